Background: an optimization exercise with open tools, aiming at small area. Do not read the settings as production practice.
Function was checked by simulation only, so behaviour that the tests miss may differ from the original.
The runs stand in the order in which they began. Some may have run side by side, so a run need not build on the results above it, and the first need not be the original design.
Some runs may be left out. An edit can pass the tests and still lose a function that they never use.

### flow/run.sh
#!/bin/bash
# synth_recipe.tcl (not shown) runs the flow's synth.tcl, then flattens the netlist and writes it again
# the make line also repeats each setting of config.mk as NAME=value (left out here)
make -C /OpenROAD-flow-scripts/flow DESIGN_CONFIG=/design/flow/config.mk WORK_HOME=/design/flow/orfs CLKGATE_MAP_FILE= SYNTH_SCRIPT=/design/flow/synth_recipe.tcl finish
### flow/config.mk
export PLATFORM = sky130hd
export DESIGN_NAME = sd_card_top
export DESIGN_NICKNAME = sd_card_top
export VERILOG_FILES = /design/flow/design.v
export SDC_FILE = /design/flow/constraint.sdc
export NUM_CORES = 4
export LEC_CHECK = 0
export CAP_MARGIN = 20
export CORE_MARGIN = 2
export CORE_UTILIZATION = 40
export SLEW_MARGIN = 20
### flow/constraint.sdc
create_clock -name core_clock -period 5.0 [get_ports {clk}]
set_input_delay 1.0000 -clock core_clock [delete_from_list [all_inputs] [get_ports {clk}]]
set_output_delay 1.0000 -clock core_clock [all_outputs]
set_load 0.01 [all_outputs]
### flow/design.v
module spi_master
(
	input                       sys_clk,
	input                       rst,
	output                      nCS,        
	output                      DCLK,       
	output                      MOSI,       
	input                       MISO,       
	input                       CPOL,
	input                       CPHA,
	input                       nCS_ctrl,
	input[15:0]                 clk_div,
	input                       wr_req,
	output                      wr_ack,
	input[7:0]                  data_in,
	output[7:0]                 data_out
);
localparam                   IDLE            = 0;
localparam                   DCLK_EDGE       = 1;
localparam                   DCLK_IDLE       = 2;
localparam                   ACK             = 3;
localparam                   LAST_HALF_CYCLE = 4;
localparam                   ACK_WAIT        = 5;
reg                          DCLK_reg;
reg[7:0]                     MOSI_shift;
reg[7:0]                     MISO_shift;
reg[2:0]                     state;
reg[2:0]                     next_state;
reg [15:0]                   clk_cnt;
reg[4:0]                     clk_edge_cnt;
assign MOSI = MOSI_shift[7];
assign DCLK = DCLK_reg;
assign data_out = MISO_shift;
assign wr_ack = (state == ACK);
assign nCS = nCS_ctrl;
always@(posedge sys_clk or posedge rst)
begin
	if(rst)
		state <= IDLE;
	else
		state <= next_state;
end
always@(*)
begin
	case(state)
		IDLE:
			if(wr_req == 1'b1)
				next_state <= DCLK_IDLE;
			else
				next_state <= IDLE;
		DCLK_IDLE:
			if(clk_cnt == clk_div)
				next_state <= DCLK_EDGE;
			else
				next_state <= DCLK_IDLE;
		DCLK_EDGE:
			if(clk_edge_cnt == 5'd15)
				next_state <= LAST_HALF_CYCLE;
			else
				next_state <= DCLK_IDLE;
		LAST_HALF_CYCLE:
			if(clk_cnt == clk_div)
				next_state <= ACK;
			else
				next_state <= LAST_HALF_CYCLE;
		ACK:
			next_state <= ACK_WAIT;
		ACK_WAIT:
			next_state <= IDLE;
		default:
			next_state <= IDLE;
	endcase
end
always@(posedge sys_clk or posedge rst)
begin
	if(rst)
		DCLK_reg <= 1'b0;
	else if(state == IDLE)
		DCLK_reg <= CPOL;
	else if(state == DCLK_EDGE)
		DCLK_reg <= ~DCLK_reg; 
end
always@(posedge sys_clk or posedge rst)
begin
	if(rst)
		clk_cnt <= 16'd0;
	else if(state == DCLK_IDLE || state == LAST_HALF_CYCLE)
		clk_cnt <= clk_cnt + 16'd1;
	else
		clk_cnt <= 16'd0;
end
always@(posedge sys_clk or posedge rst)
begin
	if(rst)
		clk_edge_cnt <= 5'd0;
	else if(state == DCLK_EDGE)
		clk_edge_cnt <= clk_edge_cnt + 5'd1;
	else if(state == IDLE)
		clk_edge_cnt <= 5'd0;
end
always@(posedge sys_clk or posedge rst)
begin
	if(rst)
		MOSI_shift <= 8'd0;
	else if(state == IDLE && wr_req)
		MOSI_shift <= data_in;
	else if(state == DCLK_EDGE)
		if(CPHA == 1'b0 && clk_edge_cnt[0] == 1'b1)
			MOSI_shift <= {MOSI_shift[6:0],MOSI_shift[7]};
		else if(CPHA == 1'b1 && (clk_edge_cnt != 5'd0 && clk_edge_cnt[0] == 1'b0))
			MOSI_shift <= {MOSI_shift[6:0],MOSI_shift[7]};
end
always@(posedge sys_clk or posedge rst)
begin
	if(rst)
		MISO_shift <= 8'd0;
	else if(state == IDLE && wr_req)
		MISO_shift <= 8'h00;
	else if(state == DCLK_EDGE)
		if(CPHA == 1'b0 && clk_edge_cnt[0] == 1'b0)
			MISO_shift <= {MISO_shift[6:0],MISO};
		else if(CPHA == 1'b1 && (clk_edge_cnt[0] == 1'b1))
			MISO_shift <= {MISO_shift[6:0],MISO};
end
endmodule
module sd_card_cmd(
	input                       sys_clk,
	input                       rst,
	input[15:0]                 spi_clk_div,                   
	input                       cmd_req,                       
	output                      cmd_req_ack,                   
	output reg                  cmd_req_error,                 
	input[47:0]                 cmd,                           
	input[7:0]                  cmd_r1,                        
	input[15:0]                 cmd_data_len,                  
	input                       block_read_req,                
	output reg                  block_read_valid,              
	output reg[7:0]             block_read_data,               
	output                      block_read_req_ack,            
	input                       block_write_req,               
	input[7:0]                  block_write_data,              
	output                      block_write_data_rd,           
	output                      block_write_req_ack,           
	output                      nCS_ctrl,                      
	output reg[15:0]            clk_div,
	output reg                  spi_wr_req,                    
	input                       spi_wr_ack,                    
	output[7:0]                 spi_data_in,                   
	input[7:0]                  spi_data_out                   
);
parameter S_IDLE         = 0;
parameter S_WAIT         = 1;
parameter S_INIT         = 2;
parameter S_CMD_PRE      = 3;
parameter S_CMD          = 4;
parameter S_CMD_DATA     = 5;
parameter S_READ_WAIT    = 6;
parameter S_READ         = 7;
parameter S_READ_ACK     = 8;
parameter S_WRITE_TOKEN  = 9;
parameter S_WRITE_DATA_0 = 10;
parameter S_WRITE_DATA_1 = 11;
parameter S_WRITE_CRC    = 12;
parameter S_WRITE_SUC    = 13;
parameter S_WRITE_BUSY   = 14;
parameter S_WRITE_ACK    = 15;
parameter S_ERR          = 16;
parameter S_END          = 17;
reg[4:0]                      state;
reg                           CS_reg;
reg[15:0]                     byte_cnt;
reg[7:0]                      send_data;
wire[7:0]                     data_recv;
reg[9:0]                      wr_data_cnt;
assign cmd_req_ack = (state == S_END);
assign block_read_req_ack = (state == S_READ_ACK);
assign block_write_req_ack= (state == S_WRITE_ACK);
assign block_write_data_rd = (state == S_WRITE_DATA_0);
assign spi_data_in = send_data;
assign data_recv = spi_data_out;
assign nCS_ctrl = CS_reg;
always@(posedge sys_clk or posedge rst)
begin
	if(rst == 1'b1)
	begin
		CS_reg <= 1'b1;
		spi_wr_req <= 1'b0;
		byte_cnt <= 16'd0;
		clk_div <= 16'd0;
		send_data <= 8'hff;
		state <= S_IDLE;
		cmd_req_error <= 1'b0;
		wr_data_cnt <= 10'd0;
	end
	else
		case(state)
			S_IDLE:
			begin
				state <= S_INIT;
				clk_div <= spi_clk_div;
				CS_reg <= 1'b1;
			end
			S_INIT:
			begin
				if(spi_wr_ack == 1'b1)
				begin
					if(byte_cnt >= 16'd10)
					begin
						byte_cnt <= 16'd0;
						spi_wr_req <= 1'b0;
						state <= S_WAIT;
					end
					begin
						byte_cnt <= byte_cnt + 16'd1;
					end
				end
				else
				begin
					spi_wr_req <= 1'b1;
					send_data <= 8'hff;
				end
			end
			S_WAIT:
			begin
				cmd_req_error <= 1'b0;
				wr_data_cnt <= 10'd0;
				if(cmd_req == 1'b1)
					state <= S_CMD_PRE;
				else if(block_read_req == 1'b1)
					state <= S_READ_WAIT;
				else if(block_write_req == 1'b1)
					state <= S_WRITE_TOKEN;
				clk_div <= spi_clk_div;
			end
			S_CMD_PRE:
			begin
				if(spi_wr_ack == 1'b1)
				begin
					state <= S_CMD;
					spi_wr_req <= 1'b0;
					byte_cnt <= 16'd0;
				end
				else
				begin
					spi_wr_req <= 1'b1;
					CS_reg <= 1'b1;
					send_data <= 8'hff;
				end
			end
			S_CMD:
			begin
				if(spi_wr_ack == 1'b1)
				begin
					if((byte_cnt == 16'hffff) || (data_recv != cmd_r1 && data_recv[7] == 1'b0))
					begin
						state <= S_ERR;
						spi_wr_req <= 1'b0;
						byte_cnt <= 16'd0;
					end
					else if(data_recv == cmd_r1)
					begin
						spi_wr_req <= 1'b0;
						if(cmd_data_len != 16'd0)
						begin
							state <= S_CMD_DATA;
							byte_cnt <= 16'd0;
						end
						else
						begin
							state <= S_END;
							byte_cnt <= 16'd0;
						end
					end
					else
						byte_cnt <=  byte_cnt + 16'd1;
				end
				else
				begin
					spi_wr_req <= 1'b1;
					CS_reg <= 1'b0;
					if(byte_cnt == 16'd0)
						send_data <= (cmd[47:40] | 8'h40);
					else if(byte_cnt == 16'd1)
						send_data <= cmd[39:32];
					else if(byte_cnt == 16'd2)
						send_data <= cmd[31:24];
					else if(byte_cnt == 16'd3)
						send_data <= cmd[23:16];
					else if(byte_cnt == 16'd4)
						send_data <= cmd[15:8];
					else if(byte_cnt == 16'd5)
						send_data <= cmd[7:0];
					else
						send_data <= 8'hff;
				end
			end
			S_CMD_DATA:
			begin
				if(spi_wr_ack == 1'b1)
				begin
					if(byte_cnt == cmd_data_len - 16'd1)
					begin
						state <= S_END;
						spi_wr_req <= 1'b0;
						byte_cnt <= 16'd0;
					end
					else
					begin
						byte_cnt <= byte_cnt + 16'd1;
					end
				end
				else
				begin
					spi_wr_req <= 1'b1;
					send_data <= 8'hff;
				end
			end
			S_READ_WAIT:
			begin
				if(spi_wr_ack == 1'b1 && data_recv == 8'hfe)
				begin
					spi_wr_req <= 1'b0;
					state <= S_READ;
					byte_cnt <= 16'd0;
				end
				else
				begin
					spi_wr_req <= 1'b1;
					send_data <= 8'hff;
				end
			end
			S_READ:
			begin
				if(spi_wr_ack == 1'b1)
				begin
					if(byte_cnt == 16'd513)
					begin
						state <= S_READ_ACK;
						spi_wr_req <= 1'b0;
						byte_cnt <= 16'd0;
					end
					else
					begin
						byte_cnt <= byte_cnt + 16'd1;
					end
				end
				else
				begin
					spi_wr_req <= 1'b1;
					send_data <= 8'hff;
				end
			end
			S_WRITE_TOKEN:
				if(spi_wr_ack == 1'b1)
				begin
					state <= S_WRITE_DATA_0;
					spi_wr_req <= 1'b0;
					byte_cnt <= 16'd0;  
				end
				else
				begin
					spi_wr_req <= 1'b1;
					send_data <= 8'hfe;
				end
			S_WRITE_DATA_0:
			begin
				state <= S_WRITE_DATA_1;
				wr_data_cnt <= wr_data_cnt + 10'd1;
			end
			S_WRITE_DATA_1:
			begin
				if(spi_wr_ack == 1'b1 && wr_data_cnt == 10'd512)
				begin
					state <= S_WRITE_CRC;
					spi_wr_req <= 1'b0;
				end
				else if(spi_wr_ack == 1'b1)
				begin
					state <= S_WRITE_DATA_0;
					spi_wr_req <= 1'b0;
				end
				else
				begin
					spi_wr_req <= 1'b1;
					send_data <= block_write_data;
				end
			end
			S_WRITE_CRC:
			begin
				if(spi_wr_ack == 1'b1)
				begin
					if(byte_cnt == 16'd1)
					begin
						state <= S_WRITE_SUC;
						spi_wr_req <= 1'b0;
						byte_cnt <= 16'd0;
					end
					else
					begin
						byte_cnt <= byte_cnt + 16'd1;
					end
				end
				else
				begin
					spi_wr_req <= 1'b1;
					send_data <= 8'hff;
				end
			end
			S_WRITE_SUC :
			begin
				if(spi_wr_ack == 1'b1)
				begin
					if(data_recv[4:0] == 5'b00101)
					begin
						state <= S_WRITE_BUSY;
						spi_wr_req <= 1'b0;
					end
				end
				else
				begin
					spi_wr_req <= 1'b1;
					send_data <= 8'hff;
				end
			end
			S_WRITE_BUSY :
			begin
				if(spi_wr_ack == 1'b1)
				begin
					if(data_recv == 8'hff)
					begin
						state <= S_WRITE_ACK;
						spi_wr_req <= 1'b0;
					end
				end
				else
				begin
					spi_wr_req <= 1'b1;
					send_data <= 8'hff;
				end
			end
			S_ERR:
			begin
				state <= S_END;
				cmd_req_error <= 1'b1;
			end
			S_READ_ACK,S_WRITE_ACK,S_END:
			begin
				state <= S_WAIT;
			end
			default:
				state <= S_IDLE;
		endcase
end
always@(posedge sys_clk or posedge rst)
begin
	if(rst == 1'b1)
		block_read_valid <= 1'b0;
	else if(state == S_READ && byte_cnt < 16'd512)
		block_read_valid <= spi_wr_ack;
	else
		block_read_valid <= 1'b0;
end
always@(posedge sys_clk or posedge rst)
begin
	if(rst == 1'b1)
		block_read_data <= 8'd0;
	else if(state == S_READ && spi_wr_ack == 1'b1)
		block_read_data <= data_recv;
end
endmodule
module sd_card_sec_read_write
#(
	parameter  SPI_LOW_SPEED_DIV = 248,          
	parameter  SPI_HIGH_SPEED_DIV = 0            
)
(
	input            clk,
	input            rst,
	output reg       sd_init_done,
	input            sd_sec_read,
	input[31:0]      sd_sec_read_addr,
	output[7:0]      sd_sec_read_data,
	output           sd_sec_read_data_valid,
	output           sd_sec_read_end,
	input            sd_sec_write,
	input[31:0]      sd_sec_write_addr,
	input[7:0]       sd_sec_write_data,
	output           sd_sec_write_data_req,
	output           sd_sec_write_end,
	output reg[15:0] spi_clk_div,
	output reg       cmd_req,
	input            cmd_req_ack,
	input            cmd_req_error,
	output reg[47:0] cmd,
	output reg[7:0]  cmd_r1,
	output reg[15:0] cmd_data_len,
	output reg       block_read_req,
	input            block_read_valid,
	input[7:0]       block_read_data,
	input            block_read_req_ack,
	output reg       block_write_req,
	output[7:0]      block_write_data,
	input            block_write_data_rd,
	input            block_write_req_ack
);
reg[7:0] read_data;
reg[31:0] timer;
localparam S_IDLE               = 0;
localparam S_CMD0               = 1;
localparam S_CMD8               = 2;
localparam S_CMD55              = 3;
localparam S_CMD41              = 4;
localparam S_CMD17              = 5;
localparam S_READ               = 6;
localparam S_CMD24              = 7;
localparam S_WRITE              = 8;
localparam S_ERR                = 14;
localparam S_WRITE_END          = 15;
localparam S_READ_END           = 16;
localparam S_WAIT_READ_WRITE    = 17;
localparam S_CMD16              = 18;
reg[4:0]                       state;
reg[31:0]                      sec_addr;
assign sd_sec_read_data_valid = (state == S_READ) && block_read_valid;
assign sd_sec_read_data = block_read_data;
assign sd_sec_read_end = (state == S_READ_END);
assign sd_sec_write_data_req = (state == S_WRITE) && block_write_data_rd;
assign block_write_data = sd_sec_write_data;
assign sd_sec_write_end = (state == S_WRITE_END);
always@(posedge clk or posedge rst)
begin
	if(rst == 1'b1)
	begin
		state <= S_IDLE;
		cmd_req <= 1'b0;
		cmd_data_len <= 16'd0;
		cmd_r1 <= 8'd0;
		cmd <= 48'd0;
		spi_clk_div <= SPI_LOW_SPEED_DIV[15:0];
		block_write_req <= 1'b0;
		block_read_req <= 1'b0;
		sec_addr <= 32'd0;
		sd_init_done <= 1'b0;
	end
	else
		case(state)
			S_IDLE:
			begin
				state <= S_CMD0;
				sd_init_done <= 1'b0;
				spi_clk_div <= SPI_LOW_SPEED_DIV[15:0];
			end
			S_CMD0:
			begin
				if(cmd_req_ack & ~cmd_req_error)
				begin
					state <= S_CMD8;
					cmd_req <= 1'b0;
				end
				else
				begin
					cmd_req <= 1'b1;
					cmd_data_len <= 16'd0;
					cmd_r1 <= 8'h01;
					cmd <= {8'd0,8'h00,8'h00,8'h00,8'h00,8'h95};
				end
			end
			S_CMD8:
			begin
				if(cmd_req_ack & ~cmd_req_error)
				begin
					state <= S_CMD55;
					cmd_req <= 1'b0;
				end
				else
				begin
					cmd_req <= 1'b1;
					cmd_data_len <= 16'd4;
					cmd_r1 <= 8'h01;
					cmd <= {8'd8,8'h00,8'h00,8'h01,8'haa,8'h87};
				end
			end
			S_CMD55:
			begin
				if(cmd_req_ack & ~cmd_req_error)
				begin
					state <= S_CMD41;
					cmd_req <= 1'b0;
				end
				else
				begin
					cmd_req <= 1'b1;
					cmd_data_len <= 16'd0;
					cmd_r1 <= 8'h01;
					cmd <= {8'd55,8'h00,8'h00,8'h00,8'h00,8'hff};
				end
			end
			S_CMD41:
			begin
				if(cmd_req_ack & ~cmd_req_error)
				begin
					state <= S_CMD16;
					cmd_req <= 1'b0;
					sd_init_done <= 1'b1;
					spi_clk_div <= SPI_HIGH_SPEED_DIV[15:0];
				end
				else if(cmd_req_ack)
				begin
					state <= S_CMD55;
				end
				else
				begin
					cmd_req <= 1'b1;
					cmd_data_len <= 16'd0;
					cmd_r1 <= 8'h00;
					cmd <= {8'd41,8'h40,8'h00,8'h00,8'h00,8'hff};
				end
			end
			S_CMD16:
			begin
				if(cmd_req_ack & ~cmd_req_error)
				begin
					state <= S_WAIT_READ_WRITE;
					cmd_req <= 1'b0;
					sd_init_done <= 1'b1;
					spi_clk_div <= SPI_HIGH_SPEED_DIV[15:0];
				end
				else if(cmd_req_ack)
				begin
					state <= S_CMD55;
				end
				else
				begin
					cmd_req <= 1'b1;
					cmd_data_len <= 16'd0;
					cmd_r1 <= 8'h00;
					cmd <= {8'd16,32'd512,8'hff};
				end
			end			
			S_WAIT_READ_WRITE:
			begin
				if(sd_sec_write ==  1'b1)
				begin
					state <= S_CMD24;
					sec_addr <= sd_sec_write_addr;
				end
				else if(sd_sec_read == 1'b1)
				begin
					state <= S_CMD17;
					sec_addr <= sd_sec_read_addr;
				end
				spi_clk_div <= 16'd0;
			end
			S_CMD24:
			begin
				if(cmd_req_ack & ~cmd_req_error)
				begin
					state <= S_WRITE;
					cmd_req <= 1'b0;
				end
				else
				begin
					cmd_req <= 1'b1;
					cmd_data_len <= 16'd0;
					cmd_r1 <= 8'h00;
					cmd <= {8'd24,sec_addr,8'hff};
				end
			end
			S_WRITE:
			begin
				if(block_write_req_ack == 1'b1)
				begin
					block_write_req <= 1'b0;
					state <= S_WRITE_END;
				end
				else
					block_write_req <= 1'b1;
			end
			S_CMD17:
			begin
				if(cmd_req_ack & ~cmd_req_error)
				begin
					state <= S_READ;
					cmd_req <= 1'b0;
				end
				else
				begin
					cmd_req <= 1'b1;
					cmd_data_len <= 16'd0;
					cmd_r1 <= 8'h00;
					cmd <= {8'd17,sec_addr,8'hff};
				end
			end
			S_READ:
			begin
				if(block_read_req_ack)
				begin
					state <= S_READ_END;
					block_read_req <= 1'b0;
				end
				else
				begin
					block_read_req <= 1'b1;
				end
			end
			S_WRITE_END:
			begin
				state <= S_WAIT_READ_WRITE;
			end
			S_READ_END:
			begin
				state <= S_WAIT_READ_WRITE;
			end
			default:
				state <= S_IDLE;
		endcase
end
endmodule
module sd_card_top
#(
	parameter  SPI_LOW_SPEED_DIV = 248,          
	parameter  SPI_HIGH_SPEED_DIV = 0            
)
(
	input            clk,
	input            rst,
	output           SD_nCS,                     
	output           SD_DCLK,                    
	output           SD_MOSI,                    
	input            SD_MISO,                    
	output           sd_init_done,               
	input            sd_sec_read,                
	input[31:0]      sd_sec_read_addr,           
	output[7:0]      sd_sec_read_data,           
	output           sd_sec_read_data_valid,     
	output           sd_sec_read_end,            
	input            sd_sec_write,               
	input[31:0]      sd_sec_write_addr,          
	input[7:0]       sd_sec_write_data,          
	output           sd_sec_write_data_req,      
	output           sd_sec_write_end            
);
wire[15:0]           spi_clk_div;                
wire                 cmd_req;                    
wire                 cmd_req_ack;                
wire                 cmd_req_error;              
wire[47:0]           cmd;                        
wire[7:0]            cmd_r1;                     
wire[15:0]           cmd_data_len;               
wire                 block_read_req;             
wire                 block_read_valid;           
wire[7:0]            block_read_data;            
wire                 block_read_req_ack;         
wire                 block_write_req;            
wire[7:0]            block_write_data;           
wire                 block_write_data_rd;        
wire                 block_write_req_ack;        
wire                 nCS_ctrl;                   
wire                 spi_wr_req;                 
wire                 spi_wr_ack;                 
wire[7:0]            spi_data_in;                
wire[7:0]            spi_data_out;               
wire[15:0]           clk_div;
sd_card_sec_read_write
#(
	.SPI_LOW_SPEED_DIV(SPI_LOW_SPEED_DIV),
	.SPI_HIGH_SPEED_DIV(SPI_HIGH_SPEED_DIV)
)
sd_card_sec_read_write_m0(
	.clk                            (clk                    ),
	.rst                            (rst                    ),
	.sd_init_done                   (sd_init_done           ),
	.sd_sec_read                    (sd_sec_read            ),
	.sd_sec_read_addr               (sd_sec_read_addr       ),
	.sd_sec_read_data               (sd_sec_read_data       ),
	.sd_sec_read_data_valid         (sd_sec_read_data_valid ),
	.sd_sec_read_end                (sd_sec_read_end        ),
	.sd_sec_write                   (sd_sec_write           ),
	.sd_sec_write_addr              (sd_sec_write_addr      ),
	.sd_sec_write_data              (sd_sec_write_data      ),
	.sd_sec_write_data_req          (sd_sec_write_data_req  ),
	.sd_sec_write_end               (sd_sec_write_end       ),
	.spi_clk_div                    (spi_clk_div            ),
	.cmd_req                        (cmd_req                ),
	.cmd_req_ack                    (cmd_req_ack            ),
	.cmd_req_error                  (cmd_req_error          ),
	.cmd                            (cmd                    ),
	.cmd_r1                         (cmd_r1                 ),
	.cmd_data_len                   (cmd_data_len           ),
	.block_read_req                 (block_read_req         ),
	.block_read_valid               (block_read_valid       ),
	.block_read_data                (block_read_data        ),
	.block_read_req_ack             (block_read_req_ack     ),
	.block_write_req                (block_write_req        ),
	.block_write_data               (block_write_data       ),
	.block_write_data_rd            (block_write_data_rd    ),
	.block_write_req_ack            (block_write_req_ack    )
);
sd_card_cmd sd_card_cmd_m0(
	.sys_clk                        (clk                    ),
	.rst                            (rst                    ),
	.spi_clk_div                    (spi_clk_div            ),
	.cmd_req                        (cmd_req                ),
	.cmd_req_ack                    (cmd_req_ack            ),
	.cmd_req_error                  (cmd_req_error          ),
	.cmd                            (cmd                    ),
	.cmd_r1                         (cmd_r1                 ),
	.cmd_data_len                   (cmd_data_len           ),
	.block_read_req                 (block_read_req         ),
	.block_read_req_ack             (block_read_req_ack     ),
	.block_read_data                (block_read_data        ),
	.block_read_valid               (block_read_valid       ),
	.block_write_req                (block_write_req        ),
	.block_write_data               (block_write_data       ),
	.block_write_data_rd            (block_write_data_rd    ),
	.block_write_req_ack            (block_write_req_ack    ),
	.nCS_ctrl                       (nCS_ctrl               ),
	.clk_div                        (clk_div                ),
	.spi_wr_req                     (spi_wr_req             ),
	.spi_wr_ack                     (spi_wr_ack             ),
	.spi_data_in                    (spi_data_in            ),
	.spi_data_out                   (spi_data_out           )
);
spi_master spi_master_m0(
	.sys_clk                        (clk                    ),
	.rst                            (rst                    ),
	.nCS                            (SD_nCS                 ),
	.DCLK                           (SD_DCLK                ),
	.MOSI                           (SD_MOSI                ),
	.MISO                           (SD_MISO                ),
	.clk_div                        (clk_div                ),
	.CPOL                           (1'b1                   ),
	.CPHA                           (1'b1                   ),
	.nCS_ctrl                       (nCS_ctrl               ),
	.wr_req                         (spi_wr_req             ),
	.wr_ack                         (spi_wr_ack             ),
	.data_in                        (spi_data_in            ),
	.data_out                       (spi_data_out           )
);
endmodule
==> report_table.html, run 1 <==
<table>
<tr><th>Metric</th><th>Value</th></tr>
<tr><th colspan="2">Routing</th></tr>
<tr><td>Wirelength, routed</td><td>23920 um</td></tr>
<tr><td>Antenna viol nets, final</td><td>0</td></tr>
<tr><td>Via total after detailed routing</td><td>approximately 8.0k</td></tr>
<tr><td>Average detailed-routed wire length per instance</td><td>about 17 um</td></tr>
<tr><td>Starting DRT DRC Count</td><td>662</td></tr>
<tr><td>Vias per cell</td><td>roughly 5.6</td></tr>
<tr><td>1st-pass router iterations</td><td>5</td></tr>
<tr><td>Remaining design rule violation count</td><td>0</td></tr>
<tr><th colspan="2">Final layout</th></tr>
<tr><td>Most flops, register</td><td>sd_card_sec_read_write_m0.cmd</td></tr>
<tr><td>Share of cells above drive strength 1</td><td>0.07658</td></tr>
<tr><td>Flip-flop count of the largest register after layout</td><td>41</td></tr>
<tr><td>Top flop regs</td><td>sd_card_sec_read_write_m0.cmd (41), sd_card_sec_read_write_m0.sec_addr (32)</td></tr>
<tr><td>Area Overhead vs Synth</td><td>19.53%</td></tr>
<tr><td>Final cell count without fillers</td><td>1429</td></tr>
<tr><td>Number of antenna cells inserted</td><td>0</td></tr>
<tr><td>Nets</td><td>1185</td></tr>
<tr><th colspan="2">Timing</th></tr>
<tr><td>Clock tree skew after final layout</td><td>about 12 ps</td></tr>
<tr><td>Fmax</td><td>257.8 MHz</td></tr>
<tr><td>Count of pins over their slew limit</td><td>0</td></tr>
<tr><td>Setup repair after global routing missed its margin</td><td>no</td></tr>
<tr><td>Total setup violations reported at the end of the flow</td><td>0</td></tr>
<tr><td>Hold Slack</td><td>476.4 ps</td></tr>
<tr><td>Summed negative setup slack over all endpoints</td><td>0 ps</td></tr>
<tr><td>Share of the cycle needed by the critical path after routing</td><td>0.7759</td></tr>
<tr><td>Number of hold violations in the final report</td><td>0</td></tr>
<tr><td>Final critical delay including setup and external delays</td><td>around 3900 ps</td></tr>
<tr><td>Post-route worst setup slack</td><td>about 1100 ps</td></tr>
<tr><td>Slew at the pin with the worst max-slew slack</td><td>927.1 ps</td></tr>
<tr><td>Remaining max-slew budget at the tightest pin</td><td>0.3796</td></tr>
<tr><th colspan="2">Placed design</th></tr>
<tr><td>Dpl hpwl</td><td>17160 um</td></tr>
<tr><td>Placement Setup Slack</td><td>1599 ps</td></tr>
<tr><td>Placed cells</td><td>approximately 1.4k</td></tr>
<tr><td>Global placer's final weighted congestion</td><td>slightly below 0.9</td></tr>
<tr><td>Count of buffers from port buffering</td><td>between 90 and 100</td></tr>
<tr><th colspan="2">Critical path</th></tr>
<tr><td>Data arrival at the endpoint of the critical path</td><td>2880 ps</td></tr>
<tr><td>Largest driver fanout on the critical path</td><td>28</td></tr>
<tr><td>Critical path capture point type</td><td>output port</td></tr>
<tr><td>List of cells traversed by the critical path</td><td>or3b_2 &gt; or2_2 &gt; nor3_1 &gt; clkdlybuf4s50_1</td></tr>
<tr><td>Worst reg-to-reg setup slack</td><td>1640 ps</td></tr>
<tr><td>Data required time at the worst endpoint</td><td>~4000 ps</td></tr>
<tr><td>Delay contributed by the slowest stage of the critical path</td><td>about 700 ps</td></tr>
<tr><td>Slowest cell on crit path</td><td>dfrtp_1</td></tr>
<tr><td>Crit Path Class</td><td>reg2out</td></tr>
<tr><td>Nature of the critical path startpoint</td><td>flip-flop</td></tr>
<tr><th colspan="2">Clock network</th></tr>
<tr><td>H-tree levels</td><td>4</td></tr>
<tr><td>Clock tree from TritonCTS</td><td>done</td></tr>
<tr><td>Cell at the root of the clock tree</td><td>clkbuf_16</td></tr>
<tr><td>TritonCTS sink count</td><td>between 150 and 200</td></tr>
<tr><td>Clock slew at reported path FFs</td><td>approximately 70 ps</td></tr>
<tr><td>Num CTS Buffers</td><td>17</td></tr>
<tr><td>Clock Path Buffers</td><td>2</td></tr>
<tr><td>Worst skew pair latency</td><td>about 440 ps</td></tr>
<tr><td>PostCTS Resize Cnt</td><td>0</td></tr>
<tr><td>Post-CTS setup repair buffer count</td><td>0</td></tr>
<tr><td>Number of hold buffers added after cts</td><td>0</td></tr>
<tr><th colspan="2">Synthesis</th></tr>
<tr><td>Syn. warnings</td><td>3</td></tr>
<tr><td>Most instantiated flip-flop cell in the synthesis netlist</td><td>dfrtp_1</td></tr>
<tr><td>EDFF count, synth</td><td>0</td></tr>
<tr><td>Post-synth top area cell</td><td>dfrtp_1</td></tr>
<tr><td>Mapped cell area</td><td>9425 um2</td></tr>
<tr><td>Ranking of synthesized cells by area</td><td>dfrtp_1, mux2i_1, a21oi_1, nor2_1, o21ai_0</td></tr>
<tr><td>Flop and latch count out of synthesis</td><td>between 150 and 200</td></tr>
<tr><td>Fraction of synthesized cell area taken by the top area cell type</td><td>0.4460</td></tr>
<tr><td>Mapped Avg Cell Area</td><td>around 9.1 um2</td></tr>
<tr><td>Number of unique standard cell types used by synthesis</td><td>67</td></tr>
<tr><td>Sequential area share after synthesis</td><td>0.4739</td></tr>
<tr><td>Net count after synthesis</td><td>about 1.1k</td></tr>
<tr><td>Post-synthesis async set-or-reset flop share</td><td>1.000</td></tr>
<tr><td>Number of instances in the synthesized netlist</td><td>between 1k and 1.5k</td></tr>
<tr><th colspan="2">GRT</th></tr>
<tr><td>All-layer global routing usage</td><td>0.2003</td></tr>
<tr><td>Number of antenna violations at the first check in global routing</td><td>0</td></tr>
<tr><td>Global route hottest layer</td><td>met2</td></tr>
<tr><td>Met1 demand-to-capacity share in global routing</td><td>0.2817</td></tr>
<tr><td>First-pass GRT wire length</td><td>between 30000 and 40000 um</td></tr>
<tr><td>Met2 GRT Util</td><td>0.3248</td></tr>
<tr><td>Global-route track usage on met3</td><td>0.02781</td></tr>
<tr><td>Pin count of the biggest net entering global routing</td><td>108</td></tr>
<tr><td>Vias in the first global route</td><td>between 7k and 8k</td></tr>
<tr><td>Global route total overflow</td><td>0</td></tr>
<tr><th colspan="2">Floorplanning</th></tr>
<tr><td>Num ports</td><td>between 90 and 100</td></tr>
<tr><td>Core Area</td><td>between 20000 and 25000 um2</td></tr>
<tr><td>Height of the die</td><td>157.5 um</td></tr>
<tr><td>Die outline width</td><td>157.5 um</td></tr>
<tr><td>Num rows</td><td>56</td></tr>
<tr><td>Floorplan die area</td><td>approximately 25000 um2</td></tr>
<tr><td>Starting utilization of the core area</td><td>0.4040</td></tr>
<tr><th colspan="2">Status</th></tr>
<tr><td>Outcome</td><td>no timing/DRC/antenna violations</td></tr>
<tr><th colspan="2">Hold path</th></tr>
<tr><td>Path type of the worst min-delay path</td><td>reg2reg</td></tr>
<tr><th colspan="2">Flow run</th></tr>
<tr><td>Max Cap Violations</td><td>0</td></tr>
</table>
through the flow:
stage	area [um2]	util
final	11270	0.4828
after global routing	11270	0.4828
after CTS	11240	0.4818
after detailed placement	10630	0.4557
after global placement	10630	0.4557
after floorplan	9429	-
worst max-delay path: cells and delay by family (launching register included):
family | cells | cell delay [ps]
simple gates | 3 | 1180
flops | 1 | 700
buf+inv | 1 | 570
area by class of cell:
type / instances / area, um2
clock buffers: 17 / 425.4
fillers: 2263 / 12070
well taps: 319 / 399.1
flip-flops and latches: 178 / 4467
multi-input cells: 765 / 4633
clock inverters: 15 / 182.7
inverters: 29 / 112.6
repair buffers: 106 / 1046
synth_stat cells, types with 13 or more instances:
| cell type | count |
|---|---|
| o21ai_0 | 83 |
| nor3_1 | 17 |
| nand2_1 | 104 |
| clkbuf_1 | 53 |
| nand3_1 | 39 |
| mux2i_1 | 46 |
| dfrtp_1 | 168 |
| a22o_1 | 29 |
| nor2_1 | 114 |
| nor2b_1 | 13 |
| inv_1 | 29 |
| a21oi_1 | 86 |
| and3_1 | 16 |
cells in the final DEF, fill, tap and decap left out, types with 12 or more instances in the layout:
cell / synthesis / final
a22o_1: 29 / 29
nand2b_1: 12 / 12
mux2_2: 12 / 12
o22ai_1: 12 / 12
a21oi_1: 86 / 86
inv_1: 29 / 28
nor2b_1: 13 / 13
nand2_1: 104 / 104
nor3_1: 17 / 16
nand3_1: 39 / 39
buf_4: 0 / 12
o21ai_0: 83 / 83
clkbuf_16: 0 / 17
nor2_1: 114 / 113
a31oi_1: 12 / 12
dfrtp_1: 168 / 168
clkdlybuf4s50_1: 0 / 91
nand4_1: 12 / 12
and3_1: 16 / 16
mux2i_1: 46 / 46
worst paths after layout:
kind	from	end	depth (start not counted)
max in group asynchronous	rst	spi_master_m0.MISO_shift[1]	3
min in group asynchronous	rst	sd_card_sec_read_write_m0.state[3]	2
min	sd_card_sec_read_write_m0.cmd[7]	sd_card_sec_read_write_m0.cmd[7]	1
max	sd_card_cmd_m0.state[2]	sd_sec_write_data_req	4
max reg2reg	sd_card_cmd_m0.state[2]	sd_card_cmd_m0.byte_cnt[11]	8
min reg2reg	sd_card_sec_read_write_m0.cmd[7]	sd_card_sec_read_write_m0.cmd[7]	1
layer usage:
metal,vias to the layer above,part of all wire
met1,3828,0.48
met4,0,0.013
met2,202,0.47
li1,3905,-
met3,19,0.037
met5,-,0
logic make-up (layout without fill, tap and decap cells):
family,Yosys count,in the layout,share of synthesized area
AO/OA/AOI/OAI,307,307,0.2088
flip-flops,178,178,0.4739
AND/OR/NAND/NOR,374,374,0.1890
buffers and inverters,91,167,0.03650
multiplexers,58,58,0.06319
XOR/XNOR,15,15,0.01394
adder cells (fa/ha/maj),11,11,0.01460
Power of run 1 is not shown: the default activity estimate is doubtful for this run.
==> run 2, diff against run 1 <==
==> flow/design.v (replaced) <==
module sd_card_top
#(
	parameter  SPI_LOW_SPEED_DIV = 248,
	parameter  SPI_HIGH_SPEED_DIV = 0
)
(
	input            clk,
	input            rst,
	output           SD_nCS,
	output           SD_DCLK,
	output           SD_MOSI,
	input            SD_MISO,
	output reg       sd_init_done,
	input            sd_sec_read,
	input[31:0]      sd_sec_read_addr,
	output reg[7:0]  sd_sec_read_data,
	output reg       sd_sec_read_data_valid,
	output           sd_sec_read_end,
	input            sd_sec_write,
	input[31:0]      sd_sec_write_addr,
	input[7:0]       sd_sec_write_data,
	output           sd_sec_write_data_req,
	output           sd_sec_write_end
);
localparam [4:0] H_LAST = 5'd16, H_AW = 5'd18, H_IDLE = 5'd20, H_RST = 5'd21;
reg  [4:0] h;
reg  [7:0] cc;           
reg  [7:0] tx;           
reg  [7:0] rx;           
reg        mosi_q;       
reg        wr_req;
wire edge_c = cc[0] & ~cc[1] & ~cc[2] & (cc[7:3] == {5{~sd_init_done}});
wire active = ~h[4] | (h == H_LAST);
wire ack    = (h == H_LAST) & edge_c;
reg  [2:0] idx;
always @(*)
	case (h[3:0])
		4'd0, 4'd1, 4'd2: idx = 3'd7;
		4'd3, 4'd4:       idx = 3'd6;
		4'd5, 4'd6:       idx = 3'd5;
		4'd7, 4'd8:       idx = 3'd4;
		4'd9, 4'd10:      idx = 3'd3;
		4'd11, 4'd12:     idx = 3'd2;
		4'd13, 4'd14:     idx = 3'd1;
		default:          idx = 3'd0;
	endcase
assign SD_MOSI = h[4] ? mosi_q : tx[idx];
assign SD_DCLK = ~h[0];
always @(posedge clk or posedge rst)
	if (rst) begin
		h <= H_RST;
		mosi_q <= 1'b0;
	end else begin
		mosi_q <= SD_MOSI;
		if (h == H_RST || h == H_AW)
			h <= H_IDLE;
		else if (h == H_IDLE) begin
			if (wr_req) h <= 5'd0;
		end else if (edge_c)
			h <= (h == H_LAST) ? H_AW : h + 5'd1;
	end
always @(posedge clk) begin
	cc <= (active & ~edge_c) ? cc + 8'd1 : 8'd0;
	if (~h[4] & edge_c & h[0]) rx <= {rx[6:0], SD_MISO};
end
localparam [3:0] S_IDLE = 4'd0, S_CMD0 = 4'd1, S_CMD8 = 4'd2, S_CMD55 = 4'd3,
	S_CMD41 = 4'd4, S_CMD16 = 4'd5, S_CMD17 = 4'd6, S_CMD24 = 4'd7,
	S_READ = 4'd8, S_WRITE = 4'd9, S_REND = 4'd10, S_WEND = 4'd11, S_WRW = 4'd12;
localparam [4:0] C_IDLE = 5'd0, C_INIT = 5'd1, C_WAIT = 5'd2, C_PRE = 5'd3,
	C_CMD = 5'd4, C_CDATA = 5'd5, C_RWAIT = 5'd6, C_READ = 5'd7, C_RACK = 5'd8,
	C_WTOK = 5'd9, C_WD0 = 5'd10, C_WD1 = 5'd11, C_WCRC = 5'd12, C_WSUC = 5'd13,
	C_WBUSY = 5'd14, C_WACK = 5'd15, C_ERR = 5'd16, C_END = 5'd17, C_ENDE = 5'd18;
reg  [3:0]  ss;
reg  [4:0]  cs;
reg         req;
reg  [31:0] addr;
reg  [15:0] bc;
reg         ncs;
assign SD_nCS = ncs;
assign sd_sec_read_end = (ss == S_REND);
assign sd_sec_write_end = (ss == S_WEND);
assign sd_sec_write_data_req = (cs == C_WD0);
wire r1 = (ss == S_CMD0) | (ss == S_CMD8) | (ss == S_CMD55);
wire r1_ok = (rx[7:1] == 7'd0) & (rx[0] == r1);
always @(posedge clk or posedge rst)
	if (rst) begin
		ss <= S_IDLE;
		req <= 1'b0;
		sd_init_done <= 1'b0;
	end else begin
		req <= ~((ss == S_IDLE) | (ss == S_WRW) | (ss == S_REND) | (ss == S_WEND)) &
		       ~((cs == C_END) | (cs == C_RACK) | (cs == C_WACK));
		if (ss == S_CMD41 && cs == C_END) sd_init_done <= 1'b1;
		case (ss)
			S_IDLE:  ss <= S_CMD0;
			S_CMD0:  if (cs == C_END) ss <= S_CMD8;
			S_CMD8:  if (cs == C_END) ss <= S_CMD55;
			S_CMD55: if (cs == C_END) ss <= S_CMD41;
			S_CMD41: if (cs == C_END) ss <= S_CMD16; else if (cs == C_ENDE) ss <= S_CMD55;
			S_CMD16: if (cs == C_END) ss <= S_WRW;   else if (cs == C_ENDE) ss <= S_CMD55;
			S_WRW:   if (sd_sec_write) ss <= S_CMD24; else if (sd_sec_read) ss <= S_CMD17;
			S_CMD24: if (cs == C_END) ss <= S_WRITE;
			S_CMD17: if (cs == C_END) ss <= S_READ;
			S_WRITE: if (cs == C_WACK) ss <= S_WEND;
			S_READ:  if (cs == C_RACK) ss <= S_REND;
			default: ss <= S_WRW;
		endcase
	end
always @(posedge clk)
	if (ss == S_WRW) addr <= sd_sec_write ? sd_sec_write_addr : sd_sec_read_addr;
reg [7:0] cbyte;
always @(*) begin
	cbyte = 8'hff;
	if (bc[15:3] == 13'd0)
		case (bc[2:0])
			3'd0: case (ss)
				S_CMD0:  cbyte = 8'h40;
				S_CMD8:  cbyte = 8'h48;
				S_CMD55: cbyte = 8'h77;
				S_CMD41: cbyte = 8'h69;
				S_CMD16: cbyte = 8'h50;
				S_CMD17: cbyte = 8'h51;
				default: cbyte = 8'h58;
			endcase
			3'd1: cbyte = (ss == S_CMD17 || ss == S_CMD24) ? addr[31:24] : (ss == S_CMD41) ? 8'h40 : 8'h00;
			3'd2: cbyte = (ss == S_CMD17 || ss == S_CMD24) ? addr[23:16] : 8'h00;
			3'd3: cbyte = (ss == S_CMD17 || ss == S_CMD24) ? addr[15:8] : (ss == S_CMD8) ? 8'h01 : (ss == S_CMD16) ? 8'h02 : 8'h00;
			3'd4: cbyte = (ss == S_CMD17 || ss == S_CMD24) ? addr[7:0] : (ss == S_CMD8) ? 8'haa : 8'h00;
			3'd5: cbyte = (ss == S_CMD0) ? 8'h95 : (ss == S_CMD8) ? 8'h87 : 8'hff;
			default: cbyte = 8'hff;
		endcase
end
always @(posedge clk)
	case (cs)
		C_CMD:   tx <= cbyte;
		C_WTOK:  tx <= 8'hfe;
		C_WD1:   tx <= wr_req ? tx : sd_sec_write_data;
		default: tx <= 8'hff;
	endcase
reg [4:0] cn;
always @(*) begin
	cn = cs;
	case (cs)
		C_IDLE:  cn = C_INIT;
		C_INIT:  if (ack & bc[3] & bc[1]) cn = C_WAIT;
		C_WAIT:  if (req) cn = (ss == S_READ) ? C_RWAIT : (ss == S_WRITE) ? C_WTOK : C_PRE;
		C_PRE:   if (ack) cn = C_CMD;
		C_CMD:   if (ack) begin
				if ((&bc) | (~r1_ok & ~rx[7])) cn = C_ERR;
				else if (r1_ok) cn = (ss == S_CMD8) ? C_CDATA : C_END;
			end
		C_CDATA: if (ack & bc[1] & bc[0]) cn = C_END;
		C_RWAIT: if (ack & (rx == 8'hfe)) cn = C_READ;
		C_READ:  if (ack & bc[9] & bc[0]) cn = C_RACK;
		C_WTOK:  if (ack) cn = C_WD0;
		C_WD0:   cn = C_WD1;
		C_WD1:   if (ack) cn = bc[9] ? C_WCRC : C_WD0;
		C_WCRC:  if (ack & bc[0]) cn = C_WSUC;
		C_WSUC:  if (ack & (rx[4:0] == 5'b00101)) cn = C_WBUSY;
		C_WBUSY: if (ack & (&rx)) cn = C_WACK;
		C_ERR:   cn = C_ENDE;
		default: cn = C_WAIT;
	endcase
end
wire xfer = (cs == C_INIT) | (cs == C_PRE) | (cs == C_CMD) | (cs == C_CDATA) |
            (cs == C_RWAIT) | (cs == C_READ) | (cs == C_WTOK) | (cs == C_WD1) |
            (cs == C_WCRC) | (cs == C_WSUC) | (cs == C_WBUSY);
always @(posedge clk or posedge rst)
	if (rst) begin
		cs <= C_IDLE;
		wr_req <= 1'b0;
		ncs <= 1'b1;
		sd_sec_read_data_valid <= 1'b0;
		sd_sec_read_data <= 8'd0;
	end else begin
		cs <= cn;
		wr_req <= xfer & (cn == cs);
		if (cs == C_PRE) ncs <= 1'b1;
		else if (cs == C_CMD) ncs <= 1'b0;
		sd_sec_read_data_valid <= (cs == C_READ) & ~bc[9] & ack;
		if (cs == C_READ && ack) sd_sec_read_data <= rx;
	end
wire bc_clr = (cs == C_IDLE) | (cs == C_WAIT) |
              ((cs == C_CMD) & ack & r1_ok & (ss == S_CMD8)) |
              ((cs == C_WD1) & ack & bc[9]);
wire bc_inc = (cs == C_WD0) | (ack & ((cs == C_INIT) | (cs == C_CMD) | (cs == C_CDATA) |
              (cs == C_READ) | (cs == C_WCRC)));
always @(posedge clk)
	if (bc_clr) bc <= 16'd0;
	else if (bc_inc) bc <= bc + 16'd1;
endmodule
==> run 2 against run 1 <==
  * Hold slack gained 12 ps
  * Via count shrank 35%
  * Count of clock-buffer cells in the layout is 8 lower
  * Cell count fell by 38%
  * Maximum frequency down 9.9%
  * Non-clock buffer count shrank 9
  * Register-to-register slack improved by 190 ps
  * Global-route usage grew 0.35 points
  * Sequential share of layout area decreased by 3.8 points
==> report_table.html, run 2 <==
<table>
<tr><th>Metric</th><th>Value</th></tr>
<tr><th colspan="2">Status</th></tr>
<tr><td>Outcome</td><td>no timing/DRC/antenna violations (unchanged)</td></tr>
<tr><th colspan="2">Hold path</th></tr>
<tr><td>Path type of the worst min-delay path</td><td>reg2reg (unchanged)</td></tr>
<tr><th colspan="2">Final layout</th></tr>
<tr><td>Commonest cells after routing, fill and taps aside</td><td>clkdlybuf4s50_1, nor2_1, nand2_1, edfxtp_1, mux2_2 (was dfrtp_1, nor2_1, nand2_1, clkdlybuf4s50_1, a21oi_1)</td></tr>
<tr><td>Area Overhead vs Synth</td><td>21.54% (was 19.53%)</td></tr>
<tr><td>Top flop regs</td><td>addr (32), bc (16) (was sd_card_sec_read_write_m0.cmd (41), sd_card_sec_read_write_m0.sec_addr (32))</td></tr>
<tr><td>Most flops, register</td><td>addr (was sd_card_sec_read_write_m0.cmd)</td></tr>
<tr><td>Share of cells above drive strength 1</td><td>0.1237 (was 0.07658)</td></tr>
<tr><td>Final cell count without fillers</td><td>879 (was 1429)</td></tr>
<tr><td>Number of antenna cells inserted</td><td>0 (unchanged)</td></tr>
<tr><td>Nets</td><td>779 (was 1185)</td></tr>
<tr><td>Flip-flop count of the largest register after layout</td><td>32 (was 41)</td></tr>
<tr><td>Fill cell total of the finished layout</td><td>1370 (was 2263)</td></tr>
<tr><td>Leading cell type in the layout, fill and taps excluded</td><td>clkdlybuf4s50_1 (was dfrtp_1)</td></tr>
<tr><th colspan="2">Timing</th></tr>
<tr><td>Remaining max-slew budget at the tightest pin</td><td>0.2833 (was 0.3796)</td></tr>
<tr><td>Clock tree skew after final layout</td><td>10.59 ps (was 12.44 ps)</td></tr>
<tr><td>Count of pins over their slew limit</td><td>0 (unchanged)</td></tr>
<tr><td>Summed negative setup slack over all endpoints</td><td>0 ps (unchanged)</td></tr>
<tr><td>Total setup violations reported at the end of the flow</td><td>0 (unchanged)</td></tr>
<tr><td>Setup repair after global routing missed its margin</td><td>no (unchanged)</td></tr>
<tr><td>Fmax</td><td>232.2 MHz (was 257.8 MHz)</td></tr>
<tr><td>Slew at the pin with the worst max-slew slack</td><td>1070 ps (was 927.1 ps)</td></tr>
<tr><td>Number of hold violations in the final report</td><td>0 (unchanged)</td></tr>
<tr><td>Share of the cycle needed by the critical path after routing</td><td>0.8614 (was 0.7759)</td></tr>
<tr><td>Final critical delay including setup and external delays</td><td>4307 ps (was 3880 ps)</td></tr>
<tr><th colspan="2">Synthesis</th></tr>
<tr><td>Mapped cell area</td><td>6030 um2 (was 9425 um2)</td></tr>
<tr><td>Post-synthesis async set-or-reset flop share</td><td>0.2800 (was 1.000)</td></tr>
<tr><td>Post-synth top area cell</td><td>edfxtp_1 (was dfrtp_1)</td></tr>
<tr><td>Sequential area share after synthesis</td><td>0.4358 (was 0.4739)</td></tr>
<tr><td>Fraction of synthesized cell area taken by the top area cell type</td><td>0.2391 (was 0.4460)</td></tr>
<tr><td>EDFF count, synth</td><td>48 (was 0)</td></tr>
<tr><td>Number of instances in the synthesized netlist</td><td>621 (was 1034)</td></tr>
<tr><td>Most repeated cell in the gate-level netlist after synthesis</td><td>nor2_1 (was dfrtp_1)</td></tr>
<tr><td>Most numerous cell types in the synthesized netlist</td><td>nor2_1, nand2_1, edfxtp_1 (was dfrtp_1, nor2_1, nand2_1)</td></tr>
<tr><td>Net count after synthesis</td><td>710 (was 1122)</td></tr>
<tr><td>Most instantiated flip-flop cell in the synthesis netlist</td><td>edfxtp_1 (was dfrtp_1)</td></tr>
<tr><td>Mapped Avg Cell Area</td><td>9.709 um2 (was 9.115 um2)</td></tr>
<tr><td>Syn. warnings</td><td>1 (was 3)</td></tr>
<tr><td>Ranking of synthesized cells by area</td><td>edfxtp_1, dfrtp_1, mux2_2, dfxtp_1, nor2_1 (was dfrtp_1, mux2i_1, a21oi_1, nor2_1, o21ai_0)</td></tr>
<tr><td>Number of unique standard cell types used by synthesis</td><td>75 (was 67)</td></tr>
<tr><td>Flop and latch count out of synthesis</td><td>100 (was 178)</td></tr>
<tr><th colspan="2">Placed design</th></tr>
<tr><td>Count of buffers from port buffering</td><td>92 (unchanged)</td></tr>
<tr><td>Placed cells</td><td>863 (was 1396)</td></tr>
<tr><td>Global placer's final weighted congestion</td><td>0.9467 (was 0.8885)</td></tr>
<tr><td>Dpl hpwl</td><td>11650 um (was 17160 um)</td></tr>
<tr><th colspan="2">Clock network</th></tr>
<tr><td>H-tree levels</td><td>3 (was 4)</td></tr>
<tr><td>Clock Path Buffers</td><td>2 (unchanged)</td></tr>
<tr><td>Number of hold buffers added after cts</td><td>0 (unchanged)</td></tr>
<tr><td>Clock slew at reported path FFs</td><td>70 ps (about the same)</td></tr>
<tr><td>Worst skew pair latency</td><td>370 ps (was 440 ps)</td></tr>
<tr><td>Post-CTS setup repair buffer count</td><td>0 (unchanged)</td></tr>
<tr><td>Clock tree from TritonCTS</td><td>done (unchanged)</td></tr>
<tr><td>Num CTS Buffers</td><td>9 (was 17)</td></tr>
<tr><td>Cell at the root of the clock tree</td><td>clkbuf_16 (unchanged)</td></tr>
<tr><td>PostCTS Resize Cnt</td><td>0 (unchanged)</td></tr>
<tr><td>TritonCTS sink count</td><td>100 (was 178)</td></tr>
<tr><th colspan="2">GRT</th></tr>
<tr><td>Vias in the first global route</td><td>5043 (was 7444)</td></tr>
<tr><td>Number of antenna violations at the first check in global routing</td><td>0 (unchanged)</td></tr>
<tr><td>First-pass GRT wire length</td><td>25960 um (was 39630 um)</td></tr>
<tr><td>Global route total overflow</td><td>0 (unchanged)</td></tr>
<tr><td>Pin count of the biggest net entering global routing</td><td>34 (was 108)</td></tr>
<tr><td>All-layer global routing usage</td><td>0.2039 (was 0.2003)</td></tr>
<tr><th colspan="2">Critical path</th></tr>
<tr><td>Nature of the critical path startpoint</td><td>flip-flop (unchanged)</td></tr>
<tr><td>Critical path capture point type</td><td>output port (unchanged)</td></tr>
<tr><td>Crit Path Class</td><td>reg2out (unchanged)</td></tr>
<tr><td>Data required time at the worst endpoint</td><td>4000 ps (about the same)</td></tr>
<tr><td>Delay contributed by the slowest stage of the critical path</td><td>570 ps (was 700 ps)</td></tr>
<tr><td>Worst reg-to-reg setup slack</td><td>1830 ps (was 1640 ps)</td></tr>
<tr><td>List of cells traversed by the critical path</td><td>inv_1 &gt; ha_1 &gt; mux2i_1 &gt; mux2_2 &gt; o32ai_1 &gt; a222oi_1 &gt; mux2_2 &gt; clkdlybuf4s50_1 (was or3b_2 &gt; or2_2 &gt; nor3_1 &gt; clkdlybuf4s50_1)</td></tr>
<tr><td>Data arrival at the endpoint of the critical path</td><td>3310 ps (was 2880 ps)</td></tr>
<tr><td>Slowest cell on crit path</td><td>dfstp_2 (was dfrtp_1)</td></tr>
<tr><td>Cell repeated most along the worst path</td><td>mux2_2</td></tr>
<tr><td>Largest driver fanout on the critical path</td><td>6 (was 28)</td></tr>
<tr><th colspan="2">Routing</th></tr>
<tr><td>Antenna viol nets, final</td><td>0 (unchanged)</td></tr>
<tr><td>Vias per cell</td><td>5.918 (was 5.566)</td></tr>
<tr><td>Average detailed-routed wire length per instance</td><td>18.30 um (was 16.74 um)</td></tr>
<tr><td>Remaining design rule violation count</td><td>0 (unchanged)</td></tr>
<tr><td>Via total after detailed routing</td><td>5202 (was 7954)</td></tr>
<tr><td>Wirelength, routed</td><td>16090 um (was 23920 um)</td></tr>
<tr><td>Starting DRT DRC Count</td><td>401 (was 662)</td></tr>
<tr><td>1st-pass router iterations</td><td>5 (unchanged)</td></tr>
<tr><th colspan="2">Floorplanning</th></tr>
<tr><td>Num ports</td><td>93 (unchanged)</td></tr>
<tr><td>Die outline width</td><td>126.8 um (was 157.5 um)</td></tr>
<tr><td>Starting utilization of the core area</td><td>0.4117 (was 0.4040)</td></tr>
<tr><td>Height of the die</td><td>126.8 um (was 157.5 um)</td></tr>
<tr><td>Core Area</td><td>14640 um2 (was 23330 um2)</td></tr>
<tr><td>Num rows</td><td>44 (was 56)</td></tr>
<tr><td>Floorplan die area</td><td>16070 um2 (was 24810 um2)</td></tr>
<tr><th colspan="2">Flow run</th></tr>
<tr><td>Max Cap Violations</td><td>0 (unchanged)</td></tr>
</table>
==> run 2: worst paths after layout <==
check / startpoint / to / cells past startpoint
worst max-delay path: h[0] / SD_MOSI / 8
worst min-delay path: ncs / ncs / 2
worst max register to register: bc[2] / wr_req / 5
worst min register to register: ncs / ncs / 2
max in group asynchronous: rst / h[2] / 3
min in group asynchronous: rst / cs[0] / 3
==> run 2: layout make-up <==
| class | instances | area [um2] | area share |
|---|---|---|---|
| inverters | 21 | 78.83 | 0.01076 |
| multi-input cells | 461 | 3143 | 0.4289 |
| clock inverters | 7 | 65.06 | 0.008878 |
| well taps | 184 | 230.2 | 0.03142 |
| clock buffers | 9 | 225.2 | 0.03073 |
| repair buffers | 97 | 958.4 | 0.1308 |
| flip-flops and latches | 100 | 2628 | 0.3585 |
==> run 2: layer usage <==
| metal | up-vias | part of all wire | GRT usage |
|---|---|---|---|
| met3 | 20 | 0.060 | 0.04302 |
| li1 | 2484 | - | - |
| met4 | 0 | 0.017 | 0.06658 |
| met2 | 182 | 0.48 | 0.3364 |
| met5 | - | 0 | 0 |
| met1 | 2516 | 0.44 | 0.2689 |
==> run 2: through the flow <==
stage | worst slack [ps] | hold slack [ps] | cell area, um2 | utilization
floorplan | 1697 | 441.4 | 6030 | -
global placement | 1154 | 457.4 | 7038 | 0.4806
detailed placement | 1093 | 480.8 | 7038 | 0.4806
CTS | 680.0 | 490.9 | 7328 | 0.5004
global route | 517.1 | 519.5 | 7328 | 0.5004
finish | 692.9 | 488.0 | 7328 | 0.5004
==> run 2: kinds of logic after synthesis <==
group,share of synthesized area
simple gates,0.1828
compound gates,0.1919
flops,0.4358
buf+inv,0.04337
mux,0.09359
xor+xnor,0.02760
fa+ha+maj,0.02490
==> run 2: critical path: cells and delay by family (launching register included) <==
family          cells  cell delay [ps]
fa+ha+maj           1              320
mux                 3             1070
buf+inv             2              590
compound gates      2              380
flops               1              570
Power of run 2 is not shown: the default activity estimate is doubtful for this run.
==> run 3, diff against run 2 <==
--- a/flow/config.mk
+++ b/flow/config.mk
@@ -5,6 +5,8 @@
 export SDC_FILE = /design/flow/constraint.sdc
 export NUM_CORES = 4
 export LEC_CHECK = 0
+export ABC_AREA = 1
+export ABC_CLOCK_PERIOD_IN_PS = 5000
 export CAP_MARGIN = 20
 export CORE_MARGIN = 2
 export CORE_UTILIZATION = 40
==> run 3 against run 2 <==
  * Cell count rose by 26%
  * Maximum frequency rose by 3.8%
  * Still clean on timing, DRC and antenna
  * Clock skew down 2.3 ps
  * Global-route usage grew 0.23 points
  * Hold slack lost 16 ps
  * Worst setup slack better by 160 ps
  * First-iteration DRC count fell by 10%
  * Flip-flop and latch count unchanged
  * Non-clock buffer count unchanged
  * Cell area increased by 2.8%
  * Register-to-register slack better by 690 ps
  * Critical endpoint unchanged
  * Highest routed layer is now met5
==> report_table.html, run 3 <==
<table>
<tr><th>Metric</th><th>Value</th></tr>
<tr><th colspan="2">Final layout</th></tr>
<tr><td>Share of cells above drive strength 1</td><td>0.08785 (was 0.1237)</td></tr>
<tr><td>Flip-flop count of the largest register after layout</td><td>32 (unchanged)</td></tr>
<tr><td>Top flop regs</td><td>addr (32), bc (16) (unchanged)</td></tr>
<tr><td>Most flops, register</td><td>addr (unchanged)</td></tr>
<tr><td>Final non-filler cell area</td><td>7535 um2 (was 7328 um2)</td></tr>
<tr><td>Area Overhead vs Synth</td><td>23.20% (was 21.54%)</td></tr>
<tr><td>Fill cell total of the finished layout</td><td>1519 (was 1370)</td></tr>
<tr><td>Commonest cells after routing, fill and taps aside</td><td>nand2_1, inv_1, clkdlybuf4s50_1, nor2_1, nand3_1 (was clkdlybuf4s50_1, nor2_1, nand2_1, edfxtp_1, mux2_2)</td></tr>
<tr><td>Leading cell type in the layout, fill and taps excluded</td><td>nand2_1 (was clkdlybuf4s50_1)</td></tr>
<tr><td>Number of antenna cells inserted</td><td>0 (unchanged)</td></tr>
<tr><td>Nets</td><td>1006 (was 779)</td></tr>
<tr><th colspan="2">Routing</th></tr>
<tr><td>Remaining design rule violation count</td><td>0 (unchanged)</td></tr>
<tr><td>Antenna viol nets, final</td><td>0 (unchanged)</td></tr>
<tr><td>Vias per cell</td><td>4.988 (was 5.918)</td></tr>
<tr><td>Starting DRT DRC Count</td><td>361 (was 401)</td></tr>
<tr><td>Via total after detailed routing</td><td>5537 (was 5202)</td></tr>
<tr><td>1st-pass router iterations</td><td>5 (unchanged)</td></tr>
<tr><td>Wirelength, routed</td><td>16000 um (was 16090 um)</td></tr>
<tr><td>Average detailed-routed wire length per instance</td><td>14.42 um (was 18.30 um)</td></tr>
<tr><th colspan="2">Synthesis</th></tr>
<tr><td>Complex-gate fraction of the synthesized area</td><td>0.1152 (was 0.1919)</td></tr>
<tr><td>Syn. warnings</td><td>1 (unchanged)</td></tr>
<tr><td>Post-synth top area cell</td><td>edfxtp_1 (unchanged)</td></tr>
<tr><td>Sequential area share after synthesis</td><td>0.4296 (was 0.4358)</td></tr>
<tr><td>Mapped Avg Cell Area</td><td>7.413 um2 (was 9.709 um2)</td></tr>
<tr><td>Number of unique standard cell types used by synthesis</td><td>56 (was 75)</td></tr>
<tr><td>Most instantiated flip-flop cell in the synthesis netlist</td><td>edfxtp_1 (unchanged)</td></tr>
<tr><td>Share of synthesized cell area in full adder, half adder and majority cells</td><td>0.02455 (was 0.02490)</td></tr>
<tr><td>Fraction of synthesized cell area taken by the top area cell type</td><td>0.2357 (was 0.2391)</td></tr>
<tr><td>Multiplexer area fraction after synthesis</td><td>0.005319 (was 0.09359)</td></tr>
<tr><td>Ranking of synthesized cells by area</td><td>edfxtp_1, nand2_1, dfrtp_1, dfxtp_1, inv_1 (was edfxtp_1, dfrtp_1, mux2_2, dfxtp_1, nor2_1)</td></tr>
<tr><td>EDFF count, synth</td><td>48 (unchanged)</td></tr>
<tr><td>Area share of and/or/nand/nor cells after synthesis</td><td>0.3318 (was 0.1828)</td></tr>
<tr><td>Post-synthesis async set-or-reset flop share</td><td>0.2800 (unchanged)</td></tr>
<tr><td>Net count after synthesis</td><td>914 (was 710)</td></tr>
<tr><td>Number of instances in the synthesized netlist</td><td>825 (was 621)</td></tr>
<tr><td>Mapped cell area</td><td>6116 um2 (was 6030 um2)</td></tr>
<tr><td>Largest family of logic cells by synthesized area</td><td>simple AND/OR/NAND/NOR gates (was compound AO/OA/AOI/OAI gates)</td></tr>
<tr><td>Flop and latch count out of synthesis</td><td>100 (unchanged)</td></tr>
<tr><td>Synthesized-area fraction occupied by xor and xnor cells</td><td>0.01146 (was 0.02760)</td></tr>
<tr><td>Most numerous cell types in the synthesized netlist</td><td>nand2_1, inv_1, nor2_1 (was nor2_1, nand2_1, edfxtp_1)</td></tr>
<tr><td>Most repeated cell in the gate-level netlist after synthesis</td><td>nand2_1 (was nor2_1)</td></tr>
<tr><th colspan="2">Clock network</th></tr>
<tr><td>Num CTS Buffers</td><td>9 (unchanged)</td></tr>
<tr><td>Number of hold buffers added after cts</td><td>0 (unchanged)</td></tr>
<tr><td>Cell at the root of the clock tree</td><td>clkbuf_16 (unchanged)</td></tr>
<tr><td>Worst skew pair latency</td><td>360 ps (was 370 ps)</td></tr>
<tr><td>PostCTS Resize Cnt</td><td>0 (unchanged)</td></tr>
<tr><td>Clock tree from TritonCTS</td><td>done (unchanged)</td></tr>
<tr><td>H-tree levels</td><td>3 (unchanged)</td></tr>
<tr><td>Clock slew at reported path FFs</td><td>70 ps (about the same)</td></tr>
<tr><td>TritonCTS sink count</td><td>100 (unchanged)</td></tr>
<tr><td>Post-CTS setup repair buffer count</td><td>0 (unchanged)</td></tr>
<tr><td>Clock Path Buffers</td><td>2 (unchanged)</td></tr>
<tr><th colspan="2">GRT</th></tr>
<tr><td>Pin count of the biggest net entering global routing</td><td>35 (was 34)</td></tr>
<tr><td>Global route total overflow</td><td>0 (unchanged)</td></tr>
<tr><td>All-layer global routing usage</td><td>0.2061 (was 0.2039)</td></tr>
<tr><td>Number of antenna violations at the first check in global routing</td><td>1 (was 0)</td></tr>
<tr><td>Vias in the first global route</td><td>5241 (was 5043)</td></tr>
<tr><td>First-pass GRT wire length</td><td>26500 um (was 25960 um)</td></tr>
<tr><th colspan="2">Floorplanning</th></tr>
<tr><td>Height of the die</td><td>127.7 um (was 126.8 um)</td></tr>
<tr><td>Num rows</td><td>45 (was 44)</td></tr>
<tr><td>Core Area</td><td>15090 um2 (was 14640 um2)</td></tr>
<tr><td>Floorplan die area</td><td>16290 um2 (was 16070 um2)</td></tr>
<tr><td>Die outline width</td><td>127.7 um (was 126.8 um)</td></tr>
<tr><td>Starting utilization of the core area</td><td>0.4053 (was 0.4117)</td></tr>
<tr><td>Num ports</td><td>93 (unchanged)</td></tr>
<tr><th colspan="2">Timing</th></tr>
<tr><td>Slew at the pin with the worst max-slew slack</td><td>875.4 ps (was 1070 ps)</td></tr>
<tr><td>Fmax</td><td>240.9 MHz (was 232.2 MHz)</td></tr>
<tr><td>Summed negative setup slack over all endpoints</td><td>0 ps (unchanged)</td></tr>
<tr><td>Count of pins over their slew limit</td><td>0 (unchanged)</td></tr>
<tr><td>Remaining max-slew budget at the tightest pin</td><td>0.4142 (was 0.2833)</td></tr>
<tr><td>Number of hold violations in the final report</td><td>0 (unchanged)</td></tr>
<tr><td>Share of the cycle needed by the critical path after routing</td><td>0.8302 (was 0.8614)</td></tr>
<tr><td>Hold Slack</td><td>472.1 ps (was 488.0 ps)</td></tr>
<tr><td>Total setup violations reported at the end of the flow</td><td>0 (unchanged)</td></tr>
<tr><td>Setup repair after global routing missed its margin</td><td>no (unchanged)</td></tr>
<tr><td>Final critical delay including setup and external delays</td><td>4151 ps (was 4307 ps)</td></tr>
<tr><td>Clock tree skew after final layout</td><td>8.271 ps (was 10.59 ps)</td></tr>
<tr><th colspan="2">Critical path</th></tr>
<tr><td>Origin of the critical flop-to-flop path</td><td>h[0] (was bc[2])</td></tr>
<tr><td>Length in cells of the worst reg-to-reg path</td><td>15 (was 5)</td></tr>
<tr><td>Worst reg2reg path endpoint</td><td>bc[12] (was wr_req)</td></tr>
<tr><td>Nature of the critical path startpoint</td><td>flip-flop (unchanged)</td></tr>
<tr><td>Data required time at the worst endpoint</td><td>4000 ps (about the same)</td></tr>
<tr><td>Critical path capture point type</td><td>output port (unchanged)</td></tr>
<tr><td>Largest driver fanout on the critical path</td><td>7 (was 6)</td></tr>
<tr><td>Crit Path Class</td><td>reg2out (unchanged)</td></tr>
<tr><td>Data arrival at the endpoint of the critical path</td><td>3150 ps (was 3310 ps)</td></tr>
<tr><td>Worst reg-to-reg setup slack</td><td>2520 ps (was 1830 ps)</td></tr>
<tr><th colspan="2">Hold path</th></tr>
<tr><td>End point of the most critical hold path</td><td>cc[0] (was ncs)</td></tr>
<tr><td>Path type of the worst min-delay path</td><td>reg2reg (unchanged)</td></tr>
<tr><td>Worst Min Path Start</td><td>cc[0] (was ncs)</td></tr>
<tr><td>Worst hold path stage count</td><td>1 (was 2)</td></tr>
<tr><th colspan="2">Placed design</th></tr>
<tr><td>Placed instance area</td><td>7243 um2 (was 7038 um2)</td></tr>
<tr><td>Count of buffers from port buffering</td><td>92 (unchanged)</td></tr>
<tr><td>Global placer's final weighted congestion</td><td>0.9120 (was 0.9467)</td></tr>
<tr><td>Dpl hpwl</td><td>12340 um (was 11650 um)</td></tr>
<tr><th colspan="2">Status</th></tr>
<tr><td>Outcome</td><td>no timing/DRC/antenna violations (unchanged)</td></tr>
<tr><th colspan="2">Flow run</th></tr>
<tr><td>Max Cap Violations</td><td>0 (unchanged)</td></tr>
</table>
## run 3: cell types whose count changed after synthesis, sizes merged, moves of 14 or more
cell	change
mux2	-41
nor2	+30
o21ai	+25
nand2	+208
xnor2	-14
inv	+87
nand3	+45
## run 3: final cells by class
class / count / area, um2 / share of cell area
clock buffers: 13 / 271.5 / 0.03603
multi-input cells: 595 / 2992 / 0.3970
inverters: 114 / 430.4 / 0.05712
well taps: 188 / 235.2 / 0.03122
clock inverters: 3 / 20.02 / 0.002657
flip-flops and latches: 100 / 2628 / 0.3487
repair buffers: 97 / 958.4 / 0.1272
## run 3: worst max-delay path, stage by stage, from the launching register on
cell and delay [ps]:
dfstp_2 560, inv_1 120, ha_1 330, o21ai_0 480
nor2_1 100, o32ai_1 270, o21ai_0 140, o21ai_0 220
clkdlybuf4s50_1 570
## run 3: worst max-delay path by stage
stage / slack [ps] / start / endpoint / cells after the start
6_report: 850 / h[0] / SD_MOSI / 8
5_1_grt: 630 / h[0] / SD_MOSI / 8
4_1_cts: 880 / h[0] / SD_MOSI / 8
3_5_place_dp: 1290 / h[0] / SD_MOSI / 8
3_3_place_gp: 1330 / h[0] / SD_MOSI / 8
2_1_floorplan: 1320 / ss[1] / ss[0] / 7
## run 3: kinds of logic (layout without fill, tap and decap cells)
group,count (synthesis),after routing
simple gates,452,452
compound gates,120,120
mux,3,3
buf+inv,130,227
xor+xnor,8,8
flops,100,100
fa+ha+maj,12,12
## run 3: metal layers
metal | part of all wire | global-route usage | vias up
met1 | 0.48 | 0.2771 | 2457
met2 | 0.45 | 0.3278 | 153
met3 | 0.045 | 0.03798 | 30
li1 | - | - | 2895
met5 | 0.0010 | 0 | -
met4 | 0.028 | 0.08727 | 2
## run 3: through the flow
stage | instances | utilization | worst slack (ps)
floorplan | 825 | - | 1321
global placement | 1094 | 0.4800 | 1333
detailed placement | 1094 | 0.4800 | 1287
CTS | 1110 | 0.4993 | 880.1
global route | 1110 | 0.4993 | 632.1
finish | 1110 | 0.4993 | 848.9
Power of run 3 is not shown: the default activity estimate is doubtful for this run.
==> run 4, diff against run 3 <==
--- a/flow/config.mk
+++ b/flow/config.mk
@@ -6,7 +6,6 @@
 export NUM_CORES = 4
 export LEC_CHECK = 0
 export ABC_AREA = 1
-export ABC_CLOCK_PERIOD_IN_PS = 5000
 export CAP_MARGIN = 20
 export CORE_MARGIN = 2
 export CORE_UTILIZATION = 40
==> run 4 against run 3 <==
  * Sequential share of layout area unchanged
  * Cell area unchanged
  * Maximum frequency unchanged
  * Die area unchanged
  * Cell count unchanged
  * Core utilization unchanged
  * Area after synthesis unchanged
  * Worst setup slack unchanged
==> report_table.html, run 4 <==
<table>
<tr><th>Metric</th><th>Value</th></tr>
<tr><th colspan="2">Final layout</th></tr>
<tr><td>Commonest cells after routing, fill and taps aside</td><td>nand2_1, inv_1, clkdlybuf4s50_1, nor2_1, nand3_1 (unchanged)</td></tr>
<tr><td>Flip-flop count of the largest register after layout</td><td>32 (unchanged)</td></tr>
<tr><td>Number of antenna cells inserted</td><td>0 (unchanged)</td></tr>
<tr><td>Top flop regs</td><td>addr (32), bc (16) (unchanged)</td></tr>
<tr><td>Leading cell type in the layout, fill and taps excluded</td><td>nand2_1 (unchanged)</td></tr>
<tr><td>Share of cells above drive strength 1</td><td>0.08785 (unchanged)</td></tr>
<tr><td>Fill cell total of the finished layout</td><td>1519 (unchanged)</td></tr>
<tr><td>Area Overhead vs Synth</td><td>23.20% (unchanged)</td></tr>
<tr><td>Most flops, register</td><td>addr (unchanged)</td></tr>
<tr><td>Nets</td><td>1006 (unchanged)</td></tr>
<tr><th colspan="2">Clock network</th></tr>
<tr><td>Number of hold buffers added after cts</td><td>0 (unchanged)</td></tr>
<tr><td>Worst skew pair latency</td><td>360 ps (about the same)</td></tr>
<tr><td>TritonCTS sink count</td><td>100 (unchanged)</td></tr>
<tr><td>Clock tree from TritonCTS</td><td>done (unchanged)</td></tr>
<tr><td>Cell at the root of the clock tree</td><td>clkbuf_16 (unchanged)</td></tr>
<tr><td>Num CTS Buffers</td><td>9 (unchanged)</td></tr>
<tr><td>Post-CTS setup repair buffer count</td><td>0 (unchanged)</td></tr>
<tr><td>H-tree levels</td><td>3 (unchanged)</td></tr>
<tr><td>PostCTS Resize Cnt</td><td>0 (unchanged)</td></tr>
<tr><td>Clock Path Buffers</td><td>2 (unchanged)</td></tr>
<tr><td>Clock slew at reported path FFs</td><td>70 ps (about the same)</td></tr>
<tr><th colspan="2">Critical path</th></tr>
<tr><td>Worst reg-to-reg setup slack</td><td>2520 ps (about the same)</td></tr>
<tr><td>Worst reg2reg path endpoint</td><td>bc[12] (unchanged)</td></tr>
<tr><td>Delay contributed by the slowest stage of the critical path</td><td>570 ps (about the same)</td></tr>
<tr><td>Slowest cell on crit path</td><td>clkdlybuf4s50_1 (unchanged)</td></tr>
<tr><td>CP Launch Point</td><td>h[0] (unchanged)</td></tr>
<tr><td>Top Family by Delay on Critical Path</td><td>compound AO/OA/AOI/OAI gates (unchanged)</td></tr>
<tr><td>List of cells traversed by the critical path</td><td>inv_1 &gt; ha_1 &gt; o21ai_0 &gt; nor2_1 &gt; o32ai_1 &gt; o21ai_0 &gt; o21ai_0 &gt; clkdlybuf4s50_1 (unchanged)</td></tr>
<tr><td>Origin of the critical flop-to-flop path</td><td>h[0] (unchanged)</td></tr>
<tr><td>Crit Path Class</td><td>reg2out (unchanged)</td></tr>
<tr><td>Data arrival at the endpoint of the critical path</td><td>3150 ps (about the same)</td></tr>
<tr><td>Number of buffers and inverters on the critical path</td><td>2 (unchanged)</td></tr>
<tr><td>Length in cells of the worst reg-to-reg path</td><td>15 (unchanged)</td></tr>
<tr><td>Data required time at the worst endpoint</td><td>4000 ps (about the same)</td></tr>
<tr><td>Critical path capture point type</td><td>output port (unchanged)</td></tr>
<tr><td>Largest driver fanout on the critical path</td><td>7 (unchanged)</td></tr>
<tr><td>Nature of the critical path startpoint</td><td>flip-flop (unchanged)</td></tr>
<tr><td>Cell repeated most along the worst path</td><td>o21ai_0 (unchanged)</td></tr>
<tr><th colspan="2">Flow run</th></tr>
<tr><td>Max Cap Violations</td><td>0 (unchanged)</td></tr>
<tr><th colspan="2">Timing</th></tr>
<tr><td>Setup repair after global routing missed its margin</td><td>no (unchanged)</td></tr>
<tr><td>Total setup violations reported at the end of the flow</td><td>0 (unchanged)</td></tr>
<tr><td>Remaining max-slew budget at the tightest pin</td><td>0.4142 (unchanged)</td></tr>
<tr><td>Slew at the pin with the worst max-slew slack</td><td>875.4 ps (unchanged)</td></tr>
<tr><td>Fmax</td><td>240.9 MHz (unchanged)</td></tr>
<tr><td>Clock tree skew after final layout</td><td>8.271 ps (unchanged)</td></tr>
<tr><td>Number of hold violations in the final report</td><td>0 (unchanged)</td></tr>
<tr><td>Count of pins over their slew limit</td><td>0 (unchanged)</td></tr>
<tr><td>Final critical delay including setup and external delays</td><td>4151 ps (unchanged)</td></tr>
<tr><td>Summed negative setup slack over all endpoints</td><td>0 ps (unchanged)</td></tr>
<tr><td>Share of the cycle needed by the critical path after routing</td><td>0.8302 (unchanged)</td></tr>
<tr><th colspan="2">Placed design</th></tr>
<tr><td>Global placer's final weighted congestion</td><td>0.9120 (unchanged)</td></tr>
<tr><td>Dpl hpwl</td><td>12340 um (unchanged)</td></tr>
<tr><td>Count of buffers from port buffering</td><td>92 (unchanged)</td></tr>
<tr><th colspan="2">Synthesis</th></tr>
<tr><td>Most numerous cell types in the synthesized netlist</td><td>nand2_1, inv_1, nor2_1 (unchanged)</td></tr>
<tr><td>Number of unique standard cell types used by synthesis</td><td>56 (unchanged)</td></tr>
<tr><td>Mapped Avg Cell Area</td><td>7.413 um2 (unchanged)</td></tr>
<tr><td>Post-synthesis async set-or-reset flop share</td><td>0.2800 (unchanged)</td></tr>
<tr><td>Most repeated cell in the gate-level netlist after synthesis</td><td>nand2_1 (unchanged)</td></tr>
<tr><td>Syn. warnings</td><td>1 (unchanged)</td></tr>
<tr><td>Flop and latch count out of synthesis</td><td>100 (unchanged)</td></tr>
<tr><td>Number of instances in the synthesized netlist</td><td>825 (unchanged)</td></tr>
<tr><td>Ranking of synthesized cells by area</td><td>edfxtp_1, nand2_1, dfrtp_1, dfxtp_1, inv_1 (unchanged)</td></tr>
<tr><td>Fraction of synthesized cell area taken by the top area cell type</td><td>0.2357 (unchanged)</td></tr>
<tr><td>Mapped cell area</td><td>6116 um2 (unchanged)</td></tr>
<tr><td>EDFF count, synth</td><td>48 (unchanged)</td></tr>
<tr><td>Most instantiated flip-flop cell in the synthesis netlist</td><td>edfxtp_1 (unchanged)</td></tr>
<tr><td>Net count after synthesis</td><td>914 (unchanged)</td></tr>
<tr><td>Post-synth top area cell</td><td>edfxtp_1 (unchanged)</td></tr>
<tr><td>Sequential area share after synthesis</td><td>0.4296 (unchanged)</td></tr>
<tr><th colspan="2">Hold path</th></tr>
<tr><td>Worst Min Path Start</td><td>cc[0] (unchanged)</td></tr>
<tr><td>End point of the most critical hold path</td><td>cc[0] (unchanged)</td></tr>
<tr><td>Worst hold path stage count</td><td>1 (unchanged)</td></tr>
<tr><td>Path type of the worst min-delay path</td><td>reg2reg (unchanged)</td></tr>
<tr><th colspan="2">Floorplanning</th></tr>
<tr><td>Num rows</td><td>45 (unchanged)</td></tr>
<tr><td>Core Area</td><td>15090 um2 (unchanged)</td></tr>
<tr><td>Height of the die</td><td>127.7 um (unchanged)</td></tr>
<tr><td>Die outline width</td><td>127.7 um (unchanged)</td></tr>
<tr><td>Starting utilization of the core area</td><td>0.4053 (unchanged)</td></tr>
<tr><td>Num ports</td><td>93 (unchanged)</td></tr>
<tr><td>Floorplan die area</td><td>16290 um2 (unchanged)</td></tr>
<tr><th colspan="2">GRT</th></tr>
<tr><td>Vias in the first global route</td><td>5241 (unchanged)</td></tr>
<tr><td>Number of antenna violations at the first check in global routing</td><td>1 (unchanged)</td></tr>
<tr><td>First-pass GRT wire length</td><td>26500 um (unchanged)</td></tr>
<tr><td>All-layer global routing usage</td><td>0.2061 (unchanged)</td></tr>
<tr><td>Global route total overflow</td><td>0 (unchanged)</td></tr>
<tr><td>Pin count of the biggest net entering global routing</td><td>35 (unchanged)</td></tr>
<tr><th colspan="2">Routing</th></tr>
<tr><td>1st-pass router iterations</td><td>5 (unchanged)</td></tr>
<tr><td>Remaining design rule violation count</td><td>0 (unchanged)</td></tr>
<tr><td>Starting DRT DRC Count</td><td>361 (unchanged)</td></tr>
<tr><td>Average detailed-routed wire length per instance</td><td>14.42 um (unchanged)</td></tr>
<tr><td>Vias per cell</td><td>4.988 (unchanged)</td></tr>
<tr><td>Antenna viol nets, final</td><td>0 (unchanged)</td></tr>
<tr><td>Via total after detailed routing</td><td>5537 (unchanged)</td></tr>
<tr><td>Wirelength, routed</td><td>16000 um (unchanged)</td></tr>
<tr><th colspan="2">Status</th></tr>
<tr><td>Outcome</td><td>no timing/DRC/antenna violations (unchanged)</td></tr>
</table>
## run 4: cell counts after synthesis
Identical to the previous run, type by type.
## run 4: stage by stage
| stage | cell area [um2] | setup WS [ps] | utilization | instances | hold WS [ps] |
|---|---|---|---|---|---|
| after floorplan | 6116 | 1321 | - | 825 | 433.7 |
| after global placement | 7243 | 1333 | 0.4800 | 1094 | 453.1 |
| after detailed placement | 7243 | 1287 | 0.4800 | 1094 | 458.1 |
| after CTS | 7535 | 880.1 | 0.4993 | 1110 | 473.0 |
| after global routing | 7535 | 632.1 | 0.4993 | 1110 | 490.0 |
| final | 7535 | 848.9 | 0.4993 | 1110 | 472.1 |
## run 4: cells by family (layout without fill, tap and decap cells)
family,count (synthesis),in the layout,share of synthesized area
AO/OA/AOI/OAI,120,120,0.1152
XOR/XNOR,8,8,0.01146
adder cells (fa/ha/maj),12,12,0.02455
buffers and inverters,130,227,0.08204
flip-flops,100,100,0.4296
multiplexers,3,3,0.005319
AND/OR/NAND/NOR,452,452,0.3318
## run 4: worst max-delay path by stage
stage / end / depth (start not counted)
2_1_floorplan: ss[0] / 7
4_1_cts: SD_MOSI / 8
6_report: SD_MOSI / 8
3_3_place_gp: SD_MOSI / 8
3_5_place_dp: SD_MOSI / 8
5_1_grt: SD_MOSI / 8
## run 4: area by class of cell
cell class                      count  area [um2]  area share
Multi-Input combinational cell    595        2992      0.3970
Sequential cell                   100        2628      0.3487
Timing Repair Buffer               97       958.4      0.1272
Inverter                          114       430.4     0.05712
Clock buffer                       13       271.5     0.03603
Tap cell                          188       235.2     0.03122
Clock inverter                      3       20.02    0.002657
## run 4: metal layers
metal	routed length [um]	share of wire	GRT usage	vias up
met1	7635	0.48	0.2771	2457
met2	7179	0.45	0.3278	153
met5	16	0.0010	0	-
li1	-	-	-	2895
met3	723	0.045	0.03798	30
met4	447	0.028	0.08727	2
Power of run 4 is not shown: the default activity estimate is doubtful for this run.
==> run 5, diff against run 4 <==
--- a/flow/design.v
+++ b/flow/design.v
@@ -29,7 +29,7 @@
 reg  [7:0] rx;           
 reg        mosi_q;       
 reg        wr_req;
-wire edge_c = cc[0] & ~cc[1] & ~cc[2] & (cc[7:3] == {5{~sd_init_done}});
+wire edge_c = sd_init_done ? (cc == 8'h01) : (cc == 8'hec);
 wire active = ~h[4] | (h == H_LAST);
 wire ack    = (h == H_LAST) & edge_c;
 reg  [2:0] idx;
@@ -60,7 +60,7 @@
 			h <= (h == H_LAST) ? H_AW : h + 5'd1;
 	end
 always @(posedge clk) begin
-	cc <= (active & ~edge_c) ? cc + 8'd1 : 8'd0;
+	cc <= (active & ~edge_c) ? {cc[6:0], ~(cc[7] ^ cc[5] ^ cc[4] ^ cc[3])} : 8'd0;
 	if (~h[4] & edge_c & h[0]) rx <= {rx[6:0], SD_MISO};
 end
 localparam [3:0] S_IDLE = 4'd0, S_CMD0 = 4'd1, S_CMD8 = 4'd2, S_CMD55 = 4'd3,
@@ -75,6 +75,9 @@
 reg         req;
 reg  [31:0] addr;
 reg  [15:0] bc;
+wire bc_512  = (bc == 16'ha031);
+wire bc_513  = (bc == 16'h4062);
+wire bc_last = (bc == 16'h8000);
 reg         ncs;
 assign SD_nCS = ncs;
 assign sd_sec_read_end = (ss == S_REND);
@@ -111,9 +114,9 @@
 reg [7:0] cbyte;
 always @(*) begin
 	cbyte = 8'hff;
-	if (bc[15:3] == 13'd0)
-		case (bc[2:0])
-			3'd0: case (ss)
+	if (bc[15:5] == 11'd0)
+		case (bc[4:0])
+			5'h00: case (ss)
 				S_CMD0:  cbyte = 8'h40;
 				S_CMD8:  cbyte = 8'h48;
 				S_CMD55: cbyte = 8'h77;
@@ -122,11 +125,11 @@
 				S_CMD17: cbyte = 8'h51;
 				default: cbyte = 8'h58;
 			endcase
-			3'd1: cbyte = (ss == S_CMD17 || ss == S_CMD24) ? addr[31:24] : (ss == S_CMD41) ? 8'h40 : 8'h00;
-			3'd2: cbyte = (ss == S_CMD17 || ss == S_CMD24) ? addr[23:16] : 8'h00;
-			3'd3: cbyte = (ss == S_CMD17 || ss == S_CMD24) ? addr[15:8] : (ss == S_CMD8) ? 8'h01 : (ss == S_CMD16) ? 8'h02 : 8'h00;
-			3'd4: cbyte = (ss == S_CMD17 || ss == S_CMD24) ? addr[7:0] : (ss == S_CMD8) ? 8'haa : 8'h00;
-			3'd5: cbyte = (ss == S_CMD0) ? 8'h95 : (ss == S_CMD8) ? 8'h87 : 8'hff;
+			5'h01: cbyte = (ss == S_CMD17 || ss == S_CMD24) ? addr[31:24] : (ss == S_CMD41) ? 8'h40 : 8'h00;
+			5'h02: cbyte = (ss == S_CMD17 || ss == S_CMD24) ? addr[23:16] : 8'h00;
+			5'h04: cbyte = (ss == S_CMD17 || ss == S_CMD24) ? addr[15:8] : (ss == S_CMD8) ? 8'h01 : (ss == S_CMD16) ? 8'h02 : 8'h00;
+			5'h08: cbyte = (ss == S_CMD17 || ss == S_CMD24) ? addr[7:0] : (ss == S_CMD8) ? 8'haa : 8'h00;
+			5'h10: cbyte = (ss == S_CMD0) ? 8'h95 : (ss == S_CMD8) ? 8'h87 : 8'hff;
 			default: cbyte = 8'hff;
 		endcase
 end
@@ -142,19 +145,19 @@
 	cn = cs;
 	case (cs)
 		C_IDLE:  cn = C_INIT;
-		C_INIT:  if (ack & bc[3] & bc[1]) cn = C_WAIT;
+		C_INIT:  if (ack & bc[9]) cn = C_WAIT;
 		C_WAIT:  if (req) cn = (ss == S_READ) ? C_RWAIT : (ss == S_WRITE) ? C_WTOK : C_PRE;
 		C_PRE:   if (ack) cn = C_CMD;
 		C_CMD:   if (ack) begin
-				if ((&bc) | (~r1_ok & ~rx[7])) cn = C_ERR;
+				if (bc_last | (~r1_ok & ~rx[7])) cn = C_ERR;
 				else if (r1_ok) cn = (ss == S_CMD8) ? C_CDATA : C_END;
 			end
-		C_CDATA: if (ack & bc[1] & bc[0]) cn = C_END;
+		C_CDATA: if (ack & bc[2]) cn = C_END;
 		C_RWAIT: if (ack & (rx == 8'hfe)) cn = C_READ;
-		C_READ:  if (ack & bc[9] & bc[0]) cn = C_RACK;
+		C_READ:  if (ack & bc_513) cn = C_RACK;
 		C_WTOK:  if (ack) cn = C_WD0;
 		C_WD0:   cn = C_WD1;
-		C_WD1:   if (ack) cn = bc[9] ? C_WCRC : C_WD0;
+		C_WD1:   if (ack) cn = bc_512 ? C_WCRC : C_WD0;
 		C_WCRC:  if (ack & bc[0]) cn = C_WSUC;
 		C_WSUC:  if (ack & (rx[4:0] == 5'b00101)) cn = C_WBUSY;
 		C_WBUSY: if (ack & (&rx)) cn = C_WACK;
@@ -177,15 +180,15 @@
 		wr_req <= xfer & (cn == cs);
 		if (cs == C_PRE) ncs <= 1'b1;
 		else if (cs == C_CMD) ncs <= 1'b0;
-		sd_sec_read_data_valid <= (cs == C_READ) & ~bc[9] & ack;
+		sd_sec_read_data_valid <= (cs == C_READ) & ~bc_512 & ~bc_513 & ack;
 		if (cs == C_READ && ack) sd_sec_read_data <= rx;
 	end
 wire bc_clr = (cs == C_IDLE) | (cs == C_WAIT) |
               ((cs == C_CMD) & ack & r1_ok & (ss == S_CMD8)) |
-              ((cs == C_WD1) & ack & bc[9]);
+              ((cs == C_WD1) & ack & bc_512);
 wire bc_inc = (cs == C_WD0) | (ack & ((cs == C_INIT) | (cs == C_CMD) | (cs == C_CDATA) |
               (cs == C_READ) | (cs == C_WCRC)));
 always @(posedge clk)
 	if (bc_clr) bc <= 16'd0;
-	else if (bc_inc) bc <= bc + 16'd1;
+	else if (bc_inc) bc <= {bc[14:0], bc[15] ^ bc[13] ^ bc[12] ^ bc[10] ^ (bc[14:0] == 15'd0)};
 endmodule
--- a/flow/config.mk
+++ b/flow/config.mk
@@ -5,7 +5,6 @@
 export SDC_FILE = /design/flow/constraint.sdc
 export NUM_CORES = 4
 export LEC_CHECK = 0
-export ABC_AREA = 1
 export CAP_MARGIN = 20
 export CORE_MARGIN = 2
 export CORE_UTILIZATION = 40
==> run 5 against run 4 <==
  * Still clean on timing, DRC and antenna
  * Register-to-register slack got worse by 410 ps
  * Flip-flop and latch count did not move
  * Area after synthesis down 7.4%
  * Worst setup slack worse by 94 ps
  * Maximum frequency shrank 2.2%
  * Non-clock buffer count is 4 higher
  * Core utilization increased by 0.70 points
  * Cell count down 24%
  * Critical endpoint unchanged
  * Highest routed layer is now met4
==> report_table.html, run 5 <==
<table>
<tr><th>Metric</th><th>Value</th></tr>
<tr><th colspan="2">Synthesis</th></tr>
<tr><td>Complex-gate fraction of the synthesized area</td><td>0.1918 (was 0.1152)</td></tr>
<tr><td>Largest family of logic cells by synthesized area</td><td>compound AO/OA/AOI/OAI gates (was simple AND/OR/NAND/NOR gates)</td></tr>
<tr><td>Sequential area share after synthesis</td><td>0.4641 (was 0.4296)</td></tr>
<tr><td>Multiplexer area fraction after synthesis</td><td>0.09569 (was 0.005319)</td></tr>
<tr><td>Ranking of synthesized cells by area</td><td>edfxtp_1, dfrtp_1, dfxtp_1, mux2_2, a21oi_1 (was edfxtp_1, nand2_1, dfrtp_1, dfxtp_1, inv_1)</td></tr>
<tr><td>Syn. warnings</td><td>1 (unchanged)</td></tr>
<tr><td>Fraction of synthesized cell area taken by the top area cell type</td><td>0.2546 (was 0.2357)</td></tr>
<tr><td>Net count after synthesis</td><td>667 (was 914)</td></tr>
<tr><td>Mapped cell area</td><td>5662 um2 (was 6116 um2)</td></tr>
<tr><td>Post-synthesis async set-or-reset flop share</td><td>0.2800 (unchanged)</td></tr>
<tr><td>Flop and latch count out of synthesis</td><td>100 (unchanged)</td></tr>
<tr><td>Post-synth top area cell</td><td>edfxtp_1 (unchanged)</td></tr>
<tr><td>Most instantiated flip-flop cell in the synthesis netlist</td><td>edfxtp_1 (unchanged)</td></tr>
<tr><td>Most repeated cell in the gate-level netlist after synthesis</td><td>nor2_1 (was nand2_1)</td></tr>
<tr><td>Mapped Avg Cell Area</td><td>9.678 um2 (was 7.413 um2)</td></tr>
<tr><td>Synthesized-area fraction occupied by xor and xnor cells</td><td>0.01083 (was 0.01146)</td></tr>
<tr><td>Most numerous cell types in the synthesized netlist</td><td>nor2_1, edfxtp_1, a21oi_1, nand2_1, mux2_2 (was nand2_1, inv_1, nor2_1)</td></tr>
<tr><td>Number of unique standard cell types used by synthesis</td><td>69 (was 56)</td></tr>
<tr><td>Area share of and/or/nand/nor cells after synthesis</td><td>0.1903 (was 0.3318)</td></tr>
<tr><td>Number of instances in the synthesized netlist</td><td>585 (was 825)</td></tr>
<tr><td>EDFF count, synth</td><td>48 (unchanged)</td></tr>
<tr><td>Share of synthesized cell area in full adder, half adder and majority cells</td><td>0.01282 (was 0.02455)</td></tr>
<tr><th colspan="2">Clock network</th></tr>
<tr><td>H-tree levels</td><td>3 (unchanged)</td></tr>
<tr><td>Number of hold buffers added after cts</td><td>0 (unchanged)</td></tr>
<tr><td>Num CTS Buffers</td><td>9 (unchanged)</td></tr>
<tr><td>Clock Path Buffers</td><td>2 (unchanged)</td></tr>
<tr><td>Clock slew at reported path FFs</td><td>60 ps (was 70 ps)</td></tr>
<tr><td>TritonCTS sink count</td><td>100 (unchanged)</td></tr>
<tr><td>Worst skew pair latency</td><td>350 ps (was 360 ps)</td></tr>
<tr><td>Clock tree from TritonCTS</td><td>done (unchanged)</td></tr>
<tr><td>Cell at the root of the clock tree</td><td>clkbuf_16 (unchanged)</td></tr>
<tr><td>Post-CTS setup repair buffer count</td><td>0 (unchanged)</td></tr>
<tr><td>PostCTS Resize Cnt</td><td>0 (unchanged)</td></tr>
<tr><th colspan="2">Floorplanning</th></tr>
<tr><td>Num ports</td><td>93 (unchanged)</td></tr>
<tr><td>Starting utilization of the core area</td><td>0.4095 (was 0.4053)</td></tr>
<tr><td>Num rows</td><td>43 (was 45)</td></tr>
<tr><td>Height of the die</td><td>123.0 um (was 127.7 um)</td></tr>
<tr><td>Floorplan die area</td><td>15120 um2 (was 16290 um2)</td></tr>
<tr><td>Die outline width</td><td>123.0 um (was 127.7 um)</td></tr>
<tr><td>Core Area</td><td>13830 um2 (was 15090 um2)</td></tr>
<tr><th colspan="2">GRT</th></tr>
<tr><td>Pin count of the biggest net entering global routing</td><td>35 (unchanged)</td></tr>
<tr><td>Number of antenna violations at the first check in global routing</td><td>0 (was 1)</td></tr>
<tr><td>First-pass GRT wire length</td><td>23810 um (was 26500 um)</td></tr>
<tr><td>Global route total overflow</td><td>0 (unchanged)</td></tr>
<tr><td>All-layer global routing usage</td><td>0.2043 (was 0.2061)</td></tr>
<tr><td>Vias in the first global route</td><td>4604 (was 5241)</td></tr>
<tr><th colspan="2">Final layout</th></tr>
<tr><td>Commonest cells after routing, fill and taps aside</td><td>clkdlybuf4s50_1, nor2_1, edfxtp_1, nand2_1, a21oi_1 (was nand2_1, inv_1, clkdlybuf4s50_1, nor2_1, nand3_1)</td></tr>
<tr><td>Nets</td><td>740 (was 1006)</td></tr>
<tr><td>Final cell count without fillers</td><td>843 (was 1110)</td></tr>
<tr><td>Share of cells above drive strength 1</td><td>0.1222 (was 0.08785)</td></tr>
<tr><td>Leading cell type in the layout, fill and taps excluded</td><td>clkdlybuf4s50_1 (was nand2_1)</td></tr>
<tr><td>Number of antenna cells inserted</td><td>0 (unchanged)</td></tr>
<tr><td>Fill cell total of the finished layout</td><td>1280 (was 1519)</td></tr>
<tr><td>Final core area utilization</td><td>0.5064 (was 0.4993)</td></tr>
<tr><td>Flip-flop count of the largest register after layout</td><td>32 (unchanged)</td></tr>
<tr><td>FF+latch area</td><td>2628 um2 (unchanged)</td></tr>
<tr><td>Multi-input logic area</td><td>2841 um2 (was 2992 um2)</td></tr>
<tr><td>Area Overhead vs Synth</td><td>23.67% (was 23.20%)</td></tr>
<tr><td>Most flops, register</td><td>addr (unchanged)</td></tr>
<tr><td>Top flop regs</td><td>addr (32), bc (16) (unchanged)</td></tr>
<tr><th colspan="2">Timing</th></tr>
<tr><td>Number of hold violations in the final report</td><td>0 (unchanged)</td></tr>
<tr><td>Share of the cycle needed by the critical path after routing</td><td>0.8490 (was 0.8302)</td></tr>
<tr><td>Fmax</td><td>235.6 MHz (was 240.9 MHz)</td></tr>
<tr><td>Final critical delay including setup and external delays</td><td>4245 ps (was 4151 ps)</td></tr>
<tr><td>Slew at the pin with the worst max-slew slack</td><td>958.6 ps (was 875.4 ps)</td></tr>
<tr><td>Remaining max-slew budget at the tightest pin</td><td>0.3586 (was 0.4142)</td></tr>
<tr><td>Summed negative setup slack over all endpoints</td><td>0 ps (unchanged)</td></tr>
<tr><td>Total setup violations reported at the end of the flow</td><td>0 (unchanged)</td></tr>
<tr><td>Clock tree skew after final layout</td><td>7.884 ps (was 8.271 ps)</td></tr>
<tr><td>Count of pins over their slew limit</td><td>0 (unchanged)</td></tr>
<tr><td>Setup repair after global routing missed its margin</td><td>no (unchanged)</td></tr>
<tr><th colspan="2">Routing</th></tr>
<tr><td>Wirelength, routed</td><td>14890 um (was 16000 um)</td></tr>
<tr><td>Remaining design rule violation count</td><td>0 (unchanged)</td></tr>
<tr><td>Vias per cell</td><td>5.658 (was 4.988)</td></tr>
<tr><td>Via total after detailed routing</td><td>4770 (was 5537)</td></tr>
<tr><td>Antenna viol nets, final</td><td>0 (unchanged)</td></tr>
<tr><td>Starting DRT DRC Count</td><td>422 (was 361)</td></tr>
<tr><td>1st-pass router iterations</td><td>5 (unchanged)</td></tr>
<tr><td>Average detailed-routed wire length per instance</td><td>17.66 um (was 14.42 um)</td></tr>
<tr><th colspan="2">Critical path</th></tr>
<tr><td>Number of logic stages on the critical path including buffering</td><td>8 (unchanged)</td></tr>
<tr><td>Origin of the critical flop-to-flop path</td><td>h[0] (unchanged)</td></tr>
<tr><td>Number of buffers and inverters on the critical path</td><td>2 (unchanged)</td></tr>
<tr><td>List of cells traversed by the critical path</td><td>inv_1 &gt; ha_1 &gt; o21ai_0 &gt; mux2_2 &gt; o32ai_1 &gt; a211oi_1 &gt; a21o_1 &gt; clkdlybuf4s50_1 (was inv_1 &gt; ha_1 &gt; o21ai_0 &gt; nor2_1 &gt; o32ai_1 &gt; o21ai_0 &gt; o21ai_0 &gt; clkdlybuf4s50_1)</td></tr>
<tr><td>Nature of the critical path startpoint</td><td>flip-flop (unchanged)</td></tr>
<tr><td>CP Launch Point</td><td>h[0] (unchanged)</td></tr>
<tr><td>Crit Path Class</td><td>reg2out (unchanged)</td></tr>
<tr><td>Slowest cell on crit path</td><td>dfstp_2 (was clkdlybuf4s50_1)</td></tr>
<tr><td>Delay contributed by the slowest stage of the critical path</td><td>570 ps (about the same)</td></tr>
<tr><td>Data required time at the worst endpoint</td><td>4000 ps (about the same)</td></tr>
<tr><td>Length in cells of the worst reg-to-reg path</td><td>9 (was 15)</td></tr>
<tr><td>Top Family by Delay on Critical Path</td><td>compound AO/OA/AOI/OAI gates (unchanged)</td></tr>
<tr><td>Critical path capture point type</td><td>output port (unchanged)</td></tr>
<tr><td>Data arrival at the endpoint of the critical path</td><td>3250 ps (was 3150 ps)</td></tr>
<tr><td>Largest driver fanout on the critical path</td><td>6 (was 7)</td></tr>
<tr><th colspan="2">Placed design</th></tr>
<tr><td>Count of buffers from port buffering</td><td>92 (unchanged)</td></tr>
<tr><td>Global placer's final weighted congestion</td><td>0.8848 (was 0.9120)</td></tr>
<tr><td>Placed cells</td><td>827 (was 1094)</td></tr>
<tr><td>Dpl hpwl</td><td>10970 um (was 12340 um)</td></tr>
<tr><th colspan="2">Hold path</th></tr>
<tr><td>Path type of the worst min-delay path</td><td>reg2reg (unchanged)</td></tr>
<tr><td>Worst hold path stage count</td><td>1 (unchanged)</td></tr>
<tr><td>Worst Min Path Start</td><td>cc[1] (was cc[0])</td></tr>
<tr><th colspan="2">Flow run</th></tr>
<tr><td>Max Cap Violations</td><td>0 (unchanged)</td></tr>
<tr><th colspan="2">Status</th></tr>
<tr><td>Outcome</td><td>no timing/DRC/antenna violations (unchanged)</td></tr>
</table>
[run 5: final timing paths]
path | to | slack, ps
max in group asynchronous | h[4] | 3650
worst min-delay path | cc[2] | 470
worst max register to register | bc[2] | 2110
worst min register to register | cc[2] | 470
min in group asynchronous | sd_sec_read_data[4] | 1030
worst max-delay path | SD_MOSI | 750
[run 5: area by class of cell]
type,count,share of cell area
inverter,9,0.004825
clock inverter,5,0.007505
clock buffer,11,0.03324
tap,180,0.03217
multi-input combinational,437,0.4058
sequential,100,0.3753
timing repair buffer,101,0.1412
[run 5: through the flow]
step                      instance area [um2]  hold slack [ps]  worst slack [ps]
after floorplan                          5662            430.5              1770
after global placement                   6716            440.2              1247
after detailed placement                 6716            449.7              1120
after CTS                                7002            473.4             744.3
after global routing                     7002            488.3             518.2
final                                    7002            466.7             754.8
[run 5: logic make-up (layout without fill, tap and decap cells)]
group | after synthesis | count (layout)
compound gates | 170 | 170
fa+ha+maj | 6 | 6
buf+inv | 48 | 126
mux | 48 | 48
simple gates | 206 | 206
flops | 100 | 100
xor+xnor | 7 | 7
[run 5: layer usage]
layer,up-vias,routed length (um),track usage
li1,2343,-,-
met1,2250,6794,0.2811
met4,0,296,0.07102
met5,-,0,0
met2,154,6880,0.3149
met3,23,920,0.05028
Power of run 5 is not shown: the default activity estimate is doubtful for this run.
==> run 6, diff against run 5 <==
==> flow/flow/run.sh (new file) <==
#!/bin/bash
# Own layout flow: the standard layout (standard.sh, all ORFS steps) with two changes:
#  1. synthesis maps logic with an area-oriented ABC script (flow/area.abc) instead of
#     ORFS's speed script; everything else in synthesis (registers included) is unchanged;
#  2. clock tree synthesis inserts no dummy loads (CTS_ARGS, from CTS_ARGS_OWN below).
# Each tool's output is in the ORFS logs under orfs/logs/; make's own output is in flow_make.log.
set -euo pipefail
W=$(pwd)
F="$W/flow"
cat > "$W/own_synth.tcl" <<EOT
# The standard flow's synthesis (synth_recipe.tcl), with abc's -script and -D replaced by flow/area.abc
proc abc {args} {
  set out {}
  set skip 0
  foreach a \$args {
    if {\$skip} { set skip 0; continue }
    if {\$a eq "-script" || \$a eq "-D"} { set skip 1; continue }
    lappend out \$a
  }
  yosys abc -script $F/area.abc {*}\$out
}
source $W/synth_recipe.tcl
EOT
sed "s#SYNTH_SCRIPT=[^ ]*synth_recipe.tcl#SYNTH_SCRIPT=$W/own_synth.tcl#" "$W/standard.sh" > "$W/own_standard.sh"
grep -q "SYNTH_SCRIPT=$W/own_synth.tcl" "$W/own_standard.sh"
export CTS_ARGS="${CTS_ARGS_OWN:--sink_clustering_enable -repair_clock_nets -dont_use_dummy_load}"
bash "$W/own_standard.sh" > "$W/flow_make.log" 2>&1
==> flow/flow/area.abc (new file) <==
strash
&get -n
&deepsyn -T 30
&put
dch -f
map -a
topo
==> flow/standard.sh (new file) <==
#!/bin/bash
# synth_recipe.tcl (not shown) runs the flow's synth.tcl, then flattens the netlist and writes it again
# the make line also repeats each setting of config.mk as NAME=value (left out here)
make -C /OpenROAD-flow-scripts/flow DESIGN_CONFIG=/design/flow/config.mk WORK_HOME=/design/flow/orfs CLKGATE_MAP_FILE= SYNTH_SCRIPT=/design/flow/synth_recipe.tcl "${@:-finish}"
removed: flow/run.sh
==> run 6 against run 5 <==
  * Critical path depth unchanged
  * Via count down 9.8%
  * Global-route usage is 0.63 points lower
  * Synthesized cell count fell by 7.2%
  * Still clean
==> report_table.html, run 6 <==
<table>
<tr><th>Metric</th><th>Value</th></tr>
<tr><th colspan="2">Synthesis</th></tr>
<tr><td>Post-synthesis async set-or-reset flop share</td><td>0.2800 (unchanged)</td></tr>
<tr><td>Flop and latch count out of synthesis</td><td>100 (unchanged)</td></tr>
<tr><td>Number of unique standard cell types used by synthesis</td><td>36 (was 69)</td></tr>
<tr><td>Mapped cell area</td><td>4961 um2 (was 5662 um2)</td></tr>
<tr><td>Sequential area share after synthesis</td><td>0.5296 (was 0.4641)</td></tr>
<tr><td>Ranking of synthesized cells by area</td><td>edfxtp_1, dfrtp_1, dfxtp_1, mux2_2, nand2_1 (was edfxtp_1, dfrtp_1, dfxtp_1, mux2_2, a21oi_1)</td></tr>
<tr><td>Syn. warnings</td><td>1 (unchanged)</td></tr>
<tr><td>EDFF count, synth</td><td>48 (unchanged)</td></tr>
<tr><td>Post-synth top area cell</td><td>edfxtp_1 (unchanged)</td></tr>
<tr><td>Most instantiated flip-flop cell in the synthesis netlist</td><td>edfxtp_1 (unchanged)</td></tr>
<tr><td>Fraction of synthesized cell area taken by the top area cell type</td><td>0.2905 (was 0.2546)</td></tr>
<tr><td>Mapped Avg Cell Area</td><td>9.136 um2 (was 9.678 um2)</td></tr>
<tr><td>Most repeated cell in the gate-level netlist after synthesis</td><td>nand2_1 (was nor2_1)</td></tr>
<tr><td>Number of instances in the synthesized netlist</td><td>543 (was 585)</td></tr>
<tr><td>Net count after synthesis</td><td>625 (was 667)</td></tr>
<tr><td>Most numerous cell types in the synthesized netlist</td><td>nand2_1, nor2_1, clkinv_1 (was nor2_1, edfxtp_1, a21oi_1, nand2_1, mux2_2)</td></tr>
<tr><th colspan="2">Timing</th></tr>
<tr><td>Clock tree skew after final layout</td><td>17.11 ps (was 7.884 ps)</td></tr>
<tr><td>Fmax</td><td>253.3 MHz (was 235.6 MHz)</td></tr>
<tr><td>Final critical delay including setup and external delays</td><td>3948 ps (was 4245 ps)</td></tr>
<tr><td>Slew at the pin with the worst max-slew slack</td><td>967.3 ps (was 958.6 ps)</td></tr>
<tr><td>Total setup violations reported at the end of the flow</td><td>0 (unchanged)</td></tr>
<tr><td>Summed negative setup slack over all endpoints</td><td>0 ps (unchanged)</td></tr>
<tr><td>Remaining max-slew budget at the tightest pin</td><td>0.3385 (was 0.3586)</td></tr>
<tr><td>Setup repair after global routing missed its margin</td><td>no (unchanged)</td></tr>
<tr><td>Number of hold violations in the final report</td><td>0 (unchanged)</td></tr>
<tr><td>Count of pins over their slew limit</td><td>0 (unchanged)</td></tr>
<tr><td>Share of the cycle needed by the critical path after routing</td><td>0.7896 (was 0.8490)</td></tr>
<tr><th colspan="2">Critical path</th></tr>
<tr><td>Nature of the critical path startpoint</td><td>flip-flop (unchanged)</td></tr>
<tr><td>Worst reg-to-reg setup slack</td><td>1160 ps (was 2110 ps)</td></tr>
<tr><td>Critical path capture point type</td><td>output port (unchanged)</td></tr>
<tr><td>Delay contributed by the slowest stage of the critical path</td><td>560 ps (was 570 ps)</td></tr>
<tr><td>Largest driver fanout on the critical path</td><td>7 (was 6)</td></tr>
<tr><td>Slowest cell on crit path</td><td>dfstp_2 (unchanged)</td></tr>
<tr><td>Data arrival at the endpoint of the critical path</td><td>2950 ps (was 3250 ps)</td></tr>
<tr><td>List of cells traversed by the critical path</td><td>clkinv_1 &gt; ha_1 &gt; o21ai_0 &gt; nand2_1 &gt; a21boi_0 &gt; a221o_2 &gt; a21oi_1 &gt; clkdlybuf4s50_1 (was inv_1 &gt; ha_1 &gt; o21ai_0 &gt; mux2_2 &gt; o32ai_1 &gt; a211oi_1 &gt; a21o_1 &gt; clkdlybuf4s50_1)</td></tr>
<tr><td>Data required time at the worst endpoint</td><td>4000 ps (about the same)</td></tr>
<tr><td>Crit Path Class</td><td>reg2out (unchanged)</td></tr>
<tr><th colspan="2">Final layout</th></tr>
<tr><td>Fill cell total of the finished layout</td><td>1108 (was 1280)</td></tr>
<tr><td>Most flops, register</td><td>addr (unchanged)</td></tr>
<tr><td>Number of antenna cells inserted</td><td>0 (unchanged)</td></tr>
<tr><td>Commonest cells after routing, fill and taps aside</td><td>clkdlybuf4s50_1, nand2_1, nor2_1, clkinv_1, edfxtp_1 (was clkdlybuf4s50_1, nor2_1, edfxtp_1, nand2_1, a21oi_1)</td></tr>
<tr><td>Final non-filler cell area</td><td>6370 um2 (was 7002 um2)</td></tr>
<tr><td>Flip-flop count of the largest register after layout</td><td>32 (unchanged)</td></tr>
<tr><td>Share of cells above drive strength 1</td><td>0.08346 (was 0.1222)</td></tr>
<tr><td>Area Overhead vs Synth</td><td>28.40% (was 23.67%)</td></tr>
<tr><td>Nets</td><td>731 (was 740)</td></tr>
<tr><td>Leading cell type in the layout, fill and taps excluded</td><td>clkdlybuf4s50_1 (unchanged)</td></tr>
<tr><td>Top flop regs</td><td>addr (32), bc (16) (unchanged)</td></tr>
<tr><th colspan="2">Status</th></tr>
<tr><td>Outcome</td><td>no timing/DRC/antenna violations (unchanged)</td></tr>
<tr><th colspan="2">Clock network</th></tr>
<tr><td>Number of hold buffers added after cts</td><td>0 (unchanged)</td></tr>
<tr><td>Worst skew pair latency</td><td>350 ps (about the same)</td></tr>
<tr><td>Cell at the root of the clock tree</td><td>clkbuf_16 (unchanged)</td></tr>
<tr><td>Clock tree from TritonCTS</td><td>done (unchanged)</td></tr>
<tr><td>TritonCTS sink count</td><td>100 (unchanged)</td></tr>
<tr><td>Num CTS Buffers</td><td>9 (unchanged)</td></tr>
<tr><td>PostCTS Resize Cnt</td><td>0 (unchanged)</td></tr>
<tr><td>Clock Path Buffers</td><td>2 (unchanged)</td></tr>
<tr><td>Clock slew at reported path FFs</td><td>70 ps (was 60 ps)</td></tr>
<tr><td>Post-CTS setup repair buffer count</td><td>0 (unchanged)</td></tr>
<tr><td>H-tree levels</td><td>3 (unchanged)</td></tr>
<tr><th colspan="2">Floorplanning</th></tr>
<tr><td>Num ports</td><td>93 (unchanged)</td></tr>
<tr><td>Die outline width</td><td>115.4 um (was 123.0 um)</td></tr>
<tr><td>Floorplan die area</td><td>13310 um2 (was 15120 um2)</td></tr>
<tr><td>Core Area</td><td>12060 um2 (was 13830 um2)</td></tr>
<tr><td>Height of the die</td><td>115.4 um (was 123.0 um)</td></tr>
<tr><td>Starting utilization of the core area</td><td>0.4113 (was 0.4095)</td></tr>
<tr><td>Num rows</td><td>40 (was 43)</td></tr>
<tr><th colspan="2">Placed design</th></tr>
<tr><td>Global placer's final weighted congestion</td><td>0.9230 (was 0.8848)</td></tr>
<tr><td>Placed instance area</td><td>6140 um2 (was 6716 um2)</td></tr>
<tr><td>Dpl hpwl</td><td>9729 um (was 10970 um)</td></tr>
<tr><td>Count of buffers from port buffering</td><td>92 (unchanged)</td></tr>
<tr><th colspan="2">GRT</th></tr>
<tr><td>All-layer global routing usage</td><td>0.1980 (was 0.2043)</td></tr>
<tr><td>Vias in the first global route</td><td>4163 (was 4604)</td></tr>
<tr><td>Number of antenna violations at the first check in global routing</td><td>0 (unchanged)</td></tr>
<tr><td>Pin count of the biggest net entering global routing</td><td>35 (unchanged)</td></tr>
<tr><td>First-pass GRT wire length</td><td>20420 um (was 23810 um)</td></tr>
<tr><td>Global route total overflow</td><td>0 (unchanged)</td></tr>
<tr><th colspan="2">Routing</th></tr>
<tr><td>Antenna viol nets, final</td><td>0 (unchanged)</td></tr>
<tr><td>1st-pass router iterations</td><td>4 (was 5)</td></tr>
<tr><td>Remaining design rule violation count</td><td>0 (unchanged)</td></tr>
<tr><td>Starting DRT DRC Count</td><td>247 (was 422)</td></tr>
<tr><td>Wirelength, routed</td><td>12660 um (was 14890 um)</td></tr>
<tr><td>Vias per cell</td><td>5.281 (was 5.658)</td></tr>
<tr><td>Via total after detailed routing</td><td>4304 (was 4770)</td></tr>
<tr><td>Average detailed-routed wire length per instance</td><td>15.53 um (was 17.66 um)</td></tr>
<tr><th colspan="2">Flow run</th></tr>
<tr><td>Max Cap Violations</td><td>0 (unchanged)</td></tr>
<tr><th colspan="2">Hold path</th></tr>
<tr><td>Path type of the worst min-delay path</td><td>reg2reg (unchanged)</td></tr>
</table>
## run 6: cell types whose count changed after synthesis, sizes merged, moves of 13 or more
| cell | previous run | this run |
|---|---|---|
| a21oi | 46 | 29 |
| clkbuf | 30 | 0 |
| clkinv | 1 | 77 |
| mux2 | 46 | 32 |
| nand2 | 46 | 80 |
| nor2 | 51 | 78 |
| o21ai | 42 | 24 |
| o22ai | 7 | 20 |
## run 6: critical path, delay by kind of cell, from the launching register on
kind                     cells  cell delay [ps]
AND/OR/NAND/NOR              1              160
buffers and inverters        2              760
adder cells (fa/ha/maj)      1              370
AO/OA/AOI/OAI                4              760
flip-flops                   1              560
## run 6: path summary, 6_finish.rpt
check                      start      end  cells past startpoint
setup / recovery            h[0]  SD_MOSI                      8
hold / removal             cc[5]    cc[6]                      2
setup reg to reg            h[0]   wr_req                     15
hold reg to reg            cc[5]    cc[6]                      2
max in group asynchronous    rst      ncs                      3
min in group asynchronous    rst   mosi_q                      2
## run 6: metal layers
layer,up-vias,global-route usage,wire length (um)
met5,-,0,0
met4,0,0.07711,332
met3,24,0.03532,710
met2,160,0.3201,5937
met1,1988,0.2651,5674
li1,2132,-,-
## run 6: area by class of cell
class | count | area [um2] | share of cell area
multi-input cells | 366 | 2054 | 0.3225
flip-flops and latches | 100 | 2628 | 0.4125
well taps | 168 | 210.2 | 0.03300
inverters | 77 | 289.0 | 0.04537
clock buffers | 9 | 225.2 | 0.03536
repair buffers | 95 | 963.4 | 0.1512
## run 6: kinds of logic after synthesis
family | after synthesis | share of synthesized area
XOR/XNOR | 4 | 0.007063
multiplexers | 32 | 0.07264
flip-flops | 100 | 0.5296
adder cells (fa/ha/maj) | 5 | 0.01261
AND/OR/NAND/NOR | 211 | 0.1763
AO/OA/AOI/OAI | 114 | 0.1435
buffers and inverters | 77 | 0.05826
## run 6: metrics by stage
stage,util,hold WS (ps),std cells,setup slack [ps]
6_report,0.5281,438.1,815,1052
4_1_cts,0.5277,440.9,815,1025
3_5_place_dp,0.5090,428.6,806,1267
3_3_place_gp,0.5067,423.0,805,1468
5_1_grt,0.5281,457.1,815,808.0
2_1_floorplan,-,403.8,543,1212
Power of run 6 is not shown: the default activity estimate is doubtful for this run.
==> run 7, diff against run 6 <==
--- a/flow/design.v
+++ b/flow/design.v
@@ -109,8 +109,9 @@
 			default: ss <= S_WRW;
 		endcase
 	end
+wire wsel = (ss == S_WRW) & sd_sec_write, rsel = (ss == S_WRW) & ~sd_sec_write, hsel = (ss != S_WRW);
 always @(posedge clk)
-	if (ss == S_WRW) addr <= sd_sec_write ? sd_sec_write_addr : sd_sec_read_addr;
+	addr <= ({32{wsel}} & sd_sec_write_addr) | ({32{rsel}} & sd_sec_read_addr) | ({32{hsel}} & addr);
 reg [7:0] cbyte;
 always @(*) begin
 	cbyte = 8'hff;
--- a/flow/flow/run.sh
+++ b/flow/flow/run.sh
@@ -23,5 +23,5 @@
 EOT
 sed "s#SYNTH_SCRIPT=[^ ]*synth_recipe.tcl#SYNTH_SCRIPT=$W/own_synth.tcl#" "$W/standard.sh" > "$W/own_standard.sh"
 grep -q "SYNTH_SCRIPT=$W/own_synth.tcl" "$W/own_standard.sh"
-export CTS_ARGS="${CTS_ARGS_OWN:--sink_clustering_enable -repair_clock_nets -dont_use_dummy_load}"
+export CTS_ARGS="-sink_clustering_enable -repair_clock_nets -dont_use_dummy_load -buf_list sky130_fd_sc_hd__clkbuf_4 -root_buf sky130_fd_sc_hd__clkbuf_8 -sink_clustering_size 10 -sink_clustering_max_diameter 60"
 bash "$W/own_standard.sh" > "$W/flow_make.log" 2>&1
==> flow/flow/area.abc (replaced) <==
strash
&get -n
&deepsyn -T 30
&nf -a
&put
==> run 7 against run 6 <==
  * Maximum frequency increased by 0.65%
  * Cell area decreased by 6.7%
  * Count of clock-buffer cells in the layout unchanged
  * Via count increased by 0.33%
  * Flip-flop and latch count unchanged
  * Clock skew increased by 1.6 ps
  * Hold slack improved by 50 ps
==> report_table.html, run 7 <==
<table>
<tr><th>Metric</th><th>Value</th></tr>
<tr><th colspan="2">Floorplanning</th></tr>
<tr><td>Die outline width</td><td>112.2 um (was 115.4 um)</td></tr>
<tr><td>Num ports</td><td>93 (unchanged)</td></tr>
<tr><td>Core Area</td><td>11420 um2 (was 12060 um2)</td></tr>
<tr><td>Height of the die</td><td>112.2 um (was 115.4 um)</td></tr>
<tr><td>Num rows</td><td>39 (was 40)</td></tr>
<tr><td>Floorplan die area</td><td>12590 um2 (was 13310 um2)</td></tr>
<tr><td>Starting utilization of the core area</td><td>0.4100 (was 0.4113)</td></tr>
<tr><th colspan="2">Timing</th></tr>
<tr><td>Summed negative setup slack over all endpoints</td><td>0 ps (unchanged)</td></tr>
<tr><td>Share of the cycle needed by the critical path after routing</td><td>0.7845 (was 0.7896)</td></tr>
<tr><td>Count of pins over their slew limit</td><td>0 (unchanged)</td></tr>
<tr><td>Setup repair after global routing missed its margin</td><td>no (unchanged)</td></tr>
<tr><td>Total setup violations reported at the end of the flow</td><td>0 (unchanged)</td></tr>
<tr><td>Final critical delay including setup and external delays</td><td>3923 ps (was 3948 ps)</td></tr>
<tr><td>Fmax</td><td>254.9 MHz (was 253.3 MHz)</td></tr>
<tr><td>Slew at the pin with the worst max-slew slack</td><td>1061 ps (was 967.3 ps)</td></tr>
<tr><td>Remaining max-slew budget at the tightest pin</td><td>0.2907 (was 0.3385)</td></tr>
<tr><td>Number of hold violations in the final report</td><td>0 (unchanged)</td></tr>
<tr><td>Clock tree skew after final layout</td><td>18.72 ps (was 17.11 ps)</td></tr>
<tr><th colspan="2">Synthesis</th></tr>
<tr><td>Syn. warnings</td><td>1 (unchanged)</td></tr>
<tr><td>Net count after synthesis</td><td>586 (was 625)</td></tr>
<tr><td>Flop and latch count out of synthesis</td><td>100 (unchanged)</td></tr>
<tr><td>Fraction of synthesized cell area taken by the top area cell type</td><td>0.2394 (was 0.2905)</td></tr>
<tr><td>Sequential area share after synthesis</td><td>0.4928 (was 0.5296)</td></tr>
<tr><td>Mapped Avg Cell Area</td><td>9.290 um2 (was 9.136 um2)</td></tr>
<tr><td>EDFF count, synth</td><td>16 (was 48)</td></tr>
<tr><td>Most instantiated flip-flop cell in the synthesis netlist</td><td>dfxtp_1 (was edfxtp_1)</td></tr>
<tr><td>Number of instances in the synthesized netlist</td><td>504 (was 543)</td></tr>
<tr><td>Ranking of synthesized cells by area</td><td>dfxtp_1, dfrtp_1, edfxtp_1, nor2_1, o22ai_1 (was edfxtp_1, dfrtp_1, dfxtp_1, mux2_2, nand2_1)</td></tr>
<tr><td>Most numerous cell types in the synthesized netlist</td><td>nor2_1, dfxtp_1, nand2_1 (was nand2_1, nor2_1, clkinv_1)</td></tr>
<tr><td>Post-synthesis async set-or-reset flop share</td><td>0.2800 (unchanged)</td></tr>
<tr><td>Most repeated cell in the gate-level netlist after synthesis</td><td>nor2_1 (was nand2_1)</td></tr>
<tr><td>Post-synth top area cell</td><td>dfxtp_1 (was edfxtp_1)</td></tr>
<tr><td>Mapped cell area</td><td>4682 um2 (was 4961 um2)</td></tr>
<tr><td>Number of unique standard cell types used by synthesis</td><td>54 (was 36)</td></tr>
<tr><th colspan="2">Critical path</th></tr>
<tr><td>Critical path capture point type</td><td>output port (unchanged)</td></tr>
<tr><td>Data arrival at the endpoint of the critical path</td><td>2920 ps (was 2950 ps)</td></tr>
<tr><td>Delay contributed by the slowest stage of the critical path</td><td>590 ps (was 560 ps)</td></tr>
<tr><td>Cell repeated most along the worst path</td><td>clkinv_1</td></tr>
<tr><td>Slowest cell on crit path</td><td>dfstp_2 (unchanged)</td></tr>
<tr><td>Largest driver fanout on the critical path</td><td>6 (was 7)</td></tr>
<tr><td>Top Family by Delay on Critical Path</td><td>compound AO/OA/AOI/OAI gates (was buffers and inverters)</td></tr>
<tr><td>Crit Path Class</td><td>reg2out (unchanged)</td></tr>
<tr><td>Nature of the critical path startpoint</td><td>flip-flop (unchanged)</td></tr>
<tr><td>List of cells traversed by the critical path</td><td>clkinv_1 &gt; ha_1 &gt; clkinv_1 &gt; a22o_1 &gt; a31oi_1 &gt; a221oi_1 &gt; a311oi_1 &gt; a21oi_1 &gt; clkdlybuf4s50_1 (was clkinv_1 &gt; ha_1 &gt; o21ai_0 &gt; nand2_1 &gt; a21boi_0 &gt; a221o_2 &gt; a21oi_1 &gt; clkdlybuf4s50_1)</td></tr>
<tr><td>Number of buffers and inverters on the critical path</td><td>3 (was 2)</td></tr>
<tr><td>Data required time at the worst endpoint</td><td>4000 ps (about the same)</td></tr>
<tr><th colspan="2">Clock network</th></tr>
<tr><td>Clock slew at reported path FFs</td><td>90 ps (was 70 ps)</td></tr>
<tr><td>Cell at the root of the clock tree</td><td>clkbuf_8 (was clkbuf_16)</td></tr>
<tr><td>TritonCTS sink count</td><td>100 (unchanged)</td></tr>
<tr><td>Num CTS Buffers</td><td>9 (unchanged)</td></tr>
<tr><td>H-tree levels</td><td>3 (unchanged)</td></tr>
<tr><td>Clock tree from TritonCTS</td><td>done (unchanged)</td></tr>
<tr><td>Number of hold buffers added after cts</td><td>0 (unchanged)</td></tr>
<tr><td>Post-CTS setup repair buffer count</td><td>0 (unchanged)</td></tr>
<tr><td>Clock Path Buffers</td><td>2 (unchanged)</td></tr>
<tr><td>PostCTS Resize Cnt</td><td>0 (unchanged)</td></tr>
<tr><td>Worst skew pair latency</td><td>380 ps (was 350 ps)</td></tr>
<tr><th colspan="2">Routing</th></tr>
<tr><td>Wirelength, routed</td><td>12740 um (was 12660 um)</td></tr>
<tr><td>Average detailed-routed wire length per instance</td><td>16.94 um (was 15.53 um)</td></tr>
<tr><td>Starting DRT DRC Count</td><td>290 (was 247)</td></tr>
<tr><td>Remaining design rule violation count</td><td>0 (unchanged)</td></tr>
<tr><td>Via total after detailed routing</td><td>4318 (was 4304)</td></tr>
<tr><td>Vias per cell</td><td>5.742 (was 5.281)</td></tr>
<tr><td>Antenna viol nets, final</td><td>0 (unchanged)</td></tr>
<tr><td>1st-pass router iterations</td><td>5 (was 4)</td></tr>
<tr><th colspan="2">Placed design</th></tr>
<tr><td>Dpl hpwl</td><td>9321 um (was 9729 um)</td></tr>
<tr><td>Global placer's final weighted congestion</td><td>0.9152 (was 0.9230)</td></tr>
<tr><td>Count of buffers from port buffering</td><td>92 (unchanged)</td></tr>
<tr><th colspan="2">Final layout</th></tr>
<tr><td>Top flop regs</td><td>addr (32), bc (16) (unchanged)</td></tr>
<tr><td>Most flops, register</td><td>addr (unchanged)</td></tr>
<tr><td>Commonest cells after routing, fill and taps aside</td><td>nor2_1, clkdlybuf4s50_1, dfxtp_1, nand2_1, o22ai_1 (was clkdlybuf4s50_1, nand2_1, nor2_1, clkinv_1, edfxtp_1)</td></tr>
<tr><td>Leading cell type in the layout, fill and taps excluded</td><td>nor2_1 (was clkdlybuf4s50_1)</td></tr>
<tr><td>Number of antenna cells inserted</td><td>0 (unchanged)</td></tr>
<tr><td>Area Overhead vs Synth</td><td>26.91% (was 28.40%)</td></tr>
<tr><td>Final core area utilization</td><td>0.5204 (was 0.5281)</td></tr>
<tr><td>Share of cells above drive strength 1</td><td>0.03120 (was 0.08346)</td></tr>
<tr><td>Flip-flop count of the largest register after layout</td><td>32 (unchanged)</td></tr>
<tr><td>Nets</td><td>693 (was 731)</td></tr>
<tr><th colspan="2">GRT</th></tr>
<tr><td>All-layer global routing usage</td><td>0.2015 (was 0.1980)</td></tr>
<tr><td>Number of antenna violations at the first check in global routing</td><td>0 (unchanged)</td></tr>
<tr><td>Pin count of the biggest net entering global routing</td><td>35 (unchanged)</td></tr>
<tr><td>Vias in the first global route</td><td>4100 (was 4163)</td></tr>
<tr><td>First-pass GRT wire length</td><td>20230 um (was 20420 um)</td></tr>
<tr><td>Global route total overflow</td><td>0 (unchanged)</td></tr>
<tr><th colspan="2">Status</th></tr>
<tr><td>Outcome</td><td>no timing/DRC/antenna violations (unchanged)</td></tr>
<tr><th colspan="2">Flow run</th></tr>
<tr><td>Max Cap Violations</td><td>0 (unchanged)</td></tr>
<tr><th colspan="2">Hold path</th></tr>
<tr><td>Path type of the worst min-delay path</td><td>reg2reg (unchanged)</td></tr>
</table>
## run 7: cell types whose count changed in the layout (fill, tap and decap cells not counted), moves of 11 or more
cell,previous run,this run
a22o_1,0,16
and2_0,0,12
clkinv_1,77,16
dfxtp_1,24,56
edfxtp_1,48,16
mux2_2,32,0
nand2_1,80,34
nor2_1,78,96
o21ai_0,24,13
o22ai_1,20,32
## run 7: cell families after synthesis
group / share of synthesized area
and+or+nand+nor: 0.2191
adders and majority gates: 0.01336
xor gates and xnor gates: 0.01122
AOI/OAI and AO/OA: 0.2178
buffers and inverters: 0.01363
DFF: 0.4928
muxes: 0.03207
## run 7: worst register-to-register path, stage by stage (launching register included)
cell and delay, ps:
dfstp_2 610, nor2b_1 270, nand2_1 160, a2111oi_1 920, and2_0 270, nand3_1 420
mux2_1 490
## run 7: layout make-up
cell class | instances | area [um2]
repair buffers | 96 | 950.9
flip-flops and latches | 100 | 2307
well taps | 143 | 178.9
multi-input cells | 387 | 2316
clock buffers | 9 | 123.9
fillers | 1089 | 5477
inverters | 17 | 65.06
## run 7: through the flow
step | hold slack [ps] | worst slack [ps] | instances | area [um2]
2_1_floorplan | 423.5 | 2106 | 504 | 4682
5_1_grt | 501.1 | 834.1 | 752 | 5942
3_3_place_gp | 462.8 | 1614 | 743 | 5813
4_1_cts | 496.2 | 1089 | 752 | 5942
6_report | 488.0 | 1077 | 752 | 5942
3_5_place_dp | 476.1 | 1522 | 743 | 5818
## run 7: final timing paths
path | start | to | slack (ps) | cells after the start
min in group asynchronous | rst | sd_sec_read_data_valid | 960 | 2
max in group asynchronous | rst | h[0] | 3680 | 2
worst min-delay path | cc[2] | cc[3] | 490 | 1
worst max register to register | h[4] | sd_sec_read_data[1] | 1720 | 6
worst max-delay path | h[0] | SD_MOSI | 1080 | 9
worst min register to register | cc[2] | cc[3] | 490 | 1
## run 7: per-layer routing
metal  part of all wire  GRT usage  wire length [um]
met1               0.46     0.2692              5868
met2               0.46     0.3153              5815
met3              0.059    0.04482               757
met4              0.023    0.08943               299
met5                  0          0                 0
Power of run 7 is not shown: the default activity estimate is doubtful for this run.
==> run 8, diff against run 7 <==
--- a/flow/flow/run.sh
+++ b/flow/flow/run.sh
@@ -23,5 +23,5 @@
 EOT
 sed "s#SYNTH_SCRIPT=[^ ]*synth_recipe.tcl#SYNTH_SCRIPT=$W/own_synth.tcl#" "$W/standard.sh" > "$W/own_standard.sh"
 grep -q "SYNTH_SCRIPT=$W/own_synth.tcl" "$W/own_standard.sh"
-export CTS_ARGS="-sink_clustering_enable -repair_clock_nets -dont_use_dummy_load -buf_list sky130_fd_sc_hd__clkbuf_4 -root_buf sky130_fd_sc_hd__clkbuf_8 -sink_clustering_size 10 -sink_clustering_max_diameter 60"
+export CTS_ARGS="-sink_clustering_enable -repair_clock_nets -dont_use_dummy_load -buf_list sky130_fd_sc_hd__clkbuf_8 -root_buf sky130_fd_sc_hd__clkbuf_8 -sink_clustering_size 30 -sink_clustering_max_diameter 150"
 bash "$W/own_standard.sh" > "$W/flow_make.log" 2>&1
==> run 8 against run 7 <==
  * Still clean
  * Critical path depth unchanged
  * Count of clock-buffer cells in the layout unchanged
  * Area after synthesis did not move
  * Cell count did not move
  * Core utilization did not move
  * Maximum frequency unchanged
  * Sequential share of layout area is the same
  * Largest cell class unchanged
==> report_table.html, run 8 <==
<table>
<tr><th>Metric</th><th>Value</th></tr>
<tr><th colspan="2">Status</th></tr>
<tr><td>Outcome</td><td>no timing/DRC/antenna violations (unchanged)</td></tr>
<tr><th colspan="2">Clock network</th></tr>
<tr><td>TritonCTS sink count</td><td>100 (unchanged)</td></tr>
<tr><td>Number of hold buffers added after cts</td><td>0 (unchanged)</td></tr>
<tr><td>Worst skew pair latency</td><td>380 ps (about the same)</td></tr>
<tr><td>H-tree levels</td><td>3 (unchanged)</td></tr>
<tr><td>Clock Path Buffers</td><td>2 (unchanged)</td></tr>
<tr><td>Clock slew at reported path FFs</td><td>90 ps (about the same)</td></tr>
<tr><td>Cell at the root of the clock tree</td><td>clkbuf_8 (unchanged)</td></tr>
<tr><td>PostCTS Resize Cnt</td><td>0 (unchanged)</td></tr>
<tr><td>Num CTS Buffers</td><td>9 (unchanged)</td></tr>
<tr><td>Post-CTS setup repair buffer count</td><td>0 (unchanged)</td></tr>
<tr><td>Clock tree from TritonCTS</td><td>done (unchanged)</td></tr>
<tr><th colspan="2">Synthesis</th></tr>
<tr><td>Mapped cell area</td><td>4682 um2 (unchanged)</td></tr>
<tr><td>Ranking of synthesized cells by area</td><td>dfxtp_1, dfrtp_1, edfxtp_1, nor2_1, o22ai_1 (unchanged)</td></tr>
<tr><td>Number of unique standard cell types used by synthesis</td><td>54 (unchanged)</td></tr>
<tr><td>Most numerous cell types in the synthesized netlist</td><td>nor2_1, dfxtp_1, nand2_1 (unchanged)</td></tr>
<tr><td>Mapped Avg Cell Area</td><td>9.290 um2 (unchanged)</td></tr>
<tr><td>Post-synthesis async set-or-reset flop share</td><td>0.2800 (unchanged)</td></tr>
<tr><td>Flop and latch count out of synthesis</td><td>100 (unchanged)</td></tr>
<tr><td>Syn. warnings</td><td>1 (unchanged)</td></tr>
<tr><td>Most repeated cell in the gate-level netlist after synthesis</td><td>nor2_1 (unchanged)</td></tr>
<tr><td>Net count after synthesis</td><td>586 (unchanged)</td></tr>
<tr><td>Sequential area share after synthesis</td><td>0.4928 (unchanged)</td></tr>
<tr><td>Number of instances in the synthesized netlist</td><td>504 (unchanged)</td></tr>
<tr><td>Most instantiated flip-flop cell in the synthesis netlist</td><td>dfxtp_1 (unchanged)</td></tr>
<tr><td>Fraction of synthesized cell area taken by the top area cell type</td><td>0.2394 (unchanged)</td></tr>
<tr><td>EDFF count, synth</td><td>16 (unchanged)</td></tr>
<tr><td>Post-synth top area cell</td><td>dfxtp_1 (unchanged)</td></tr>
<tr><th colspan="2">Floorplanning</th></tr>
<tr><td>Floorplan die area</td><td>12590 um2 (unchanged)</td></tr>
<tr><td>Die outline width</td><td>112.2 um (unchanged)</td></tr>
<tr><td>Num rows</td><td>39 (unchanged)</td></tr>
<tr><td>Num ports</td><td>93 (unchanged)</td></tr>
<tr><td>Core Area</td><td>11420 um2 (unchanged)</td></tr>
<tr><td>Starting utilization of the core area</td><td>0.4100 (unchanged)</td></tr>
<tr><td>Height of the die</td><td>112.2 um (unchanged)</td></tr>
<tr><th colspan="2">Timing</th></tr>
<tr><td>Remaining max-slew budget at the tightest pin</td><td>0.2907 (unchanged)</td></tr>
<tr><td>Slew at the pin with the worst max-slew slack</td><td>1061 ps (unchanged)</td></tr>
<tr><td>Final critical delay including setup and external delays</td><td>3923 ps (unchanged)</td></tr>
<tr><td>Share of the cycle needed by the critical path after routing</td><td>0.7845 (unchanged)</td></tr>
<tr><td>Fmax</td><td>254.9 MHz (unchanged)</td></tr>
<tr><td>Number of hold violations in the final report</td><td>0 (unchanged)</td></tr>
<tr><td>Setup repair after global routing missed its margin</td><td>no (unchanged)</td></tr>
<tr><td>Clock tree skew after final layout</td><td>18.72 ps (unchanged)</td></tr>
<tr><td>Total setup violations reported at the end of the flow</td><td>0 (unchanged)</td></tr>
<tr><td>Summed negative setup slack over all endpoints</td><td>0 ps (unchanged)</td></tr>
<tr><td>Count of pins over their slew limit</td><td>0 (unchanged)</td></tr>
<tr><th colspan="2">Critical path</th></tr>
<tr><td>Worst reg2reg path endpoint</td><td>sd_sec_read_data[1] (unchanged)</td></tr>
<tr><td>Length in cells of the worst reg-to-reg path</td><td>6 (unchanged)</td></tr>
<tr><td>Worst reg-to-reg setup slack</td><td>1720 ps (about the same)</td></tr>
<tr><td>Data required time at the worst endpoint</td><td>4000 ps (about the same)</td></tr>
<tr><td>CP Launch Point</td><td>h[0] (unchanged)</td></tr>
<tr><td>Nature of the critical path startpoint</td><td>flip-flop (unchanged)</td></tr>
<tr><td>Worst setup path endpoint</td><td>SD_MOSI (unchanged)</td></tr>
<tr><td>Data arrival at the endpoint of the critical path</td><td>2920 ps (about the same)</td></tr>
<tr><td>Origin of the critical flop-to-flop path</td><td>h[4] (unchanged)</td></tr>
<tr><td>Crit Path Class</td><td>reg2out (unchanged)</td></tr>
<tr><td>Largest driver fanout on the critical path</td><td>6 (unchanged)</td></tr>
<tr><td>Critical path capture point type</td><td>output port (unchanged)</td></tr>
<tr><th colspan="2">GRT</th></tr>
<tr><td>Pin count of the biggest net entering global routing</td><td>35 (unchanged)</td></tr>
<tr><td>Global route total overflow</td><td>0 (unchanged)</td></tr>
<tr><td>Met1 demand-to-capacity share in global routing</td><td>0.2692 (unchanged)</td></tr>
<tr><td>Global route hottest layer</td><td>met2 (unchanged)</td></tr>
<tr><td>All-layer global routing usage</td><td>0.2015 (unchanged)</td></tr>
<tr><td>First-pass GRT wire length</td><td>20230 um (unchanged)</td></tr>
<tr><td>Number of antenna violations at the first check in global routing</td><td>0 (unchanged)</td></tr>
<tr><td>Vias in the first global route</td><td>4100 (unchanged)</td></tr>
<tr><td>Global-route track usage on met3</td><td>0.04482 (unchanged)</td></tr>
<tr><td>Met2 GRT Util</td><td>0.3153 (unchanged)</td></tr>
<tr><th colspan="2">Final layout</th></tr>
<tr><td>Nets</td><td>693 (unchanged)</td></tr>
<tr><td>Top flop regs</td><td>addr (32), bc (16) (unchanged)</td></tr>
<tr><td>Number of antenna cells inserted</td><td>0 (unchanged)</td></tr>
<tr><td>Leading cell type in the layout, fill and taps excluded</td><td>nor2_1 (unchanged)</td></tr>
<tr><td>Area Overhead vs Synth</td><td>26.91% (unchanged)</td></tr>
<tr><td>Commonest cells after routing, fill and taps aside</td><td>nor2_1, clkdlybuf4s50_1, dfxtp_1, nand2_1, o22ai_1 (unchanged)</td></tr>
<tr><td>Most flops, register</td><td>addr (unchanged)</td></tr>
<tr><td>Final cell count without fillers</td><td>752 (unchanged)</td></tr>
<tr><td>Share of cells above drive strength 1</td><td>0.03120 (unchanged)</td></tr>
<tr><td>Flip-flop count of the largest register after layout</td><td>32 (unchanged)</td></tr>
<tr><th colspan="2">Routing</th></tr>
<tr><td>Average detailed-routed wire length per instance</td><td>16.94 um (unchanged)</td></tr>
<tr><td>1st-pass router iterations</td><td>5 (unchanged)</td></tr>
<tr><td>Vias per cell</td><td>5.742 (unchanged)</td></tr>
<tr><td>Antenna viol nets, final</td><td>0 (unchanged)</td></tr>
<tr><td>Remaining design rule violation count</td><td>0 (unchanged)</td></tr>
<tr><td>Wirelength, routed</td><td>12740 um (unchanged)</td></tr>
<tr><td>Via total after detailed routing</td><td>4318 (unchanged)</td></tr>
<tr><td>Starting DRT DRC Count</td><td>290 (unchanged)</td></tr>
<tr><th colspan="2">Placed design</th></tr>
<tr><td>Global placer's final weighted congestion</td><td>0.9152 (unchanged)</td></tr>
<tr><td>Count of buffers from port buffering</td><td>92 (unchanged)</td></tr>
<tr><td>Dpl hpwl</td><td>9321 um (unchanged)</td></tr>
<tr><td>Placed cells</td><td>743 (unchanged)</td></tr>
<tr><th colspan="2">Hold path</th></tr>
<tr><td>Path type of the worst min-delay path</td><td>reg2reg (unchanged)</td></tr>
<tr><th colspan="2">Flow run</th></tr>
<tr><td>Max Cap Violations</td><td>0 (unchanged)</td></tr>
</table>
[run 8: cell counts after synthesis]
No cell type changed its count.
[run 8: worst min-delay path by stage]
stage	end	from	slack [ps]	cells past startpoint
after floorplan	cc[2]	cc[1]	420	1
after global placement	cc[2]	cc[1]	460	1
after detailed placement	cc[7]	cc[6]	480	1
after CTS	cc[7]	cc[6]	500	1
after global routing	cc[3]	cc[2]	500	1
final	cc[3]	cc[2]	490	1
[run 8: per-layer routing]
| metal | up-vias | share of wire |
|---|---|---|
| met2 | 152 | 0.46 |
| met5 | - | 0 |
| li1 | 2113 | - |
| met3 | 21 | 0.059 |
| met1 | 2032 | 0.46 |
| met4 | 0 | 0.023 |
[run 8: worst max-delay path, stage by stage, from the launching register on]
cell	delay (ps)
dfstp_2	590
clkinv_1	170
ha_1	290
clkinv_1	90
a22o_1	200
a31oi_1	60
a221oi_1	310
a311oi_1	90
a21oi_1	180
clkdlybuf4s50_1	560
[run 8: kinds of logic (layout without fill, tap and decap cells)]
family	after synthesis	count (layout)	synth area share
simple gates	218	218	0.2191
flops	100	100	0.4928
mux	14	14	0.03207
xor+xnor	6	6	0.01122
compound gates	144	144	0.2178
fa+ha+maj	5	5	0.01336
buf+inv	17	122	0.01363
[run 8: area by class of cell]
class / count / area (um2)
fill: 1089 / 5477
clock buffer: 9 / 123.9
timing repair buffer: 96 / 950.9
sequential: 100 / 2307
inverter: 17 / 65.06
multi-input combinational: 387 / 2316
tap: 143 / 178.9
[run 8: through the flow]
stage / worst slack (ps) / cell area (um2) / utilization / hold slack [ps]
floorplan: 2106 / 4682 / - / 423.5
global placement: 1614 / 5813 / 0.5091 / 462.8
detailed placement: 1522 / 5818 / 0.5095 / 476.1
CTS: 1089 / 5942 / 0.5204 / 496.2
global route: 834.1 / 5942 / 0.5204 / 501.1
finish: 1077 / 5942 / 0.5204 / 488.0
Power of run 8 is not shown: the default activity estimate is doubtful for this run.
==> run 9, diff against run 8 <==
--- a/flow/flow/run.sh
+++ b/flow/flow/run.sh
@@ -23,5 +23,5 @@
 EOT
 sed "s#SYNTH_SCRIPT=[^ ]*synth_recipe.tcl#SYNTH_SCRIPT=$W/own_synth.tcl#" "$W/standard.sh" > "$W/own_standard.sh"
 grep -q "SYNTH_SCRIPT=$W/own_synth.tcl" "$W/own_standard.sh"
-export CTS_ARGS="-sink_clustering_enable -repair_clock_nets -dont_use_dummy_load -buf_list sky130_fd_sc_hd__clkbuf_8 -root_buf sky130_fd_sc_hd__clkbuf_8 -sink_clustering_size 30 -sink_clustering_max_diameter 150"
+export CTS_ARGS="-sink_clustering_enable -repair_clock_nets -dont_use_dummy_load -buf_list sky130_fd_sc_hd__clkbuf_8 -root_buf sky130_fd_sc_hd__clkbuf_8"
 bash "$W/own_standard.sh" > "$W/flow_make.log" 2>&1
==> run 9 against run 8 <==
  * Non-clock buffer count fell by 1
  * Largest cell class is now sequential cells
  * Cell count fell by 2.3%
  * Via count fell by 0.76%
  * Still clean on timing, DRC and antenna
  * Highest routed layer unchanged
  * Register-to-register slack improved by 320 ps
  * Maximum frequency rose by 2.2%
  * Clock skew rose by 6.2 ps
  * Worst setup slack improved by 84 ps
  * Routed wire length rose by 1.2%
  * Area after synthesis fell by 0.19%
  * Critical path depth fell by 1
  * Cell area fell by 0.25%
==> report_table.html, run 9 <==
<table>
<tr><th>Metric</th><th>Value</th></tr>
<tr><th colspan="2">Floorplanning</th></tr>
<tr><td>Core Area</td><td>11420 um2 (unchanged)</td></tr>
<tr><td>Floorplan die area</td><td>12560 um2 (was 12590 um2)</td></tr>
<tr><td>Height of the die</td><td>112.1 um (was 112.2 um)</td></tr>
<tr><td>Num rows</td><td>39 (unchanged)</td></tr>
<tr><td>Starting utilization of the core area</td><td>0.4093 (was 0.4100)</td></tr>
<tr><td>Die outline width</td><td>112.1 um (was 112.2 um)</td></tr>
<tr><td>Num ports</td><td>93 (unchanged)</td></tr>
<tr><th colspan="2">Critical path</th></tr>
<tr><td>Largest driver fanout on the critical path</td><td>9 (was 6)</td></tr>
<tr><td>Length in cells of the worst reg-to-reg path</td><td>7 (was 6)</td></tr>
<tr><td>Nature of the critical path startpoint</td><td>flip-flop (unchanged)</td></tr>
<tr><td>Data required time at the worst endpoint</td><td>4000 ps (about the same)</td></tr>
<tr><td>Data arrival at the endpoint of the critical path</td><td>2840 ps (was 2920 ps)</td></tr>
<tr><td>Crit Path Class</td><td>reg2out (unchanged)</td></tr>
<tr><td>Critical path capture point type</td><td>output port (unchanged)</td></tr>
<tr><th colspan="2">Synthesis</th></tr>
<tr><td>Mapped Avg Cell Area</td><td>9.576 um2 (was 9.290 um2)</td></tr>
<tr><td>Most repeated cell in the gate-level netlist after synthesis</td><td>nor2_1 (unchanged)</td></tr>
<tr><td>Number of instances in the synthesized netlist</td><td>488 (was 504)</td></tr>
<tr><td>Post-synthesis async set-or-reset flop share</td><td>0.2800 (unchanged)</td></tr>
<tr><td>Post-synth top area cell</td><td>dfxtp_1 (unchanged)</td></tr>
<tr><td>Most numerous cell types in the synthesized netlist</td><td>nor2_1, dfxtp_1, nand2_1 (unchanged)</td></tr>
<tr><td>Net count after synthesis</td><td>570 (was 586)</td></tr>
<tr><td>Fraction of synthesized cell area taken by the top area cell type</td><td>0.2399 (was 0.2394)</td></tr>
<tr><td>Mapped cell area</td><td>4673 um2 (was 4682 um2)</td></tr>
<tr><td>Most instantiated flip-flop cell in the synthesis netlist</td><td>dfxtp_1 (unchanged)</td></tr>
<tr><td>Ranking of synthesized cells by area</td><td>dfxtp_1, dfrtp_1, edfxtp_1, a222oi_1, nor2_1 (was dfxtp_1, dfrtp_1, edfxtp_1, nor2_1, o22ai_1)</td></tr>
<tr><td>EDFF count, synth</td><td>16 (unchanged)</td></tr>
<tr><td>Syn. warnings</td><td>1 (unchanged)</td></tr>
<tr><td>Number of unique standard cell types used by synthesis</td><td>56 (was 54)</td></tr>
<tr><td>Sequential area share after synthesis</td><td>0.4937 (was 0.4928)</td></tr>
<tr><td>Flop and latch count out of synthesis</td><td>100 (unchanged)</td></tr>
<tr><th colspan="2">Timing</th></tr>
<tr><td>Setup repair after global routing missed its margin</td><td>no (unchanged)</td></tr>
<tr><td>Summed negative setup slack over all endpoints</td><td>0 ps (unchanged)</td></tr>
<tr><td>Share of the cycle needed by the critical path after routing</td><td>0.7678 (was 0.7845)</td></tr>
<tr><td>Remaining max-slew budget at the tightest pin</td><td>0.2722 (was 0.2907)</td></tr>
<tr><td>Clock tree skew after final layout</td><td>24.93 ps (was 18.72 ps)</td></tr>
<tr><td>Slew at the pin with the worst max-slew slack</td><td>1090 ps (was 1061 ps)</td></tr>
<tr><td>Count of pins over their slew limit</td><td>0 (unchanged)</td></tr>
<tr><td>Total setup violations reported at the end of the flow</td><td>0 (unchanged)</td></tr>
<tr><td>Number of hold violations in the final report</td><td>0 (unchanged)</td></tr>
<tr><td>Final critical delay including setup and external delays</td><td>3839 ps (was 3923 ps)</td></tr>
<tr><td>Fmax</td><td>260.5 MHz (was 254.9 MHz)</td></tr>
<tr><th colspan="2">Clock network</th></tr>
<tr><td>TritonCTS sink count</td><td>100 (unchanged)</td></tr>
<tr><td>Post-CTS setup repair buffer count</td><td>0 (unchanged)</td></tr>
<tr><td>Num CTS Buffers</td><td>9 (unchanged)</td></tr>
<tr><td>Worst skew pair latency</td><td>370 ps (was 380 ps)</td></tr>
<tr><td>PostCTS Resize Cnt</td><td>0 (unchanged)</td></tr>
<tr><td>Clock Path Buffers</td><td>2 (unchanged)</td></tr>
<tr><td>Clock tree from TritonCTS</td><td>done (unchanged)</td></tr>
<tr><td>Cell at the root of the clock tree</td><td>clkbuf_8 (unchanged)</td></tr>
<tr><td>H-tree levels</td><td>3 (unchanged)</td></tr>
<tr><td>Clock slew at reported path FFs</td><td>70 ps (was 90 ps)</td></tr>
<tr><td>Number of hold buffers added after cts</td><td>0 (unchanged)</td></tr>
<tr><th colspan="2">Routing</th></tr>
<tr><td>Average detailed-routed wire length per instance</td><td>17.54 um (was 16.94 um)</td></tr>
<tr><td>1st-pass router iterations</td><td>8 (was 5)</td></tr>
<tr><td>Remaining design rule violation count</td><td>0 (unchanged)</td></tr>
<tr><td>Via total after detailed routing</td><td>4285 (was 4318)</td></tr>
<tr><td>Antenna viol nets, final</td><td>0 (unchanged)</td></tr>
<tr><td>Starting DRT DRC Count</td><td>405 (was 290)</td></tr>
<tr><td>Wirelength, routed</td><td>12890 um (was 12740 um)</td></tr>
<tr><td>Vias per cell</td><td>5.830 (was 5.742)</td></tr>
<tr><th colspan="2">Placed design</th></tr>
<tr><td>Dpl hpwl</td><td>9523 um (was 9321 um)</td></tr>
<tr><td>Global placer's final weighted congestion</td><td>0.8685 (was 0.9152)</td></tr>
<tr><td>Count of buffers from port buffering</td><td>92 (unchanged)</td></tr>
<tr><th colspan="2">Final layout</th></tr>
<tr><td>Number of antenna cells inserted</td><td>0 (unchanged)</td></tr>
<tr><td>Most flops, register</td><td>addr (unchanged)</td></tr>
<tr><td>Top flop regs</td><td>addr (32), bc (16) (unchanged)</td></tr>
<tr><td>Nets</td><td>676 (was 693)</td></tr>
<tr><td>Area Overhead vs Synth</td><td>26.83% (was 26.91%)</td></tr>
<tr><td>Share of cells above drive strength 1</td><td>0.03041 (was 0.03120)</td></tr>
<tr><td>Leading cell type in the layout, fill and taps excluded</td><td>clkdlybuf4s50_1 (was nor2_1)</td></tr>
<tr><td>Flip-flop count of the largest register after layout</td><td>32 (unchanged)</td></tr>
<tr><td>Commonest cells after routing, fill and taps aside</td><td>clkdlybuf4s50_1, nor2_1, dfxtp_1, nand2_1, clkinv_1 (was nor2_1, clkdlybuf4s50_1, dfxtp_1, nand2_1, o22ai_1)</td></tr>
<tr><th colspan="2">GRT</th></tr>
<tr><td>Vias in the first global route</td><td>4261 (was 4100)</td></tr>
<tr><td>First-pass GRT wire length</td><td>21220 um (was 20230 um)</td></tr>
<tr><td>Number of antenna violations at the first check in global routing</td><td>0 (unchanged)</td></tr>
<tr><td>Global route total overflow</td><td>0 (unchanged)</td></tr>
<tr><td>Pin count of the biggest net entering global routing</td><td>29 (was 35)</td></tr>
<tr><td>All-layer global routing usage</td><td>0.2084 (was 0.2015)</td></tr>
<tr><th colspan="2">Status</th></tr>
<tr><td>Outcome</td><td>no timing/DRC/antenna violations (unchanged)</td></tr>
<tr><th colspan="2">Flow run</th></tr>
<tr><td>Max Cap Violations</td><td>0 (unchanged)</td></tr>
<tr><th colspan="2">Hold path</th></tr>
<tr><td>Path type of the worst min-delay path</td><td>reg2reg (unchanged)</td></tr>
<tr><td>Worst hold path stage count</td><td>1 (unchanged)</td></tr>
</table>
-- run 9: per-stage QoR --
stage / utilization / setup WS (ps) / std cells / hold slack, ps / instance area (um2)
6_report: 0.5191 / 1161 / 735 / 456.2 / 5927
3_3_place_gp: 0.5076 / 1632 / 726 / 440.4 / 5796
5_1_grt: 0.5191 / 970.3 / 735 / 488.6 / 5927
2_1_floorplan: - / 2108 / 488 / 431.7 / 4673
4_1_cts: 0.5191 / 1157 / 735 / 460.6 / 5927
3_5_place_dp: 0.5082 / 1560 / 726 / 453.1 / 5803
-- run 9: per-layer routing --
layer	vias up	global-route usage	routed length [um]
met2	152	0.3386	6028
met1	2017	0.2813	5892
li1	2101	-	-
met3	15	0.04752	795
met5	-	0	0
met4	0	0.05854	173
-- run 9: area by class of cell --
cell class	instances	area, um2
Fill cell	1086	5492
Sequential cell	100	2307
Inverter	33	125.1
Multi-Input combinational cell	355	2248
Timing Repair Buffer	95	943.4
Clock buffer	9	123.9
Tap cell	143	178.9
-- run 9: logic make-up after synthesis --
family,count (synthesis),synth area share
multiplexers,10,0.02329
XOR/XNOR,7,0.01312
AND/OR/NAND/NOR,187,0.1922
buffers and inverters,33,0.02651
AO/OA/AOI/OAI,146,0.2378
flip-flops,100,0.4937
adder cells (fa/ha/maj),5,0.01339
-- run 9: path summary, 6_finish.rpt --
| kind | from | to | slack (ps) |
|---|---|---|---|
| worst max-delay path | h[0] | SD_MOSI | 1160 |
| worst min-delay path | cc[1] | cc[2] | 460 |
| worst max register to register | cs[2] | wr_req | 2040 |
| worst min register to register | cc[1] | cc[2] | 460 |
| max in group asynchronous | rst | h[0] | 3650 |
| min in group asynchronous | rst | sd_sec_read_data[1] | 970 |
-- run 9: critical path, stage by stage (launching register included) --
cell and delay [ps]:
dfstp_2 600, clkinv_1 150, ha_1 330, nor2_1 230, a211oi_1 110, a221oi_1 250
a31oi_1 120, a22o_1 220, clkdlybuf4s50_1 470
Power of run 9 is not shown: the default activity estimate is doubtful for this run.
==> run 10, diff against run 9 <==
==> flow/design.v (replaced) <==
module sd_card_top
#(
	parameter  SPI_LOW_SPEED_DIV = 248,
	parameter  SPI_HIGH_SPEED_DIV = 0
)
(
	input            clk,
	input            rst,
	output           SD_nCS,
	output           SD_DCLK,
	output           SD_MOSI,
	input            SD_MISO,
	output reg       sd_init_done,
	input            sd_sec_read,
	input[31:0]      sd_sec_read_addr,
	output reg[7:0]  sd_sec_read_data,
	output reg       sd_sec_read_data_valid,
	output           sd_sec_read_end,
	input            sd_sec_write,
	input[31:0]      sd_sec_write_addr,
	input[7:0]       sd_sec_write_data,
	output           sd_sec_write_data_req,
	output           sd_sec_write_end
);
localparam [3:0] S_CMD0 = 4'b0000, S_CMD8 = 4'b0001, S_CMD55 = 4'b0010, S_CMD41 = 4'b0011,
	S_CMD16 = 4'b0100, S_CMD17 = 4'b0110, S_CMD24 = 4'b0111,
	S_IDLE = 4'b1000, S_WRW = 4'b1001, S_REND = 4'b1010, S_WEND = 4'b1011,
	S_READ = 4'b1100, S_WRITE = 4'b1101;
localparam [4:0] C_IDLE = 5'b00000, C_WAIT = 5'b00001, C_ERR = 5'b00010, C_ENDE = 5'b00011,
	C_END = 5'b00100, C_RACK = 5'b00110, C_WACK = 5'b00111,
	C_PRE = 5'b01000, C_RWAIT = 5'b01001, C_WTOK = 5'b01010, C_WSUC = 5'b01100, C_WBUSY = 5'b01101,
	C_WD0 = 5'b10100,
	C_INIT = 5'b11000, C_CMD = 5'b11001, C_CDATA = 5'b11010, C_READ = 5'b11011,
	C_WD1 = 5'b11100, C_WCRC = 5'b11101;
reg  [3:0]  ss;
reg  [4:0]  cs;
reg         req;         
reg         wr_req;      
reg  [31:0] addr;        
reg  [15:0] bc;          
reg         ncs;
localparam [4:0] H_LAST = 5'd16, H_AW = 5'd18, H_IDLE = 5'd20, H_RST = 5'd21;
reg  [4:0] h;
reg  [7:0] cc;           
reg  [7:0] rx;           
reg        mosi_q;       
wire edge_c = sd_init_done ? (cc == 8'h01) : (cc == 8'hec);
wire active = ~h[4] | (h == H_LAST);
wire ack    = (h == H_LAST) & edge_c;
reg  [2:0] idx;
always @(*)
	case (h[3:0])
		4'd0, 4'd1, 4'd2: idx = 3'd7;
		4'd3, 4'd4:       idx = 3'd6;
		4'd5, 4'd6:       idx = 3'd5;
		4'd7, 4'd8:       idx = 3'd4;
		4'd9, 4'd10:      idx = 3'd3;
		4'd11, 4'd12:     idx = 3'd2;
		4'd13, 4'd14:     idx = 3'd1;
		default:          idx = 3'd0;
	endcase
wire [7:0] tbyte;
assign SD_MOSI = h[4] ? mosi_q : tbyte[idx];
assign SD_DCLK = ~h[0];
always @(posedge clk or posedge rst)
	if (rst) begin
		h <= H_RST;
		mosi_q <= 1'b0;
	end else begin
		mosi_q <= SD_MOSI;
		if (h == H_RST || h == H_AW)
			h <= H_IDLE;
		else if (h == H_IDLE) begin
			if (cs[3] & wr_req) h <= 5'd0;
		end else if (edge_c)
			h <= (h == H_LAST) ? H_AW : h + 5'd1;
	end
always @(posedge clk) begin
	cc <= (active & ~edge_c) ? {cc[6:0], ~(cc[7] ^ cc[5] ^ cc[4] ^ cc[3])} : 8'd0;
	if (~h[4] & edge_c & h[0]) rx <= {rx[6:0], SD_MISO};
end
wire bc_511  = bc[3] & bc[4] & ~bc[5] & ~bc[9] & bc[12] & bc[14];     
wire bc_512  = (bc == 16'ha031);
wire bc_513  = bc[1] & bc[5] & ~bc[7] & ~bc[11] & ~bc[12] & bc[14];   
wire bc_last = (bc == 16'h8000);
wire bc_lo   = (bc[15:5] == 11'd0);
assign SD_nCS = ncs;
assign sd_sec_read_end = (ss == S_REND);
assign sd_sec_write_end = (ss == S_WEND);
assign sd_sec_write_data_req = (cs == C_WD0);
wire r1 = (ss == S_CMD0) | (ss == S_CMD8) | (ss == S_CMD55);
wire r1_ok = (rx[7:1] == 7'd0) & (rx[0] == r1);
wire cs_ackst = ~cs[4] & ~cs[3] & cs[2];    
always @(posedge clk)
	req <= (~ss[3] | ss[2]) & ~cs_ackst;
always @(posedge clk or posedge rst)
	if (rst) begin
		ss <= S_IDLE;
		sd_init_done <= 1'b0;
	end else begin
		if (ss == S_CMD41 && cs == C_END) sd_init_done <= 1'b1;
		case (ss)
			S_IDLE:  ss <= S_CMD0;
			S_CMD0:  if (cs == C_END) ss <= S_CMD8;
			S_CMD8:  if (cs == C_END) ss <= S_CMD55;
			S_CMD55: if (cs == C_END) ss <= S_CMD41;
			S_CMD41: if (cs == C_END) ss <= S_CMD16; else if (cs == C_ENDE) ss <= S_CMD55;
			S_CMD16: if (cs == C_END) ss <= S_WRW;   else if (cs == C_ENDE) ss <= S_CMD55;
			S_WRW:   if (sd_sec_write) ss <= S_CMD24; else if (sd_sec_read) ss <= S_CMD17;
			S_CMD24: if (cs == C_END) ss <= S_WRITE;
			S_CMD17: if (cs == C_END) ss <= S_READ;
			S_WRITE: if (cs == C_WACK) ss <= S_WEND;
			S_READ:  if (cs == C_RACK) ss <= S_REND;
			default: ss <= S_WRW;
		endcase
	end
wire a_w = (ss == S_WRW) & sd_sec_write;
wire a_r = (ss == S_WRW) & ~sd_sec_write;
wire a_d = (cs == C_WD1) & ~wr_req;
wire a_h = (ss != S_WRW);
always @(posedge clk) begin
	addr[31:8] <= ({24{a_w}} & sd_sec_write_addr[31:8]) | ({24{a_r}} & sd_sec_read_addr[31:8]) |
	              ({24{a_h}} & addr[31:8]);
	addr[7:0]  <= ({8{a_w}} & sd_sec_write_addr[7:0]) | ({8{a_r}} & sd_sec_read_addr[7:0]) |
	              ({8{a_d}} & sd_sec_write_data) | ({8{a_h & ~a_d}} & addr[7:0]);
end
wire rw  = (cs == C_CMD) & (ss[2:1] == 2'b11);
wire ab1 = rw & bc_lo & (bc[4:0] == 5'h01);
wire ab2 = rw & bc_lo & (bc[4:0] == 5'h02);
wire ab3 = rw & bc_lo & (bc[4:0] == 5'h04);
wire ab4 = (rw & bc_lo & (bc[4:0] == 5'h08)) | (cs == C_WD1);
reg [7:0] cconst;
always @(*) begin
	cconst = 8'hff;
	if (cs == C_WTOK)
		cconst = 8'hfe;
	else if (cs == C_WD1)
		cconst = 8'h00;
	else if (cs == C_CMD && bc_lo)
		case (bc[4:0])
			5'h00: case (ss)
				S_CMD0:  cconst = 8'h40;
				S_CMD8:  cconst = 8'h48;
				S_CMD55: cconst = 8'h77;
				S_CMD41: cconst = 8'h69;
				S_CMD16: cconst = 8'h50;
				S_CMD17: cconst = 8'h51;
				default: cconst = 8'h58;
			endcase
			5'h01: cconst = (ss == S_CMD41) ? 8'h40 : 8'h00;
			5'h02: cconst = 8'h00;
			5'h04: cconst = (ss == S_CMD8) ? 8'h01 : (ss == S_CMD16) ? 8'h02 : 8'h00;
			5'h08: cconst = (ss == S_CMD8) ? 8'haa : 8'h00;
			5'h10: cconst = (ss == S_CMD0) ? 8'h95 : (ss == S_CMD8) ? 8'h87 : 8'hff;
			default: cconst = 8'hff;
		endcase
end
assign tbyte = cconst | ({8{ab1}} & addr[31:24]) | ({8{ab2}} & addr[23:16]) |
               ({8{ab3}} & addr[15:8]) | ({8{ab4}} & addr[7:0]);
reg [4:0] cn;
always @(*) begin
	cn = cs;
	case (cs)
		C_IDLE:  cn = C_INIT;
		C_INIT:  if (ack & bc[9]) cn = C_WAIT;
		C_WAIT:  if (req) cn = (ss == S_READ) ? C_RWAIT : (ss == S_WRITE) ? C_WTOK : C_PRE;
		C_PRE:   if (ack) cn = C_CMD;
		C_CMD:   if (ack) begin
				if (bc_last | (~r1_ok & ~rx[7])) cn = C_ERR;
				else if (r1_ok) cn = (ss == S_CMD8) ? C_CDATA : C_END;
			end
		C_CDATA: if (ack & bc[2]) cn = C_END;
		C_RWAIT: if (ack & (rx == 8'hfe)) cn = C_READ;
		C_READ:  if (ack & bc_513) cn = C_RACK;
		C_WTOK:  if (ack) cn = C_WD0;
		C_WD0:   cn = C_WD1;
		C_WD1:   if (ack) cn = bc_511 ? C_WCRC : C_WD0;
		C_WCRC:  if (ack & bc[0]) cn = C_WSUC;
		C_WSUC:  if (ack & (rx[4:0] == 5'b00101)) cn = C_WBUSY;
		C_WBUSY: if (ack & (&rx)) cn = C_WACK;
		C_ERR:   cn = C_ENDE;
		default: cn = C_WAIT;
	endcase
end
always @(posedge clk or posedge rst)
	if (rst) begin
		cs <= C_IDLE;
		wr_req <= 1'b0;
		ncs <= 1'b1;
		sd_sec_read_data_valid <= 1'b0;
		sd_sec_read_data <= 8'd0;
	end else begin
		cs <= cn;
		wr_req <= cs[3];
		if (cs == C_PRE) ncs <= 1'b1;
		else if (cs == C_CMD) ncs <= 1'b0;
		sd_sec_read_data_valid <= (cs == C_READ) & ~bc_512 & ~bc_513 & ack;
		if (cs == C_READ && ack) sd_sec_read_data <= rx;
	end
wire bc_clr = ~cs[4] |
              ((cs == C_CMD) & ack & r1_ok & (ss == S_CMD8)) |
              ((cs == C_WD1) & ack & bc_511);
always @(posedge clk)
	if (bc_clr) bc <= 16'd0;
	else if (ack) bc <= {bc[14:0], bc[15] ^ bc[13] ^ bc[12] ^ bc[10] ^ (bc[14:0] == 15'd0)};
endmodule
==> flow/flow/area.abc (replaced) <==
strash
&get -n
&deepsyn -T 30
&nf -a
&put
mfs3 -a
topo
==> run 10 against run 9 <==
  * Critical path depth is 1 lower
  * Core utilization is 1.3 points higher
  * Still clean on timing, DRC and antenna
  * Area after synthesis is 6.1% lower
  * Synthesized cell count is 4.5% lower
  * Critical endpoint unchanged
  * Highest routed layer unchanged
  * Via count is 0.16% lower
  * Cell count is 2.0% lower
==> report_table.html, run 10 <==
<table>
<tr><th>Metric</th><th>Value</th></tr>
<tr><th colspan="2">Routing</th></tr>
<tr><td>Antenna viol nets, final</td><td>0 (unchanged)</td></tr>
<tr><td>1st-pass router iterations</td><td>7 (was 8)</td></tr>
<tr><td>Vias per cell</td><td>5.942 (was 5.830)</td></tr>
<tr><td>Starting DRT DRC Count</td><td>412 (was 405)</td></tr>
<tr><td>Average detailed-routed wire length per instance</td><td>17.82 um (was 17.54 um)</td></tr>
<tr><td>Remaining design rule violation count</td><td>0 (unchanged)</td></tr>
<tr><td>Via total after detailed routing</td><td>4278 (was 4285)</td></tr>
<tr><td>Wirelength, routed</td><td>12830 um (was 12890 um)</td></tr>
<tr><th colspan="2">Synthesis</th></tr>
<tr><td>Post-synthesis async set-or-reset flop share</td><td>0.2935 (was 0.2800)</td></tr>
<tr><td>Most numerous cell types in the synthesized netlist</td><td>dfxtp_1, nand2_1, clkinv_1 (was nor2_1, dfxtp_1, nand2_1)</td></tr>
<tr><td>Number of unique standard cell types used by synthesis</td><td>54 (was 56)</td></tr>
<tr><td>Fraction of synthesized cell area taken by the top area cell type</td><td>0.2601 (was 0.2399)</td></tr>
<tr><td>Net count after synthesis</td><td>547 (was 570)</td></tr>
<tr><td>Post-synth top area cell</td><td>dfxtp_1 (unchanged)</td></tr>
<tr><td>Number of instances in the synthesized netlist</td><td>466 (was 488)</td></tr>
<tr><td>Most repeated cell in the gate-level netlist after synthesis</td><td>dfxtp_1 (was nor2_1)</td></tr>
<tr><td>Ranking of synthesized cells by area</td><td>dfxtp_1, dfrtp_1, a222oi_1, edfxtp_1, nand2_1 (was dfxtp_1, dfrtp_1, edfxtp_1, a222oi_1, nor2_1)</td></tr>
<tr><td>Mapped Avg Cell Area</td><td>9.416 um2 (was 9.576 um2)</td></tr>
<tr><td>Syn. warnings</td><td>1 (unchanged)</td></tr>
<tr><td>Most instantiated flip-flop cell in the synthesis netlist</td><td>dfxtp_1 (unchanged)</td></tr>
<tr><td>Sequential area share after synthesis</td><td>0.4702 (was 0.4937)</td></tr>
<tr><td>Flop and latch count out of synthesis</td><td>92 (was 100)</td></tr>
<tr><td>Mapped cell area</td><td>4388 um2 (was 4673 um2)</td></tr>
<tr><td>EDFF count, synth</td><td>8 (was 16)</td></tr>
<tr><th colspan="2">Timing</th></tr>
<tr><td>Clock tree skew after final layout</td><td>22.12 ps (was 24.93 ps)</td></tr>
<tr><td>Total setup violations reported at the end of the flow</td><td>0 (unchanged)</td></tr>
<tr><td>Count of pins over their slew limit</td><td>0 (unchanged)</td></tr>
<tr><td>Post-route worst setup slack</td><td>296.0 ps (was 1161 ps)</td></tr>
<tr><td>Final critical delay including setup and external delays</td><td>4704 ps (was 3839 ps)</td></tr>
<tr><td>Hold Slack</td><td>443.1 ps (was 456.2 ps)</td></tr>
<tr><td>Fmax</td><td>212.6 MHz (was 260.5 MHz)</td></tr>
<tr><td>Summed negative setup slack over all endpoints</td><td>0 ps (unchanged)</td></tr>
<tr><td>Share of the cycle needed by the critical path after routing</td><td>0.9408 (was 0.7678)</td></tr>
<tr><td>Number of hold violations in the final report</td><td>0 (unchanged)</td></tr>
<tr><td>Setup repair after global routing missed its margin</td><td>no (unchanged)</td></tr>
<tr><td>Remaining max-slew budget at the tightest pin</td><td>0.3571 (was 0.2722)</td></tr>
<tr><td>Slew at the pin with the worst max-slew slack</td><td>962.0 ps (was 1090 ps)</td></tr>
<tr><th colspan="2">Clock network</th></tr>
<tr><td>Num CTS Buffers</td><td>9 (unchanged)</td></tr>
<tr><td>Worst skew pair latency</td><td>360 ps (was 370 ps)</td></tr>
<tr><td>TritonCTS sink count</td><td>92 (was 100)</td></tr>
<tr><td>Clock slew at reported path FFs</td><td>80 ps (was 70 ps)</td></tr>
<tr><td>H-tree levels</td><td>3 (unchanged)</td></tr>
<tr><td>Number of hold buffers added after cts</td><td>0 (unchanged)</td></tr>
<tr><td>Cell at the root of the clock tree</td><td>clkbuf_8 (unchanged)</td></tr>
<tr><td>Clock Path Buffers</td><td>2 (unchanged)</td></tr>
<tr><td>Clock tree from TritonCTS</td><td>done (unchanged)</td></tr>
<tr><th colspan="2">Hold path</th></tr>
<tr><td>Path type of the worst min-delay path</td><td>reg2reg (unchanged)</td></tr>
<tr><td>Worst hold path stage count</td><td>2 (was 1)</td></tr>
<tr><th colspan="2">Floorplanning</th></tr>
<tr><td>Num ports</td><td>93 (unchanged)</td></tr>
<tr><td>Die outline width</td><td>108.7 um (was 112.1 um)</td></tr>
<tr><td>Num rows</td><td>38 (was 39)</td></tr>
<tr><td>Core Area</td><td>10790 um2 (was 11420 um2)</td></tr>
<tr><td>Starting utilization of the core area</td><td>0.4066 (was 0.4093)</td></tr>
<tr><td>Floorplan die area</td><td>11820 um2 (was 12560 um2)</td></tr>
<tr><td>Height of the die</td><td>108.7 um (was 112.1 um)</td></tr>
<tr><th colspan="2">Final layout</th></tr>
<tr><td>Most flops, register</td><td>addr (unchanged)</td></tr>
<tr><td>Share of cells above drive strength 1</td><td>0.05345 (was 0.03041)</td></tr>
<tr><td>Nets</td><td>663 (was 676)</td></tr>
<tr><td>Commonest cells after routing, fill and taps aside</td><td>clkdlybuf4s50_1, dfxtp_1, nand2_1, clkinv_1, a222oi_1 (was clkdlybuf4s50_1, nor2_1, dfxtp_1, nand2_1, clkinv_1)</td></tr>
<tr><td>Leading cell type in the layout, fill and taps excluded</td><td>clkdlybuf4s50_1 (unchanged)</td></tr>
<tr><td>Area Overhead vs Synth</td><td>30.85% (was 26.83%)</td></tr>
<tr><td>Number of antenna cells inserted</td><td>0 (unchanged)</td></tr>
<tr><td>Flip-flop count of the largest register after layout</td><td>32 (unchanged)</td></tr>
<tr><td>Final cell count without fillers</td><td>720 (was 735)</td></tr>
<tr><td>Top flop regs</td><td>addr (32), bc (16) (unchanged)</td></tr>
<tr><th colspan="2">GRT</th></tr>
<tr><td>Global route total overflow</td><td>0 (unchanged)</td></tr>
<tr><td>Number of antenna violations at the first check in global routing</td><td>0 (unchanged)</td></tr>
<tr><td>Pin count of the biggest net entering global routing</td><td>33 (was 29)</td></tr>
<tr><td>Vias in the first global route</td><td>4121 (was 4261)</td></tr>
<tr><td>First-pass GRT wire length</td><td>20620 um (was 21220 um)</td></tr>
<tr><td>All-layer global routing usage</td><td>0.2240 (was 0.2084)</td></tr>
<tr><th colspan="2">Critical path</th></tr>
<tr><td>Crit Path Class</td><td>reg2out (unchanged)</td></tr>
<tr><td>Delay contributed by the slowest stage of the critical path</td><td>770 ps (was 600 ps)</td></tr>
<tr><td>Critical path capture point type</td><td>output port (unchanged)</td></tr>
<tr><td>Data required time at the worst endpoint</td><td>4000 ps (about the same)</td></tr>
<tr><td>Slowest cell on crit path</td><td>o31ai_1 (was dfstp_2)</td></tr>
<tr><td>Data arrival at the endpoint of the critical path</td><td>3700 ps (was 2840 ps)</td></tr>
<tr><td>Nature of the critical path startpoint</td><td>flip-flop (unchanged)</td></tr>
<tr><td>Largest driver fanout on the critical path</td><td>6 (was 9)</td></tr>
<tr><td>List of cells traversed by the critical path</td><td>ha_1 &gt; o31ai_1 &gt; o221ai_1 &gt; a2111o_1 &gt; a32o_1 &gt; o41a_1 &gt; clkdlybuf4s50_1 (was clkinv_1 &gt; ha_1 &gt; nor2_1 &gt; a211oi_1 &gt; a221oi_1 &gt; a31oi_1 &gt; a22o_1 &gt; clkdlybuf4s50_1)</td></tr>
<tr><td>Length in cells of the worst reg-to-reg path</td><td>9 (was 7)</td></tr>
<tr><th colspan="2">Placed design</th></tr>
<tr><td>Global placer's final weighted congestion</td><td>0.9224 (was 0.8685)</td></tr>
<tr><td>Count of buffers from port buffering</td><td>92 (unchanged)</td></tr>
<tr><td>Placement Setup Slack</td><td>509.8 ps (was 1560 ps)</td></tr>
<tr><td>Dpl hpwl</td><td>9755 um (was 9523 um)</td></tr>
<tr><td>Placed cells</td><td>710 (was 726)</td></tr>
<tr><th colspan="2">Flow run</th></tr>
<tr><td>Max Cap Violations</td><td>0 (unchanged)</td></tr>
<tr><th colspan="2">Status</th></tr>
<tr><td>Outcome</td><td>no timing/DRC/antenna violations (unchanged)</td></tr>
</table>
==> run 10: per-stage QoR <==
step | utilization | cell area [um2]
after global placement | 0.5160 | 5569
after floorplan | - | 4388
after CTS | 0.5305 | 5725
after detailed placement | 0.5190 | 5602
after global routing | 0.5320 | 5742
final | 0.5320 | 5742
==> run 10: repair_timing <==
| item | in CTS | in global routing |
|---|---|---|
| setup endpoints to repair | 0 | 1 |
| buffers inserted | 0 | 1 |
| resized for setup | 0 | 4 |
==> run 10: metal layers <==
metal,global-route usage,share of wire,up-vias
li1,-,-,2035
met1,0.2897,0.44,2037
met2,0.3701,0.48,189
met3,0.05021,0.069,17
met4,0.07509,0.015,0
met5,0,0,-
==> run 10: worst paths after layout <==
| check | from | endpoint | slack, ps |
|---|---|---|---|
| max | h[0] | SD_MOSI | 300 |
| min | addr[3] | addr[3] | 440 |
| max reg2reg | cc[7] | cs[4] | 1470 |
| min reg2reg | addr[3] | addr[3] | 440 |
| max in group asynchronous | rst | ss[3] | 3510 |
| min in group asynchronous | rst | sd_init_done | 940 |
==> run 10: kinds of logic (layout without fill, tap and decap cells) <==
logic type,after synthesis,count (layout),synth area share
buffers and inverters,45,159,0.03849
muxes,10,10,0.02509
AOI/OAI and AO/OA,140,140,0.2509
and+or+nand+nor,170,170,0.1939
DFF,92,92,0.4702
xor gates and xnor gates,5,5,0.009982
adders and majority gates,4,4,0.01141
==> run 10: worst max-delay path: cells and delay by family, from the launching register on <==
family / cells / cell delay, ps
AO/OA/AOI/OAI: 5 / 2230
adder cells (fa/ha/maj): 1 / 230
buffers and inverters: 1 / 490
flip-flops: 1 / 400
==> run 10: area by class of cell <==
| class | count | area (um2) |
|---|---|---|
| sequential | 92 | 2064 |
| inverter | 45 | 168.9 |
| timing repair buffer | 105 | 1039 |
| fill | 996 | 5051 |
| multi-input combinational | 329 | 2171 |
| tap | 140 | 175.2 |
| clock buffer | 9 | 123.9 |
Power of run 10 is not shown: the default activity estimate is doubtful for this run.
==> run 11, diff against run 10 <==
--- a/flow/design.v
+++ b/flow/design.v
@@ -41,10 +41,10 @@
 reg         ncs;
 localparam [4:0] H_LAST = 5'd16, H_AW = 5'd18, H_IDLE = 5'd20, H_RST = 5'd21;
 reg  [4:0] h;
-reg  [7:0] cc;           
+reg        ccf;          
 reg  [7:0] rx;           
 reg        mosi_q;       
-wire edge_c = sd_init_done ? (cc == 8'h01) : (cc == 8'hec);
+wire edge_c = sd_init_done ? ccf : (addr[7:0] == 8'hec);
 wire active = ~h[4] | (h == H_LAST);
 wire ack    = (h == H_LAST) & edge_c;
 reg  [2:0] idx;
@@ -76,7 +76,7 @@
 			h <= (h == H_LAST) ? H_AW : h + 5'd1;
 	end
 always @(posedge clk) begin
-	cc <= (active & ~edge_c) ? {cc[6:0], ~(cc[7] ^ cc[5] ^ cc[4] ^ cc[3])} : 8'd0;
+	ccf <= active & ~ccf;
 	if (~h[4] & edge_c & h[0]) rx <= {rx[6:0], SD_MISO};
 end
 wire bc_511  = bc[3] & bc[4] & ~bc[5] & ~bc[9] & bc[12] & bc[14];     
@@ -118,11 +118,15 @@
 wire a_r = (ss == S_WRW) & ~sd_sec_write;
 wire a_d = (cs == C_WD1) & ~wr_req;
 wire a_h = (ss != S_WRW);
+wire a_c = ~sd_init_done & active & ~edge_c;
 always @(posedge clk) begin
 	addr[31:8] <= ({24{a_w}} & sd_sec_write_addr[31:8]) | ({24{a_r}} & sd_sec_read_addr[31:8]) |
 	              ({24{a_h}} & addr[31:8]);
-	addr[7:0]  <= ({8{a_w}} & sd_sec_write_addr[7:0]) | ({8{a_r}} & sd_sec_read_addr[7:0]) |
-	              ({8{a_d}} & sd_sec_write_data) | ({8{a_h & ~a_d}} & addr[7:0]);
+	if (sd_init_done)
+		addr[7:0] <= ({8{a_w}} & sd_sec_write_addr[7:0]) | ({8{a_r}} & sd_sec_read_addr[7:0]) |
+		             ({8{a_d}} & sd_sec_write_data) | ({8{a_h & ~a_d}} & addr[7:0]);
+	else
+		addr[7:0] <= {8{a_c}} & {addr[6:0], ~(addr[7] ^ addr[5] ^ addr[4] ^ addr[3])};
 end
 wire rw  = (cs == C_CMD) & (ss[2:1] == 2'b11);
 wire ab1 = rw & bc_lo & (bc[4:0] == 5'h01);
--- a/flow/config.mk
+++ b/flow/config.mk
@@ -8,4 +8,5 @@
 export CAP_MARGIN = 20
 export CORE_MARGIN = 2
 export CORE_UTILIZATION = 40
+export GPL_TIMING_DRIVEN = 0
 export SLEW_MARGIN = 20
==> run 11 against run 10 <==
  * Synthesized cell count down 2.4%
  * Sequential share of layout area down 1.1 points
  * Highest routed layer unchanged
  * Cell area down 3.9%
  * Clock skew up 12 ps
  * Critical path depth up 2
  * Global-route usage down 0.29 points
  * Routed wire length down 5.4%
  * Cell count down 3.6%
  * Core utilization up 0.25 points
  * Hold slack worse by 8.4 ps
  * Still clean on timing, DRC and antenna
  * Non-clock buffer count down 11
==> report_table.html, run 11 <==
<table>
<tr><th>Metric</th><th>Value</th></tr>
<tr><th colspan="2">Floorplanning</th></tr>
<tr><td>Height of the die</td><td>106.9 um (was 108.7 um)</td></tr>
<tr><td>Core Area</td><td>10320 um2 (was 10790 um2)</td></tr>
<tr><td>Floorplan die area</td><td>11430 um2 (was 11820 um2)</td></tr>
<tr><td>Num rows</td><td>37 (was 38)</td></tr>
<tr><td>Num ports</td><td>93 (unchanged)</td></tr>
<tr><td>Starting utilization of the core area</td><td>0.4103 (was 0.4066)</td></tr>
<tr><td>Die outline width</td><td>106.9 um (was 108.7 um)</td></tr>
<tr><th colspan="2">Status</th></tr>
<tr><td>Outcome</td><td>no timing/DRC/antenna violations (unchanged)</td></tr>
<tr><th colspan="2">Critical path</th></tr>
<tr><td>Data required time at the worst endpoint</td><td>4000 ps (about the same)</td></tr>
<tr><td>Largest driver fanout on the critical path</td><td>12 (was 6)</td></tr>
<tr><td>Data arrival at the endpoint of the critical path</td><td>3780 ps (was 3700 ps)</td></tr>
<tr><td>Slowest cell on crit path</td><td>clkdlybuf4s50_1 (was o31ai_1)</td></tr>
<tr><td>List of cells traversed by the critical path</td><td>nor2_1 &gt; and3_1 &gt; a22o_1 &gt; clkinv_1 &gt; o21ai_0 &gt; o22ai_1 &gt; a2111o_1 &gt; a41oi_1 &gt; clkdlybuf4s50_1 (was ha_1 &gt; o31ai_1 &gt; o221ai_1 &gt; a2111o_1 &gt; a32o_1 &gt; o41a_1 &gt; clkdlybuf4s50_1)</td></tr>
<tr><td>Crit Path Class</td><td>reg2out (unchanged)</td></tr>
<tr><td>Critical path capture point type</td><td>output port (unchanged)</td></tr>
<tr><td>Nature of the critical path startpoint</td><td>flip-flop (unchanged)</td></tr>
<tr><td>Delay contributed by the slowest stage of the critical path</td><td>610 ps (was 770 ps)</td></tr>
<tr><th colspan="2">Final layout</th></tr>
<tr><td>Most flops, register</td><td>addr (unchanged)</td></tr>
<tr><td>Area Overhead vs Synth</td><td>30.28% (was 30.85%)</td></tr>
<tr><td>Final non-filler cell area</td><td>5518 um2 (was 5742 um2)</td></tr>
<tr><td>Final cell count without fillers</td><td>694 (was 720)</td></tr>
<tr><td>Share of cells above drive strength 1</td><td>0.04480 (was 0.05345)</td></tr>
<tr><td>Number of antenna cells inserted</td><td>0 (unchanged)</td></tr>
<tr><td>Leading cell type in the layout, fill and taps excluded</td><td>clkdlybuf4s50_1 (unchanged)</td></tr>
<tr><td>Nets</td><td>641 (was 663)</td></tr>
<tr><td>Fill cell total of the finished layout</td><td>985 (was 996)</td></tr>
<tr><td>Top flop regs</td><td>addr (32), bc (16) (unchanged)</td></tr>
<tr><td>Flip-flop count of the largest register after layout</td><td>32 (unchanged)</td></tr>
<tr><td>Multi-input logic area</td><td>2190 um2 (was 2171 um2)</td></tr>
<tr><td>Commonest cells after routing, fill and taps aside</td><td>clkdlybuf4s50_1, dfxtp_1, nand2_1, nor2_1, clkinv_1 (was clkdlybuf4s50_1, dfxtp_1, nand2_1, clkinv_1, a222oi_1)</td></tr>
<tr><td>FF+latch area</td><td>1926 um2 (was 2064 um2)</td></tr>
<tr><th colspan="2">Routing</th></tr>
<tr><td>Antenna viol nets, final</td><td>0 (unchanged)</td></tr>
<tr><td>Starting DRT DRC Count</td><td>344 (was 412)</td></tr>
<tr><td>Wirelength, routed</td><td>12140 um (was 12830 um)</td></tr>
<tr><td>Remaining design rule violation count</td><td>0 (unchanged)</td></tr>
<tr><td>1st-pass router iterations</td><td>7 (unchanged)</td></tr>
<tr><td>Vias per cell</td><td>5.928 (was 5.942)</td></tr>
<tr><td>Average detailed-routed wire length per instance</td><td>17.49 um (was 17.82 um)</td></tr>
<tr><td>Via total after detailed routing</td><td>4114 (was 4278)</td></tr>
<tr><th colspan="2">Timing</th></tr>
<tr><td>Final critical delay including setup and external delays</td><td>4780 ps (was 4704 ps)</td></tr>
<tr><td>Post-route worst setup slack</td><td>220.2 ps (was 296.0 ps)</td></tr>
<tr><td>Total setup violations reported at the end of the flow</td><td>0 (unchanged)</td></tr>
<tr><td>Setup repair after global routing missed its margin</td><td>no (unchanged)</td></tr>
<tr><td>Share of the cycle needed by the critical path after routing</td><td>0.9560 (was 0.9408)</td></tr>
<tr><td>Clock tree skew after final layout</td><td>34.61 ps (was 22.12 ps)</td></tr>
<tr><td>Count of pins over their slew limit</td><td>0 (unchanged)</td></tr>
<tr><td>Fmax</td><td>209.2 MHz (was 212.6 MHz)</td></tr>
<tr><td>Number of hold violations in the final report</td><td>0 (unchanged)</td></tr>
<tr><td>Slew at the pin with the worst max-slew slack</td><td>1038 ps (was 962.0 ps)</td></tr>
<tr><td>Remaining max-slew budget at the tightest pin</td><td>0.3057 (was 0.3571)</td></tr>
<tr><th colspan="2">Clock network</th></tr>
<tr><td>TritonCTS sink count</td><td>85 (was 92)</td></tr>
<tr><td>Cell at the root of the clock tree</td><td>clkbuf_8 (unchanged)</td></tr>
<tr><td>Clock Path Buffers</td><td>2 (unchanged)</td></tr>
<tr><td>Clock slew at reported path FFs</td><td>70 ps (was 80 ps)</td></tr>
<tr><td>H-tree levels</td><td>3 (unchanged)</td></tr>
<tr><td>Number of hold buffers added after cts</td><td>0 (unchanged)</td></tr>
<tr><td>Num CTS Buffers</td><td>9 (unchanged)</td></tr>
<tr><td>Clock tree from TritonCTS</td><td>done (unchanged)</td></tr>
<tr><td>Worst skew pair latency</td><td>360 ps (about the same)</td></tr>
<tr><th colspan="2">Placed design</th></tr>
<tr><td>Global placer's final weighted congestion</td><td>0.8826 (was 0.9224)</td></tr>
<tr><td>Count of buffers from port buffering</td><td>92 (unchanged)</td></tr>
<tr><td>Placement Setup Slack</td><td>74.21 ps (was 509.8 ps)</td></tr>
<tr><td>Dpl hpwl</td><td>8999 um (was 9755 um)</td></tr>
<tr><td>Placed instance area</td><td>5359 um2 (was 5602 um2)</td></tr>
<tr><td>Placed cells</td><td>685 (was 710)</td></tr>
<tr><th colspan="2">Synthesis</th></tr>
<tr><td>Largest family of logic cells by synthesized area</td><td>compound AO/OA/AOI/OAI gates (unchanged)</td></tr>
<tr><td>Most instantiated flip-flop cell in the synthesis netlist</td><td>dfxtp_1 (unchanged)</td></tr>
<tr><td>Post-synth top area cell</td><td>dfxtp_1 (unchanged)</td></tr>
<tr><td>Fraction of synthesized cell area taken by the top area cell type</td><td>0.2363 (was 0.2601)</td></tr>
<tr><td>Synthesized-area fraction occupied by xor and xnor cells</td><td>0.01034 (was 0.009980)</td></tr>
<tr><td>Ranking of synthesized cells by area</td><td>dfxtp_1, dfrtp_1, a222oi_1, edfxtp_1, nand2_1 (unchanged)</td></tr>
<tr><td>Flop and latch count out of synthesis</td><td>85 (was 92)</td></tr>
<tr><td>Most numerous cell types in the synthesized netlist</td><td>dfxtp_1, nand2_1, nor2_1 (was dfxtp_1, nand2_1, clkinv_1)</td></tr>
<tr><td>Area share of and/or/nand/nor cells after synthesis</td><td>0.1900 (was 0.1939)</td></tr>
<tr><td>EDFF count, synth</td><td>8 (unchanged)</td></tr>
<tr><td>Share of synthesized cell area in full adder, half adder and majority cells</td><td>0.01182 (was 0.01141)</td></tr>
<tr><td>Sequential area share after synthesis</td><td>0.4541 (was 0.4702)</td></tr>
<tr><td>Mapped Avg Cell Area</td><td>9.308 um2 (was 9.416 um2)</td></tr>
<tr><td>Mapped cell area</td><td>4235 um2 (was 4388 um2)</td></tr>
<tr><td>Complex-gate fraction of the synthesized area</td><td>0.2744 (was 0.2509)</td></tr>
<tr><td>Most repeated cell in the gate-level netlist after synthesis</td><td>dfxtp_1 (unchanged)</td></tr>
<tr><td>Syn. warnings</td><td>1 (unchanged)</td></tr>
<tr><td>Multiplexer area fraction after synthesis</td><td>0.02127 (was 0.02509)</td></tr>
<tr><td>Number of instances in the synthesized netlist</td><td>455 (was 466)</td></tr>
<tr><td>Post-synthesis async set-or-reset flop share</td><td>0.3176 (was 0.2935)</td></tr>
<tr><td>Net count after synthesis</td><td>536 (was 547)</td></tr>
<tr><td>Number of unique standard cell types used by synthesis</td><td>58 (was 54)</td></tr>
<tr><th colspan="2">Hold path</th></tr>
<tr><td>Path type of the worst min-delay path</td><td>reg2reg (unchanged)</td></tr>
<tr><th colspan="2">Flow run</th></tr>
<tr><td>Max Cap Violations</td><td>0 (unchanged)</td></tr>
<tr><th colspan="2">GRT</th></tr>
<tr><td>Vias in the first global route</td><td>4060 (was 4121)</td></tr>
<tr><td>All-layer global routing usage</td><td>0.2211 (was 0.2240)</td></tr>
<tr><td>Number of antenna violations at the first check in global routing</td><td>0 (unchanged)</td></tr>
<tr><td>Global route total overflow</td><td>0 (unchanged)</td></tr>
<tr><td>First-pass GRT wire length</td><td>20110 um (was 20620 um)</td></tr>
<tr><td>Pin count of the biggest net entering global routing</td><td>30 (was 33)</td></tr>
</table>
-- run 11: metrics by stage --
step | util | hold WS, ps | setup TNS, ps
2_1_floorplan | - | 393.2 | 0
3_3_place_gp | 0.5159 | 404.6 | -207.9
3_5_place_dp | 0.5191 | 422.3 | 0
4_1_cts | 0.5328 | 432.7 | 0
5_1_grt | 0.5345 | 469.2 | 0
6_report | 0.5345 | 434.7 | 0
-- run 11: logic make-up after synthesis --
group	count (synthesis)
compound gates	144
xor+xnor	5
fa+ha+maj	4
buf+inv	43
flops	85
mux	8
simple gates	166
-- run 11: timing repair --
item / CTS / global route
gates cloned: 0 / 0
endpoints found under the setup margin: 1 / 1
resized for setup: 2 / 4
setup buffers: 0 / 0
-- run 11: area by class of cell --
cell class	count	share of cell area
multi-input combinational	327	0.3968
sequential	85	0.3490
timing repair buffer	94	0.1717
tap	136	0.03084
inverter	43	0.02925
clock buffer	9	0.02245
-- run 11: path summary, 6_finish.rpt --
kind / startpoint / to / slack (ps) / cells past startpoint
max: cs[0] / SD_MOSI / 220 / 9
min: ccf / ccf / 430 / 1
max reg2reg: ss[3] / addr[7] / 1660 / 8
min reg2reg: ccf / ccf / 430 / 1
max in group asynchronous: rst / cs[4] / 3540 / 2
min in group asynchronous: rst / ss[0] / 1030 / 2
-- run 11: worst max-delay path, delay by kind of cell (launching register included) --
kind,cells,cell delay (ps)
simple gates,2,840
compound gates,5,1280
flops,1,530
buf+inv,2,800
-- run 11: metal layers --
layer	GRT usage	routed length, um
met2	0.3749	5879
met4	0.04545	106
met5	0	0
met3	0.04498	737
met1	0.2926	5411
Power of run 11 is not shown: the default activity estimate is doubtful for this run.
==> run 12, diff against run 11 <==
==> flow/config.mk (replaced) <==
export PLATFORM = sky130hd
export DESIGN_NAME = sd_card_top
export DESIGN_NICKNAME = sd_card_top
export VERILOG_FILES = /design/flow/design.v
export SDC_FILE = /design/flow/constraint.sdc
export NUM_CORES = 4
export LEC_CHECK = 0
export CAP_MARGIN = 0
export CORE_MARGIN = 2
export CORE_UTILIZATION = 60
export GPL_TIMING_DRIVEN = 0
export SLEW_MARGIN = 0
==> run 12 against run 11 <==
  * Still clean
  * Maximum frequency up 1.0%
  * Sequential share of layout area increased by 0.59 points
  * First-iteration DRC count up 50%
  * Core utilization increased by 26 points
  * Worst setup slack improved by 48 ps
  * Highest routed layer unchanged
==> report_table.html, run 12 <==
<table>
<tr><th>Metric</th><th>Value</th></tr>
<tr><th colspan="2">Status</th></tr>
<tr><td>Outcome</td><td>no timing/DRC/antenna violations (unchanged)</td></tr>
<tr><th colspan="2">Placed design</th></tr>
<tr><td>Count of buffers from port buffering</td><td>92 (unchanged)</td></tr>
<tr><td>Dpl hpwl</td><td>8217 um (was 8999 um)</td></tr>
<tr><td>Global placer's final weighted congestion</td><td>0.9113 (was 0.8826)</td></tr>
<tr><th colspan="2">Synthesis</th></tr>
<tr><td>Mapped Avg Cell Area</td><td>9.308 um2 (unchanged)</td></tr>
<tr><td>Number of instances in the synthesized netlist</td><td>455 (unchanged)</td></tr>
<tr><td>Post-synthesis async set-or-reset flop share</td><td>0.3176 (unchanged)</td></tr>
<tr><td>Fraction of synthesized cell area taken by the top area cell type</td><td>0.2363 (unchanged)</td></tr>
<tr><td>Flop and latch count out of synthesis</td><td>85 (unchanged)</td></tr>
<tr><td>EDFF count, synth</td><td>8 (unchanged)</td></tr>
<tr><td>Post-synth top area cell</td><td>dfxtp_1 (unchanged)</td></tr>
<tr><td>Most instantiated flip-flop cell in the synthesis netlist</td><td>dfxtp_1 (unchanged)</td></tr>
<tr><td>Sequential area share after synthesis</td><td>0.4541 (unchanged)</td></tr>
<tr><td>Ranking of synthesized cells by area</td><td>dfxtp_1, dfrtp_1, a222oi_1, edfxtp_1, nand2_1 (unchanged)</td></tr>
<tr><td>Most repeated cell in the gate-level netlist after synthesis</td><td>dfxtp_1 (unchanged)</td></tr>
<tr><td>Most numerous cell types in the synthesized netlist</td><td>dfxtp_1, nand2_1, nor2_1 (unchanged)</td></tr>
<tr><td>Net count after synthesis</td><td>536 (unchanged)</td></tr>
<tr><td>Syn. warnings</td><td>1 (unchanged)</td></tr>
<tr><td>Number of unique standard cell types used by synthesis</td><td>58 (unchanged)</td></tr>
<tr><td>Mapped cell area</td><td>4235 um2 (unchanged)</td></tr>
<tr><th colspan="2">Routing</th></tr>
<tr><td>Via total after detailed routing</td><td>4264 (was 4114)</td></tr>
<tr><td>Wirelength, routed</td><td>11400 um (was 12140 um)</td></tr>
<tr><td>Starting DRT DRC Count</td><td>515 (was 344)</td></tr>
<tr><td>Metal2 WL</td><td>5476 um (was 5879 um)</td></tr>
<tr><td>Highest metal layer with signal wires</td><td>met4 (unchanged)</td></tr>
<tr><td>Remaining design rule violation count</td><td>0 (unchanged)</td></tr>
<tr><td>1st-pass router iterations</td><td>7 (unchanged)</td></tr>
<tr><td>Metal-1 WL</td><td>4587 um (was 5411 um)</td></tr>
<tr><td>Met3 wire length</td><td>952 um (was 737 um)</td></tr>
<tr><td>Antenna viol nets, final</td><td>0 (unchanged)</td></tr>
<tr><td>Vias per cell</td><td>6.540 (was 5.928)</td></tr>
<tr><td>Average detailed-routed wire length per instance</td><td>17.48 um (was 17.49 um)</td></tr>
<tr><th colspan="2">Clock network</th></tr>
<tr><td>Clock Path Buffers</td><td>2 (unchanged)</td></tr>
<tr><td>Clock slew at reported path FFs</td><td>70 ps (about the same)</td></tr>
<tr><td>Num CTS Buffers</td><td>9 (unchanged)</td></tr>
<tr><td>Cell at the root of the clock tree</td><td>clkbuf_8 (unchanged)</td></tr>
<tr><td>Clock tree from TritonCTS</td><td>done (unchanged)</td></tr>
<tr><td>H-tree levels</td><td>3 (unchanged)</td></tr>
<tr><td>TritonCTS sink count</td><td>85 (unchanged)</td></tr>
<tr><td>Post-CTS setup repair buffer count</td><td>0 (unchanged)</td></tr>
<tr><td>Worst skew pair latency</td><td>370 ps (was 360 ps)</td></tr>
<tr><th colspan="2">Critical path</th></tr>
<tr><td>Data arrival at the endpoint of the critical path</td><td>3730 ps (was 3780 ps)</td></tr>
<tr><td>Largest driver fanout on the critical path</td><td>12 (unchanged)</td></tr>
<tr><td>Critical path capture point type</td><td>output port (unchanged)</td></tr>
<tr><td>Nature of the critical path startpoint</td><td>flip-flop (unchanged)</td></tr>
<tr><td>Crit Path Class</td><td>reg2out (unchanged)</td></tr>
<tr><td>Data required time at the worst endpoint</td><td>4000 ps (about the same)</td></tr>
<tr><th colspan="2">GRT</th></tr>
<tr><td>All-layer global routing usage</td><td>0.3027 (was 0.2211)</td></tr>
<tr><td>Global route total overflow</td><td>0 (unchanged)</td></tr>
<tr><td>First-pass GRT wire length</td><td>18570 um (was 20110 um)</td></tr>
<tr><td>Pin count of the biggest net entering global routing</td><td>30 (unchanged)</td></tr>
<tr><td>Number of antenna violations at the first check in global routing</td><td>0 (unchanged)</td></tr>
<tr><td>Vias in the first global route</td><td>3981 (was 4060)</td></tr>
<tr><th colspan="2">Final layout</th></tr>
<tr><td>Commonest cells after routing, fill and taps aside</td><td>clkdlybuf4s50_1, dfxtp_1, nand2_1, clkinv_1, nor2_1 (was clkdlybuf4s50_1, dfxtp_1, nand2_1, nor2_1, clkinv_1)</td></tr>
<tr><td>Top flop regs</td><td>addr (32), bc (16) (unchanged)</td></tr>
<tr><td>Nets</td><td>639 (was 641)</td></tr>
<tr><td>Most flops, register</td><td>addr (unchanged)</td></tr>
<tr><td>Flip-flop count of the largest register after layout</td><td>32 (unchanged)</td></tr>
<tr><td>Multi-input logic area</td><td>2175 um2 (was 2190 um2)</td></tr>
<tr><td>Area Overhead vs Synth</td><td>28.12% (was 30.28%)</td></tr>
<tr><td>Fill cell total of the finished layout</td><td>473 (was 985)</td></tr>
<tr><td>Number of antenna cells inserted</td><td>0 (unchanged)</td></tr>
<tr><td>Share of cells above drive strength 1</td><td>0.03417 (was 0.04480)</td></tr>
<tr><td>Leading cell type in the layout, fill and taps excluded</td><td>clkdlybuf4s50_1 (unchanged)</td></tr>
<tr><td>FF+latch area</td><td>1926 um2 (unchanged)</td></tr>
<tr><th colspan="2">Timing</th></tr>
<tr><td>Slew at the pin with the worst max-slew slack</td><td>1162 ps (was 1038 ps)</td></tr>
<tr><td>Number of hold violations in the final report</td><td>0 (unchanged)</td></tr>
<tr><td>Count of pins over their slew limit</td><td>0 (unchanged)</td></tr>
<tr><td>Clock tree skew after final layout</td><td>30.77 ps (was 34.61 ps)</td></tr>
<tr><td>Total setup violations reported at the end of the flow</td><td>0 (unchanged)</td></tr>
<tr><td>Final critical delay including setup and external delays</td><td>4732 ps (was 4780 ps)</td></tr>
<tr><td>Fmax</td><td>211.3 MHz (was 209.2 MHz)</td></tr>
<tr><td>Share of the cycle needed by the critical path after routing</td><td>0.9463 (was 0.9560)</td></tr>
<tr><td>Setup repair after global routing missed its margin</td><td>no (unchanged)</td></tr>
<tr><td>Summed negative setup slack over all endpoints</td><td>0 ps (unchanged)</td></tr>
<tr><td>Remaining max-slew budget at the tightest pin</td><td>0.2053 (was 0.3057)</td></tr>
<tr><th colspan="2">Hold path</th></tr>
<tr><td>Path type of the worst min-delay path</td><td>reg2reg (unchanged)</td></tr>
<tr><th colspan="2">Floorplanning</th></tr>
<tr><td>Floorplan die area</td><td>7747 um2 (was 11430 um2)</td></tr>
<tr><td>Num ports</td><td>93 (unchanged)</td></tr>
<tr><td>Height of the die</td><td>88.02 um (was 106.9 um)</td></tr>
<tr><td>Num rows</td><td>30 (was 37)</td></tr>
<tr><td>Core Area</td><td>6794 um2 (was 10320 um2)</td></tr>
<tr><td>Starting utilization of the core area</td><td>0.6234 (was 0.4103)</td></tr>
<tr><td>Die outline width</td><td>88.02 um (was 106.9 um)</td></tr>
<tr><th colspan="2">Flow run</th></tr>
<tr><td>Max Cap Violations</td><td>0 (unchanged)</td></tr>
</table>
==> run 12: worst paths after layout <==
path,start,to,slack (ps),cells past startpoint
min reg2reg,ccf,ccf,420,1
min in group asynchronous,rst,sd_sec_read_data[0],1040,2
min,ccf,ccf,420,1
max in group asynchronous,rst,cs[3],3450,2
max,cs[0],SD_MOSI,270,10
max reg2reg,ss[3],addr[2],1460,7
==> run 12: critical path, cell delays in order (launching register included) <==
cell and delay (ps):
dfrtp_1 530, nor2_1 370, and3_1 390, a22o_1 380
clkinv_1 190, nand4_1 150, nor2_1 70, or4_1 480
o2111ai_1 110, a41oi_1 170, clkdlybuf4s50_1 530
==> run 12: metrics by stage <==
stage | instance area [um2] | utilization | setup WS, ps | std cells | hold WS, ps
after global placement | 5276 | 0.7766 | -122.4 | 643 | 401.8
after detailed placement | 5279 | 0.7770 | -156.1 | 643 | 411.7
final | 5426 | 0.7987 | 268.4 | 652 | 420.3
after floorplan | 4235 | - | 1126 | 455 | 393.2
after CTS | 5409 | 0.7961 | 18.43 | 652 | 420.9
after global routing | 5426 | 0.7987 | 49.44 | 652 | 452.8
==> run 12: repair_timing <==
action | in CTS | in global routing
pin swaps | 0 | 0
endpoints found under the hold margin | 0 | 0
endpoints found under the setup margin | 1 | 1
hold buffers | 0 | 0
resized for setup | 2 | 4
==> run 12: layout make-up <==
cell class / instances / share of cell area
Inverter: 43 / 0.02974
Sequential cell: 85 / 0.3549
Clock buffer: 9 / 0.02283
Timing Repair Buffer: 92 / 0.1697
Multi-Input combinational cell: 327 / 0.4007
Tap cell: 96 / 0.02214
==> run 12: kinds of logic (layout without fill, tap and decap cells) <==
group / after synthesis / after routing / share of synthesized area
DFF: 85 / 85 / 0.4541
xor gates and xnor gates: 5 / 5 / 0.01034
muxes: 8 / 8 / 0.02127
and+or+nand+nor: 166 / 166 / 0.1900
adders and majority gates: 4 / 4 / 0.01182
AOI/OAI and AO/OA: 144 / 144 / 0.2745
buffers and inverters: 43 / 144 / 0.03811
==> run 12: metal layers <==
metal	vias up	GRT usage
li1	1993	-
met1	1946	0.3835
met2	275	0.4986
met3	50	0.07163
met4	0	0.1240
met5	-	0
Power of run 12 is not shown: the default activity estimate is doubtful for this run.
==> run 13, diff against run 12 <==
--- a/flow/design.v
+++ b/flow/design.v
@@ -80,7 +80,7 @@
 	if (~h[4] & edge_c & h[0]) rx <= {rx[6:0], SD_MISO};
 end
 wire bc_511  = bc[3] & bc[4] & ~bc[5] & ~bc[9] & bc[12] & bc[14];     
-wire bc_512  = (bc == 16'ha031);
+wire bc_512  = bc[0] & bc[4] & ~bc[6] & ~bc[10] & ~bc[11] & bc[13];  
 wire bc_513  = bc[1] & bc[5] & ~bc[7] & ~bc[11] & ~bc[12] & bc[14];   
 wire bc_last = (bc == 16'h8000);
 wire bc_lo   = (bc[15:5] == 11'd0);
==> flow/flow/area.abc (replaced) <==
strash
dc2
&get -n
&deepsyn -T 30
&nf -a -R 1000
&put
mfs3 -ae
topo
--- a/flow/config.mk
+++ b/flow/config.mk
@@ -7,6 +7,6 @@
 export LEC_CHECK = 0
 export CAP_MARGIN = 0
 export CORE_MARGIN = 2
-export CORE_UTILIZATION = 60
+export CORE_UTILIZATION = 75
 export GPL_TIMING_DRIVEN = 0
 export SLEW_MARGIN = 0
==> run 13 against run 12 <==
  * The run now fails in 3_3_place_gp
  * Area after synthesis down 1.2%
  * Synthesized cell count down 3.1%
==> report_table.html, run 13 <==
<table>
<tr><th>Metric</th><th>Value</th></tr>
<tr><th colspan="2">Status</th></tr>
<tr><td>Log Error</td><td>[ERROR GPL-0301] Utilization 106.619 % exceeds 100%.</td></tr>
<tr><td>Last step reached</td><td>3_3_place_gp</td></tr>
<tr><td>Outcome</td><td>did not finish (was no timing/DRC/antenna violations)</td></tr>
<tr><th colspan="2">Synthesis</th></tr>
<tr><td>EDFF count, synth</td><td>8 (unchanged)</td></tr>
<tr><td>Fraction of synthesized cell area taken by the top area cell type</td><td>0.2392 (was 0.2363)</td></tr>
<tr><td>Sequential area share after synthesis</td><td>0.4595 (was 0.4541)</td></tr>
<tr><td>Largest family of logic cells by synthesized area</td><td>compound AO/OA/AOI/OAI gates (unchanged)</td></tr>
<tr><td>Ranking of synthesized cells by area</td><td>dfxtp_1, dfrtp_1, a222oi_1, edfxtp_1, nand2_1 (unchanged)</td></tr>
<tr><td>Net count after synthesis</td><td>522 (was 536)</td></tr>
<tr><td>Most numerous cell types in the synthesized netlist</td><td>dfxtp_1, nand2_1, clkinv_1 (was dfxtp_1, nand2_1, nor2_1)</td></tr>
<tr><td>Share of synthesized cell area in full adder, half adder and majority cells</td><td>0.01196 (was 0.01182)</td></tr>
<tr><td>Multiplexer area fraction after synthesis</td><td>0.03109 (was 0.02127)</td></tr>
<tr><td>Post-synth top area cell</td><td>dfxtp_1 (unchanged)</td></tr>
<tr><td>Syn. warnings</td><td>1 (unchanged)</td></tr>
<tr><td>Synthesized-area fraction occupied by xor and xnor cells</td><td>0.01256 (was 0.01034)</td></tr>
<tr><td>Post-synthesis async set-or-reset flop share</td><td>0.3176 (unchanged)</td></tr>
<tr><td>Mapped cell area</td><td>4185 um2 (was 4235 um2)</td></tr>
<tr><td>Flop and latch count out of synthesis</td><td>85 (unchanged)</td></tr>
<tr><td>Most instantiated flip-flop cell in the synthesis netlist</td><td>dfxtp_1 (unchanged)</td></tr>
<tr><td>Complex-gate fraction of the synthesized area</td><td>0.2706 (was 0.2744)</td></tr>
<tr><td>Number of unique standard cell types used by synthesis</td><td>56 (was 58)</td></tr>
<tr><td>Area share of and/or/nand/nor cells after synthesis</td><td>0.1794 (was 0.1900)</td></tr>
<tr><td>Number of instances in the synthesized netlist</td><td>441 (was 455)</td></tr>
<tr><td>Mapped Avg Cell Area</td><td>9.490 um2 (was 9.308 um2)</td></tr>
<tr><td>Most repeated cell in the gate-level netlist after synthesis</td><td>dfxtp_1 (unchanged)</td></tr>
<tr><th colspan="2">Placed design</th></tr>
<tr><td>Count of buffers from port buffering</td><td>92 (unchanged)</td></tr>
<tr><th colspan="2">Floorplanning</th></tr>
<tr><td>Starting utilization of the core area</td><td>0.7695 (was 0.6234)</td></tr>
<tr><td>Num rows</td><td>27 (was 30)</td></tr>
<tr><td>Num ports</td><td>93 (unchanged)</td></tr>
<tr><td>Die outline width</td><td>78.70 um (was 88.02 um)</td></tr>
<tr><td>Height of the die</td><td>78.70 um (was 88.02 um)</td></tr>
</table>
==> run 13: cell types whose count changed after synthesis, moves of 5 or more <==
cell | before | now
nand2b_1 | 2 | 9
a21oi_1 | 13 | 18
a32oi_1 | 5 | 0
nand2_1 | 48 | 41
nor3_1 | 10 | 16
a22oi_1 | 10 | 15
nor2_1 | 44 | 35
==> run 13: kinds of logic after synthesis <==
logic type,Yosys count
adder cells (fa/ha/maj),4
XOR/XNOR,6
AND/OR/NAND/NOR,152
buffers and inverters,39
multiplexers,12
flip-flops,85
AO/OA/AOI/OAI,143
==> run 14, diff against run 13 <==
==> flow/flow/area.abc (replaced) <==
strash
dc2
&get -n
&deepsyn -I 1 -T 1000
&nf -a -R 1000
&put
mfs3 -ae
topo
--- a/flow/config.mk
+++ b/flow/config.mk
@@ -7,6 +7,6 @@
 export LEC_CHECK = 0
 export CAP_MARGIN = 0
 export CORE_MARGIN = 2
-export CORE_UTILIZATION = 75
+export CORE_UTILIZATION = 60
 export GPL_TIMING_DRIVEN = 0
 export SLEW_MARGIN = 0
==> run 14 against run 13 <==
  * Area after synthesis barely moved
  * Now clean on timing, DRC and antenna
  * Synthesized cell count increased by 3.2%
==> report_table.html, run 14 <==
<table>
<tr><th>Metric</th><th>Value</th></tr>
<tr><th colspan="2">Status</th></tr>
<tr><td>Outcome</td><td>no timing/DRC/antenna violations (was did not finish)</td></tr>
<tr><th colspan="2">Floorplanning</th></tr>
<tr><td>Num rows</td><td>30 (was 27)</td></tr>
<tr><td>Core Area</td><td>slightly below 7000 um2</td></tr>
<tr><td>Floorplan die area</td><td>7662 um2</td></tr>
<tr><td>Height of the die</td><td>87.53 um (was 78.70 um)</td></tr>
<tr><td>Die outline width</td><td>87.53 um (was 78.70 um)</td></tr>
<tr><td>Num ports</td><td>93 (unchanged)</td></tr>
<tr><td>Starting utilization of the core area</td><td>0.6196 (was 0.7695)</td></tr>
<tr><th colspan="2">Synthesis</th></tr>
<tr><td>Post-synthesis async set-or-reset flop share</td><td>0.3176 (unchanged)</td></tr>
<tr><td>Most repeated cell in the gate-level netlist after synthesis</td><td>dfxtp_1 (unchanged)</td></tr>
<tr><td>Post-synth top area cell</td><td>dfxtp_1 (unchanged)</td></tr>
<tr><td>Mapped Avg Cell Area</td><td>9.201 um2 (was 9.490 um2)</td></tr>
<tr><td>Syn. warnings</td><td>1 (unchanged)</td></tr>
<tr><td>Sequential area share after synthesis</td><td>0.4594 (was 0.4595)</td></tr>
<tr><td>Number of instances in the synthesized netlist</td><td>455 (was 441)</td></tr>
<tr><td>Net count after synthesis</td><td>536 (was 522)</td></tr>
<tr><td>Number of unique standard cell types used by synthesis</td><td>51 (was 56)</td></tr>
<tr><td>EDFF count, synth</td><td>8 (unchanged)</td></tr>
<tr><td>Most instantiated flip-flop cell in the synthesis netlist</td><td>dfxtp_1 (unchanged)</td></tr>
<tr><td>Flop and latch count out of synthesis</td><td>85 (unchanged)</td></tr>
<tr><td>Fraction of synthesized cell area taken by the top area cell type</td><td>0.2391 (was 0.2392)</td></tr>
<tr><td>Most numerous cell types in the synthesized netlist</td><td>dfxtp_1, nand2_1, nor2_1 (was dfxtp_1, nand2_1, clkinv_1)</td></tr>
<tr><td>Ranking of synthesized cells by area</td><td>dfxtp_1, dfrtp_1, a222oi_1, edfxtp_1, nand2_1 (unchanged)</td></tr>
<tr><td>Mapped cell area</td><td>4187 um2 (was 4185 um2)</td></tr>
<tr><th colspan="2">GRT</th></tr>
<tr><td>All-layer global routing usage</td><td>0.2925</td></tr>
<tr><td>Global route total overflow</td><td>0</td></tr>
<tr><td>Number of antenna violations at the first check in global routing</td><td>0</td></tr>
<tr><td>Vias in the first global route</td><td>3858</td></tr>
<tr><td>Pin count of the biggest net entering global routing</td><td>28</td></tr>
<tr><td>First-pass GRT wire length</td><td>between 15000 and 20000 um</td></tr>
<tr><th colspan="2">Final layout</th></tr>
<tr><td>Final core area utilization</td><td>0.7952</td></tr>
<tr><td>Most flops, register</td><td>addr</td></tr>
<tr><td>Top flop regs</td><td>addr (32), bc (16)</td></tr>
<tr><td>Commonest cells after routing, fill and taps aside</td><td>clkdlybuf4s50_1, dfxtp_1, nand2_1, nor2_1, clkinv_1</td></tr>
<tr><td>Number of antenna cells inserted</td><td>0</td></tr>
<tr><td>Nets</td><td>~640</td></tr>
<tr><td>Final non-filler cell area</td><td>between 5000 and 6000 um2</td></tr>
<tr><td>Area Overhead vs Synth</td><td>28.33%</td></tr>
<tr><td>Flip-flop count of the largest register after layout</td><td>32</td></tr>
<tr><td>Share of cells above drive strength 1</td><td>0.04856</td></tr>
<tr><td>Final cell count without fillers</td><td>between 600 and 700</td></tr>
<tr><td>Leading cell type in the layout, fill and taps excluded</td><td>clkdlybuf4s50_1</td></tr>
<tr><th colspan="2">Placed design</th></tr>
<tr><td>Placed cells</td><td>between 600 and 700</td></tr>
<tr><td>Global placer's final weighted congestion</td><td>around 0.91</td></tr>
<tr><td>Dpl hpwl</td><td>7956 um</td></tr>
<tr><td>Placed instance area</td><td>approximately 5200 um2</td></tr>
<tr><td>Count of buffers from port buffering</td><td>92 (unchanged)</td></tr>
<tr><th colspan="2">Routing</th></tr>
<tr><td>Remaining design rule violation count</td><td>0</td></tr>
<tr><td>Highest metal layer with signal wires</td><td>met4</td></tr>
<tr><td>Starting DRT DRC Count</td><td>527</td></tr>
<tr><td>Metal2 WL</td><td>approximately 5500 um</td></tr>
<tr><td>1st-pass router iterations</td><td>7</td></tr>
<tr><td>Wirelength, routed</td><td>between 10000 and 15000 um</td></tr>
<tr><td>Average detailed-routed wire length per instance</td><td>between 15 and 20 um</td></tr>
<tr><td>Via total after detailed routing</td><td>4221</td></tr>
<tr><td>Antenna viol nets, final</td><td>0</td></tr>
<tr><td>Metal-1 WL</td><td>4589 um</td></tr>
<tr><td>Vias per cell</td><td>around 6.6</td></tr>
<tr><td>Met3 wire length</td><td>approximately 790 um</td></tr>
<tr><th colspan="2">Timing</th></tr>
<tr><td>Total setup violations reported at the end of the flow</td><td>0</td></tr>
<tr><td>Clock tree skew after final layout</td><td>around 21 ps</td></tr>
<tr><td>Final critical delay including setup and external delays</td><td>between 4000 and 5000 ps</td></tr>
<tr><td>Slew at the pin with the worst max-slew slack</td><td>1055 ps</td></tr>
<tr><td>Number of hold violations in the final report</td><td>0</td></tr>
<tr><td>Fmax</td><td>208.6 MHz</td></tr>
<tr><td>Setup repair after global routing missed its margin</td><td>no</td></tr>
<tr><td>Share of the cycle needed by the critical path after routing</td><td>0.9586</td></tr>
<tr><td>Count of pins over their slew limit</td><td>0</td></tr>
<tr><td>Hold Slack</td><td>just over 400 ps</td></tr>
<tr><td>Remaining max-slew budget at the tightest pin</td><td>0.2940</td></tr>
<tr><th colspan="2">Clock network</th></tr>
<tr><td>Number of hold buffers added after cts</td><td>0</td></tr>
<tr><td>Cell at the root of the clock tree</td><td>clkbuf_8</td></tr>
<tr><td>Worst skew pair latency</td><td>roughly 350 ps</td></tr>
<tr><td>Clock slew at reported path FFs</td><td>around 80 ps</td></tr>
<tr><td>Clock tree from TritonCTS</td><td>done</td></tr>
<tr><td>TritonCTS sink count</td><td>between 80 and 90</td></tr>
<tr><td>Clock Path Buffers</td><td>2</td></tr>
<tr><td>Num CTS Buffers</td><td>9</td></tr>
<tr><td>H-tree levels</td><td>3</td></tr>
<tr><th colspan="2">Critical path</th></tr>
<tr><td>Length in cells of the worst reg-to-reg path</td><td>7</td></tr>
<tr><td>Worst setup path endpoint</td><td>SD_MOSI</td></tr>
<tr><td>Nature of the critical path startpoint</td><td>flip-flop</td></tr>
<tr><td>Crit Path Class</td><td>reg2out</td></tr>
<tr><td>Critical path capture point type</td><td>output port</td></tr>
<tr><td>Worst reg2reg path endpoint</td><td>addr[0]</td></tr>
<tr><td>Data arrival at the endpoint of the critical path</td><td>approximately 3800 ps</td></tr>
<tr><td>Worst reg-to-reg setup slack</td><td>1470 ps</td></tr>
<tr><td>Origin of the critical flop-to-flop path</td><td>ss[3]</td></tr>
<tr><td>Largest driver fanout on the critical path</td><td>11</td></tr>
<tr><td>CP Launch Point</td><td>cs[0]</td></tr>
<tr><td>Data required time at the worst endpoint</td><td>~4000 ps</td></tr>
<tr><th colspan="2">Flow run</th></tr>
<tr><td>Max Cap Violations</td><td>0</td></tr>
<tr><th colspan="2">Hold path</th></tr>
<tr><td>Path type of the worst min-delay path</td><td>reg2reg</td></tr>
</table>
==> run 14: routing by layer <==
metal / vias to the layer above / track usage
li1: 1966 / -
met1: 2002 / 0.3813
met2: 232 / 0.4924
met3: 21 / 0.05749
met4: 0 / 0.09231
met5: - / 0
==> run 14: layout make-up <==
| cell class | instances | area, um2 |
|---|---|---|
| fillers | 469 | 1384 |
| repair buffers | 92 | 920.9 |
| multi-input cells | 333 | 2162 |
| inverters | 37 | 138.9 |
| well taps | 80 | 100.1 |
| flip-flops and latches | 85 | 1927 |
| clock buffers | 9 | 123.9 |
==> run 14: kinds of logic after synthesis <==
| kind of cell | synth area share |
|---|---|
| adder cells (fa/ha/maj) | 0.01196 |
| AO/OA/AOI/OAI | 0.2672 |
| XOR/XNOR | 0.01046 |
| flip-flops | 0.4594 |
| buffers and inverters | 0.03317 |
| AND/OR/NAND/NOR | 0.1964 |
| multiplexers | 0.02152 |
==> run 14: how the worst min path moves through the flow <==
| stage | slack (ps) | endpoint | startpoint | cells past startpoint |
|---|---|---|---|---|
| after floorplan | 390 | ccf | ccf | 1 |
| after global placement | 400 | ccf | ccf | 1 |
| after detailed placement | 410 | ccf | ccf | 1 |
| after CTS | 410 | ccf | ccf | 1 |
| after global routing | 450 | ccf | ccf | 1 |
| final | 410 | ccf | ccf | 1 |
==> run 14: what timing repair did <==
item	in CTS	in global routing
resized for setup	12	11
buffers inserted	0	0
pin swaps	0	0
endpoints found under the setup margin	1	1
==> run 14: stage by stage <==
step                setup TNS, ps  worst slack, ps
global placement           -70.89           -70.89
global route                    0            36.36
detailed placement         -102.6           -102.6
finish                          0            207.0
CTS                             0            2.252
floorplan                       0             1170
==> run 14: worst max-delay path, cell delays in order (launching register included) <==
cell and delay (ps):
dfrtp_1 580, or2_1 320, a21boi_0 150, nor2b_1 180, and2_2 250, a21o_2 280
o21ai_0 250, a21oi_1 60, a2111oi_0 440, nor4_1 90, o21ai_1 240, clkdlybuf4s50_1 590
Power of run 14 is not shown: the default activity estimate is doubtful for this run.
==> run 15, diff against run 14 <==
--- a/flow/flow/run.sh
+++ b/flow/flow/run.sh
@@ -23,5 +23,6 @@
 EOT
 sed "s#SYNTH_SCRIPT=[^ ]*synth_recipe.tcl#SYNTH_SCRIPT=$W/own_synth.tcl#" "$W/standard.sh" > "$W/own_standard.sh"
 grep -q "SYNTH_SCRIPT=$W/own_synth.tcl" "$W/own_standard.sh"
+export BUFFER_PORTS_ARGS="-inputs -outputs -buffer_cell sky130_fd_sc_hd__buf_1"
 export CTS_ARGS="-sink_clustering_enable -repair_clock_nets -dont_use_dummy_load -buf_list sky130_fd_sc_hd__clkbuf_8 -root_buf sky130_fd_sc_hd__clkbuf_8"
 bash "$W/own_standard.sh" > "$W/flow_make.log" 2>&1
==> flow/flow/area.abc (replaced) <==
strash
dc2
&get -n
&deepsyn -T 30
&nf -a -R 1000
&put
mfs3 -ae
topo
==> run 15 against run 14 <==
  * Flip-flop and latch count did not move
  * First-iteration DRC count fell by 27%
  * Clock skew rose by 2.1 ps
  * Hold slack improved by 3.4 ps
  * Area after synthesis barely moved
  * Via count fell by 2.5%
  * Critical path depth rose by 5
  * Synthesized cell count fell by 3.1%
==> report_table.html, run 15 <==
<table>
<tr><th>Metric</th><th>Value</th></tr>
<tr><th colspan="2">Synthesis</th></tr>
<tr><td>Share of synthesized cell area in full adder, half adder and majority cells</td><td>0.01196 (was 0.01195)</td></tr>
<tr><td>EDFF count, synth</td><td>8 (unchanged)</td></tr>
<tr><td>Multiplexer area fraction after synthesis</td><td>0.03109 (was 0.02152)</td></tr>
<tr><td>Number of instances in the synthesized netlist</td><td>441 (was 455)</td></tr>
<tr><td>Area share of and/or/nand/nor cells after synthesis</td><td>0.1794 (was 0.1964)</td></tr>
<tr><td>Complex-gate fraction of the synthesized area</td><td>0.2706 (was 0.2672)</td></tr>
<tr><td>Synthesized-area fraction occupied by xor and xnor cells</td><td>0.01256 (was 0.01046)</td></tr>
<tr><td>Post-synth top area cell</td><td>dfxtp_1 (unchanged)</td></tr>
<tr><td>Sequential area share after synthesis</td><td>0.4595 (was 0.4594)</td></tr>
<tr><td>Largest family of logic cells by synthesized area</td><td>compound AO/OA/AOI/OAI gates (unchanged)</td></tr>
<tr><td>Syn. warnings</td><td>1 (unchanged)</td></tr>
<tr><td>Mapped Avg Cell Area</td><td>9.490 um2 (was 9.201 um2)</td></tr>
<tr><td>Post-synthesis async set-or-reset flop share</td><td>0.3176 (unchanged)</td></tr>
<tr><td>Net count after synthesis</td><td>522 (was 536)</td></tr>
<tr><td>Most numerous cell types in the synthesized netlist</td><td>dfxtp_1, nand2_1, clkinv_1 (was dfxtp_1, nand2_1, nor2_1)</td></tr>
<tr><td>Fraction of synthesized cell area taken by the top area cell type</td><td>0.2392 (was 0.2391)</td></tr>
<tr><td>Flop and latch count out of synthesis</td><td>85 (unchanged)</td></tr>
<tr><td>Number of unique standard cell types used by synthesis</td><td>56 (was 51)</td></tr>
<tr><td>Ranking of synthesized cells by area</td><td>dfxtp_1, dfrtp_1, a222oi_1, edfxtp_1, nand2_1 (unchanged)</td></tr>
<tr><td>Most instantiated flip-flop cell in the synthesis netlist</td><td>dfxtp_1 (unchanged)</td></tr>
<tr><td>Mapped cell area</td><td>4185 um2 (was 4187 um2)</td></tr>
<tr><td>Most repeated cell in the gate-level netlist after synthesis</td><td>dfxtp_1 (unchanged)</td></tr>
<tr><th colspan="2">Timing</th></tr>
<tr><td>Count of pins over their slew limit</td><td>0 (unchanged)</td></tr>
<tr><td>Final critical delay including setup and external delays</td><td>4737 ps (was 4793 ps)</td></tr>
<tr><td>Remaining max-slew budget at the tightest pin</td><td>0.2250 (was 0.2940)</td></tr>
<tr><td>Setup repair after global routing missed its margin</td><td>no (unchanged)</td></tr>
<tr><td>Slew at the pin with the worst max-slew slack</td><td>1154 ps (was 1055 ps)</td></tr>
<tr><td>Clock tree skew after final layout</td><td>22.98 ps (was 20.86 ps)</td></tr>
<tr><td>Fmax</td><td>211.1 MHz (was 208.6 MHz)</td></tr>
<tr><td>Total setup violations reported at the end of the flow</td><td>0 (unchanged)</td></tr>
<tr><td>Summed negative setup slack over all endpoints</td><td>0 ps (unchanged)</td></tr>
<tr><td>Number of hold violations in the final report</td><td>0 (unchanged)</td></tr>
<tr><td>Share of the cycle needed by the critical path after routing</td><td>0.9474 (was 0.9586)</td></tr>
<tr><th colspan="2">Final layout</th></tr>
<tr><td>Commonest cells after routing, fill and taps aside</td><td>buf_1, dfxtp_1, nand2_1, clkinv_1, a222oi_1 (was clkdlybuf4s50_1, dfxtp_1, nand2_1, nor2_1, clkinv_1)</td></tr>
<tr><td>Leading cell type in the layout, fill and taps excluded</td><td>buf_1 (was clkdlybuf4s50_1)</td></tr>
<tr><td>Final non-filler cell area</td><td>4801 um2 (was 5373 um2)</td></tr>
<tr><td>Flip-flop count of the largest register after layout</td><td>32 (unchanged)</td></tr>
<tr><td>Top flop regs</td><td>addr (32), bc (16) (unchanged)</td></tr>
<tr><td>FF+latch area</td><td>1924 um2 (was 1927 um2)</td></tr>
<tr><td>Nets</td><td>627 (was 639)</td></tr>
<tr><td>Most flops, register</td><td>addr (unchanged)</td></tr>
<tr><td>Multi-input logic area</td><td>2138 um2 (was 2162 um2)</td></tr>
<tr><td>Share of cells above drive strength 1</td><td>0.04044 (was 0.04856)</td></tr>
<tr><td>Area Overhead vs Synth</td><td>14.71% (was 28.33%)</td></tr>
<tr><td>Number of antenna cells inserted</td><td>0 (unchanged)</td></tr>
<tr><td>Fill cell total of the finished layout</td><td>547 (was 469)</td></tr>
<tr><th colspan="2">Routing</th></tr>
<tr><td>Wirelength, routed</td><td>10750 um (was 11140 um)</td></tr>
<tr><td>Remaining design rule violation count</td><td>0 (unchanged)</td></tr>
<tr><td>Average detailed-routed wire length per instance</td><td>17.23 um (was 17.51 um)</td></tr>
<tr><td>Starting DRT DRC Count</td><td>387 (was 527)</td></tr>
<tr><td>Via total after detailed routing</td><td>4114 (was 4221)</td></tr>
<tr><td>1st-pass router iterations</td><td>8 (was 7)</td></tr>
<tr><td>Antenna viol nets, final</td><td>0 (unchanged)</td></tr>
<tr><td>Vias per cell</td><td>6.593 (was 6.637)</td></tr>
<tr><th colspan="2">Placed design</th></tr>
<tr><td>Dpl hpwl</td><td>7754 um (was 7956 um)</td></tr>
<tr><td>Global placer's final weighted congestion</td><td>0.9211 (was 0.9081)</td></tr>
<tr><td>Placed instance area</td><td>4662 um2 (was 5210 um2)</td></tr>
<tr><td>Count of buffers from port buffering</td><td>92 (unchanged)</td></tr>
<tr><th colspan="2">Floorplanning</th></tr>
<tr><td>Num ports</td><td>93 (unchanged)</td></tr>
<tr><td>Floorplan die area</td><td>7660 um2 (was 7662 um2)</td></tr>
<tr><td>Num rows</td><td>30 (unchanged)</td></tr>
<tr><td>Height of the die</td><td>87.52 um (was 87.53 um)</td></tr>
<tr><td>Core Area</td><td>6756 um2 (unchanged)</td></tr>
<tr><td>Starting utilization of the core area</td><td>0.6194 (was 0.6196)</td></tr>
<tr><td>Die outline width</td><td>87.52 um (was 87.53 um)</td></tr>
<tr><th colspan="2">Critical path</th></tr>
<tr><td>Data arrival at the endpoint of the critical path</td><td>3740 ps (was 3790 ps)</td></tr>
<tr><td>Delay contributed by the slowest stage of the critical path</td><td>450 ps (was 590 ps)</td></tr>
<tr><td>Data required time at the worst endpoint</td><td>4000 ps (about the same)</td></tr>
<tr><td>Number of buffers and inverters on the critical path</td><td>2 (was 1)</td></tr>
<tr><td>Slowest cell on crit path</td><td>dfrtp_2 (was clkdlybuf4s50_1)</td></tr>
<tr><td>Critical path capture point type</td><td>output port (unchanged)</td></tr>
<tr><td>Top Family by Delay on Critical Path</td><td>simple AND/OR/NAND/NOR gates (was compound AO/OA/AOI/OAI gates)</td></tr>
<tr><td>Largest driver fanout on the critical path</td><td>7 (was 11)</td></tr>
<tr><td>Cell repeated most along the worst path</td><td>o21ai_0</td></tr>
<tr><td>List of cells traversed by the critical path</td><td>clkinv_1 &gt; nor2_2 &gt; nand3_1 &gt; nor2_4 &gt; nor4bb_1 &gt; o21ai_0 &gt; or2_0 &gt; o41ai_1 &gt; nand2_1 &gt; a21boi_2 &gt; o2111ai_1 &gt; a311oi_1 &gt; o21ai_0 &gt; o21ai_0 &gt; nor2_1 &gt; buf_1 (was or2_1 &gt; a21boi_0 &gt; nor2b_1 &gt; and2_2 &gt; a21o_2 &gt; o21ai_0 &gt; a21oi_1 &gt; a2111oi_0 &gt; nor4_1 &gt; o21ai_1 &gt; clkdlybuf4s50_1)</td></tr>
<tr><td>Nature of the critical path startpoint</td><td>flip-flop (unchanged)</td></tr>
<tr><td>Crit Path Class</td><td>reg2out (unchanged)</td></tr>
<tr><th colspan="2">Clock network</th></tr>
<tr><td>TritonCTS sink count</td><td>85 (unchanged)</td></tr>
<tr><td>Post-CTS setup repair buffer count</td><td>0 (unchanged)</td></tr>
<tr><td>Clock Path Buffers</td><td>2 (unchanged)</td></tr>
<tr><td>Number of hold buffers added after cts</td><td>0 (unchanged)</td></tr>
<tr><td>Clock tree from TritonCTS</td><td>done (unchanged)</td></tr>
<tr><td>Worst skew pair latency</td><td>350 ps (about the same)</td></tr>
<tr><td>H-tree levels</td><td>3 (unchanged)</td></tr>
<tr><td>Cell at the root of the clock tree</td><td>clkbuf_8 (unchanged)</td></tr>
<tr><td>Num CTS Buffers</td><td>9 (unchanged)</td></tr>
<tr><td>Clock slew at reported path FFs</td><td>80 ps (about the same)</td></tr>
<tr><th colspan="2">GRT</th></tr>
<tr><td>First-pass GRT wire length</td><td>17750 um (was 17960 um)</td></tr>
<tr><td>All-layer global routing usage</td><td>0.2888 (was 0.2925)</td></tr>
<tr><td>Vias in the first global route</td><td>3815 (was 3858)</td></tr>
<tr><td>Number of antenna violations at the first check in global routing</td><td>0 (unchanged)</td></tr>
<tr><td>Pin count of the biggest net entering global routing</td><td>28 (unchanged)</td></tr>
<tr><td>Global route total overflow</td><td>0 (unchanged)</td></tr>
<tr><th colspan="2">Status</th></tr>
<tr><td>Outcome</td><td>no timing/DRC/antenna violations (unchanged)</td></tr>
<tr><th colspan="2">Hold path</th></tr>
<tr><td>Path type of the worst min-delay path</td><td>reg2reg (unchanged)</td></tr>
<tr><th colspan="2">Flow run</th></tr>
<tr><td>Max Cap Violations</td><td>0 (unchanged)</td></tr>
</table>
[run 15: logic make-up after synthesis]
family / count (synthesis)
AOI/OAI and AO/OA: 143
xor gates and xnor gates: 6
adders and majority gates: 4
buffers and inverters: 39
DFF: 85
muxes: 12
and+or+nand+nor: 152
[run 15: routing by layer]
metal,global-route usage,vias to the layer above,routed length [um]
li1,-,1946,-
met2,0.4752,218,5246
met3,0.05498,21,722
met5,0,-,0
met1,0.3796,1929,4603
met4,0.1063,0,181
[run 15: worst register-to-register path, stage by stage (launching register included)]
cell,delay [ps]
dfrtp_1,490
nor4b_1,340
nand3_1,110
nor2_1,160
a21oi_1,130
nor3b_1,620
a21boi_0,200
a311oi_1,530
o21ai_0,430
a311oi_1,300
a21oi_1,70
[run 15: path summary, 6_finish.rpt]
kind	end	slack [ps]	cells past startpoint	startpoint
worst min-delay path	ccf	420	1	ccf
worst max-delay path	SD_MOSI	260	16	cs[3]
worst max register to register	cs[0]	1500	10	sd_init_done
max in group asynchronous	cs[3]	3800	2	rst
worst min register to register	ccf	420	1	ccf
min in group asynchronous	sd_sec_read_data[2]	720	2	rst
[run 15: final cells by class]
class | count | share of cell area
clock buffers | 9 | 0.02580
inverters | 39 | 0.03049
multi-input cells | 317 | 0.4454
flip-flops and latches | 85 | 0.4008
well taps | 80 | 0.02085
repair buffers | 94 | 0.07662
[run 15: what timing repair did]
action | CTS | global route
gates cloned | 0 | 0
setup endpoints to repair | 1 | 1
gates resized for setup | 1 | 5
[run 15: metrics by stage]
step	std cells	utilization	hold slack, ps	worst slack [ps]
final	624	0.7106	416.9	263.0
after global routing	624	0.7106	440.7	8.460
after CTS	624	0.7083	419.2	23.09
after detailed placement	615	0.6900	407.8	320.8
after global placement	613	0.6854	402.1	334.3
after floorplan	441	-	392.8	1178
Power of run 15 is not shown: the default activity estimate is doubtful for this run.
==> run 16, diff against run 15 <==
--- a/flow/flow/run.sh
+++ b/flow/flow/run.sh
@@ -1,8 +1,9 @@
 #!/bin/bash
-# Own layout flow: the standard layout (standard.sh, all ORFS steps) with two changes:
+# Own layout flow: the standard layout (standard.sh, all ORFS steps) with these changes:
 #  1. synthesis maps logic with an area-oriented ABC script (flow/area.abc) instead of
 #     ORFS's speed script; everything else in synthesis (registers included) is unchanged;
-#  2. clock tree synthesis inserts no dummy loads (CTS_ARGS, from CTS_ARGS_OWN below).
+#  2. clock tree synthesis uses clkbuf_8 buffers and inserts no dummy loads (CTS_ARGS);
+#  3. every input and output port still gets its own buffer, but a buf_1 (BUFFER_PORTS_ARGS).
 # Each tool's output is in the ORFS logs under orfs/logs/; make's own output is in flow_make.log.
 set -euo pipefail
 W=$(pwd)
==> run 16 against run 15 <==
  * Die area did not move
  * Hold slack did not move
  * Cell count did not move
  * Critical endpoint unchanged
  * Largest cell class unchanged
  * Highest routed layer unchanged
==> report_table.html, run 16 <==
<table>
<tr><th>Metric</th><th>Value</th></tr>
<tr><th colspan="2">Routing</th></tr>
<tr><td>Met3 wire length</td><td>722 um (unchanged)</td></tr>
<tr><td>Highest metal layer with signal wires</td><td>met4 (unchanged)</td></tr>
<tr><td>Vias per cell</td><td>6.593 (unchanged)</td></tr>
<tr><td>Via total after detailed routing</td><td>4114 (unchanged)</td></tr>
<tr><td>Starting DRT DRC Count</td><td>387 (unchanged)</td></tr>
<tr><td>Average detailed-routed wire length per instance</td><td>17.23 um (unchanged)</td></tr>
<tr><td>Antenna viol nets, final</td><td>0 (unchanged)</td></tr>
<tr><td>Metal2 WL</td><td>5246 um (unchanged)</td></tr>
<tr><td>Remaining design rule violation count</td><td>0 (unchanged)</td></tr>
<tr><td>1st-pass router iterations</td><td>8 (unchanged)</td></tr>
<tr><td>Metal-1 WL</td><td>4603 um (unchanged)</td></tr>
<tr><td>Wirelength, routed</td><td>10750 um (unchanged)</td></tr>
<tr><th colspan="2">Timing</th></tr>
<tr><td>Total setup violations reported at the end of the flow</td><td>0 (unchanged)</td></tr>
<tr><td>Setup repair after global routing missed its margin</td><td>no (unchanged)</td></tr>
<tr><td>Final critical delay including setup and external delays</td><td>4737 ps (unchanged)</td></tr>
<tr><td>Slew at the pin with the worst max-slew slack</td><td>1154 ps (unchanged)</td></tr>
<tr><td>Clock tree skew after final layout</td><td>22.98 ps (unchanged)</td></tr>
<tr><td>Share of the cycle needed by the critical path after routing</td><td>0.9474 (unchanged)</td></tr>
<tr><td>Count of pins over their slew limit</td><td>0 (unchanged)</td></tr>
<tr><td>Fmax</td><td>211.1 MHz (unchanged)</td></tr>
<tr><td>Number of hold violations in the final report</td><td>0 (unchanged)</td></tr>
<tr><td>Remaining max-slew budget at the tightest pin</td><td>0.2250 (unchanged)</td></tr>
<tr><td>Summed negative setup slack over all endpoints</td><td>0 ps (unchanged)</td></tr>
<tr><th colspan="2">Critical path</th></tr>
<tr><td>Data required time at the worst endpoint</td><td>4000 ps (about the same)</td></tr>
<tr><td>Data arrival at the endpoint of the critical path</td><td>3740 ps (about the same)</td></tr>
<tr><td>Crit Path Class</td><td>reg2out (unchanged)</td></tr>
<tr><td>Cell repeated most along the worst path</td><td>o21ai_0 (unchanged)</td></tr>
<tr><td>Origin of the critical flop-to-flop path</td><td>sd_init_done (unchanged)</td></tr>
<tr><td>Worst reg2reg path endpoint</td><td>cs[0] (unchanged)</td></tr>
<tr><td>Top Family by Delay on Critical Path</td><td>simple AND/OR/NAND/NOR gates (unchanged)</td></tr>
<tr><td>List of cells traversed by the critical path</td><td>clkinv_1 &gt; nor2_2 &gt; nand3_1 &gt; nor2_4 &gt; nor4bb_1 &gt; o21ai_0 &gt; or2_0 &gt; o41ai_1 &gt; nand2_1 &gt; a21boi_2 &gt; o2111ai_1 &gt; a311oi_1 &gt; o21ai_0 &gt; o21ai_0 &gt; nor2_1 &gt; buf_1 (unchanged)</td></tr>
<tr><td>Nature of the critical path startpoint</td><td>flip-flop (unchanged)</td></tr>
<tr><td>Length in cells of the worst reg-to-reg path</td><td>10 (unchanged)</td></tr>
<tr><td>Worst reg-to-reg setup slack</td><td>1500 ps (about the same)</td></tr>
<tr><td>Critical path capture point type</td><td>output port (unchanged)</td></tr>
<tr><td>Largest driver fanout on the critical path</td><td>7 (unchanged)</td></tr>
<tr><td>Slowest cell on crit path</td><td>dfrtp_2 (unchanged)</td></tr>
<tr><td>Number of buffers and inverters on the critical path</td><td>2 (unchanged)</td></tr>
<tr><td>Delay contributed by the slowest stage of the critical path</td><td>450 ps (about the same)</td></tr>
<tr><th colspan="2">Clock network</th></tr>
<tr><td>H-tree levels</td><td>3 (unchanged)</td></tr>
<tr><td>Cell at the root of the clock tree</td><td>clkbuf_8 (unchanged)</td></tr>
<tr><td>Number of hold buffers added after cts</td><td>0 (unchanged)</td></tr>
<tr><td>Post-CTS setup repair buffer count</td><td>0 (unchanged)</td></tr>
<tr><td>Worst skew pair latency</td><td>350 ps (about the same)</td></tr>
<tr><td>Clock Path Buffers</td><td>2 (unchanged)</td></tr>
<tr><td>Num CTS Buffers</td><td>9 (unchanged)</td></tr>
<tr><td>Clock slew at reported path FFs</td><td>80 ps (about the same)</td></tr>
<tr><td>TritonCTS sink count</td><td>85 (unchanged)</td></tr>
<tr><td>Clock tree from TritonCTS</td><td>done (unchanged)</td></tr>
<tr><th colspan="2">Floorplanning</th></tr>
<tr><td>Die outline width</td><td>87.52 um (unchanged)</td></tr>
<tr><td>Height of the die</td><td>87.52 um (unchanged)</td></tr>
<tr><td>Num rows</td><td>30 (unchanged)</td></tr>
<tr><td>Starting utilization of the core area</td><td>0.6194 (unchanged)</td></tr>
<tr><td>Core Area</td><td>6756 um2 (unchanged)</td></tr>
<tr><td>Floorplan die area</td><td>7660 um2 (unchanged)</td></tr>
<tr><td>Num ports</td><td>93 (unchanged)</td></tr>
<tr><th colspan="2">Synthesis</th></tr>
<tr><td>Flop and latch count out of synthesis</td><td>85 (unchanged)</td></tr>
<tr><td>Post-synth top area cell</td><td>dfxtp_1 (unchanged)</td></tr>
<tr><td>Post-synthesis async set-or-reset flop share</td><td>0.3176 (unchanged)</td></tr>
<tr><td>Number of instances in the synthesized netlist</td><td>441 (unchanged)</td></tr>
<tr><td>Sequential area share after synthesis</td><td>0.4595 (unchanged)</td></tr>
<tr><td>Fraction of synthesized cell area taken by the top area cell type</td><td>0.2392 (unchanged)</td></tr>
<tr><td>Ranking of synthesized cells by area</td><td>dfxtp_1, dfrtp_1, a222oi_1, edfxtp_1, nand2_1 (unchanged)</td></tr>
<tr><td>Net count after synthesis</td><td>522 (unchanged)</td></tr>
<tr><td>Most repeated cell in the gate-level netlist after synthesis</td><td>dfxtp_1 (unchanged)</td></tr>
<tr><td>Most instantiated flip-flop cell in the synthesis netlist</td><td>dfxtp_1 (unchanged)</td></tr>
<tr><td>Mapped Avg Cell Area</td><td>9.490 um2 (unchanged)</td></tr>
<tr><td>Mapped cell area</td><td>4185 um2 (unchanged)</td></tr>
<tr><td>Most numerous cell types in the synthesized netlist</td><td>dfxtp_1, nand2_1, clkinv_1 (unchanged)</td></tr>
<tr><td>Syn. warnings</td><td>1 (unchanged)</td></tr>
<tr><td>Number of unique standard cell types used by synthesis</td><td>56 (unchanged)</td></tr>
<tr><td>EDFF count, synth</td><td>8 (unchanged)</td></tr>
<tr><th colspan="2">Final layout</th></tr>
<tr><td>Nets</td><td>627 (unchanged)</td></tr>
<tr><td>Share of cells above drive strength 1</td><td>0.04044 (unchanged)</td></tr>
<tr><td>Leading cell type in the layout, fill and taps excluded</td><td>buf_1 (unchanged)</td></tr>
<tr><td>Flip-flop count of the largest register after layout</td><td>32 (unchanged)</td></tr>
<tr><td>Number of antenna cells inserted</td><td>0 (unchanged)</td></tr>
<tr><td>Area Overhead vs Synth</td><td>14.71% (unchanged)</td></tr>
<tr><td>Commonest cells after routing, fill and taps aside</td><td>buf_1, dfxtp_1, nand2_1, clkinv_1, a222oi_1 (unchanged)</td></tr>
<tr><td>Top flop regs</td><td>addr (32), bc (16) (unchanged)</td></tr>
<tr><td>Most flops, register</td><td>addr (unchanged)</td></tr>
<tr><th colspan="2">GRT</th></tr>
<tr><td>Number of antenna violations at the first check in global routing</td><td>0 (unchanged)</td></tr>
<tr><td>Vias in the first global route</td><td>3815 (unchanged)</td></tr>
<tr><td>Pin count of the biggest net entering global routing</td><td>28 (unchanged)</td></tr>
<tr><td>All-layer global routing usage</td><td>0.2888 (unchanged)</td></tr>
<tr><td>First-pass GRT wire length</td><td>17750 um (unchanged)</td></tr>
<tr><td>Global route total overflow</td><td>0 (unchanged)</td></tr>
<tr><th colspan="2">Status</th></tr>
<tr><td>Outcome</td><td>no timing/DRC/antenna violations (unchanged)</td></tr>
<tr><th colspan="2">Hold path</th></tr>
<tr><td>End point of the most critical hold path</td><td>ccf (unchanged)</td></tr>
<tr><td>Worst Min Path Start</td><td>ccf (unchanged)</td></tr>
<tr><td>Worst hold path stage count</td><td>1 (unchanged)</td></tr>
<tr><td>Path type of the worst min-delay path</td><td>reg2reg (unchanged)</td></tr>
<tr><th colspan="2">Placed design</th></tr>
<tr><td>Count of buffers from port buffering</td><td>92 (unchanged)</td></tr>
<tr><td>Global placer's final weighted congestion</td><td>0.9211 (unchanged)</td></tr>
<tr><td>Dpl hpwl</td><td>7754 um (unchanged)</td></tr>
<tr><th colspan="2">Flow run</th></tr>
<tr><td>Max Cap Violations</td><td>0 (unchanged)</td></tr>
</table>
==> run 16: cell counts after synthesis <==
No cell type changed its count.
==> run 16: worst max-delay path by stage <==
stage / from / to / slack (ps) / cells past startpoint
2_1_floorplan: cs[3] / SD_MOSI / 1180 / 15
3_3_place_gp: cs[3] / SD_MOSI / 330 / 16
3_5_place_dp: cs[3] / SD_MOSI / 320 / 16
4_1_cts: cs[3] / SD_MOSI / 20 / 16
5_1_grt: cs[3] / SD_MOSI / 8 / 16
6_report: cs[3] / SD_MOSI / 260 / 16
==> run 16: final cells by class <==
type,instances,area [um2]
Tap cell,80,100.1
Fill cell,547,1956
Timing Repair Buffer,94,367.9
Sequential cell,85,1924
Inverter,39,146.4
Multi-Input combinational cell,317,2138
Clock buffer,9,123.9
==> run 16: logic make-up (layout without fill, tap and decap cells) <==
logic type / after synthesis / after routing / synth area share
AOI/OAI and AO/OA: 143 / 143 / 0.2706
xor gates and xnor gates: 6 / 6 / 0.01256
adders and majority gates: 4 / 4 / 0.01196
buffers and inverters: 39 / 142 / 0.03498
DFF: 85 / 85 / 0.4595
muxes: 12 / 12 / 0.03109
and+or+nand+nor: 152 / 152 / 0.1794
==> run 16: metrics by stage <==
| step | instances | setup WS (ps) | cell area (um2) | util | hold WS [ps] |
|---|---|---|---|---|---|
| 2_1_floorplan | 441 | 1178 | 4185 | - | 392.8 |
| 5_1_grt | 624 | 8.460 | 4801 | 0.7106 | 440.7 |
| 4_1_cts | 624 | 23.09 | 4786 | 0.7083 | 419.2 |
| 6_report | 624 | 263.0 | 4801 | 0.7106 | 416.9 |
| 3_5_place_dp | 615 | 320.8 | 4662 | 0.6900 | 407.8 |
| 3_3_place_gp | 613 | 334.3 | 4631 | 0.6854 | 402.1 |
==> run 16: routing by layer <==
| layer | global-route usage | up-vias |
|---|---|---|
| li1 | - | 1946 |
| met1 | 0.3796 | 1929 |
| met2 | 0.4752 | 218 |
| met3 | 0.05498 | 21 |
| met4 | 0.1063 | 0 |
| met5 | 0 | - |
==> run 16: repair_timing <==
action | 4_1_cts | 5_1_grt
resized for setup | 1 | 5
hold endpoints to repair | 0 | 0
setup endpoints to repair | 1 | 1
Power of run 16 is not shown: the default activity estimate is doubtful for this run.
==> run 17, diff against run 16 <==
--- a/flow/flow/run.sh
+++ b/flow/flow/run.sh
@@ -2,7 +2,7 @@
 # Own layout flow: the standard layout (standard.sh, all ORFS steps) with these changes:
 #  1. synthesis maps logic with an area-oriented ABC script (flow/area.abc) instead of
 #     ORFS's speed script; everything else in synthesis (registers included) is unchanged;
-#  2. clock tree synthesis uses clkbuf_8 buffers and inserts no dummy loads (CTS_ARGS);
+#  2. clock tree synthesis uses clkbuf_4 buffers (clkbuf_8 at the root) and inserts no dummy loads (CTS_ARGS);
 #  3. every input and output port still gets its own buffer, but a buf_1 (BUFFER_PORTS_ARGS).
 # Each tool's output is in the ORFS logs under orfs/logs/; make's own output is in flow_make.log.
 set -euo pipefail
@@ -25,5 +25,5 @@
 sed "s#SYNTH_SCRIPT=[^ ]*synth_recipe.tcl#SYNTH_SCRIPT=$W/own_synth.tcl#" "$W/standard.sh" > "$W/own_standard.sh"
 grep -q "SYNTH_SCRIPT=$W/own_synth.tcl" "$W/own_standard.sh"
 export BUFFER_PORTS_ARGS="-inputs -outputs -buffer_cell sky130_fd_sc_hd__buf_1"
-export CTS_ARGS="-sink_clustering_enable -repair_clock_nets -dont_use_dummy_load -buf_list sky130_fd_sc_hd__clkbuf_8 -root_buf sky130_fd_sc_hd__clkbuf_8"
+export CTS_ARGS="-sink_clustering_enable -repair_clock_nets -dont_use_dummy_load -buf_list sky130_fd_sc_hd__clkbuf_4 -root_buf sky130_fd_sc_hd__clkbuf_8"
 bash "$W/own_standard.sh" > "$W/flow_make.log" 2>&1
==> run 17 against run 16 <==
  * Count of clock-buffer cells in the layout stayed put
  * Register-to-register slack is essentially flat
  * Routed wire length is the same
  * Global-route usage unchanged
  * Maximum frequency unchanged
  * Flip-flop and latch count unchanged
  * Area after synthesis is the same
  * Cell count is the same
  * Cell area stayed put
  * Critical endpoint unchanged
==> report_table.html, run 17 <==
<table>
<tr><th>Metric</th><th>Value</th></tr>
<tr><th colspan="2">Timing</th></tr>
<tr><td>Setup repair after global routing missed its margin</td><td>no (unchanged)</td></tr>
<tr><td>Clock tree skew after final layout</td><td>22.98 ps (unchanged)</td></tr>
<tr><td>Total setup violations reported at the end of the flow</td><td>0 (unchanged)</td></tr>
<tr><td>Share of the cycle needed by the critical path after routing</td><td>0.9474 (unchanged)</td></tr>
<tr><td>Summed negative setup slack over all endpoints</td><td>0 ps (unchanged)</td></tr>
<tr><td>Count of pins over their slew limit</td><td>0 (unchanged)</td></tr>
<tr><td>Slew at the pin with the worst max-slew slack</td><td>1154 ps (unchanged)</td></tr>
<tr><td>Final critical delay including setup and external delays</td><td>4737 ps (unchanged)</td></tr>
<tr><td>Remaining max-slew budget at the tightest pin</td><td>0.2250 (unchanged)</td></tr>
<tr><td>Fmax</td><td>211.1 MHz (unchanged)</td></tr>
<tr><td>Number of hold violations in the final report</td><td>0 (unchanged)</td></tr>
<tr><th colspan="2">Routing</th></tr>
<tr><td>Antenna viol nets, final</td><td>0 (unchanged)</td></tr>
<tr><td>Average detailed-routed wire length per instance</td><td>17.23 um (unchanged)</td></tr>
<tr><td>1st-pass router iterations</td><td>8 (unchanged)</td></tr>
<tr><td>Via total after detailed routing</td><td>4114 (unchanged)</td></tr>
<tr><td>Starting DRT DRC Count</td><td>387 (unchanged)</td></tr>
<tr><td>Wirelength, routed</td><td>10750 um (unchanged)</td></tr>
<tr><td>Vias per cell</td><td>6.593 (unchanged)</td></tr>
<tr><td>Remaining design rule violation count</td><td>0 (unchanged)</td></tr>
<tr><th colspan="2">Synthesis</th></tr>
<tr><td>Number of instances in the synthesized netlist</td><td>441 (unchanged)</td></tr>
<tr><td>Most repeated cell in the gate-level netlist after synthesis</td><td>dfxtp_1 (unchanged)</td></tr>
<tr><td>EDFF count, synth</td><td>8 (unchanged)</td></tr>
<tr><td>Post-synthesis async set-or-reset flop share</td><td>0.3176 (unchanged)</td></tr>
<tr><td>Syn. warnings</td><td>1 (unchanged)</td></tr>
<tr><td>Most numerous cell types in the synthesized netlist</td><td>dfxtp_1, nand2_1, clkinv_1 (unchanged)</td></tr>
<tr><td>Net count after synthesis</td><td>522 (unchanged)</td></tr>
<tr><td>Post-synth top area cell</td><td>dfxtp_1 (unchanged)</td></tr>
<tr><td>Flop and latch count out of synthesis</td><td>85 (unchanged)</td></tr>
<tr><td>Sequential area share after synthesis</td><td>0.4595 (unchanged)</td></tr>
<tr><td>Mapped cell area</td><td>4185 um2 (unchanged)</td></tr>
<tr><td>Number of unique standard cell types used by synthesis</td><td>56 (unchanged)</td></tr>
<tr><td>Ranking of synthesized cells by area</td><td>dfxtp_1, dfrtp_1, a222oi_1, edfxtp_1, nand2_1 (unchanged)</td></tr>
<tr><td>Most instantiated flip-flop cell in the synthesis netlist</td><td>dfxtp_1 (unchanged)</td></tr>
<tr><td>Fraction of synthesized cell area taken by the top area cell type</td><td>0.2392 (unchanged)</td></tr>
<tr><td>Mapped Avg Cell Area</td><td>9.490 um2 (unchanged)</td></tr>
<tr><th colspan="2">Final layout</th></tr>
<tr><td>Flip-flop count of the largest register after layout</td><td>32 (unchanged)</td></tr>
<tr><td>Most flops, register</td><td>addr (unchanged)</td></tr>
<tr><td>Number of antenna cells inserted</td><td>0 (unchanged)</td></tr>
<tr><td>Commonest cells after routing, fill and taps aside</td><td>buf_1, dfxtp_1, nand2_1, clkinv_1, a222oi_1 (unchanged)</td></tr>
<tr><td>Area Overhead vs Synth</td><td>14.71% (unchanged)</td></tr>
<tr><td>Top flop regs</td><td>addr (32), bc (16) (unchanged)</td></tr>
<tr><td>Leading cell type in the layout, fill and taps excluded</td><td>buf_1 (unchanged)</td></tr>
<tr><td>Share of cells above drive strength 1</td><td>0.04044 (unchanged)</td></tr>
<tr><td>Nets</td><td>627 (unchanged)</td></tr>
<tr><td>Fill cell total of the finished layout</td><td>547 (unchanged)</td></tr>
<tr><th colspan="2">Floorplanning</th></tr>
<tr><td>Starting utilization of the core area</td><td>0.6194 (unchanged)</td></tr>
<tr><td>Num rows</td><td>30 (unchanged)</td></tr>
<tr><td>Die outline width</td><td>87.52 um (unchanged)</td></tr>
<tr><td>Num ports</td><td>93 (unchanged)</td></tr>
<tr><td>Core Area</td><td>6756 um2 (unchanged)</td></tr>
<tr><td>Floorplan die area</td><td>7660 um2 (unchanged)</td></tr>
<tr><td>Height of the die</td><td>87.52 um (unchanged)</td></tr>
<tr><th colspan="2">Critical path</th></tr>
<tr><td>Largest driver fanout on the critical path</td><td>7 (unchanged)</td></tr>
<tr><td>Critical path capture point type</td><td>output port (unchanged)</td></tr>
<tr><td>List of cells traversed by the critical path</td><td>clkinv_1 &gt; nor2_2 &gt; nand3_1 &gt; nor2_4 &gt; nor4bb_1 &gt; o21ai_0 &gt; or2_0 &gt; o41ai_1 &gt; nand2_1 &gt; a21boi_2 &gt; o2111ai_1 &gt; a311oi_1 &gt; o21ai_0 &gt; o21ai_0 &gt; nor2_1 &gt; buf_1 (unchanged)</td></tr>
<tr><td>Data required time at the worst endpoint</td><td>4000 ps (about the same)</td></tr>
<tr><td>Cell repeated most along the worst path</td><td>o21ai_0 (unchanged)</td></tr>
<tr><td>Crit Path Class</td><td>reg2out (unchanged)</td></tr>
<tr><td>Top Family by Delay on Critical Path</td><td>simple AND/OR/NAND/NOR gates (unchanged)</td></tr>
<tr><td>Delay contributed by the slowest stage of the critical path</td><td>450 ps (about the same)</td></tr>
<tr><td>Data arrival at the endpoint of the critical path</td><td>3740 ps (about the same)</td></tr>
<tr><td>Nature of the critical path startpoint</td><td>flip-flop (unchanged)</td></tr>
<tr><td>Number of buffers and inverters on the critical path</td><td>2 (unchanged)</td></tr>
<tr><td>Slowest cell on crit path</td><td>dfrtp_2 (unchanged)</td></tr>
<tr><th colspan="2">Clock network</th></tr>
<tr><td>Num CTS Buffers</td><td>9 (unchanged)</td></tr>
<tr><td>Clock tree from TritonCTS</td><td>done (unchanged)</td></tr>
<tr><td>Clock slew at reported path FFs</td><td>80 ps (about the same)</td></tr>
<tr><td>Number of hold buffers added after cts</td><td>0 (unchanged)</td></tr>
<tr><td>Worst skew pair latency</td><td>350 ps (about the same)</td></tr>
<tr><td>Cell at the root of the clock tree</td><td>clkbuf_8 (unchanged)</td></tr>
<tr><td>Clock Path Buffers</td><td>2 (unchanged)</td></tr>
<tr><td>H-tree levels</td><td>3 (unchanged)</td></tr>
<tr><td>TritonCTS sink count</td><td>85 (unchanged)</td></tr>
<tr><td>Post-CTS setup repair buffer count</td><td>0 (unchanged)</td></tr>
<tr><th colspan="2">Flow run</th></tr>
<tr><td>Max Cap Violations</td><td>0 (unchanged)</td></tr>
<tr><th colspan="2">Status</th></tr>
<tr><td>Outcome</td><td>no timing/DRC/antenna violations (unchanged)</td></tr>
<tr><th colspan="2">GRT</th></tr>
<tr><td>All-layer global routing usage</td><td>0.2888 (unchanged)</td></tr>
<tr><td>Global route total overflow</td><td>0 (unchanged)</td></tr>
<tr><td>Vias in the first global route</td><td>3815 (unchanged)</td></tr>
<tr><td>Pin count of the biggest net entering global routing</td><td>28 (unchanged)</td></tr>
<tr><td>First-pass GRT wire length</td><td>17750 um (unchanged)</td></tr>
<tr><td>Number of antenna violations at the first check in global routing</td><td>0 (unchanged)</td></tr>
<tr><th colspan="2">Placed design</th></tr>
<tr><td>Global placer's final weighted congestion</td><td>0.9211 (unchanged)</td></tr>
<tr><td>Count of buffers from port buffering</td><td>92 (unchanged)</td></tr>
<tr><td>Dpl hpwl</td><td>7754 um (unchanged)</td></tr>
<tr><th colspan="2">Hold path</th></tr>
<tr><td>Path type of the worst min-delay path</td><td>reg2reg (unchanged)</td></tr>
</table>
-- run 17: final timing paths --
kind / start / end / slack, ps / depth (start not counted)
setup / recovery: cs[3] / SD_MOSI / 260 / 16
min in group asynchronous: rst / sd_sec_read_data[2] / 720 / 2
setup reg to reg: sd_init_done / cs[0] / 1500 / 10
max in group asynchronous: rst / cs[3] / 3800 / 2
hold reg to reg: ccf / ccf / 420 / 1
hold / removal: ccf / ccf / 420 / 1
-- run 17: cell type report --
| type | count | area [um2] | area share |
|---|---|---|---|
| clock buffer | 9 | 123.9 | 0.02580 |
| inverter | 39 | 146.4 | 0.03049 |
| multi-input combinational | 317 | 2138 | 0.4454 |
| sequential | 85 | 1924 | 0.4008 |
| tap | 80 | 100.1 | 0.02085 |
| timing repair buffer | 94 | 367.9 | 0.07662 |
-- run 17: stage by stage --
| stage | worst slack (ps) | utilization | hold WS (ps) | area, um2 | instances |
|---|---|---|---|---|---|
| floorplan | 1178 | - | 392.8 | 4185 | 441 |
| global placement | 334.3 | 0.6854 | 402.1 | 4631 | 613 |
| detailed placement | 320.8 | 0.6900 | 407.8 | 4662 | 615 |
| CTS | 23.09 | 0.7083 | 419.2 | 4786 | 624 |
| global route | 8.460 | 0.7106 | 440.7 | 4801 | 624 |
| finish | 263.0 | 0.7106 | 416.9 | 4801 | 624 |
-- run 17: logic make-up (layout without fill, tap and decap cells) --
group | after synthesis | count (layout) | share of synthesized area
AND/OR/NAND/NOR | 152 | 152 | 0.1794
flip-flops | 85 | 85 | 0.4595
adder cells (fa/ha/maj) | 4 | 4 | 0.01196
AO/OA/AOI/OAI | 143 | 143 | 0.2706
XOR/XNOR | 6 | 6 | 0.01256
multiplexers | 12 | 12 | 0.03109
buffers and inverters | 39 | 142 | 0.03498
-- run 17: routing by layer --
metal | wire (um) | share of wire | vias up | GRT usage
li1 | - | - | 1946 | -
met1 | 4603 | 0.43 | 1929 | 0.3796
met2 | 5246 | 0.49 | 218 | 0.4752
met3 | 722 | 0.067 | 21 | 0.05498
met4 | 181 | 0.017 | 0 | 0.1063
met5 | 0 | 0 | - | 0
-- run 17: what timing repair did --
action,4_1_cts,5_1_grt
gates resized for setup,1,5
endpoints found under the hold margin,0,0
setup endpoints to repair,1,1
Power of run 17 is not shown: the default activity estimate is doubtful for this run.
==> run 18, diff against run 17 <==
--- a/flow/design.v
+++ b/flow/design.v
@@ -62,19 +62,21 @@
 wire [7:0] tbyte;
 assign SD_MOSI = h[4] ? mosi_q : tbyte[idx];
 assign SD_DCLK = ~h[0];
+wire [4:0] h_n = (h[4] & h[0]) | (h == H_AW) ? H_IDLE :
+                 (h == H_IDLE) ? ((cs[3] & wr_req) ? 5'd0 : H_IDLE) :
+                 edge_c ? ((h == H_LAST) ? H_AW : h + 5'd1) : h;
 always @(posedge clk or posedge rst)
 	if (rst) begin
-		h <= H_RST;
+		h[4] <= 1'b1;
+		h[0] <= 1'b1;
 		mosi_q <= 1'b0;
 	end else begin
+		h[4] <= h_n[4];
+		h[0] <= h_n[0];
 		mosi_q <= SD_MOSI;
-		if (h == H_RST || h == H_AW)
-			h <= H_IDLE;
-		else if (h == H_IDLE) begin
-			if (cs[3] & wr_req) h <= 5'd0;
-		end else if (edge_c)
-			h <= (h == H_LAST) ? H_AW : h + 5'd1;
 	end
+always @(posedge clk)
+	h[3:1] <= h_n[3:1];
 always @(posedge clk) begin
 	ccf <= active & ~ccf;
 	if (~h[4] & edge_c & h[0]) rx <= {rx[6:0], SD_MISO};
@@ -189,13 +191,11 @@
 always @(posedge clk or posedge rst)
 	if (rst) begin
 		cs <= C_IDLE;
-		wr_req <= 1'b0;
 		ncs <= 1'b1;
 		sd_sec_read_data_valid <= 1'b0;
 		sd_sec_read_data <= 8'd0;
 	end else begin
 		cs <= cn;
-		wr_req <= cs[3];
 		if (cs == C_PRE) ncs <= 1'b1;
 		else if (cs == C_CMD) ncs <= 1'b0;
 		sd_sec_read_data_valid <= (cs == C_READ) & ~bc_512 & ~bc_513 & ack;
@@ -205,6 +205,8 @@
               ((cs == C_CMD) & ack & r1_ok & (ss == S_CMD8)) |
               ((cs == C_WD1) & ack & bc_511);
 always @(posedge clk)
+	wr_req <= cs[3];
+always @(posedge clk)
 	if (bc_clr) bc <= 16'd0;
 	else if (ack) bc <= {bc[14:0], bc[15] ^ bc[13] ^ bc[12] ^ bc[10] ^ (bc[14:0] == 15'd0)};
 endmodule
--- a/flow/flow/run.sh
+++ b/flow/flow/run.sh
@@ -2,7 +2,7 @@
 # Own layout flow: the standard layout (standard.sh, all ORFS steps) with these changes:
 #  1. synthesis maps logic with an area-oriented ABC script (flow/area.abc) instead of
 #     ORFS's speed script; everything else in synthesis (registers included) is unchanged;
-#  2. clock tree synthesis uses clkbuf_4 buffers (clkbuf_8 at the root) and inserts no dummy loads (CTS_ARGS);
+#  2. clock tree synthesis uses clkbuf_8 buffers and inserts no dummy loads (CTS_ARGS);
 #  3. every input and output port still gets its own buffer, but a buf_1 (BUFFER_PORTS_ARGS).
 # Each tool's output is in the ORFS logs under orfs/logs/; make's own output is in flow_make.log.
 set -euo pipefail
@@ -25,5 +25,5 @@
 sed "s#SYNTH_SCRIPT=[^ ]*synth_recipe.tcl#SYNTH_SCRIPT=$W/own_synth.tcl#" "$W/standard.sh" > "$W/own_standard.sh"
 grep -q "SYNTH_SCRIPT=$W/own_synth.tcl" "$W/own_standard.sh"
 export BUFFER_PORTS_ARGS="-inputs -outputs -buffer_cell sky130_fd_sc_hd__buf_1"
-export CTS_ARGS="-sink_clustering_enable -repair_clock_nets -dont_use_dummy_load -buf_list sky130_fd_sc_hd__clkbuf_4 -root_buf sky130_fd_sc_hd__clkbuf_8"
+export CTS_ARGS="-sink_clustering_enable -repair_clock_nets -dont_use_dummy_load -buf_list sky130_fd_sc_hd__clkbuf_8 -root_buf sky130_fd_sc_hd__clkbuf_8"
 bash "$W/own_standard.sh" > "$W/flow_make.log" 2>&1
==> run 18 against run 17 <==
  * Non-clock buffer count up 2
  * Cell count is 4.3% higher
  * Hold slack got worse by 3.3 ps
  * Via count down 0.44%
  * Routed wire length rose by 0.20%
  * Count of clock-buffer cells in the layout unchanged
  * Largest cell class unchanged
==> report_table.html, run 18 <==
<table>
<tr><th>Metric</th><th>Value</th></tr>
<tr><th colspan="2">Status</th></tr>
<tr><td>Outcome</td><td>no timing/DRC/antenna violations (unchanged)</td></tr>
<tr><th colspan="2">Clock network</th></tr>
<tr><td>Clock tree from TritonCTS</td><td>done (unchanged)</td></tr>
<tr><td>Num CTS Buffers</td><td>9 (unchanged)</td></tr>
<tr><td>Clock Path Buffers</td><td>2 (unchanged)</td></tr>
<tr><td>Cell at the root of the clock tree</td><td>clkbuf_8 (unchanged)</td></tr>
<tr><td>Clock slew at reported path FFs</td><td>70 ps (was 80 ps)</td></tr>
<tr><td>H-tree levels</td><td>3 (unchanged)</td></tr>
<tr><td>Number of hold buffers added after cts</td><td>0 (unchanged)</td></tr>
<tr><td>Worst skew pair latency</td><td>350 ps (about the same)</td></tr>
<tr><td>TritonCTS sink count</td><td>85 (unchanged)</td></tr>
<tr><th colspan="2">Routing</th></tr>
<tr><td>Remaining design rule violation count</td><td>0 (unchanged)</td></tr>
<tr><td>Average detailed-routed wire length per instance</td><td>16.55 um (was 17.23 um)</td></tr>
<tr><td>Vias per cell</td><td>6.292 (was 6.593)</td></tr>
<tr><td>Starting DRT DRC Count</td><td>473 (was 387)</td></tr>
<tr><td>Antenna viol nets, final</td><td>0 (unchanged)</td></tr>
<tr><td>Via total after detailed routing</td><td>4096 (was 4114)</td></tr>
<tr><td>Wirelength, routed</td><td>10780 um (was 10750 um)</td></tr>
<tr><td>1st-pass router iterations</td><td>5 (was 8)</td></tr>
<tr><th colspan="2">Final layout</th></tr>
<tr><td>Top flop regs</td><td>addr (32), bc (16) (unchanged)</td></tr>
<tr><td>Final cell count without fillers</td><td>651 (was 624)</td></tr>
<tr><td>Multi-input logic area</td><td>2186 um2 (was 2138 um2)</td></tr>
<tr><td>Most flops, register</td><td>addr (unchanged)</td></tr>
<tr><td>Final non-filler cell area</td><td>4746 um2 (was 4801 um2)</td></tr>
<tr><td>Nets</td><td>653 (was 627)</td></tr>
<tr><td>Leading cell type in the layout, fill and taps excluded</td><td>buf_1 (unchanged)</td></tr>
<tr><td>Area Overhead vs Synth</td><td>15.39% (was 14.71%)</td></tr>
<tr><td>Fill cell total of the finished layout</td><td>562 (was 547)</td></tr>
<tr><td>FF+latch area</td><td>1904 um2 (was 1924 um2)</td></tr>
<tr><td>Number of antenna cells inserted</td><td>0 (unchanged)</td></tr>
<tr><td>Share of cells above drive strength 1</td><td>0.04378 (was 0.04044)</td></tr>
<tr><td>Flip-flop count of the largest register after layout</td><td>32 (unchanged)</td></tr>
<tr><td>Commonest cells after routing, fill and taps aside</td><td>buf_1, nor2_1, dfxtp_1, nand2_1, o22ai_1 (was buf_1, dfxtp_1, nand2_1, clkinv_1, a222oi_1)</td></tr>
<tr><th colspan="2">Floorplanning</th></tr>
<tr><td>Starting utilization of the core area</td><td>0.6121 (was 0.6194)</td></tr>
<tr><td>Num ports</td><td>93 (unchanged)</td></tr>
<tr><td>Core Area</td><td>6719 um2 (was 6756 um2)</td></tr>
<tr><td>Die outline width</td><td>86.79 um (was 87.52 um)</td></tr>
<tr><td>Num rows</td><td>30 (unchanged)</td></tr>
<tr><td>Height of the die</td><td>86.79 um (was 87.52 um)</td></tr>
<tr><td>Floorplan die area</td><td>7533 um2 (was 7660 um2)</td></tr>
<tr><th colspan="2">Synthesis</th></tr>
<tr><td>Sequential area share after synthesis</td><td>0.4624 (was 0.4595)</td></tr>
<tr><td>Number of instances in the synthesized netlist</td><td>466 (was 441)</td></tr>
<tr><td>Syn. warnings</td><td>1 (unchanged)</td></tr>
<tr><td>Net count after synthesis</td><td>546 (was 522)</td></tr>
<tr><td>EDFF count, synth</td><td>8 (unchanged)</td></tr>
<tr><td>Most instantiated flip-flop cell in the synthesis netlist</td><td>dfxtp_1 (unchanged)</td></tr>
<tr><td>Most repeated cell in the gate-level netlist after synthesis</td><td>nor2_1 (was dfxtp_1)</td></tr>
<tr><td>Number of unique standard cell types used by synthesis</td><td>54 (was 56)</td></tr>
<tr><td>Post-synthesis async set-or-reset flop share</td><td>0.2706 (was 0.3176)</td></tr>
<tr><td>Post-synth top area cell</td><td>dfxtp_1 (unchanged)</td></tr>
<tr><td>Mapped Avg Cell Area</td><td>8.826 um2 (was 9.490 um2)</td></tr>
<tr><td>Fraction of synthesized cell area taken by the top area cell type</td><td>0.2629 (was 0.2392)</td></tr>
<tr><td>Mapped cell area</td><td>4113 um2 (was 4185 um2)</td></tr>
<tr><td>Ranking of synthesized cells by area</td><td>dfxtp_1, dfrtp_1, nor2_1, edfxtp_1, nand2_1 (was dfxtp_1, dfrtp_1, a222oi_1, edfxtp_1, nand2_1)</td></tr>
<tr><td>Flop and latch count out of synthesis</td><td>85 (unchanged)</td></tr>
<tr><td>Most numerous cell types in the synthesized netlist</td><td>nor2_1, dfxtp_1, nand2_1 (was dfxtp_1, nand2_1, clkinv_1)</td></tr>
<tr><th colspan="2">Placed design</th></tr>
<tr><td>Placed instance area</td><td>4581 um2 (was 4662 um2)</td></tr>
<tr><td>Count of buffers from port buffering</td><td>92 (unchanged)</td></tr>
<tr><td>Dpl hpwl</td><td>7792 um (was 7754 um)</td></tr>
<tr><td>Placed cells</td><td>639 (was 615)</td></tr>
<tr><td>Global placer's final weighted congestion</td><td>0.9531 (was 0.9211)</td></tr>
<tr><th colspan="2">Critical path</th></tr>
<tr><td>Cell repeated most along the worst path</td><td>nand2_1 (was o21ai_0)</td></tr>
<tr><td>Nature of the critical path startpoint</td><td>flip-flop (unchanged)</td></tr>
<tr><td>Slowest cell on crit path</td><td>dfrtp_2 (unchanged)</td></tr>
<tr><td>Data required time at the worst endpoint</td><td>4000 ps (about the same)</td></tr>
<tr><td>List of cells traversed by the critical path</td><td>nor2b_2 &gt; and2_1 &gt; nand2_1 &gt; or2_1 &gt; or3_1 &gt; nor3_2 &gt; or2_4 &gt; a31oi_1 &gt; a31oi_2 &gt; nand3_1 &gt; a21oi_1 &gt; nand2_1 &gt; a311o_1 &gt; o22a_1 &gt; buf_1 (was clkinv_1 &gt; nor2_2 &gt; nand3_1 &gt; nor2_4 &gt; nor4bb_1 &gt; o21ai_0 &gt; or2_0 &gt; o41ai_1 &gt; nand2_1 &gt; a21boi_2 &gt; o2111ai_1 &gt; a311oi_1 &gt; o21ai_0 &gt; o21ai_0 &gt; nor2_1 &gt; buf_1)</td></tr>
<tr><td>Data arrival at the endpoint of the critical path</td><td>3770 ps (was 3740 ps)</td></tr>
<tr><td>Crit Path Class</td><td>reg2out (unchanged)</td></tr>
<tr><td>Delay contributed by the slowest stage of the critical path</td><td>490 ps (was 450 ps)</td></tr>
<tr><td>Critical path capture point type</td><td>output port (unchanged)</td></tr>
<tr><td>Largest driver fanout on the critical path</td><td>10 (was 7)</td></tr>
<tr><th colspan="2">GRT</th></tr>
<tr><td>Global route total overflow</td><td>0 (unchanged)</td></tr>
<tr><td>All-layer global routing usage</td><td>0.2984 (was 0.2888)</td></tr>
<tr><td>Pin count of the biggest net entering global routing</td><td>27 (was 28)</td></tr>
<tr><td>Number of antenna violations at the first check in global routing</td><td>0 (unchanged)</td></tr>
<tr><td>Vias in the first global route</td><td>3853 (was 3815)</td></tr>
<tr><td>First-pass GRT wire length</td><td>18050 um (was 17750 um)</td></tr>
<tr><th colspan="2">Timing</th></tr>
<tr><td>Final critical delay including setup and external delays</td><td>4768 ps (was 4737 ps)</td></tr>
<tr><td>Fmax</td><td>209.7 MHz (was 211.1 MHz)</td></tr>
<tr><td>Number of hold violations in the final report</td><td>0 (unchanged)</td></tr>
<tr><td>Total setup violations reported at the end of the flow</td><td>0 (unchanged)</td></tr>
<tr><td>Summed negative setup slack over all endpoints</td><td>0 ps (unchanged)</td></tr>
<tr><td>Slew at the pin with the worst max-slew slack</td><td>1126 ps (was 1154 ps)</td></tr>
<tr><td>Clock tree skew after final layout</td><td>26.85 ps (was 22.98 ps)</td></tr>
<tr><td>Hold Slack</td><td>413.7 ps (was 416.9 ps)</td></tr>
<tr><td>Count of pins over their slew limit</td><td>0 (unchanged)</td></tr>
<tr><td>Share of the cycle needed by the critical path after routing</td><td>0.9535 (was 0.9474)</td></tr>
<tr><td>Remaining max-slew budget at the tightest pin</td><td>0.2431 (was 0.2250)</td></tr>
<tr><th colspan="2">Flow run</th></tr>
<tr><td>Max Cap Violations</td><td>0 (unchanged)</td></tr>
<tr><th colspan="2">Hold path</th></tr>
<tr><td>Path type of the worst min-delay path</td><td>reg2reg (unchanged)</td></tr>
</table>
[run 18: cell count changes in the layout (fill, tap and decap cells not counted), sizes merged, moves of 4 or more]
cell / before / now
a21oi: 18 / 22
a222oi: 35 / 9
a31oi: 1 / 5
clkinv: 39 / 13
dfxtp: 50 / 54
mux2i: 4 / 0
nand2: 41 / 48
nand3: 11 / 18
nor2: 35 / 82
o22ai: 2 / 28
xor2: 0 / 4
[run 18: final timing paths]
| path | start | endpoint | slack (ps) | cells past startpoint |
|---|---|---|---|---|
| max | cs[2] | SD_MOSI | 230 | 15 |
| min | ccf | ccf | 410 | 1 |
| max in group asynchronous | rst | cs[2] | 3870 | 2 |
| min reg2reg | ccf | ccf | 410 | 1 |
| max reg2reg | cs[2] | mosi_q | 1580 | 14 |
| min in group asynchronous | rst | sd_sec_read_data[0] | 680 | 2 |
[run 18: area by class of cell]
type	instances	area share
clock buffer	9	0.02610
inverter	13	0.01028
multi-input combinational	368	0.4606
sequential	85	0.4013
tap	80	0.02109
timing repair buffer	96	0.08067
[run 18: kinds of logic after synthesis]
group,Yosys count,synth area share
xor gates and xnor gates,7,0.01491
buffers and inverters,13,0.01187
adders and majority gates,3,0.009128
muxes,9,0.02464
and+or+nand+nor,208,0.2318
AOI/OAI and AO/OA,141,0.2452
DFF,85,0.4624
[run 18: worst max-delay path: cells and delay by family, from the launching register on]
| kind | cells | cell delay, ps |
|---|---|---|
| AOI/OAI and AO/OA | 5 | 1030 |
| buffers and inverters | 1 | 140 |
| DFF | 1 | 490 |
| and+or+nand+nor | 9 | 1770 |
[run 18: per-layer routing]
layer	up-vias	wire [um]	track usage	part of all wire
met3	28	704	0.05714	0.065
li1	1989	-	-	-
met1	1908	4599	0.3878	0.43
met4	0	248	0.1165	0.023
met2	171	5223	0.4899	0.48
met5	-	0	0	0
[run 18: what timing repair did]
item / 4_1_cts / 5_1_grt
hold endpoints to repair: 0 / 0
pin swaps: 0 / 1
resized for setup: 4 / 8
setup endpoints to repair: 1 / 1
buffers inserted: 1 / 2
[run 18: per-stage QoR]
| step | utilization | setup WS [ps] |
|---|---|---|
| after CTS | 0.7026 | 49.62 |
| after floorplan | - | 842.1 |
| after global routing | 0.7063 | -7.816 |
| final | 0.7063 | 232.3 |
| after detailed placement | 0.6818 | 147.3 |
| after global placement | 0.6784 | 188.6 |
Power of run 18 is not shown: the default activity estimate is doubtful for this run.
==> run 19, diff against run 18 <==
--- a/flow/flow/run.sh
+++ b/flow/flow/run.sh
@@ -25,5 +25,5 @@
 sed "s#SYNTH_SCRIPT=[^ ]*synth_recipe.tcl#SYNTH_SCRIPT=$W/own_synth.tcl#" "$W/standard.sh" > "$W/own_standard.sh"
 grep -q "SYNTH_SCRIPT=$W/own_synth.tcl" "$W/own_standard.sh"
 export BUFFER_PORTS_ARGS="-inputs -outputs -buffer_cell sky130_fd_sc_hd__buf_1"
-export CTS_ARGS="-sink_clustering_enable -repair_clock_nets -dont_use_dummy_load -buf_list sky130_fd_sc_hd__clkbuf_8 -root_buf sky130_fd_sc_hd__clkbuf_8"
+export CTS_ARGS="-repair_clock_nets -dont_use_dummy_load -buf_list sky130_fd_sc_hd__clkbuf_8 -root_buf sky130_fd_sc_hd__clkbuf_8"
 bash "$W/own_standard.sh" > "$W/flow_make.log" 2>&1
==> run 19 against run 18 <==
  * Non-clock buffer count unchanged
  * Count of clock-buffer cells in the layout unchanged
  * Worst setup slack unchanged
  * Routed wire length unchanged
  * Cell area unchanged
  * Still clean
  * Global-route usage unchanged
  * Sequential share of layout area unchanged
  * Clock skew unchanged
  * Hold slack unchanged
  * Via count unchanged
  * Die area unchanged
  * Critical path depth unchanged
==> report_table.html, run 19 <==
<table>
<tr><th>Metric</th><th>Value</th></tr>
<tr><th colspan="2">Floorplanning</th></tr>
<tr><td>Num rows</td><td>30 (unchanged)</td></tr>
<tr><td>Num ports</td><td>93 (unchanged)</td></tr>
<tr><td>Core Area</td><td>6719 um2 (unchanged)</td></tr>
<tr><td>Die outline width</td><td>86.79 um (unchanged)</td></tr>
<tr><td>Floorplan die area</td><td>7533 um2 (unchanged)</td></tr>
<tr><td>Height of the die</td><td>86.79 um (unchanged)</td></tr>
<tr><td>Starting utilization of the core area</td><td>0.6121 (unchanged)</td></tr>
<tr><th colspan="2">Critical path</th></tr>
<tr><td>Data arrival at the endpoint of the critical path</td><td>3770 ps (about the same)</td></tr>
<tr><td>Largest driver fanout on the critical path</td><td>10 (unchanged)</td></tr>
<tr><td>Nature of the critical path startpoint</td><td>flip-flop (unchanged)</td></tr>
<tr><td>CP Launch Point</td><td>cs[2] (unchanged)</td></tr>
<tr><td>Origin of the critical flop-to-flop path</td><td>cs[2] (unchanged)</td></tr>
<tr><td>Delay contributed by the slowest stage of the critical path</td><td>490 ps (about the same)</td></tr>
<tr><td>Cell repeated most along the worst path</td><td>nand2_1 (unchanged)</td></tr>
<tr><td>Data required time at the worst endpoint</td><td>4000 ps (about the same)</td></tr>
<tr><td>List of cells traversed by the critical path</td><td>nor2b_2 &gt; and2_1 &gt; nand2_1 &gt; or2_1 &gt; or3_1 &gt; nor3_2 &gt; or2_4 &gt; a31oi_1 &gt; a31oi_2 &gt; nand3_1 &gt; a21oi_1 &gt; nand2_1 &gt; a311o_1 &gt; o22a_1 &gt; buf_1 (unchanged)</td></tr>
<tr><td>Crit Path Class</td><td>reg2out (unchanged)</td></tr>
<tr><td>Slowest cell on crit path</td><td>dfrtp_2 (unchanged)</td></tr>
<tr><td>Critical path capture point type</td><td>output port (unchanged)</td></tr>
<tr><th colspan="2">Routing</th></tr>
<tr><td>Remaining design rule violation count</td><td>0 (unchanged)</td></tr>
<tr><td>Vias per cell</td><td>6.292 (unchanged)</td></tr>
<tr><td>Antenna viol nets, final</td><td>0 (unchanged)</td></tr>
<tr><td>Starting DRT DRC Count</td><td>473 (unchanged)</td></tr>
<tr><td>Via total after detailed routing</td><td>4096 (unchanged)</td></tr>
<tr><td>Average detailed-routed wire length per instance</td><td>16.55 um (unchanged)</td></tr>
<tr><td>Wirelength, routed</td><td>10780 um (unchanged)</td></tr>
<tr><td>1st-pass router iterations</td><td>5 (unchanged)</td></tr>
<tr><th colspan="2">Hold path</th></tr>
<tr><td>Worst Min Path Start</td><td>ccf (unchanged)</td></tr>
<tr><td>Path type of the worst min-delay path</td><td>reg2reg (unchanged)</td></tr>
<tr><th colspan="2">Clock network</th></tr>
<tr><td>H-tree levels</td><td>3 (unchanged)</td></tr>
<tr><td>Worst skew pair latency</td><td>350 ps (about the same)</td></tr>
<tr><td>Num CTS Buffers</td><td>9 (unchanged)</td></tr>
<tr><td>Cell at the root of the clock tree</td><td>clkbuf_8 (unchanged)</td></tr>
<tr><td>Clock Path Buffers</td><td>2 (unchanged)</td></tr>
<tr><td>Clock tree from TritonCTS</td><td>done (unchanged)</td></tr>
<tr><td>TritonCTS sink count</td><td>85 (unchanged)</td></tr>
<tr><td>Clock slew at reported path FFs</td><td>70 ps (about the same)</td></tr>
<tr><th colspan="2">Status</th></tr>
<tr><td>Outcome</td><td>no timing/DRC/antenna violations (unchanged)</td></tr>
<tr><th colspan="2">Synthesis</th></tr>
<tr><td>Sequential area share after synthesis</td><td>0.4624 (unchanged)</td></tr>
<tr><td>Mapped Avg Cell Area</td><td>8.826 um2 (unchanged)</td></tr>
<tr><td>Fraction of synthesized cell area taken by the top area cell type</td><td>0.2629 (unchanged)</td></tr>
<tr><td>Most instantiated flip-flop cell in the synthesis netlist</td><td>dfxtp_1 (unchanged)</td></tr>
<tr><td>Flop and latch count out of synthesis</td><td>85 (unchanged)</td></tr>
<tr><td>Ranking of synthesized cells by area</td><td>dfxtp_1, dfrtp_1, nor2_1, edfxtp_1, nand2_1 (unchanged)</td></tr>
<tr><td>Post-synthesis async set-or-reset flop share</td><td>0.2706 (unchanged)</td></tr>
<tr><td>Number of instances in the synthesized netlist</td><td>466 (unchanged)</td></tr>
<tr><td>Most repeated cell in the gate-level netlist after synthesis</td><td>nor2_1 (unchanged)</td></tr>
<tr><td>Most numerous cell types in the synthesized netlist</td><td>nor2_1, dfxtp_1, nand2_1 (unchanged)</td></tr>
<tr><td>EDFF count, synth</td><td>8 (unchanged)</td></tr>
<tr><td>Mapped cell area</td><td>4113 um2 (unchanged)</td></tr>
<tr><td>Number of unique standard cell types used by synthesis</td><td>54 (unchanged)</td></tr>
<tr><td>Net count after synthesis</td><td>546 (unchanged)</td></tr>
<tr><td>Syn. warnings</td><td>1 (unchanged)</td></tr>
<tr><td>Post-synth top area cell</td><td>dfxtp_1 (unchanged)</td></tr>
<tr><th colspan="2">Timing</th></tr>
<tr><td>Final critical delay including setup and external delays</td><td>4768 ps (unchanged)</td></tr>
<tr><td>Number of hold violations in the final report</td><td>0 (unchanged)</td></tr>
<tr><td>Total setup violations reported at the end of the flow</td><td>0 (unchanged)</td></tr>
<tr><td>Remaining max-slew budget at the tightest pin</td><td>0.2431 (unchanged)</td></tr>
<tr><td>Share of the cycle needed by the critical path after routing</td><td>0.9535 (unchanged)</td></tr>
<tr><td>Count of pins over their slew limit</td><td>0 (unchanged)</td></tr>
<tr><td>Clock tree skew after final layout</td><td>26.85 ps (unchanged)</td></tr>
<tr><td>Fmax</td><td>209.7 MHz (unchanged)</td></tr>
<tr><td>Slew at the pin with the worst max-slew slack</td><td>1126 ps (unchanged)</td></tr>
<tr><th colspan="2">Placed design</th></tr>
<tr><td>Count of buffers from port buffering</td><td>92 (unchanged)</td></tr>
<tr><td>Dpl hpwl</td><td>7792 um (unchanged)</td></tr>
<tr><td>Placed instance area</td><td>4581 um2 (unchanged)</td></tr>
<tr><td>Global placer's final weighted congestion</td><td>0.9531 (unchanged)</td></tr>
<tr><th colspan="2">Final layout</th></tr>
<tr><td>Final non-filler cell area</td><td>4746 um2 (unchanged)</td></tr>
<tr><td>Share of cells above drive strength 1</td><td>0.04378 (unchanged)</td></tr>
<tr><td>Number of antenna cells inserted</td><td>0 (unchanged)</td></tr>
<tr><td>Leading cell type in the layout, fill and taps excluded</td><td>buf_1 (unchanged)</td></tr>
<tr><td>Final core area utilization</td><td>0.7063 (unchanged)</td></tr>
<tr><td>Flip-flop count of the largest register after layout</td><td>32 (unchanged)</td></tr>
<tr><td>Most flops, register</td><td>addr (unchanged)</td></tr>
<tr><td>Area Overhead vs Synth</td><td>15.39% (unchanged)</td></tr>
<tr><td>Commonest cells after routing, fill and taps aside</td><td>buf_1, nor2_1, dfxtp_1, nand2_1, o22ai_1 (unchanged)</td></tr>
<tr><td>Nets</td><td>653 (unchanged)</td></tr>
<tr><td>Top flop regs</td><td>addr (32), bc (16) (unchanged)</td></tr>
<tr><th colspan="2">GRT</th></tr>
<tr><td>First-pass GRT wire length</td><td>18050 um (unchanged)</td></tr>
<tr><td>All-layer global routing usage</td><td>0.2984 (unchanged)</td></tr>
<tr><td>Number of antenna violations at the first check in global routing</td><td>0 (unchanged)</td></tr>
<tr><td>Pin count of the biggest net entering global routing</td><td>27 (unchanged)</td></tr>
<tr><td>Global route total overflow</td><td>0 (unchanged)</td></tr>
<tr><td>Vias in the first global route</td><td>3853 (unchanged)</td></tr>
<tr><th colspan="2">Flow run</th></tr>
<tr><td>Max Cap Violations</td><td>0 (unchanged)</td></tr>
</table>
==> run 19: cell counts after synthesis <==
Identical to the previous run, type by type.
==> run 19: path summary, 6_finish.rpt <==
path                                        to  slack [ps]  cells past startpoint
min in group asynchronous  sd_sec_read_data[0]         680                      2
min reg2reg                                ccf         410                      1
min                                        ccf         410                      1
max reg2reg                             mosi_q        1580                     14
max in group asynchronous                cs[2]        3870                      2
max                                    SD_MOSI         230                     15
==> run 19: stage by stage <==
| stage | TNS (ps) | hold slack (ps) | instances | setup WS, ps |
|---|---|---|---|---|
| 6_report | 0 | 413.7 | 651 | 232.3 |
| 5_1_grt | -7.816 | 445.9 | 651 | -7.816 |
| 4_1_cts | 0 | 417.0 | 649 | 49.62 |
| 3_5_place_dp | 0 | 407.9 | 639 | 147.3 |
| 3_3_place_gp | 0 | 401.9 | 638 | 188.6 |
| 2_1_floorplan | 0 | 392.9 | 466 | 842.1 |
==> run 19: what timing repair did <==
action	in CTS	in global routing
pin swaps	0	1
hold buffers	0	0
gates cloned	0	0
setup endpoints to repair	1	1
hold endpoints to repair	0	0
resized for setup	4	8
buffers inserted	1	2
==> run 19: layer usage <==
metal | track usage | part of all wire | vias up
met5 | 0 | 0 | -
met4 | 0.1165 | 0.023 | 0
met3 | 0.05714 | 0.065 | 28
met2 | 0.4899 | 0.48 | 171
met1 | 0.3878 | 0.43 | 1908
li1 | - | - | 1989
==> run 19: kinds of logic after synthesis <==
| group | synth area share |
|---|---|
| AO/OA/AOI/OAI | 0.2452 |
| XOR/XNOR | 0.01491 |
| adder cells (fa/ha/maj) | 0.009128 |
| buffers and inverters | 0.01187 |
| flip-flops | 0.4624 |
| multiplexers | 0.02464 |
| AND/OR/NAND/NOR | 0.2318 |
==> run 19: cell type report <==
class                      count  area (um2)
fill                         562        1973
inverter                      13       48.80
sequential                    85        1904
timing repair buffer          96       382.9
multi-input combinational    368        2186
tap                           80       100.1
clock buffer                   9       123.9
==> run 19: worst max-delay path, delay by kind of cell (launching register included) <==
kind                   cells  cell delay (ps)
AND/OR/NAND/NOR            9             1770
buffers and inverters      1              140
AO/OA/AOI/OAI              5             1030
flip-flops                 1              490
Power of run 19 is not shown: the default activity estimate is doubtful for this run.
==> run 20, diff against run 19 <==
--- a/flow/flow/run.sh
+++ b/flow/flow/run.sh
@@ -25,5 +25,5 @@
 sed "s#SYNTH_SCRIPT=[^ ]*synth_recipe.tcl#SYNTH_SCRIPT=$W/own_synth.tcl#" "$W/standard.sh" > "$W/own_standard.sh"
 grep -q "SYNTH_SCRIPT=$W/own_synth.tcl" "$W/own_standard.sh"
 export BUFFER_PORTS_ARGS="-inputs -outputs -buffer_cell sky130_fd_sc_hd__buf_1"
-export CTS_ARGS="-repair_clock_nets -dont_use_dummy_load -buf_list sky130_fd_sc_hd__clkbuf_8 -root_buf sky130_fd_sc_hd__clkbuf_8"
+export CTS_ARGS="-sink_clustering_enable -dont_use_dummy_load -buf_list sky130_fd_sc_hd__clkbuf_2 -root_buf sky130_fd_sc_hd__clkbuf_8"
 bash "$W/own_standard.sh" > "$W/flow_make.log" 2>&1
==> run 20 against run 19 <==
  * Still clean
  * Worst setup slack unchanged
  * Cell area stayed put
  * Flip-flop and latch count unchanged
  * Core utilization unchanged
  * Area after synthesis stayed put
  * First-iteration DRC count unchanged
  * Count of clock-buffer cells in the layout unchanged
  * Critical path depth unchanged
  * Synthesized cell count did not move
  * Global-route usage is the same
  * Routed wire length unchanged
==> report_table.html, run 20 <==
<table>
<tr><th>Metric</th><th>Value</th></tr>
<tr><th colspan="2">Status</th></tr>
<tr><td>Outcome</td><td>no timing/DRC/antenna violations (unchanged)</td></tr>
<tr><th colspan="2">Critical path</th></tr>
<tr><td>Slowest cell on crit path</td><td>dfrtp_2 (unchanged)</td></tr>
<tr><td>Cell repeated most along the worst path</td><td>nand2_1 (unchanged)</td></tr>
<tr><td>Critical path capture point type</td><td>output port (unchanged)</td></tr>
<tr><td>Data arrival at the endpoint of the critical path</td><td>3770 ps (about the same)</td></tr>
<tr><td>Crit Path Class</td><td>reg2out (unchanged)</td></tr>
<tr><td>List of cells traversed by the critical path</td><td>nor2b_2 &gt; and2_1 &gt; nand2_1 &gt; or2_1 &gt; or3_1 &gt; nor3_2 &gt; or2_4 &gt; a31oi_1 &gt; a31oi_2 &gt; nand3_1 &gt; a21oi_1 &gt; nand2_1 &gt; a311o_1 &gt; o22a_1 &gt; buf_1 (unchanged)</td></tr>
<tr><td>Largest driver fanout on the critical path</td><td>10 (unchanged)</td></tr>
<tr><td>Delay contributed by the slowest stage of the critical path</td><td>490 ps (about the same)</td></tr>
<tr><td>Nature of the critical path startpoint</td><td>flip-flop (unchanged)</td></tr>
<tr><td>Data required time at the worst endpoint</td><td>4000 ps (about the same)</td></tr>
<tr><th colspan="2">Timing</th></tr>
<tr><td>Slew at the pin with the worst max-slew slack</td><td>1126 ps (unchanged)</td></tr>
<tr><td>Share of the cycle needed by the critical path after routing</td><td>0.9535 (unchanged)</td></tr>
<tr><td>Clock tree skew after final layout</td><td>26.85 ps (unchanged)</td></tr>
<tr><td>Fmax</td><td>209.7 MHz (unchanged)</td></tr>
<tr><td>Remaining max-slew budget at the tightest pin</td><td>0.2431 (unchanged)</td></tr>
<tr><td>Count of pins over their slew limit</td><td>0 (unchanged)</td></tr>
<tr><td>Total setup violations reported at the end of the flow</td><td>0 (unchanged)</td></tr>
<tr><td>Summed negative setup slack over all endpoints</td><td>0 ps (unchanged)</td></tr>
<tr><td>Final critical delay including setup and external delays</td><td>4768 ps (unchanged)</td></tr>
<tr><td>Number of hold violations in the final report</td><td>0 (unchanged)</td></tr>
<tr><td>Hold Slack</td><td>413.7 ps (unchanged)</td></tr>
<tr><th colspan="2">Placed design</th></tr>
<tr><td>Count of buffers from port buffering</td><td>92 (unchanged)</td></tr>
<tr><td>Placed instance area</td><td>4581 um2 (unchanged)</td></tr>
<tr><td>Global placer's final weighted congestion</td><td>0.9531 (unchanged)</td></tr>
<tr><td>Dpl hpwl</td><td>7792 um (unchanged)</td></tr>
<tr><th colspan="2">Final layout</th></tr>
<tr><td>Nets</td><td>653 (unchanged)</td></tr>
<tr><td>Number of antenna cells inserted</td><td>0 (unchanged)</td></tr>
<tr><td>Flip-flop count of the largest register after layout</td><td>32 (unchanged)</td></tr>
<tr><td>Area Overhead vs Synth</td><td>15.39% (unchanged)</td></tr>
<tr><td>Fill cell total of the finished layout</td><td>562 (unchanged)</td></tr>
<tr><td>Commonest cells after routing, fill and taps aside</td><td>buf_1, nor2_1, dfxtp_1, nand2_1, o22ai_1 (unchanged)</td></tr>
<tr><td>Top flop regs</td><td>addr (32), bc (16) (unchanged)</td></tr>
<tr><td>Most flops, register</td><td>addr (unchanged)</td></tr>
<tr><td>Leading cell type in the layout, fill and taps excluded</td><td>buf_1 (unchanged)</td></tr>
<tr><td>Share of cells above drive strength 1</td><td>0.04378 (unchanged)</td></tr>
<tr><td>Final non-filler cell area</td><td>4746 um2 (unchanged)</td></tr>
<tr><th colspan="2">Synthesis</th></tr>
<tr><td>Sequential area share after synthesis</td><td>0.4624 (unchanged)</td></tr>
<tr><td>Syn. warnings</td><td>1 (unchanged)</td></tr>
<tr><td>Post-synth top area cell</td><td>dfxtp_1 (unchanged)</td></tr>
<tr><td>Most numerous cell types in the synthesized netlist</td><td>nor2_1, dfxtp_1, nand2_1 (unchanged)</td></tr>
<tr><td>EDFF count, synth</td><td>8 (unchanged)</td></tr>
<tr><td>Mapped Avg Cell Area</td><td>8.826 um2 (unchanged)</td></tr>
<tr><td>Post-synthesis async set-or-reset flop share</td><td>0.2706 (unchanged)</td></tr>
<tr><td>Net count after synthesis</td><td>546 (unchanged)</td></tr>
<tr><td>Number of unique standard cell types used by synthesis</td><td>54 (unchanged)</td></tr>
<tr><td>Most repeated cell in the gate-level netlist after synthesis</td><td>nor2_1 (unchanged)</td></tr>
<tr><td>Flop and latch count out of synthesis</td><td>85 (unchanged)</td></tr>
<tr><td>Number of instances in the synthesized netlist</td><td>466 (unchanged)</td></tr>
<tr><td>Fraction of synthesized cell area taken by the top area cell type</td><td>0.2629 (unchanged)</td></tr>
<tr><td>Mapped cell area</td><td>4113 um2 (unchanged)</td></tr>
<tr><td>Ranking of synthesized cells by area</td><td>dfxtp_1, dfrtp_1, nor2_1, edfxtp_1, nand2_1 (unchanged)</td></tr>
<tr><td>Most instantiated flip-flop cell in the synthesis netlist</td><td>dfxtp_1 (unchanged)</td></tr>
<tr><th colspan="2">Routing</th></tr>
<tr><td>1st-pass router iterations</td><td>5 (unchanged)</td></tr>
<tr><td>Wirelength, routed</td><td>10780 um (unchanged)</td></tr>
<tr><td>Starting DRT DRC Count</td><td>473 (unchanged)</td></tr>
<tr><td>Antenna viol nets, final</td><td>0 (unchanged)</td></tr>
<tr><td>Via total after detailed routing</td><td>4096 (unchanged)</td></tr>
<tr><td>Vias per cell</td><td>6.292 (unchanged)</td></tr>
<tr><td>Remaining design rule violation count</td><td>0 (unchanged)</td></tr>
<tr><td>Average detailed-routed wire length per instance</td><td>16.55 um (unchanged)</td></tr>
<tr><th colspan="2">GRT</th></tr>
<tr><td>Pin count of the biggest net entering global routing</td><td>27 (unchanged)</td></tr>
<tr><td>Vias in the first global route</td><td>3853 (unchanged)</td></tr>
<tr><td>Global route total overflow</td><td>0 (unchanged)</td></tr>
<tr><td>All-layer global routing usage</td><td>0.2984 (unchanged)</td></tr>
<tr><td>Number of antenna violations at the first check in global routing</td><td>0 (unchanged)</td></tr>
<tr><td>First-pass GRT wire length</td><td>18050 um (unchanged)</td></tr>
<tr><th colspan="2">Clock network</th></tr>
<tr><td>Clock slew at reported path FFs</td><td>70 ps (about the same)</td></tr>
<tr><td>Cell at the root of the clock tree</td><td>clkbuf_8 (unchanged)</td></tr>
<tr><td>Number of hold buffers added after cts</td><td>0 (unchanged)</td></tr>
<tr><td>TritonCTS sink count</td><td>85 (unchanged)</td></tr>
<tr><td>Clock tree from TritonCTS</td><td>done (unchanged)</td></tr>
<tr><td>Num CTS Buffers</td><td>9 (unchanged)</td></tr>
<tr><td>Clock Path Buffers</td><td>2 (unchanged)</td></tr>
<tr><td>H-tree levels</td><td>3 (unchanged)</td></tr>
<tr><td>Worst skew pair latency</td><td>350 ps (about the same)</td></tr>
<tr><th colspan="2">Floorplanning</th></tr>
<tr><td>Height of the die</td><td>86.79 um (unchanged)</td></tr>
<tr><td>Num rows</td><td>30 (unchanged)</td></tr>
<tr><td>Num ports</td><td>93 (unchanged)</td></tr>
<tr><td>Die outline width</td><td>86.79 um (unchanged)</td></tr>
<tr><td>Starting utilization of the core area</td><td>0.6121 (unchanged)</td></tr>
<tr><td>Core Area</td><td>6719 um2 (unchanged)</td></tr>
<tr><td>Floorplan die area</td><td>7533 um2 (unchanged)</td></tr>
<tr><th colspan="2">Hold path</th></tr>
<tr><td>Path type of the worst min-delay path</td><td>reg2reg (unchanged)</td></tr>
<tr><th colspan="2">Flow run</th></tr>
<tr><td>Max Cap Violations</td><td>0 (unchanged)</td></tr>
</table>
-- run 20: cells by family after synthesis --
group,Yosys count,share of synthesized area
and+or+nand+nor,208,0.2318
xor gates and xnor gates,7,0.01491
DFF,85,0.4624
adders and majority gates,3,0.009128
buffers and inverters,13,0.01187
AOI/OAI and AO/OA,141,0.2452
muxes,9,0.02464
-- run 20: timing repair --
item,4_1_cts,5_1_grt
resized for setup,4,8
hold endpoints to repair,0,0
setup endpoints to repair,1,1
pin swaps,0,1
buffers inserted,1,2
-- run 20: path summary, 6_finish.rpt --
| check | from | endpoint | slack [ps] | cells past startpoint |
|---|---|---|---|---|
| min in group asynchronous | rst | sd_sec_read_data[0] | 680 | 2 |
| setup reg to reg | cs[2] | mosi_q | 1580 | 14 |
| hold / removal | ccf | ccf | 410 | 1 |
| hold reg to reg | ccf | ccf | 410 | 1 |
| setup / recovery | cs[2] | SD_MOSI | 230 | 15 |
| max in group asynchronous | rst | cs[2] | 3870 | 2 |
-- run 20: worst max-delay path, delay by kind of cell (launching register included) --
| kind | cells | cell delay, ps |
|---|---|---|
| compound gates | 5 | 1030 |
| buf+inv | 1 | 140 |
| flops | 1 | 490 |
| simple gates | 9 | 1770 |
-- run 20: layout make-up --
type	instances	area (um2)	area share
Timing Repair Buffer	96	382.9	0.08067
Inverter	13	48.80	0.01028
Tap cell	80	100.1	0.02109
Multi-Input combinational cell	368	2186	0.4606
Clock buffer	9	123.9	0.02610
Sequential cell	85	1904	0.4013
-- run 20: per-layer routing --
layer,track usage,share of wire,up-vias
met5,0,0,-
met4,0.1165,0.023,0
met3,0.05714,0.065,28
met2,0.4899,0.48,171
met1,0.3878,0.43,1908
li1,-,-,1989
-- run 20: per-stage QoR --
step             util  setup WS [ps]  std cells
3_5_place_dp   0.6818          147.3        639
3_3_place_gp   0.6784          188.6        638
5_1_grt        0.7063         -7.816        651
6_report       0.7063          232.3        651
4_1_cts        0.7026          49.62        649
2_1_floorplan       -          842.1        466
Power of run 20 is not shown: the default activity estimate is doubtful for this run.
==> run 21, diff against run 20 <==
--- a/flow/flow/run.sh
+++ b/flow/flow/run.sh
@@ -25,5 +25,5 @@
 sed "s#SYNTH_SCRIPT=[^ ]*synth_recipe.tcl#SYNTH_SCRIPT=$W/own_synth.tcl#" "$W/standard.sh" > "$W/own_standard.sh"
 grep -q "SYNTH_SCRIPT=$W/own_synth.tcl" "$W/own_standard.sh"
 export BUFFER_PORTS_ARGS="-inputs -outputs -buffer_cell sky130_fd_sc_hd__buf_1"
-export CTS_ARGS="-sink_clustering_enable -dont_use_dummy_load -buf_list sky130_fd_sc_hd__clkbuf_2 -root_buf sky130_fd_sc_hd__clkbuf_8"
+export CTS_ARGS="-sink_clustering_enable -dont_use_dummy_load -buf_list sky130_fd_sc_hd__clkbuf_4 -root_buf sky130_fd_sc_hd__clkbuf_8"
 bash "$W/own_standard.sh" > "$W/flow_make.log" 2>&1
==> run 21 against run 20 <==
  * Die area unchanged
  * Largest cell class unchanged
  * Clock skew unchanged
  * Cell area unchanged
  * Critical path depth unchanged
  * Area after synthesis unchanged
  * Register-to-register slack about the same
  * Synthesized cell count unchanged
  * Core utilization unchanged
  * Count of clock-buffer cells in the layout unchanged
  * Flip-flop and latch count unchanged
==> report_table.html, run 21 <==
<table>
<tr><th>Metric</th><th>Value</th></tr>
<tr><th colspan="2">Timing</th></tr>
<tr><td>Share of the cycle needed by the critical path after routing</td><td>0.9535 (unchanged)</td></tr>
<tr><td>Hold Slack</td><td>413.7 ps (unchanged)</td></tr>
<tr><td>Remaining max-slew budget at the tightest pin</td><td>0.2431 (unchanged)</td></tr>
<tr><td>Total setup violations reported at the end of the flow</td><td>0 (unchanged)</td></tr>
<tr><td>Final critical delay including setup and external delays</td><td>4768 ps (unchanged)</td></tr>
<tr><td>Summed negative setup slack over all endpoints</td><td>0 ps (unchanged)</td></tr>
<tr><td>Count of pins over their slew limit</td><td>0 (unchanged)</td></tr>
<tr><td>Fmax</td><td>209.7 MHz (unchanged)</td></tr>
<tr><td>Slew at the pin with the worst max-slew slack</td><td>1126 ps (unchanged)</td></tr>
<tr><td>Number of hold violations in the final report</td><td>0 (unchanged)</td></tr>
<tr><td>Clock tree skew after final layout</td><td>26.85 ps (unchanged)</td></tr>
<tr><th colspan="2">Final layout</th></tr>
<tr><td>Fill cell total of the finished layout</td><td>562 (unchanged)</td></tr>
<tr><td>Number of antenna cells inserted</td><td>0 (unchanged)</td></tr>
<tr><td>Leading cell type in the layout, fill and taps excluded</td><td>buf_1 (unchanged)</td></tr>
<tr><td>Commonest cells after routing, fill and taps aside</td><td>buf_1, nor2_1, dfxtp_1, nand2_1, o22ai_1 (unchanged)</td></tr>
<tr><td>Final non-filler cell area</td><td>4746 um2 (unchanged)</td></tr>
<tr><td>Nets</td><td>653 (unchanged)</td></tr>
<tr><td>Top flop regs</td><td>addr (32), bc (16) (unchanged)</td></tr>
<tr><td>Final cell count without fillers</td><td>651 (unchanged)</td></tr>
<tr><td>Share of cells above drive strength 1</td><td>0.04378 (unchanged)</td></tr>
<tr><td>Area Overhead vs Synth</td><td>15.39% (unchanged)</td></tr>
<tr><td>Flip-flop count of the largest register after layout</td><td>32 (unchanged)</td></tr>
<tr><td>Most flops, register</td><td>addr (unchanged)</td></tr>
<tr><th colspan="2">Clock network</th></tr>
<tr><td>Cell at the root of the clock tree</td><td>clkbuf_8 (unchanged)</td></tr>
<tr><td>Number of hold buffers added after cts</td><td>0 (unchanged)</td></tr>
<tr><td>Clock Path Buffers</td><td>2 (unchanged)</td></tr>
<tr><td>H-tree levels</td><td>3 (unchanged)</td></tr>
<tr><td>Worst skew pair latency</td><td>350 ps (about the same)</td></tr>
<tr><td>Clock tree from TritonCTS</td><td>done (unchanged)</td></tr>
<tr><td>TritonCTS sink count</td><td>85 (unchanged)</td></tr>
<tr><td>Clock slew at reported path FFs</td><td>70 ps (about the same)</td></tr>
<tr><td>Num CTS Buffers</td><td>9 (unchanged)</td></tr>
<tr><th colspan="2">Floorplanning</th></tr>
<tr><td>Height of the die</td><td>86.79 um (unchanged)</td></tr>
<tr><td>Starting utilization of the core area</td><td>0.6121 (unchanged)</td></tr>
<tr><td>Num rows</td><td>30 (unchanged)</td></tr>
<tr><td>Num ports</td><td>93 (unchanged)</td></tr>
<tr><td>Floorplan die area</td><td>7533 um2 (unchanged)</td></tr>
<tr><td>Core Area</td><td>6719 um2 (unchanged)</td></tr>
<tr><td>Die outline width</td><td>86.79 um (unchanged)</td></tr>
<tr><th colspan="2">Synthesis</th></tr>
<tr><td>Synthesized-area fraction occupied by xor and xnor cells</td><td>0.01491 (unchanged)</td></tr>
<tr><td>Share of synthesized cell area in full adder, half adder and majority cells</td><td>0.009127 (unchanged)</td></tr>
<tr><td>Most numerous cell types in the synthesized netlist</td><td>nor2_1, dfxtp_1, nand2_1 (unchanged)</td></tr>
<tr><td>Largest family of logic cells by synthesized area</td><td>compound AO/OA/AOI/OAI gates (unchanged)</td></tr>
<tr><td>EDFF count, synth</td><td>8 (unchanged)</td></tr>
<tr><td>Area share of and/or/nand/nor cells after synthesis</td><td>0.2318 (unchanged)</td></tr>
<tr><td>Fraction of synthesized cell area taken by the top area cell type</td><td>0.2629 (unchanged)</td></tr>
<tr><td>Post-synthesis async set-or-reset flop share</td><td>0.2706 (unchanged)</td></tr>
<tr><td>Post-synth top area cell</td><td>dfxtp_1 (unchanged)</td></tr>
<tr><td>Most repeated cell in the gate-level netlist after synthesis</td><td>nor2_1 (unchanged)</td></tr>
<tr><td>Mapped Avg Cell Area</td><td>8.826 um2 (unchanged)</td></tr>
<tr><td>Number of instances in the synthesized netlist</td><td>466 (unchanged)</td></tr>
<tr><td>Most instantiated flip-flop cell in the synthesis netlist</td><td>dfxtp_1 (unchanged)</td></tr>
<tr><td>Multiplexer area fraction after synthesis</td><td>0.02464 (unchanged)</td></tr>
<tr><td>Mapped cell area</td><td>4113 um2 (unchanged)</td></tr>
<tr><td>Ranking of synthesized cells by area</td><td>dfxtp_1, dfrtp_1, nor2_1, edfxtp_1, nand2_1 (unchanged)</td></tr>
<tr><td>Sequential area share after synthesis</td><td>0.4624 (unchanged)</td></tr>
<tr><td>Syn. warnings</td><td>1 (unchanged)</td></tr>
<tr><td>Net count after synthesis</td><td>546 (unchanged)</td></tr>
<tr><td>Complex-gate fraction of the synthesized area</td><td>0.2452 (unchanged)</td></tr>
<tr><td>Number of unique standard cell types used by synthesis</td><td>54 (unchanged)</td></tr>
<tr><td>Flop and latch count out of synthesis</td><td>85 (unchanged)</td></tr>
<tr><th colspan="2">Routing</th></tr>
<tr><td>Antenna viol nets, final</td><td>0 (unchanged)</td></tr>
<tr><td>1st-pass router iterations</td><td>5 (unchanged)</td></tr>
<tr><td>Via total after detailed routing</td><td>4096 (unchanged)</td></tr>
<tr><td>Average detailed-routed wire length per instance</td><td>16.55 um (unchanged)</td></tr>
<tr><td>Vias per cell</td><td>6.292 (unchanged)</td></tr>
<tr><td>Wirelength, routed</td><td>10780 um (unchanged)</td></tr>
<tr><td>Remaining design rule violation count</td><td>0 (unchanged)</td></tr>
<tr><td>Starting DRT DRC Count</td><td>473 (unchanged)</td></tr>
<tr><th colspan="2">Critical path</th></tr>
<tr><td>Crit Path Class</td><td>reg2out (unchanged)</td></tr>
<tr><td>Data arrival at the endpoint of the critical path</td><td>3770 ps (about the same)</td></tr>
<tr><td>Nature of the critical path startpoint</td><td>flip-flop (unchanged)</td></tr>
<tr><td>Worst reg-to-reg setup slack</td><td>1580 ps (about the same)</td></tr>
<tr><td>Critical path capture point type</td><td>output port (unchanged)</td></tr>
<tr><td>Largest driver fanout on the critical path</td><td>10 (unchanged)</td></tr>
<tr><td>Data required time at the worst endpoint</td><td>4000 ps (about the same)</td></tr>
<tr><th colspan="2">Placed design</th></tr>
<tr><td>Placed instance area</td><td>4581 um2 (unchanged)</td></tr>
<tr><td>Placed cells</td><td>639 (unchanged)</td></tr>
<tr><td>Count of buffers from port buffering</td><td>92 (unchanged)</td></tr>
<tr><td>Global placer's final weighted congestion</td><td>0.9531 (unchanged)</td></tr>
<tr><td>Dpl hpwl</td><td>7792 um (unchanged)</td></tr>
<tr><th colspan="2">GRT</th></tr>
<tr><td>Pin count of the biggest net entering global routing</td><td>27 (unchanged)</td></tr>
<tr><td>Global route total overflow</td><td>0 (unchanged)</td></tr>
<tr><td>All-layer global routing usage</td><td>0.2984 (unchanged)</td></tr>
<tr><td>First-pass GRT wire length</td><td>18050 um (unchanged)</td></tr>
<tr><td>Number of antenna violations at the first check in global routing</td><td>0 (unchanged)</td></tr>
<tr><td>Vias in the first global route</td><td>3853 (unchanged)</td></tr>
<tr><th colspan="2">Flow run</th></tr>
<tr><td>Max Cap Violations</td><td>0 (unchanged)</td></tr>
<tr><th colspan="2">Hold path</th></tr>
<tr><td>Path type of the worst min-delay path</td><td>reg2reg (unchanged)</td></tr>
<tr><th colspan="2">Status</th></tr>
<tr><td>Outcome</td><td>no timing/DRC/antenna violations (unchanged)</td></tr>
</table>
run 21: area by class of cell:
| cell class | instances | area, um2 | share of cell area |
|---|---|---|---|
| tap | 80 | 100.1 | 0.02109 |
| multi-input combinational | 368 | 2186 | 0.4606 |
| clock buffer | 9 | 123.9 | 0.02610 |
| timing repair buffer | 96 | 382.9 | 0.08067 |
| inverter | 13 | 48.80 | 0.01028 |
| sequential | 85 | 1904 | 0.4013 |
run 21: final timing paths:
| kind | cells after the start | from | to |
|---|---|---|---|
| min in group asynchronous | 2 | rst | sd_sec_read_data[0] |
| max | 15 | cs[2] | SD_MOSI |
| max reg2reg | 14 | cs[2] | mosi_q |
| min reg2reg | 1 | ccf | ccf |
| min | 1 | ccf | ccf |
| max in group asynchronous | 2 | rst | cs[2] |
run 21: worst max-delay path, stage by stage (launching register included):
cell and delay (ps):
dfrtp_2 490, nor2b_2 160, and2_1 210, nand2_1 110, or2_1 300, or3_1 430, nor3_2 220, or2_4 170
a31oi_1 60, a31oi_2 250, nand3_1 100, a21oi_1 160, nand2_1 70, a311o_1 370, o22a_1 190, buf_1 140
run 21: through the flow:
stage	worst slack (ps)	utilization
2_1_floorplan	842.1	-
3_3_place_gp	188.6	0.6784
3_5_place_dp	147.3	0.6818
4_1_cts	49.62	0.7026
5_1_grt	-7.816	0.7063
6_report	232.3	0.7063
run 21: metal layers:
| layer | part of all wire | global-route usage | vias to the layer above | wire, um |
|---|---|---|---|---|
| li1 | - | - | 1989 | - |
| met3 | 0.065 | 0.05714 | 28 | 704 |
| met1 | 0.43 | 0.3878 | 1908 | 4599 |
| met2 | 0.48 | 0.4899 | 171 | 5223 |
| met4 | 0.023 | 0.1165 | 0 | 248 |
| met5 | 0 | 0 | - | 0 |
run 21: timing repair:
item / 4_1_cts / 5_1_grt
pin swaps: 0 / 1
endpoints found under the hold margin: 0 / 0
setup endpoints to repair: 1 / 1
resized for setup: 4 / 8
setup buffers: 1 / 2
run 21: logic make-up after synthesis:
kind of cell             Yosys count
AO/OA/AOI/OAI                    141
XOR/XNOR                           7
adder cells (fa/ha/maj)            3
buffers and inverters             13
flip-flops                        85
multiplexers                       9
AND/OR/NAND/NOR                  208
Power of run 21 is not shown: the default activity estimate is doubtful for this run.
==> run 22, diff against run 21 <==
--- a/flow/flow/run.sh
+++ b/flow/flow/run.sh
@@ -25,5 +25,5 @@
 sed "s#SYNTH_SCRIPT=[^ ]*synth_recipe.tcl#SYNTH_SCRIPT=$W/own_synth.tcl#" "$W/standard.sh" > "$W/own_standard.sh"
 grep -q "SYNTH_SCRIPT=$W/own_synth.tcl" "$W/own_standard.sh"
 export BUFFER_PORTS_ARGS="-inputs -outputs -buffer_cell sky130_fd_sc_hd__buf_1"
-export CTS_ARGS="-sink_clustering_enable -dont_use_dummy_load -buf_list sky130_fd_sc_hd__clkbuf_4 -root_buf sky130_fd_sc_hd__clkbuf_8"
+export CTS_ARGS="-sink_clustering_enable -repair_clock_nets -dont_use_dummy_load -buf_list sky130_fd_sc_hd__clkbuf_4 -root_buf sky130_fd_sc_hd__clkbuf_8 -tree_buf sky130_fd_sc_hd__clkbuf_4"
 bash "$W/own_standard.sh" > "$W/flow_make.log" 2>&1
==> run 22 against run 21 <==
  * Still clean on timing, DRC and antenna
  * Sequential share of layout area unchanged
  * Global-route usage unchanged
  * Area after synthesis unchanged
  * Clock skew unchanged
  * Critical endpoint unchanged
  * Largest cell class unchanged
==> report_table.html, run 22 <==
<table>
<tr><th>Metric</th><th>Value</th></tr>
<tr><th colspan="2">Status</th></tr>
<tr><td>Outcome</td><td>no timing/DRC/antenna violations (unchanged)</td></tr>
<tr><th colspan="2">Synthesis</th></tr>
<tr><td>EDFF count, synth</td><td>8 (unchanged)</td></tr>
<tr><td>Number of instances in the synthesized netlist</td><td>466 (unchanged)</td></tr>
<tr><td>Flop and latch count out of synthesis</td><td>85 (unchanged)</td></tr>
<tr><td>Ranking of synthesized cells by area</td><td>dfxtp_1, dfrtp_1, nor2_1, edfxtp_1, nand2_1 (unchanged)</td></tr>
<tr><td>Net count after synthesis</td><td>546 (unchanged)</td></tr>
<tr><td>Syn. warnings</td><td>1 (unchanged)</td></tr>
<tr><td>Mapped cell area</td><td>4113 um2 (unchanged)</td></tr>
<tr><td>Post-synthesis async set-or-reset flop share</td><td>0.2706 (unchanged)</td></tr>
<tr><td>Post-synth top area cell</td><td>dfxtp_1 (unchanged)</td></tr>
<tr><td>Number of unique standard cell types used by synthesis</td><td>54 (unchanged)</td></tr>
<tr><td>Most numerous cell types in the synthesized netlist</td><td>nor2_1, dfxtp_1, nand2_1 (unchanged)</td></tr>
<tr><td>Most repeated cell in the gate-level netlist after synthesis</td><td>nor2_1 (unchanged)</td></tr>
<tr><td>Mapped Avg Cell Area</td><td>8.826 um2 (unchanged)</td></tr>
<tr><td>Fraction of synthesized cell area taken by the top area cell type</td><td>0.2629 (unchanged)</td></tr>
<tr><td>Most instantiated flip-flop cell in the synthesis netlist</td><td>dfxtp_1 (unchanged)</td></tr>
<tr><td>Sequential area share after synthesis</td><td>0.4624 (unchanged)</td></tr>
<tr><th colspan="2">GRT</th></tr>
<tr><td>First-pass GRT wire length</td><td>18050 um (unchanged)</td></tr>
<tr><td>Pin count of the biggest net entering global routing</td><td>27 (unchanged)</td></tr>
<tr><td>Number of antenna violations at the first check in global routing</td><td>0 (unchanged)</td></tr>
<tr><td>Global route total overflow</td><td>0 (unchanged)</td></tr>
<tr><td>All-layer global routing usage</td><td>0.2984 (unchanged)</td></tr>
<tr><td>Vias in the first global route</td><td>3853 (unchanged)</td></tr>
<tr><th colspan="2">Hold path</th></tr>
<tr><td>Path type of the worst min-delay path</td><td>reg2reg (unchanged)</td></tr>
<tr><th colspan="2">Routing</th></tr>
<tr><td>Via total after detailed routing</td><td>4096 (unchanged)</td></tr>
<tr><td>Metal2 WL</td><td>5223 um (unchanged)</td></tr>
<tr><td>Metal-1 WL</td><td>4599 um (unchanged)</td></tr>
<tr><td>Average detailed-routed wire length per instance</td><td>16.55 um (unchanged)</td></tr>
<tr><td>Remaining design rule violation count</td><td>0 (unchanged)</td></tr>
<tr><td>Wirelength, routed</td><td>10780 um (unchanged)</td></tr>
<tr><td>Highest metal layer with signal wires</td><td>met4 (unchanged)</td></tr>
<tr><td>Antenna viol nets, final</td><td>0 (unchanged)</td></tr>
<tr><td>Starting DRT DRC Count</td><td>473 (unchanged)</td></tr>
<tr><td>Met3 wire length</td><td>704 um (unchanged)</td></tr>
<tr><td>Vias per cell</td><td>6.292 (unchanged)</td></tr>
<tr><td>1st-pass router iterations</td><td>5 (unchanged)</td></tr>
<tr><th colspan="2">Placed design</th></tr>
<tr><td>Count of buffers from port buffering</td><td>92 (unchanged)</td></tr>
<tr><td>Placed cells</td><td>639 (unchanged)</td></tr>
<tr><td>Placement Setup Slack</td><td>147.3 ps (unchanged)</td></tr>
<tr><td>Dpl hpwl</td><td>7792 um (unchanged)</td></tr>
<tr><td>Global placer's final weighted congestion</td><td>0.9531 (unchanged)</td></tr>
<tr><th colspan="2">Clock network</th></tr>
<tr><td>Clock slew at reported path FFs</td><td>70 ps (about the same)</td></tr>
<tr><td>Cell at the root of the clock tree</td><td>clkbuf_8 (unchanged)</td></tr>
<tr><td>Clock tree from TritonCTS</td><td>done (unchanged)</td></tr>
<tr><td>Num CTS Buffers</td><td>9 (unchanged)</td></tr>
<tr><td>Clock Path Buffers</td><td>2 (unchanged)</td></tr>
<tr><td>Number of hold buffers added after cts</td><td>0 (unchanged)</td></tr>
<tr><td>H-tree levels</td><td>3 (unchanged)</td></tr>
<tr><td>TritonCTS sink count</td><td>85 (unchanged)</td></tr>
<tr><td>Worst skew pair latency</td><td>350 ps (about the same)</td></tr>
<tr><th colspan="2">Final layout</th></tr>
<tr><td>Leading cell type in the layout, fill and taps excluded</td><td>buf_1 (unchanged)</td></tr>
<tr><td>Top flop regs</td><td>addr (32), bc (16) (unchanged)</td></tr>
<tr><td>Fill cell total of the finished layout</td><td>562 (unchanged)</td></tr>
<tr><td>Flip-flop count of the largest register after layout</td><td>32 (unchanged)</td></tr>
<tr><td>Nets</td><td>653 (unchanged)</td></tr>
<tr><td>Share of cells above drive strength 1</td><td>0.04378 (unchanged)</td></tr>
<tr><td>Area Overhead vs Synth</td><td>15.39% (unchanged)</td></tr>
<tr><td>Commonest cells after routing, fill and taps aside</td><td>buf_1, nor2_1, dfxtp_1, nand2_1, o22ai_1 (unchanged)</td></tr>
<tr><td>Final cell count without fillers</td><td>651 (unchanged)</td></tr>
<tr><td>Final core area utilization</td><td>0.7063 (unchanged)</td></tr>
<tr><td>Multi-input logic area</td><td>2186 um2 (unchanged)</td></tr>
<tr><td>Most flops, register</td><td>addr (unchanged)</td></tr>
<tr><td>FF+latch area</td><td>1904 um2 (unchanged)</td></tr>
<tr><td>Number of antenna cells inserted</td><td>0 (unchanged)</td></tr>
<tr><th colspan="2">Critical path</th></tr>
<tr><td>Data required time at the worst endpoint</td><td>4000 ps (about the same)</td></tr>
<tr><td>Crit Path Class</td><td>reg2out (unchanged)</td></tr>
<tr><td>Critical path capture point type</td><td>output port (unchanged)</td></tr>
<tr><td>Data arrival at the endpoint of the critical path</td><td>3770 ps (about the same)</td></tr>
<tr><td>Nature of the critical path startpoint</td><td>flip-flop (unchanged)</td></tr>
<tr><td>Largest driver fanout on the critical path</td><td>10 (unchanged)</td></tr>
<tr><th colspan="2">Floorplanning</th></tr>
<tr><td>Core Area</td><td>6719 um2 (unchanged)</td></tr>
<tr><td>Floorplan die area</td><td>7533 um2 (unchanged)</td></tr>
<tr><td>Num rows</td><td>30 (unchanged)</td></tr>
<tr><td>Starting utilization of the core area</td><td>0.6121 (unchanged)</td></tr>
<tr><td>Height of the die</td><td>86.79 um (unchanged)</td></tr>
<tr><td>Die outline width</td><td>86.79 um (unchanged)</td></tr>
<tr><td>Num ports</td><td>93 (unchanged)</td></tr>
<tr><th colspan="2">Flow run</th></tr>
<tr><td>Max Cap Violations</td><td>0 (unchanged)</td></tr>
<tr><th colspan="2">Timing</th></tr>
<tr><td>Final critical delay including setup and external delays</td><td>4768 ps (unchanged)</td></tr>
<tr><td>Share of the cycle needed by the critical path after routing</td><td>0.9535 (unchanged)</td></tr>
<tr><td>Remaining max-slew budget at the tightest pin</td><td>0.2431 (unchanged)</td></tr>
<tr><td>Fmax</td><td>209.7 MHz (unchanged)</td></tr>
<tr><td>Number of hold violations in the final report</td><td>0 (unchanged)</td></tr>
<tr><td>Post-route worst setup slack</td><td>232.3 ps (unchanged)</td></tr>
<tr><td>Total setup violations reported at the end of the flow</td><td>0 (unchanged)</td></tr>
<tr><td>Count of pins over their slew limit</td><td>0 (unchanged)</td></tr>
<tr><td>Clock tree skew after final layout</td><td>26.85 ps (unchanged)</td></tr>
<tr><td>Summed negative setup slack over all endpoints</td><td>0 ps (unchanged)</td></tr>
<tr><td>Slew at the pin with the worst max-slew slack</td><td>1126 ps (unchanged)</td></tr>
</table>
run 22: cell counts after synthesis:
No cell type changed its count.
run 22: path summary, 6_finish.rpt:
check	startpoint	to	slack, ps	depth (start not counted)
max	cs[2]	SD_MOSI	230	15
max reg2reg	cs[2]	mosi_q	1580	14
max in group asynchronous	rst	cs[2]	3870	2
min	ccf	ccf	410	1
min reg2reg	ccf	ccf	410	1
min in group asynchronous	rst	sd_sec_read_data[0]	680	2
run 22: per-layer routing:
| layer | track usage | vias to the layer above |
|---|---|---|
| li1 | - | 1989 |
| met1 | 0.3878 | 1908 |
| met2 | 0.4899 | 171 |
| met3 | 0.05714 | 28 |
| met4 | 0.1165 | 0 |
| met5 | 0 | - |
run 22: metrics by stage:
step	instance area, um2	hold WS [ps]
6_report	4746	413.7
5_1_grt	4746	445.9
4_1_cts	4721	417.0
3_5_place_dp	4581	407.9
3_3_place_gp	4558	401.9
2_1_floorplan	4113	392.9
run 22: cells by family after synthesis:
group                      count (synthesis)  synth area share
adders and majority gates                  3          0.009128
xor gates and xnor gates                   7           0.01491
muxes                                      9           0.02464
and+or+nand+nor                          208            0.2318
DFF                                       85            0.4624
buffers and inverters                     13           0.01187
AOI/OAI and AO/OA                        141            0.2452
run 22: final cells by class:
cell class | instances | area share
tap | 80 | 0.02109
timing repair buffer | 96 | 0.08067
inverter | 13 | 0.01028
multi-input combinational | 368 | 0.4606
sequential | 85 | 0.4013
clock buffer | 9 | 0.02610
run 22: what timing repair did:
item | CTS | global route
setup buffers | 1 | 2
pin swaps | 0 | 1
resized for setup | 4 | 8
setup endpoints to repair | 1 | 1
run 22: critical path: stages, from the launching register on:
cell	delay, ps
dfrtp_2	490
nor2b_2	160
and2_1	210
nand2_1	110
or2_1	300
or3_1	430
nor3_2	220
or2_4	170
a31oi_1	60
a31oi_2	250
nand3_1	100
a21oi_1	160
nand2_1	70
a311o_1	370
o22a_1	190
buf_1	140
Power of run 22 is not shown: the default activity estimate is doubtful for this run.
==> run 23, diff against run 22 <==
--- a/flow/flow/run.sh
+++ b/flow/flow/run.sh
@@ -25,5 +25,5 @@
 sed "s#SYNTH_SCRIPT=[^ ]*synth_recipe.tcl#SYNTH_SCRIPT=$W/own_synth.tcl#" "$W/standard.sh" > "$W/own_standard.sh"
 grep -q "SYNTH_SCRIPT=$W/own_synth.tcl" "$W/own_standard.sh"
 export BUFFER_PORTS_ARGS="-inputs -outputs -buffer_cell sky130_fd_sc_hd__buf_1"
-export CTS_ARGS="-sink_clustering_enable -repair_clock_nets -dont_use_dummy_load -buf_list sky130_fd_sc_hd__clkbuf_4 -root_buf sky130_fd_sc_hd__clkbuf_8 -tree_buf sky130_fd_sc_hd__clkbuf_4"
+export CTS_ARGS="-sink_clustering_enable -repair_clock_nets -dont_use_dummy_load -buf_list sky130_fd_sc_hd__clkbuf_8 -root_buf sky130_fd_sc_hd__clkbuf_8"
 bash "$W/own_standard.sh" > "$W/flow_make.log" 2>&1
==> flow/flow/area.abc (replaced) <==
strash
dc2
&get -n
&deepsyn -T 30
&nf -a -R 1000
&put
mfs3 -ae
strash
&get -n
&dch
&nf -a -R 1000
&put
mfs3 -ae
topo
==> run 23 against run 22 <==
  * Critical path type unchanged
  * Worst setup slack got worse by 11 ps
  * Flip-flop and latch count did not move
  * Maximum frequency is 0.24% lower
  * Register-to-register slack improved by 20 ps
  * Critical path depth increased by 1
  * Core utilization is 0.39 points higher
  * Clock skew decreased by 10 ps
  * Still clean
  * Largest cell class unchanged
==> report_table.html, run 23 <==
<table>
<tr><th>Metric</th><th>Value</th></tr>
<tr><th colspan="2">Final layout</th></tr>
<tr><td>Most flops, register</td><td>addr (unchanged)</td></tr>
<tr><td>Commonest cells after routing, fill and taps aside</td><td>buf_1, nor2_1, dfxtp_1, nand2_1, o22ai_1 (unchanged)</td></tr>
<tr><td>Nets</td><td>663 (was 653)</td></tr>
<tr><td>Top flop regs</td><td>addr (32), bc (16) (unchanged)</td></tr>
<tr><td>Leading cell type in the layout, fill and taps excluded</td><td>buf_1 (unchanged)</td></tr>
<tr><td>Fill cell total of the finished layout</td><td>590 (was 562)</td></tr>
<tr><td>Area Overhead vs Synth</td><td>16.42% (was 15.39%)</td></tr>
<tr><td>Number of antenna cells inserted</td><td>0 (unchanged)</td></tr>
<tr><td>Share of cells above drive strength 1</td><td>0.05336 (was 0.04378)</td></tr>
<tr><td>Flip-flop count of the largest register after layout</td><td>32 (unchanged)</td></tr>
<tr><td>Final non-filler cell area</td><td>4772 um2 (was 4746 um2)</td></tr>
<tr><th colspan="2">GRT</th></tr>
<tr><td>All-layer global routing usage</td><td>0.3033 (was 0.2984)</td></tr>
<tr><td>Pin count of the biggest net entering global routing</td><td>27 (unchanged)</td></tr>
<tr><td>First-pass GRT wire length</td><td>18070 um (was 18050 um)</td></tr>
<tr><td>Vias in the first global route</td><td>3880 (was 3853)</td></tr>
<tr><td>Number of antenna violations at the first check in global routing</td><td>0 (unchanged)</td></tr>
<tr><td>Global route total overflow</td><td>0 (unchanged)</td></tr>
<tr><th colspan="2">Timing</th></tr>
<tr><td>Fmax</td><td>209.2 MHz (was 209.7 MHz)</td></tr>
<tr><td>Count of pins over their slew limit</td><td>0 (unchanged)</td></tr>
<tr><td>Remaining max-slew budget at the tightest pin</td><td>0.1043 (was 0.2431)</td></tr>
<tr><td>Clock tree skew after final layout</td><td>16.79 ps (was 26.85 ps)</td></tr>
<tr><td>Share of the cycle needed by the critical path after routing</td><td>0.9558 (was 0.9535)</td></tr>
<tr><td>Slew at the pin with the worst max-slew slack</td><td>1337 ps (was 1126 ps)</td></tr>
<tr><td>Setup repair after global routing missed its margin</td><td>no</td></tr>
<tr><td>Summed negative setup slack over all endpoints</td><td>0 ps (unchanged)</td></tr>
<tr><td>Number of hold violations in the final report</td><td>0 (unchanged)</td></tr>
<tr><td>Final critical delay including setup and external delays</td><td>4779 ps (was 4768 ps)</td></tr>
<tr><td>Total setup violations reported at the end of the flow</td><td>0 (unchanged)</td></tr>
<tr><th colspan="2">Routing</th></tr>
<tr><td>Antenna viol nets, final</td><td>0 (unchanged)</td></tr>
<tr><td>Starting DRT DRC Count</td><td>297 (was 473)</td></tr>
<tr><td>Wirelength, routed</td><td>11200 um (was 10780 um)</td></tr>
<tr><td>1st-pass router iterations</td><td>8 (was 5)</td></tr>
<tr><td>Vias per cell</td><td>6.422 (was 6.292)</td></tr>
<tr><td>Via total after detailed routing</td><td>4245 (was 4096)</td></tr>
<tr><td>Average detailed-routed wire length per instance</td><td>16.94 um (was 16.55 um)</td></tr>
<tr><td>Remaining design rule violation count</td><td>0 (unchanged)</td></tr>
<tr><th colspan="2">Critical path</th></tr>
<tr><td>List of cells traversed by the critical path</td><td>clkinv_1 &gt; and3_1 &gt; nand2_1 &gt; or4_4 &gt; or2_4 &gt; nor2_4 &gt; nor2b_1 &gt; o41ai_2 &gt; nand2_1 &gt; a21oi_1 &gt; nand3_1 &gt; a221oi_1 &gt; a21oi_1 &gt; o311ai_1 &gt; a32oi_1 &gt; buf_1 (was nor2b_2 &gt; and2_1 &gt; nand2_1 &gt; or2_1 &gt; or3_1 &gt; nor3_2 &gt; or2_4 &gt; a31oi_1 &gt; a31oi_2 &gt; nand3_1 &gt; a21oi_1 &gt; nand2_1 &gt; a311o_1 &gt; o22a_1 &gt; buf_1)</td></tr>
<tr><td>Data required time at the worst endpoint</td><td>4000 ps (about the same)</td></tr>
<tr><td>Data arrival at the endpoint of the critical path</td><td>3780 ps (was 3770 ps)</td></tr>
<tr><td>Largest driver fanout on the critical path</td><td>7 (was 10)</td></tr>
<tr><td>Critical path capture point type</td><td>output port (unchanged)</td></tr>
<tr><td>Crit Path Class</td><td>reg2out (unchanged)</td></tr>
<tr><td>Delay contributed by the slowest stage of the critical path</td><td>530 ps (was 490 ps)</td></tr>
<tr><td>Nature of the critical path startpoint</td><td>flip-flop (unchanged)</td></tr>
<tr><td>Slowest cell on crit path</td><td>or4_4 (was dfrtp_2)</td></tr>
<tr><th colspan="2">Synthesis</th></tr>
<tr><td>Fraction of synthesized cell area taken by the top area cell type</td><td>0.2637 (was 0.2629)</td></tr>
<tr><td>Ranking of synthesized cells by area</td><td>dfxtp_1, dfrtp_1, nor2_1, edfxtp_1, nand2_1 (unchanged)</td></tr>
<tr><td>Post-synthesis async set-or-reset flop share</td><td>0.2706 (unchanged)</td></tr>
<tr><td>Most repeated cell in the gate-level netlist after synthesis</td><td>nor2_1 (unchanged)</td></tr>
<tr><td>Mapped cell area</td><td>4099 um2 (was 4113 um2)</td></tr>
<tr><td>EDFF count, synth</td><td>8 (unchanged)</td></tr>
<tr><td>Flop and latch count out of synthesis</td><td>85 (unchanged)</td></tr>
<tr><td>Number of instances in the synthesized netlist</td><td>471 (was 466)</td></tr>
<tr><td>Syn. warnings</td><td>1 (unchanged)</td></tr>
<tr><td>Most instantiated flip-flop cell in the synthesis netlist</td><td>dfxtp_1 (unchanged)</td></tr>
<tr><td>Sequential area share after synthesis</td><td>0.4640 (was 0.4624)</td></tr>
<tr><td>Mapped Avg Cell Area</td><td>8.703 um2 (was 8.826 um2)</td></tr>
<tr><td>Post-synth top area cell</td><td>dfxtp_1 (unchanged)</td></tr>
<tr><td>Net count after synthesis</td><td>551 (was 546)</td></tr>
<tr><td>Number of unique standard cell types used by synthesis</td><td>52 (was 54)</td></tr>
<tr><td>Most numerous cell types in the synthesized netlist</td><td>nor2_1, dfxtp_1, nand2_1 (unchanged)</td></tr>
<tr><th colspan="2">Clock network</th></tr>
<tr><td>Clock tree from TritonCTS</td><td>done (unchanged)</td></tr>
<tr><td>Clock Path Buffers</td><td>2 (unchanged)</td></tr>
<tr><td>TritonCTS sink count</td><td>85 (unchanged)</td></tr>
<tr><td>Cell at the root of the clock tree</td><td>clkbuf_8 (unchanged)</td></tr>
<tr><td>Worst skew pair latency</td><td>360 ps (was 350 ps)</td></tr>
<tr><td>Clock slew at reported path FFs</td><td>80 ps (was 70 ps)</td></tr>
<tr><td>Num CTS Buffers</td><td>9 (unchanged)</td></tr>
<tr><td>Number of hold buffers added after cts</td><td>0 (unchanged)</td></tr>
<tr><td>H-tree levels</td><td>3 (unchanged)</td></tr>
<tr><th colspan="2">Floorplanning</th></tr>
<tr><td>Core Area</td><td>6719 um2 (unchanged)</td></tr>
<tr><td>Num rows</td><td>30 (unchanged)</td></tr>
<tr><td>Height of the die</td><td>86.66 um (was 86.79 um)</td></tr>
<tr><td>Num ports</td><td>93 (unchanged)</td></tr>
<tr><td>Starting utilization of the core area</td><td>0.6101 (was 0.6121)</td></tr>
<tr><td>Die outline width</td><td>86.66 um (was 86.79 um)</td></tr>
<tr><td>Floorplan die area</td><td>7509 um2 (was 7533 um2)</td></tr>
<tr><th colspan="2">Placed design</th></tr>
<tr><td>Placed instance area</td><td>4562 um2 (was 4581 um2)</td></tr>
<tr><td>Count of buffers from port buffering</td><td>92 (unchanged)</td></tr>
<tr><td>Dpl hpwl</td><td>7976 um (was 7792 um)</td></tr>
<tr><td>Global placer's final weighted congestion</td><td>0.8936 (was 0.9531)</td></tr>
<tr><th colspan="2">Flow run</th></tr>
<tr><td>Max Cap Violations</td><td>0 (unchanged)</td></tr>
<tr><th colspan="2">Hold path</th></tr>
<tr><td>Path type of the worst min-delay path</td><td>reg2reg (unchanged)</td></tr>
<tr><th colspan="2">Status</th></tr>
<tr><td>Outcome</td><td>no timing/DRC/antenna violations (unchanged)</td></tr>
</table>
==> run 23: cell count changes after synthesis, sizes merged, moves of 4 or more <==
cell    previous run  this run
a31oi              5         9
and2               8         4
nand2b             6         2
nor2              82        86
nor3              13        17
o211ai             2         6
==> run 23: kinds of logic (layout without fill, tap and decap cells) <==
group / count (synthesis) / after routing / share of synthesized area
and+or+nand+nor: 205 / 205 / 0.2216
AOI/OAI and AO/OA: 145 / 145 / 0.2494
DFF: 85 / 85 / 0.4640
buffers and inverters: 16 / 126 / 0.01465
xor gates and xnor gates: 9 / 9 / 0.01923
muxes: 8 / 8 / 0.02198
adders and majority gates: 3 / 3 / 0.009158
==> run 23: path summary, 6_finish.rpt <==
kind                                        to  slack, ps  cells past startpoint   from
setup / recovery                       SD_MOSI        220                     16  cs[2]
min in group asynchronous  sd_sec_read_data[4]        670                      2    rst
setup reg to reg                        mosi_q       1600                     15  cs[2]
hold reg to reg                            ccf        410                      1    ccf
max in group asynchronous                cs[4]       3920                      2    rst
hold / removal                             ccf        410                      1    ccf
==> run 23: critical path: cells and delay by family, from the launching register on <==
kind,cells,cell delay (ps)
compound gates,6,1020
buf+inv,2,280
flops,1,460
simple gates,8,1660
==> run 23: timing repair <==
item	CTS	global route
buffers inserted	0	8
pin swaps	0	4
setup endpoints to repair	1	1
gates resized for setup	3	8
==> run 23: layout make-up <==
cell class | instances | area [um2] | share of cell area
multi-input combinational | 370 | 2161 | 0.4528
sequential | 85 | 1907 | 0.3996
timing repair buffer | 101 | 420.4 | 0.08810
clock buffer | 9 | 123.9 | 0.02596
tap | 80 | 100.1 | 0.02098
inverter | 16 | 60.06 | 0.01259
==> run 23: routing by layer <==
metal,up-vias,global-route usage,part of all wire
met1,1999,0.3748,0.41
met2,197,0.5091,0.50
met4,0,0.1335,0.024
met5,-,0,0
met3,32,0.06476,0.066
li1,2017,-,-
==> run 23: stage by stage <==
step	setup slack, ps	cells	utilization	hold slack (ps)
after global placement	272.7	643	0.6764	400.1
after detailed placement	262.7	644	0.6790	407.0
final	220.9	661	0.7102	413.5
after floorplan	913.1	471	-	392.9
after CTS	23.36	653	0.6989	415.3
after global routing	31.97	661	0.7102	422.3
Power of run 23 is not shown: the default activity estimate is doubtful for this run.
==> run 24, diff against run 23 <==
--- a/flow/design.v
+++ b/flow/design.v
@@ -27,7 +27,7 @@
 	S_IDLE = 4'b1000, S_WRW = 4'b1001, S_REND = 4'b1010, S_WEND = 4'b1011,
 	S_READ = 4'b1100, S_WRITE = 4'b1101;
 localparam [4:0] C_IDLE = 5'b00000, C_WAIT = 5'b00001, C_ERR = 5'b00010, C_ENDE = 5'b00011,
-	C_END = 5'b00100, C_RACK = 5'b00110, C_WACK = 5'b00111,
+	C_END = 5'b00100,
 	C_PRE = 5'b01000, C_RWAIT = 5'b01001, C_WTOK = 5'b01010, C_WSUC = 5'b01100, C_WBUSY = 5'b01101,
 	C_WD0 = 5'b10100,
 	C_INIT = 5'b11000, C_CMD = 5'b11001, C_CDATA = 5'b11010, C_READ = 5'b11011,
@@ -100,19 +100,19 @@
 		ss <= S_IDLE;
 		sd_init_done <= 1'b0;
 	end else begin
-		if (ss == S_CMD41 && cs == C_END) sd_init_done <= 1'b1;
+		if (ss == S_CMD41 && cs_ackst) sd_init_done <= 1'b1;
 		case (ss)
 			S_IDLE:  ss <= S_CMD0;
-			S_CMD0:  if (cs == C_END) ss <= S_CMD8;
-			S_CMD8:  if (cs == C_END) ss <= S_CMD55;
-			S_CMD55: if (cs == C_END) ss <= S_CMD41;
-			S_CMD41: if (cs == C_END) ss <= S_CMD16; else if (cs == C_ENDE) ss <= S_CMD55;
-			S_CMD16: if (cs == C_END) ss <= S_WRW;   else if (cs == C_ENDE) ss <= S_CMD55;
+			S_CMD0:  if (cs_ackst) ss <= S_CMD8;
+			S_CMD8:  if (cs_ackst) ss <= S_CMD55;
+			S_CMD55: if (cs_ackst) ss <= S_CMD41;
+			S_CMD41: if (cs_ackst) ss <= S_CMD16; else if (cs == C_ENDE) ss <= S_CMD55;
+			S_CMD16: if (cs_ackst) ss <= S_WRW;   else if (cs == C_ENDE) ss <= S_CMD55;
 			S_WRW:   if (sd_sec_write) ss <= S_CMD24; else if (sd_sec_read) ss <= S_CMD17;
-			S_CMD24: if (cs == C_END) ss <= S_WRITE;
-			S_CMD17: if (cs == C_END) ss <= S_READ;
-			S_WRITE: if (cs == C_WACK) ss <= S_WEND;
-			S_READ:  if (cs == C_RACK) ss <= S_REND;
+			S_CMD24: if (cs_ackst) ss <= S_WRITE;
+			S_CMD17: if (cs_ackst) ss <= S_READ;
+			S_WRITE: if (cs_ackst) ss <= S_WEND;
+			S_READ:  if (cs_ackst) ss <= S_REND;
 			default: ss <= S_WRW;
 		endcase
 	end
@@ -177,13 +177,13 @@
 			end
 		C_CDATA: if (ack & bc[2]) cn = C_END;
 		C_RWAIT: if (ack & (rx == 8'hfe)) cn = C_READ;
-		C_READ:  if (ack & bc_513) cn = C_RACK;
+		C_READ:  if (ack & bc_513) cn = C_END;
 		C_WTOK:  if (ack) cn = C_WD0;
 		C_WD0:   cn = C_WD1;
 		C_WD1:   if (ack) cn = bc_511 ? C_WCRC : C_WD0;
 		C_WCRC:  if (ack & bc[0]) cn = C_WSUC;
 		C_WSUC:  if (ack & (rx[4:0] == 5'b00101)) cn = C_WBUSY;
-		C_WBUSY: if (ack & (&rx)) cn = C_WACK;
+		C_WBUSY: if (ack & (&rx)) cn = C_END;
 		C_ERR:   cn = C_ENDE;
 		default: cn = C_WAIT;
 	endcase
==> flow/flow/area.abc (replaced) <==
strash
dc2
&get -n
&deepsyn -T 30
&nf -a -R 1000
&put
mfs3 -ae
topo
==> run 24 against run 23 <==
  * Cell area down 2.8%
  * Clock skew increased by 7.6 ps
  * Critical path depth unchanged
  * Core utilization increased by 1.2 points
  * Critical endpoint unchanged
  * Highest routed layer unchanged
==> report_table.html, run 24 <==
<table>
<tr><th>Metric</th><th>Value</th></tr>
<tr><th colspan="2">Status</th></tr>
<tr><td>Outcome</td><td>no timing/DRC/antenna violations (unchanged)</td></tr>
<tr><th colspan="2">Synthesis</th></tr>
<tr><td>Post-synthesis async set-or-reset flop share</td><td>0.2706 (unchanged)</td></tr>
<tr><td>Sequential area share after synthesis</td><td>0.4702 (was 0.4640)</td></tr>
<tr><td>Mapped Avg Cell Area</td><td>8.969 um2 (was 8.703 um2)</td></tr>
<tr><td>Ranking of synthesized cells by area</td><td>dfxtp_1, dfrtp_1, nor2_1, edfxtp_1, a22o_1 (was dfxtp_1, dfrtp_1, nor2_1, edfxtp_1, nand2_1)</td></tr>
<tr><td>Mapped cell area</td><td>4045 um2 (was 4099 um2)</td></tr>
<tr><td>Most repeated cell in the gate-level netlist after synthesis</td><td>nor2_1 (unchanged)</td></tr>
<tr><td>Flop and latch count out of synthesis</td><td>85 (unchanged)</td></tr>
<tr><td>Most numerous cell types in the synthesized netlist</td><td>nor2_1, dfxtp_1, nand2_1 (unchanged)</td></tr>
<tr><td>Net count after synthesis</td><td>531 (was 551)</td></tr>
<tr><td>Fraction of synthesized cell area taken by the top area cell type</td><td>0.2672 (was 0.2637)</td></tr>
<tr><td>Post-synth top area cell</td><td>dfxtp_1 (unchanged)</td></tr>
<tr><td>Number of instances in the synthesized netlist</td><td>451 (was 471)</td></tr>
<tr><td>Number of unique standard cell types used by synthesis</td><td>51 (was 52)</td></tr>
<tr><td>Most instantiated flip-flop cell in the synthesis netlist</td><td>dfxtp_1 (unchanged)</td></tr>
<tr><td>Syn. warnings</td><td>1 (unchanged)</td></tr>
<tr><td>EDFF count, synth</td><td>8 (unchanged)</td></tr>
<tr><th colspan="2">Routing</th></tr>
<tr><td>Vias per cell</td><td>6.268 (was 6.422)</td></tr>
<tr><td>1st-pass router iterations</td><td>5 (was 8)</td></tr>
<tr><td>Average detailed-routed wire length per instance</td><td>16.19 um (was 16.94 um)</td></tr>
<tr><td>Via total after detailed routing</td><td>3949 (was 4245)</td></tr>
<tr><td>Starting DRT DRC Count</td><td>385 (was 297)</td></tr>
<tr><td>Wirelength, routed</td><td>10200 um (was 11200 um)</td></tr>
<tr><td>Remaining design rule violation count</td><td>0 (unchanged)</td></tr>
<tr><td>Antenna viol nets, final</td><td>0 (unchanged)</td></tr>
<tr><th colspan="2">GRT</th></tr>
<tr><td>All-layer global routing usage</td><td>0.2893 (was 0.3033)</td></tr>
<tr><td>Vias in the first global route</td><td>3770 (was 3880)</td></tr>
<tr><td>Pin count of the biggest net entering global routing</td><td>27 (unchanged)</td></tr>
<tr><td>Number of antenna violations at the first check in global routing</td><td>0 (unchanged)</td></tr>
<tr><td>Global route total overflow</td><td>0 (unchanged)</td></tr>
<tr><td>First-pass GRT wire length</td><td>17230 um (was 18070 um)</td></tr>
<tr><th colspan="2">Final layout</th></tr>
<tr><td>Number of antenna cells inserted</td><td>0 (unchanged)</td></tr>
<tr><td>Area Overhead vs Synth</td><td>14.63% (was 16.42%)</td></tr>
<tr><td>Share of cells above drive strength 1</td><td>0.03255 (was 0.05336)</td></tr>
<tr><td>FF+latch area</td><td>1904 um2 (was 1907 um2)</td></tr>
<tr><td>Multi-input logic area</td><td>2103 um2 (was 2161 um2)</td></tr>
<tr><td>Most flops, register</td><td>addr (unchanged)</td></tr>
<tr><td>Fill cell total of the finished layout</td><td>522 (was 590)</td></tr>
<tr><td>Commonest cells after routing, fill and taps aside</td><td>buf_1, nor2_1, dfxtp_1, nand2_1, o22ai_1 (unchanged)</td></tr>
<tr><td>Nets</td><td>635 (was 663)</td></tr>
<tr><td>Leading cell type in the layout, fill and taps excluded</td><td>buf_1 (unchanged)</td></tr>
<tr><td>Flip-flop count of the largest register after layout</td><td>32 (unchanged)</td></tr>
<tr><td>Top flop regs</td><td>addr (32), bc (16) (unchanged)</td></tr>
<tr><th colspan="2">Floorplanning</th></tr>
<tr><td>Die outline width</td><td>86.11 um (was 86.66 um)</td></tr>
<tr><td>Num ports</td><td>93 (unchanged)</td></tr>
<tr><td>Starting utilization of the core area</td><td>0.6298 (was 0.6101)</td></tr>
<tr><td>Height of the die</td><td>86.11 um (was 86.66 um)</td></tr>
<tr><td>Core Area</td><td>6422 um2 (was 6719 um2)</td></tr>
<tr><td>Floorplan die area</td><td>7415 um2 (was 7509 um2)</td></tr>
<tr><td>Num rows</td><td>29 (was 30)</td></tr>
<tr><th colspan="2">Hold path</th></tr>
<tr><td>End point of the most critical hold path</td><td>ccf (unchanged)</td></tr>
<tr><td>Worst hold path stage count</td><td>1 (unchanged)</td></tr>
<tr><td>Worst Min Path Start</td><td>ccf (unchanged)</td></tr>
<tr><td>Path type of the worst min-delay path</td><td>reg2reg (unchanged)</td></tr>
<tr><th colspan="2">Timing</th></tr>
<tr><td>Count of pins over their slew limit</td><td>0 (unchanged)</td></tr>
<tr><td>Summed negative setup slack over all endpoints</td><td>0 ps (unchanged)</td></tr>
<tr><td>Total setup violations reported at the end of the flow</td><td>0 (unchanged)</td></tr>
<tr><td>Number of hold violations in the final report</td><td>0 (unchanged)</td></tr>
<tr><td>Slew at the pin with the worst max-slew slack</td><td>1288 ps (was 1337 ps)</td></tr>
<tr><td>Share of the cycle needed by the critical path after routing</td><td>0.9510 (was 0.9558)</td></tr>
<tr><td>Remaining max-slew budget at the tightest pin</td><td>0.1371 (was 0.1043)</td></tr>
<tr><td>Clock tree skew after final layout</td><td>24.35 ps (was 16.79 ps)</td></tr>
<tr><td>Fmax</td><td>210.3 MHz (was 209.2 MHz)</td></tr>
<tr><td>Final critical delay including setup and external delays</td><td>4755 ps (was 4779 ps)</td></tr>
<tr><td>Setup repair after global routing missed its margin</td><td>no (unchanged)</td></tr>
<tr><th colspan="2">Clock network</th></tr>
<tr><td>Worst skew pair latency</td><td>350 ps (was 360 ps)</td></tr>
<tr><td>Clock tree from TritonCTS</td><td>done (unchanged)</td></tr>
<tr><td>Num CTS Buffers</td><td>9 (unchanged)</td></tr>
<tr><td>Clock Path Buffers</td><td>2 (unchanged)</td></tr>
<tr><td>Cell at the root of the clock tree</td><td>clkbuf_8 (unchanged)</td></tr>
<tr><td>TritonCTS sink count</td><td>85 (unchanged)</td></tr>
<tr><td>Clock slew at reported path FFs</td><td>70 ps (was 80 ps)</td></tr>
<tr><td>H-tree levels</td><td>3 (unchanged)</td></tr>
<tr><td>Number of hold buffers added after cts</td><td>0 (unchanged)</td></tr>
<tr><th colspan="2">Critical path</th></tr>
<tr><td>Data required time at the worst endpoint</td><td>4000 ps (about the same)</td></tr>
<tr><td>Largest driver fanout on the critical path</td><td>9 (was 7)</td></tr>
<tr><td>Worst reg-to-reg setup slack</td><td>1590 ps (was 1600 ps)</td></tr>
<tr><td>Nature of the critical path startpoint</td><td>flip-flop (unchanged)</td></tr>
<tr><td>Crit Path Class</td><td>reg2out (unchanged)</td></tr>
<tr><td>Origin of the critical flop-to-flop path</td><td>cs[4] (was cs[2])</td></tr>
<tr><td>Worst reg2reg path endpoint</td><td>mosi_q (unchanged)</td></tr>
<tr><td>Critical path capture point type</td><td>output port (unchanged)</td></tr>
<tr><td>Length in cells of the worst reg-to-reg path</td><td>15 (unchanged)</td></tr>
<tr><td>CP Launch Point</td><td>cs[4] (was cs[2])</td></tr>
<tr><td>Data arrival at the endpoint of the critical path</td><td>3760 ps (was 3780 ps)</td></tr>
<tr><th colspan="2">Placed design</th></tr>
<tr><td>Dpl hpwl</td><td>7395 um (was 7976 um)</td></tr>
<tr><td>Count of buffers from port buffering</td><td>92 (unchanged)</td></tr>
<tr><td>Global placer's final weighted congestion</td><td>0.9237 (was 0.8936)</td></tr>
<tr><th colspan="2">Flow run</th></tr>
<tr><td>Max Cap Violations</td><td>0 (unchanged)</td></tr>
</table>
==> run 24: how the worst max path moves through the flow <==
stage                   end  slack, ps  depth (start not counted)
floorplan           SD_MOSI       1290                         15
global placement    SD_MOSI        490                         16
detailed placement  SD_MOSI        530                         16
CTS                 SD_MOSI        150                         16
global route        SD_MOSI          7                         16
finish              SD_MOSI        240                         16
==> run 24: cell families (layout without fill, tap and decap cells) <==
logic type	Yosys count	count (layout)	share of synthesized area
fa+ha+maj	3	3	0.009280
flops	85	85	0.4702
simple gates	197	197	0.2273
mux	9	9	0.02475
compound gates	136	136	0.2391
buf+inv	13	115	0.01206
xor+xnor	8	8	0.01732
==> run 24: timing repair <==
item                                    CTS  global route
endpoints found under the setup margin    0             1
resized for setup                         0             4
setup buffers                             0             0
==> run 24: area by class of cell <==
| type | instances | share of cell area |
|---|---|---|
| Sequential cell | 85 | 0.4107 |
| Timing Repair Buffer | 93 | 0.07771 |
| Multi-Input combinational cell | 353 | 0.4536 |
| Clock buffer | 9 | 0.02671 |
| Tap cell | 77 | 0.02078 |
| Inverter | 13 | 0.01052 |
==> run 24: stage by stage <==
step	utilization	instance area [um2]	std cells	setup slack [ps]	hold WS, ps
after floorplan	-	4045	451	1293	392.9
after global placement	0.6986	4487	620	487.8	401.1
after detailed placement	0.7013	4504	621	534.8	405.8
after CTS	0.7206	4628	630	146.1	415.5
after global routing	0.7220	4637	630	7.098	429.4
final	0.7220	4637	630	244.8	414.1
==> run 24: routing by layer <==
metal,vias up,share of wire,track usage
met4,0,0.022,0.1227
met5,-,0,0
met1,1842,0.44,0.3892
li1,1936,-,-
met2,149,0.48,0.4651
met3,22,0.056,0.04331
==> run 24: critical path, stage by stage (launching register included) <==
cell	delay [ps]
dfrtp_2	450
clkinv_1	170
nand2_1	180
and2_1	260
and2_0	250
nor4bb_2	340
o21ai_0	180
or2_0	240
nand2_1	110
clkinv_1	110
o41ai_1	90
nor2b_1	230
nand4b_1	120
a31oi_1	190
o31ai_1	100
a22o_1	230
buf_1	140
Power of run 24 is not shown: the default activity estimate is doubtful for this run.

==> afterwards: timing with drivers on the ports <==
The results above use ideal ports. As a check the final layouts listed here were re-extracted and re-timed, cells and wires unchanged. Step 1 assumes that a clkbuf_16 drives the clock port and a buf_2 every other input. Step 2 also shifts input and output timing later by t, the mid clock arrival at the registers, as if the neighbouring blocks saw the same clock. a / b / c = no drivers / after step 1 / after step 2; a / b = the first two.
| run | t, ns | setup slack, ns | latest minus earliest clock arrival (ns) |
|---|---|---|---|
| run 1 | 0.482 | 1.120 / 1.070 / 1.552 | 0.014 / 0.014 |
| run 2 | 0.407 | 0.693 / 0.647 / 1.054 | 0.011 / 0.011 |
| run 3 | 0.394 | 0.849 / 0.807 / 1.201 | 0.008 / 0.008 |
| run 4 | 0.394 | 0.849 / 0.807 / 1.201 | 0.008 / 0.008 |
| run 5 | 0.394 | 0.755 / 0.711 / 1.105 | 0.008 / 0.008 |
| run 6 | 0.373 | 1.052 / 1.015 / 1.159 | 0.017 / 0.017 |
| run 7 | 0.407 | 1.077 / 1.043 / 1.451 | 0.019 / 0.019 |
| run 8 | 0.407 | 1.077 / 1.043 / 1.451 | 0.019 / 0.019 |
| run 9 | 0.390 | 1.161 / 1.127 / 1.517 | 0.027 / 0.027 |
| run 10 | 0.385 | 0.296 / 0.260 / 0.644 | 0.023 / 0.023 |
| run 11 | 0.373 | 0.220 / 0.186 / 0.560 | 0.035 / 0.035 |
| run 12 | 0.387 | 0.268 / 0.237 / 0.623 | 0.030 / 0.031 |
| run 14 | 0.363 | 0.207 / 0.178 / 0.542 | 0.021 / 0.021 |
| run 15 | 0.363 | 0.263 / 0.235 / 0.598 | 0.023 / 0.023 |
| run 16 | 0.363 | 0.263 / 0.235 / 0.598 | 0.023 / 0.023 |
| run 17 | 0.363 | 0.263 / 0.235 / 0.598 | 0.023 / 0.023 |
| run 18 | 0.372 | 0.232 / 0.201 / 0.574 | 0.027 / 0.027 |
| run 19 | 0.372 | 0.232 / 0.201 / 0.574 | 0.027 / 0.027 |
| run 20 | 0.372 | 0.232 / 0.201 / 0.574 | 0.027 / 0.027 |
| run 21 | 0.372 | 0.232 / 0.201 / 0.574 | 0.027 / 0.027 |
| run 22 | 0.372 | 0.232 / 0.201 / 0.574 | 0.027 / 0.027 |
| run 23 | 0.379 | 0.221 / 0.189 / 0.568 | 0.017 / 0.016 |
| run 24 | 0.368 | 0.245 / 0.214 / 0.583 | 0.026 / 0.025 |
After both steps every run listed still meets setup and hold.
